Background: an optimization exercise with open tools, aiming at small area, a short achievable clock period and few clock cycles per item. Do not read the settings as production practice. Where RTL was checked, it was by simulation tests only, not by an equivalence proof against the original. Order is by start time. A run may have started before the one above it ended, and the first run may already hold edits. Some runs may be left out. An edit can pass the tests and still lose a function that they never use. The RTL of runs 8, 22, 24 to 28, 30, 37, 38, 40 and 46 was laid out without a check of its function.

==> design/flow/design.v <==
module mdc_b(  
    input ld, clk,
    input [31:0] i_a, i_b,
    output [31:0] res,  
    output done);  
    reg [31:0] a, b;
    always @(posedge clk)
        if (ld) begin  
            a <= i_a;  
            b <= i_b;  
        end
        else  
            if (b <= a)
                a <= a - b;
            else
                b <= b - a;
    assign res = a + b;
    assign done = !(a && b);
endmodule
==> design/flow/run.sh <==
#!/bin/bash
# synth_recipe.tcl (not shown) runs the flow's synth.tcl, then flattens the netlist and writes it again
# the make line also repeats each setting of config.mk as NAME=value (left out here)
make -C /OpenROAD-flow-scripts/flow DESIGN_CONFIG=/design/flow/config.mk WORK_HOME=/design/flow/orfs CLKGATE_MAP_FILE= SYNTH_SCRIPT=/design/flow/synth_recipe.tcl finish
==> design/flow/config.mk <==
export PLATFORM = sky130hd
export DESIGN_NAME = mdc_b
export DESIGN_NICKNAME = mdc_b
export VERILOG_FILES = /design/flow/design.v
export SDC_FILE = /design/flow/constraint.sdc
export NUM_CORES = 4
export LEC_CHECK = 0
export CAP_MARGIN = 20
export CORE_MARGIN = 2
export CORE_UTILIZATION = 40
export SLEW_MARGIN = 20
==> design/flow/constraint.sdc <==
create_clock -name core_clock -period 5.5 [get_ports {clk}]
set_input_delay 1.1000 -clock core_clock [delete_from_list [all_inputs] [get_ports {clk}]]
set_output_delay 1.1000 -clock core_clock [all_outputs]
set_load 0.01 [all_outputs]
==> notes.md, run 1 <==
The biggest area contributor in the post-synthesis netlist is sky130_fd_sc_hd__edfxtp_1. The maximum frequency from static timing analysis is 191 MHz. The clock net sink count is 64. The count of warnings emitted by yosys is 1. The buffer cell driving the clock tree root is sky130_fd_sc_hd__clkbuf_16. The share of synthesized flip-flops with an asynchronous set or reset came out at 0%. After detailed routing, the total wire length is 31.4 mm. The count of state elements after synthesis is 64. After the first detailed-routing iteration, the DRC count stood at 782. The count of input and output buffers came out at 98. The mean routed wirelength per cell is 22.1 um.

The final hold violation count is 0. The full die area came out at 0.0220 mm2. Entering global routing, the biggest net connects 107 pins. The sum of net half-perimeters after detailed placement came out at 24.4 mm. The number of distinct library cells after synthesis came out at 70. The critical path in this run is classified as reg2out. The number of optimization iterations in the first detailed-route pass came out at 5. The count of hold-fix buffers inserted at cts is 0. The kind of start point of the critical path is a register. The number of nets handed over by synthesis was 1233.

The run finished with no timing, DRC or antenna violations. The portion of the clock cycle consumed by the worst path in the final layout came out at 95.4%. The die is 148 um wide.

Sorting the synthesized cells by how often they occur yields sky130_fd_sc_hd__inv_1 (108), sky130_fd_sc_hd__a21oi_1 (99), sky130_fd_sc_hd__ha_1 (94). The total track usage came out at 28.5%. The kind of path behind the tightest hold check is reg2reg. In this run the number of H-tree levels came out at 3. The net count reported at finish came out at 1309. During I/O placement, the number of pins put on the boundary was 99.

The die extent in y came out at 148 um. Ranked by total cell area, the synthesized netlist is headed by sky130_fd_sc_hd__edfxtp_1 (23%), sky130_fd_sc_hd__ha_1 (14%), sky130_fd_sc_hd__a21oi_1 (6.0%), sky130_fd_sc_hd__xnor2_1 (4.9%), sky130_fd_sc_hd__inv_1 (4.9%). The remaining antenna violation count came out at 0.

The number of cell rows is 52. The max-slew violation total from the final report came out at 0. The average size of a mapped cell came out at 7.78 um2. The actual slew at the worst max-slew pin is 1.10 ns. The remaining design rule violation count is 0. The CTS clock-pin slew for the worst setup and hold paths is 0.06 ns. Subtracting the final worst setup slack from the clock period gives 5.25 ns. The netlist area before placement is 0.00833 mm2. The most instantiated library cell after synthesis is sky130_fd_sc_hd__inv_1. For the final database, setup skew stands at 0.00500 ns. The deepest clock path buffer count is 2. The first-pass GRT wire length came out at 47.8 mm. TritonCTS created 9 clock buffers. For the worst setup path, the data arrival time is 4.15 ns. The number of instances in the synthesized netlist came out at 1070. The floorplan step defined a core boundary enclosing 0.0204 mm2.

The worst path required time came out at 4.40 ns. Compared with the post-synthesis result, the final layout area differs by 18.5%. The number of enable flip-flop cells after synthesis is 64.

Setup repair after global routing left no endpoint under its margin. The detail-routed via count per cell is 6.02. The setup TNS after final layout came out at 0 ns. The via count of the first global-routing pass came out at 8044. The tool flagged a number of max-cap violations equal to 0.

The starting density of the core is 40.9%. In this run the post-CTS setup repair buffer count came out at 0. The largest fanout on the critical path came out at 5. The endpoint kind of the worst setup timing path is an output port.

The proportion of layout cells with a drive suffix above 1 came out at 5.04%. The headroom to the max-slew limit is 26.6%. The register area share after synthesis came out at 23.1%.

TritonCTS built the clock tree. The commonest register cell after synthesis is sky130_fd_sc_hd__edfxtp_1. The portion of synthesized cell area occupied by the leading cell type came out at 23.1%. The congestion estimate from routability-driven global placement came to 0.952. After global routing the overflow that remains totals 0. Clock latency on the worst-skew pair, taken at its later pin, is 0.35 ns. The number of antenna violations at the first check in global routing came out at 0. Setup violations remaining at the end of the flow were counted as 0. The via count of the routed design is 8549. The number of antenna repair diodes is 0. Gates resized during post-CTS repair numbered 0.
[cells in the final DEF, fill, tap and decap left out, types with 15 or more instances in the layout]
cell type                         synthesis  layout
sky130_fd_sc_hd__a211oi_1                15      15
sky130_fd_sc_hd__a21o_1                  30      30
sky130_fd_sc_hd__a21oi_1                 99      99
sky130_fd_sc_hd__nand3_1                 16      15
sky130_fd_sc_hd__edfxtp_1                64      64
sky130_fd_sc_hd__nor2b_1                 15      15
sky130_fd_sc_hd__ha_1                    94      94
sky130_fd_sc_hd__nor4_1                  23      23
sky130_fd_sc_hd__inv_1                  108     108
sky130_fd_sc_hd__nand2_1                 93      93
sky130_fd_sc_hd__buf_4                    1      17
sky130_fd_sc_hd__o21bai_1                16      16
sky130_fd_sc_hd__nor3_1                  26      26
sky130_fd_sc_hd__xnor2_1                 47      47
sky130_fd_sc_hd__nor2_1                  86      86
sky130_fd_sc_hd__o21ai_0                 81      81
sky130_fd_sc_hd__clkdlybuf4s50_1          0      97
[registers in the layout (all words and copies together), names as in the netlist]
| signal | flops |
|---|---|
| a | 32 |
| b | 32 |
[routing by layer]
metal | vias up | track usage [%] | part of all wire (%)
met5 | - | 0 | 0
met4 | 0 | 10.6 | 3.7
met3 | 63 | 5.64 | 7.3
met2 | 414 | 46.8 | 46
met1 | 4047 | 37.1 | 43
li1 | 4025 | - | -
[path summary, 6_finish.rpt]
| path | start | to | slack, ns | depth (start not counted) |
|---|---|---|---|---|
| hold / removal | b[0]$_DFFE_PP_ | b[0]$_DFFE_PP_ | 0.89 | 2 |
| setup / recovery | a[1]$_DFFE_PP_ | res[28] | 0.25 | 10 |
| setup reg to reg | b[22]$_DFFE_PP_ | a[23]$_DFFE_PP_ | 1.24 | 8 |
| hold reg to reg | b[0]$_DFFE_PP_ | b[0]$_DFFE_PP_ | 0.89 | 2 |
[logic make-up after synthesis]
group	share of synthesized area [%]
AO/OA/AOI/OAI	28.0
AND/OR/NAND/NOR	18.8
buffers and inverters	7.54
adder cells (fa/ha/maj)	14.8
flip-flops	23.1
XOR/XNOR	6.21
multiplexers	1.59
[area by class of cell]
type / instances / area, um2
Sequential cell: 64 / 1920
Timing Repair Buffer: 115 / 1120
Clock buffer: 10 / 229
Tap cell: 270 / 338
Fill cell: 2035 / 10500
Multi-Input combinational cell: 845 / 5780
Clock inverter: 6 / 60.1
Inverter: 111 / 417
[stage by stage]
step                util (%)  instances  hold WS (ns)  worst slack, ns  area (um2)
global route            48.4       1421         0.935           0.0995        9870
global placement        47.0       1405         0.843            0.844        9580
CTS                     48.4       1421         0.897            0.331        9870
finish                  48.4       1421         0.893            0.253        9870
detailed placement      47.0       1405         0.882            0.702        9580
floorplan                  -       1070         0.765             1.79        8330
[critical path: stages, from the launching register on]
cell and delay, ns:
sky130_fd_sc_hd__edfxtp_1 0.49, sky130_fd_sc_hd__inv_1 0.16, sky130_fd_sc_hd__fa_1 0.48, sky130_fd_sc_hd__o21ba_1 0.19, sky130_fd_sc_hd__o21ai_0 0.34, sky130_fd_sc_hd__nand3_1 0.18
sky130_fd_sc_hd__a311oi_2 0.57, sky130_fd_sc_hd__a311o_1 0.43, sky130_fd_sc_hd__a311oi_1 0.14, sky130_fd_sc_hd__nor3b_1 0.24, sky130_fd_sc_hd__clkdlybuf4s50_1 0.57
Testbench counts, summed over its fixed seeds: cycles 560,273, items 3,200.
Power of run 1 is left out: the tool's default activity adds up to more than one toggle a clock period on the data nets, which glitch-free logic cannot reach.
==> run 2: changes to the inputs <==
==> design/flow/design.v (replaced) <==
module mdc_b(
    input ld, clk,
    input [31:0] i_a, i_b,
    output [31:0] res,
    output done);
    reg [31:0] a, b;
    reg [4:0]  k;
    wire bz = (b == 32'd0);
    wire kz = (k == 5'd0);
    wire [32:0] d_ab = {1'b0, a} - {1'b0, b};
    wire [31:0] d_ba = b - a;
    wire a_lt_b = d_ab[32];
    wire [31:0] dif = a_lt_b ? d_ba : d_ab[31:0];
    wire both_odd = a[0] & b[0];
    wire [31:0] y = both_odd ? dif : b;
    wire [31:0] x = both_odd ? (a ^ b) : b;
    reg [4:0] sh;
    integer i;
    always @* begin
        sh = 5'd0;
        for (i = 31; i >= 0; i = i - 1)
            if (x[i]) sh = i[4:0];
    end
    wire [31:0] ys = y >> sh;
    always @(posedge clk)
        if (ld) begin
            a <= i_a;
            b <= i_b;
            k <= 5'd0;
        end else if (bz) begin
            if (!kz) begin
                a <= {a[30:0], 1'b0};
                k <= k - 5'd1;
            end
        end else if (!a[0] && !b[0]) begin
            a <= {1'b0, a[31:1]};
            b <= {1'b0, b[31:1]};
            k <= k + 5'd1;
        end else if (!a[0]) begin
            a <= b;
            b <= a;
        end else begin
            if (both_odd && a_lt_b == 1'b0)
                a <= b;
            b <= ys;
        end
    assign res = a;
    assign done = bz & kz;
endmodule
==> run 2 against run 1 <==
Compared with the run above: critical endpoint is now b[6]$_DFFE_PP_; still clean on timing, DRC and antenna; critical path depth is 5 higher; critical path type is now reg2reg; register-to-register slack worse by 0.94 ns; wire length up 78%; clock-buffer cell count up 1; global-route usage increased by 9.0 points; via count grew 56%; setup slack better by 0.047 ns; non-clock buffer count grew 63; die area is 34% higher.
==> notes.md, run 2 <==
Status: finished clean (unchanged). The count of hold-fix buffers inserted at cts is 0 (unchanged). The critical path's largest stage delay came out at 0.66 ns (was 0.57 ns). The portion of the clock cycle consumed by the worst path in the final layout is 94.5% (was 95.4%). The worst path required time came out at 5.71 ns (was 4.40 ns).

The number of distinct library cells after synthesis is 104 (was 70). The actual slew at the worst max-slew pin came out at 0.914 ns (was 1.10 ns). The final setup skew came to 0.0102 ns (was 0.00500 ns). The average size of a mapped cell was 7.46 um2 (was 7.78 um2). The full die area came out at 0.0295 mm2 (was 0.0220 mm2). The starting density of the core came out at 40.6% (was 40.9%). The sum of net half-perimeters after detailed placement is 43.7 mm (was 24.4 mm).

The logic depth of the worst register-to-register path came out at 15 (was 8). The number of enable flip-flop cells after synthesis is 64 (unchanged). The number of optimization iterations in the first detailed-route pass came out at 9 (was 5).

The number of antenna repair diodes came out at 0 (unchanged). The total length of routed wires is 55.9 mm (was 31.4 mm). The total track usage is 37.4% (was 28.5%). The deepest level of the CTS H-tree came out at 3 (unchanged). Commonest cells after routing, fill and taps aside: sky130_fd_sc_hd__a21oi_1 (219), sky130_fd_sc_hd__inv_1 (113), sky130_fd_sc_hd__nand2_1 (112), sky130_fd_sc_hd__o21ai_0 (99), sky130_fd_sc_hd__nor2_1 (98) (was sky130_fd_sc_hd__inv_1 (108), sky130_fd_sc_hd__a21oi_1 (99), sky130_fd_sc_hd__clkdlybuf4s50_1 (97), sky130_fd_sc_hd__ha_1 (94), sky130_fd_sc_hd__nand2_1 (93)). The post-synthesis cell type with the largest combined area is sky130_fd_sc_hd__edfxtp_1 (unchanged). The shortest period the worst path allows came out at 5.20 ns (was 5.25 ns). The maximum number of pins on one net before global-route repair came to 69 (was 107). The headroom to the max-slew limit came out at 38.5% (was 26.6%). The peak-usage layer in the global routing report is met1 (was met2). The detail-routed via count per cell is 6.75 (was 6.02).

The count of warnings emitted by yosys was 1 (unchanged). The post-cts resize count is 0 (unchanged). The filler cell count in the final layout came out at 2831 (was 2035). The number of cell rows is 61 (was 52). The synthesis-to-finish area growth is 16.8% (was 18.5%). The kind of start point of the critical path is a register (unchanged). RSZ-0062 raised after global routing: false (unchanged). The remaining antenna violation count is 0 (unchanged). The number of instances in the synthesized netlist came out at 1511 (was 1070).

The end point of the critical path is b[6]$_DFFE_PP_ (was res[28]). The met2 usage is 52.9% (was 46.8%). The via count of the routed design came to 13294 (was 8549).

The remaining design rule violation count is 0 (unchanged). The final worst hold slack came out at 0.479 ns (was 0.893 ns). The die extent in y is 172 um (was 148 um). The commonest register cell after synthesis is sky130_fd_sc_hd__edfxtp_1 (unchanged).

The final core area utilization is 47.4% (was 48.4%). The total congestion overflow is 0 (unchanged). The max-capacitance violation count came out at 0 (unchanged).

The first-pass GRT wire length came out at 81.0 mm (was 47.8 mm). The critical path start-end classification is reg2reg (was reg2out). The end of the worst register-to-register path was b[6]$_DFFE_PP_ (was a[23]$_DFFE_PP_). The top-level I/O count came out at 99 (unchanged). The kind of path behind the tightest hold check is reg2reg (unchanged). The fraction of met3 tracks used by global routing came out at 10.6% (was 5.64%). The portion of synthesized cell area occupied by the leading cell type came to 17.1% (was 23.1%). The net count reported at finish came out at 1724 (was 1309). The most instantiated library cell after synthesis was sky130_fd_sc_hd__a21oi_1 (was sky130_fd_sc_hd__inv_1). The number of antenna violations at the first check in global routing is 1 (was 0). The clock net sink count is 69 (was 64).

The number of buffers added for setup after CTS is 0 (unchanged). The setup TNS after final layout is 0 ns (unchanged). The count of routing violations after the opening detailed-route iteration is 1965 (was 782).

The proportion of layout cells with a drive suffix above 1 came out at 10.8% (was 5.04%). The final weighted congestion in routability-driven placement was 1.02 (was 0.952). The clock latency reported for the late side of the worst-skew pair was 0.36 ns (was 0.35 ns).

The slowest stage cell on the critical path is sky130_fd_sc_hd__ha_1 (was sky130_fd_sc_hd__a311oi_2). The core area came out at 0.0278 mm2 (was 0.0204 mm2). The count of input and output buffers came out at 98 (unchanged). The number of buffers created by CTS came out at 9 (unchanged). The register area share after synthesis was 17.9% (was 23.1%). The critical path data arrival time came to 5.41 ns (was 4.15 ns).

The CTS tree was built (unchanged). Ranking of synthesized cells by instance count: sky130_fd_sc_hd__a21oi_1 (219), sky130_fd_sc_hd__inv_1 (113), sky130_fd_sc_hd__nand2_1 (113) (was sky130_fd_sc_hd__inv_1 (108), sky130_fd_sc_hd__a21oi_1 (99), sky130_fd_sc_hd__ha_1 (94)). The mean routed wirelength per cell is 28.4 um (was 22.1 um). The pre-CTS setup slack came out at 0.497 ns (was 0.702 ns). The maximum frequency from static timing analysis was 192 MHz (was 191 MHz). The final hold violation count came to 0 (unchanged). The commonest non-fill, non-tap cell in the layout was sky130_fd_sc_hd__a21oi_1 (was sky130_fd_sc_hd__inv_1). The count of state elements after synthesis came to 69 (was 64). Dominant cells by area after synthesis: sky130_fd_sc_hd__edfxtp_1 (17%), sky130_fd_sc_hd__a21oi_1 (9.7%), sky130_fd_sc_hd__ha_1 (7.7%), sky130_fd_sc_hd__o21ai_0 (4.4%), sky130_fd_sc_hd__mux2i_1 (4.0%) (was sky130_fd_sc_hd__edfxtp_1 (23%), sky130_fd_sc_hd__ha_1 (14%), sky130_fd_sc_hd__a21oi_1 (6.0%), sky130_fd_sc_hd__xnor2_1 (4.9%), sky130_fd_sc_hd__inv_1 (4.9%)).

Largest registers: a: 32 flops, b: 32 flops, k: 5 flops (was a: 32 flops, b: 32 flops). The met1 usage came to 53.5% (was 37.1%). The origin of the worst setup path is b[20]$_DFFE_PP_ (was a[1]$_DFFE_PP_). Critical Path, Cell by Cell: inv_1 > ha_1 > nand2_1 > nor3_1 > buf_4 > nand2_1 > a21oi_1 > nand3b_1 > o32a_1 > nand3_1 > a221oi_1 > mux2i_1 > o2bb2ai_1 > a22oi_1 > a21oi_1 (was inv_1 > fa_1 > o21ba_1 > o21ai_0 > nand3_1 > a311oi_2 > a311o_1 > a311oi_1 > nor3b_1 > clkdlybuf4s50_1). The worst setup margin came out at 0.300 ns (was 0.253 ns). The max-slew violation total from the final report came out at 0 (unchanged). The reg-to-reg startpoint is b[20]$_DFFE_PP_ (was b[22]$_DFFE_PP_). The largest fanout on the critical path came out at 13 (was 5). The endpoint kind of the worst setup timing path was a register (was output port). The via count of the first global-routing pass is 12360 (was 8044). The flop-to-flop setup slack came to 0.30 ns (was 1.24 ns). The share of synthesized flip-flops with an asynchronous set or reset came out at 0% (unchanged).

The CTS clock-pin slew for the worst setup and hold paths came out at 0.06 ns (about the same). The synthesized netlist net count came to 1649 (was 1233). The die boundary width came out at 172 um (was 148 um). The netlist area before placement came out at 0.0113 mm2 (was 0.00833 mm2). The number of setup violations in the final report is 0 (unchanged). The deepest clock path buffer count came out at 2 (unchanged). The buffer cell driving the clock tree root was sky130_fd_sc_hd__clkbuf_16 (unchanged).
-- run 2: cell count changes in the layout (fill, tap and decap cells not counted), sizes merged, moves of 22 or more --
cell	change
mux2i	+35
a211oi	+38
a21oi	+127
nand2	+22
o21ai	+24
buf	+63
ha	-25
xnor2	-36
-- run 2: final cells by class --
cell class                      count  area (um2)  share of cell area, %
Tap cell                          378         473                   3.59
Multi-Input combinational cell   1215        8320                   63.2
Clock inverter                      5        75.1                  0.571
Sequential cell                    69        2020                   15.4
Timing Repair Buffer              178        1600                   12.2
Inverter                          113         424                   3.22
Clock buffer                       11         243                   1.84
-- run 2: routing by layer --
metal  routed length, um  up-vias
met2               22800      923
met5                  18        -
met3                6770      133
met1               24100     6362
li1                    -     5874
met4                2300        2
-- run 2: stage by stage --
stage,std cells,area (um2)
floorplan,1511,11300
global placement,1953,12800
detailed placement,1953,12800
CTS,1969,13200
global route,1969,13200
finish,1969,13200
-- run 2: logic make-up (layout without fill, tap and decap cells) --
kind of cell,after synthesis,in the layout,synth area share (%)
and+or+nand+nor,408,408,17.9
DFF,69,69,17.9
xor gates and xnor gates,29,29,2.25
muxes,62,62,6.35
buffers and inverters,227,307,8.66
adders and majority gates,72,72,8.20
AOI/OAI and AO/OA,644,644,38.7
-- run 2: how the worst min path moves through the flow --
stage | cells after the start | slack (ns) | end | from
final | 2 | 0.48 | k[4]$_SDFFE_PP0P_ | k[4]$_SDFFE_PP0P_
after global routing | 2 | 0.52 | k[4]$_SDFFE_PP0P_ | k[4]$_SDFFE_PP0P_
after CTS | 2 | 0.49 | k[4]$_SDFFE_PP0P_ | k[4]$_SDFFE_PP0P_
after detailed placement | 2 | 0.48 | k[4]$_SDFFE_PP0P_ | k[4]$_SDFFE_PP0P_
after global placement | 2 | 0.47 | k[4]$_SDFFE_PP0P_ | k[4]$_SDFFE_PP0P_
after floorplan | 2 | 0.45 | k[4]$_SDFFE_PP0P_ | k[4]$_SDFFE_PP0P_
-- run 2: critical path: cells and delay by family, from the launching register on --
kind / cells / cell delay [ns]
AO/OA/AOI/OAI: 6 / 2.08
AND/OR/NAND/NOR: 5 / 1.12
adder cells (fa/ha/maj): 1 / 0.66
flip-flops: 1 / 0.63
buffers and inverters: 2 / 0.36
multiplexers: 1 / 0.19
Testbench counts for the RTL of run 2, summed over its fixed seeds: cycles 73,918, items 3,200.
Power of run 2 is left out for the same reason.
==> run 3: changes to the inputs <==
==> design/flow/design.v (replaced) <==
module mdc_b(
    input ld, clk,
    input [31:0] i_a, i_b,
    output [31:0] res,
    output done);
    reg [31:0] a, b;
    reg [4:0]  k;
    wire bz = (b == 32'd0);
    wire kz = (k == 5'd0);
    wire both_odd = a[0] & b[0];
    wire a_even   = ~a[0];
    wire [32:0] d   = {1'b0, a} - {1'b0, b};
    wire        neg = d[32];
    wire [32:0] y = both_odd ? d : a_even ? {1'b0, a} : {1'b0, b};
    wire [8:0]  x = both_odd ? (a[8:0] ^ b[8:0]) : a_even ? a[8:0] : b[8:0];
    wire [2:0] sh = x[1] ? 3'd0 : x[2] ? 3'd1 : x[3] ? 3'd2 : x[4] ? 3'd3 :
                    x[5] ? 3'd4 : x[6] ? 3'd5 : x[7] ? 3'd6 : 3'd7;
    wire       big = (x[8:1] == 8'd0);
    wire [32:0] y1 = {y[32], y[32:1]};
    wire [40:0] yx = {{8{y1[32]}}, y1} >> sh;
    wire [32:0] ys = yx[32:0];
    wire        fix = both_odd & neg;
    wire [31:0] nb  = fix ? {~ys[31:1], 1'b1} : ys[31:0];
    always @(posedge clk)
        if (ld) begin
            a <= i_a;
            b <= i_b;
            k <= 5'd0;
        end else if (bz) begin
            if (!kz) begin
                a <= {a[30:0], 1'b0};
                k <= k - 5'd1;
            end
        end else if (!a[0] && !b[0]) begin
            a <= {1'b0, a[31:1]};
            b <= {1'b0, b[31:1]};
            k <= k + 5'd1;
        end else if (fix && big) begin
            a <= b;
            b <= a;
        end else begin
            if (a_even || (both_odd && !neg))
                a <= b;
            b <= nb;
        end
    assign res = a;
    assign done = bz & kz;
endmodule
==> run 3 against run 2 <==
Compared with the run above: synthesized cell count shrank 18%; clock-buffer cell count shrank 1; highest routed layer is now met4; core utilization shrank 0.11 points.
==> notes.md, run 3 <==
The portion of synthesized cell area occupied by the leading cell type is 22.0% (was 17.1%). The critical path data arrival time is 4.78 ns (was 5.41 ns). The number of instances in the synthesized netlist came out at 1242 (was 1511). The synthesis-to-finish area growth is 16.9% (was 16.8%). The deepest level of the CTS H-tree came to 3 (unchanged). The largest fanout on the critical path came out at 21 (was 13). The clock net sink count was 69 (unchanged). The die boundary width is 152 um (was 172 um). The deepest clock path buffer count came out at 2 (unchanged). The max-capacitance violation count came to 0 (unchanged). The via count of the routed design came out at 9934 (was 13294). The number of antenna violations at the first check in global routing is 0 (was 1). The final setup skew came out at 0.00850 ns (was 0.0102 ns).

The worst setup margin is 0.800 ns (was 0.300 ns). The filler cell count in the final layout came out at 2272 (was 2831). The actual slew at the worst max-slew pin came out at 1.11 ns (was 0.914 ns).

The count of state elements after synthesis came out at 69 (unchanged). The synthesized netlist net count came out at 1344 (was 1649). The top-level I/O count is 99 (unchanged).

The headroom to the max-slew limit came to 26.0% (was 38.5%). The starting density of the core came out at 40.4% (was 40.6%). The critical path start-end classification is reg2reg (unchanged).

The number of enable flip-flop cells after synthesis came to 64 (unchanged). The critical path's largest stage delay is 0.88 ns (was 0.66 ns). The total congestion overflow came out at 0 (unchanged). The number of distinct library cells after synthesis came to 78 (was 104). The remaining antenna violation count is 0 (unchanged).

RSZ-0062 raised after global routing: false (unchanged). The count of hold-fix buffers inserted at cts is 0 (unchanged). The average size of a mapped cell was 7.04 um2 (was 7.46 um2). Largest registers: a: 32 flops, b: 32 flops, k: 5 flops (unchanged). The number of cell rows is 54 (was 61).

The most instantiated library cell after synthesis is sky130_fd_sc_hd__nand2_1 (was sky130_fd_sc_hd__a21oi_1). The CTS tree is built (unchanged). The count of input and output buffers came out at 98 (unchanged). The maximum frequency from static timing analysis is 213 MHz (was 192 MHz). The proportion of layout cells with a drive suffix above 1 is 5.81% (was 10.8%).

The count of routing violations after the opening detailed-route iteration was 1090 (was 1965). The worst path required time is 5.58 ns (was 5.71 ns). The shortest period the worst path allows is 4.70 ns (was 5.20 ns).

The maximum number of pins on one net before global-route repair came out at 92 (was 69). The commonest register cell after synthesis is sky130_fd_sc_hd__edfxtp_1 (unchanged). The post-cts resize count is 0 (unchanged).

The net count reported at finish is 1387 (was 1724). The CTS clock-pin slew for the worst setup and hold paths was 0.06 ns (about the same). The placed instance count came out at 1554 (was 1953). The pre-CTS setup slack came out at 0.950 ns (was 0.497 ns).

Commonest cells after routing, fill and taps aside: sky130_fd_sc_hd__nand2_1 (210), sky130_fd_sc_hd__a21oi_1 (165), sky130_fd_sc_hd__o21ai_0 (110), sky130_fd_sc_hd__nor2_1 (103), sky130_fd_sc_hd__clkdlybuf4s50_1 (97) (was sky130_fd_sc_hd__a21oi_1 (219), sky130_fd_sc_hd__inv_1 (113), sky130_fd_sc_hd__nand2_1 (112), sky130_fd_sc_hd__o21ai_0 (99), sky130_fd_sc_hd__nor2_1 (98)). The number of optimization iterations in the first detailed-route pass is 5 (was 9). The buffer cell driving the clock tree root is sky130_fd_sc_hd__clkbuf_16 (unchanged). The share of synthesized flip-flops with an asynchronous set or reset is 0% (unchanged). Dominant cells by area after synthesis: sky130_fd_sc_hd__edfxtp_1 (22%), sky130_fd_sc_hd__a21oi_1 (9.5%), sky130_fd_sc_hd__nand2_1 (9.1%), sky130_fd_sc_hd__o21ai_0 (6.3%), sky130_fd_sc_hd__ha_1 (4.9%) (was sky130_fd_sc_hd__edfxtp_1 (17%), sky130_fd_sc_hd__a21oi_1 (9.7%), sky130_fd_sc_hd__ha_1 (7.7%), sky130_fd_sc_hd__o21ai_0 (4.4%), sky130_fd_sc_hd__mux2i_1 (4.0%)).

The number of buffers added for setup after CTS came out at 0 (unchanged). The endpoint kind of the worst setup timing path is a register (unchanged). The portion of the clock cycle consumed by the worst path in the final layout is 85.5% (was 94.5%). The number of setup violations in the final report came out at 0 (unchanged). The detail-routed via count per cell came to 6.33 (was 6.75). The slowest stage cell on the critical path is sky130_fd_sc_hd__o21ai_2 (was sky130_fd_sc_hd__ha_1). The die extent in y is 152 um (was 172 um).

The total track usage came out at 28.8% (was 37.4%). The setup TNS after final layout is 0 ns (unchanged). The netlist area before placement came to 0.00874 mm2 (was 0.0113 mm2). The count of warnings emitted by yosys came out at 1 (unchanged).

The number of buffers created by CTS came out at 9 (unchanged). The footprint of the multi-input gates came out at 0.00619 mm2 (was 0.00832 mm2). The mean routed wirelength per cell came to 22.0 um (was 28.4 um). The sum of net half-perimeters after detailed placement came out at 26.3 mm (was 43.7 mm). The commonest non-fill, non-tap cell in the layout is sky130_fd_sc_hd__nand2_1 (was sky130_fd_sc_hd__a21oi_1). The core area came out at 0.0216 mm2 (was 0.0278 mm2). The max-slew violation total from the final report was 0 (unchanged). Critical Path, Cell by Cell: nor2b_4 > fa_1 > nand2b_1 > a21oi_1 > o21ai_1 > o211ai_2 > a31oi_1 > o211a_1 > o21ai_2 > nand2_1 > o211ai_1 > o21ai_0 > a221o_1 (was inv_1 > ha_1 > nand2_1 > nor3_1 > buf_4 > nand2_1 > a21oi_1 > nand3b_1 > o32a_1 > nand3_1 > a221oi_1 > mux2i_1 > o2bb2ai_1 > a22oi_1 > a21oi_1). Ranking of synthesized cells by instance count: sky130_fd_sc_hd__nand2_1 (211), sky130_fd_sc_hd__a21oi_1 (165), sky130_fd_sc_hd__o21ai_0 (110) (was sky130_fd_sc_hd__a21oi_1 (219), sky130_fd_sc_hd__inv_1 (113), sky130_fd_sc_hd__nand2_1 (113)). The clock latency reported for the late side of the worst-skew pair came out at 0.34 ns (was 0.36 ns). The remaining design rule violation count is 0 (unchanged). The final weighted congestion in routability-driven placement came to 1.01 (was 1.02). The final hold violation count is 0 (unchanged). The number of antenna repair diodes is 0 (unchanged). Status: finished clean (unchanged). The first-pass GRT wire length came out at 53.2 mm (was 81.0 mm).

The kind of start point of the critical path is a register (unchanged). The register area share after synthesis came out at 23.1% (was 17.9%). The post-synthesis cell type with the largest combined area is sky130_fd_sc_hd__edfxtp_1 (unchanged). The via count of the first global-routing pass is 9092 (was 12360). The post-layout instance count excluding filler cells is 1570 (was 1969). The combined flip-flop and latch cell area is 0.00202 mm2 (unchanged). The total length of routed wires is 34.5 mm (was 55.9 mm). The full die area was 0.0230 mm2 (was 0.0295 mm2). The kind of path behind the tightest hold check is reg2reg (unchanged).
[run 3: kinds of logic after synthesis]
group                    count (synthesis)  synth area share (%)
AND/OR/NAND/NOR                        451                  22.7
AO/OA/AOI/OAI                          486                  35.3
buffers and inverters                  138                  6.36
adder cells (fa/ha/maj)                 36                  5.33
flip-flops                              69                  23.1
multiplexers                            36                  4.64
XOR/XNOR                                26                  2.61
[run 3: path summary, 6_finish.rpt]
| path | startpoint | depth (start not counted) | slack, ns | endpoint |
|---|---|---|---|---|
| setup / recovery | b[0]$_DFFE_PP_ | 13 | 0.80 | b[23]$_DFFE_PP_ |
| hold reg to reg | k[4]$_SDFFE_PP0P_ | 2 | 0.49 | k[4]$_SDFFE_PP0P_ |
| hold / removal | k[4]$_SDFFE_PP0P_ | 2 | 0.49 | k[4]$_SDFFE_PP0P_ |
| setup reg to reg | b[0]$_DFFE_PP_ | 13 | 0.80 | b[23]$_DFFE_PP_ |
[run 3: cell type report]
class / instances / share of cell area [%]
timing repair buffer: 125 / 11.6
inverter: 45 / 1.65
clock buffer: 10 / 2.24
multi-input combinational: 1035 / 60.6
clock inverter: 6 / 0.759
sequential: 69 / 19.8
tap: 280 / 3.43
[run 3: per-stage QoR]
step / utilization (%) / hold slack [ns] / instance area [um2]
final: 47.3 / 0.485 / 10200
after CTS: 47.3 / 0.490 / 10200
after global placement: 45.8 / 0.471 / 9910
after global routing: 47.3 / 0.534 / 10200
after floorplan: - / 0.453 / 8740
after detailed placement: 45.8 / 0.481 / 9910
[run 3: critical path: cells and delay by family, from the launching register on]
family | cells | cell delay, ns
AND/OR/NAND/NOR | 3 | 0.88
adder cells (fa/ha/maj) | 1 | 0.37
AO/OA/AOI/OAI | 9 | 2.72
flip-flops | 1 | 0.48
[run 3: routing by layer]
metal | wire [um] | vias to the layer above | global-route usage (%) | share of wire, %
met3 | 3490 | 58 | 5.56 | 10
met2 | 14100 | 508 | 40.9 | 41
met4 | 887 | 0 | 8.10 | 2.6
met1 | 16000 | 4660 | 44.2 | 46
li1 | - | 4708 | - | -
met5 | 0 | - | 0 | 0
Testbench counts for the RTL of run 3, summed over its fixed seeds: cycles 73,086, items 3,200.
Power of run 3 is left out for the same reason.
==> run 4: changes to the inputs <==
--- a/design/flow/config.mk
+++ b/design/flow/config.mk
@@ -8,4 +8,5 @@
 export CAP_MARGIN = 20
 export CORE_MARGIN = 2
 export CORE_UTILIZATION = 40
+export SETUP_SLACK_MARGIN = 1
 export SLEW_MARGIN = 20
==> run 4 against run 3 <==
Compared with the run above: wire length grew 0.59%; first-iteration DRC count increased by 8.2%; synthesized cell count unchanged; critical path type is now reg2out.
==> notes.md, run 4 <==
The count of routing violations after the opening detailed-route iteration is 1179 (was 1090). The reg-to-reg startpoint is b[0]$_DFFE_PP_ (unchanged). The number of setup violations in the final report was 0 (unchanged). The deepest clock path buffer count is 2 (unchanged). The starting density of the core came out at 40.4% (unchanged). Commonest cells after routing, fill and taps aside: sky130_fd_sc_hd__nand2_1 (209), sky130_fd_sc_hd__a21oi_1 (165), sky130_fd_sc_hd__o21ai_0 (110), sky130_fd_sc_hd__nor2_1 (102), sky130_fd_sc_hd__clkdlybuf4s50_1 (97) (was sky130_fd_sc_hd__nand2_1 (210), sky130_fd_sc_hd__a21oi_1 (165), sky130_fd_sc_hd__o21ai_0 (110), sky130_fd_sc_hd__nor2_1 (103), sky130_fd_sc_hd__clkdlybuf4s50_1 (97)).

The setup TNS after final layout came out at 0 ns (unchanged). The via count of the first global-routing pass is 9092 (unchanged). Status: finished clean (unchanged).

The critical path start-end classification is reg2out (was reg2reg). The number of enable flip-flop cells after synthesis is 64 (unchanged). The average size of a mapped cell is 7.04 um2 (unchanged). The maximum number of pins on one net before global-route repair came out at 92 (unchanged). The via count of the routed design was 9948 (was 9934). The count of warnings emitted by yosys was 1 (unchanged). The buffer cell driving the clock tree root was sky130_fd_sc_hd__clkbuf_16 (unchanged). The deepest level of the CTS H-tree came to 3 (unchanged).

The portion of the clock cycle consumed by the worst path in the final layout is 79.8% (was 85.5%). The total track usage is 28.8% (unchanged). The proportion of layout cells with a drive suffix above 1 came to 6.20% (was 5.81%). The shortest period the worst path allows came out at 4.39 ns (was 4.70 ns).

The filler cell count in the final layout is 2263 (was 2272). The CTS tree is built (unchanged). The first-pass GRT wire length was 53.2 mm (unchanged). The number of antenna repair diodes is 0 (unchanged).

The endpoint kind of the worst setup timing path was an output port (was register). The flop-to-flop setup slack is 1.20 ns (was 0.80 ns). Largest registers: a: 32 flops, b: 32 flops, k: 5 flops (unchanged). The maximum frequency from static timing analysis came out at 228 MHz (was 213 MHz). The commonest non-fill, non-tap cell in the layout is sky130_fd_sc_hd__nand2_1 (unchanged).

The most instantiated library cell after synthesis was sky130_fd_sc_hd__nand2_1 (unchanged). The CTS clock-pin slew for the worst setup and hold paths came to 0.06 ns (about the same). The number of distinct library cells after synthesis was 78 (unchanged).

The sum of net half-perimeters after detailed placement was 26.3 mm (unchanged). The mean routed wirelength per cell is 22.1 um (was 22.0 um). The commonest register cell after synthesis was sky130_fd_sc_hd__edfxtp_1 (unchanged). The register area share after synthesis came to 23.1% (unchanged). The count of input and output buffers came out at 98 (unchanged). The final weighted congestion in routability-driven placement is 1.01 (unchanged). The synthesized netlist net count came to 1344 (unchanged). The remaining antenna violation count came out at 0 (unchanged).

The final hold violation count was 0 (unchanged). The top-level I/O count is 99 (unchanged). The actual slew at the worst max-slew pin is 1.03 ns (was 1.11 ns). The share of synthesized flip-flops with an asynchronous set or reset came to 0% (unchanged). The core area came out at 0.0216 mm2 (unchanged). Dominant cells by area after synthesis: sky130_fd_sc_hd__edfxtp_1 (22%), sky130_fd_sc_hd__a21oi_1 (9.5%), sky130_fd_sc_hd__nand2_1 (9.1%), sky130_fd_sc_hd__o21ai_0 (6.3%), sky130_fd_sc_hd__ha_1 (4.9%) (unchanged). The number of instances in the synthesized netlist was 1242 (unchanged). The end of the worst register-to-register path is b[23]$_DFFE_PP_ (unchanged). The number of optimization iterations in the first detailed-route pass came out at 6 (was 5).

The number of antenna violations at the first check in global routing is 0 (unchanged). The total congestion overflow was 0 (unchanged). The full die area is 0.0230 mm2 (unchanged). The portion of synthesized cell area occupied by the leading cell type is 22.0% (unchanged).

The origin of the worst setup path is b[5]$_DFFE_PP_ (was b[0]$_DFFE_PP_). The count of state elements after synthesis was 69 (unchanged). The synthesis-to-finish area growth came out at 17.5% (was 16.9%). The number of buffers created by CTS is 9 (unchanged). The end point of the critical path is done (was b[23]$_DFFE_PP_). The final setup skew is 0.00854 ns (was 0.00850 ns). The die boundary width is 152 um (unchanged).

Ranking of synthesized cells by instance count: sky130_fd_sc_hd__nand2_1 (211), sky130_fd_sc_hd__a21oi_1 (165), sky130_fd_sc_hd__o21ai_0 (110) (unchanged). The remaining design rule violation count is 0 (unchanged). The max-slew violation total from the final report is 0 (unchanged). The net count reported at finish is 1387 (unchanged). The largest fanout on the critical path is 5 (was 21). The worst path required time came to 4.40 ns (was 5.58 ns). The headroom to the max-slew limit came out at 30.7% (was 26.0%).

The kind of path behind the tightest hold check was reg2reg (unchanged). The die extent in y came out at 152 um (unchanged). The number of cell rows is 54 (unchanged). The kind of start point of the critical path was a register (unchanged). The post-synthesis cell type with the largest combined area is sky130_fd_sc_hd__edfxtp_1 (unchanged). The max-capacitance violation count is 0 (unchanged). The detail-routed via count per cell is 6.34 (was 6.33). RSZ-0062 raised after global routing: true (was false).

The clock latency reported for the late side of the worst-skew pair came out at 0.33 ns (was 0.34 ns). The critical path data arrival time is 3.29 ns (was 4.78 ns). The netlist area before placement came out at 0.00874 mm2 (unchanged). The logic depth of the worst register-to-register path came out at 13 (unchanged). The total length of routed wires came out at 34.7 mm (was 34.5 mm). The clock net sink count came out at 69 (unchanged).
[run 4: cell counts after synthesis]
No cell type changed its count.
[run 4: worst min path at each step]
stage                       from                end  depth (start not counted)
2_1_floorplan  k[4]$_SDFFE_PP0P_  k[4]$_SDFFE_PP0P_                          2
3_3_place_gp   k[4]$_SDFFE_PP0P_  k[4]$_SDFFE_PP0P_                          2
3_5_place_dp   k[4]$_SDFFE_PP0P_  k[4]$_SDFFE_PP0P_                          2
4_1_cts        k[4]$_SDFFE_PP0P_  k[4]$_SDFFE_PP0P_                          2
5_1_grt        k[4]$_SDFFE_PP0P_  k[4]$_SDFFE_PP0P_                          2
6_report       k[4]$_SDFFE_PP0P_  k[4]$_SDFFE_PP0P_                          2
[run 4: repair_timing]
action	in CTS	in global routing
hold buffers	0	0
setup endpoints to repair	3	21
setup buffers	0	0
gates resized for setup	1	7
gates cloned	0	0
[run 4: area by class of cell]
cell class	count	area, um2	share of cell area (%)
well taps	280	350	3.41
multi-input cells	1035	6240	60.8
repair buffers	125	1180	11.5
clock buffers	10	229	2.23
clock inverters	6	77.6	0.756
inverters	45	169	1.65
flip-flops and latches	69	2020	19.7
[run 4: cells by family (layout without fill, tap and decap cells)]
logic type | Yosys count | after routing | share of synthesized area, %
flip-flops | 69 | 69 | 23.1
buffers and inverters | 138 | 186 | 6.36
XOR/XNOR | 26 | 26 | 2.61
AO/OA/AOI/OAI | 486 | 486 | 35.3
multiplexers | 36 | 36 | 4.64
adder cells (fa/ha/maj) | 36 | 36 | 5.33
AND/OR/NAND/NOR | 451 | 451 | 22.7
[run 4: worst max-delay path, stage by stage, from the launching register on]
cell and delay (ns):
sky130_fd_sc_hd__edfxtp_1 0.49, sky130_fd_sc_hd__nor4_1 0.92, sky130_fd_sc_hd__nand4_1 0.34, sky130_fd_sc_hd__nor2_4 0.19, sky130_fd_sc_hd__inv_1 0.09, sky130_fd_sc_hd__nor3_1 0.32
sky130_fd_sc_hd__clkdlybuf4s50_1 0.61
[run 4: per-layer routing]
metal  share of wire, %  track usage, %
met1                 46            44.2
met2                 41            40.9
met3                 11            5.56
met4                2.5            8.10
met5                  0               0
[run 4: per-stage QoR]
stage	std cells	hold WS, ns	setup WS [ns]	util [%]	instance area [um2]
final	1570	0.485	1.11	47.5	10300
after global routing	1570	0.534	0.947	47.5	10300
after CTS	1570	0.490	1.12	47.3	10200
after detailed placement	1554	0.481	0.950	45.8	9910
after global placement	1554	0.471	0.948	45.8	9910
after floorplan	1242	0.453	1.98	-	8740
Power of run 4 is left out for the same reason.
==> run 5: changes to the inputs <==
--- a/design/flow/config.mk
+++ b/design/flow/config.mk
@@ -8,5 +8,5 @@
 export CAP_MARGIN = 20
 export CORE_MARGIN = 2
 export CORE_UTILIZATION = 40
-export SETUP_SLACK_MARGIN = 1
+export SETUP_SLACK_MARGIN = 2
 export SLEW_MARGIN = 20
==> run 5 against run 4 <==
Compared with the run above: flip-flop and latch count stayed put; setup slack better by 0.73 ns; non-clock buffer count is 123 higher; worst hold slack better by 0.0053 ns.
==> notes.md, run 5 <==
The number of distinct library cells after synthesis came out at 78 (unchanged). The actual slew at the worst max-slew pin is 0.902 ns (was 1.03 ns). The top-level I/O count came to 99 (unchanged).

The count of warnings emitted by yosys is 1 (unchanged). The starting density of the core came out at 40.4% (unchanged). The count of routing violations after the opening detailed-route iteration was 1524 (was 1179). The register area share after synthesis is 23.1% (unchanged).

The total track usage is 32.2% (was 28.8%). The critical path data arrival time came out at 3.72 ns (was 3.29 ns). The final hold violation count came out at 0 (unchanged). The most instantiated library cell after synthesis was sky130_fd_sc_hd__nand2_1 (unchanged). The kind of path behind the tightest hold check is reg2reg (unchanged). The mean routed wirelength per cell is 23.3 um (was 22.1 um). The remaining design rule violation count is 0 (unchanged). The CTS tree is built (unchanged). The total length of routed wires came out at 39.6 mm (was 34.7 mm). The die boundary width is 152 um (unchanged). The number of instances in the synthesized netlist came to 1242 (unchanged). The count of hold-fix buffers inserted at cts came out at 0 (unchanged). The net count reported at finish is 1514 (was 1387). The met1 usage came out at 47.9% (was 44.2%). The max-slew violation total from the final report is 0 (unchanged). Status: finished clean (unchanged). The proportion of layout cells with a drive suffix above 1 came out at 26.6% (was 6.20%).

The number of antenna violations at the first check in global routing is 1 (was 0). The number of optimization iterations in the first detailed-route pass is 6 (unchanged). The share of synthesized flip-flops with an asynchronous set or reset is 0% (unchanged). The logic depth of the worst register-to-register path came to 13 (unchanged). The met2 usage came out at 46.4% (was 40.9%). The commonest non-fill, non-tap cell in the layout is sky130_fd_sc_hd__nand2_1 (unchanged). The full die area is 0.0230 mm2 (unchanged).

RSZ-0062 raised after global routing: true (unchanged). The clock net sink count came out at 69 (unchanged). Dominant cells by area after synthesis: sky130_fd_sc_hd__edfxtp_1 (22%), sky130_fd_sc_hd__a21oi_1 (9.5%), sky130_fd_sc_hd__nand2_1 (9.1%), sky130_fd_sc_hd__o21ai_0 (6.3%), sky130_fd_sc_hd__ha_1 (4.9%) (unchanged). The count of state elements after synthesis came out at 69 (unchanged). The via count of the first global-routing pass is 9738 (was 9092). The detail-routed via count per cell is 6.38 (was 6.34). The number of enable flip-flop cells after synthesis is 64 (unchanged). The deepest clock path buffer count came to 2 (unchanged). The post-synthesis cell type with the largest combined area is sky130_fd_sc_hd__edfxtp_1 (unchanged).

The portion of synthesized cell area occupied by the leading cell type came out at 22.0% (unchanged). The peak-usage layer in the global routing report is met1 (unchanged). Ranking of synthesized cells by instance count: sky130_fd_sc_hd__nand2_1 (211), sky130_fd_sc_hd__a21oi_1 (165), sky130_fd_sc_hd__o21ai_0 (110) (unchanged). The maximum frequency from static timing analysis is 273 MHz (was 228 MHz). The via count of the routed design is 10823 (was 9948). The largest fanout on the critical path is 6 (was 5). The shortest period the worst path allows is 3.66 ns (was 4.39 ns). The headroom to the max-slew limit is 39.6% (was 30.7%).

Commonest cells after routing, fill and taps aside: sky130_fd_sc_hd__nand2_1 (206), sky130_fd_sc_hd__a21oi_1 (142), sky130_fd_sc_hd__buf_4 (134), sky130_fd_sc_hd__clkdlybuf4s50_1 (96), sky130_fd_sc_hd__nor2_1 (93) (was sky130_fd_sc_hd__nand2_1 (209), sky130_fd_sc_hd__a21oi_1 (165), sky130_fd_sc_hd__o21ai_0 (110), sky130_fd_sc_hd__nor2_1 (102), sky130_fd_sc_hd__clkdlybuf4s50_1 (97)). The total congestion overflow is 0 (unchanged). The average size of a mapped cell is 7.04 um2 (unchanged).

The maximum number of pins on one net before global-route repair is 85 (was 92). The commonest register cell after synthesis was sky130_fd_sc_hd__edfxtp_1 (unchanged). The max-capacitance violation count was 0 (unchanged). The deepest level of the CTS H-tree was 3 (unchanged).

The setup TNS after final layout came out at 0 ns (unchanged). The count of input and output buffers is 98 (unchanged). The core area was 0.0216 mm2 (unchanged). The number of cell rows is 54 (unchanged).

The fraction of met3 tracks used by global routing is 7.13% (was 5.56%). The portion of the clock cycle consumed by the worst path in the final layout is 66.6% (was 79.8%). Largest registers: a: 32 flops, b: 32 flops, k: 5 flops (unchanged).

The synthesized netlist net count was 1344 (unchanged). The critical path start-end classification is reg2reg (was reg2out). The final weighted congestion in routability-driven placement came to 0.991 (was 1.01). The CTS clock-pin slew for the worst setup and hold paths was 0.07 ns (was 0.06 ns). The sum of net half-perimeters after detailed placement is 26.6 mm (was 26.3 mm).

The worst path required time came out at 5.56 ns (was 4.40 ns). The netlist area before placement is 0.00874 mm2 (unchanged). The number of setup violations in the final report came out at 0 (unchanged). The endpoint kind of the worst setup timing path is a register (was output port).

The die extent in y came out at 152 um (unchanged). The final setup skew is 0.0129 ns (was 0.00854 ns). The number of buffers created by CTS is 9 (unchanged). The count of cells along the worst hold path came to 2 (unchanged). The remaining antenna violation count came out at 0 (unchanged). The buffer cell driving the clock tree root is sky130_fd_sc_hd__clkbuf_16 (unchanged). The synthesis-to-finish area growth is 44.2% (was 17.5%). The filler cell count in the final layout is 1987 (was 2263). The number of antenna repair diodes came out at 0 (unchanged). The kind of start point of the critical path was a register (unchanged). The first-pass GRT wire length is 58.6 mm (was 53.2 mm). The clock latency reported for the late side of the worst-skew pair is 0.34 ns (was 0.33 ns).
-- run 5: routing by layer --
layer	routed length, um	share of wire [%]
met1	16800	42
met2	16500	42
met3	5240	13
met4	1020	2.6
met5	23	0.058
-- run 5: layout make-up --
type                       count  area [um2]  area share [%]
multi-input combinational   1039        7470            59.3
timing repair buffer         248        2240            17.8
sequential                    69        2020            16.1
tap                          280         350            2.78
clock buffer                  10         229            1.82
inverter                      45         175            1.39
clock inverter                 6         111           0.884
-- run 5: cell families (layout without fill, tap and decap cells) --
group	after synthesis	after routing	share of synthesized area [%]
compound gates	486	488	35.3
fa+ha+maj	36	36	5.33
simple gates	451	453	22.7
buf+inv	138	309	6.36
mux	36	36	4.64
xor+xnor	26	26	2.61
flops	69	69	23.1
-- run 5: worst max-delay path, stage by stage, from the launching register on --
cell and delay, ns:
sky130_fd_sc_hd__edfxtp_1 0.47, sky130_fd_sc_hd__buf_6 0.17, sky130_fd_sc_hd__ha_4 0.26, sky130_fd_sc_hd__nand2_2 0.05
sky130_fd_sc_hd__o21a_4 0.22, sky130_fd_sc_hd__o31a_1 0.34, sky130_fd_sc_hd__o2111a_1 0.28, sky130_fd_sc_hd__a221o_1 0.29
sky130_fd_sc_hd__mux4_2 0.50, sky130_fd_sc_hd__mux2_4 0.32, sky130_fd_sc_hd__nand2_1 0.07, sky130_fd_sc_hd__o21ai_1 0.07
sky130_fd_sc_hd__mux2i_1 0.23, sky130_fd_sc_hd__o31ai_1 0.10
-- run 5: what timing repair did --
| action | 4_1_cts | 5_1_grt |
|---|---|---|
| hold endpoints to repair | 0 | 0 |
| pin swaps | 47 | 77 |
| resized for setup | 177 | 122 |
| buffers inserted | 70 | 51 |
| gates cloned | 5 | 0 |
| setup endpoints to repair | 67 | 65 |
-- run 5: worst paths after layout --
path                          start           endpoint  slack (ns)
hold reg to reg   k[4]$_SDFFE_PP0P_  k[4]$_SDFFE_PP0P_        0.49
setup reg to reg     a[1]$_DFFE_PP_     b[8]$_DFFE_PP_        1.84
hold / removal    k[4]$_SDFFE_PP0P_  k[4]$_SDFFE_PP0P_        0.49
setup / recovery     a[1]$_DFFE_PP_     b[8]$_DFFE_PP_        1.84
-- run 5: per-stage QoR --
stage | setup slack (ns) | hold WS [ns] | cells | cell area (um2) | utilization [%]
floorplan | 2.02 | 0.453 | 1242 | 8740 | -
global placement | 1.11 | 0.471 | 1555 | 9920 | 45.9
detailed placement | 1.11 | 0.486 | 1555 | 9920 | 45.9
CTS | 1.92 | 0.495 | 1646 | 11700 | 54.1
global route | 1.76 | 0.550 | 1697 | 12600 | 58.3
finish | 1.84 | 0.490 | 1697 | 12600 | 58.3
Power of run 5 is left out for the same reason.
==> run 6: changes to the inputs <==
--- a/design/flow/config.mk
+++ b/design/flow/config.mk
@@ -8,5 +8,5 @@
 export CAP_MARGIN = 20
 export CORE_MARGIN = 2
 export CORE_UTILIZATION = 40
-export SETUP_SLACK_MARGIN = 2
+export SETUP_SLACK_MARGIN = 1.6
 export SLEW_MARGIN = 20
==> run 6 against run 5 <==
Compared with the run above: non-clock buffer count is 65 lower; critical endpoint is now b[12]$_DFFE_PP_; final cell count is 3.8% lower; global-route usage is 2.0 points lower; via count is 3.6% lower; fmax is 4.5% lower; still clean on timing, DRC and antenna; die area stayed put; clock-buffer cell count stayed put; largest cell class unchanged; clock skew is 0.0034 ns lower.
==> notes.md, run 6 <==
The filler cell count in the final layout came out at 2163 (was 1987). The combined flip-flop and latch cell area was 0.00202 mm2 (unchanged). The count of hold-fix buffers inserted at cts came to 0 (unchanged).

The number of antenna violations at the first check in global routing is 0 (was 1). The netlist area before placement came out at 0.00874 mm2 (unchanged). The post-detailed-placement cell area is 0.00991 mm2 (was 0.00992 mm2). The detail-routed via count per cell is 6.39 (was 6.38). The mean routed wirelength per cell came out at 22.9 um (was 23.3 um). The via count of the first global-routing pass came to 9317 (was 9738). The commonest non-fill, non-tap cell in the layout was sky130_fd_sc_hd__nand2_1 (unchanged). The die extent in y is 152 um (unchanged). The critical path's largest stage delay is 0.51 ns (was 0.50 ns). The placed instance count came out at 1554 (was 1555). The maximum frequency from static timing analysis is 261 MHz (was 273 MHz). The worst setup margin came out at 1.67 ns (was 1.84 ns). The clock latency reported for the late side of the worst-skew pair was 0.34 ns (about the same).

The number of cell rows is 54 (unchanged). The most numerous cell type found on the critical path is sky130_fd_sc_hd__a21oi_1. The flop-to-flop setup slack is 1.67 ns (was 1.84 ns). The post-synthesis cell type with the largest combined area is sky130_fd_sc_hd__edfxtp_1 (unchanged). The number of antenna repair diodes came out at 0 (unchanged). The slowest stage cell on the critical path is sky130_fd_sc_hd__edfxtp_1 (was sky130_fd_sc_hd__mux4_2). The total length of routed wires came to 37.3 mm (was 39.6 mm).

The clock net sink count is 69 (unchanged). The path length in cells of the critical path is 14 (was 13). The headroom to the max-slew limit is 33.6% (was 39.6%). The register area share after synthesis is 23.1% (unchanged). The sum of net half-perimeters after detailed placement was 26.3 mm (was 26.6 mm). Critical Path, Cell by Cell: inv_2 > ha_2 > a21oi_1 > o21ai_0 > or2_2 > o211a_4 > or3_1 > nand3_1 > a21oi_1 > o21bai_1 > mux2i_2 > a221o_1 > a21oi_1 > a211o_1 (was buf_6 > ha_4 > nand2_2 > o21a_4 > o31a_1 > o2111a_1 > a221o_1 > mux4_2 > mux2_4 > nand2_1 > o21ai_1 > mux2i_1 > o31ai_1).

The kind of path behind the tightest hold check is reg2reg (unchanged). The total congestion overflow is 0 (unchanged). The core area came out at 0.0216 mm2 (unchanged).

The synthesized netlist net count was 1344 (unchanged). The portion of synthesized cell area occupied by the leading cell type is 22.0% (unchanged). Largest registers: a: 32 flops, b: 32 flops, k: 5 flops (unchanged).

Status: finished clean (unchanged). The final weighted congestion in routability-driven placement was 1.01 (was 0.991). The count of state elements after synthesis is 69 (unchanged). The end of the worst register-to-register path is b[12]$_DFFE_PP_ (was b[8]$_DFFE_PP_).

The number of setup violations in the final report came to 0 (unchanged). The critical path data arrival time is 3.92 ns (was 3.72 ns). The largest fanout on the critical path is 8 (was 6). The via count of the routed design came out at 10429 (was 10823). The most instantiated library cell after synthesis is sky130_fd_sc_hd__nand2_1 (unchanged). The kind of start point of the critical path is a register (unchanged). Dominant cells by area after synthesis: sky130_fd_sc_hd__edfxtp_1 (22%), sky130_fd_sc_hd__a21oi_1 (9.5%), sky130_fd_sc_hd__nand2_1 (9.1%), sky130_fd_sc_hd__o21ai_0 (6.3%), sky130_fd_sc_hd__ha_1 (4.9%) (unchanged). The max-capacitance violation count was 0 (unchanged). The CTS tree is built (unchanged). The worst hold path startpoint is k[4]$_SDFFE_PP0P_ (unchanged). The shortest period the worst path allows is 3.83 ns (was 3.66 ns). The buffer cell driving the clock tree root is sky130_fd_sc_hd__clkbuf_16 (unchanged).

The count of input and output buffers is 98 (unchanged). The portion of the clock cycle consumed by the worst path in the final layout is 69.7% (was 66.6%). The total track usage came out at 30.2% (was 32.2%).

The average size of a mapped cell is 7.04 um2 (unchanged). The starting density of the core is 40.4% (unchanged). The first-pass GRT wire length came out at 55.5 mm (was 58.6 mm). The top cell family by delay on the critical path is compound AO/OA/AOI/OAI gates (unchanged). The number of instances in the synthesized netlist came out at 1242 (unchanged). Commonest cells after routing, fill and taps aside: sky130_fd_sc_hd__nand2_1 (208), sky130_fd_sc_hd__a21oi_1 (154), sky130_fd_sc_hd__o21ai_0 (103), sky130_fd_sc_hd__nor2_1 (99), sky130_fd_sc_hd__clkdlybuf4s50_1 (96) (was sky130_fd_sc_hd__nand2_1 (206), sky130_fd_sc_hd__a21oi_1 (142), sky130_fd_sc_hd__buf_4 (134), sky130_fd_sc_hd__clkdlybuf4s50_1 (96), sky130_fd_sc_hd__nor2_1 (93)).

The commonest register cell after synthesis is sky130_fd_sc_hd__edfxtp_1 (unchanged). The worst path required time is 5.59 ns (was 5.56 ns). The share of synthesized flip-flops with an asynchronous set or reset is 0% (unchanged). The footprint of the multi-input gates is 0.00674 mm2 (was 0.00747 mm2). The pre-CTS setup slack is 0.950 ns (was 1.11 ns). The count of warnings emitted by yosys came to 1 (unchanged). The logic depth of the worst register-to-register path was 14 (was 13). The endpoint with the worst hold slack is k[4]$_SDFFE_PP0P_ (unchanged). The count of routing violations after the opening detailed-route iteration came out at 1267 (was 1524). The remaining antenna violation count came out at 0 (unchanged).

The die boundary width is 152 um (unchanged). The max-slew violation total from the final report is 0 (unchanged). The CTS clock-pin slew for the worst setup and hold paths is 0.06 ns (was 0.07 ns). The full die area came to 0.0230 mm2 (unchanged). The critical path start-end classification is reg2reg (unchanged).

The number of optimization iterations in the first detailed-route pass is 5 (was 6). The remaining design rule violation count came out at 0 (unchanged). Ranking of synthesized cells by instance count: sky130_fd_sc_hd__nand2_1 (211), sky130_fd_sc_hd__a21oi_1 (165), sky130_fd_sc_hd__o21ai_0 (110) (unchanged). The net count reported at finish came out at 1449 (was 1514). The endpoint kind of the worst setup timing path is a register (unchanged).

The count of cells along the worst hold path is 2 (unchanged). The reg-to-reg startpoint is b[11]$_DFFE_PP_ (was a[1]$_DFFE_PP_). The deepest level of the CTS H-tree is 3 (unchanged). The deepest clock path buffer count came out at 2 (unchanged). RSZ-0062 raised after global routing: true (unchanged).

The number of enable flip-flop cells after synthesis is 64 (unchanged). The synthesis-to-finish area growth is 29.1% (was 44.2%). The maximum number of pins on one net before global-route repair came out at 92 (was 85).

The setup TNS after final layout is 0 ns (unchanged). The final instance area is 0.0113 mm2 (was 0.0126 mm2). The final hold violation count came out at 0 (unchanged).

The number of buffers created by CTS came out at 9 (unchanged). The number of distinct library cells after synthesis is 78 (unchanged). The number of buffers and inverters on the critical path came out at 1 (unchanged).

The final setup skew came out at 0.00956 ns (was 0.0129 ns). The proportion of layout cells with a drive suffix above 1 came out at 16.0% (was 26.6%). The post-layout instance count excluding filler cells came out at 1632 (was 1697). The top-level I/O count came to 99 (unchanged). The actual slew at the worst max-slew pin came out at 0.993 ns (was 0.902 ns).
==> run 6: cell count changes in the layout (fill, tap and decap cells not counted), moves of 6 or more <==
cell and delta:
sky130_fd_sc_hd__o21ai_2 -8, sky130_fd_sc_hd__buf_4 -55, sky130_fd_sc_hd__o21ai_0 +18, sky130_fd_sc_hd__a21oi_1 +12, sky130_fd_sc_hd__a21oi_2 -8, sky130_fd_sc_hd__nor2_2 -6
sky130_fd_sc_hd__o21ai_1 -6, sky130_fd_sc_hd__inv_1 +7, sky130_fd_sc_hd__inv_2 -6, sky130_fd_sc_hd__buf_6 -7, sky130_fd_sc_hd__nor2_1 +6, sky130_fd_sc_hd__ha_4 -13
sky130_fd_sc_hd__ha_1 +14
==> run 6: metrics by stage <==
| stage | hold WS, ns | utilization, % |
|---|---|---|
| floorplan | 0.453 | - |
| global placement | 0.471 | 45.8 |
| detailed placement | 0.481 | 45.8 |
| CTS | 0.490 | 48.8 |
| global route | 0.535 | 52.2 |
| finish | 0.485 | 52.2 |
==> run 6: cell type report <==
cell class	count	share of cell area [%]
clock buffer	10	2.03
sequential	69	17.9
timing repair buffer	183	15.0
inverter	45	1.53
multi-input combinational	1039	59.7
tap	280	3.11
clock inverter	6	0.688
==> run 6: worst max path at each step <==
| stage | start | to | slack, ns |
|---|---|---|---|
| floorplan | a[0]$_DFFE_PP_ | b[25]$_DFFE_PP_ | 1.98 |
| global placement | b[0]$_DFFE_PP_ | b[23]$_DFFE_PP_ | 0.95 |
| detailed placement | b[0]$_DFFE_PP_ | b[23]$_DFFE_PP_ | 0.95 |
| CTS | b[9]$_DFFE_PP_ | b[15]$_DFFE_PP_ | 1.56 |
| global route | a[5]$_DFFE_PP_ | b[9]$_DFFE_PP_ | 1.49 |
| finish | b[11]$_DFFE_PP_ | b[12]$_DFFE_PP_ | 1.67 |
==> run 6: cells by family (layout without fill, tap and decap cells) <==
logic type | Yosys count | in the layout | share of synthesized area, %
muxes | 36 | 36 | 4.64
xor gates and xnor gates | 26 | 26 | 2.61
AOI/OAI and AO/OA | 486 | 489 | 35.3
adders and majority gates | 36 | 36 | 5.33
DFF | 69 | 69 | 23.1
buffers and inverters | 138 | 244 | 6.36
and+or+nand+nor | 451 | 452 | 22.7
==> run 6: timing repair <==
| item | 4_1_cts | 5_1_grt |
|---|---|---|
| pin swaps | 6 | 14 |
| endpoints found under the setup margin | 65 | 62 |
| buffers inserted | 13 | 44 |
| gates cloned | 2 | 3 |
| resized for setup | 39 | 84 |
==> run 6: per-layer routing <==
layer | track usage, % | vias up | part of all wire (%)
li1 | - | 4836 | -
met1 | 45.6 | 4896 | 44
met2 | 44.8 | 630 | 42
met3 | 5.48 | 67 | 12
met4 | 6.68 | 0 | 2.2
met5 | 0 | - | 0
==> run 6: tightest hold or removal path, stage by stage (launching register included) <==
cell                      delay, ns
sky130_fd_sc_hd__dfxtp_1       0.31
sky130_fd_sc_hd__o21ai_0       0.07
sky130_fd_sc_hd__a21oi_1       0.06
Power of run 6 is left out for the same reason.
==> run 7: changes to the inputs <==
--- a/design/flow/config.mk
+++ b/design/flow/config.mk
@@ -8,5 +8,5 @@
 export CAP_MARGIN = 20
 export CORE_MARGIN = 2
 export CORE_UTILIZATION = 40
-export SETUP_SLACK_MARGIN = 1.6
+export SETUP_SLACK_MARGIN = 1.3
 export SLEW_MARGIN = 20
==> run 7 against run 6 <==
Compared with the run above: first-iteration DRC count is 8.1% lower; area after synthesis did not move; flip-flop and latch count unchanged; clock-buffer cell count unchanged; cell area decreased by 6.7%; synthesized cell count stayed put; critical path type unchanged; critical endpoint unchanged; largest cell class unchanged; highest routed layer unchanged.
==> notes.md, run 7 <==
The count of state elements after synthesis is 69 (unchanged). The synthesis-to-finish area growth came out at 20.4% (was 29.1%). The net count reported at finish came to 1400 (was 1449).

The final weighted congestion in routability-driven placement is 1.01 (unchanged). The count of warnings emitted by yosys was 1 (unchanged). The max-capacitance violation count is 0 (unchanged).

The clock latency reported for the late side of the worst-skew pair is 0.34 ns (about the same). The number of cell rows came to 54 (unchanged). The CTS clock-pin slew for the worst setup and hold paths is 0.06 ns (about the same). The commonest register cell after synthesis is sky130_fd_sc_hd__edfxtp_1 (unchanged). The combined flip-flop and latch cell area was 0.00202 mm2 (unchanged).

Commonest cells after routing, fill and taps aside: sky130_fd_sc_hd__nand2_1 (208), sky130_fd_sc_hd__a21oi_1 (160), sky130_fd_sc_hd__o21ai_0 (108), sky130_fd_sc_hd__nor2_1 (101), sky130_fd_sc_hd__clkdlybuf4s50_1 (97) (was sky130_fd_sc_hd__nand2_1 (208), sky130_fd_sc_hd__a21oi_1 (154), sky130_fd_sc_hd__o21ai_0 (103), sky130_fd_sc_hd__nor2_1 (99), sky130_fd_sc_hd__clkdlybuf4s50_1 (96)). The count of input and output buffers came to 98 (unchanged). The slowest stage cell on the critical path is sky130_fd_sc_hd__edfxtp_1 (unchanged).

The via count of the first global-routing pass is 9126 (was 9317). The via count of the routed design was 10074 (was 10429). The shortest period the worst path allows was 4.09 ns (was 3.83 ns).

The commonest non-fill, non-tap cell in the layout was sky130_fd_sc_hd__nand2_1 (unchanged). The max-slew violation total from the final report came out at 0 (unchanged). The proportion of layout cells with a drive suffix above 1 came out at 8.75% (was 16.0%). The clock net sink count came out at 69 (unchanged).

The setup TNS after final layout is 0 ns (unchanged). The sum of net half-perimeters after detailed placement came out at 26.3 mm (unchanged). The worst path required time came out at 5.59 ns (about the same). The register area share after synthesis came out at 23.1% (unchanged).

The post-synthesis cell type with the largest combined area is sky130_fd_sc_hd__edfxtp_1 (unchanged). The die boundary width came out at 152 um (unchanged). The most instantiated library cell after synthesis was sky130_fd_sc_hd__nand2_1 (unchanged). The portion of synthesized cell area occupied by the leading cell type is 22.0% (unchanged). The core area came to 0.0216 mm2 (unchanged). The buffer cell driving the clock tree root is sky130_fd_sc_hd__clkbuf_16 (unchanged). The average size of a mapped cell was 7.04 um2 (unchanged). The number of distinct library cells after synthesis came out at 78 (unchanged). The number of setup violations in the final report came to 0 (unchanged). The number of optimization iterations in the first detailed-route pass came out at 6 (was 5).

The starting density of the core came out at 40.4% (unchanged). The CTS tree is built (unchanged). The mean routed wirelength per cell is 22.5 um (was 22.9 um).

The critical path data arrival time came out at 4.17 ns (was 3.92 ns). Dominant cells by area after synthesis: sky130_fd_sc_hd__edfxtp_1 (22%), sky130_fd_sc_hd__a21oi_1 (9.5%), sky130_fd_sc_hd__nand2_1 (9.1%), sky130_fd_sc_hd__o21ai_0 (6.3%), sky130_fd_sc_hd__ha_1 (4.9%) (unchanged). The critical path start-end classification is reg2reg (unchanged).

The total congestion overflow came out at 0 (unchanged). The count of routing violations after the opening detailed-route iteration came out at 1164 (was 1267). Status: finished clean (unchanged). The footprint of the multi-input gates came out at 0.00639 mm2 (was 0.00674 mm2). The remaining antenna violation count is 0 (unchanged).

The maximum number of pins on one net before global-route repair is 92 (unchanged). The deepest level of the CTS H-tree is 3 (unchanged). The number of enable flip-flop cells after synthesis came to 64 (unchanged). Critical Path, Cell by Cell: inv_1 > ha_1 > nand2_1 > o211ai_1 > o21ai_1 > nand2b_2 > a21o_1 > buf_4 > nor2_1 > a211oi_1 > a21o_1 > a221o_1 > a21oi_1 > a211o_1 (was inv_2 > ha_2 > a21oi_1 > o21ai_0 > or2_2 > o211a_4 > or3_1 > nand3_1 > a21oi_1 > o21bai_1 > mux2i_2 > a221o_1 > a21oi_1 > a211o_1).

The share of synthesized flip-flops with an asynchronous set or reset came out at 0% (unchanged). The endpoint kind of the worst setup timing path was a register (unchanged). The first-pass GRT wire length came out at 53.4 mm (was 55.5 mm). The largest fanout on the critical path came out at 34 (was 8). The count of hold-fix buffers inserted at cts came to 0 (unchanged). Largest registers: a: 32 flops, b: 32 flops, k: 5 flops (unchanged). The top-level I/O count came to 99 (unchanged). The number of antenna repair diodes came out at 0 (unchanged).

RSZ-0062 raised after global routing: true (unchanged). The total track usage came out at 28.9% (was 30.2%). Ranking of synthesized cells by instance count: sky130_fd_sc_hd__nand2_1 (211), sky130_fd_sc_hd__a21oi_1 (165), sky130_fd_sc_hd__o21ai_0 (110) (unchanged).

The full die area is 0.0230 mm2 (unchanged). The kind of start point of the critical path is a register (unchanged). The maximum frequency from static timing analysis is 245 MHz (was 261 MHz). The final hold violation count came out at 0 (unchanged).

The number of antenna violations at the first check in global routing is 0 (unchanged). The kind of path behind the tightest hold check is reg2reg (unchanged). The netlist area before placement came out at 0.00874 mm2 (unchanged). The critical path's largest stage delay is 0.55 ns (was 0.51 ns). The deepest clock path buffer count came to 2 (unchanged).

The die extent in y is 152 um (unchanged). The remaining design rule violation count is 0 (unchanged). The synthesized netlist net count is 1344 (unchanged). The final setup skew is 0.00972 ns (was 0.00956 ns).

The detail-routed via count per cell was 6.36 (was 6.39). The number of buffers created by CTS is 9 (unchanged). The filler cell count in the final layout was 2246 (was 2163). The portion of the clock cycle consumed by the worst path in the final layout was 74.3% (was 69.7%). The headroom to the max-slew limit is 27.7% (was 33.6%). The number of instances in the synthesized netlist was 1242 (unchanged). The actual slew at the worst max-slew pin came out at 1.07 ns (was 0.993 ns). The total length of routed wires is 35.6 mm (was 37.3 mm). The most repeated library cell on the critical path is sky130_fd_sc_hd__a21o_1 (was sky130_fd_sc_hd__a21oi_1).
==> run 7: cell count changes in the layout (fill, tap and decap cells not counted), moves of 4 or more <==
cell	before	now
sky130_fd_sc_hd__buf_4	79	34
sky130_fd_sc_hd__ha_1	23	34
sky130_fd_sc_hd__ha_2	8	0
sky130_fd_sc_hd__inv_1	36	44
sky130_fd_sc_hd__inv_2	7	0
sky130_fd_sc_hd__a21oi_1	154	160
sky130_fd_sc_hd__o21ai_0	103	108
sky130_fd_sc_hd__a21oi_4	4	0
sky130_fd_sc_hd__nor4_2	1	5
sky130_fd_sc_hd__nor4_4	4	0
==> run 7: cell type report <==
class                           instances  area share, %
Inverter                               45           1.61
Sequential cell                        69           19.2
Clock buffer                           10           2.18
Timing Repair Buffer                  135           12.2
Tap cell                              280           3.33
Clock inverter                          6          0.737
Multi-Input combinational cell       1038           60.7
==> run 7: repair_timing <==
item	in CTS	in global routing
pin swaps	0	2
cloned	0	3
setup buffers	0	10
resized for setup	10	29
setup endpoints to repair	30	63
==> run 7: path summary, 6_finish.rpt <==
kind / from / slack (ns) / cells past startpoint / to
max: b[1]$_DFFE_PP_ / 1.41 / 14 / b[12]$_DFFE_PP_
min: k[4]$_SDFFE_PP0P_ / 0.49 / 2 / k[4]$_SDFFE_PP0P_
max reg2reg: b[1]$_DFFE_PP_ / 1.41 / 14 / b[12]$_DFFE_PP_
min reg2reg: k[4]$_SDFFE_PP0P_ / 0.49 / 2 / k[4]$_SDFFE_PP0P_
==> run 7: cell families after synthesis <==
family | count (synthesis) | share of synthesized area, %
compound gates | 486 | 35.3
simple gates | 451 | 22.7
buf+inv | 138 | 6.36
flops | 69 | 23.1
mux | 36 | 4.64
fa+ha+maj | 36 | 5.33
xor+xnor | 26 | 2.61
==> run 7: layer usage <==
metal	track usage, %	vias up	wire [um]
li1	-	4729	-
met3	5.33	57	3700
met4	8.19	0	981
met1	44.4	4732	16200
met2	41.0	556	14700
met5	0	-	0
==> run 7: worst max-delay path: cells and delay by family (launching register included) <==
kind / cells / cell delay, ns
flip-flops: 1 / 0.55
buffers and inverters: 2 / 0.54
AND/OR/NAND/NOR: 3 / 0.65
adder cells (fa/ha/maj): 1 / 0.33
AO/OA/AOI/OAI: 8 / 1.74
==> run 7: metrics by stage <==
stage | cell area, um2 | worst slack (ns) | hold slack [ns] | utilization, % | cells
after CTS | 10300 | 1.27 | 0.490 | 47.5 | 1570
after global placement | 9910 | 0.948 | 0.471 | 45.8 | 1554
after floorplan | 8740 | 1.98 | 0.453 | - | 1242
after global routing | 10500 | 1.26 | 0.535 | 48.7 | 1583
final | 10500 | 1.41 | 0.485 | 48.7 | 1583
after detailed placement | 9910 | 0.950 | 0.481 | 45.8 | 1554
Power of run 7 is left out for the same reason.
==> run 8: changes to the inputs <==
==> design/flow/design.v (replaced) <==
module mdc_b(
    input ld, clk,
    input [31:0] i_a, i_b,
    output [31:0] res,
    output done);
    reg [31:0] a, b;
    reg [4:0]  k;
    wire bz = (b == 32'd0);
    wire kz = (k == 5'd0);
    wire [31:0] bg  = b & {32{a[0]}};
    wire [32:0] d   = {1'b0, a} - {1'b0, bg};
    wire        neg = d[32];
    wire [8:0]  x   = a[8:0] ^ bg[8:0];
    wire [2:0] sh = x[1] ? 3'd0 : x[2] ? 3'd1 : x[3] ? 3'd2 : x[4] ? 3'd3 :
                    x[5] ? 3'd4 : x[6] ? 3'd5 : x[7] ? 3'd6 : 3'd7;
    wire       big = (x[8:1] == 8'd0);
    wire [40:0] yx = {{9{neg}}, d[32:1]} >> sh;
    wire [31:0] ys = yx[31:0];
    wire [31:0] nb = neg ? {~ys[31:1], 1'b1} : ys;
    always @(posedge clk)
        if (ld) begin
            a <= i_a;
            b <= i_b;
            k <= 5'd0;
        end else if (bz) begin
            if (!kz) begin
                a <= {a[30:0], 1'b0};
                k <= k - 5'd1;
            end
        end else if (!a[0] && !b[0]) begin
            a <= {1'b0, a[31:1]};
            b <= {1'b0, b[31:1]};
            k <= k + 5'd1;
        end else if (!b[0] || (neg && big)) begin
            a <= b;
            b <= a;
        end else begin
            if (!neg)
                a <= b;
            b <= nb;
        end
    assign res = a;
    assign done = bz & kz;
endmodule
==> run 8 against run 7 <==
Compared with the run above: critical endpoint is now b[28]$_DFFE_PP_; die area fell by 5.8%; cell area fell by 6.6%; critical path type unchanged; wire length fell by 13%; critical path depth did not move; non-clock buffer count fell by 10; sequential share of layout area rose by 1.3 points; still clean.
==> notes.md, run 8 <==
The share of synthesized flip-flops with an asynchronous set or reset is 0% (unchanged). The die extent in y came out at 147 um (was 152 um). The average size of a mapped cell came out at 7.36 um2 (was 7.04 um2). The remaining antenna violation count came to 0 (unchanged).

The full die area came to 0.0217 mm2 (was 0.0230 mm2). The final setup skew is 0.00739 ns (was 0.00972 ns). The starting density of the core came to 40.6% (was 40.4%).

The count of routing violations after the opening detailed-route iteration is 910 (was 1164). The count of hold-fix buffers inserted at cts came out at 0 (unchanged). The clock net sink count came to 69 (unchanged). RSZ-0062 raised after global routing: false (was true). The endpoint kind of the worst setup timing path is a register (unchanged). The critical path start-end classification is reg2reg (unchanged). The core area is 0.0202 mm2 (was 0.0216 mm2).

The portion of the clock cycle consumed by the worst path in the final layout came out at 74.3% (about the same). The mean routed wirelength per cell came to 21.4 um (was 22.5 um). The final hold violation count came out at 0 (unchanged). The most instantiated library cell after synthesis was sky130_fd_sc_hd__nand2_1 (unchanged). The critical path data arrival time came out at 4.20 ns (was 4.17 ns).

The synthesis-to-finish area growth came out at 19.6% (was 20.4%). The shortest period the worst path allows came out at 4.09 ns (about the same). The combined flip-flop and latch cell area is 0.00202 mm2 (unchanged). The post-synthesis cell type with the largest combined area is sky130_fd_sc_hd__edfxtp_1 (unchanged).

The critical path's largest stage delay is 0.55 ns (about the same). The maximum number of pins on one net before global-route repair is 68 (was 92). The total congestion overflow is 0 (unchanged). The synthesized netlist net count is 1223 (was 1344).

The CTS tree was built (unchanged). The commonest non-fill, non-tap cell in the layout is sky130_fd_sc_hd__nand2_1 (unchanged). The clock latency reported for the late side of the worst-skew pair is 0.36 ns (was 0.34 ns).

The footprint of the multi-input gates came out at 0.00590 mm2 (was 0.00639 mm2). The slowest stage cell on the critical path is sky130_fd_sc_hd__mux4_2 (was sky130_fd_sc_hd__edfxtp_1). The count of input and output buffers came out at 98 (unchanged). The logic depth of the worst register-to-register path is 14 (unchanged).

The total track usage came out at 28.0% (was 28.9%). The netlist area before placement is 0.00822 mm2 (was 0.00874 mm2). The max-slew violation total from the final report came to 0 (unchanged).

The number of instances in the synthesized netlist is 1117 (was 1242). The top-level I/O count is 99 (unchanged). The kind of start point of the critical path is a register (unchanged). The die boundary width is 147 um (was 152 um). The number of distinct library cells after synthesis came out at 80 (was 78). The number of antenna violations at the first check in global routing came out at 1 (was 0). The total length of routed wires came to 31.0 mm (was 35.6 mm).

The worst path required time is 5.61 ns (was 5.59 ns). The reg-to-reg startpoint is a[0]$_DFFE_PP_ (was b[1]$_DFFE_PP_). The via count of the routed design came out at 8902 (was 10074). The headroom to the max-slew limit came out at 33.1% (was 27.7%). The number of optimization iterations in the first detailed-route pass was 6 (unchanged). The deepest clock path buffer count came out at 2 (unchanged).

The count of warnings emitted by yosys came out at 1 (unchanged). The buffer cell driving the clock tree root was sky130_fd_sc_hd__clkbuf_16 (unchanged). The deepest level of the CTS H-tree is 3 (unchanged). The first-pass GRT wire length is 47.5 mm (was 53.4 mm). The detail-routed via count per cell came out at 6.16 (was 6.36).

The number of buffers created by CTS is 9 (unchanged). The flop-to-flop setup slack came to 1.41 ns (about the same). Critical Path, Cell by Cell: buf_6 > nand2_1 > inv_1 > fa_1 > nand2b_1 > a21oi_4 > o21ai_1 > and3_4 > or3_1 > o21ai_1 > xor2_1 > mux4_2 > mux2i_1 > a211o_1 (was inv_1 > ha_1 > nand2_1 > o211ai_1 > o21ai_1 > nand2b_2 > a21o_1 > buf_4 > nor2_1 > a211oi_1 > a21o_1 > a221o_1 > a21oi_1 > a211o_1).

The count of state elements after synthesis is 69 (unchanged). Ranking of synthesized cells by instance count: sky130_fd_sc_hd__nand2_1 (212), sky130_fd_sc_hd__a21oi_1 (149), sky130_fd_sc_hd__nor2_1 (90) (was sky130_fd_sc_hd__nand2_1 (211), sky130_fd_sc_hd__a21oi_1 (165), sky130_fd_sc_hd__o21ai_0 (110)). The origin of the worst setup path is a[0]$_DFFE_PP_ (was b[1]$_DFFE_PP_). The kind of path behind the tightest hold check is reg2reg (unchanged).

The CTS clock-pin slew for the worst setup and hold paths is 0.06 ns (about the same). Status: finished clean (unchanged). The maximum frequency from static timing analysis was 245 MHz (about the same).

The number of setup violations in the final report came out at 0 (unchanged). The net count reported at finish is 1277 (was 1400). Commonest cells after routing, fill and taps aside: sky130_fd_sc_hd__nand2_1 (211), sky130_fd_sc_hd__a21oi_1 (145), sky130_fd_sc_hd__clkdlybuf4s50_1 (97), sky130_fd_sc_hd__nor2_1 (88), sky130_fd_sc_hd__o21ai_0 (79) (was sky130_fd_sc_hd__nand2_1 (208), sky130_fd_sc_hd__a21oi_1 (160), sky130_fd_sc_hd__o21ai_0 (108), sky130_fd_sc_hd__nor2_1 (101), sky130_fd_sc_hd__clkdlybuf4s50_1 (97)). The most repeated library cell on the critical path is sky130_fd_sc_hd__o21ai_1 (was sky130_fd_sc_hd__a21o_1). The largest fanout on the critical path came out at 13 (was 34). The setup TNS after final layout came out at 0 ns (unchanged). The proportion of layout cells with a drive suffix above 1 is 7.91% (was 8.75%). The via count of the first global-routing pass is 8377 (was 9126). The filler cell count in the final layout is 2040 (was 2246). The number of enable flip-flop cells after synthesis came to 64 (unchanged). The remaining design rule violation count is 0 (unchanged). The end point of the critical path is b[28]$_DFFE_PP_ (was b[12]$_DFFE_PP_). The register area share after synthesis came out at 24.6% (was 23.1%). The number of cell rows is 52 (was 54).

Dominant cells by area after synthesis: sky130_fd_sc_hd__edfxtp_1 (23%), sky130_fd_sc_hd__nand2_1 (9.7%), sky130_fd_sc_hd__a21oi_1 (9.1%), sky130_fd_sc_hd__ha_1 (5.8%), sky130_fd_sc_hd__o21ai_0 (4.9%) (was sky130_fd_sc_hd__edfxtp_1 (22%), sky130_fd_sc_hd__a21oi_1 (9.5%), sky130_fd_sc_hd__nand2_1 (9.1%), sky130_fd_sc_hd__o21ai_0 (6.3%), sky130_fd_sc_hd__ha_1 (4.9%)). The max-capacitance violation count was 0 (unchanged). Largest registers: a: 32 flops, b: 32 flops, k: 5 flops (unchanged). The number of antenna repair diodes came to 0 (unchanged). The final weighted congestion in routability-driven placement came to 0.923 (was 1.01).

The commonest register cell after synthesis is sky130_fd_sc_hd__edfxtp_1 (unchanged). The sum of net half-perimeters after detailed placement came out at 23.0 mm (was 26.3 mm). The portion of synthesized cell area occupied by the leading cell type came out at 23.4% (was 22.0%). The end of the worst register-to-register path is b[28]$_DFFE_PP_ (was b[12]$_DFFE_PP_). The actual slew at the worst max-slew pin was 1.00 ns (was 1.07 ns).
[run 8: logic make-up after synthesis]
kind of cell / share of synthesized area, %
mux: 6.41
other cells: 0.0456
compound gates: 29.7
simple gates: 22.7
xor+xnor: 5.40
buf+inv: 4.92
fa+ha+maj: 6.27
flops: 24.6
[run 8: how the worst min path moves through the flow]
stage	from	endpoint	slack [ns]	cells after the start
floorplan	k[4]$_SDFFE_PP0P_	k[4]$_SDFFE_PP0P_	0.45	2
global placement	k[4]$_SDFFE_PP0P_	k[4]$_SDFFE_PP0P_	0.47	2
detailed placement	k[4]$_SDFFE_PP0P_	k[4]$_SDFFE_PP0P_	0.49	2
CTS	k[4]$_SDFFE_PP0P_	k[4]$_SDFFE_PP0P_	0.50	2
global route	k[4]$_SDFFE_PP0P_	k[4]$_SDFFE_PP0P_	0.54	2
finish	k[4]$_SDFFE_PP0P_	k[4]$_SDFFE_PP0P_	0.50	2
[run 8: worst max-delay path, delay by kind of cell (launching register included)]
kind	cells	cell delay (ns)
adders and majority gates	1	0.43
buffers and inverters	2	0.24
xor gates and xnor gates	1	0.11
AOI/OAI and AO/OA	4	0.90
and+or+nand+nor	4	0.99
muxes	2	0.75
DFF	1	0.40
[run 8: layer usage]
layer / global-route usage (%) / wire (um) / up-vias
li1: - / - / 4251
met1: 39.8 / 13900 / 4184
met2: 42.1 / 13600 / 399
met3: 5.78 / 2540 / 68
met4: 10.0 / 969 / 0
met5: 0 / 0 / -
[run 8: what timing repair did]
item,CTS,global route
endpoints found under the setup margin,64,50
buffers inserted,4,1
pin swaps,0,1
cloned,0,0
gates resized for setup,1,16
[run 8: area by class of cell]
class / instances / area share (%)
multi-input cells: 949 / 60.0
flip-flops and latches: 69 / 20.6
repair buffers: 125 / 12.4
well taps: 270 / 3.44
clock buffers: 11 / 2.57
inverters: 17 / 0.649
clock inverters: 5 / 0.344
[run 8: per-stage QoR]
stage / instances / hold slack (ns) / cell area, um2 / util (%) / worst slack [ns]
2_1_floorplan: 1117 / 0.453 / 8230 / - / 1.35
3_3_place_gp: 1425 / 0.471 / 9420 / 46.6 / 0.800
3_5_place_dp: 1425 / 0.491 / 9420 / 46.6 / 0.809
4_1_cts: 1445 / 0.503 / 9760 / 48.2 / 1.29
5_1_grt: 1446 / 0.544 / 9830 / 48.6 / 1.30
6_report: 1446 / 0.499 / 9830 / 48.6 / 1.41
Power of run 8 is left out for the same reason.
==> run 9: changes to the inputs <==
--- a/design/flow/design.v
+++ b/design/flow/design.v
@@ -8,9 +8,29 @@
     wire bz = (b == 32'd0);
     wire kz = (k == 5'd0);
     wire [31:0] bg  = b & {32{a[0]}};
-    wire [32:0] d   = {1'b0, a} - {1'b0, bg};
+    wire [31:0] gg = a & ~bg;
+    wire [31:0] pp = ~(a ^ bg);
+    reg  [31:0] G, P;
+    integer i, j;
+    always @* begin
+        G = gg; P = pp;
+        for (i = 1; i <= 5; i = i + 1)
+            for (j = (1 << i) - 1; j < 32; j = j + (1 << i)) begin
+                G[j] = G[j] | (P[j] & G[j - (1 << (i - 1))]);
+                P[j] = P[j] & P[j - (1 << (i - 1))];
+            end
+        for (i = 5; i > 0; i = i - 1)
+            for (j = (1 << i) + (1 << (i - 1)) - 1; j < 32; j = j + (1 << i)) begin
+                G[j] = G[j] | (P[j] & G[j - (1 << (i - 1))]);
+                P[j] = P[j] & P[j - (1 << (i - 1))];
+            end
+    end
+    wire [32:0] c   = {G | P, 1'b1};
+    wire [32:0] d   = {~c[32], pp ^ c[31:0]};
+    wire        eq  = P[31];
     wire        neg = d[32];
-    wire [8:0]  x   = a[8:0] ^ bg[8:0];
+    wire both_even  = ~a[0] & ~b[0];
+    wire [8:0]  x   = (a[8:0] ^ bg[8:0]) | {7'd0, both_even, 1'b0};
     wire [2:0] sh = x[1] ? 3'd0 : x[2] ? 3'd1 : x[3] ? 3'd2 : x[4] ? 3'd3 :
                     x[5] ? 3'd4 : x[6] ? 3'd5 : x[7] ? 3'd6 : 3'd7;
     wire       big = (x[8:1] == 8'd0);
@@ -27,9 +47,9 @@
                 a <= {a[30:0], 1'b0};
                 k <= k - 5'd1;
             end
-        end else if (!a[0] && !b[0]) begin
-            a <= {1'b0, a[31:1]};
-            b <= {1'b0, b[31:1]};
+        end else if (both_even) begin
+            a <= {1'b0, b[31:1]};
+            b <= nb;
             k <= k + 5'd1;
         end else if (!b[0] || (neg && big)) begin
             a <= b;
@@ -40,5 +60,5 @@
             b <= nb;
         end
     assign res = a;
-    assign done = bz & kz;
+    assign done = kz & (bz | (eq & a[0]));
 endmodule
==> run 9 against run 8 <==
Compared with the run above: still clean; non-clock buffer count is 11 higher; global-route usage increased by 0.079 points; cell area decreased by 6.5%; register-to-register slack better by 0.12 ns; clock skew is 0.0016 ns higher; setup slack better by 0.071 ns; die area fell by 8.8%; core utilization is 2.1 points higher.
==> notes.md, run 9 <==
The number of antenna repair diodes is 0 (unchanged). The net count reported at finish is 1092 (was 1277). The die boundary width came to 141 um (was 147 um). The portion of the clock cycle consumed by the worst path in the final layout came out at 73.0% (was 74.3%). The shortest period the worst path allows came out at 4.02 ns (was 4.09 ns). The count of warnings emitted by yosys is 1 (unchanged). The setup TNS after final layout came out at 0 ns (unchanged).

The final weighted congestion in routability-driven placement came out at 0.999 (was 0.923). The maximum frequency from static timing analysis came out at 249 MHz (was 245 MHz). The final instance area was 0.00920 mm2 (was 0.00983 mm2).

Largest registers: a: 32 flops, b: 32 flops, k: 5 flops (unchanged). The CTS tree was built (unchanged). The total congestion overflow came out at 0 (unchanged). The headroom to the max-slew limit was 38.8% (was 33.1%). The count of routing violations after the opening detailed-route iteration was 842 (was 910). The die extent in y is 141 um (was 147 um).

The kind of path behind the tightest hold check is reg2reg (unchanged). The via count of the routed design is 8021 (was 8902). The top cell family by delay on the critical path was simple AND/OR/NAND/NOR gates (unchanged). The synthesized netlist net count is 1015 (was 1223). The maximum number of pins on one net before global-route repair is 78 (was 68). The number of setup violations in the final report came to 0 (unchanged).

RSZ-0062 raised after global routing: true (was false). The total track usage came out at 28.1% (was 28.0%). The share of synthesized flip-flops with an asynchronous set or reset was 0% (unchanged).

The met2 usage is 46.0% (was 42.1%). The buffer cell driving the clock tree root is sky130_fd_sc_hd__clkbuf_16 (unchanged). The max-capacitance violation count is 0 (unchanged). The number of optimization iterations in the first detailed-route pass is 7 (was 6). The top-level I/O count is 99 (unchanged).

The number of instances in the synthesized netlist is 914 (was 1117). The post-synthesis cell type with the largest combined area is sky130_fd_sc_hd__edfxtp_1 (unchanged). The max-slew violation total from the final report was 0 (unchanged). The clock latency reported for the late side of the worst-skew pair came out at 0.35 ns (was 0.36 ns). The mean routed wirelength per cell came out at 23.4 um (was 21.4 um). The sum of net half-perimeters after detailed placement is 21.0 mm (was 23.0 mm). The final setup skew came out at 0.00898 ns (was 0.00739 ns). The count of hold-fix buffers inserted at cts came out at 0 (unchanged). The largest fanout on the critical path is 11 (was 13). The met1 usage came to 36.8% (was 39.8%). Critical Path, Cell by Cell: buf_12 > nand2_1 > ha_2 > nand4_1 > or2_2 > nor3_1 > a31oi_2 > nor3_1 > dlygate4sd2_1 (was buf_6 > nand2_1 > inv_1 > fa_1 > nand2b_1 > a21oi_4 > o21ai_1 > and3_4 > or3_1 > o21ai_1 > xor2_1 > mux4_2 > mux2i_1 > a211o_1).

The netlist area before placement was 0.00747 mm2 (was 0.00822 mm2). The final hold violation count was 0 (unchanged). The number of distinct library cells after synthesis was 77 (was 80). The most repeated library cell on the critical path is sky130_fd_sc_hd__nor3_1 (was sky130_fd_sc_hd__o21ai_1). The register area share after synthesis is 27.1% (was 24.6%).

The critical path start-end classification is reg2out (was reg2reg). The average size of a mapped cell is 8.18 um2 (was 7.36 um2). The number of cell rows is 49 (was 52). The total length of routed wires is 28.7 mm (was 31.0 mm). Commonest cells after routing, fill and taps aside: sky130_fd_sc_hd__clkdlybuf4s50_1 (96), sky130_fd_sc_hd__nand2_1 (89), sky130_fd_sc_hd__a21oi_1 (71), sky130_fd_sc_hd__edfxtp_1 (64), sky130_fd_sc_hd__nor2_1 (56) (was sky130_fd_sc_hd__nand2_1 (211), sky130_fd_sc_hd__a21oi_1 (145), sky130_fd_sc_hd__clkdlybuf4s50_1 (97), sky130_fd_sc_hd__nor2_1 (88), sky130_fd_sc_hd__o21ai_0 (79)). The critical path's largest stage delay is 0.44 ns (was 0.55 ns). The number of buffers created by CTS was 9 (unchanged). The critical path data arrival time came out at 2.92 ns (was 4.20 ns).

The first-pass GRT wire length came out at 43.0 mm (was 47.5 mm). The via count of the first global-routing pass is 7344 (was 8377). The worst path required time is 4.40 ns (was 5.61 ns). Dominant cells by area after synthesis: sky130_fd_sc_hd__edfxtp_1 (26%), sky130_fd_sc_hd__ha_1 (5.7%), sky130_fd_sc_hd__a21oi_1 (4.8%), sky130_fd_sc_hd__nand2_1 (4.5%), sky130_fd_sc_hd__o21ai_0 (3.3%) (was sky130_fd_sc_hd__edfxtp_1 (23%), sky130_fd_sc_hd__nand2_1 (9.7%), sky130_fd_sc_hd__a21oi_1 (9.1%), sky130_fd_sc_hd__ha_1 (5.8%), sky130_fd_sc_hd__o21ai_0 (4.9%)). The count of input and output buffers came to 98 (unchanged).

The actual slew at the worst max-slew pin is 0.918 ns (was 1.00 ns). The number of buffers and inverters on the critical path came out at 2 (unchanged). The commonest register cell after synthesis is sky130_fd_sc_hd__edfxtp_1 (unchanged). The portion of synthesized cell area occupied by the leading cell type came out at 25.7% (was 23.4%). The most instantiated library cell after synthesis is sky130_fd_sc_hd__nand2_1 (unchanged). The full die area came to 0.0198 mm2 (was 0.0217 mm2).

The post-detailed-placement cell area is 0.00867 mm2 (was 0.00942 mm2). The starting density of the core came out at 41.2% (was 40.6%). Ranking of synthesized cells by instance count: sky130_fd_sc_hd__nand2_1 (89), sky130_fd_sc_hd__a21oi_1 (72), sky130_fd_sc_hd__edfxtp_1 (64) (was sky130_fd_sc_hd__nand2_1 (212), sky130_fd_sc_hd__a21oi_1 (149), sky130_fd_sc_hd__nor2_1 (90)). The deepest level of the CTS H-tree is 3 (unchanged).

The number of antenna violations at the first check in global routing is 0 (was 1). The detail-routed via count per cell came out at 6.55 (was 6.16). The CTS clock-pin slew for the worst setup and hold paths is 0.06 ns (about the same).

The deepest clock path buffer count is 2 (unchanged). The synthesis-to-finish area growth came out at 23.0% (was 19.6%). The core area is 0.0181 mm2 (was 0.0202 mm2). The peak-usage layer in the global routing report is met2 (unchanged). Status: finished clean (unchanged).

The endpoint kind of the worst setup timing path is an output port (was register). The remaining antenna violation count came out at 0 (unchanged). The fraction of met3 tracks used by global routing came to 5.23% (was 5.78%). The remaining design rule violation count is 0 (unchanged). The commonest non-fill, non-tap cell in the layout was sky130_fd_sc_hd__clkdlybuf4s50_1 (was sky130_fd_sc_hd__nand2_1). The proportion of layout cells with a drive suffix above 1 is 13.0% (was 7.91%).

The kind of start point of the critical path is a register (unchanged). The clock net sink count came out at 69 (unchanged). The number of enable flip-flop cells after synthesis is 64 (unchanged).

The count of state elements after synthesis is 69 (unchanged). The slowest stage cell on the critical path is sky130_fd_sc_hd__ha_2 (was sky130_fd_sc_hd__mux4_2).
[run 9: cell types whose count changed after synthesis, moves of 15 or more]
cell                       change
sky130_fd_sc_hd__a21oi_1      -77
sky130_fd_sc_hd__a22oi_1      +19
sky130_fd_sc_hd__nand2_1     -123
sky130_fd_sc_hd__clkbuf_1     -15
sky130_fd_sc_hd__nor2_1       -30
sky130_fd_sc_hd__mux2i_1      -17
sky130_fd_sc_hd__o21ai_0      -31
sky130_fd_sc_hd__a221o_1      +17
sky130_fd_sc_hd__nor3b_1      +24
[run 9: area by class of cell]
| class | instances | area, um2 |
|---|---|---|
| clock buffer | 9 | 225 |
| clock inverter | 7 | 73.8 |
| fill | 1792 | 8950 |
| inverter | 29 | 109 |
| multi-input combinational | 746 | 5190 |
| sequential | 69 | 2020 |
| tap | 229 | 287 |
| timing repair buffer | 136 | 1290 |
[run 9: final timing paths]
| path | start | to | slack, ns | cells past startpoint |
|---|---|---|---|---|
| worst max register to register | a[0]$_DFFE_PP_ | b[13]$_DFFE_PP_ | 1.53 | 14 |
| worst min-delay path | k[4]$_SDFFE_PP0P_ | k[4]$_SDFFE_PP0P_ | 0.53 | 2 |
| worst max-delay path | a[0]$_DFFE_PP_ | done | 1.48 | 9 |
| worst min register to register | k[4]$_SDFFE_PP0P_ | k[4]$_SDFFE_PP0P_ | 0.53 | 2 |
[run 9: cells by family (layout without fill, tap and decap cells)]
logic type / after synthesis / after routing / share of synthesized area, %
flops: 69 / 69 / 27.1
buf+inv: 99 / 181 / 5.42
fa+ha+maj: 35 / 35 / 5.96
simple gates: 316 / 316 / 21.5
mux: 39 / 39 / 5.49
compound gates: 336 / 336 / 32.3
xor+xnor: 20 / 20 / 2.34
[run 9: what timing repair did]
action | CTS | global route
setup endpoints to repair | 51 | 47
buffers inserted | 7 | 6
pin swaps | 3 | 4
resized for setup | 9 | 17
[run 9: stage by stage]
step | setup WS, ns | std cells | hold WS [ns] | util, %
2_1_floorplan | 1.71 | 914 | 0.471 | -
3_3_place_gp | 0.735 | 1196 | 0.495 | 47.8
3_5_place_dp | 0.589 | 1196 | 0.511 | 47.8
4_1_cts | 1.31 | 1219 | 0.533 | 50.0
5_1_grt | 1.29 | 1225 | 0.583 | 50.7
6_report | 1.48 | 1225 | 0.527 | 50.7
[run 9: worst register-to-register path, stage by stage, from the launching register on]
cell,delay [ns]
sky130_fd_sc_hd__edfxtp_1,0.39
sky130_fd_sc_hd__buf_12,0.15
sky130_fd_sc_hd__buf_4,0.21
sky130_fd_sc_hd__nand2_1,0.08
sky130_fd_sc_hd__ha_1,0.46
sky130_fd_sc_hd__o21ai_2,0.17
sky130_fd_sc_hd__a2111o_1,0.45
sky130_fd_sc_hd__a21oi_4,0.27
sky130_fd_sc_hd__o21a_1,0.21
sky130_fd_sc_hd__nor3_1,0.08
sky130_fd_sc_hd__o31ai_2,0.40
sky130_fd_sc_hd__a31oi_1,0.21
sky130_fd_sc_hd__mux2i_1,0.28
sky130_fd_sc_hd__mux2i_1,0.28
sky130_fd_sc_hd__nand2_1,0.07
[run 9: layer usage]
layer / share of wire (%) / vias to the layer above
li1: - / 3703
met3: 7.3 / 83
met5: 0 / -
met2: 46 / 405
met1: 42 / 3830
met4: 4.3 / 0
Testbench counts for the RTL of run 9, summed over its fixed seeds: cycles 72,118, items 3,200.
Power of run 9 is not shown: the default activity estimate is doubtful for this run.
==> run 10: changes to the inputs <==
==> design/flow/flow/run.sh (new file) <==
#!/bin/bash
# Standard layout, except that the port buffers are the smallest buffer
# (sky130_fd_sc_hd__buf_1) rather than the cell buffer_ports picks by itself.
# Every input and output port still gets its own buffer.
set -o pipefail
export BUFFER_PORTS_ARGS="-inputs -outputs -buffer_cell sky130_fd_sc_hd__buf_1"
bash standard.sh > standard.log 2>&1
==> design/flow/standard.sh (new file) <==
#!/bin/bash
# synth_recipe.tcl (not shown) runs the flow's synth.tcl, then flattens the netlist and writes it again
# the make line also repeats each setting of config.mk as NAME=value (left out here)
make -C /OpenROAD-flow-scripts/flow DESIGN_CONFIG=/design/flow/config.mk WORK_HOME=/design/flow/orfs CLKGATE_MAP_FILE= SYNTH_SCRIPT=/design/flow/synth_recipe.tcl "${@:-finish}"
removed: design/flow/run.sh
==> run 10 against run 9 <==
Compared with the run above: still clean; sequential share of layout area grew 1.7 points; critical path depth is the same; first-iteration DRC count is 13% higher; core utilization decreased by 3.7 points; non-clock buffer count down 5; worst hold slack worse by 0.0022 ns; clock skew rose by 0.0018 ns; via count is 0.42% lower; wire length decreased by 4.3%; largest cell class unchanged.
==> notes.md, run 10 <==
Status: finished clean (unchanged). The critical path data arrival time came out at 2.99 ns (was 2.92 ns). Commonest cells after routing, fill and taps aside: sky130_fd_sc_hd__buf_1 (97), sky130_fd_sc_hd__nand2_1 (89), sky130_fd_sc_hd__a21oi_1 (72), sky130_fd_sc_hd__edfxtp_1 (64), sky130_fd_sc_hd__nor2_1 (57) (was sky130_fd_sc_hd__clkdlybuf4s50_1 (96), sky130_fd_sc_hd__nand2_1 (89), sky130_fd_sc_hd__a21oi_1 (71), sky130_fd_sc_hd__edfxtp_1 (64), sky130_fd_sc_hd__nor2_1 (56)).

The max-slew violation total from the final report came out at 0 (unchanged). The full die area is 0.0198 mm2 (unchanged). The final setup skew is 0.0107 ns (was 0.00898 ns). The remaining design rule violation count is 0 (unchanged). The critical path start-end classification is reg2out (unchanged). The number of cell rows came out at 49 (unchanged). Critical Path, Cell by Cell: buf_4 > nand2_1 > ha_1 > nand4_1 > or2_2 > nor3_1 > a31oi_1 > nor3_1 > buf_1 (was buf_12 > nand2_1 > ha_2 > nand4_1 > or2_2 > nor3_1 > a31oi_2 > nor3_1 > dlygate4sd2_1).

The number of setup violations in the final report was 0 (unchanged). The slowest stage cell on the critical path is sky130_fd_sc_hd__edfxtp_1 (was sky130_fd_sc_hd__ha_2). The CTS clock-pin slew for the worst setup and hold paths is 0.06 ns (about the same). The count of warnings emitted by yosys came out at 1 (unchanged). The proportion of layout cells with a drive suffix above 1 is 11.3% (was 13.0%). The final weighted congestion in routability-driven placement was 0.981 (was 0.999). The average size of a mapped cell came out at 8.18 um2 (unchanged). The number of distinct library cells after synthesis is 77 (unchanged). The setup TNS after final layout is 0 ns (unchanged). The worst path required time came out at 4.40 ns (about the same). The number of buffers created by CTS came out at 9 (unchanged). The final hold violation count came out at 0 (unchanged). The kind of path behind the tightest hold check was reg2reg (unchanged). The largest fanout on the critical path is 11 (unchanged). The logic depth of the worst register-to-register path is 14 (unchanged).

The portion of the clock cycle consumed by the worst path in the final layout is 74.3% (was 73.0%). The worst setup margin is 1.41 ns (was 1.48 ns). The synthesis-to-finish area growth is 14.0% (was 23.0%). The via count of the routed design came out at 7987 (was 8021). The mean routed wirelength per cell is 22.5 um (was 23.4 um). The commonest register cell after synthesis was sky130_fd_sc_hd__edfxtp_1 (unchanged).

The flop-to-flop setup slack is 1.43 ns (was 1.53 ns). The most repeated library cell on the critical path was sky130_fd_sc_hd__nor3_1 (unchanged). The number of instances in the synthesized netlist was 914 (unchanged). The deepest clock path buffer count came out at 2 (unchanged). Dominant cells by area after synthesis: sky130_fd_sc_hd__edfxtp_1 (26%), sky130_fd_sc_hd__ha_1 (5.7%), sky130_fd_sc_hd__a21oi_1 (4.8%), sky130_fd_sc_hd__nand2_1 (4.5%), sky130_fd_sc_hd__o21ai_0 (3.3%) (unchanged). The total length of routed wires is 27.4 mm (was 28.7 mm).

The netlist area before placement is 0.00747 mm2 (unchanged). The number of antenna repair diodes came to 0 (unchanged). The max-capacitance violation count was 0 (unchanged). The complex-gate fraction of the synthesized area is 32.3% (unchanged).

The actual slew at the worst max-slew pin is 0.833 ns (was 0.918 ns). The xor and xnor fraction of the mapped netlist area came to 2.34% (unchanged). The clock latency reported for the late side of the worst-skew pair came out at 0.34 ns (was 0.35 ns).

The top-level I/O count came out at 99 (unchanged). The post-synthesis simple-gate area fraction came out at 21.5% (unchanged). The starting density of the core came out at 41.2% (unchanged).

The count of cells along the worst hold path is 2 (unchanged). The maximum number of pins on one net before global-route repair was 77 (was 78). The fraction of the mapped netlist area in adder cells is 5.96% (unchanged). The count of routing violations after the opening detailed-route iteration is 951 (was 842).

The register area share after synthesis came out at 27.1% (unchanged). The pre-CTS setup slack came out at 0.684 ns (was 0.589 ns). The via count of the first global-routing pass came out at 7094 (was 7344). The end of the worst register-to-register path was b[28]$_DFFE_PP_ (was b[13]$_DFFE_PP_). The CTS tree is built (unchanged). Largest registers: a: 32 flops, b: 32 flops, k: 5 flops (unchanged). The deepest level of the CTS H-tree came out at 3 (unchanged). The synthesized netlist net count came to 1015 (unchanged).

The remaining antenna violation count is 0 (unchanged). The count of hold-fix buffers inserted at cts came out at 0 (unchanged). The number of enable flip-flop cells after synthesis is 64 (unchanged). The number of antenna violations at the first check in global routing was 0 (unchanged). The endpoint kind of the worst setup timing path is an output port (unchanged). The buffer cell driving the clock tree root is sky130_fd_sc_hd__clkbuf_16 (unchanged).

The headroom to the max-slew limit came out at 44.5% (was 38.8%). The die boundary width is 141 um (unchanged). The origin of the worst setup path is a[0]$_DFFE_PP_ (unchanged). The portion of synthesized cell area occupied by the leading cell type came out at 25.7% (unchanged). The total track usage came out at 26.9% (was 28.1%). The die extent in y came out at 141 um (unchanged). The clock net sink count came out at 69 (unchanged). Ranking of synthesized cells by instance count: sky130_fd_sc_hd__nand2_1 (89), sky130_fd_sc_hd__a21oi_1 (72), sky130_fd_sc_hd__edfxtp_1 (64) (unchanged). The commonest non-fill, non-tap cell in the layout is sky130_fd_sc_hd__buf_1 (was sky130_fd_sc_hd__clkdlybuf4s50_1). The most instantiated library cell after synthesis is sky130_fd_sc_hd__nand2_1 (unchanged). RSZ-0062 raised after global routing: true (unchanged). The count of input and output buffers came out at 98 (unchanged). The net count reported at finish came out at 1087 (was 1092). The largest family of logic cells by synthesized area is compound AO/OA/AOI/OAI gates (unchanged). The detail-routed via count per cell came out at 6.55 (about the same). The kind of start point of the critical path is a register (unchanged). The end point of the critical path is done (unchanged). The number of optimization iterations in the first detailed-route pass is 5 (was 7). The share of synthesized flip-flops with an asynchronous set or reset came out at 0% (unchanged). The shortest period the worst path allows was 4.09 ns (was 4.02 ns).

The multiplexer area fraction after synthesis is 5.49% (unchanged). The reg-to-reg startpoint was a[0]$_DFFE_PP_ (unchanged). The critical path's largest stage delay is 0.41 ns (was 0.44 ns). The total congestion overflow is 0 (unchanged).

The maximum frequency from static timing analysis came out at 245 MHz (was 249 MHz). The core area came out at 0.0181 mm2 (unchanged). The post-synthesis cell type with the largest combined area was sky130_fd_sc_hd__edfxtp_1 (unchanged). The sum of net half-perimeters after detailed placement is 20.2 mm (was 21.0 mm).

The count of state elements after synthesis is 69 (unchanged). The first-pass GRT wire length is 41.6 mm (was 43.0 mm).
-- run 10: changes by cell type in the layout (fill, tap and decap cells not counted), sizes merged --
cell,previous run,this run
buf,39,130
clkinv,1,3
inv,31,29
dlygate4sd2,1,0
clkbuf,9,14
clkdlybuf4s50,96,0
bufinv,1,0
clkinvlp,3,0
-- run 10: logic make-up (layout without fill, tap and decap cells) --
logic type | after synthesis | count (layout)
compound gates | 336 | 336
xor+xnor | 20 | 20
fa+ha+maj | 35 | 35
buf+inv | 99 | 176
flops | 69 | 69
mux | 39 | 39
simple gates | 316 | 316
-- run 10: per-layer routing --
| metal | up-vias | track usage (%) | share of wire, % |
|---|---|---|---|
| met3 | 69 | 4.42 | 9.1 |
| met2 | 437 | 42.5 | 44 |
| met1 | 3793 | 37.4 | 42 |
| li1 | 3688 | - | - |
| met4 | 0 | 9.47 | 4.0 |
| met5 | - | 0 | 0 |
-- run 10: worst max-delay path: cells and delay by family, from the launching register on --
family                   cells  cell delay (ns)
AND/OR/NAND/NOR              5             1.21
buffers and inverters        2             0.44
flip-flops                   1             0.41
adder cells (fa/ha/maj)      1             0.38
AO/OA/AOI/OAI                1             0.20
-- run 10: layout make-up --
class                      count  area (um2)
inverter                      29         109
multi-input combinational    746        5140
timing repair buffer         131         636
fill                        1820        9620
sequential                    69        2020
tap                          229         287
clock buffer                  13         304
clock inverter                 3        22.5
-- run 10: worst min-delay path by stage --
stage	start	to	slack, ns
6_report	k[4]$_SDFFE_PP0P_	k[4]$_SDFFE_PP0P_	0.52
3_5_place_dp	k[4]$_SDFFE_PP0P_	k[4]$_SDFFE_PP0P_	0.50
5_1_grt	k[3]$_SDFFE_PP0P_	k[3]$_SDFFE_PP0P_	0.56
2_1_floorplan	k[4]$_SDFFE_PP0P_	k[4]$_SDFFE_PP0P_	0.47
4_1_cts	k[4]$_SDFFE_PP0P_	k[4]$_SDFFE_PP0P_	0.52
3_3_place_gp	k[4]$_SDFFE_PP0P_	k[4]$_SDFFE_PP0P_	0.49
-- run 10: per-stage QoR --
stage / hold WS (ns) / cell area [um2] / cells / utilization (%)
after floorplan: 0.471 / 7470 / 914 / -
after global placement: 0.486 / 8050 / 1195 / 44.3
after detailed placement: 0.500 / 8050 / 1195 / 44.3
after CTS: 0.520 / 8440 / 1215 / 46.5
after global routing: 0.558 / 8520 / 1220 / 47.0
final: 0.525 / 8520 / 1220 / 47.0
-- run 10: timing repair --
item,in CTS,in global routing
pin swaps,1,5
hold endpoints to repair,0,0
setup endpoints to repair,55,45
buffers inserted,4,5
resized for setup,3,11
Power of run 10 is not shown: the default activity estimate is doubtful for this run.
==> run 11: changes to the inputs <==
--- a/design/flow/config.mk
+++ b/design/flow/config.mk
@@ -5,6 +5,7 @@
 export SDC_FILE = /design/flow/constraint.sdc
 export NUM_CORES = 4
 export LEC_CHECK = 0
+export ABC_AREA = 1
 export CAP_MARGIN = 20
 export CORE_MARGIN = 2
 export CORE_UTILIZATION = 40
==> run 11 against run 10 <==
Compared with the run above: clock skew fell by 0.0042 ns; sequential share of layout area grew 1.5 points; still clean; via count fell by 6.6%; cell area is 5.9% lower; critical path depth increased by 1; final cell count rose by 12%; largest cell class unchanged; worst hold slack worse by 0.030 ns; flip-flop and latch count did not move; setup slack better by 0.12 ns.
==> notes.md, run 11 <==
The placed instance count came out at 1346 (was 1195). The max-capacitance violation count came out at 0 (unchanged). The largest fanout on the critical path is 19 (was 11). The number of enable flip-flop cells after synthesis came to 64 (unchanged). The synthesized netlist net count came out at 1164 (was 1015).

The shortest period the worst path allows was 3.97 ns (was 4.09 ns). The portion of synthesized cell area occupied by the leading cell type is 26.9% (was 25.7%). Ranking of synthesized cells by instance count: sky130_fd_sc_hd__nand2_1 (357), sky130_fd_sc_hd__nand3_1 (127), sky130_fd_sc_hd__inv_1 (83) (was sky130_fd_sc_hd__nand2_1 (89), sky130_fd_sc_hd__a21oi_1 (72), sky130_fd_sc_hd__edfxtp_1 (64)). The maximum frequency from static timing analysis is 252 MHz (was 245 MHz). Status: finished clean (unchanged). The die extent in y is 138 um (was 141 um). The flop-to-flop setup slack came out at 1.54 ns (was 1.43 ns). The core area came out at 0.0174 mm2 (was 0.0181 mm2). The detail-routed via count per cell is 5.46 (was 6.55). The critical path data arrival time is 2.87 ns (was 2.99 ns).

Dominant cells by area after synthesis: sky130_fd_sc_hd__edfxtp_1 (27%), sky130_fd_sc_hd__nand2_1 (19%), sky130_fd_sc_hd__nand3_1 (8.9%), sky130_fd_sc_hd__ha_1 (6.0%), sky130_fd_sc_hd__inv_1 (4.4%) (was sky130_fd_sc_hd__edfxtp_1 (26%), sky130_fd_sc_hd__ha_1 (5.7%), sky130_fd_sc_hd__a21oi_1 (4.8%), sky130_fd_sc_hd__nand2_1 (4.5%), sky130_fd_sc_hd__o21ai_0 (3.3%)). The kind of path behind the tightest hold check is reg2reg (unchanged). The via count of the first global-routing pass was 6622 (was 7094). Largest registers: a: 32 flops, b: 32 flops, k: 5 flops (unchanged). The sum of net half-perimeters after detailed placement is 17.8 mm (was 20.2 mm). RSZ-0062 raised after global routing: false (was true).

The reg-to-reg startpoint is a[0]$_DFFE_PP_ (unchanged). The commonest non-fill, non-tap cell in the layout is sky130_fd_sc_hd__nand2_1 (was sky130_fd_sc_hd__buf_1). The kind of start point of the critical path is a register (unchanged). The end point of the critical path is done (unchanged). The net count reported at finish is 1237 (was 1087). The maximum number of pins on one net before global-route repair came out at 67 (was 77). The count of state elements after synthesis came out at 69 (unchanged).

The most instantiated library cell after synthesis was sky130_fd_sc_hd__nand2_1 (unchanged). The count of routing violations after the opening detailed-route iteration came to 654 (was 951). The deepest level of the CTS H-tree is 3 (unchanged). The total congestion overflow came out at 0 (unchanged).

The count of input and output buffers came out at 98 (unchanged). The top-level I/O count is 99 (unchanged). The worst setup margin came to 1.53 ns (was 1.41 ns).

The number of antenna repair diodes is 0 (unchanged). The number of optimization iterations in the first detailed-route pass came out at 5 (unchanged). The number of instances in the synthesized netlist was 1063 (was 914). The pre-CTS setup slack is 1.15 ns (was 0.684 ns). The deepest clock path buffer count came out at 2 (unchanged). The netlist area before placement is 0.00715 mm2 (was 0.00747 mm2).

The proportion of layout cells with a drive suffix above 1 is 13.0% (was 11.3%). The via count of the routed design came out at 7461 (was 7987). The CTS tree was built (unchanged).

The number of buffers created by CTS was 9 (unchanged). The first-pass GRT wire length is 36.9 mm (was 41.6 mm). The mean routed wirelength per cell is 17.3 um (was 22.5 um).

The share of synthesized flip-flops with an asynchronous set or reset is 0% (unchanged). The die boundary width came to 138 um (was 141 um). The filler cell count in the final layout is 1820 (unchanged). The portion of the clock cycle consumed by the worst path in the final layout is 72.1% (was 74.3%).

The origin of the worst setup path is a[0]$_DFFE_PP_ (unchanged). The max-slew violation total from the final report is 0 (unchanged). The synthesis-to-finish area growth was 12.2% (was 14.0%). The setup TNS after final layout is 0 ns (unchanged). Commonest cells after routing, fill and taps aside: sky130_fd_sc_hd__nand2_1 (357), sky130_fd_sc_hd__nand3_1 (127), sky130_fd_sc_hd__buf_1 (97), sky130_fd_sc_hd__inv_1 (81), sky130_fd_sc_hd__edfxtp_1 (64) (was sky130_fd_sc_hd__buf_1 (97), sky130_fd_sc_hd__nand2_1 (89), sky130_fd_sc_hd__a21oi_1 (72), sky130_fd_sc_hd__edfxtp_1 (64), sky130_fd_sc_hd__nor2_1 (57)). The clock latency reported for the late side of the worst-skew pair is 0.35 ns (was 0.34 ns). The headroom to the max-slew limit came out at 36.9% (was 44.5%). The total track usage is 25.4% (was 26.9%). The number of setup violations in the final report is 0 (unchanged). The starting density of the core came out at 41.2% (about the same). The register area share after synthesis came out at 28.3% (was 27.1%). The final weighted congestion in routability-driven placement is 0.890 (was 0.981). The count of warnings emitted by yosys came out at 1 (unchanged). The remaining antenna violation count was 0 (unchanged).

The clock net sink count came out at 69 (unchanged). The CTS clock-pin slew for the worst setup and hold paths came out at 0.06 ns (about the same). The end of the worst register-to-register path is b[30]$_DFFE_PP_ (was b[28]$_DFFE_PP_). The actual slew at the worst max-slew pin came out at 0.945 ns (was 0.833 ns). The buffer cell driving the clock tree root was sky130_fd_sc_hd__clkbuf_16 (unchanged). The post-synthesis cell type with the largest combined area is sky130_fd_sc_hd__edfxtp_1 (unchanged). The post-layout instance count excluding filler cells was 1366 (was 1220). The remaining design rule violation count came out at 0 (unchanged).

The number of cell rows is 48 (was 49). The final hold violation count is 0 (unchanged). The critical path start-end classification is reg2out (unchanged).

The total length of routed wires is 23.6 mm (was 27.4 mm). The full die area is 0.0190 mm2 (was 0.0198 mm2). The worst path required time is 4.40 ns (about the same). The number of distinct library cells after synthesis came to 47 (was 77). The endpoint kind of the worst setup timing path is an output port (unchanged).

The average size of a mapped cell was 6.73 um2 (was 8.18 um2). The number of antenna violations at the first check in global routing is 0 (unchanged). The logic depth of the worst register-to-register path came out at 19 (was 14). The final setup skew is 0.00658 ns (was 0.0107 ns). The commonest register cell after synthesis is sky130_fd_sc_hd__edfxtp_1 (unchanged).
run 11: cell types whose count changed in the layout (fill, tap and decap cells not counted), moves of 19 or more:
cell / before / now
sky130_fd_sc_hd__a211oi_1: 19 / 0
sky130_fd_sc_hd__a22oi_1: 23 / 4
sky130_fd_sc_hd__mux2i_1: 23 / 0
sky130_fd_sc_hd__a21oi_1: 72 / 37
sky130_fd_sc_hd__nand3_2: 0 / 29
sky130_fd_sc_hd__nand3_1: 20 / 127
sky130_fd_sc_hd__nor3_1: 29 / 7
sky130_fd_sc_hd__o21ai_1: 4 / 28
sky130_fd_sc_hd__nor3b_1: 25 / 0
sky130_fd_sc_hd__nand2_2: 0 / 43
sky130_fd_sc_hd__inv_1: 29 / 81
sky130_fd_sc_hd__nand2_1: 89 / 357
sky130_fd_sc_hd__nor2_1: 57 / 32
run 11: cell type report:
type	count	area (um2)	area share [%]
Inverter	97	367	4.57
Sequential cell	69	2020	25.2
Tap cell	225	282	3.51
Clock inverter	5	85.1	1.06
Timing Repair Buffer	115	520	6.49
Clock buffer	11	243	3.03
Multi-Input combinational cell	844	4500	56.1
run 11: repair_timing:
item                                    CTS  global route
gates resized for setup                   0             3
pin swaps                                 0             0
endpoints found under the setup margin   32            32
endpoints found under the hold margin     0             0
setup buffers                             3             0
hold buffers                              0             0
run 11: cell families after synthesis:
| logic type | count (synthesis) | synth area share [%] |
|---|---|---|
| AO/OA/AOI/OAI | 149 | 12.1 |
| XOR/XNOR | 15 | 2.05 |
| adder cells (fa/ha/maj) | 35 | 6.23 |
| buffers and inverters | 150 | 8.96 |
| flip-flops | 69 | 28.3 |
| AND/OR/NAND/NOR | 645 | 42.4 |
run 11: metal layers:
layer | global-route usage (%) | share of wire [%] | vias to the layer above
li1 | - | - | 3734
met1 | 38.1 | 47 | 3421
met2 | 38.8 | 44 | 292
met3 | 3.72 | 8.0 | 14
met4 | 4.76 | 0.91 | 0
met5 | 0 | 0 | -
run 11: critical path: stages (launching register included):
cell and delay [ns]:
sky130_fd_sc_hd__edfxtp_1 0.50, sky130_fd_sc_hd__buf_6 0.24, sky130_fd_sc_hd__nand2_1 0.08, sky130_fd_sc_hd__ha_1 0.38, sky130_fd_sc_hd__nand2_2 0.09, sky130_fd_sc_hd__nor2_2 0.15, sky130_fd_sc_hd__nand4_1 0.14, sky130_fd_sc_hd__nor3_1 0.27
sky130_fd_sc_hd__nand3_1 0.22, sky130_fd_sc_hd__a21boi_0 0.24, sky130_fd_sc_hd__buf_1 0.18
run 11: stage by stage:
step                      cell area [um2]  hold WS [ns]  utilization (%)
final                                8020         0.494             46.2
after global routing                 8020         0.533             46.2
after CTS                            8000         0.495             46.1
after detailed placement             7640         0.484             44.0
after global placement               7640         0.474             44.0
after floorplan                      7160         0.445                -
run 11: worst min-delay path by stage:
| stage | from | to | slack (ns) | cells after the start |
|---|---|---|---|---|
| 6_report | k[4]$_SDFFE_PP0P_ | k[4]$_SDFFE_PP0P_ | 0.49 | 2 |
| 5_1_grt | k[0]$_SDFFE_PP0P_ | k[0]$_SDFFE_PP0P_ | 0.53 | 1 |
| 4_1_cts | k[4]$_SDFFE_PP0P_ | k[4]$_SDFFE_PP0P_ | 0.49 | 2 |
| 3_5_place_dp | k[4]$_SDFFE_PP0P_ | k[4]$_SDFFE_PP0P_ | 0.48 | 2 |
| 3_3_place_gp | k[4]$_SDFFE_PP0P_ | k[4]$_SDFFE_PP0P_ | 0.47 | 2 |
| 2_1_floorplan | k[4]$_SDFFE_PP0P_ | k[4]$_SDFFE_PP0P_ | 0.44 | 2 |
Power of run 11 is left out: the tool's default activity adds up to more than one toggle a clock period on the data nets, which glitch-free logic cannot reach.
==> run 12: changes to the inputs <==
--- a/design/flow/config.mk
+++ b/design/flow/config.mk
@@ -9,5 +9,5 @@
 export CAP_MARGIN = 20
 export CORE_MARGIN = 2
 export CORE_UTILIZATION = 40
-export SETUP_SLACK_MARGIN = 1.3
+export SETUP_SLACK_MARGIN = 1.7
 export SLEW_MARGIN = 20
==> run 12 against run 11 <==
Compared with the run above: clock-buffer cell count is the same; final cell count rose by 0.15%; largest cell class unchanged; via count is 0.19% lower; first-iteration DRC count down 9.9%; synthesized cell count stayed put; flip-flop and latch count is the same; cell area up 0.59%; worst hold slack gained 0.0029 ns; area after synthesis is the same; setup slack better by 0.19 ns.
==> notes.md, run 12 <==
Status: finished clean (unchanged). The placed instance count came out at 1346 (unchanged). The proportion of layout cells with a drive suffix above 1 is 13.5% (was 13.0%).

The most instantiated library cell after synthesis is sky130_fd_sc_hd__nand2_1 (unchanged). The final hold violation count is 0 (unchanged). The total track usage came out at 25.4% (about the same).

The count of hold-fix buffers inserted at cts was 0 (unchanged). The footprint of the multi-input gates came out at 0.00453 mm2 (was 0.00450 mm2). The reg-to-reg startpoint is a[0]$_DFFE_PP_ (unchanged). Largest registers: a: 32 flops, b: 32 flops, k: 5 flops (unchanged). The die boundary width is 138 um (unchanged). The total congestion overflow is 0 (unchanged). The max-capacitance violation count is 0 (unchanged). The kind of start point of the critical path is a register (unchanged). The total length of routed wires is 23.7 mm (was 23.6 mm). The number of instances in the synthesized netlist is 1063 (unchanged).

The portion of synthesized cell area occupied by the leading cell type is 26.9% (unchanged). The combined flip-flop and latch cell area is 0.00202 mm2 (unchanged). The commonest register cell after synthesis was sky130_fd_sc_hd__edfxtp_1 (unchanged).

The core area is 0.0174 mm2 (unchanged). The kind of path behind the tightest hold check is reg2reg (unchanged). The top-level I/O count is 99 (unchanged). The portion of the clock cycle consumed by the worst path in the final layout is 68.6% (was 72.1%). The full die area is 0.0190 mm2 (unchanged).

The CTS tree is built (unchanged). The number of buffers created by CTS is 9 (unchanged). The shortest period the worst path allows was 3.78 ns (was 3.97 ns). Dominant cells by area after synthesis: sky130_fd_sc_hd__edfxtp_1 (27%), sky130_fd_sc_hd__nand2_1 (19%), sky130_fd_sc_hd__nand3_1 (8.9%), sky130_fd_sc_hd__ha_1 (6.0%), sky130_fd_sc_hd__inv_1 (4.4%) (unchanged). Commonest cells after routing, fill and taps aside: sky130_fd_sc_hd__nand2_1 (357), sky130_fd_sc_hd__nand3_1 (127), sky130_fd_sc_hd__buf_1 (97), sky130_fd_sc_hd__inv_1 (81), sky130_fd_sc_hd__edfxtp_1 (64) (unchanged). The starting density of the core is 41.2% (unchanged). The largest fanout on the critical path is 19 (unchanged). The final core area utilization is 46.5% (was 46.2%). The remaining antenna violation count came to 0 (unchanged). The worst path required time came out at 4.40 ns (about the same). The final setup skew was 0.00682 ns (was 0.00658 ns). The die extent in y came out at 138 um (unchanged). The register area share after synthesis is 28.3% (unchanged). The filler cell count in the final layout is 1806 (was 1820). The remaining design rule violation count came out at 0 (unchanged).

The critical path data arrival time came out at 2.68 ns (was 2.87 ns). The max-slew violation total from the final report is 0 (unchanged). The average size of a mapped cell is 6.73 um2 (unchanged).

The deepest level of the CTS H-tree came out at 3 (unchanged). The setup TNS after final layout was 0 ns (unchanged). The deepest clock path buffer count is 2 (unchanged). The clock latency reported for the late side of the worst-skew pair came out at 0.34 ns (was 0.35 ns). The logic depth of the worst register-to-register path is 20 (was 19). The first-pass GRT wire length is 36.9 mm (about the same). The count of state elements after synthesis is 69 (unchanged). The maximum number of pins on one net before global-route repair came out at 67 (unchanged).

The number of cell rows came out at 48 (unchanged). The count of warnings emitted by yosys is 1 (unchanged). The endpoint kind of the worst setup timing path was an output port (unchanged). The maximum frequency from static timing analysis is 265 MHz (was 252 MHz). The count of cells along the worst hold path is 2 (unchanged). The final worst hold slack came out at 0.497 ns (was 0.494 ns).

The number of setup violations in the final report came out at 0 (unchanged). The final weighted congestion in routability-driven placement is 0.890 (unchanged). The number of enable flip-flop cells after synthesis is 64 (unchanged). The worst hold path startpoint is k[4]$_SDFFE_PP0P_ (unchanged). The post-layout instance count excluding filler cells came to 1368 (was 1366). The number of antenna repair diodes came to 0 (unchanged). The number of distinct library cells after synthesis came out at 47 (unchanged). The share of synthesized flip-flops with an asynchronous set or reset came out at 0% (unchanged).

The post-synthesis cell type with the largest combined area is sky130_fd_sc_hd__edfxtp_1 (unchanged). The detail-routed via count per cell was 5.44 (was 5.46). The number of optimization iterations in the first detailed-route pass came out at 5 (unchanged). The count of routing violations after the opening detailed-route iteration came to 589 (was 654). The commonest non-fill, non-tap cell in the layout was sky130_fd_sc_hd__nand2_1 (unchanged). The number of antenna violations at the first check in global routing came to 0 (unchanged). The actual slew at the worst max-slew pin was 0.983 ns (was 0.945 ns). The mean routed wirelength per cell came out at 17.3 um (about the same). The netlist area before placement is 0.00715 mm2 (unchanged). The synthesized netlist net count is 1164 (unchanged).

The CTS clock-pin slew for the worst setup and hold paths is 0.06 ns (about the same). The buffer cell driving the clock tree root was sky130_fd_sc_hd__clkbuf_16 (unchanged). RSZ-0062 raised after global routing: true (was false). The count of input and output buffers is 98 (unchanged). The via count of the first global-routing pass came out at 6631 (was 6622).

The via count of the routed design was 7447 (was 7461). The headroom to the max-slew limit came out at 34.4% (was 36.9%). The clock net sink count is 69 (unchanged).

Ranking of synthesized cells by instance count: sky130_fd_sc_hd__nand2_1 (357), sky130_fd_sc_hd__nand3_1 (127), sky130_fd_sc_hd__inv_1 (83) (unchanged). The origin of the worst setup path is a[0]$_DFFE_PP_ (unchanged). The synthesis-to-finish area growth came out at 12.9% (was 12.2%). The net count reported at finish was 1239 (was 1237). The critical path start-end classification is reg2out (unchanged). The sum of net half-perimeters after detailed placement is 17.8 mm (unchanged).
[run 12: cell counts after synthesis]
Identical to the previous run, type by type.
[run 12: area by class of cell]
cell class | count | area share, %
timing repair buffer | 117 | 6.68
tap | 225 | 3.49
sequential | 69 | 25.1
clock inverter | 5 | 1.05
multi-input combinational | 844 | 56.2
clock buffer | 11 | 3.01
inverter | 97 | 4.54
[run 12: metrics by stage]
step	instance area [um2]	setup slack, ns
floorplan	7160	1.84
finish	8070	1.72
global route	8070	1.61
CTS	8020	1.64
detailed placement	7640	1.15
global placement	7640	1.25
[run 12: critical path, cell delays in order (launching register included)]
cell                       delay [ns]
sky130_fd_sc_hd__edfxtp_1        0.43
sky130_fd_sc_hd__buf_6           0.23
sky130_fd_sc_hd__nand2_1         0.08
sky130_fd_sc_hd__ha_1            0.38
sky130_fd_sc_hd__nand2_2         0.09
sky130_fd_sc_hd__nor2_2          0.15
sky130_fd_sc_hd__nand4_1         0.17
sky130_fd_sc_hd__nor3_2          0.21
sky130_fd_sc_hd__nand3_1         0.19
sky130_fd_sc_hd__a21boi_1        0.21
sky130_fd_sc_hd__buf_1           0.17
[run 12: cells by family (layout without fill, tap and decap cells)]
group	Yosys count	count (layout)	share of synthesized area (%)
buffers and inverters	150	230	8.96
AND/OR/NAND/NOR	645	645	42.4
adder cells (fa/ha/maj)	35	35	6.23
flip-flops	69	69	28.3
AO/OA/AOI/OAI	149	149	12.1
XOR/XNOR	15	15	2.05
[run 12: metal layers]
metal	share of wire, %	vias up	global-route usage, %
li1	-	3722	-
met1	46	3398	38.4
met2	44	309	38.5
met3	8.9	18	3.61
met4	1.2	0	5.27
met5	0	-	0
[run 12: what timing repair did]
| action | in CTS | in global routing |
|---|---|---|
| pin swaps | 1 | 0 |
| endpoints found under the setup margin | 62 | 44 |
| gates resized for setup | 3 | 7 |
| buffers inserted | 4 | 1 |
[run 12: final timing paths]
path	end	slack, ns
hold / removal	k[4]$_SDFFE_PP0P_	0.50
setup reg to reg	b[30]$_DFFE_PP_	1.89
setup / recovery	done	1.72
hold reg to reg	k[4]$_SDFFE_PP0P_	0.50
Power of run 12 is left out for the same reason.
==> run 13: changes to the inputs <==
==> design/flow/run.sh (new file) <==
#!/bin/bash
# synth_recipe.tcl (not shown) runs the flow's synth.tcl, then flattens the netlist and writes it again
# the make line also repeats each setting of config.mk as NAME=value (left out here)
make -C /OpenROAD-flow-scripts/flow DESIGN_CONFIG=/design/flow/config.mk WORK_HOME=/design/flow/orfs CLKGATE_MAP_FILE= SYNTH_SCRIPT=/design/flow/synth_recipe.tcl finish
--- a/design/flow/config.mk
+++ b/design/flow/config.mk
@@ -9,5 +9,5 @@
 export CAP_MARGIN = 20
 export CORE_MARGIN = 2
 export CORE_UTILIZATION = 40
-export SETUP_SLACK_MARGIN = 1.7
+export SETUP_SLACK_MARGIN = 1.3
 export SLEW_MARGIN = 20
removed: design/flow/flow/run.sh
removed: design/flow/standard.sh
==> run 13 against run 12 <==
Compared with the run above: critical path depth grew 1; cell area increased by 6.7%; area after synthesis is the same; fmax fell by 6.8%; synthesized cell count unchanged; highest routed layer unchanged.
==> notes.md, run 13 <==
Status: finished clean (unchanged). The top layer used by detailed routing is met4 (unchanged). The sum of net half-perimeters after detailed placement is 18.2 mm (was 17.8 mm). The footprint of the multi-input gates came out at 0.00452 mm2 (was 0.00453 mm2). The count of input and output buffers is 98 (unchanged). The average size of a mapped cell came out at 6.73 um2 (unchanged).

The largest fanout on the critical path is 21 (was 19). The final weighted congestion in routability-driven placement is 0.881 (was 0.890). The detail-routed via count per cell came to 5.45 (was 5.44).

The count of state elements after synthesis is 69 (unchanged). The sum of met3 wire segment lengths after detailed routing came out at 1.97 mm (was 2.12 mm). The number of instances in the synthesized netlist is 1063 (unchanged). The number of antenna violations at the first check in global routing is 0 (unchanged). The actual slew at the worst max-slew pin came out at 1.03 ns (was 0.983 ns).

The routed length on met1 came to 11.6 mm (was 10.9 mm). The share of synthesized flip-flops with an asynchronous set or reset came out at 0% (unchanged). The number of antenna repair diodes is 0 (unchanged). The count of cells along the worst hold path is 2 (unchanged). The number of buffers and inverters on the critical path came out at 4 (was 2). Critical Path, Cell by Cell: buf_4 > buf_6 > nand2_1 > ha_1 > nand2_1 > inv_2 > nand3_1 > nor3_2 > nand3_1 > a21boi_0 > clkdlybuf4s50_1 (was buf_6 > nand2_1 > ha_1 > nand2_2 > nor2_2 > nand4_1 > nor3_2 > nand3_1 > a21boi_1 > buf_1).

The number of optimization iterations in the first detailed-route pass came out at 5 (unchanged). The max-slew violation total from the final report is 0 (unchanged). The clock latency reported for the late side of the worst-skew pair came out at 0.36 ns (was 0.34 ns). The via count of the routed design is 7451 (was 7447). The commonest non-fill, non-tap cell in the layout is sky130_fd_sc_hd__nand2_1 (unchanged). The core area is 0.0174 mm2 (unchanged).

The max-capacitance violation count is 0 (unchanged). The number of buffers created by CTS is 9 (unchanged). The flop-to-flop setup slack is 1.67 ns (was 1.89 ns).

The portion of the clock cycle consumed by the worst path in the final layout is 73.7% (was 68.6%). The endpoint kind of the worst setup timing path is an output port (unchanged). The post-synthesis cell type with the largest combined area is sky130_fd_sc_hd__edfxtp_1 (unchanged).

The slowest stage cell on the critical path is sky130_fd_sc_hd__clkdlybuf4s50_1 (was sky130_fd_sc_hd__edfxtp_1). The worst path required time came to 4.40 ns (about the same). The count of warnings emitted by yosys came out at 1 (unchanged).

The portion of synthesized cell area occupied by the leading cell type came out at 26.9% (unchanged). The count of routing violations after the opening detailed-route iteration is 637 (was 589). The number of setup violations in the final report came to 0 (unchanged).

The first-pass GRT wire length came out at 37.6 mm (was 36.9 mm). The synthesis-to-finish area growth is 20.5% (was 12.9%). The netlist area before placement came out at 0.00715 mm2 (unchanged). The number of distinct library cells after synthesis came out at 47 (unchanged).

The critical path start-end classification is reg2out (unchanged). The CTS clock-pin slew for the worst setup and hold paths is 0.07 ns (was 0.06 ns). The full die area is 0.0190 mm2 (unchanged).

RSZ-0062 raised after global routing: true (unchanged). The critical path data arrival time came to 2.95 ns (was 2.68 ns). The filler cell count in the final layout is 1763 (was 1806). The register area share after synthesis came out at 28.3% (unchanged). The deepest level of the CTS H-tree is 3 (unchanged).

The headroom to the max-slew limit came to 31.0% (was 34.4%). The endpoint with the worst hold slack is k[4]$_SDFFE_PP0P_ (unchanged). The commonest register cell after synthesis is sky130_fd_sc_hd__edfxtp_1 (unchanged). The kind of start point of the critical path is a register (unchanged). The final setup skew is 0.0133 ns (was 0.00682 ns). The total congestion overflow came to 0 (unchanged). The routed length on met2 was 10.1 mm (was 10.4 mm). The final hold violation count came to 0 (unchanged). The shortest period the worst path allows is 4.05 ns (was 3.78 ns). The logic depth of the worst register-to-register path came to 18 (was 20).

The buffer cell driving the clock tree root is sky130_fd_sc_hd__clkbuf_16 (unchanged). The most instantiated library cell after synthesis is sky130_fd_sc_hd__nand2_1 (unchanged). The top-level I/O count is 99 (unchanged). The reg-to-reg startpoint is a[0]$_DFFE_PP_ (unchanged). The maximum frequency from static timing analysis was 247 MHz (was 265 MHz). The kind of path behind the tightest hold check is reg2reg (unchanged).

The starting density of the core is 41.2% (unchanged). The remaining antenna violation count came to 0 (unchanged). The end of the worst register-to-register path is b[1]$_DFFE_PP_ (was b[30]$_DFFE_PP_). The number of enable flip-flop cells after synthesis was 64 (unchanged).

The die boundary width came out at 138 um (unchanged). Dominant cells by area after synthesis: sky130_fd_sc_hd__edfxtp_1 (27%), sky130_fd_sc_hd__nand2_1 (19%), sky130_fd_sc_hd__nand3_1 (8.9%), sky130_fd_sc_hd__ha_1 (6.0%), sky130_fd_sc_hd__inv_1 (4.4%) (unchanged). The net count reported at finish was 1237 (was 1239). The proportion of layout cells with a drive suffix above 1 came out at 13.1% (was 13.5%). Largest registers: a: 32 flops, b: 32 flops, k: 5 flops (unchanged).

The number of cell rows came to 48 (unchanged). The critical path's largest stage delay came to 0.57 ns (was 0.43 ns). The combined flip-flop and latch cell area came out at 0.00202 mm2 (unchanged). The setup TNS after final layout is 0 ns (unchanged).

The via count of the first global-routing pass is 6806 (was 6631). The total length of routed wires is 24.1 mm (was 23.7 mm). The CTS tree is built (unchanged). The top cell family by delay on the critical path is buffers and inverters (was simple AND/OR/NAND/NOR gates).

The total track usage came out at 26.2% (was 25.4%). The remaining design rule violation count is 0 (unchanged). The worst hold path startpoint was k[4]$_SDFFE_PP0P_ (unchanged). The synthesized netlist net count came out at 1164 (unchanged). The clock net sink count is 69 (unchanged). Ranking of synthesized cells by instance count: sky130_fd_sc_hd__nand2_1 (357), sky130_fd_sc_hd__nand3_1 (127), sky130_fd_sc_hd__inv_1 (83) (unchanged).

The maximum number of pins on one net before global-route repair came out at 48 (was 67). The mean routed wirelength per cell came out at 17.6 um (was 17.3 um). Commonest cells after routing, fill and taps aside: sky130_fd_sc_hd__nand2_1 (357), sky130_fd_sc_hd__nand3_1 (127), sky130_fd_sc_hd__clkdlybuf4s50_1 (97), sky130_fd_sc_hd__inv_1 (81), sky130_fd_sc_hd__edfxtp_1 (64) (was sky130_fd_sc_hd__nand2_1 (357), sky130_fd_sc_hd__nand3_1 (127), sky130_fd_sc_hd__buf_1 (97), sky130_fd_sc_hd__inv_1 (81), sky130_fd_sc_hd__edfxtp_1 (64)). The deepest clock path buffer count is 2 (unchanged). The die extent in y came out at 138 um (unchanged).
==> run 13: kinds of logic (layout without fill, tap and decap cells) <==
kind of cell / Yosys count / count (layout) / synth area share (%)
buffers and inverters: 150 / 228 / 8.96
DFF: 69 / 69 / 28.3
adders and majority gates: 35 / 35 / 6.23
and+or+nand+nor: 645 / 645 / 42.4
xor gates and xnor gates: 15 / 15 / 2.05
AOI/OAI and AO/OA: 149 / 149 / 12.1
==> run 13: area by class of cell <==
| class | instances | share of cell area, % |
|---|---|---|
| clock buffer | 12 | 3.24 |
| clock inverter | 4 | 0.407 |
| inverter | 97 | 4.26 |
| multi-input combinational | 844 | 52.5 |
| sequential | 69 | 23.5 |
| tap | 225 | 3.27 |
| timing repair buffer | 115 | 12.9 |
==> run 13: how the worst max path moves through the flow <==
stage	startpoint	endpoint	slack (ns)	cells past startpoint
floorplan	a[0]$_DFFE_PP_	a[0]$_DFFE_PP_	1.84	13
global placement	a[0]$_DFFE_PP_	b[16]$_DFFE_PP_	1.34	18
detailed placement	a[0]$_DFFE_PP_	b[14]$_DFFE_PP_	1.25	20
CTS	a[0]$_DFFE_PP_	done	1.33	10
global route	a[0]$_DFFE_PP_	done	1.29	11
finish	a[0]$_DFFE_PP_	done	1.45	11
==> run 13: repair_timing <==
item | 4_1_cts | 5_1_grt
setup endpoints to repair | 20 | 7
hold buffers | 0 | 0
resized for setup | 0 | 7
gates cloned | 0 | 0
setup buffers | 4 | 0
==> run 13: layer usage <==
| metal | global-route usage, % | vias up |
|---|---|---|
| li1 | - | 3723 |
| met1 | 39.6 | 3417 |
| met2 | 37.3 | 283 |
| met3 | 5.52 | 28 |
| met4 | 7.09 | 0 |
| met5 | 0 | - |
==> run 13: stage by stage <==
step                      setup WS [ns]  instance area (um2)  util (%)  hold WS [ns]  std cells
after floorplan                    1.84                 7160         -         0.445       1063
after global placement             1.34                 8240      47.5         0.474       1346
after detailed placement           1.25                 8240      47.5         0.483       1346
after CTS                          1.33                 8580      49.5         0.493       1366
after global routing               1.29                 8610      49.6         0.531       1366
final                              1.45                 8610      49.6         0.484       1366
==> run 13: worst register-to-register path: cells and delay by family (launching register included) <==
family          cells  cell delay, ns
buf+inv             5            1.13
compound gates      5            1.01
simple gates        6            0.45
fa+ha+maj           1            0.36
flops               1            0.35
xor+xnor            1            0.28
Power of run 13 is left out for the same reason.
==> run 14: changes to the inputs <==
==> design/flow/flow/run.sh (new file) <==
#!/bin/bash
# Standard layout, except that the port buffers are the smallest buffer
# (sky130_fd_sc_hd__buf_1) rather than the cell buffer_ports picks by itself.
# Every input and output port still gets its own buffer.
set -o pipefail
export BUFFER_PORTS_ARGS="-inputs -outputs -buffer_cell sky130_fd_sc_hd__buf_1"
bash standard.sh > standard.log 2>&1
==> design/flow/standard.sh (new file) <==
#!/bin/bash
# synth_recipe.tcl (not shown) runs the flow's synth.tcl, then flattens the netlist and writes it again
# the make line also repeats each setting of config.mk as NAME=value (left out here)
make -C /OpenROAD-flow-scripts/flow DESIGN_CONFIG=/design/flow/config.mk WORK_HOME=/design/flow/orfs CLKGATE_MAP_FILE= SYNTH_SCRIPT=/design/flow/synth_recipe.tcl "${@:-finish}"
--- a/design/flow/config.mk
+++ b/design/flow/config.mk
@@ -9,5 +9,6 @@
 export CAP_MARGIN = 20
 export CORE_MARGIN = 2
 export CORE_UTILIZATION = 40
+export CTS_BUF_LIST = sky130_fd_sc_hd__clkbuf_4 sky130_fd_sc_hd__clkbuf_8
 export SETUP_SLACK_MARGIN = 1.3
 export SLEW_MARGIN = 20
removed: design/flow/run.sh
==> run 14 against run 13 <==
Compared with the run above: die area unchanged; worst hold slack improved by 0.014 ns; core utilization decreased by 4.0 points; area after synthesis unchanged; clock-buffer cell count decreased by 1; final cell count about the same; register-to-register slack got worse by 0.07 ns; critical path type unchanged; first-iteration DRC count increased by 0.63%.
==> notes.md, run 14 <==
The count of routing violations after the opening detailed-route iteration is 641 (was 637). The core area is 0.0174 mm2 (unchanged). The via count of the first global-routing pass was 6622 (was 6806). The maximum frequency from static timing analysis came out at 251 MHz (was 247 MHz). The kind of path behind the tightest hold check is reg2reg (unchanged). Status: finished clean (unchanged). The net count reported at finish is 1236 (was 1237). The first-pass GRT wire length is 36.8 mm (was 37.6 mm). The worst path required time is 4.40 ns (about the same). The register area share after synthesis came out at 28.3% (unchanged). The remaining design rule violation count is 0 (unchanged). The count of state elements after synthesis is 69 (unchanged). The portion of synthesized cell area occupied by the leading cell type came out at 26.9% (unchanged).

The maximum number of pins on one net before global-route repair came out at 67 (was 48). The critical path data arrival time came out at 2.89 ns (was 2.95 ns). The actual slew at the worst max-slew pin is 0.928 ns (was 1.03 ns). The starting density of the core is 41.2% (unchanged).

The via count of the routed design is 7402 (was 7451). The worst hold path startpoint is k[4]$_SDFFE_PP0P_ (unchanged). The detail-routed via count per cell came out at 5.42 (was 5.45). The CTS clock-pin slew for the worst setup and hold paths was 0.09 ns (was 0.07 ns).

The clock latency reported for the late side of the worst-skew pair came to 0.37 ns (was 0.36 ns). The synthesis-to-finish area growth came out at 10.7% (was 20.5%). The final setup skew is 0.0114 ns (was 0.0133 ns). The largest fanout on the critical path was 19 (was 21).

The setup TNS after final layout came out at 0 ns (unchanged). The max-capacitance violation count is 0 (unchanged). The number of antenna violations at the first check in global routing was 0 (unchanged). RSZ-0062 raised after global routing: false (was true). The number of antenna repair diodes came to 0 (unchanged). The number of buffers created by CTS is 9 (unchanged). The commonest non-fill, non-tap cell in the layout is sky130_fd_sc_hd__nand2_1 (unchanged). The number of distinct library cells after synthesis is 47 (unchanged). The netlist area before placement came to 0.00715 mm2 (unchanged). The mean routed wirelength per cell came to 17.2 um (was 17.6 um).

The die extent in y was 138 um (unchanged). The total length of routed wires came out at 23.5 mm (was 24.1 mm). The critical path start-end classification is reg2out (unchanged). Ranking of synthesized cells by instance count: sky130_fd_sc_hd__nand2_1 (357), sky130_fd_sc_hd__nand3_1 (127), sky130_fd_sc_hd__inv_1 (83) (unchanged). The count of warnings emitted by yosys came out at 1 (unchanged). The total track usage is 25.3% (was 26.2%). The number of setup violations in the final report is 0 (unchanged).

The total congestion overflow is 0 (unchanged). The logic depth of the worst register-to-register path is 19 (was 18). The number of optimization iterations in the first detailed-route pass is 5 (unchanged).

The final hold violation count is 0 (unchanged). The endpoint kind of the worst setup timing path is an output port (unchanged). The flop-to-flop setup slack came to 1.60 ns (was 1.67 ns). The average size of a mapped cell is 6.73 um2 (unchanged). The max-slew violation total from the final report came to 0 (unchanged).

The clock net sink count is 69 (unchanged). The portion of the clock cycle consumed by the worst path in the final layout is 72.5% (was 73.7%). The deepest clock path buffer count came out at 2 (unchanged).

The buffer cell driving the clock tree root is sky130_fd_sc_hd__clkbuf_8 (was sky130_fd_sc_hd__clkbuf_16). Commonest cells after routing, fill and taps aside: sky130_fd_sc_hd__nand2_1 (357), sky130_fd_sc_hd__nand3_1 (127), sky130_fd_sc_hd__buf_1 (97), sky130_fd_sc_hd__inv_1 (81), sky130_fd_sc_hd__edfxtp_1 (64) (was sky130_fd_sc_hd__nand2_1 (357), sky130_fd_sc_hd__nand3_1 (127), sky130_fd_sc_hd__clkdlybuf4s50_1 (97), sky130_fd_sc_hd__inv_1 (81), sky130_fd_sc_hd__edfxtp_1 (64)). Largest registers: a: 32 flops, b: 32 flops, k: 5 flops (unchanged). The proportion of layout cells with a drive suffix above 1 came out at 13.0% (was 13.1%). The deepest level of the CTS H-tree was 3 (unchanged).

The end of the worst register-to-register path was b[30]$_DFFE_PP_ (was b[1]$_DFFE_PP_). The count of cells along the worst hold path is 2 (unchanged). The final weighted congestion in routability-driven placement is 0.890 (was 0.881). The CTS tree was built (unchanged).

The final core area utilization is 45.6% (was 49.6%). Dominant cells by area after synthesis: sky130_fd_sc_hd__edfxtp_1 (27%), sky130_fd_sc_hd__nand2_1 (19%), sky130_fd_sc_hd__nand3_1 (8.9%), sky130_fd_sc_hd__ha_1 (6.0%), sky130_fd_sc_hd__inv_1 (4.4%) (unchanged). The share of synthesized flip-flops with an asynchronous set or reset came out at 0% (unchanged). The synthesized netlist net count came out at 1164 (unchanged). The number of instances in the synthesized netlist is 1063 (unchanged). The remaining antenna violation count came out at 0 (unchanged). The count of input and output buffers is 98 (unchanged). The filler cell count in the final layout was 1836 (was 1763). The kind of start point of the critical path was a register (unchanged). The number of enable flip-flop cells after synthesis is 64 (unchanged). The commonest register cell after synthesis is sky130_fd_sc_hd__edfxtp_1 (unchanged). The headroom to the max-slew limit came out at 38.0% (was 31.0%).

The reg-to-reg startpoint is a[0]$_DFFE_PP_ (unchanged). The die boundary width came out at 138 um (unchanged). The full die area is 0.0190 mm2 (unchanged). The endpoint with the worst hold slack is k[4]$_SDFFE_PP0P_ (unchanged). The top-level I/O count came to 99 (unchanged). The post-synthesis cell type with the largest combined area is sky130_fd_sc_hd__edfxtp_1 (unchanged). The number of cell rows is 48 (unchanged).

The sum of net half-perimeters after detailed placement came out at 17.8 mm (was 18.2 mm). The most instantiated library cell after synthesis is sky130_fd_sc_hd__nand2_1 (unchanged). The shortest period the worst path allows is 3.99 ns (was 4.05 ns).
## run 14: cell counts after synthesis
Identical to the previous run, type by type.
## run 14: cell type report
cell class                 count  area [um2]  area share (%)
clock buffer                  11         145            1.83
clock inverter                 5        85.1            1.08
inverter                      97         367            4.63
multi-input combinational    844        4500            56.9
sequential                    69        2020            25.5
tap                          225         282            3.56
timing repair buffer         114         509            6.43
## run 14: logic make-up (layout without fill, tap and decap cells)
| family | Yosys count | in the layout | synth area share [%] |
|---|---|---|---|
| AND/OR/NAND/NOR | 645 | 645 | 42.4 |
| AO/OA/AOI/OAI | 149 | 149 | 12.1 |
| XOR/XNOR | 15 | 15 | 2.05 |
| buffers and inverters | 150 | 227 | 8.96 |
| adder cells (fa/ha/maj) | 35 | 35 | 6.23 |
| flip-flops | 69 | 69 | 28.3 |
## run 14: worst max-delay path by stage
| stage | to | from | cells after the start |
|---|---|---|---|
| 5_1_grt | b[30]$_DFFE_PP_ | a[0]$_DFFE_PP_ | 19 |
| 6_report | done | a[0]$_DFFE_PP_ | 10 |
| 2_1_floorplan | a[0]$_DFFE_PP_ | a[0]$_DFFE_PP_ | 13 |
| 3_3_place_gp | b[13]$_DFFE_PP_ | a[0]$_DFFE_PP_ | 18 |
| 4_1_cts | b[30]$_DFFE_PP_ | a[0]$_DFFE_PP_ | 19 |
| 3_5_place_dp | b[11]$_DFFE_PP_ | a[0]$_DFFE_PP_ | 20 |
## run 14: critical path, stage by stage, from the launching register on
cell and delay (ns):
sky130_fd_sc_hd__edfxtp_1 0.42, sky130_fd_sc_hd__buf_4 0.28, sky130_fd_sc_hd__nand2_1 0.09, sky130_fd_sc_hd__ha_1 0.38, sky130_fd_sc_hd__nand2_2 0.09, sky130_fd_sc_hd__nor2_2 0.15, sky130_fd_sc_hd__nand4_1 0.15, sky130_fd_sc_hd__nor3_1 0.28
sky130_fd_sc_hd__nand3_1 0.22, sky130_fd_sc_hd__a21boi_0 0.25, sky130_fd_sc_hd__buf_1 0.18
## run 14: stage by stage
step	setup slack [ns]	std cells	area, um2	hold WS, ns
final	1.51	1365	7910	0.497
after detailed placement	1.15	1346	7640	0.484
after global placement	1.25	1346	7640	0.474
after CTS	1.49	1364	7880	0.498
after floorplan	1.84	1063	7160	0.445
after global routing	1.34	1365	7910	0.538
## run 14: per-layer routing
layer | wire [um] | up-vias | share of wire (%) | track usage (%)
met3 | 1700 | 24 | 7.2 | 3.46
met4 | 284 | 0 | 1.2 | 5.73
met5 | 0 | - | 0 | 0
li1 | - | 3717 | - | -
met1 | 11300 | 3393 | 48 | 38.3
met2 | 10200 | 268 | 44 | 38.2
## run 14: what timing repair did
action                                 in CTS  in global routing
setup endpoints to repair                  32                 30
pin swaps                                   0                  0
hold buffers                                0                  0
buffers inserted                            2                  0
endpoints found under the hold margin       0                  0
gates resized for setup                     0                  2
Power of run 14 is left out for the same reason.
==> run 15: changes to the inputs <==
--- a/design/flow/config.mk
+++ b/design/flow/config.mk
@@ -10,5 +10,5 @@
 export CORE_MARGIN = 2
 export CORE_UTILIZATION = 40
 export CTS_BUF_LIST = sky130_fd_sc_hd__clkbuf_4 sky130_fd_sc_hd__clkbuf_8
-export SETUP_SLACK_MARGIN = 1.3
+export SETUP_SLACK_MARGIN = 2.1
 export SLEW_MARGIN = 20
==> run 15 against run 14 <==
Compared with the run above: core utilization rose by 7.9 points; wire length rose by 12%; fmax rose by 12%; final cell count rose by 4.1%; die area did not move; still clean; sequential share of layout area fell by 3.8 points; synthesized cell count did not move; cell area rose by 17%; area after synthesis did not move; clock-buffer cell count did not move; flip-flop and latch count did not move; largest cell class unchanged.
==> notes.md, run 15 <==
The buffer cell driving the clock tree root is sky130_fd_sc_hd__clkbuf_8 (unchanged). The number of instances in the synthesized netlist is 1063 (unchanged). The kind of path behind the tightest hold check is reg2reg (unchanged).

The register area share after synthesis is 28.3% (unchanged). The starting density of the core is 41.2% (unchanged). The total track usage is 26.1% (was 25.3%). The portion of synthesized cell area occupied by the leading cell type came out at 26.9% (unchanged). The total congestion overflow is 0 (unchanged). The commonest non-fill, non-tap cell in the layout is sky130_fd_sc_hd__nand2_1 (unchanged). The count of routing violations after the opening detailed-route iteration came out at 946 (was 641). The top-level I/O count came out at 99 (unchanged).

Critical Path, Cell by Cell: buf_6 > nand2_1 > ha_4 > nand2_1 > clkinv_1 > nand4_1 > nor3_4 > nand3_2 > a21boi_2 > buf_2 (was buf_4 > nand2_1 > ha_1 > nand2_2 > nor2_2 > nand4_1 > nor3_1 > nand3_1 > a21boi_0 > buf_1). The slowest stage cell on the critical path is sky130_fd_sc_hd__edfxtp_1 (unchanged). The netlist area before placement was 0.00715 mm2 (unchanged). The filler cell count in the final layout came out at 1665 (was 1836). The largest fanout on the critical path is 6 (was 19). The detail-routed via count per cell came out at 5.59 (was 5.42). The top cell family by delay on the critical path is simple AND/OR/NAND/NOR gates (unchanged). The number of buffers and inverters on the critical path came out at 3 (was 2). The count of cells along the worst hold path is 2 (unchanged). The final hold violation count came out at 0 (unchanged). The logic depth of the worst register-to-register path came to 15 (was 19).

The sum of net half-perimeters after detailed placement came to 18.1 mm (was 17.8 mm). The die boundary width is 138 um (unchanged). The end of the worst register-to-register path was b[1]$_DFFE_PP_ (was b[30]$_DFFE_PP_). The clock latency reported for the late side of the worst-skew pair is 0.36 ns (was 0.37 ns). The critical path's largest stage delay is 0.38 ns (was 0.42 ns). The remaining design rule violation count was 0 (unchanged). The final instance area came out at 0.00929 mm2 (was 0.00791 mm2). The footprint of the multi-input gates is 0.00531 mm2 (was 0.00450 mm2). The critical path data arrival time is 2.45 ns (was 2.89 ns). The average size of a mapped cell is 6.73 um2 (unchanged). The number of distinct library cells after synthesis is 47 (unchanged).

The via count of the first global-routing pass is 6796 (was 6622). The full die area came out at 0.0190 mm2 (unchanged). The mean routed wirelength per cell is 18.5 um (was 17.2 um).

The post-detailed-placement cell area is 0.00766 mm2 (was 0.00764 mm2). The combined flip-flop and latch cell area came to 0.00202 mm2 (unchanged). The CTS tree is built (unchanged).

The CTS clock-pin slew for the worst setup and hold paths is 0.07 ns (was 0.09 ns). The post-synthesis cell type with the largest combined area is sky130_fd_sc_hd__edfxtp_1 (unchanged). The die extent in y was 138 um (unchanged). The count of input and output buffers was 98 (unchanged). The deepest level of the CTS H-tree was 3 (unchanged). The number of antenna violations at the first check in global routing came out at 0 (unchanged). The endpoint with the worst hold slack is k[4]$_SDFFE_PP0P_ (unchanged).

The final worst hold slack was 0.491 ns (was 0.497 ns). The number of setup violations in the final report was 0 (unchanged). The reg-to-reg startpoint is a[0]$_DFFE_PP_ (unchanged). The portion of the clock cycle consumed by the worst path in the final layout is 64.6% (was 72.5%). The via count of the routed design came out at 7950 (was 7402). The shortest period the worst path allows is 3.55 ns (was 3.99 ns). Commonest cells after routing, fill and taps aside: sky130_fd_sc_hd__nand2_1 (330), sky130_fd_sc_hd__nand3_1 (102), sky130_fd_sc_hd__buf_1 (96), sky130_fd_sc_hd__inv_1 (77), sky130_fd_sc_hd__edfxtp_1 (64) (was sky130_fd_sc_hd__nand2_1 (357), sky130_fd_sc_hd__nand3_1 (127), sky130_fd_sc_hd__buf_1 (97), sky130_fd_sc_hd__inv_1 (81), sky130_fd_sc_hd__edfxtp_1 (64)). The setup TNS after final layout came out at 0 ns (unchanged). The net count reported at finish came out at 1292 (was 1236). The number of buffers created by CTS was 9 (unchanged). The worst hold path startpoint is k[4]$_SDFFE_PP0P_ (unchanged). The most repeated library cell on the critical path is sky130_fd_sc_hd__nand2_1. The endpoint kind of the worst setup timing path is an output port (unchanged). The maximum frequency from static timing analysis came out at 282 MHz (was 251 MHz).

The kind of start point of the critical path is a register (unchanged). The deepest clock path buffer count is 2 (unchanged). The max-capacitance violation count came out at 0 (unchanged).

The most instantiated library cell after synthesis is sky130_fd_sc_hd__nand2_1 (unchanged). The commonest register cell after synthesis is sky130_fd_sc_hd__edfxtp_1 (unchanged). The actual slew at the worst max-slew pin is 0.700 ns (was 0.928 ns). The count of hold-fix buffers inserted at cts is 0 (unchanged). Dominant cells by area after synthesis: sky130_fd_sc_hd__edfxtp_1 (27%), sky130_fd_sc_hd__nand2_1 (19%), sky130_fd_sc_hd__nand3_1 (8.9%), sky130_fd_sc_hd__ha_1 (6.0%), sky130_fd_sc_hd__inv_1 (4.4%) (unchanged). The number of cell rows came out at 48 (unchanged). The first-pass GRT wire length is 37.7 mm (was 36.8 mm).

The total length of routed wires came out at 26.3 mm (was 23.5 mm). Ranking of synthesized cells by instance count: sky130_fd_sc_hd__nand2_1 (357), sky130_fd_sc_hd__nand3_1 (127), sky130_fd_sc_hd__inv_1 (83) (unchanged). The proportion of layout cells with a drive suffix above 1 came out at 25.8% (was 13.0%). The final weighted congestion in routability-driven placement came to 0.900 (was 0.890).

RSZ-0062 raised after global routing: true (was false). The critical path start-end classification is reg2out (unchanged). The worst path required time is 4.40 ns (about the same). The number of optimization iterations in the first detailed-route pass is 7 (was 5). The clock net sink count is 69 (unchanged). The count of state elements after synthesis is 69 (unchanged).

The core area came out at 0.0174 mm2 (unchanged). Status: finished clean (unchanged). The path length in cells of the critical path is 10 (unchanged). The number of antenna repair diodes is 0 (unchanged).

The remaining antenna violation count came out at 0 (unchanged). The synthesis-to-finish area growth came out at 29.9% (was 10.7%). The maximum number of pins on one net before global-route repair was 48 (was 67). The share of synthesized flip-flops with an asynchronous set or reset is 0% (unchanged). The max-slew violation total from the final report is 0 (unchanged). The synthesized netlist net count came out at 1164 (unchanged). The final setup skew is 0.0112 ns (was 0.0114 ns). The count of warnings emitted by yosys was 1 (unchanged). The flop-to-flop setup slack came to 2.15 ns (was 1.60 ns). The number of enable flip-flop cells after synthesis came out at 64 (unchanged). Largest registers: a: 32 flops, b: 32 flops, k: 5 flops (unchanged).

The headroom to the max-slew limit is 53.3% (was 38.0%).
## run 15: routing by layer
metal / share of wire [%] / vias up / GRT usage (%)
li1: - / 3833 / -
met2: 44 / 402 / 38.5
met1: 45 / 3689 / 40.4
met4: 1.3 / 0 / 4.93
met3: 9.0 / 26 / 3.75
met5: 0 / - / 0
## run 15: what timing repair did
item / 4_1_cts / 5_1_grt
cloned: 0 / 7
gates resized for setup: 69 / 117
buffers inserted: 24 / 25
endpoints found under the setup margin: 64 / 64
pin swaps: 21 / 43
## run 15: how the worst max path moves through the flow
stage	from	end	slack, ns
3_5_place_dp	a[0]$_DFFE_PP_	done	1.30
6_report	a[0]$_DFFE_PP_	done	1.95
3_3_place_gp	a[0]$_DFFE_PP_	done	1.33
4_1_cts	a[0]$_DFFE_PP_	done	1.92
2_1_floorplan	a[0]$_DFFE_PP_	a[0]$_DFFE_PP_	2.16
5_1_grt	a[0]$_DFFE_PP_	done	1.90
## run 15: through the flow
step	setup WS, ns	util, %	instances
detailed placement	1.30	44.1	1348
floorplan	2.16	-	1063
global placement	1.33	44.1	1348
global route	1.90	53.5	1421
finish	1.95	53.5	1421
CTS	1.92	48.6	1388
## run 15: worst min-delay path, delay by kind of cell (launching register included)
family                 cells  cell delay [ns]
AOI/OAI and AO/OA          1             0.06
DFF                        1             0.30
buffers and inverters      1             0.08
## run 15: kinds of logic after synthesis
family | count (synthesis) | share of synthesized area (%)
adder cells (fa/ha/maj) | 35 | 6.23
AO/OA/AOI/OAI | 149 | 12.1
buffers and inverters | 150 | 8.96
AND/OR/NAND/NOR | 645 | 42.4
flip-flops | 69 | 28.3
XOR/XNOR | 15 | 2.05
## run 15: layout make-up
type	instances	share of cell area [%]
repair buffers	164	11.1
flip-flops and latches	69	21.8
repair inverters	6	0.633
clock buffers	11	1.50
clock inverters	5	0.552
well taps	225	3.03
multi-input cells	844	57.2
inverters	97	4.24
Power of run 15 is left out for the same reason.
==> run 16: changes to the inputs <==
--- a/design/flow/config.mk
+++ b/design/flow/config.mk
@@ -10,5 +10,5 @@
 export CORE_MARGIN = 2
 export CORE_UTILIZATION = 40
 export CTS_BUF_LIST = sky130_fd_sc_hd__clkbuf_4 sky130_fd_sc_hd__clkbuf_8
-export SETUP_SLACK_MARGIN = 2.1
+export SETUP_SLACK_MARGIN = 1.7
 export SLEW_MARGIN = 20
==> run 16 against run 15 <==
Compared with the run above: setup slack got worse by 0.23 ns; fmax decreased by 6.0%; sequential share of layout area increased by 3.5 points; critical path type unchanged; still clean on timing, DRC and antenna; first-iteration DRC count decreased by 32%.
==> notes.md, run 16 <==
Critical Path, Cell by Cell: buf_12 > nand2_1 > ha_2 > nand2_2 > nor2_2 > nand4_1 > nor3_2 > nand3_2 > a21boi_1 > clkbuf_2 (was buf_6 > nand2_1 > ha_4 > nand2_1 > clkinv_1 > nand4_1 > nor3_4 > nand3_2 > a21boi_2 > buf_2). The kind of start point of the critical path is a register (unchanged). The pre-CTS setup slack is 1.15 ns (was 1.30 ns).

The first-pass GRT wire length came out at 36.7 mm (was 37.7 mm). The full die area is 0.0190 mm2 (unchanged). Commonest cells after routing, fill and taps aside: sky130_fd_sc_hd__nand2_1 (357), sky130_fd_sc_hd__nand3_1 (126), sky130_fd_sc_hd__buf_1 (96), sky130_fd_sc_hd__inv_1 (80), sky130_fd_sc_hd__edfxtp_1 (64) (was sky130_fd_sc_hd__nand2_1 (330), sky130_fd_sc_hd__nand3_1 (102), sky130_fd_sc_hd__buf_1 (96), sky130_fd_sc_hd__inv_1 (77), sky130_fd_sc_hd__edfxtp_1 (64)). The net count reported at finish is 1240 (was 1292).

The clock latency reported for the late side of the worst-skew pair is 0.37 ns (was 0.36 ns). The headroom to the max-slew limit is 37.0% (was 53.3%). The count of warnings emitted by yosys is 1 (unchanged).

The mean routed wirelength per cell is 17.3 um (was 18.5 um). The share of synthesized flip-flops with an asynchronous set or reset is 0% (unchanged). The endpoint kind of the worst setup timing path is an output port (unchanged). The logic depth of the worst register-to-register path was 20 (was 15). The number of optimization iterations in the first detailed-route pass came out at 5 (was 7).

The number of antenna violations at the first check in global routing is 0 (unchanged). The most instantiated library cell after synthesis was sky130_fd_sc_hd__nand2_1 (unchanged). The shortest period the worst path allows came out at 3.78 ns (was 3.55 ns). The CTS clock-pin slew for the worst setup and hold paths is 0.09 ns (was 0.07 ns). The critical path's largest stage delay came out at 0.47 ns (was 0.38 ns).

The count of state elements after synthesis is 69 (unchanged). The clock net sink count is 69 (unchanged). The via count of the first global-routing pass came to 6632 (was 6796).

The final worst hold slack is 0.498 ns (was 0.491 ns). The number of antenna repair diodes was 0 (unchanged). The netlist area before placement is 0.00715 mm2 (unchanged). The deepest clock path buffer count is 2 (unchanged). The placed instance count came out at 1346 (was 1348). The total track usage is 25.4% (was 26.1%). The number of cell rows is 48 (unchanged). The max-slew violation total from the final report came out at 0 (unchanged).

The commonest non-fill, non-tap cell in the layout is sky130_fd_sc_hd__nand2_1 (unchanged). The commonest register cell after synthesis is sky130_fd_sc_hd__edfxtp_1 (unchanged). The largest fanout on the critical path is 13 (was 6). The portion of the clock cycle consumed by the worst path in the final layout came out at 68.7% (was 64.6%). The number of setup violations in the final report is 0 (unchanged). The register area share after synthesis was 28.3% (unchanged). The total length of routed wires is 23.6 mm (was 26.3 mm). The number of instances in the synthesized netlist came out at 1063 (unchanged). The count of cells along the worst hold path is 2 (unchanged).

The critical path data arrival time is 2.68 ns (was 2.45 ns). The number of enable flip-flop cells after synthesis came out at 64 (unchanged). The die extent in y is 138 um (unchanged).

The slowest stage cell on the critical path is sky130_fd_sc_hd__edfxtp_1 (unchanged). The total congestion overflow came out at 0 (unchanged). The final hold violation count came out at 0 (unchanged).

The setup TNS after final layout is 0 ns (unchanged). Dominant cells by area after synthesis: sky130_fd_sc_hd__edfxtp_1 (27%), sky130_fd_sc_hd__nand2_1 (19%), sky130_fd_sc_hd__nand3_1 (8.9%), sky130_fd_sc_hd__ha_1 (6.0%), sky130_fd_sc_hd__inv_1 (4.4%) (unchanged). The max-capacitance violation count is 0 (unchanged). Ranking of synthesized cells by instance count: sky130_fd_sc_hd__nand2_1 (357), sky130_fd_sc_hd__nand3_1 (127), sky130_fd_sc_hd__inv_1 (83) (unchanged). The remaining design rule violation count is 0 (unchanged). The final weighted congestion in routability-driven placement came out at 0.890 (was 0.900). The kind of path behind the tightest hold check is reg2reg (unchanged). The buffer cell driving the clock tree root was sky130_fd_sc_hd__clkbuf_8 (unchanged). The maximum frequency from static timing analysis is 265 MHz (was 282 MHz). The final setup skew came out at 0.0110 ns (was 0.0112 ns). The deepest level of the CTS H-tree came out at 3 (unchanged). The number of distinct library cells after synthesis came out at 47 (unchanged).

The portion of synthesized cell area occupied by the leading cell type came out at 26.9% (unchanged). The count of routing violations after the opening detailed-route iteration is 642 (was 946). RSZ-0062 raised after global routing: true (unchanged). The average size of a mapped cell came out at 6.73 um2 (unchanged). The detail-routed via count per cell came out at 5.44 (was 5.59). The sum of net half-perimeters after detailed placement came out at 17.8 mm (was 18.1 mm). The core area came out at 0.0174 mm2 (unchanged). The remaining antenna violation count came to 0 (unchanged). The count of input and output buffers is 98 (unchanged).

The filler cell count in the final layout is 1826 (was 1665). The die boundary width was 138 um (unchanged). The actual slew at the worst max-slew pin came out at 0.944 ns (was 0.700 ns). The CTS tree is built (unchanged). The worst path required time came out at 4.40 ns (about the same). The number of buffers created by CTS was 9 (unchanged).

The via count of the routed design came out at 7445 (was 7950). The top-level I/O count came out at 99 (unchanged). The synthesis-to-finish area growth is 12.1% (was 29.9%).

Status: finished clean (unchanged). The post-synthesis cell type with the largest combined area was sky130_fd_sc_hd__edfxtp_1 (unchanged). The proportion of layout cells with a drive suffix above 1 is 14.0% (was 25.8%). The post-layout instance count excluding filler cells is 1369 (was 1421). The critical path start-end classification is reg2out (unchanged). The maximum number of pins on one net before global-route repair is 67 (was 48). The synthesized netlist net count is 1164 (unchanged). Largest registers: a: 32 flops, b: 32 flops, k: 5 flops (unchanged). The worst setup margin came out at 1.72 ns (was 1.95 ns). The starting density of the core is 41.2% (unchanged).
[run 16: cell counts after synthesis]
No cell type changed its count.
[run 16: worst paths after layout]
kind | endpoint | slack, ns | startpoint
min reg2reg | k[4]$_SDFFE_PP0P_ | 0.50 | k[4]$_SDFFE_PP0P_
max | done | 1.72 | a[0]$_DFFE_PP_
max reg2reg | b[30]$_DFFE_PP_ | 1.87 | a[0]$_DFFE_PP_
min | k[4]$_SDFFE_PP0P_ | 0.50 | k[4]$_SDFFE_PP0P_
[run 16: what timing repair did]
action	CTS	global route
pin swaps	1	2
hold buffers	0	0
buffers inserted	3	3
gates resized for setup	4	12
setup endpoints to repair	62	41
endpoints found under the hold margin	0	0
[run 16: layout make-up]
type	count	area (um2)	area share, %
multi-input combinational	844	4530	56.6
sequential	69	2020	25.2
timing repair buffer	118	573	7.15
inverter	97	370	4.62
tap	225	282	3.51
clock buffer	11	145	1.81
clock inverter	5	85.1	1.06
[run 16: critical path, delay by kind of cell (launching register included)]
kind / cells / cell delay, ns
buffers and inverters: 2 / 0.33
adder cells (fa/ha/maj): 1 / 0.39
AND/OR/NAND/NOR: 6 / 0.91
flip-flops: 1 / 0.47
AO/OA/AOI/OAI: 1 / 0.18
[run 16: logic make-up (layout without fill, tap and decap cells)]
group           count (synthesis)  after routing  synth area share (%)
compound gates                149            149                  12.1
fa+ha+maj                      35             35                  6.23
buf+inv                       150            231                  8.96
xor+xnor                       15             15                  2.05
flops                          69             69                  28.3
simple gates                  645            645                  42.4
[run 16: metrics by stage]
| step | util [%] | instance area [um2] |
|---|---|---|
| finish | 46.2 | 8010 |
| global route | 46.2 | 8010 |
| CTS | 45.5 | 7910 |
| detailed placement | 44.0 | 7640 |
| global placement | 44.0 | 7640 |
| floorplan | - | 7160 |
[run 16: metal layers]
layer	GRT usage [%]	wire length, um
met5	0	0
met3	3.46	1920
met4	5.73	306
met2	38.2	10400
met1	38.3	11100
Power of run 16 is left out for the same reason.
==> run 17: changes to the inputs <==
==> design/flow/flow/run.sh (replaced) <==
#!/bin/bash
# The standard layout (standard.sh) with two changes:
#  - synthesis maps the logic with the ABC script flow/abc.script (an
#    area-oriented mapping) in place of ORFS's; everything else in the
#    synthesis, including the registers and their names, is the standard flow's own;
#  - the port buffers are sky130_fd_sc_hd__buf_1; every port still gets one.
# The output of the whole run goes to standard.log; ORFS's per-step logs are
# under orfs/logs/.
set -euo pipefail
here=$(pwd)
export BUFFER_PORTS_ARGS="-inputs -outputs -buffer_cell sky130_fd_sc_hd__buf_1"
sed 's#log_cmd abc {\*}$abc_args#set abc_args [lreplace $abc_args 1 1 '"$here"'/flow/abc.script]\n  log_cmd abc {*}$abc_args#' \
    "$FLOW_HOME/scripts/synth.tcl" > synth_custom.tcl
grep -q 'flow/abc.script' synth_custom.tcl
sed 's#source $::env(SCRIPTS_DIR)/synth.tcl#source '"$here"'/synth_custom.tcl#' synth_recipe.tcl > synth_recipe_custom.tcl
grep -q 'synth_custom.tcl' synth_recipe_custom.tcl
sed 's#SYNTH_SCRIPT=[^ ]*#SYNTH_SCRIPT='"$here"'/synth_recipe_custom.tcl#' standard.sh > standard_custom.sh
grep -q 'synth_recipe_custom.tcl' standard_custom.sh
bash standard_custom.sh > standard.log 2>&1
==> design/flow/flow/abc.script (new file) <==
&get -n
&st
&dch
&nf -R 1000
&put
topo
stime -c
buffer -c
upsize -c
dnsize -c
==> run 17 against run 16 <==
Compared with the run above: worst hold slack gained 0.015 ns; area after synthesis shrank 13%; critical path depth grew 14; clock skew shrank 0.0010 ns; largest cell class unchanged; still clean on timing, DRC and antenna; wire length shrank 11%; via count shrank 14%; non-clock buffer count grew 51; synthesized cell count shrank 28%; fmax shrank 6.2%.
==> notes.md, run 17 <==
Status: finished clean (unchanged). The headroom to the max-slew limit came out at 47.8% (was 37.0%). The final weighted congestion in routability-driven placement is 0.869 (was 0.890). The deepest clock path buffer count is 2 (unchanged). The endpoint with the worst hold slack is k[4]$_SDFFE_PP0P_ (unchanged). The deepest level of the CTS H-tree is 3 (unchanged). The maximum frequency from static timing analysis came out at 248 MHz (was 265 MHz). The synthesis-to-finish area growth came to 31.4% (was 12.1%).

The number of distinct library cells after synthesis is 54 (was 47). The number of cell rows was 45 (was 48). The first-pass GRT wire length came to 31.7 mm (was 36.7 mm).

The number of instances in the synthesized netlist came out at 768 (was 1063). The sum of met3 wire segment lengths after detailed routing was 1.18 mm (was 1.92 mm). The remaining antenna violation count is 0 (unchanged). The most instantiated library cell after synthesis was sky130_fd_sc_hd__nand2_1 (unchanged). The count of hold-fix buffers inserted at cts is 0 (unchanged). The die extent in y is 129 um (was 138 um). The filler cell count in the final layout was 1414 (was 1826). The combined flip-flop and latch cell area came out at 0.00202 mm2 (unchanged).

The net count reported at finish came out at 998 (was 1240). The total congestion overflow came to 0 (unchanged). The actual slew at the worst max-slew pin is 0.784 ns (was 0.944 ns). The portion of synthesized cell area occupied by the leading cell type came out at 30.8% (was 26.9%). The critical path data arrival time came out at 4.12 ns (was 2.68 ns). The clock latency reported for the late side of the worst-skew pair came out at 0.38 ns (was 0.37 ns).

The clock net sink count came to 69 (unchanged). The mean routed wirelength per cell is 19.2 um (was 17.3 um). The core area is 0.0152 mm2 (was 0.0174 mm2). The total length of routed wires is 20.9 mm (was 23.6 mm). Ranking of synthesized cells by instance count: sky130_fd_sc_hd__nand2_1 (121), sky130_fd_sc_hd__o21ai_0 (89), sky130_fd_sc_hd__nor2_1 (87) (was sky130_fd_sc_hd__nand2_1 (357), sky130_fd_sc_hd__nand3_1 (127), sky130_fd_sc_hd__inv_1 (83)). The via count of the routed design came out at 6387 (was 7445). The netlist area before placement is 0.00623 mm2 (was 0.00715 mm2).

Commonest cells after routing, fill and taps aside: sky130_fd_sc_hd__nand2_1 (113), sky130_fd_sc_hd__buf_1 (96), sky130_fd_sc_hd__nor2_1 (75), sky130_fd_sc_hd__o21ai_0 (71), sky130_fd_sc_hd__edfxtp_1 (64) (was sky130_fd_sc_hd__nand2_1 (357), sky130_fd_sc_hd__nand3_1 (126), sky130_fd_sc_hd__buf_1 (96), sky130_fd_sc_hd__inv_1 (80), sky130_fd_sc_hd__edfxtp_1 (64)). The detail-routed via count per cell was 5.86 (was 5.44). The footprint of the multi-input gates came out at 0.00467 mm2 (was 0.00453 mm2). The top layer used by detailed routing is met4 (unchanged). The largest fanout on the critical path came to 6 (was 13). The commonest non-fill, non-tap cell in the layout was sky130_fd_sc_hd__nand2_1 (unchanged). The sum of net half-perimeters after detailed placement came out at 13.1 mm (was 17.8 mm).

RSZ-0062 raised after global routing: true (unchanged). Largest registers: a: 32 flops, b: 32 flops, k: 5 flops (unchanged). The routed length on met2 is 9.47 mm (was 10.4 mm).

The routed length on met1 came out at 9.67 mm (was 11.1 mm). The reg-to-reg startpoint is a[0]$_DFFE_PP_ (unchanged). The most numerous cell type found on the critical path is sky130_fd_sc_hd__buf_4. The remaining design rule violation count came out at 0 (unchanged).

The total track usage came out at 24.4% (was 25.4%). The count of warnings emitted by yosys came out at 1 (unchanged). The count of input and output buffers came out at 98 (unchanged). The critical path start-end classification was reg2reg (was reg2out).

The commonest register cell after synthesis was sky130_fd_sc_hd__edfxtp_1 (unchanged). The via count of the first global-routing pass came to 6047 (was 6632). The end of the worst register-to-register path is b[20]$_DFFE_PP_ (was b[30]$_DFFE_PP_).

The max-slew violation total from the final report is 0 (unchanged). The number of antenna repair diodes is 0 (unchanged). The worst hold path startpoint was k[4]$_SDFFE_PP0P_ (unchanged). The top-level I/O count is 99 (unchanged). The number of setup violations in the final report is 0 (unchanged).

Dominant cells by area after synthesis: sky130_fd_sc_hd__edfxtp_1 (31%), sky130_fd_sc_hd__nand2_1 (7.3%), sky130_fd_sc_hd__o21ai_0 (7.2%), sky130_fd_sc_hd__ha_1 (6.8%), sky130_fd_sc_hd__nor2_1 (5.2%) (was sky130_fd_sc_hd__edfxtp_1 (27%), sky130_fd_sc_hd__nand2_1 (19%), sky130_fd_sc_hd__nand3_1 (8.9%), sky130_fd_sc_hd__ha_1 (6.0%), sky130_fd_sc_hd__inv_1 (4.4%)). The buffer cell driving the clock tree root is sky130_fd_sc_hd__clkbuf_8 (unchanged). The maximum number of pins on one net before global-route repair came out at 88 (was 67).

The proportion of layout cells with a drive suffix above 1 came out at 24.4% (was 14.0%). The flop-to-flop setup slack is 1.47 ns (was 1.87 ns). The count of state elements after synthesis came out at 69 (unchanged). The CTS clock-pin slew for the worst setup and hold paths was 0.08 ns (was 0.09 ns). The starting density of the core is 41.0% (was 41.2%). The final setup skew is 0.00994 ns (was 0.0110 ns). The synthesized netlist net count is 869 (was 1164). The die boundary width came out at 129 um (was 138 um). The full die area came to 0.0166 mm2 (was 0.0190 mm2).

Critical Path, Cell by Cell: buf_4 > buf_12 > buf_4 > nand2_1 > ha_4 > nand2_1 > o21ai_1 > a21o_1 > inv_2 > o21ai_4 > inv_1 > o21ai_2 > a21o_1 > a21oi_2 > buf_4 > buf_4 > xor2_2 > a21oi_2 > nor2_1 > a21oi_4 > mux2i_1 > xnor2_1 > nor2_1 > o31ai_2 (was buf_12 > nand2_1 > ha_2 > nand2_2 > nor2_2 > nand4_1 > nor3_2 > nand3_2 > a21boi_1 > clkbuf_2). The shortest period the worst path allows came out at 4.03 ns (was 3.78 ns). The kind of path behind the tightest hold check is reg2reg (unchanged). The average size of a mapped cell came out at 8.11 um2 (was 6.73 um2). The worst path required time came out at 5.59 ns (was 4.40 ns). The slowest stage cell on the critical path is sky130_fd_sc_hd__edfxtp_1 (unchanged). The critical path's largest stage delay came out at 0.33 ns (was 0.47 ns). The kind of start point of the critical path is a register (unchanged). The max-capacitance violation count came out at 0 (unchanged). The number of antenna violations at the first check in global routing is 0 (unchanged). The count of routing violations after the opening detailed-route iteration came out at 499 (was 642). The endpoint kind of the worst setup timing path is a register (was output port).

The setup TNS after final layout is 0 ns (unchanged). The share of synthesized flip-flops with an asynchronous set or reset is 0% (unchanged). The final hold violation count is 0 (unchanged). The post-synthesis cell type with the largest combined area is sky130_fd_sc_hd__edfxtp_1 (unchanged). The number of enable flip-flop cells after synthesis came out at 64 (unchanged). The number of optimization iterations in the first detailed-route pass came out at 7 (was 5). The CTS tree is built (unchanged).

The count of cells along the worst hold path is 1 (was 2). The portion of the clock cycle consumed by the worst path in the final layout came out at 73.3% (was 68.7%). The logic depth of the worst register-to-register path came out at 24 (was 20). The register area share after synthesis came out at 32.5% (was 28.3%). The number of buffers created by CTS is 9 (unchanged).
==> run 17: cell types whose count changed in the layout (fill, tap and decap cells not counted), moves of 28 or more <==
cell	delta
sky130_fd_sc_hd__mux2i_1	+28
sky130_fd_sc_hd__buf_4	+45
sky130_fd_sc_hd__nand2_1	-244
sky130_fd_sc_hd__nand3_1	-124
sky130_fd_sc_hd__nand3_2	-30
sky130_fd_sc_hd__nand2_2	-35
sky130_fd_sc_hd__nor2_1	+43
sky130_fd_sc_hd__a22oi_1	+32
sky130_fd_sc_hd__inv_1	-64
sky130_fd_sc_hd__o21ai_0	+32
==> run 17: cell families after synthesis <==
family,synth area share [%]
DFF,32.5
AOI/OAI and AO/OA,26.2
buffers and inverters,4.54
xor gates and xnor gates,7.45
muxes,5.92
and+or+nand+nor,16.3
adders and majority gates,7.15
==> run 17: stage by stage <==
| stage | hold WS [ns] | instance area (um2) | instances | utilization, % | setup WS, ns |
|---|---|---|---|---|---|
| global placement | 0.487 | 6850 | 1016 | 45.0 | 0.819 |
| CTS | 0.520 | 7740 | 1069 | 50.9 | 1.44 |
| global route | 0.531 | 8190 | 1090 | 53.8 | 1.26 |
| floorplan | 0.463 | 6320 | 768 | - | 1.70 |
| detailed placement | 0.499 | 6850 | 1016 | 45.0 | 0.737 |
| finish | 0.514 | 8190 | 1090 | 53.8 | 1.47 |
==> run 17: worst max-delay path by stage <==
stage | startpoint | to | slack (ns) | cells past startpoint
floorplan | a[0]$_DFFE_PP_ | b[10]$_DFFE_PP_ | 1.70 | 22
global placement | a[0]$_DFFE_PP_ | b[23]$_DFFE_PP_ | 0.82 | 20
detailed placement | a[0]$_DFFE_PP_ | b[23]$_DFFE_PP_ | 0.74 | 20
CTS | a[0]$_DFFE_PP_ | b[27]$_DFFE_PP_ | 1.44 | 22
global route | a[0]$_DFFE_PP_ | b[20]$_DFFE_PP_ | 1.26 | 24
finish | a[0]$_DFFE_PP_ | b[20]$_DFFE_PP_ | 1.47 | 24
==> run 17: layout make-up <==
| type | instances | area share, % |
|---|---|---|
| Clock buffer | 13 | 2.19 |
| Inverter | 18 | 0.825 |
| Tap cell | 188 | 2.87 |
| Sequential cell | 69 | 24.7 |
| Multi-Input combinational cell | 630 | 57.1 |
| Timing Repair Buffer | 169 | 12.1 |
| Clock inverter | 3 | 0.214 |
==> run 17: worst max-delay path, delay by kind of cell (launching register included) <==
kind,cells,cell delay (ns)
XOR/XNOR,2,0.32
flip-flops,1,0.33
AO/OA/AOI/OAI,9,1.43
buffers and inverters,7,0.83
AND/OR/NAND/NOR,4,0.39
multiplexers,1,0.12
adder cells (fa/ha/maj),1,0.31
==> run 17: routing by layer <==
metal	up-vias	track usage [%]
met5	-	0
met4	0	8.44
met3	60	5.20
met2	216	38.4
met1	3042	33.4
li1	3069	-
==> run 17: repair_timing <==
action | 4_1_cts | 5_1_grt
cloned | 3 | 2
resized for setup | 78 | 68
buffers inserted | 34 | 19
setup endpoints to repair | 65 | 65
pin swaps | 50 | 56
Power of run 17 is left out for the same reason.
==> run 18: changes to the inputs <==
==> design/flow/flow/abc.script (replaced) <==
strash
dch
amap
topo
stime -c
buffer -c
upsize -c
dnsize -c
==> run 18 against run 17 <==
Compared with the run above: die area down 2.4%; non-clock buffer count down 11; setup slack worse by 0.16 ns; critical path depth up 2; synthesized cell count down 2.2%; largest cell class unchanged; via count up 1.6%.
==> notes.md, run 18 <==
The fraction of the mapped netlist area in adder cells is 7.33% (was 7.15%). The core area is 0.0150 mm2 (was 0.0152 mm2). The average size of a mapped cell came out at 8.09 um2 (was 8.11 um2). The final weighted congestion in routability-driven placement is 0.904 (was 0.869). The CTS tree was built (unchanged). The shortest period the worst path allows came out at 4.19 ns (was 4.03 ns). The synthesized netlist net count is 852 (was 869). The max-capacitance violation count came to 0 (unchanged). The clock latency reported for the late side of the worst-skew pair was 0.38 ns (about the same).

The count of input and output buffers was 98 (unchanged). The headroom to the max-slew limit is 46.8% (was 47.8%). The complex-gate fraction of the synthesized area is 38.4% (was 26.2%). The final hold violation count is 0 (unchanged). Status: finished clean (unchanged). The die extent in y came out at 127 um (was 129 um). The number of distinct library cells after synthesis is 47 (was 54). The post-synthesis cell type with the largest combined area is sky130_fd_sc_hd__edfxtp_1 (unchanged). The netlist area before placement came to 0.00608 mm2 (was 0.00623 mm2). The deepest clock path buffer count is 2 (unchanged).

The remaining antenna violation count came to 0 (unchanged). The remaining design rule violation count is 0 (unchanged). The actual slew at the worst max-slew pin was 0.798 ns (was 0.784 ns).

The share of synthesized flip-flops with an asynchronous set or reset is 0% (unchanged). The deepest level of the CTS H-tree was 3 (unchanged). The maximum frequency from static timing analysis came out at 239 MHz (was 248 MHz). The buffer cell driving the clock tree root is sky130_fd_sc_hd__clkbuf_8 (unchanged).

The proportion of layout cells with a drive suffix above 1 is 22.9% (was 24.4%). The first-pass GRT wire length came to 32.1 mm (was 31.7 mm). The footprint of the multi-input gates is 0.00420 mm2 (was 0.00467 mm2). The count of cells along the worst hold path was 1 (unchanged). The placed instance count came out at 999 (was 1016). The detail-routed via count per cell came out at 6.14 (was 5.86).

Commonest cells after routing, fill and taps aside: sky130_fd_sc_hd__buf_1 (96), sky130_fd_sc_hd__nand2_1 (89), sky130_fd_sc_hd__edfxtp_1 (64), sky130_fd_sc_hd__nor2_1 (60), sky130_fd_sc_hd__a21oi_1 (54) (was sky130_fd_sc_hd__nand2_1 (113), sky130_fd_sc_hd__buf_1 (96), sky130_fd_sc_hd__nor2_1 (75), sky130_fd_sc_hd__o21ai_0 (71), sky130_fd_sc_hd__edfxtp_1 (64)). The number of setup violations in the final report is 0 (unchanged). The commonest non-fill, non-tap cell in the layout was sky130_fd_sc_hd__buf_1 (was sky130_fd_sc_hd__nand2_1). The multiplexer area fraction after synthesis is 0% (was 5.92%). The slowest stage cell on the critical path was sky130_fd_sc_hd__or3_4 (was sky130_fd_sc_hd__edfxtp_1).

Ranking of synthesized cells by instance count: sky130_fd_sc_hd__nand2_1 (94), sky130_fd_sc_hd__a21oi_1 (76), sky130_fd_sc_hd__nor2_1 (76) (was sky130_fd_sc_hd__nand2_1 (121), sky130_fd_sc_hd__o21ai_0 (89), sky130_fd_sc_hd__nor2_1 (87)). The total track usage is 24.7% (was 24.4%). RSZ-0062 raised after global routing: true (unchanged). The die boundary width is 127 um (was 129 um). The mean routed wirelength per cell is 20.0 um (was 19.2 um). The kind of start point of the critical path was a register (unchanged). The CTS clock-pin slew for the worst setup and hold paths came to 0.09 ns (was 0.08 ns). The worst path required time came to 5.61 ns (was 5.59 ns).

The via count of the first global-routing pass was 6258 (was 6047). The critical path data arrival time came out at 4.30 ns (was 4.12 ns). The clock net sink count is 69 (unchanged).

The most instantiated library cell after synthesis is sky130_fd_sc_hd__nand2_1 (unchanged). The post-synthesis simple-gate area fraction came out at 14.5% (was 16.3%). The maximum number of pins on one net before global-route repair is 90 (was 88). The number of enable flip-flop cells after synthesis came out at 64 (unchanged). The portion of the clock cycle consumed by the worst path in the final layout was 76.2% (was 73.3%). Dominant cells by area after synthesis: sky130_fd_sc_hd__edfxtp_1 (32%), sky130_fd_sc_hd__ha_1 (7.0%), sky130_fd_sc_hd__o22a_1 (6.8%), sky130_fd_sc_hd__a21oi_1 (6.3%), sky130_fd_sc_hd__o21ai_0 (6.0%) (was sky130_fd_sc_hd__edfxtp_1 (31%), sky130_fd_sc_hd__nand2_1 (7.3%), sky130_fd_sc_hd__o21ai_0 (7.2%), sky130_fd_sc_hd__ha_1 (6.8%), sky130_fd_sc_hd__nor2_1 (5.2%)). The endpoint kind of the worst setup timing path is a register (unchanged). The number of antenna repair diodes came to 0 (unchanged).

The largest fanout on the critical path came out at 6 (unchanged). The top-level I/O count is 99 (unchanged). The kind of path behind the tightest hold check is reg2reg (unchanged).

The post-layout instance count excluding filler cells is 1058 (was 1090). The critical path start-end classification is reg2reg (unchanged). The portion of synthesized cell area occupied by the leading cell type is 31.6% (was 30.8%). The sum of net half-perimeters after detailed placement is 13.9 mm (was 13.1 mm).

The largest family of logic cells by synthesized area is compound AO/OA/AOI/OAI gates (unchanged). Largest registers: a: 32 flops, b: 32 flops, k: 5 flops (unchanged). The commonest register cell after synthesis is sky130_fd_sc_hd__edfxtp_1 (unchanged).

The final setup skew is 0.0127 ns (was 0.00994 ns). The combined flip-flop and latch cell area came out at 0.00202 mm2 (unchanged). The flop-to-flop setup slack is 1.31 ns (was 1.47 ns). The number of buffers created by CTS is 9 (unchanged). The logic depth of the worst register-to-register path came out at 26 (was 24).

The critical path's largest stage delay is 0.39 ns (was 0.33 ns). The xor and xnor fraction of the mapped netlist area came to 0% (was 7.45%). The number of instances in the synthesized netlist is 751 (was 768). The synthesis-to-finish area growth is 30.6% (was 31.4%). The setup TNS after final layout is 0 ns (unchanged).

The total congestion overflow came to 0 (unchanged). The max-slew violation total from the final report is 0 (unchanged). The number of optimization iterations in the first detailed-route pass was 8 (was 7). The full die area came to 0.0162 mm2 (was 0.0166 mm2). The starting density of the core came out at 40.4% (was 41.0%). The total length of routed wires came out at 21.2 mm (was 20.9 mm).

The net count reported at finish is 966 (was 998). The via count of the routed design is 6491 (was 6387). The register area share after synthesis came out at 33.3% (was 32.5%). The count of routing violations after the opening detailed-route iteration was 686 (was 499). The filler cell count in the final layout is 1422 (was 1414). The number of antenna violations at the first check in global routing came out at 0 (unchanged). The count of warnings emitted by yosys was 1 (unchanged). The count of state elements after synthesis is 69 (unchanged). The number of cell rows is 45 (unchanged).
[run 18: changes by cell type in the layout (fill, tap and decap cells not counted), moves of 17 or more]
cell                       change
sky130_fd_sc_hd__a21oi_1      +23
sky130_fd_sc_hd__o21ai_0      -23
sky130_fd_sc_hd__o22ai_1      +18
sky130_fd_sc_hd__nand2_1      -24
sky130_fd_sc_hd__xnor2_1      -31
sky130_fd_sc_hd__a222oi_1     +17
sky130_fd_sc_hd__buf_4        -17
sky130_fd_sc_hd__a22oi_1      -30
sky130_fd_sc_hd__o22a_1       +46
sky130_fd_sc_hd__mux2i_1      -28
sky130_fd_sc_hd__inv_1        +18
[run 18: logic make-up (layout without fill, tap and decap cells)]
| group | after synthesis | in the layout |
|---|---|---|
| buffers and inverters | 103 | 222 |
| and+or+nand+nor | 208 | 208 |
| AOI/OAI and AO/OA | 336 | 336 |
| DFF | 69 | 69 |
| adders and majority gates | 35 | 35 |
[run 18: layout make-up]
type / count / area share [%]
clock buffers: 10 / 1.73
flip-flops and latches: 69 / 25.5
well taps: 188 / 2.96
multi-input cells: 579 / 52.9
inverters: 47 / 2.58
clock inverters: 6 / 1.69
repair buffers: 158 / 12.6
repair inverters: 1 / 0.0630
[run 18: per-stage QoR]
step | setup WS (ns) | area (um2) | hold WS, ns | utilization [%]
after global routing | 1.10 | 7940 | 0.493 | 52.8
after detailed placement | 0.831 | 6700 | 0.461 | 44.6
after global placement | 0.923 | 6700 | 0.460 | 44.6
final | 1.31 | 7940 | 0.470 | 52.8
after CTS | 1.37 | 7400 | 0.469 | 49.2
after floorplan | 1.42 | 6190 | 0.437 | -
[run 18: layer usage]
metal  share of wire (%)  up-vias  routed length, um  GRT usage, %
met3                 4.6       21                976          3.02
met5                   0        -                  0             0
li1                    -     3146                  -             -
met1                  44     3103               9430          32.8
met2                  49      221              10400          42.2
met4                 1.7        0                355          7.89
[run 18: path summary, 6_finish.rpt]
kind	startpoint	to
setup / recovery	a[0]$_DFFE_PP_	b[25]$_DFFE_PP_
hold / removal	k[4]$_SDFFE_PP0P_	k[4]$_SDFFE_PP0P_
setup reg to reg	a[0]$_DFFE_PP_	b[25]$_DFFE_PP_
hold reg to reg	k[4]$_SDFFE_PP0P_	k[4]$_SDFFE_PP0P_
[run 18: critical path: cells and delay by family (launching register included)]
kind                       cells  cell delay [ns]
and+or+nand+nor                6             0.95
AOI/OAI and AO/OA             13             1.84
DFF                            1             0.38
buffers and inverters          6             0.43
adders and majority gates      1             0.29
[run 18: timing repair]
item | CTS | global route
setup endpoints to repair | 65 | 65
resized for setup | 63 | 73
gates cloned | 1 | 5
hold buffers | 0 | 0
pin swaps | 15 | 27
setup buffers | 21 | 15
Power of run 18 is left out for the same reason.
==> run 19: changes to the inputs <==
==> design/flow/flow/abc.script (replaced) <==
strash
dch
map -D 3000
topo
stime -c
buffer -c
upsize -c
dnsize -c
--- a/design/flow/config.mk
+++ b/design/flow/config.mk
@@ -8,7 +8,7 @@
 export ABC_AREA = 1
 export CAP_MARGIN = 20
 export CORE_MARGIN = 2
-export CORE_UTILIZATION = 40
+export CORE_UTILIZATION = 50
 export CTS_BUF_LIST = sky130_fd_sc_hd__clkbuf_4 sky130_fd_sc_hd__clkbuf_8
 export SETUP_SLACK_MARGIN = 1.7
 export SLEW_MARGIN = 20
==> run 19 against run 18 <==
Compared with the run above: still clean on timing, DRC and antenna; die area fell by 16%; wire length decreased by 0.29%; fmax up 2.8%; register-to-register slack better by 0.11 ns; clock skew grew 0.0014 ns; setup slack improved by 0.11 ns; first-iteration DRC count shrank 4.2%; largest cell class unchanged.
==> notes.md, run 19 <==
Status: finished clean (unchanged). Largest registers: a: 32 flops, b: 32 flops, k: 5 flops (unchanged). The register area share after synthesis came out at 31.7% (was 33.3%). The full die area came out at 0.0137 mm2 (was 0.0162 mm2). The critical path data arrival time is 4.22 ns (was 4.30 ns).

The remaining antenna violation count was 0 (unchanged). The detail-routed via count per cell is 5.89 (was 6.14). The number of setup violations in the final report came out at 0 (unchanged).

The clock latency reported for the late side of the worst-skew pair is 0.38 ns (about the same). The pre-CTS setup slack came to 1.03 ns (was 0.831 ns). The worst setup margin came out at 1.42 ns (was 1.31 ns). The kind of start point of the critical path was a register (unchanged). The final setup skew came out at 0.0140 ns (was 0.0127 ns). The deepest clock path buffer count was 2 (unchanged). The number of enable flip-flop cells after synthesis came out at 64 (unchanged). The CTS clock-pin slew for the worst setup and hold paths is 0.08 ns (was 0.09 ns). The sum of net half-perimeters after detailed placement is 13.7 mm (was 13.9 mm). The average size of a mapped cell came out at 7.22 um2 (was 8.09 um2). The via count of the first global-routing pass came out at 6343 (was 6258).

The synthesized netlist net count came out at 985 (was 852). The first-pass GRT wire length is 31.7 mm (was 32.1 mm). The total congestion overflow is 0 (unchanged). Commonest cells after routing, fill and taps aside: sky130_fd_sc_hd__nand2_1 (198), sky130_fd_sc_hd__buf_1 (96), sky130_fd_sc_hd__o21ai_0 (85), sky130_fd_sc_hd__nor2_1 (73), sky130_fd_sc_hd__edfxtp_1 (64) (was sky130_fd_sc_hd__buf_1 (96), sky130_fd_sc_hd__nand2_1 (89), sky130_fd_sc_hd__edfxtp_1 (64), sky130_fd_sc_hd__nor2_1 (60), sky130_fd_sc_hd__a21oi_1 (54)). The die boundary width is 117 um (was 127 um).

Ranking of synthesized cells by instance count: sky130_fd_sc_hd__nand2_1 (202), sky130_fd_sc_hd__o21ai_0 (108), sky130_fd_sc_hd__nor2_1 (86) (was sky130_fd_sc_hd__nand2_1 (94), sky130_fd_sc_hd__a21oi_1 (76), sky130_fd_sc_hd__nor2_1 (76)). The portion of the clock cycle consumed by the worst path in the final layout is 74.2% (was 76.2%). The final hold violation count is 0 (unchanged).

The endpoint kind of the worst setup timing path is a register (unchanged). The final weighted congestion in routability-driven placement is 0.931 (was 0.904). The number of antenna violations at the first check in global routing came to 0 (unchanged). The origin of the worst setup path is a[0]$_DFFE_PP_ (unchanged). The largest fanout on the critical path came out at 9 (was 6). The total length of routed wires came to 21.1 mm (was 21.2 mm). The count of input and output buffers is 98 (unchanged).

The most instantiated library cell after synthesis is sky130_fd_sc_hd__nand2_1 (unchanged). The number of distinct library cells after synthesis was 47 (unchanged). The starting density of the core was 51.0% (was 40.4%). The deepest level of the CTS H-tree came out at 3 (unchanged).

The number of cell rows is 41 (was 45). The end point of the critical path is b[23]$_DFFE_PP_ (was b[25]$_DFFE_PP_). The maximum frequency from static timing analysis came out at 245 MHz (was 239 MHz). The synthesis-to-finish area growth is 21.8% (was 30.6%). The shortest period the worst path allows is 4.08 ns (was 4.19 ns). The filler cell count in the final layout was 1209 (was 1422).

The end of the worst register-to-register path is b[23]$_DFFE_PP_ (was b[25]$_DFFE_PP_). The max-capacitance violation count was 0 (unchanged). The xor and xnor fraction of the mapped netlist area came to 6.04% (was 0%). The number of antenna repair diodes came out at 0 (unchanged). The reg-to-reg startpoint is a[0]$_DFFE_PP_ (unchanged). The via count of the routed design was 6862 (was 6491). The max-slew violation total from the final report is 0 (unchanged). The number of instances in the synthesized netlist came out at 884 (was 751). The multiplexer area fraction after synthesis was 1.10% (was 0%). Dominant cells by area after synthesis: sky130_fd_sc_hd__edfxtp_1 (30%), sky130_fd_sc_hd__nand2_1 (12%), sky130_fd_sc_hd__o21ai_0 (8.5%), sky130_fd_sc_hd__ha_1 (6.7%), sky130_fd_sc_hd__a22oi_1 (5.4%) (was sky130_fd_sc_hd__edfxtp_1 (32%), sky130_fd_sc_hd__ha_1 (7.0%), sky130_fd_sc_hd__o22a_1 (6.8%), sky130_fd_sc_hd__a21oi_1 (6.3%), sky130_fd_sc_hd__o21ai_0 (6.0%)).

The post-synthesis simple-gate area fraction came out at 20.7% (was 14.5%). The die extent in y came out at 117 um (was 127 um). The actual slew at the worst max-slew pin is 1.07 ns (was 0.798 ns).

The maximum number of pins on one net before global-route repair came out at 57 (was 90). The count of hold-fix buffers inserted at cts came out at 0 (unchanged). The total track usage came out at 29.8% (was 24.7%).

The top-level I/O count is 99 (unchanged). The critical path start-end classification is reg2reg (unchanged). The netlist area before placement is 0.00638 mm2 (was 0.00608 mm2). The number of buffers created by CTS came out at 9 (unchanged). The count of state elements after synthesis is 69 (unchanged). The net count reported at finish is 1089 (was 966). The flop-to-flop setup slack came out at 1.42 ns (was 1.31 ns).

The kind of path behind the tightest hold check is reg2reg (unchanged). The clock net sink count came out at 69 (unchanged). The largest family of logic cells by synthesized area was compound AO/OA/AOI/OAI gates (unchanged). The proportion of layout cells with a drive suffix above 1 is 16.1% (was 22.9%).

The CTS tree is built (unchanged). The commonest non-fill, non-tap cell in the layout is sky130_fd_sc_hd__nand2_1 (was sky130_fd_sc_hd__buf_1). The logic depth of the worst register-to-register path is 23 (was 26). The mean routed wirelength per cell is 18.1 um (was 20.0 um). The core area came out at 0.0125 mm2 (was 0.0150 mm2). The headroom to the max-slew limit came out at 28.3% (was 46.8%). The fraction of the mapped netlist area in adder cells is 6.98% (was 7.33%). The worst path required time is 5.64 ns (was 5.61 ns).

The final core area utilization is 62.1% (was 52.8%). The number of optimization iterations in the first detailed-route pass came to 5 (was 8). RSZ-0062 raised after global routing: true (unchanged). The remaining design rule violation count is 0 (unchanged).

The portion of synthesized cell area occupied by the leading cell type came out at 30.1% (was 31.6%). The complex-gate fraction of the synthesized area is 26.7% (was 38.4%). The post-synthesis cell type with the largest combined area is sky130_fd_sc_hd__edfxtp_1 (unchanged). The setup TNS after final layout came out at 0 ns (unchanged). The share of synthesized flip-flops with an asynchronous set or reset came out at 0% (unchanged). The count of routing violations after the opening detailed-route iteration is 657 (was 686).

The buffer cell driving the clock tree root is sky130_fd_sc_hd__clkbuf_8 (unchanged). The count of warnings emitted by yosys is 1 (unchanged). The commonest register cell after synthesis is sky130_fd_sc_hd__edfxtp_1 (unchanged).
-- run 19: cell types whose count changed in the layout (fill, tap and decap cells not counted), moves of 14 or more --
cell	before	now
sky130_fd_sc_hd__a21oi_2	22	6
sky130_fd_sc_hd__o21ai_0	48	85
sky130_fd_sc_hd__o221ai_1	14	0
sky130_fd_sc_hd__o22a_1	46	0
sky130_fd_sc_hd__a222oi_1	30	0
sky130_fd_sc_hd__a22oi_1	6	46
sky130_fd_sc_hd__o22ai_1	19	0
sky130_fd_sc_hd__xor2_1	0	33
sky130_fd_sc_hd__o21ai_1	15	32
sky130_fd_sc_hd__inv_1	34	51
sky130_fd_sc_hd__nand2_1	89	198
-- run 19: layout make-up --
class | count | area [um2] | share of cell area [%]
clock buffer | 11 | 139 | 1.79
clock inverter | 5 | 27.5 | 0.354
inverter | 65 | 256 | 3.30
multi-input combinational | 701 | 4300 | 55.3
sequential | 69 | 2020 | 26.0
tap | 172 | 215 | 2.77
timing repair buffer | 140 | 792 | 10.2
timing repair inverter | 2 | 20.0 | 0.258
-- run 19: per-layer routing --
metal	part of all wire (%)	up-vias	routed length, um	track usage (%)
met5	0	-	0	0
met2	45	262	9520	46.5
li1	-	3303	-	-
met3	6.4	36	1360	3.35
met1	46	3261	9670	42.0
met4	2.8	0	584	12.6
-- run 19: kinds of logic after synthesis --
group | Yosys count
AO/OA/AOI/OAI | 286
adder cells (fa/ha/maj) | 35
multiplexers | 7
AND/OR/NAND/NOR | 329
flip-flops | 69
buffers and inverters | 114
XOR/XNOR | 44
-- run 19: per-stage QoR --
step | area, um2 | hold WS, ns | cells
detailed placement | 6920 | 0.471 | 1119
CTS | 7220 | 0.485 | 1141
floorplan | 6400 | 0.445 | 884
global placement | 6920 | 0.463 | 1119
finish | 7770 | 0.484 | 1165
global route | 7770 | 0.522 | 1165
-- run 19: worst min path at each step --
stage	start	end	cells after the start
finish	k[4]$_SDFFE_PP0P_	k[4]$_SDFFE_PP0P_	2
global route	k[4]$_SDFFE_PP0P_	k[4]$_SDFFE_PP0P_	2
CTS	k[4]$_SDFFE_PP0P_	k[4]$_SDFFE_PP0P_	2
detailed placement	k[4]$_SDFFE_PP0P_	k[4]$_SDFFE_PP0P_	2
global placement	k[4]$_SDFFE_PP0P_	k[4]$_SDFFE_PP0P_	2
floorplan	k[4]$_SDFFE_PP0P_	k[4]$_SDFFE_PP0P_	2
-- run 19: worst max-delay path, stage by stage (launching register included) --
cell and delay [ns]:
sky130_fd_sc_hd__edfxtp_1 0.42, sky130_fd_sc_hd__buf_12 0.17, sky130_fd_sc_hd__nand2_1 0.10, sky130_fd_sc_hd__ha_4 0.22
sky130_fd_sc_hd__a21oi_2 0.15, sky130_fd_sc_hd__nor3_1 0.07, sky130_fd_sc_hd__a211oi_2 0.22, sky130_fd_sc_hd__inv_1 0.06
sky130_fd_sc_hd__a31oi_1 0.21, sky130_fd_sc_hd__a21boi_2 0.26, sky130_fd_sc_hd__buf_4 0.15, sky130_fd_sc_hd__o21ai_4 0.07
sky130_fd_sc_hd__o21ai_2 0.16, sky130_fd_sc_hd__a21boi_2 0.10, sky130_fd_sc_hd__o21ai_2 0.18, sky130_fd_sc_hd__nand2_1 0.11
sky130_fd_sc_hd__xor2_2 0.17, sky130_fd_sc_hd__o21ai_2 0.19, sky130_fd_sc_hd__mux2i_1 0.14, sky130_fd_sc_hd__buf_4 0.16
sky130_fd_sc_hd__o21ai_2 0.12, sky130_fd_sc_hd__xor2_1 0.15, sky130_fd_sc_hd__nand2_1 0.07, sky130_fd_sc_hd__a22o_1 0.18
-- run 19: repair_timing --
| item | 4_1_cts | 5_1_grt |
|---|---|---|
| setup endpoints to repair | 65 | 83 |
| pin swaps | 6 | 23 |
| resized for setup | 21 | 93 |
| gates cloned | 0 | 4 |
| buffers inserted | 6 | 20 |
Power of run 19 is left out for the same reason.
==> run 20: changes to the inputs <==
==> design/flow/flow/run.sh (replaced) <==
#!/bin/bash
# Standard layout, except that the port buffers are the smallest buffer
# (sky130_fd_sc_hd__buf_1) rather than the cell buffer_ports picks by itself.
# Every input and output port still gets its own buffer.
set -o pipefail
export BUFFER_PORTS_ARGS="-inputs -outputs -buffer_cell sky130_fd_sc_hd__buf_1"
bash standard.sh > standard.log 2>&1
--- a/design/flow/config.mk
+++ b/design/flow/config.mk
@@ -10,5 +10,5 @@
 export CORE_MARGIN = 2
 export CORE_UTILIZATION = 50
 export CTS_BUF_LIST = sky130_fd_sc_hd__clkbuf_4 sky130_fd_sc_hd__clkbuf_8
-export SETUP_SLACK_MARGIN = 1.7
+export SETUP_SLACK_MARGIN = 1.5
 export SLEW_MARGIN = 20
removed: design/flow/flow/abc.script
==> run 20 against run 19 <==
Compared with the run above: die area increased by 12%; via count increased by 9.0%; register-to-register slack improved by 0.39 ns; critical path depth decreased by 13; cell area increased by 0.71%; largest cell class unchanged; area after synthesis increased by 12%.
==> notes.md, run 20 <==
The starting density of the core came to 51.3% (was 51.0%). Ranking of synthesized cells by instance count: sky130_fd_sc_hd__nand2_1 (357), sky130_fd_sc_hd__nand3_1 (127), sky130_fd_sc_hd__inv_1 (83) (was sky130_fd_sc_hd__nand2_1 (202), sky130_fd_sc_hd__o21ai_0 (108), sky130_fd_sc_hd__nor2_1 (86)). The worst path required time is 4.40 ns (was 5.64 ns). The net count reported at finish was 1237 (was 1089). The pre-CTS setup slack came out at 1.38 ns (was 1.03 ns). The max-capacitance violation count is 0 (unchanged). The worst hold path startpoint was k[4]$_SDFFE_PP0P_ (unchanged). The CTS tree is built (unchanged). The top-level I/O count came out at 99 (unchanged). The number of setup violations in the final report came out at 0 (unchanged). The portion of synthesized cell area occupied by the leading cell type is 26.9% (was 30.1%). The worst setup margin came to 1.75 ns (was 1.42 ns).

The synthesis-to-finish area growth is 9.50% (was 21.8%). The peak-usage layer in the global routing report is met1 (was met2). The number of antenna violations at the first check in global routing came out at 0 (unchanged).

Status: finished clean (unchanged). The largest fanout on the critical path is 21 (was 9). The number of distinct library cells after synthesis is 47 (unchanged).

The remaining antenna violation count came to 0 (unchanged). The count of state elements after synthesis is 69 (unchanged). The number of enable flip-flop cells after synthesis is 64 (unchanged).

The clock latency reported for the late side of the worst-skew pair came to 0.35 ns (was 0.38 ns). The placed instance count came out at 1302 (was 1119). The via count of the routed design is 7482 (was 6862).

The critical path start-end classification was reg2out (was reg2reg). The final worst hold slack came to 0.478 ns (was 0.484 ns). The filler cell count in the final layout is 1441 (was 1209). The reg-to-reg startpoint is a[0]$_DFFE_PP_ (unchanged). The actual slew at the worst max-slew pin came to 0.947 ns (was 1.07 ns). The total track usage is 31.3% (was 29.8%). The max-slew violation total from the final report was 0 (unchanged).

RSZ-0062 raised after global routing: false (was true). The full die area was 0.0153 mm2 (was 0.0137 mm2). The met2 usage came out at 43.2% (was 46.5%).

The headroom to the max-slew limit came out at 36.8% (was 28.3%). The deepest level of the CTS H-tree is 3 (unchanged). The critical path data arrival time is 2.65 ns (was 4.22 ns). The remaining design rule violation count came out at 0 (unchanged). The setup TNS after final layout came out at 0 ns (unchanged). The kind of start point of the critical path was a register (unchanged).

The flop-to-flop setup slack is 1.81 ns (was 1.42 ns). The endpoint kind of the worst setup timing path is an output port (was register). The netlist area before placement came out at 0.00715 mm2 (was 0.00638 mm2). The die extent in y is 124 um (was 117 um). The first-pass GRT wire length is 36.1 mm (was 31.7 mm).

The maximum frequency from static timing analysis came out at 267 MHz (was 245 MHz). The deepest clock path buffer count came out at 2 (unchanged). Commonest cells after routing, fill and taps aside: sky130_fd_sc_hd__nand2_1 (357), sky130_fd_sc_hd__nand3_1 (127), sky130_fd_sc_hd__buf_1 (97), sky130_fd_sc_hd__inv_1 (81), sky130_fd_sc_hd__edfxtp_1 (64) (was sky130_fd_sc_hd__nand2_1 (198), sky130_fd_sc_hd__buf_1 (96), sky130_fd_sc_hd__o21ai_0 (85), sky130_fd_sc_hd__nor2_1 (73), sky130_fd_sc_hd__edfxtp_1 (64)). The total congestion overflow came out at 0 (unchanged). The via count of the first global-routing pass is 6465 (was 6343). The post-synthesis cell type with the largest combined area is sky130_fd_sc_hd__edfxtp_1 (unchanged). The number of optimization iterations in the first detailed-route pass came out at 7 (was 5). The count of cells along the worst hold path is 2 (unchanged). The end of the worst register-to-register path is b[29]$_DFFE_PP_ (was b[23]$_DFFE_PP_). Largest registers: a: 32 flops, b: 32 flops, k: 5 flops (unchanged).

The synthesized netlist net count is 1164 (was 985). The commonest register cell after synthesis is sky130_fd_sc_hd__edfxtp_1 (unchanged). The share of synthesized flip-flops with an asynchronous set or reset came to 0% (unchanged). Dominant cells by area after synthesis: sky130_fd_sc_hd__edfxtp_1 (27%), sky130_fd_sc_hd__nand2_1 (19%), sky130_fd_sc_hd__nand3_1 (8.9%), sky130_fd_sc_hd__ha_1 (6.0%), sky130_fd_sc_hd__inv_1 (4.4%) (was sky130_fd_sc_hd__edfxtp_1 (30%), sky130_fd_sc_hd__nand2_1 (12%), sky130_fd_sc_hd__o21ai_0 (8.5%), sky130_fd_sc_hd__ha_1 (6.7%), sky130_fd_sc_hd__a22oi_1 (5.4%)).

The logic depth of the worst register-to-register path came out at 19 (was 23). The number of antenna repair diodes came out at 0 (unchanged). The fraction of met3 tracks used by global routing is 5.86% (was 3.35%). The average size of a mapped cell came out at 6.73 um2 (was 7.22 um2). The clock net sink count is 69 (unchanged). The core area was 0.0139 mm2 (was 0.0125 mm2). The portion of the clock cycle consumed by the worst path in the final layout was 68.2% (was 74.2%). The maximum number of pins on one net before global-route repair came to 69 (was 57). The final setup skew is 0.0109 ns (was 0.0140 ns). The final hold violation count was 0 (unchanged). The detail-routed via count per cell is 5.66 (was 5.89).

The sum of net half-perimeters after detailed placement is 18.0 mm (was 13.7 mm). The count of routing violations after the opening detailed-route iteration came out at 878 (was 657). The endpoint with the worst hold slack is k[4]$_SDFFE_PP0P_ (unchanged). The proportion of layout cells with a drive suffix above 1 was 13.3% (was 16.1%).

The final weighted congestion in routability-driven placement is 0.948 (was 0.931). The post-layout instance count excluding filler cells is 1321 (was 1165). The number of instances in the synthesized netlist came out at 1063 (was 884). The count of warnings emitted by yosys is 1 (unchanged).

The CTS clock-pin slew for the worst setup and hold paths is 0.07 ns (was 0.08 ns). The shortest period the worst path allows came out at 3.75 ns (was 4.08 ns). The count of input and output buffers is 98 (unchanged). The total length of routed wires is 23.5 mm (was 21.1 mm). The register area share after synthesis came to 28.3% (was 31.7%). The commonest non-fill, non-tap cell in the layout is sky130_fd_sc_hd__nand2_1 (unchanged). The buffer cell driving the clock tree root is sky130_fd_sc_hd__clkbuf_8 (unchanged). The most instantiated library cell after synthesis is sky130_fd_sc_hd__nand2_1 (unchanged). The count of hold-fix buffers inserted at cts came to 0 (unchanged).

The met1 usage is 49.6% (was 42.0%). The die boundary width is 124 um (was 117 um). The kind of path behind the tightest hold check was reg2reg (unchanged). The number of buffers created by CTS is 9 (unchanged). The mean routed wirelength per cell came out at 17.8 um (was 18.1 um). The number of cell rows came out at 43 (was 41).
run 20: worst max-delay path, cell delays in order (launching register included):
cell and delay (ns):
sky130_fd_sc_hd__edfxtp_1 0.36, sky130_fd_sc_hd__buf_4 0.27, sky130_fd_sc_hd__nand2_1 0.09, sky130_fd_sc_hd__ha_1 0.39
sky130_fd_sc_hd__nand2_2 0.09, sky130_fd_sc_hd__nor2_2 0.15, sky130_fd_sc_hd__nand4_1 0.14, sky130_fd_sc_hd__nor3_2 0.19
sky130_fd_sc_hd__nand3_1 0.22, sky130_fd_sc_hd__a21boi_1 0.23, sky130_fd_sc_hd__buf_1 0.17
run 20: per-layer routing:
| metal | vias to the layer above | routed length [um] |
|---|---|---|
| met5 | - | 0 |
| met4 | 0 | 357 |
| met3 | 31 | 2220 |
| met2 | 325 | 9510 |
| met1 | 3409 | 11400 |
| li1 | 3717 | - |
run 20: cell families (layout without fill, tap and decap cells):
family          after synthesis  in the layout  share of synthesized area [%]
fa+ha+maj                    35             35                           6.23
buf+inv                     150            228                           8.96
compound gates              149            149                           12.1
xor+xnor                     15             15                           2.05
simple gates                645            645                           42.4
flops                        69             69                           28.3
run 20: repair_timing:
item | 4_1_cts | 5_1_grt
gates cloned | 0 | 0
setup endpoints to repair | 49 | 35
gates resized for setup | 0 | 5
pin swaps | 0 | 1
setup buffers | 1 | 2
run 20: worst max-delay path by stage:
stage | from | endpoint | depth (start not counted)
after floorplan | a[0]$_DFFE_PP_ | a[0]$_DFFE_PP_ | 13
after global placement | a[0]$_DFFE_PP_ | b[29]$_DFFE_PP_ | 19
after detailed placement | a[0]$_DFFE_PP_ | a[9]$_DFFE_PP_ | 15
after CTS | a[0]$_DFFE_PP_ | done | 10
after global routing | a[0]$_DFFE_PP_ | b[29]$_DFFE_PP_ | 19
final | a[0]$_DFFE_PP_ | done | 10
run 20: through the flow:
| stage | instance area, um2 | utilization [%] |
|---|---|---|
| 2_1_floorplan | 7160 | - |
| 3_3_place_gp | 7580 | 54.4 |
| 3_5_place_dp | 7580 | 54.4 |
| 4_1_cts | 7790 | 55.9 |
| 5_1_grt | 7830 | 56.2 |
| 6_report | 7830 | 56.2 |
run 20: cell type report:
cell class                 instances  area (um2)  area share, %
tap                              180         225           2.88
sequential                        69        2020           25.8
multi-input combinational        844        4520           57.7
timing repair buffer             115         497           6.34
inverter                          97         369           4.71
clock buffer                      15         194           2.48
clock inverter                     1        5.00         0.0639
Power of run 20 is left out for the same reason.
==> run 21: changes to the inputs <==
--- a/design/flow/config.mk
+++ b/design/flow/config.mk
@@ -10,5 +10,5 @@
 export CORE_MARGIN = 2
 export CORE_UTILIZATION = 50
 export CTS_BUF_LIST = sky130_fd_sc_hd__clkbuf_4 sky130_fd_sc_hd__clkbuf_8
-export SETUP_SLACK_MARGIN = 1.5
+export SETUP_SLACK_MARGIN = 1.9
 export SLEW_MARGIN = 20
==> run 21 against run 20 <==
Compared with the run above: final cell count is 0.45% higher; register-to-register slack better by 0.23 ns; fmax rose by 0.87%; clock skew increased by 0.0020 ns; sequential share of layout area is 0.47 points lower; still clean on timing, DRC and antenna; global-route usage increased by 0.95 points; core utilization increased by 1.1 points; flip-flop and latch count did not move; first-iteration DRC count fell by 2.6%; area after synthesis is the same; die area is the same; highest routed layer unchanged; setup slack improved by 0.032 ns.
==> notes.md, run 21 <==
The actual slew at the worst max-slew pin came out at 0.958 ns (was 0.947 ns). The post-layout instance count excluding filler cells is 1327 (was 1321). The remaining design rule violation count is 0 (unchanged). Commonest cells after routing, fill and taps aside: sky130_fd_sc_hd__nand2_1 (357), sky130_fd_sc_hd__nand3_1 (126), sky130_fd_sc_hd__buf_1 (97), sky130_fd_sc_hd__inv_1 (80), sky130_fd_sc_hd__edfxtp_1 (64) (was sky130_fd_sc_hd__nand2_1 (357), sky130_fd_sc_hd__nand3_1 (127), sky130_fd_sc_hd__buf_1 (97), sky130_fd_sc_hd__inv_1 (81), sky130_fd_sc_hd__edfxtp_1 (64)). The largest fanout on the critical path is 9 (was 21). The worst setup margin came out at 1.78 ns (was 1.75 ns). The synthesis-to-finish area growth was 11.6% (was 9.50%).

The number of optimization iterations in the first detailed-route pass is 9 (was 7). The commonest register cell after synthesis is sky130_fd_sc_hd__edfxtp_1 (unchanged). The kind of start point of the critical path is a register (unchanged). The share of synthesized flip-flops with an asynchronous set or reset came out at 0% (unchanged). The final hold violation count is 0 (unchanged). The count of warnings emitted by yosys came to 1 (unchanged). The full die area came out at 0.0153 mm2 (unchanged). The portion of the clock cycle consumed by the worst path in the final layout is 67.6% (was 68.2%). Dominant cells by area after synthesis: sky130_fd_sc_hd__edfxtp_1 (27%), sky130_fd_sc_hd__nand2_1 (19%), sky130_fd_sc_hd__nand3_1 (8.9%), sky130_fd_sc_hd__ha_1 (6.0%), sky130_fd_sc_hd__inv_1 (4.4%) (unchanged). The number of setup violations in the final report was 0 (unchanged). The remaining antenna violation count is 0 (unchanged).

The count of routing violations after the opening detailed-route iteration is 855 (was 878). The commonest non-fill, non-tap cell in the layout is sky130_fd_sc_hd__nand2_1 (unchanged). The proportion of layout cells with a drive suffix above 1 was 14.6% (was 13.3%). The netlist area before placement is 0.00715 mm2 (unchanged). The number of cell rows is 43 (unchanged). The maximum number of pins on one net before global-route repair came to 69 (unchanged). The kind of path behind the tightest hold check is reg2reg (unchanged). The CTS tree is built (unchanged). The most instantiated library cell after synthesis is sky130_fd_sc_hd__nand2_1 (unchanged). The filler cell count in the final layout came out at 1442 (was 1441). The count of state elements after synthesis came out at 69 (unchanged). The worst path required time came to 4.40 ns (about the same). The portion of synthesized cell area occupied by the leading cell type is 26.9% (unchanged). The clock net sink count came out at 69 (unchanged). The die extent in y was 124 um (unchanged). Status: finished clean (unchanged). The count of input and output buffers is 98 (unchanged).

The core area was 0.0139 mm2 (unchanged). Critical Path, Cell by Cell: buf_4 > nand2_1 > ha_1 > inv_1 > nor3_2 > nand2_1 > nor3_2 > nand3_2 > a21boi_0 > buf_1 (was buf_4 > nand2_1 > ha_1 > nand2_2 > nor2_2 > nand4_1 > nor3_2 > nand3_1 > a21boi_1 > buf_1). The via count of the routed design came to 7550 (was 7482). The peak-usage layer in the global routing report is met1 (unchanged). The setup TNS after final layout came out at 0 ns (unchanged). The final worst hold slack came out at 0.483 ns (was 0.478 ns). The first-pass GRT wire length was 37.0 mm (was 36.1 mm).

The final setup skew came to 0.0128 ns (was 0.0109 ns). The deepest level of the CTS H-tree was 3 (unchanged). The detail-routed via count per cell came out at 5.69 (was 5.66). The total congestion overflow came out at 0 (unchanged).

The mean routed wirelength per cell is 18.2 um (was 17.8 um). The placed instance count came out at 1302 (unchanged). The CTS clock-pin slew for the worst setup and hold paths is 0.08 ns (was 0.07 ns).

The clock latency reported for the late side of the worst-skew pair came out at 0.36 ns (was 0.35 ns). The critical path start-end classification is reg2out (unchanged). The net count reported at finish is 1243 (was 1237). The buffer cell driving the clock tree root was sky130_fd_sc_hd__clkbuf_8 (unchanged).

The shortest period the worst path allows is 3.72 ns (was 3.75 ns). The final weighted congestion in routability-driven placement came out at 0.938 (was 0.948). RSZ-0062 raised after global routing: true (was false). The die boundary width is 124 um (unchanged). Largest registers: a: 32 flops, b: 32 flops, k: 5 flops (unchanged).

The number of distinct library cells after synthesis came to 47 (unchanged). The deepest clock path buffer count is 2 (unchanged). The average size of a mapped cell came to 6.73 um2 (unchanged). The via count of the first global-routing pass came to 6676 (was 6465). Ranking of synthesized cells by instance count: sky130_fd_sc_hd__nand2_1 (357), sky130_fd_sc_hd__nand3_1 (127), sky130_fd_sc_hd__inv_1 (83) (unchanged). The slowest stage cell on the critical path is sky130_fd_sc_hd__edfxtp_1 (was sky130_fd_sc_hd__ha_1). The maximum frequency from static timing analysis came out at 269 MHz (was 267 MHz). The critical path's largest stage delay was 0.39 ns (about the same). The number of instances in the synthesized netlist is 1063 (unchanged). The number of enable flip-flop cells after synthesis is 64 (unchanged). The top-level I/O count is 99 (unchanged). The sum of net half-perimeters after detailed placement came out at 18.1 mm (was 18.0 mm).

The post-synthesis cell type with the largest combined area was sky130_fd_sc_hd__edfxtp_1 (unchanged). The fraction of met3 tracks used by global routing is 5.17% (was 5.86%). The met1 usage is 51.4% (was 49.6%).

The critical path data arrival time came out at 2.62 ns (was 2.65 ns). The count of hold-fix buffers inserted at cts came to 0 (unchanged). The synthesized netlist net count came out at 1164 (unchanged). The max-slew violation total from the final report was 0 (unchanged). The number of antenna repair diodes came out at 0 (unchanged). The pre-CTS setup slack is 1.18 ns (was 1.38 ns).

The endpoint kind of the worst setup timing path was an output port (unchanged). The met2 usage came out at 45.5% (was 43.2%). The register area share after synthesis is 28.3% (unchanged).

The headroom to the max-slew limit is 36.1% (was 36.8%). The number of antenna violations at the first check in global routing is 0 (unchanged). The starting density of the core came out at 51.3% (unchanged). The number of buffers created by CTS came to 9 (unchanged).

The max-capacitance violation count is 0 (unchanged). The total length of routed wires is 24.2 mm (was 23.5 mm). The total track usage came out at 32.2% (was 31.3%).
## run 21: cell counts after synthesis
Identical to the previous run, type by type.
## run 21: kinds of logic after synthesis
logic type / count (synthesis) / synth area share, %
xor+xnor: 15 / 2.05
buf+inv: 150 / 8.96
fa+ha+maj: 35 / 6.23
flops: 69 / 28.3
compound gates: 149 / 12.1
simple gates: 645 / 42.4
## run 21: layout make-up
class                      instances  area, um2  area share [%]
tap                              180        225            2.82
clock inverter                     7       90.1            1.13
timing repair buffer             120        551            6.90
multi-input combinational        844       4580            57.4
sequential                        69       2020            25.4
inverter                          97        375            4.71
timing repair inverter             1       7.51          0.0941
clock buffer                       9        124            1.55
## run 21: stage by stage
| stage | util (%) | cell area, um2 |
|---|---|---|
| after floorplan | - | 7170 |
| after global placement | 54.5 | 7600 |
| after detailed placement | 54.5 | 7600 |
| after CTS | 56.4 | 7860 |
| after global routing | 57.2 | 7980 |
| final | 57.2 | 7980 |
## run 21: path summary, 6_finish.rpt
kind                          start           endpoint  slack [ns]  cells after the start
setup reg to reg     a[0]$_DFFE_PP_    b[20]$_DFFE_PP_        2.04                     28
hold reg to reg   k[4]$_SDFFE_PP0P_  k[4]$_SDFFE_PP0P_        0.48                      2
setup / recovery     a[0]$_DFFE_PP_               done        1.78                     10
hold / removal    k[4]$_SDFFE_PP0P_  k[4]$_SDFFE_PP0P_        0.48                      2
## run 21: worst max-delay path: cells and delay by family, from the launching register on
kind | cells | cell delay (ns)
AO/OA/AOI/OAI | 1 | 0.23
AND/OR/NAND/NOR | 5 | 0.87
adder cells (fa/ha/maj) | 1 | 0.32
flip-flops | 1 | 0.39
buffers and inverters | 3 | 0.46
## run 21: repair_timing
action / in CTS / in global routing
resized for setup: 6 / 14
pin swaps: 0 / 1
setup endpoints to repair: 64 / 64
gates cloned: 0 / 1
buffers inserted: 3 / 4
## run 21: per-layer routing
metal / vias to the layer above / wire (um)
li1: 3718 / -
met1: 3458 / 11800
met2: 352 / 10100
met3: 22 / 2020
met4: 0 / 291
met5: - / 0
Power of run 21 is left out for the same reason.
==> run 22: changes to the inputs <==
--- a/design/flow/design.v
+++ b/design/flow/design.v
@@ -10,20 +10,19 @@
     wire [31:0] bg  = b & {32{a[0]}};
     wire [31:0] gg = a & ~bg;
     wire [31:0] pp = ~(a ^ bg);
-    reg  [31:0] G, P;
+    reg  [31:0] G, P, Gn, Pn;
     integer i, j;
     always @* begin
         G = gg; P = pp;
-        for (i = 1; i <= 5; i = i + 1)
-            for (j = (1 << i) - 1; j < 32; j = j + (1 << i)) begin
-                G[j] = G[j] | (P[j] & G[j - (1 << (i - 1))]);
-                P[j] = P[j] & P[j - (1 << (i - 1))];
-            end
-        for (i = 5; i > 0; i = i - 1)
-            for (j = (1 << i) + (1 << (i - 1)) - 1; j < 32; j = j + (1 << i)) begin
-                G[j] = G[j] | (P[j] & G[j - (1 << (i - 1))]);
-                P[j] = P[j] & P[j - (1 << (i - 1))];
-            end
+        for (i = 0; i < 5; i = i + 1) begin
+            Gn = G; Pn = P;
+            for (j = 0; j < 32; j = j + 1)
+                if (j[i]) begin
+                    Gn[j] = G[j] | (P[j] & G[((j >> i) << i) - 1]);
+                    Pn[j] = P[j] & P[((j >> i) << i) - 1];
+                end
+            G = Gn; P = Pn;
+        end
     end
     wire [32:0] c   = {G | P, 1'b1};
     wire [32:0] d   = {~c[32], pp ^ c[31:0]};
--- a/design/flow/config.mk
+++ b/design/flow/config.mk
@@ -10,5 +10,5 @@
 export CORE_MARGIN = 2
 export CORE_UTILIZATION = 50
 export CTS_BUF_LIST = sky130_fd_sc_hd__clkbuf_4 sky130_fd_sc_hd__clkbuf_8
-export SETUP_SLACK_MARGIN = 1.9
+export SETUP_SLACK_MARGIN = 1.7
 export SLEW_MARGIN = 20
==> run 22 against run 21 <==
Compared with the run above: flip-flop and latch count did not move; core utilization increased by 1.6 points; sequential share of layout area decreased by 0.87 points.
==> notes.md, run 22 <==
Status: finished clean (unchanged). The number of antenna violations at the first check in global routing is 0 (unchanged). Ranking of synthesized cells by instance count: sky130_fd_sc_hd__nand2_1 (379), sky130_fd_sc_hd__nand3_1 (219), sky130_fd_sc_hd__inv_1 (88) (was sky130_fd_sc_hd__nand2_1 (357), sky130_fd_sc_hd__nand3_1 (127), sky130_fd_sc_hd__inv_1 (83)). The logic depth of the worst register-to-register path is 16 (was 28).

The setup TNS after final layout came out at 0 ns (unchanged). Critical Path, Cell by Cell: buf_12 > bufbuf_16 > nand2_1 > ha_1 > nand2_1 > nor2_4 > and3_4 > nand3b_4 > nor2_1 > o21a_1 > buf_2 (was buf_4 > nand2_1 > ha_1 > inv_1 > nor3_2 > nand2_1 > nor3_2 > nand3_2 > a21boi_0 > buf_1). The footprint of the multi-input gates is 0.00478 mm2 (was 0.00458 mm2). The synthesis-to-finish area growth came out at 14.0% (was 11.6%). The count of cells along the worst hold path came out at 2 (unchanged).

The portion of the clock cycle consumed by the worst path in the final layout is 66.8% (was 67.6%). RSZ-0062 raised after global routing: false (was true). The number of optimization iterations in the first detailed-route pass came out at 6 (was 9). The critical path start-end classification is reg2out (unchanged). The via count of the routed design is 8167 (was 7550). The clock latency reported for the late side of the worst-skew pair is 0.37 ns (was 0.36 ns). The largest family of logic cells by synthesized area is simple AND/OR/NAND/NOR gates (unchanged). The number of enable flip-flop cells after synthesis came out at 64 (unchanged). The buffer cell driving the clock tree root is sky130_fd_sc_hd__clkbuf_8 (unchanged).

The mean routed wirelength per cell came out at 18.0 um (was 18.2 um). The max-slew violation total from the final report was 0 (unchanged). The die extent in y is 124 um (about the same).

The filler cell count in the final layout came out at 1457 (was 1442). The largest fanout on the critical path is 17 (was 9). The final weighted congestion in routability-driven placement came out at 0.933 (was 0.938).

The number of instances in the synthesized netlist came out at 1133 (was 1063). The count of warnings emitted by yosys came out at 1 (unchanged). The synthesized netlist net count is 1234 (was 1164). The clock net sink count was 69 (unchanged).

The share of synthesized flip-flops with an asynchronous set or reset was 0% (unchanged). The remaining design rule violation count is 0 (unchanged). The full die area is 0.0155 mm2 (was 0.0153 mm2). The first-pass GRT wire length is 39.4 mm (was 37.0 mm). The most numerous cell type found on the critical path is sky130_fd_sc_hd__nand2_1. The number of buffers created by CTS is 9 (unchanged).

The core area is 0.0140 mm2 (was 0.0139 mm2). The detail-routed via count per cell came out at 5.84 (was 5.69). The worst path required time is 4.40 ns (about the same).

The commonest non-fill, non-tap cell in the layout is sky130_fd_sc_hd__nand2_1 (unchanged). The final instance area is 0.00826 mm2 (was 0.00798 mm2). The flop-to-flop setup slack came out at 2.00 ns (was 2.04 ns). The deepest clock path buffer count is 2 (unchanged). The number of antenna repair diodes came out at 0 (unchanged). The count of routing violations after the opening detailed-route iteration came out at 782 (was 855).

The proportion of layout cells with a drive suffix above 1 is 9.27% (was 14.6%). The total track usage is 31.8% (was 32.2%). The deepest level of the CTS H-tree came out at 3 (unchanged). The actual slew at the worst max-slew pin came to 0.915 ns (was 0.958 ns). The average size of a mapped cell came out at 6.39 um2 (was 6.73 um2). The sum of net half-perimeters after detailed placement is 18.4 mm (was 18.1 mm). The most instantiated library cell after synthesis is sky130_fd_sc_hd__nand2_1 (unchanged). The total length of routed wires is 25.2 mm (was 24.2 mm).

The post-detailed-placement cell area is 0.00771 mm2 (was 0.00760 mm2). The worst setup margin came out at 1.82 ns (was 1.78 ns). The critical path data arrival time is 2.58 ns (was 2.62 ns).

The count of input and output buffers came to 98 (unchanged). The remaining antenna violation count is 0 (unchanged). The via count of the first global-routing pass came out at 7230 (was 6676).

The pre-CTS setup slack is 1.72 ns (was 1.18 ns). The post-synthesis cell type with the largest combined area was sky130_fd_sc_hd__edfxtp_1 (unchanged). The kind of path behind the tightest hold check was reg2reg (unchanged).

Dominant cells by area after synthesis: sky130_fd_sc_hd__edfxtp_1 (27%), sky130_fd_sc_hd__nand2_1 (20%), sky130_fd_sc_hd__nand3_1 (15%), sky130_fd_sc_hd__ha_1 (5.9%), sky130_fd_sc_hd__inv_1 (4.6%) (was sky130_fd_sc_hd__edfxtp_1 (27%), sky130_fd_sc_hd__nand2_1 (19%), sky130_fd_sc_hd__nand3_1 (8.9%), sky130_fd_sc_hd__ha_1 (6.0%), sky130_fd_sc_hd__inv_1 (4.4%)). The number of setup violations in the final report came out at 0 (unchanged). The maximum frequency from static timing analysis was 272 MHz (was 269 MHz). The CTS tree is built (unchanged).

The final hold violation count is 0 (unchanged). The top cell family by delay on the critical path is simple AND/OR/NAND/NOR gates (unchanged). The final setup skew is 0.0173 ns (was 0.0128 ns). The register area share after synthesis is 27.9% (was 28.3%). The net count reported at finish came to 1315 (was 1243). The count of hold-fix buffers inserted at cts came out at 0 (unchanged). The number of cell rows came out at 43 (unchanged). The count of state elements after synthesis came out at 69 (unchanged).

The critical path's largest stage delay was 0.38 ns (was 0.39 ns). The xor and xnor fraction of the mapped netlist area was 0.967% (was 2.05%). The post-synthesis simple-gate area fraction is 46.3% (was 42.4%). The portion of synthesized cell area occupied by the leading cell type was 26.5% (was 26.9%). The headroom to the max-slew limit is 38.9% (was 36.1%). The max-capacitance violation count is 0 (unchanged). The fraction of the mapped netlist area in adder cells is 6.15% (was 6.23%). The number of distinct library cells after synthesis is 49 (was 47). The number of buffers and inverters on the critical path came out at 3 (unchanged). Commonest cells after routing, fill and taps aside: sky130_fd_sc_hd__nand2_1 (375), sky130_fd_sc_hd__nand3_1 (219), sky130_fd_sc_hd__buf_1 (96), sky130_fd_sc_hd__inv_1 (87), sky130_fd_sc_hd__edfxtp_1 (64) (was sky130_fd_sc_hd__nand2_1 (357), sky130_fd_sc_hd__nand3_1 (126), sky130_fd_sc_hd__buf_1 (97), sky130_fd_sc_hd__inv_1 (80), sky130_fd_sc_hd__edfxtp_1 (64)).

The CTS clock-pin slew for the worst setup and hold paths is 0.09 ns (was 0.08 ns). The endpoint kind of the worst setup timing path is an output port (unchanged). The total congestion overflow is 0 (unchanged). The netlist area before placement came to 0.00724 mm2 (was 0.00715 mm2). The kind of start point of the critical path was a register (unchanged).

The path length in cells of the critical path came out at 11 (was 10). The complex-gate fraction of the synthesized area was 10.1% (was 12.1%). The die boundary width came out at 124 um (about the same). The slowest stage cell on the critical path is sky130_fd_sc_hd__edfxtp_1 (unchanged). The combined flip-flop and latch cell area is 0.00202 mm2 (unchanged). The top-level I/O count is 99 (unchanged). The maximum number of pins on one net before global-route repair came to 61 (was 69).

The shortest period the worst path allows came out at 3.68 ns (was 3.72 ns). The commonest register cell after synthesis is sky130_fd_sc_hd__edfxtp_1 (unchanged). The starting density of the core came out at 51.6% (was 51.3%). Largest registers: a: 32 flops, b: 32 flops, k: 5 flops (unchanged).

The multiplexer area fraction after synthesis is 0% (unchanged).
[run 22: logic make-up after synthesis]
family | after synthesis
simple gates | 736
buf+inv | 153
compound gates | 132
flops | 69
fa+ha+maj | 35
xor+xnor | 8
[run 22: metrics by stage]
stage | hold slack, ns | std cells | utilization [%]
global placement | 0.474 | 1371 | 54.9
CTS | 0.491 | 1393 | 57.6
floorplan | 0.445 | 1133 | -
detailed placement | 0.479 | 1371 | 54.9
global route | 0.528 | 1399 | 58.8
finish | 0.487 | 1399 | 58.8
[run 22: final cells by class]
class                      instances  share of cell area [%]
inverter                         100                    4.59
timing repair buffer             122                    7.67
tap                              180                    2.73
clock buffer                       9                    1.50
clock inverter                     7                    1.18
sequential                        69                    24.5
multi-input combinational        912                    57.9
[run 22: what timing repair did]
item	4_1_cts	5_1_grt
endpoints found under the setup margin	1	57
gates cloned	2	1
pin swaps	1	6
gates resized for setup	9	25
setup buffers	4	5
[run 22: final timing paths]
check / start / end
setup / recovery: a[0]$_DFFE_PP_ / done
setup reg to reg: a[0]$_DFFE_PP_ / a[6]$_DFFE_PP_
hold / removal: k[4]$_SDFFE_PP0P_ / k[4]$_SDFFE_PP0P_
hold reg to reg: k[4]$_SDFFE_PP0P_ / k[4]$_SDFFE_PP0P_
[run 22: tightest hold or removal path: cells and delay by family (launching register included)]
family                 cells  cell delay (ns)
DFF                        1             0.30
buffers and inverters      1             0.08
AOI/OAI and AO/OA          1             0.06
[run 22: routing by layer]
metal  vias to the layer above  share of wire [%]  track usage (%)
met5                         -                  0                0
met4                         0                1.1             6.08
met3                        22                9.4             4.55
met2                       356                 42             46.7
met1                      3770                 48             49.5
li1                       4019                  -                -
Power of run 22 is left out for the same reason.
==> run 23: changes to the inputs <==
--- a/design/flow/design.v
+++ b/design/flow/design.v
@@ -10,19 +10,20 @@
     wire [31:0] bg  = b & {32{a[0]}};
     wire [31:0] gg = a & ~bg;
     wire [31:0] pp = ~(a ^ bg);
-    reg  [31:0] G, P, Gn, Pn;
+    reg  [31:0] G, P;
     integer i, j;
     always @* begin
         G = gg; P = pp;
-        for (i = 0; i < 5; i = i + 1) begin
-            Gn = G; Pn = P;
-            for (j = 0; j < 32; j = j + 1)
-                if (j[i]) begin
-                    Gn[j] = G[j] | (P[j] & G[((j >> i) << i) - 1]);
-                    Pn[j] = P[j] & P[((j >> i) << i) - 1];
-                end
-            G = Gn; P = Pn;
-        end
+        for (i = 1; i <= 5; i = i + 1)
+            for (j = (1 << i) - 1; j < 32; j = j + (1 << i)) begin
+                G[j] = G[j] | (P[j] & G[j - (1 << (i - 1))]);
+                P[j] = P[j] & P[j - (1 << (i - 1))];
+            end
+        for (i = 5; i > 0; i = i - 1)
+            for (j = (1 << i) + (1 << (i - 1)) - 1; j < 32; j = j + (1 << i)) begin
+                G[j] = G[j] | (P[j] & G[j - (1 << (i - 1))]);
+                P[j] = P[j] & P[j - (1 << (i - 1))];
+            end
     end
     wire [32:0] c   = {G | P, 1'b1};
     wire [32:0] d   = {~c[32], pp ^ c[31:0]};
==> design/flow/flow/run.sh (replaced) <==
#!/bin/bash
# The standard layout (standard.sh) with two changes:
#  - the port buffers are sky130_fd_sc_hd__buf_1 (every port still gets one);
#  - clock tree synthesis uses clkbuf_4/clkbuf_8 and inserts no dummy loads.
# The output of the whole run goes to standard.log; ORFS's per-step logs are
# under orfs/logs/.
set -euo pipefail
export BUFFER_PORTS_ARGS="-inputs -outputs -buffer_cell sky130_fd_sc_hd__buf_1"
export CTS_ARGS="-sink_clustering_enable -repair_clock_nets -dont_use_dummy_load -buf_list {sky130_fd_sc_hd__clkbuf_4 sky130_fd_sc_hd__clkbuf_8}"
bash standard.sh > standard.log 2>&1
--- a/design/flow/config.mk
+++ b/design/flow/config.mk
@@ -9,6 +9,5 @@
 export CAP_MARGIN = 20
 export CORE_MARGIN = 2
 export CORE_UTILIZATION = 50
-export CTS_BUF_LIST = sky130_fd_sc_hd__clkbuf_4 sky130_fd_sc_hd__clkbuf_8
 export SETUP_SLACK_MARGIN = 1.7
 export SLEW_MARGIN = 20
==> run 23 against run 22 <==
Compared with the run above: via count down 8.6%; wire length is 6.9% lower; global-route usage is 0.42 points lower; synthesized cell count fell by 6.2%; clock skew hardly changed; first-iteration DRC count grew 10%; still clean; critical path type unchanged.
==> notes.md, run 23 <==
The proportion of layout cells with a drive suffix above 1 was 13.0% (was 9.27%). The logic depth of the worst register-to-register path is 15 (was 16). The headroom to the max-slew limit is 39.3% (was 38.9%). The remaining design rule violation count is 0 (unchanged).

The net count reported at finish was 1240 (was 1315). The top cell family by delay on the critical path was simple AND/OR/NAND/NOR gates (unchanged). The detail-routed via count per cell came out at 5.67 (was 5.84). Dominant cells by area after synthesis: sky130_fd_sc_hd__edfxtp_1 (27%), sky130_fd_sc_hd__nand2_1 (19%), sky130_fd_sc_hd__nand3_1 (8.9%), sky130_fd_sc_hd__ha_1 (6.0%), sky130_fd_sc_hd__inv_1 (4.4%) (was sky130_fd_sc_hd__edfxtp_1 (27%), sky130_fd_sc_hd__nand2_1 (20%), sky130_fd_sc_hd__nand3_1 (15%), sky130_fd_sc_hd__ha_1 (5.9%), sky130_fd_sc_hd__inv_1 (4.6%)).

The number of instances in the synthesized netlist is 1063 (was 1133). The number of distinct library cells after synthesis came out at 47 (was 49). The synthesis-to-finish area growth is 8.80% (was 14.0%). The clock net sink count is 69 (unchanged).

The share of synthesized flip-flops with an asynchronous set or reset is 0% (unchanged). The portion of the clock cycle consumed by the worst path in the final layout came out at 68.1% (was 66.8%). The kind of start point of the critical path is a register (unchanged).

The end point of the critical path was done (unchanged). The top-level I/O count came to 99 (unchanged). The buffer cell driving the clock tree root is sky130_fd_sc_hd__clkbuf_8 (unchanged). The path length in cells of the critical path is 10 (was 11). The final worst hold slack came out at 0.476 ns (was 0.487 ns). The max-slew violation total from the final report came out at 0 (unchanged). The count of routing violations after the opening detailed-route iteration came out at 862 (was 782). The synthesized netlist net count came to 1164 (was 1234). Largest registers: a: 32 flops, b: 32 flops, k: 5 flops (unchanged).

RSZ-0062 raised after global routing: true (was false). The slowest stage cell on the critical path is sky130_fd_sc_hd__ha_1 (was sky130_fd_sc_hd__edfxtp_1). The critical path's largest stage delay came out at 0.39 ns (was 0.38 ns). The CTS clock-pin slew for the worst setup and hold paths came out at 0.08 ns (was 0.09 ns). The end of the worst register-to-register path is a[10]$_DFFE_PP_ (was a[6]$_DFFE_PP_). The setup TNS after final layout came out at 0 ns (unchanged).

The count of cells along the worst hold path came to 2 (unchanged). The number of buffers created by CTS came out at 9 (unchanged). The total congestion overflow came out at 0 (unchanged). The core area is 0.0139 mm2 (was 0.0140 mm2). The max-capacitance violation count was 0 (unchanged).

The largest fanout on the critical path is 21 (was 17). The number of antenna repair diodes came out at 0 (unchanged). The starting density of the core is 51.3% (was 51.6%). The number of setup violations in the final report came out at 0 (unchanged).

The actual slew at the worst max-slew pin is 0.909 ns (was 0.915 ns). Ranking of synthesized cells by instance count: sky130_fd_sc_hd__nand2_1 (357), sky130_fd_sc_hd__nand3_1 (127), sky130_fd_sc_hd__inv_1 (83) (was sky130_fd_sc_hd__nand2_1 (379), sky130_fd_sc_hd__nand3_1 (219), sky130_fd_sc_hd__inv_1 (88)). The most instantiated library cell after synthesis was sky130_fd_sc_hd__nand2_1 (unchanged). The deepest clock path buffer count is 2 (unchanged). The clock latency reported for the late side of the worst-skew pair came to 0.36 ns (was 0.37 ns).

Status: finished clean (unchanged). The total track usage was 31.4% (was 31.8%). The total length of routed wires was 23.5 mm (was 25.2 mm). The number of antenna violations at the first check in global routing was 0 (unchanged).

The number of enable flip-flop cells after synthesis is 64 (unchanged). The worst path required time is 4.40 ns (about the same). The flop-to-flop setup slack was 1.91 ns (was 2.00 ns). The full die area is 0.0153 mm2 (was 0.0155 mm2). The critical path data arrival time is 2.64 ns (was 2.58 ns). The commonest register cell after synthesis is sky130_fd_sc_hd__edfxtp_1 (unchanged). The register area share after synthesis came out at 28.3% (was 27.9%). The count of input and output buffers is 98 (unchanged).

The final weighted congestion in routability-driven placement is 0.948 (was 0.933). The first-pass GRT wire length is 36.1 mm (was 39.4 mm). The remaining antenna violation count is 0 (unchanged). Commonest cells after routing, fill and taps aside: sky130_fd_sc_hd__nand2_1 (357), sky130_fd_sc_hd__nand3_1 (127), sky130_fd_sc_hd__buf_1 (97), sky130_fd_sc_hd__inv_1 (81), sky130_fd_sc_hd__edfxtp_1 (64) (was sky130_fd_sc_hd__nand2_1 (375), sky130_fd_sc_hd__nand3_1 (219), sky130_fd_sc_hd__buf_1 (96), sky130_fd_sc_hd__inv_1 (87), sky130_fd_sc_hd__edfxtp_1 (64)). The die boundary width came to 124 um (about the same). The deepest level of the CTS H-tree was 3 (unchanged). The number of buffers and inverters on the critical path is 2 (was 3). The reg-to-reg startpoint was a[0]$_DFFE_PP_ (unchanged). The commonest non-fill, non-tap cell in the layout is sky130_fd_sc_hd__nand2_1 (unchanged). The number of cell rows came to 43 (unchanged).

The sum of net half-perimeters after detailed placement is 18.0 mm (was 18.4 mm). Critical Path, Cell by Cell: buf_4 > nand2_1 > ha_1 > nand2_2 > nor2_2 > nand4_1 > nor3_2 > nand3_1 > a21boi_1 > buf_1 (was buf_12 > bufbuf_16 > nand2_1 > ha_1 > nand2_1 > nor2_4 > and3_4 > nand3b_4 > nor2_1 > o21a_1 > buf_2). The final hold violation count came out at 0 (unchanged). The maximum number of pins on one net before global-route repair was 69 (was 61). The post-synthesis cell type with the largest combined area is sky130_fd_sc_hd__edfxtp_1 (unchanged). The critical path start-end classification is reg2out (unchanged). The final setup skew came to 0.0175 ns (was 0.0173 ns). The endpoint kind of the worst setup timing path is an output port (unchanged). The CTS tree is built (unchanged). The count of state elements after synthesis came out at 69 (unchanged). The portion of synthesized cell area occupied by the leading cell type came out at 26.9% (was 26.5%). The shortest period the worst path allows is 3.74 ns (was 3.68 ns). The netlist area before placement is 0.00715 mm2 (was 0.00724 mm2). The kind of path behind the tightest hold check was reg2reg (unchanged). The origin of the worst setup path is a[0]$_DFFE_PP_ (unchanged). The die extent in y is 124 um (about the same). The via count of the first global-routing pass is 6496 (was 7230).

The maximum frequency from static timing analysis is 267 MHz (was 272 MHz). The mean routed wirelength per cell is 17.8 um (was 18.0 um). The via count of the routed design is 7462 (was 8167).

The count of warnings emitted by yosys came out at 1 (unchanged). The number of optimization iterations in the first detailed-route pass came out at 5 (was 6). The average size of a mapped cell is 6.73 um2 (was 6.39 um2). The count of hold-fix buffers inserted at cts is 0 (unchanged).
-- run 23: logic make-up (layout without fill, tap and decap cells) --
family	count (synthesis)	after routing	share of synthesized area, %
buf+inv	150	224	8.96
compound gates	149	149	12.1
flops	69	69	28.3
xor+xnor	15	15	2.05
simple gates	645	645	42.4
fa+ha+maj	35	35	6.23
-- run 23: routing by layer --
metal / part of all wire, % / track usage [%]
met3: 9.0 / 5.59
met5: 0 / 0
met1: 49 / 49.9
met2: 41 / 43.4
met4: 1.4 / 7.17
-- run 23: worst min path at each step --
stage	from	end	slack (ns)
detailed placement	k[4]$_SDFFE_PP0P_	k[4]$_SDFFE_PP0P_	0.47
global route	k[4]$_SDFFE_PP0P_	k[4]$_SDFFE_PP0P_	0.52
floorplan	k[4]$_SDFFE_PP0P_	k[4]$_SDFFE_PP0P_	0.44
global placement	k[4]$_SDFFE_PP0P_	k[4]$_SDFFE_PP0P_	0.47
finish	k[4]$_SDFFE_PP0P_	k[4]$_SDFFE_PP0P_	0.48
CTS	k[4]$_SDFFE_PP0P_	k[4]$_SDFFE_PP0P_	0.48
-- run 23: layout make-up --
| class | count | area [um2] |
|---|---|---|
| Fill cell | 1448 | 6160 |
| Multi-Input combinational cell | 844 | 4520 |
| Sequential cell | 69 | 2020 |
| Timing Repair Buffer | 118 | 519 |
| Inverter | 97 | 372 |
| Tap cell | 180 | 225 |
| Clock buffer | 9 | 124 |
-- run 23: tightest hold or removal path: cells and delay by family, from the launching register on --
kind	cells	cell delay, ns
DFF	1	0.30
AOI/OAI and AO/OA	1	0.06
buffers and inverters	1	0.07
-- run 23: timing repair --
item	in CTS	in global routing
setup buffers	1	5
endpoints found under the setup margin	64	63
resized for setup	2	5
pin swaps	0	1
-- run 23: per-stage QoR --
step                util [%]  setup WS (ns)  instances  cell area [um2]
floorplan                  -           1.84       1063             7160
global placement        54.4           1.49       1302             7580
detailed placement      54.4           1.38       1302             7580
CTS                     55.4           1.73       1312             7730
global route            55.8           1.54       1317             7780
finish                  55.8           1.76       1317             7780
Testbench counts for the RTL of run 23, summed over its fixed seeds: cycles 72,118, items 3,200.
Power of run 23 is left out for the same reason.
==> run 24: changes to the inputs <==
--- a/design/flow/design.v
+++ b/design/flow/design.v
@@ -5,9 +5,10 @@
     output done);
     reg [31:0] a, b;
     reg [4:0]  k;
+    reg        bo;    
     wire bz = (b == 32'd0);
     wire kz = (k == 5'd0);
-    wire [31:0] bg  = b & {32{a[0]}};
+    wire [31:0] bg  = b & {32{bo}};
     wire [31:0] gg = a & ~bg;
     wire [31:0] pp = ~(a ^ bg);
     reg  [31:0] G, P;
@@ -37,28 +38,38 @@
     wire [40:0] yx = {{9{neg}}, d[32:1]} >> sh;
     wire [31:0] ys = yx[31:0];
     wire [31:0] nb = neg ? {~ys[31:1], 1'b1} : ys;
-    always @(posedge clk)
+    reg [31:0] an, bn;
+    reg [4:0]  kn;
+    always @* begin
+        an = a; bn = b; kn = k;
         if (ld) begin
-            a <= i_a;
-            b <= i_b;
-            k <= 5'd0;
+            an = i_a;
+            bn = i_b;
+            kn = 5'd0;
         end else if (bz) begin
             if (!kz) begin
-                a <= {a[30:0], 1'b0};
-                k <= k - 5'd1;
+                an = {a[30:0], 1'b0};
+                kn = k - 5'd1;
             end
         end else if (both_even) begin
-            a <= {1'b0, b[31:1]};
-            b <= nb;
-            k <= k + 5'd1;
+            an = {1'b0, b[31:1]};
+            bn = nb;
+            kn = k + 5'd1;
         end else if (!b[0] || (neg && big)) begin
-            a <= b;
-            b <= a;
+            an = b;
+            bn = a;
         end else begin
             if (!neg)
-                a <= b;
-            b <= nb;
+                an = b;
+            bn = nb;
         end
+    end
+    always @(posedge clk) begin
+        a  <= an;
+        b  <= bn;
+        k  <= kn;
+        bo <= an[0] & bn[0];
+    end
     assign res = a;
     assign done = kz & (bz | (eq & a[0]));
 endmodule
==> design/flow/flow/run.sh (replaced) <==
#!/bin/bash
# Standard layout, except that the port buffers are the smallest buffer
# (sky130_fd_sc_hd__buf_1) rather than the cell buffer_ports picks by itself.
# Every input and output port still gets its own buffer.
set -o pipefail
export BUFFER_PORTS_ARGS="-inputs -outputs -buffer_cell sky130_fd_sc_hd__buf_1"
bash standard.sh > standard.log 2>&1
--- a/design/flow/config.mk
+++ b/design/flow/config.mk
@@ -9,5 +9,6 @@
 export CAP_MARGIN = 20
 export CORE_MARGIN = 2
 export CORE_UTILIZATION = 50
+export CTS_BUF_LIST = sky130_fd_sc_hd__clkbuf_4 sky130_fd_sc_hd__clkbuf_8
 export SETUP_SLACK_MARGIN = 1.7
 export SLEW_MARGIN = 20
==> run 24 against run 23 <==
Compared with the run above: core utilization up 2.0 points; setup slack better by 0.048 ns; critical endpoint unchanged; global-route usage up 1.4 points; clock skew down 0.0067 ns; worst hold slack better by 0.022 ns; synthesized cell count up 3.9%; highest routed layer unchanged; register-to-register slack better by 0.09 ns; wire length up 4.3%; cell area up 3.6%; flip-flop and latch count up 1; non-clock buffer count up 3.
==> notes.md, run 24 <==
The first-pass GRT wire length was 37.9 mm (was 36.1 mm). The count of warnings emitted by yosys came out at 1 (unchanged). Critical Path, Cell by Cell: buf_12 > nand2_4 > ha_4 > nand2_2 > nor2_2 > nand2_1 > nor2_2 > nand2_1 > inv_1 > nand3_1 > a21oi_2 > buf_1 (was buf_4 > nand2_1 > ha_1 > nand2_2 > nor2_2 > nand4_1 > nor3_2 > nand3_1 > a21boi_1 > buf_1). The number of enable flip-flop cells after synthesis came out at 62 (was 64).

The largest fanout on the critical path is 11 (was 21). The number of buffers created by CTS is 9 (unchanged). The top layer used by detailed routing was met4 (unchanged). The critical path's largest stage delay was 0.38 ns (was 0.39 ns). The netlist area before placement is 0.00714 mm2 (was 0.00715 mm2). The remaining antenna violation count is 0 (unchanged).

The average size of a mapped cell came out at 6.47 um2 (was 6.73 um2). The number of antenna violations at the first check in global routing came to 0 (unchanged). The filler cell count in the final layout came out at 1459 (was 1448). The starting density of the core is 51.2% (was 51.3%). The proportion of layout cells with a drive suffix above 1 came out at 8.45% (was 13.0%).

The share of synthesized flip-flops with an asynchronous set or reset is 0% (unchanged). The synthesis-to-finish area growth is 12.9% (was 8.80%). The post-synthesis cell type with the largest combined area is sky130_fd_sc_hd__edfxtp_1 (unchanged).

The final weighted congestion in routability-driven placement is 0.902 (was 0.948). The max-capacitance violation count came to 0 (unchanged). The setup TNS after final layout is 0 ns (unchanged). The shortest period the worst path allows is 3.69 ns (was 3.74 ns). The kind of path behind the tightest hold check is reg2reg (unchanged). The buffer cell driving the clock tree root is sky130_fd_sc_hd__clkbuf_8 (unchanged).

The endpoint kind of the worst setup timing path was an output port (unchanged). Dominant cells by area after synthesis: sky130_fd_sc_hd__edfxtp_1 (26%), sky130_fd_sc_hd__nand2_1 (21%), sky130_fd_sc_hd__nand3_1 (12%), sky130_fd_sc_hd__ha_1 (6.3%), sky130_fd_sc_hd__inv_1 (4.8%) (was sky130_fd_sc_hd__edfxtp_1 (27%), sky130_fd_sc_hd__nand2_1 (19%), sky130_fd_sc_hd__nand3_1 (8.9%), sky130_fd_sc_hd__ha_1 (6.0%), sky130_fd_sc_hd__inv_1 (4.4%)). The reg-to-reg startpoint is bo$_DFF_P_ (was a[0]$_DFFE_PP_). The total length of routed wires came out at 24.5 mm (was 23.5 mm). The portion of synthesized cell area occupied by the leading cell type is 26.1% (was 26.9%). The portion of the clock cycle consumed by the worst path in the final layout is 67.2% (was 68.1%). Commonest cells after routing, fill and taps aside: sky130_fd_sc_hd__nand2_1 (384), sky130_fd_sc_hd__nand3_1 (170), sky130_fd_sc_hd__buf_1 (97), sky130_fd_sc_hd__inv_1 (89), sky130_fd_sc_hd__edfxtp_1 (62) (was sky130_fd_sc_hd__nand2_1 (357), sky130_fd_sc_hd__nand3_1 (127), sky130_fd_sc_hd__buf_1 (97), sky130_fd_sc_hd__inv_1 (81), sky130_fd_sc_hd__edfxtp_1 (64)).

The commonest register cell after synthesis was sky130_fd_sc_hd__edfxtp_1 (unchanged). The slowest stage cell on the critical path is sky130_fd_sc_hd__dfxtp_4 (was sky130_fd_sc_hd__ha_1). The final hold violation count came out at 0 (unchanged). The top-level I/O count is 99 (unchanged). RSZ-0062 raised after global routing: true (unchanged). The deepest clock path buffer count is 2 (unchanged). The register area share after synthesis came out at 28.3% (about the same). The most instantiated library cell after synthesis is sky130_fd_sc_hd__nand2_1 (unchanged). The number of buffers and inverters on the critical path is 3 (was 2). The count of input and output buffers came out at 98 (unchanged). The post-layout instance count excluding filler cells came out at 1364 (was 1317).

The critical path data arrival time is 2.59 ns (was 2.64 ns). The kind of start point of the critical path was a register (unchanged). Status: finished clean (unchanged). The number of setup violations in the final report came out at 0 (unchanged). Ranking of synthesized cells by instance count: sky130_fd_sc_hd__nand2_1 (390), sky130_fd_sc_hd__nand3_1 (170), sky130_fd_sc_hd__inv_1 (92) (was sky130_fd_sc_hd__nand2_1 (357), sky130_fd_sc_hd__nand3_1 (127), sky130_fd_sc_hd__inv_1 (83)). The worst path required time is 4.40 ns (about the same). The top cell family by delay on the critical path is simple AND/OR/NAND/NOR gates (unchanged). The count of state elements after synthesis came out at 70 (was 69). The total track usage is 32.8% (was 31.4%).

The sum of net half-perimeters after detailed placement is 18.0 mm (about the same). The maximum number of pins on one net before global-route repair is 52 (was 69). The full die area is 0.0153 mm2 (about the same). The mean routed wirelength per cell is 17.9 um (was 17.8 um).

The number of optimization iterations in the first detailed-route pass was 6 (was 5). The die extent in y is 123 um (was 124 um). The synthesized netlist net count came out at 1207 (was 1164).

The critical path start-end classification is reg2out (unchanged). The CTS tree is built (unchanged). The CTS clock-pin slew for the worst setup and hold paths came out at 0.09 ns (was 0.08 ns). Largest registers: a: 32 flops, b: 32 flops, k: 5 flops (unchanged). The headroom to the max-slew limit came out at 28.5% (was 39.3%). The number of distinct library cells after synthesis was 47 (unchanged). The actual slew at the worst max-slew pin came out at 1.07 ns (was 0.909 ns). The worst setup margin is 1.81 ns (was 1.76 ns). The via count of the routed design is 7908 (was 7462). The via count of the first global-routing pass is 6941 (was 6496).

The final setup skew came out at 0.0108 ns (was 0.0175 ns). The routed length on met1 is 11.6 mm (was 11.4 mm). The net count reported at finish is 1282 (was 1240). The final worst hold slack is 0.498 ns (was 0.476 ns). The maximum frequency from static timing analysis came out at 271 MHz (was 267 MHz). The total congestion overflow came out at 0 (unchanged).

The clock net sink count is 70 (was 69). The detail-routed via count per cell came out at 5.80 (was 5.67). The number of instances in the synthesized netlist is 1104 (was 1063). The die boundary width came out at 123 um (was 124 um). The worst hold path startpoint is k[4]$_SDFFE_PP0P_ (unchanged). The footprint of the multi-input gates is 0.00466 mm2 (was 0.00452 mm2). The sum of met3 wire segment lengths after detailed routing came to 2.61 mm (was 2.11 mm). The core area came out at 0.0139 mm2 (unchanged).

The deepest level of the CTS H-tree is 3 (unchanged). The pre-CTS setup slack came out at 1.43 ns (was 1.38 ns). The clock latency reported for the late side of the worst-skew pair is 0.38 ns (was 0.36 ns). The combined flip-flop and latch cell area is 0.00203 mm2 (was 0.00202 mm2). The origin of the worst setup path is bo$_DFF_P_ (was a[0]$_DFFE_PP_).

The remaining design rule violation count came out at 0 (unchanged). The placed instance count came out at 1342 (was 1302). The number of cell rows came to 43 (unchanged).

The max-slew violation total from the final report is 0 (unchanged). The number of antenna repair diodes is 0 (unchanged). The commonest non-fill, non-tap cell in the layout is sky130_fd_sc_hd__nand2_1 (unchanged). The count of routing violations after the opening detailed-route iteration came to 814 (was 862). The routed length on met2 came out at 10.0 mm (was 9.56 mm).
==> run 24: path summary, 6_finish.rpt <==
path	endpoint	slack [ns]	cells past startpoint
max reg2reg	b[5]$_DFFE_PP_	2.00	18
min reg2reg	k[4]$_SDFFE_PP0P_	0.50	2
min	k[4]$_SDFFE_PP0P_	0.50	2
max	done	1.81	12
==> run 24: what timing repair did <==
item                                    4_1_cts  5_1_grt
setup buffers                                 1        5
resized for setup                             3        7
pin swaps                                     0        1
hold buffers                                  0        0
endpoints found under the setup margin       47       49
hold endpoints to repair                      0        0
==> run 24: cell type report <==
class | instances | share of cell area, %
Multi-Input combinational cell | 881 | 57.8
Clock buffer | 9 | 1.54
Timing Repair Buffer | 121 | 6.92
Tap cell | 180 | 2.79
Clock inverter | 7 | 1.21
Inverter | 96 | 4.60
Sequential cell | 70 | 25.2
==> run 24: worst min-delay path, stage by stage (launching register included) <==
cell and delay, ns:
sky130_fd_sc_hd__dfxtp_1 0.31, sky130_fd_sc_hd__inv_1 0.09, sky130_fd_sc_hd__a21oi_1 0.07
==> run 24: cell families after synthesis <==
kind of cell / after synthesis / synth area share (%)
AND/OR/NAND/NOR: 661 / 39.7
AO/OA/AOI/OAI: 164 / 14.3
buffers and inverters: 153 / 8.75
flip-flops: 70 / 28.3
adder cells (fa/ha/maj): 37 / 6.59
XOR/XNOR: 18 / 2.21
multiplexers: 1 / 0.140
==> run 24: metal layers <==
metal	vias up	GRT usage [%]
met3	22	8.81
met1	3609	50.7
met2	385	44.9
met5	-	0
li1	3892	-
met4	0	7.24
==> run 24: stage by stage <==
step                      instance area, um2  util [%]
after detailed placement                7740      55.6
final                                   8060      57.8
after floorplan                         7300         -
after global routing                    8060      57.8
after global placement                  7740      55.6
after CTS                               7990      57.3
Power of run 24 is left out for the same reason.
==> run 25: changes to the inputs <==
==> design/flow/flow/run.sh (replaced) <==
#!/bin/bash
# The standard layout (standard.sh) with two changes:
#  - the port buffers are sky130_fd_sc_hd__buf_1 (every port still gets one);
#  - clock tree synthesis uses clkbuf_4/clkbuf_8 and inserts no dummy loads.
# The output of the whole run goes to standard.log; ORFS's per-step logs are
# under orfs/logs/.
set -euo pipefail
export BUFFER_PORTS_ARGS="-inputs -outputs -buffer_cell sky130_fd_sc_hd__buf_1"
export CTS_ARGS="-sink_clustering_enable -repair_clock_nets -dont_use_dummy_load -buf_list {sky130_fd_sc_hd__clkbuf_4 sky130_fd_sc_hd__clkbuf_8}"
bash standard.sh > standard.log 2>&1
--- a/design/flow/config.mk
+++ b/design/flow/config.mk
@@ -9,6 +9,5 @@
 export CAP_MARGIN = 20
 export CORE_MARGIN = 2
 export CORE_UTILIZATION = 50
-export CTS_BUF_LIST = sky130_fd_sc_hd__clkbuf_4 sky130_fd_sc_hd__clkbuf_8
 export SETUP_SLACK_MARGIN = 1.7
 export SLEW_MARGIN = 20
==> run 25 against run 24 <==
Compared with the run above: critical path type unchanged; first-iteration DRC count decreased by 14%; clock skew increased by 0.017 ns; global-route usage about the same; critical path depth decreased by 2; sequential share of layout area increased by 0.28 points; non-clock buffer count increased by 1; highest routed layer unchanged; core utilization decreased by 0.65 points.
==> notes.md, run 25 <==
The remaining design rule violation count is 0 (unchanged). The worst path required time came to 4.40 ns (about the same). The die extent in y came out at 123 um (unchanged). The largest family of logic cells by synthesized area is simple AND/OR/NAND/NOR gates (unchanged). The xor and xnor fraction of the mapped netlist area came out at 2.21% (unchanged). The count of input and output buffers is 98 (unchanged).

The total track usage was 32.7% (was 32.8%). Largest registers: a: 32 flops, b: 32 flops, k: 5 flops (unchanged). The maximum number of pins on one net before global-route repair came out at 52 (unchanged). The proportion of layout cells with a drive suffix above 1 came to 8.06% (was 8.45%). The portion of synthesized cell area occupied by the leading cell type is 26.1% (unchanged). The commonest non-fill, non-tap cell in the layout is sky130_fd_sc_hd__nand2_1 (unchanged). The top-level I/O count is 99 (unchanged). The netlist area before placement came out at 0.00714 mm2 (unchanged).

The number of cell rows came to 43 (unchanged). The die boundary width came out at 123 um (unchanged). The setup TNS after final layout is 0 ns (unchanged).

The kind of start point of the critical path is a register (unchanged). The actual slew at the worst max-slew pin is 1.07 ns (about the same). The first-pass GRT wire length is 37.7 mm (was 37.9 mm). The post-synthesis simple-gate area fraction is 39.7% (unchanged).

The total congestion overflow was 0 (unchanged). The count of hold-fix buffers inserted at cts came out at 0 (unchanged). The complex-gate fraction of the synthesized area came out at 14.3% (unchanged).

The register area share after synthesis came to 28.3% (unchanged). The via count of the first global-routing pass is 6902 (was 6941). The number of optimization iterations in the first detailed-route pass came out at 5 (was 6). The total length of routed wires is 24.3 mm (was 24.5 mm).

The starting density of the core came out at 51.2% (unchanged). The shortest period the worst path allows is 3.70 ns (was 3.69 ns). The count of state elements after synthesis was 70 (unchanged).

Status: finished clean (unchanged). Ranking of synthesized cells by instance count: sky130_fd_sc_hd__nand2_1 (390), sky130_fd_sc_hd__nand3_1 (170), sky130_fd_sc_hd__inv_1 (92) (unchanged). The commonest register cell after synthesis is sky130_fd_sc_hd__edfxtp_1 (unchanged). The portion of the clock cycle consumed by the worst path in the final layout came out at 67.2% (about the same).

The count of routing violations after the opening detailed-route iteration is 702 (was 814). The headroom to the max-slew limit was 28.3% (was 28.5%). The critical path's largest stage delay came out at 0.53 ns (was 0.38 ns). The share of synthesized flip-flops with an asynchronous set or reset is 0% (unchanged).

The full die area was 0.0153 mm2 (unchanged). The final setup skew came out at 0.0276 ns (was 0.0108 ns). RSZ-0062 raised after global routing: true (unchanged). The remaining antenna violation count came out at 0 (unchanged). The endpoint kind of the worst setup timing path is an output port (unchanged). The number of antenna violations at the first check in global routing came to 0 (unchanged). The sum of net half-perimeters after detailed placement is 18.0 mm (unchanged).

The synthesized netlist net count is 1207 (unchanged). The count of warnings emitted by yosys came out at 1 (unchanged). The number of distinct library cells after synthesis was 47 (unchanged). The count of cells along the worst hold path is 2 (unchanged). The via count of the routed design came to 7827 (was 7908). The mean routed wirelength per cell came out at 17.9 um (about the same). The number of antenna repair diodes came out at 0 (unchanged).

The logic depth of the worst register-to-register path came out at 18 (unchanged). The CTS clock-pin slew for the worst setup and hold paths is 0.08 ns (was 0.09 ns). The core area is 0.0139 mm2 (unchanged).

The critical path data arrival time is 2.60 ns (was 2.59 ns). The slowest stage cell on the critical path is sky130_fd_sc_hd__edfxtp_1 (was sky130_fd_sc_hd__dfxtp_4). The kind of path behind the tightest hold check was reg2reg (unchanged). The clock net sink count is 70 (unchanged). Dominant cells by area after synthesis: sky130_fd_sc_hd__edfxtp_1 (26%), sky130_fd_sc_hd__nand2_1 (21%), sky130_fd_sc_hd__nand3_1 (12%), sky130_fd_sc_hd__ha_1 (6.3%), sky130_fd_sc_hd__inv_1 (4.8%) (unchanged). The deepest level of the CTS H-tree is 3 (unchanged). The number of instances in the synthesized netlist is 1104 (unchanged). The critical path start-end classification is reg2out (unchanged). The deepest clock path buffer count is 2 (unchanged). The net count reported at finish came out at 1283 (was 1282). The maximum frequency from static timing analysis is 270 MHz (was 271 MHz). The number of setup violations in the final report is 0 (unchanged). The multiplexer area fraction after synthesis is 0.140% (unchanged). The max-slew violation total from the final report came to 0 (unchanged).

The largest fanout on the critical path came out at 5 (was 11). The number of buffers created by CTS is 9 (unchanged). The detail-routed via count per cell came to 5.76 (was 5.80). Critical Path, Cell by Cell: ha_4 > nand2_2 > nor2_2 > nand2_1 > nor2_2 > nand2_1 > inv_1 > nand3_1 > a21oi_2 > buf_1 (was buf_12 > nand2_4 > ha_4 > nand2_2 > nor2_2 > nand2_1 > nor2_2 > nand2_1 > inv_1 > nand3_1 > a21oi_2 > buf_1). The clock latency reported for the late side of the worst-skew pair is 0.38 ns (about the same). The most instantiated library cell after synthesis was sky130_fd_sc_hd__nand2_1 (unchanged). The buffer cell driving the clock tree root was sky130_fd_sc_hd__clkbuf_8 (unchanged). Commonest cells after routing, fill and taps aside: sky130_fd_sc_hd__nand2_1 (384), sky130_fd_sc_hd__nand3_1 (170), sky130_fd_sc_hd__buf_1 (97), sky130_fd_sc_hd__inv_1 (89), sky130_fd_sc_hd__edfxtp_1 (62) (unchanged).

The combined flip-flop and latch cell area came out at 0.00203 mm2 (unchanged). The footprint of the multi-input gates came out at 0.00466 mm2 (unchanged). The fraction of the mapped netlist area in adder cells came to 6.59% (unchanged).

The number of enable flip-flop cells after synthesis came out at 62 (unchanged). The CTS tree is built (unchanged). The max-capacitance violation count came out at 0 (unchanged).

The filler cell count in the final layout came out at 1470 (was 1459). The final hold violation count is 0 (unchanged). The average size of a mapped cell is 6.47 um2 (unchanged). The post-synthesis cell type with the largest combined area is sky130_fd_sc_hd__edfxtp_1 (unchanged).

The final weighted congestion in routability-driven placement is 0.902 (unchanged). The synthesis-to-finish area growth was 11.6% (was 12.9%).
[run 25: cell count changes in the layout (fill, tap and decap cells not counted)]
cell	delta
sky130_fd_sc_hd__inv_6	-1
sky130_fd_sc_hd__buf_4	+1
sky130_fd_sc_hd__bufinv_16	-2
sky130_fd_sc_hd__clkinvlp_4	-1
sky130_fd_sc_hd__clkinv_1	-1
sky130_fd_sc_hd__clkinv_4	-2
[run 25: routing by layer]
layer / part of all wire, % / GRT usage, % / vias up
met5: 0 / 0 / -
met4: 1.1 / 8.31 / 0
met3: 10 / 7.98 / 20
met2: 41 / 44.9 / 353
met1: 48 / 50.6 / 3569
li1: - / - / 3885
[run 25: worst paths after layout]
| kind | from | to | slack, ns |
|---|---|---|---|
| setup / recovery | a[6]$_DFFE_PP_ | done | 1.80 |
| hold reg to reg | k[4]$_SDFFE_PP0P_ | k[4]$_SDFFE_PP0P_ | 0.49 |
| hold / removal | k[4]$_SDFFE_PP0P_ | k[4]$_SDFFE_PP0P_ | 0.49 |
| setup reg to reg | bo$_DFF_P_ | b[5]$_DFFE_PP_ | 2.02 |
[run 25: critical path: cells and delay by family, from the launching register on]
kind                       cells  cell delay [ns]
adders and majority gates      1             0.36
DFF                            1             0.53
and+or+nand+nor                6             0.75
AOI/OAI and AO/OA              1             0.25
buffers and inverters          2             0.34
[run 25: area by class of cell]
| cell class | count | area share [%] |
|---|---|---|
| Clock buffer | 9 | 1.55 |
| Inverter | 96 | 4.65 |
| Multi-Input combinational cell | 881 | 58.4 |
| Sequential cell | 70 | 25.4 |
| Tap cell | 180 | 2.83 |
| Timing Repair Buffer | 122 | 7.10 |
[run 25: cell families (layout without fill, tap and decap cells)]
group / count (synthesis) / count (layout)
AO/OA/AOI/OAI: 164 / 164
buffers and inverters: 153 / 227
adder cells (fa/ha/maj): 37 / 37
XOR/XNOR: 18 / 18
AND/OR/NAND/NOR: 661 / 661
flip-flops: 70 / 70
multiplexers: 1 / 1
[run 25: metrics by stage]
stage | instances | hold slack (ns) | worst slack [ns] | utilization [%] | area, um2
detailed placement | 1342 | 0.492 | 1.43 | 55.6 | 7740
global placement | 1342 | 0.483 | 1.51 | 55.6 | 7740
floorplan | 1104 | 0.445 | 1.68 | - | 7300
CTS | 1352 | 0.502 | 1.64 | 56.6 | 7890
finish | 1358 | 0.495 | 1.80 | 57.2 | 7970
global route | 1358 | 0.545 | 1.64 | 57.2 | 7970
[run 25: timing repair]
item,in CTS,in global routing
setup endpoints to repair,47,49
hold endpoints to repair,0,0
setup buffers,1,6
gates resized for setup,3,7
Power of run 25 is left out for the same reason.
==> run 26: changes to the inputs <==
--- a/design/flow/design.v
+++ b/design/flow/design.v
@@ -4,11 +4,13 @@
     output [31:0] res,
     output done);
     reg [31:0] a, b;
+    reg        bs;    
     reg [4:0]  k;
     reg        bo;    
+    wire [31:0] ba = {b[31:1] ^ {31{bs}}, b[0]};
     wire bz = (b == 32'd0);
     wire kz = (k == 5'd0);
-    wire [31:0] bg  = b & {32{bo}};
+    wire [31:0] bg  = ba & {32{bo}};
     wire [31:0] gg = a & ~bg;
     wire [31:0] pp = ~(a ^ bg);
     reg  [31:0] G, P;
@@ -37,14 +39,15 @@
     wire       big = (x[8:1] == 8'd0);
     wire [40:0] yx = {{9{neg}}, d[32:1]} >> sh;
     wire [31:0] ys = yx[31:0];
-    wire [31:0] nb = neg ? {~ys[31:1], 1'b1} : ys;
     reg [31:0] an, bn;
+    reg        bsn;
     reg [4:0]  kn;
     always @* begin
-        an = a; bn = b; kn = k;
+        an = a; bn = b; bsn = bs; kn = k;
         if (ld) begin
             an = i_a;
             bn = i_b;
+            bsn = 1'b0;
             kn = 5'd0;
         end else if (bz) begin
             if (!kz) begin
@@ -52,21 +55,25 @@
                 kn = k - 5'd1;
             end
         end else if (both_even) begin
-            an = {1'b0, b[31:1]};
-            bn = nb;
+            an = {1'b0, ba[31:1]};
+            bn = ys;
+            bsn = 1'b0;
             kn = k + 5'd1;
         end else if (!b[0] || (neg && big)) begin
-            an = b;
+            an = ba;
             bn = a;
+            bsn = 1'b0;
         end else begin
             if (!neg)
-                an = b;
-            bn = nb;
+                an = ba;
+            bn = ys;
+            bsn = neg;
         end
     end
     always @(posedge clk) begin
         a  <= an;
         b  <= bn;
+        bs <= bsn;
         k  <= kn;
         bo <= an[0] & bn[0];
     end
==> design/flow/flow/run.sh (replaced) <==
#!/bin/bash
# Standard layout, except that the port buffers are the smallest buffer
# (sky130_fd_sc_hd__buf_1) rather than the cell buffer_ports picks by itself.
# Every input and output port still gets its own buffer.
set -o pipefail
export BUFFER_PORTS_ARGS="-inputs -outputs -buffer_cell sky130_fd_sc_hd__buf_1"
bash standard.sh > standard.log 2>&1
--- a/design/flow/config.mk
+++ b/design/flow/config.mk
@@ -9,5 +9,6 @@
 export CAP_MARGIN = 20
 export CORE_MARGIN = 2
 export CORE_UTILIZATION = 50
+export CTS_BUF_LIST = sky130_fd_sc_hd__clkbuf_4 sky130_fd_sc_hd__clkbuf_8
 export SETUP_SLACK_MARGIN = 1.7
 export SLEW_MARGIN = 20
==> run 26 against run 25 <==
Compared with the run above: still clean on timing, DRC and antenna; synthesized cell count shrank 4.3%; sequential share of layout area fell by 1.4 points; clock skew shrank 0.010 ns; critical path depth stayed put; flip-flop and latch count increased by 1; worst hold slack improved by 0.0076 ns; highest routed layer unchanged.
==> notes.md, run 26 <==
Dominant cells by area after synthesis: sky130_fd_sc_hd__edfxtp_1 (27%), sky130_fd_sc_hd__nand2_1 (22%), sky130_fd_sc_hd__nand3_1 (6.9%), sky130_fd_sc_hd__ha_1 (6.4%), sky130_fd_sc_hd__xor2_1 (4.4%) (was sky130_fd_sc_hd__edfxtp_1 (26%), sky130_fd_sc_hd__nand2_1 (21%), sky130_fd_sc_hd__nand3_1 (12%), sky130_fd_sc_hd__ha_1 (6.3%), sky130_fd_sc_hd__inv_1 (4.8%)). The net count reported at finish came out at 1254 (was 1283). The deepest clock path buffer count came to 2 (unchanged). The flop-to-flop setup slack is 1.83 ns (was 2.02 ns). The commonest register cell after synthesis is sky130_fd_sc_hd__edfxtp_1 (unchanged). The total congestion overflow came out at 0 (unchanged).

The number of optimization iterations in the first detailed-route pass is 5 (unchanged). The portion of synthesized cell area occupied by the leading cell type came out at 26.6% (was 26.1%). The number of antenna repair diodes is 0 (unchanged). The post-synthesis cell type with the largest combined area is sky130_fd_sc_hd__edfxtp_1 (unchanged).

The logic depth of the worst register-to-register path is 20 (was 18). The total track usage is 34.1% (was 32.7%). The number of distinct library cells after synthesis is 46 (was 47). The most instantiated library cell after synthesis is sky130_fd_sc_hd__nand2_1 (unchanged). The endpoint with the worst hold slack is k[4]$_SDFFE_PP0P_ (unchanged). The post-synthesis simple-gate area fraction came out at 37.5% (was 39.7%). The multiplexer area fraction after synthesis came to 0% (was 0.140%). The critical path data arrival time came out at 2.83 ns (was 2.60 ns).

The number of buffers created by CTS came out at 9 (unchanged). Largest registers: a: 32 flops, b: 32 flops, k: 5 flops (unchanged). The CTS clock-pin slew for the worst setup and hold paths is 0.10 ns (was 0.08 ns). The starting density of the core is 50.9% (was 51.2%). The count of warnings emitted by yosys is 1 (unchanged). The first-pass GRT wire length came out at 38.3 mm (was 37.7 mm). The clock latency reported for the late side of the worst-skew pair is 0.39 ns (was 0.38 ns). The kind of start point of the critical path is a register (unchanged). The number of enable flip-flop cells after synthesis is 62 (unchanged). The max-capacitance violation count is 0 (unchanged). Commonest cells after routing, fill and taps aside: sky130_fd_sc_hd__nand2_1 (398), sky130_fd_sc_hd__buf_1 (96), sky130_fd_sc_hd__nand3_1 (93), sky130_fd_sc_hd__nor2_1 (65) (was sky130_fd_sc_hd__nand2_1 (384), sky130_fd_sc_hd__nand3_1 (170), sky130_fd_sc_hd__buf_1 (97), sky130_fd_sc_hd__inv_1 (89), sky130_fd_sc_hd__edfxtp_1 (62)). The largest fanout on the critical path is 6 (was 5). The count of state elements after synthesis is 71 (was 70). The top-level I/O count came out at 99 (unchanged). The synthesis-to-finish area growth is 21.8% (was 11.6%). The count of routing violations after the opening detailed-route iteration came out at 811 (was 702). The remaining design rule violation count came out at 0 (unchanged).

The via count of the routed design is 7678 (was 7827). The detail-routed via count per cell is 5.75 (was 5.76). The remaining antenna violation count is 0 (unchanged). The maximum number of pins on one net before global-route repair came to 51 (was 52). The final setup skew is 0.0173 ns (was 0.0276 ns). The die extent in y is 122 um (was 123 um).

The final hold violation count came out at 0 (unchanged). The portion of the clock cycle consumed by the worst path in the final layout came out at 71.4% (was 67.2%). The synthesized netlist net count is 1160 (was 1207).

The full die area is 0.0150 mm2 (was 0.0153 mm2). Status: finished clean (unchanged). The commonest non-fill, non-tap cell in the layout is sky130_fd_sc_hd__nand2_1 (unchanged). The number of cell rows came to 43 (unchanged). The number of setup violations in the final report came out at 0 (unchanged). The worst hold path startpoint is k[4]$_SDFFE_PP0P_ (unchanged). The maximum frequency from static timing analysis is 255 MHz (was 270 MHz).

The fraction of the mapped netlist area in adder cells was 6.72% (was 6.59%). The total length of routed wires is 25.4 mm (was 24.3 mm). The netlist area before placement was 0.00701 mm2 (was 0.00714 mm2). The max-slew violation total from the final report came out at 0 (unchanged). The clock net sink count is 71 (was 70). Ranking of synthesized cells by instance count: sky130_fd_sc_hd__nand2_1 (407), sky130_fd_sc_hd__nand3_1 (96), sky130_fd_sc_hd__nor2_1 (70) (was sky130_fd_sc_hd__nand2_1 (390), sky130_fd_sc_hd__nand3_1 (170), sky130_fd_sc_hd__inv_1 (92)). The largest family of logic cells by synthesized area is simple AND/OR/NAND/NOR gates (unchanged).

The reg-to-reg startpoint was bs$_SDFFE_PP0N_ (was bo$_DFF_P_). The buffer cell driving the clock tree root is sky130_fd_sc_hd__clkbuf_8 (unchanged). The register area share after synthesis is 29.1% (was 28.3%).

The critical path start-end classification is reg2out (unchanged). RSZ-0062 raised after global routing: true (unchanged). The die boundary width was 122 um (was 123 um). The headroom to the max-slew limit came out at 35.8% (was 28.3%). The count of cells along the worst hold path came out at 2 (unchanged). The xor and xnor fraction of the mapped netlist area came out at 5.63% (was 2.21%). The number of antenna violations at the first check in global routing came out at 0 (unchanged).

The share of synthesized flip-flops with an asynchronous set or reset came out at 0% (unchanged). The count of input and output buffers is 98 (unchanged). The endpoint kind of the worst setup timing path is an output port (unchanged). The proportion of layout cells with a drive suffix above 1 came out at 14.0% (was 8.06%). The number of instances in the synthesized netlist is 1057 (was 1104). The worst path required time was 4.40 ns (about the same). The deepest level of the CTS H-tree came to 3 (unchanged). The actual slew at the worst max-slew pin came to 0.961 ns (was 1.07 ns). The core area is 0.0138 mm2 (was 0.0139 mm2).

The via count of the first global-routing pass came to 6873 (was 6902). The shortest period the worst path allows came out at 3.93 ns (was 3.70 ns). The complex-gate fraction of the synthesized area came out at 13.6% (was 14.3%). The setup TNS after final layout was 0 ns (unchanged).

The end of the worst register-to-register path was b[5]$_DFFE_PP_ (unchanged). The final weighted congestion in routability-driven placement was 0.961 (was 0.902). The kind of path behind the tightest hold check is reg2reg (unchanged). The average size of a mapped cell is 6.63 um2 (was 6.47 um2). The sum of net half-perimeters after detailed placement came to 18.2 mm (was 18.0 mm). The CTS tree is built (unchanged).

The mean routed wirelength per cell came out at 19.0 um (was 17.9 um).
run 26: how the worst max path moves through the flow:
stage	to	slack, ns	from	cells past startpoint
after floorplan	a[10]$_DFFE_PP_	1.73	bs$_SDFFE_PP0N_	17
after global placement	done	1.19	bo$_DFF_P_	10
after detailed placement	done	1.20	bo$_DFF_P_	10
after CTS	done	1.62	bs$_SDFFE_PP0N_	12
after global routing	done	1.50	bs$_SDFFE_PP0N_	9
final	done	1.57	bs$_SDFFE_PP0N_	10
run 26: cell type report:
class                      instances  area [um2]
sequential                        71        2050
inverter                          74         290
tap                              180         225
multi-input combinational        862        4980
fill                            1353        5240
clock inverter                     7         101
timing repair buffer             133         768
clock buffer                       9         124
run 26: kinds of logic (layout without fill, tap and decap cells):
| family | Yosys count | after routing |
|---|---|---|
| DFF | 71 | 71 |
| xor gates and xnor gates | 45 | 45 |
| buffers and inverters | 125 | 223 |
| and+or+nand+nor | 624 | 625 |
| AOI/OAI and AO/OA | 155 | 155 |
| adders and majority gates | 37 | 37 |
run 26: what timing repair did:
item / in CTS / in global routing
resized for setup: 67 / 33
pin swaps: 14 / 7
gates cloned: 4 / 1
setup endpoints to repair: 95 / 63
hold buffers: 0 / 0
buffers inserted: 11 / 7
hold endpoints to repair: 0 / 0
run 26: routing by layer:
metal	wire length (um)	global-route usage (%)	vias to the layer above
met5	0	0	-
met4	462	10.3	0
met3	2660	5.90	31
met2	10400	47.0	398
met1	11800	53.7	3553
li1	-	-	3696
run 26: through the flow:
stage          cell area, um2  utilization [%]  std cells  hold WS [ns]  worst slack (ns)
2_1_floorplan            7010                -       1057         0.445              1.73
3_3_place_gp             7480             54.3       1297         0.476              1.19
3_5_place_dp             7480             54.3       1297         0.485              1.20
4_1_cts                  8260             60.0       1328         0.502              1.62
5_1_grt                  8530             62.0       1336         0.557              1.50
6_report                 8530             62.0       1336         0.502              1.57
run 26: worst max-delay path, stage by stage (launching register included):
cell and delay (ns):
sky130_fd_sc_hd__dfxtp_4 0.46, sky130_fd_sc_hd__buf_12 0.14, sky130_fd_sc_hd__buf_16 0.14, sky130_fd_sc_hd__xor2_1 0.27, sky130_fd_sc_hd__nand2_1 0.09, sky130_fd_sc_hd__ha_1 0.37
sky130_fd_sc_hd__nand3_4 0.12, sky130_fd_sc_hd__nor3_4 0.23, sky130_fd_sc_hd__nand4_1 0.23, sky130_fd_sc_hd__a21oi_2 0.23, sky130_fd_sc_hd__buf_2 0.15
Power of run 26 is left out for the same reason.
==> run 27: changes to the inputs <==
--- a/design/flow/design.v
+++ b/design/flow/design.v
@@ -4,13 +4,11 @@
     output [31:0] res,
     output done);
     reg [31:0] a, b;
-    reg        bs;    
     reg [4:0]  k;
     reg        bo;    
-    wire [31:0] ba = {b[31:1] ^ {31{bs}}, b[0]};
     wire bz = (b == 32'd0);
     wire kz = (k == 5'd0);
-    wire [31:0] bg  = ba & {32{bo}};
+    wire [31:0] bg  = b;
     wire [31:0] gg = a & ~bg;
     wire [31:0] pp = ~(a ^ bg);
     reg  [31:0] G, P;
@@ -33,21 +31,22 @@
     wire        eq  = P[31];
     wire        neg = d[32];
     wire both_even  = ~a[0] & ~b[0];
-    wire [8:0]  x   = (a[8:0] ^ bg[8:0]) | {7'd0, both_even, 1'b0};
+    wire [32:0] y   = bo ? d : {1'b0, a};
+    wire [8:0]  x   = (bo ? (a[8:0] ^ b[8:0]) : a[8:0]) | {7'd0, both_even, 1'b0};
     wire [2:0] sh = x[1] ? 3'd0 : x[2] ? 3'd1 : x[3] ? 3'd2 : x[4] ? 3'd3 :
                     x[5] ? 3'd4 : x[6] ? 3'd5 : x[7] ? 3'd6 : 3'd7;
     wire       big = (x[8:1] == 8'd0);
-    wire [40:0] yx = {{9{neg}}, d[32:1]} >> sh;
+    wire        sneg = bo & neg;
+    wire [40:0] yx = {{9{sneg}}, y[32:1]} >> sh;
     wire [31:0] ys = yx[31:0];
+    wire [31:0] nb = sneg ? {~ys[31:1], 1'b1} : ys;
     reg [31:0] an, bn;
-    reg        bsn;
     reg [4:0]  kn;
     always @* begin
-        an = a; bn = b; bsn = bs; kn = k;
+        an = a; bn = b; kn = k;
         if (ld) begin
             an = i_a;
             bn = i_b;
-            bsn = 1'b0;
             kn = 5'd0;
         end else if (bz) begin
             if (!kz) begin
@@ -55,25 +54,21 @@
                 kn = k - 5'd1;
             end
         end else if (both_even) begin
-            an = {1'b0, ba[31:1]};
-            bn = ys;
-            bsn = 1'b0;
+            an = {1'b0, b[31:1]};
+            bn = nb;
             kn = k + 5'd1;
-        end else if (!b[0] || (neg && big)) begin
-            an = ba;
+        end else if (!b[0] || (sneg && big)) begin
+            an = b;
             bn = a;
-            bsn = 1'b0;
         end else begin
-            if (!neg)
-                an = ba;
-            bn = ys;
-            bsn = neg;
+            if (!sneg)
+                an = b;
+            bn = nb;
         end
     end
     always @(posedge clk) begin
         a  <= an;
         b  <= bn;
-        bs <= bsn;
         k  <= kn;
         bo <= an[0] & bn[0];
     end
--- a/design/flow/config.mk
+++ b/design/flow/config.mk
@@ -10,5 +10,5 @@
 export CORE_MARGIN = 2
 export CORE_UTILIZATION = 50
 export CTS_BUF_LIST = sky130_fd_sc_hd__clkbuf_4 sky130_fd_sc_hd__clkbuf_8
-export SETUP_SLACK_MARGIN = 1.7
+export SETUP_SLACK_MARGIN = 2.0
 export SLEW_MARGIN = 20
==> run 27 against run 26 <==
Compared with the run above: still clean; setup slack better by 0.52 ns; cell area is 3.4% higher; wire length is 1.3% higher; final cell count is 8.2% higher; clock skew hardly changed; clock-buffer cell count is 2 higher; worst hold slack better by 0.023 ns; sequential share of layout area is 1.0 points lower; register-to-register slack better by 0.34 ns; area after synthesis is 7.1% higher; die area is 6.9% higher; critical path type unchanged.
==> notes.md, run 27 <==
The portion of synthesized cell area occupied by the leading cell type came out at 24.8% (was 26.6%). The slowest stage cell on the critical path is sky130_fd_sc_hd__edfxtp_1 (was sky130_fd_sc_hd__dfxtp_4). The share of synthesized flip-flops with an asynchronous set or reset came out at 0% (unchanged).

The number of antenna violations at the first check in global routing was 0 (unchanged). The final weighted congestion in routability-driven placement is 0.929 (was 0.961). The full die area is 0.0160 mm2 (was 0.0150 mm2). The via count of the first global-routing pass came to 7401 (was 6873).

The top layer used by detailed routing was met4 (unchanged). The flop-to-flop setup slack was 2.17 ns (was 1.83 ns). The largest fanout on the critical path is 4 (was 6). The number of setup violations in the final report is 0 (unchanged). Dominant cells by area after synthesis: sky130_fd_sc_hd__edfxtp_1 (25%), sky130_fd_sc_hd__nand2_1 (20%), sky130_fd_sc_hd__nand3_1 (8.7%), sky130_fd_sc_hd__ha_1 (6.2%), sky130_fd_sc_hd__inv_1 (5.3%) (was sky130_fd_sc_hd__edfxtp_1 (27%), sky130_fd_sc_hd__nand2_1 (22%), sky130_fd_sc_hd__nand3_1 (6.9%), sky130_fd_sc_hd__ha_1 (6.4%), sky130_fd_sc_hd__xor2_1 (4.4%)). The shortest period the worst path allows is 3.41 ns (was 3.93 ns). The first-pass GRT wire length is 39.6 mm (was 38.3 mm).

The count of hold-fix buffers inserted at cts is 0 (unchanged). Critical Path, Cell by Cell: inv_2 > ha_4 > nand2_1 > nor3_4 > inv_2 > nor2_4 > inv_2 > nor3_2 > inv_2 > nor2_2 > nand2_1 > a21oi_1 > buf_2 (was buf_12 > buf_16 > xor2_1 > nand2_1 > ha_1 > nand3_4 > nor3_4 > nand4_1 > a21oi_2 > buf_2). The final hold violation count came out at 0 (unchanged).

The remaining design rule violation count is 0 (unchanged). The number of distinct library cells after synthesis came out at 58 (was 46). The commonest register cell after synthesis is sky130_fd_sc_hd__edfxtp_1 (unchanged). The number of antenna repair diodes is 0 (unchanged). The origin of the worst setup path is b[19]$_DFFE_PP_ (was bs$_SDFFE_PP0N_). The number of buffers created by CTS is 9 (unchanged). The maximum frequency from static timing analysis came out at 293 MHz (was 255 MHz).

The portion of the clock cycle consumed by the worst path in the final layout came out at 62.0% (was 71.4%). The reg-to-reg startpoint was a[15]$_DFFE_PP_ (was bs$_SDFFE_PP0N_). The most repeated library cell on the critical path is sky130_fd_sc_hd__inv_2. The max-slew violation total from the final report came to 0 (unchanged). The starting density of the core came out at 51.4% (was 50.9%). The worst path required time is 4.40 ns (about the same). The deepest level of the CTS H-tree was 3 (unchanged).

The die extent in y is 126 um (was 122 um). The via count of the routed design came to 8303 (was 7678). Commonest cells after routing, fill and taps aside: sky130_fd_sc_hd__nand2_1 (390), sky130_fd_sc_hd__nand3_1 (126), sky130_fd_sc_hd__inv_1 (101), sky130_fd_sc_hd__buf_1 (96), sky130_fd_sc_hd__edfxtp_1 (62) (was sky130_fd_sc_hd__nand2_1 (398), sky130_fd_sc_hd__buf_1 (96), sky130_fd_sc_hd__nand3_1 (93), sky130_fd_sc_hd__nor2_1 (65)).

The number of instances in the synthesized netlist is 1142 (was 1057). The post-synthesis cell type with the largest combined area was sky130_fd_sc_hd__edfxtp_1 (unchanged). The headroom to the max-slew limit came out at 31.9% (was 35.8%).

The critical path start-end classification is reg2out (unchanged). Status: finished clean (unchanged). The clock net sink count came out at 70 (was 71). The post-layout instance count excluding filler cells is 1445 (was 1336). The setup TNS after final layout came out at 0 ns (unchanged). The maximum number of pins on one net before global-route repair came out at 42 (was 51).

The kind of start point of the critical path was a register (unchanged). The number of cell rows is 44 (was 43). The total length of routed wires came out at 25.7 mm (was 25.4 mm). The count of input and output buffers came out at 98 (unchanged). The CTS clock-pin slew for the worst setup and hold paths was 0.09 ns (was 0.10 ns). The filler cell count in the final layout came out at 1486 (was 1353). The top-level I/O count is 99 (unchanged). The endpoint kind of the worst setup timing path is an output port (unchanged). RSZ-0062 raised after global routing: true (unchanged). The netlist area before placement is 0.00750 mm2 (was 0.00701 mm2). The total track usage came to 31.5% (was 34.1%). The number of optimization iterations in the first detailed-route pass came out at 6 (was 5). The routed length on met2 came to 12.1 mm (was 10.4 mm). The end of the worst register-to-register path is b[23]$_DFFE_PP_ (was b[5]$_DFFE_PP_). The synthesis-to-finish area growth is 17.6% (was 21.8%). The count of routing violations after the opening detailed-route iteration came out at 715 (was 811).

The count of warnings emitted by yosys is 1 (unchanged). The routed length on met1 is 11.5 mm (was 11.8 mm). The actual slew at the worst max-slew pin is 1.02 ns (was 0.961 ns). The commonest non-fill, non-tap cell in the layout is sky130_fd_sc_hd__nand2_1 (unchanged). The pre-CTS setup slack came to 1.24 ns (was 1.20 ns).

The placed instance count came out at 1380 (was 1297). The critical path's largest stage delay is 0.38 ns (was 0.46 ns). The final setup skew was 0.0173 ns (about the same). Ranking of synthesized cells by instance count: sky130_fd_sc_hd__nand2_1 (393), sky130_fd_sc_hd__nand3_1 (131), sky130_fd_sc_hd__inv_1 (105) (was sky130_fd_sc_hd__nand2_1 (407), sky130_fd_sc_hd__nand3_1 (96), sky130_fd_sc_hd__nor2_1 (70)). The proportion of layout cells with a drive suffix above 1 is 13.7% (was 14.0%).

The register area share after synthesis is 27.0% (was 29.1%). The die boundary width is 126 um (was 122 um). The final core area utilization is 60.5% (was 62.0%). The sum of net half-perimeters after detailed placement is 17.6 mm (was 18.2 mm). The core area came to 0.0146 mm2 (was 0.0138 mm2). The clock latency reported for the late side of the worst-skew pair came out at 0.39 ns (about the same).

Largest registers: a: 32 flops, b: 32 flops, k: 5 flops (unchanged). The net count reported at finish is 1360 (was 1254). The average size of a mapped cell is 6.57 um2 (was 6.63 um2). The number of enable flip-flop cells after synthesis came to 62 (unchanged). The worst setup margin was 2.09 ns (was 1.57 ns). The CTS tree is built (unchanged).

The end point of the critical path is done (unchanged). The logic depth of the worst register-to-register path came out at 23 (was 20). The remaining antenna violation count came to 0 (unchanged). The max-capacitance violation count is 0 (unchanged). The buffer cell driving the clock tree root is sky130_fd_sc_hd__clkbuf_8 (unchanged). The detail-routed via count per cell is 5.75 (about the same). The sum of met3 wire segment lengths after detailed routing came out at 1.76 mm (was 2.66 mm).

The count of state elements after synthesis was 70 (was 71). The deepest clock path buffer count came out at 2 (unchanged). The most instantiated library cell after synthesis was sky130_fd_sc_hd__nand2_1 (unchanged).

The critical path data arrival time is 2.31 ns (was 2.83 ns). The synthesized netlist net count came out at 1246 (was 1160). The mean routed wirelength per cell is 17.8 um (was 19.0 um). The kind of path behind the tightest hold check is reg2reg (unchanged). The total congestion overflow came out at 0 (unchanged).
==> run 27: cell count changes in the layout (fill, tap and decap cells not counted), sizes merged, moves of 9 or more <==
cell / delta
a21oi: -13
a221oi: -15
a41oi: -9
buf: +24
inv: +42
nand2: -18
nand3: +43
nor2: -15
o211ai: +18
o21ai: +24
o221ai: +14
o31ai: +23
xor2: -30
==> run 27: worst min-delay path by stage <==
stage,startpoint,cells after the start,slack (ns),endpoint
6_report,k[3]$_SDFFE_PP0P_,2,0.53,k[3]$_SDFFE_PP0P_
5_1_grt,k[3]$_SDFFE_PP0P_,2,0.56,k[3]$_SDFFE_PP0P_
4_1_cts,k[3]$_SDFFE_PP0P_,2,0.53,k[3]$_SDFFE_PP0P_
3_5_place_dp,k[3]$_SDFFE_PP0P_,2,0.52,k[3]$_SDFFE_PP0P_
3_3_place_gp,k[3]$_SDFFE_PP0P_,2,0.51,k[3]$_SDFFE_PP0P_
2_1_floorplan,k[3]$_SDFFE_PP0P_,2,0.49,k[3]$_SDFFE_PP0P_
==> run 27: kinds of logic after synthesis <==
logic type	after synthesis	share of synthesized area, %
and+or+nand+nor	640	37.6
buffers and inverters	175	9.94
adders and majority gates	38	6.44
AOI/OAI and AO/OA	207	17.6
DFF	70	27.0
muxes	3	0.400
xor gates and xnor gates	9	1.05
==> run 27: worst max-delay path: cells and delay by family, from the launching register on <==
family,cells,cell delay [ns]
AO/OA/AOI/OAI,1,0.13
adder cells (fa/ha/maj),1,0.29
buffers and inverters,5,0.43
flip-flops,1,0.38
AND/OR/NAND/NOR,6,0.69
==> run 27: through the flow <==
stage,area (um2),hold WS [ns]
2_1_floorplan,7500,0.485
3_3_place_gp,7900,0.508
3_5_place_dp,7900,0.516
4_1_cts,8440,0.529
5_1_grt,8820,0.557
6_report,8820,0.525
==> run 27: cell type report <==
type                            instances  area (um2)  area share, %
Clock buffer                           11         145           1.64
Clock inverter                          5        82.6          0.936
Inverter                              120         478           5.42
Multi-Input combinational cell        899        5020           56.9
Sequential cell                        70        2030           23.0
Tap cell                              184         230           2.61
Timing Repair Buffer                  156         838           9.50
==> run 27: routing by layer <==
layer,global-route usage [%],up-vias
li1,-,4118
met1,44.3,3839
met2,52.1,314
met3,2.99,32
met4,8.40,0
met5,0,-
==> run 27: repair_timing <==
action | 4_1_cts | 5_1_grt
pin swaps | 7 | 6
setup buffers | 24 | 23
gates cloned | 2 | 0
setup endpoints to repair | 83 | 95
gates resized for setup | 20 | 41
Power of run 27 is not shown: the default activity estimate is doubtful for this run.
==> run 28: changes to the inputs <==
--- a/design/flow/config.mk
+++ b/design/flow/config.mk
@@ -10,5 +10,5 @@
 export CORE_MARGIN = 2
 export CORE_UTILIZATION = 50
 export CTS_BUF_LIST = sky130_fd_sc_hd__clkbuf_4 sky130_fd_sc_hd__clkbuf_8
-export SETUP_SLACK_MARGIN = 2.0
+export SETUP_SLACK_MARGIN = 1.7
 export SLEW_MARGIN = 20
==> run 28 against run 27 <==
Compared with the run above: still clean; via count shrank 3.5%; wire length shrank 3.3%; clock skew shrank 0.0036 ns; worst hold slack is essentially flat; critical path depth shrank 5; final cell count shrank 2.8%.
==> notes.md, run 28 <==
The filler cell count in the final layout came to 1537 (was 1486). The proportion of layout cells with a drive suffix above 1 came out at 8.03% (was 13.7%). The full die area is 0.0160 mm2 (unchanged). The synthesis-to-finish area growth is 9.62% (was 17.6%). The clock net sink count was 70 (unchanged). The multiplexer area fraction after synthesis is 0.400% (unchanged). The number of buffers created by CTS came to 9 (unchanged). The number of antenna violations at the first check in global routing came out at 0 (unchanged).

The deepest clock path buffer count came out at 2 (unchanged). The max-capacitance violation count is 0 (unchanged). The worst path required time is 4.40 ns (about the same).

The critical path start-end classification is reg2out (unchanged). The deepest level of the CTS H-tree was 3 (unchanged). The remaining antenna violation count was 0 (unchanged). The buffer cell driving the clock tree root was sky130_fd_sc_hd__clkbuf_8 (unchanged).

The count of state elements after synthesis came out at 70 (unchanged). The post-detailed-placement cell area came to 0.00790 mm2 (unchanged). Dominant cells by area after synthesis: sky130_fd_sc_hd__edfxtp_1 (25%), sky130_fd_sc_hd__nand2_1 (20%), sky130_fd_sc_hd__nand3_1 (8.7%), sky130_fd_sc_hd__ha_1 (6.2%), sky130_fd_sc_hd__inv_1 (5.3%) (unchanged). The commonest non-fill, non-tap cell in the layout was sky130_fd_sc_hd__nand2_1 (unchanged). The average size of a mapped cell is 6.57 um2 (unchanged). The end of the worst register-to-register path is a[3]$_DFFE_PP_ (was b[23]$_DFFE_PP_). The remaining design rule violation count was 0 (unchanged).

The largest family of logic cells by synthesized area is simple AND/OR/NAND/NOR gates (unchanged). The share of synthesized flip-flops with an asynchronous set or reset came to 0% (unchanged). Largest registers: a: 32 flops, b: 32 flops, k: 5 flops (unchanged). The post-synthesis cell type with the largest combined area was sky130_fd_sc_hd__edfxtp_1 (unchanged). The final setup skew is 0.0137 ns (was 0.0173 ns). The number of antenna repair diodes is 0 (unchanged).

The critical path data arrival time is 2.58 ns (was 2.31 ns). The headroom to the max-slew limit came out at 33.0% (was 31.9%). The total track usage came out at 30.6% (was 31.5%). The post-synthesis simple-gate area fraction is 37.6% (unchanged). The flop-to-flop setup slack came out at 1.88 ns (was 2.17 ns). The detail-routed via count per cell came out at 5.71 (was 5.75).

The origin of the worst setup path is b[19]$_DFFE_PP_ (unchanged). The count of warnings emitted by yosys is 1 (unchanged). The net count reported at finish is 1319 (was 1360). The total length of routed wires is 24.9 mm (was 25.7 mm). The actual slew at the worst max-slew pin came out at 1.01 ns (was 1.02 ns). The synthesized netlist net count is 1246 (unchanged). The count of input and output buffers was 98 (unchanged). The number of distinct library cells after synthesis is 58 (unchanged). The largest fanout on the critical path is 7 (was 4). Ranking of synthesized cells by instance count: sky130_fd_sc_hd__nand2_1 (393), sky130_fd_sc_hd__nand3_1 (131), sky130_fd_sc_hd__inv_1 (105) (unchanged). The mean routed wirelength per cell is 17.7 um (was 17.8 um). The logic depth of the worst register-to-register path is 14 (was 23). The clock latency reported for the late side of the worst-skew pair came out at 0.38 ns (was 0.39 ns). The xor and xnor fraction of the mapped netlist area came out at 1.05% (unchanged).

The end point of the critical path is done (unchanged). The worst hold path startpoint was k[3]$_SDFFE_PP0P_ (unchanged). The most instantiated library cell after synthesis is sky130_fd_sc_hd__nand2_1 (unchanged).

The kind of path behind the tightest hold check is reg2reg (unchanged). The critical path's largest stage delay was 0.40 ns (was 0.38 ns). The portion of the clock cycle consumed by the worst path in the final layout came out at 66.9% (was 62.0%). The die extent in y came out at 126 um (unchanged). The total congestion overflow is 0 (unchanged). The path length in cells of the critical path came out at 8 (was 13). The max-slew violation total from the final report came out at 0 (unchanged). The via count of the routed design is 8011 (was 8303). The number of setup violations in the final report came out at 0 (unchanged). The maximum number of pins on one net before global-route repair came out at 42 (unchanged).

Critical Path, Cell by Cell: inv_1 > nand4_1 > nor3_1 > nand3_1 > nor2_2 > inv_1 > a21oi_1 > buf_1 (was inv_2 > ha_4 > nand2_1 > nor3_4 > inv_2 > nor2_4 > inv_2 > nor3_2 > inv_2 > nor2_2 > nand2_1 > a21oi_1 > buf_2). Commonest cells after routing, fill and taps aside: sky130_fd_sc_hd__nand2_1 (393), sky130_fd_sc_hd__nand3_1 (130), sky130_fd_sc_hd__inv_1 (105), sky130_fd_sc_hd__buf_1 (97), sky130_fd_sc_hd__edfxtp_1 (62) (was sky130_fd_sc_hd__nand2_1 (390), sky130_fd_sc_hd__nand3_1 (126), sky130_fd_sc_hd__inv_1 (101), sky130_fd_sc_hd__buf_1 (96), sky130_fd_sc_hd__edfxtp_1 (62)). The slowest stage cell on the critical path is sky130_fd_sc_hd__edfxtp_1 (unchanged). The number of optimization iterations in the first detailed-route pass came out at 6 (unchanged). The number of enable flip-flop cells after synthesis was 62 (unchanged). The register area share after synthesis came out at 27.0% (unchanged).

The endpoint kind of the worst setup timing path is an output port (unchanged). The met2 usage came to 50.2% (was 52.1%). The final worst hold slack was 0.525 ns (about the same).

The kind of start point of the critical path was a register (unchanged). The final instance area came to 0.00822 mm2 (was 0.00882 mm2). The portion of synthesized cell area occupied by the leading cell type was 24.8% (unchanged). The count of routing violations after the opening detailed-route iteration came out at 788 (was 715). The met1 usage came out at 43.2% (was 44.3%). The via count of the first global-routing pass came to 7258 (was 7401). The peak-usage layer in the global routing report was met2 (unchanged). The maximum frequency from static timing analysis came to 272 MHz (was 293 MHz). The top cell family by delay on the critical path is simple AND/OR/NAND/NOR gates (unchanged). The sum of net half-perimeters after detailed placement came to 17.6 mm (unchanged). RSZ-0062 raised after global routing: false (was true).

The shortest period the worst path allows came out at 3.68 ns (was 3.41 ns). The top-level I/O count came out at 99 (unchanged). The number of buffers and inverters on the critical path is 3 (was 5).

Status: finished clean (unchanged). The setup TNS after final layout is 0 ns (unchanged). The complex-gate fraction of the synthesized area came to 17.6% (unchanged). The most repeated library cell on the critical path is sky130_fd_sc_hd__inv_1 (was sky130_fd_sc_hd__inv_2). The core area was 0.0146 mm2 (unchanged). The count of hold-fix buffers inserted at cts came out at 0 (unchanged).

The commonest register cell after synthesis is sky130_fd_sc_hd__edfxtp_1 (unchanged). The final weighted congestion in routability-driven placement came out at 0.929 (unchanged). The die boundary width is 126 um (unchanged).

The CTS clock-pin slew for the worst setup and hold paths is 0.09 ns (about the same). The CTS tree is built (unchanged). The number of cell rows came out at 44 (unchanged). The fraction of met3 tracks used by global routing is 2.70% (was 2.99%). The fraction of the mapped netlist area in adder cells came out at 6.44% (unchanged).

The reg-to-reg startpoint is a[0]$_DFF_P_ (was a[15]$_DFFE_PP_). The number of instances in the synthesized netlist is 1142 (unchanged). The final hold violation count is 0 (unchanged). The first-pass GRT wire length is 38.6 mm (was 39.6 mm). The netlist area before placement is 0.00750 mm2 (unchanged). The starting density of the core came out at 51.4% (unchanged).
run 28: worst min-delay path, cell delays in order, from the launching register on:
cell                      delay [ns]
sky130_fd_sc_hd__dfxtp_1        0.34
sky130_fd_sc_hd__nor2_1         0.10
sky130_fd_sc_hd__nor2_1         0.05
run 28: worst min path at each step:
stage	cells past startpoint	end	slack [ns]
5_1_grt	2	k[3]$_SDFFE_PP0P_	0.56
3_3_place_gp	2	k[3]$_SDFFE_PP0P_	0.51
4_1_cts	2	k[3]$_SDFFE_PP0P_	0.53
3_5_place_dp	2	k[3]$_SDFFE_PP0P_	0.52
6_report	2	k[3]$_SDFFE_PP0P_	0.53
2_1_floorplan	2	k[3]$_SDFFE_PP0P_	0.49
run 28: layer usage:
metal  routed length (um)  part of all wire, %
met1                11300                   45
met2                11600                   46
met3                 1650                  6.7
met4                  340                  1.4
met5                    0                    0
run 28: cell type report:
class / instances / area [um2] / area share, %
flip-flops and latches: 70 / 2030 / 24.6
well taps: 184 / 230 / 2.80
repair buffers: 115 / 497 / 6.04
clock buffers: 11 / 145 / 1.76
inverters: 120 / 465 / 5.66
multi-input cells: 899 / 4780 / 58.1
clock inverters: 5 / 82.6 / 1.00
run 28: stage by stage:
stage	std cells	setup WS, ns	util, %
finish	1404	1.82	56.4
global route	1404	1.70	56.4
CTS	1396	1.67	55.8
detailed placement	1380	1.24	54.2
global placement	1380	1.25	54.2
floorplan	1142	2.46	-
run 28: timing repair:
action                     in CTS  in global routing
gates cloned                    0                  2
setup endpoints to repair      33                 37
setup buffers                   0                  6
pin swaps                       0                  3
gates resized for setup         3                  7
run 28: cells by family (layout without fill, tap and decap cells):
kind of cell | after synthesis | in the layout
mux | 3 | 3
simple gates | 640 | 642
flops | 70 | 70
xor+xnor | 9 | 9
fa+ha+maj | 38 | 38
compound gates | 207 | 207
buf+inv | 175 | 251
Power of run 28 is not shown: the default activity estimate is doubtful for this run.
==> run 29: changes to the inputs <==
==> design/flow/design.v (replaced) <==
module mdc_b(
    input ld, clk,
    input [31:0] i_a, i_b,
    output [31:0] res,
    output done);
    reg [31:0] a, b;
    reg [4:0]  k;
    wire bz = (b == 32'd0);
    wire kz = (k == 5'd0);
    wire [31:0] bg  = b & {32{a[0]}};
    wire [31:0] gg = a & ~bg;
    wire [31:0] pp = ~(a ^ bg);
    reg  [31:0] G, P;
    integer i, j;
    always @* begin
        G = gg; P = pp;
        for (i = 1; i <= 5; i = i + 1)
            for (j = (1 << i) - 1; j < 32; j = j + (1 << i)) begin
                G[j] = G[j] | (P[j] & G[j - (1 << (i - 1))]);
                P[j] = P[j] & P[j - (1 << (i - 1))];
            end
        for (i = 5; i > 0; i = i - 1)
            for (j = (1 << i) + (1 << (i - 1)) - 1; j < 32; j = j + (1 << i)) begin
                G[j] = G[j] | (P[j] & G[j - (1 << (i - 1))]);
                P[j] = P[j] & P[j - (1 << (i - 1))];
            end
    end
    wire [32:0] c   = {G | P, 1'b1};
    wire [32:0] d   = {~c[32], pp ^ c[31:0]};
    wire        eq  = P[31];
    wire        neg = d[32];
    wire both_even  = ~a[0] & ~b[0];
    wire [8:0]  x   = (a[8:0] ^ bg[8:0]) | {7'd0, both_even, 1'b0};
    wire [2:0] sh = x[1] ? 3'd0 : x[2] ? 3'd1 : x[3] ? 3'd2 : x[4] ? 3'd3 :
                    x[5] ? 3'd4 : x[6] ? 3'd5 : x[7] ? 3'd6 : 3'd7;
    wire       big = (x[8:1] == 8'd0);
    wire [40:0] yx = {{9{neg}}, d[32:1]} >> sh;
    wire [31:0] ys = yx[31:0];
    wire [31:0] nb = neg ? {~ys[31:1], 1'b1} : ys;
    always @(posedge clk)
        if (ld) begin
            a <= i_a;
            b <= i_b;
            k <= 5'd0;
        end else if (bz) begin
            if (!kz) begin
                a <= {a[30:0], 1'b0};
                k <= k - 5'd1;
            end
        end else if (both_even) begin
            a <= {1'b0, b[31:1]};
            b <= nb;
            k <= k + 5'd1;
        end else if (!b[0] || (neg && big)) begin
            a <= b;
            b <= a;
        end else begin
            if (!neg)
                a <= b;
            b <= nb;
        end
    assign res = a;
    assign done = kz & (bz | (eq & a[0]));
endmodule
==> run 29 against run 28 <==
Compared with the run above: still clean; setup slack worse by 0.024 ns; core utilization is essentially flat; die area fell by 4.6%; wire length shrank 5.7%; area after synthesis down 4.7%; critical path depth increased by 2; synthesized cell count shrank 6.9%; final cell count down 5.7%; non-clock buffer count grew 3; clock skew about the same; clock-buffer cell count is 4 higher; flip-flop and latch count down 1; critical path type unchanged; highest routed layer unchanged.
==> notes.md, run 29 <==
Status: finished clean (unchanged). The kind of start point of the critical path is a register (unchanged). The net count reported at finish came out at 1240 (was 1319). The clock latency reported for the late side of the worst-skew pair was 0.36 ns (was 0.38 ns). The buffer cell driving the clock tree root is sky130_fd_sc_hd__clkbuf_8 (unchanged). Ranking of synthesized cells by instance count: sky130_fd_sc_hd__nand2_1 (357), sky130_fd_sc_hd__nand3_1 (127), sky130_fd_sc_hd__inv_1 (83) (was sky130_fd_sc_hd__nand2_1 (393), sky130_fd_sc_hd__nand3_1 (131), sky130_fd_sc_hd__inv_1 (105)). The portion of synthesized cell area occupied by the leading cell type is 26.9% (was 24.8%). The number of enable flip-flop cells after synthesis came out at 64 (was 62). The final setup skew is 0.0134 ns (was 0.0137 ns). The portion of the clock cycle consumed by the worst path in the final layout came out at 67.4% (was 66.9%). The number of cell rows came out at 43 (was 44). The die boundary width came to 124 um (was 126 um). The critical path data arrival time came out at 2.60 ns (was 2.58 ns). The top-level I/O count came out at 99 (unchanged).

Largest registers: a: 32 flops, b: 32 flops, k: 5 flops (unchanged). The shortest period the worst path allows came out at 3.70 ns (was 3.68 ns). RSZ-0062 raised after global routing: true (was false).

The via count of the routed design came to 7486 (was 8011). The clock net sink count is 69 (was 70). The full die area was 0.0153 mm2 (was 0.0160 mm2).

The average size of a mapped cell is 6.73 um2 (was 6.57 um2). The number of setup violations in the final report is 0 (unchanged). The synthesized netlist net count is 1164 (was 1246). The commonest register cell after synthesis is sky130_fd_sc_hd__edfxtp_1 (unchanged). The number of distinct library cells after synthesis came to 47 (was 58).

The core area came out at 0.0139 mm2 (was 0.0146 mm2). The worst path required time was 4.40 ns (about the same). The maximum number of pins on one net before global-route repair is 69 (was 42).

The headroom to the max-slew limit came out at 37.5% (was 33.0%). The mean routed wirelength per cell is 17.7 um (about the same). The synthesis-to-finish area growth was 9.85% (was 9.62%). The share of synthesized flip-flops with an asynchronous set or reset is 0% (unchanged). The number of instances in the synthesized netlist was 1063 (was 1142). The endpoint kind of the worst setup timing path is an output port (unchanged). The deepest level of the CTS H-tree is 3 (unchanged).

The final worst hold slack came out at 0.478 ns (was 0.525 ns). The largest fanout on the critical path is 21 (was 7). The remaining antenna violation count came out at 0 (unchanged).

The count of warnings emitted by yosys came to 1 (unchanged). The maximum frequency from static timing analysis is 270 MHz (was 272 MHz). The critical path start-end classification is reg2out (unchanged). The final weighted congestion in routability-driven placement came out at 0.948 (was 0.929). The deepest clock path buffer count came to 2 (unchanged). The total length of routed wires is 23.4 mm (was 24.9 mm). The register area share after synthesis was 28.3% (was 27.0%). The CTS tree is built (unchanged). The post-synthesis cell type with the largest combined area is sky130_fd_sc_hd__edfxtp_1 (unchanged).

The setup TNS after final layout came out at 0 ns (unchanged). The via count of the first global-routing pass came out at 6486 (was 7258). The proportion of layout cells with a drive suffix above 1 came out at 13.5% (was 8.03%). The number of antenna violations at the first check in global routing was 0 (unchanged). The first-pass GRT wire length came out at 36.1 mm (was 38.6 mm).

The detail-routed via count per cell is 5.65 (was 5.71). The max-capacitance violation count came out at 0 (unchanged). The count of input and output buffers is 98 (unchanged). The count of routing violations after the opening detailed-route iteration is 840 (was 788).

The starting density of the core is 51.3% (was 51.4%). The kind of path behind the tightest hold check is reg2reg (unchanged). The most instantiated library cell after synthesis is sky130_fd_sc_hd__nand2_1 (unchanged). The max-slew violation total from the final report is 0 (unchanged). The CTS clock-pin slew for the worst setup and hold paths is 0.07 ns (was 0.09 ns).

The number of optimization iterations in the first detailed-route pass is 5 (was 6). The netlist area before placement is 0.00715 mm2 (was 0.00750 mm2). The pre-CTS setup slack came out at 1.38 ns (was 1.24 ns). The commonest non-fill, non-tap cell in the layout is sky130_fd_sc_hd__nand2_1 (unchanged). The worst setup margin is 1.80 ns (was 1.82 ns). The count of state elements after synthesis is 69 (was 70). The remaining design rule violation count came to 0 (unchanged).

The die extent in y is 124 um (was 126 um). The final hold violation count was 0 (unchanged). Commonest cells after routing, fill and taps aside: sky130_fd_sc_hd__nand2_1 (357), sky130_fd_sc_hd__nand3_1 (127), sky130_fd_sc_hd__buf_1 (97), sky130_fd_sc_hd__inv_1 (81), sky130_fd_sc_hd__edfxtp_1 (64) (was sky130_fd_sc_hd__nand2_1 (393), sky130_fd_sc_hd__nand3_1 (130), sky130_fd_sc_hd__inv_1 (105), sky130_fd_sc_hd__buf_1 (97), sky130_fd_sc_hd__edfxtp_1 (62)). The actual slew at the worst max-slew pin is 0.936 ns (was 1.01 ns). Dominant cells by area after synthesis: sky130_fd_sc_hd__edfxtp_1 (27%), sky130_fd_sc_hd__nand2_1 (19%), sky130_fd_sc_hd__nand3_1 (8.9%), sky130_fd_sc_hd__ha_1 (6.0%), sky130_fd_sc_hd__inv_1 (4.4%) (was sky130_fd_sc_hd__edfxtp_1 (25%), sky130_fd_sc_hd__nand2_1 (20%), sky130_fd_sc_hd__nand3_1 (8.7%), sky130_fd_sc_hd__ha_1 (6.2%), sky130_fd_sc_hd__inv_1 (5.3%)).

The total track usage is 31.3% (was 30.6%). The total congestion overflow is 0 (unchanged). The number of antenna repair diodes is 0 (unchanged). The sum of net half-perimeters after detailed placement is 18.0 mm (was 17.6 mm). The number of buffers created by CTS is 9 (unchanged).
-- run 29: cell type report --
type                            count  area (um2)
Tap cell                          180         225
Multi-Input combinational cell    844        4520
Timing Repair Buffer              118         519
Clock inverter                      1        5.00
Sequential cell                    69        2020
Inverter                           97         372
Clock buffer                       15         194
Fill cell                        1442        6080
-- run 29: timing repair --
| action | 4_1_cts | 5_1_grt |
|---|---|---|
| hold buffers | 0 | 0 |
| pin swaps | 0 | 1 |
| gates cloned | 0 | 0 |
| setup endpoints to repair | 64 | 64 |
| buffers inserted | 1 | 5 |
| resized for setup | 2 | 5 |
-- run 29: worst max-delay path, stage by stage, from the launching register on --
cell                       delay [ns]
sky130_fd_sc_hd__edfxtp_1        0.35
sky130_fd_sc_hd__buf_4           0.27
sky130_fd_sc_hd__nand2_1         0.09
sky130_fd_sc_hd__ha_1            0.39
sky130_fd_sc_hd__nand2_2         0.09
sky130_fd_sc_hd__nor2_2          0.15
sky130_fd_sc_hd__nand4_1         0.14
sky130_fd_sc_hd__nor3_2          0.19
sky130_fd_sc_hd__nand3_1         0.20
sky130_fd_sc_hd__a21boi_1        0.22
sky130_fd_sc_hd__buf_1           0.17
-- run 29: stage by stage --
| stage | utilization [%] | instance area, um2 | cells |
|---|---|---|---|
| 2_1_floorplan | - | 7160 | 1063 |
| 3_3_place_gp | 54.4 | 7580 | 1302 |
| 3_5_place_dp | 54.4 | 7580 | 1302 |
| 4_1_cts | 56.0 | 7800 | 1319 |
| 5_1_grt | 56.4 | 7850 | 1324 |
| 6_report | 56.4 | 7850 | 1324 |
-- run 29: path summary, 6_finish.rpt --
path                                         from                 to  slack (ns)  cells after the start
worst max-delay path               a[0]$_DFFE_PP_               done        1.80                     10
worst min-delay path            k[4]$_SDFFE_PP0P_  k[4]$_SDFFE_PP0P_        0.48                      2
worst max register to register     a[0]$_DFFE_PP_    a[10]$_DFFE_PP_        1.89                     15
worst min register to register  k[4]$_SDFFE_PP0P_  k[4]$_SDFFE_PP0P_        0.48                      2
-- run 29: metal layers --
layer | global-route usage, % | share of wire (%)
met1 | 49.6 | 48
met2 | 43.4 | 41
met3 | 5.86 | 9.8
met4 | 7.24 | 1.3
met5 | 0 | 0
-- run 29: kinds of logic after synthesis --
logic type / share of synthesized area [%]
compound gates: 12.1
buf+inv: 8.96
flops: 28.3
fa+ha+maj: 6.23
xor+xnor: 2.05
simple gates: 42.4
Testbench counts for the RTL of run 29, summed over its fixed seeds: cycles 72,118, items 3,200.
Power of run 29 is not shown: default switching activity piles up to over one toggle a cycle in this logic, so the estimate is an artifact.
==> run 30: changes to the inputs <==
==> design/flow/design.v (replaced) <==
module mdc_b(
    input ld, clk,
    input [31:0] i_a, i_b,
    output [31:0] res,
    output done);
    reg [31:0] a, b;
    reg [4:0]  k;
    reg        bo;    
    wire bz = (b == 32'd0);
    wire kz = (k == 5'd0);
    wire [31:0] bg  = b;
    wire [31:0] gg = a & ~bg;
    wire [31:0] pp = ~(a ^ bg);
    reg  [31:0] G, P;
    integer i, j;
    always @* begin
        G = gg; P = pp;
        for (i = 1; i <= 5; i = i + 1)
            for (j = (1 << i) - 1; j < 32; j = j + (1 << i)) begin
                G[j] = G[j] | (P[j] & G[j - (1 << (i - 1))]);
                P[j] = P[j] & P[j - (1 << (i - 1))];
            end
        for (i = 5; i > 0; i = i - 1)
            for (j = (1 << i) + (1 << (i - 1)) - 1; j < 32; j = j + (1 << i)) begin
                G[j] = G[j] | (P[j] & G[j - (1 << (i - 1))]);
                P[j] = P[j] & P[j - (1 << (i - 1))];
            end
    end
    wire [32:0] c   = {G | P, 1'b1};
    wire [32:0] d   = {~c[32], pp ^ c[31:0]};
    wire        eq  = P[31];
    wire        neg = d[32];
    wire both_even  = ~a[0] & ~b[0];
    wire [32:0] y   = bo ? d : {1'b0, a};
    wire [8:0]  x   = (bo ? (a[8:0] ^ b[8:0]) : a[8:0]) | {7'd0, both_even, 1'b0};
    wire [2:0] sh = x[1] ? 3'd0 : x[2] ? 3'd1 : x[3] ? 3'd2 : x[4] ? 3'd3 :
                    x[5] ? 3'd4 : x[6] ? 3'd5 : x[7] ? 3'd6 : 3'd7;
    wire       big = (x[8:1] == 8'd0);
    wire        sneg = bo & neg;
    wire [40:0] yx = {{9{sneg}}, y[32:1]} >> sh;
    wire [31:0] ys = yx[31:0];
    wire [31:0] nb = sneg ? {~ys[31:1], 1'b1} : ys;
    reg [31:0] an, bn;
    reg [4:0]  kn;
    always @* begin
        an = a; bn = b; kn = k;
        if (ld) begin
            an = i_a;
            bn = i_b;
            kn = 5'd0;
        end else if (bz) begin
            bn = 32'd0;   
            if (!kz) begin
                an = {a[30:0], 1'b0};
                kn = k - 5'd1;
            end
        end else if (both_even) begin
            an = {1'b0, b[31:1]};
            bn = nb;
            kn = k + 5'd1;
        end else if (!b[0] || (sneg && big)) begin
            an = b;
            bn = a;
        end else begin
            if (!sneg)
                an = b;
            bn = nb;
        end
    end
    always @(posedge clk) begin
        a  <= an;
        b  <= bn;
        k  <= kn;
        bo <= an[0] & bn[0];
    end
    assign res = a;
    assign done = kz & (bz | (eq & a[0]));
endmodule
==> run 30 against run 29 <==
Compared with the run above: sequential share of layout area fell by 3.7 points; first-iteration DRC count fell by 15%; worst hold slack improved by 0.046 ns; fmax rose by 1.7%; critical path type unchanged; flip-flop and latch count rose by 1.
==> notes.md, run 30 <==
Critical Path, Cell by Cell: ha_1 > nand4_1 > nor3_2 > nand4_1 > a21boi_0 > buf_1 (was buf_4 > nand2_1 > ha_1 > nand2_2 > nor2_2 > nand4_1 > nor3_2 > nand3_1 > a21boi_1 > buf_1). The portion of synthesized cell area occupied by the leading cell type came out at 21.2% (was 26.9%). The sum of net half-perimeters after detailed placement was 16.6 mm (was 18.0 mm).

The placed instance count came out at 1373 (was 1302). The die boundary width is 123 um (was 124 um). The post-layout instance count excluding filler cells came to 1396 (was 1324).

The remaining design rule violation count came out at 0 (unchanged). The total congestion overflow was 0 (unchanged). The top cell family by delay on the critical path was simple AND/OR/NAND/NOR gates (unchanged). The post-detailed-placement cell area came out at 0.00747 mm2 (was 0.00758 mm2). The critical path start-end classification is reg2out (unchanged). The most instantiated library cell after synthesis is sky130_fd_sc_hd__nand2_1 (unchanged). The die extent in y is 123 um (was 124 um). RSZ-0062 raised after global routing: false (was true). The starting density of the core was 51.0% (was 51.3%). The maximum frequency from static timing analysis is 275 MHz (was 270 MHz). The final worst hold slack is 0.524 ns (was 0.478 ns). The mean routed wirelength per cell was 16.7 um (was 17.7 um).

Ranking of synthesized cells by instance count: sky130_fd_sc_hd__nand2_1 (399), sky130_fd_sc_hd__nand3_1 (150), sky130_fd_sc_hd__inv_1 (105) (was sky130_fd_sc_hd__nand2_1 (357), sky130_fd_sc_hd__nand3_1 (127), sky130_fd_sc_hd__inv_1 (83)). The end of the worst register-to-register path was a[15]$_DFFE_PP_ (was a[10]$_DFFE_PP_). The logic depth of the worst register-to-register path came to 12 (was 15). The max-capacitance violation count came out at 0 (unchanged).

The proportion of layout cells with a drive suffix above 1 is 5.84% (was 13.5%). The max-slew violation total from the final report came to 0 (unchanged). Commonest cells after routing, fill and taps aside: sky130_fd_sc_hd__nand2_1 (399), sky130_fd_sc_hd__nand3_1 (150), sky130_fd_sc_hd__inv_1 (102), sky130_fd_sc_hd__buf_1 (97), sky130_fd_sc_hd__o21ai_0 (75) (was sky130_fd_sc_hd__nand2_1 (357), sky130_fd_sc_hd__nand3_1 (127), sky130_fd_sc_hd__buf_1 (97), sky130_fd_sc_hd__inv_1 (81), sky130_fd_sc_hd__edfxtp_1 (64)). The number of buffers created by CTS came out at 9 (unchanged). The final instance area came out at 0.00780 mm2 (was 0.00785 mm2). The buffer cell driving the clock tree root was sky130_fd_sc_hd__clkbuf_8 (unchanged). The number of cell rows is 43 (unchanged). The count of routing violations after the opening detailed-route iteration is 718 (was 840). The synthesis-to-finish area growth came to 10.5% (was 9.85%). The endpoint with the worst hold slack is k[3]$_SDFFE_PP0P_ (was k[4]$_SDFFE_PP0P_).

The flop-to-flop setup slack came to 2.00 ns (was 1.89 ns). Status: finished clean (unchanged). The most repeated library cell on the critical path is sky130_fd_sc_hd__nand4_1. The headroom to the max-slew limit came out at 39.2% (was 37.5%). The full die area came out at 0.0151 mm2 (was 0.0153 mm2).

The worst path required time came out at 4.40 ns (about the same). The total track usage is 31.2% (was 31.3%). The shortest period the worst path allows is 3.64 ns (was 3.70 ns). The critical path data arrival time was 2.54 ns (was 2.60 ns). The number of distinct library cells after synthesis is 51 (was 47). The number of enable flip-flop cells after synthesis came out at 31 (was 64).

The final weighted congestion in routability-driven placement came out at 0.943 (was 0.948). The endpoint kind of the worst setup timing path is an output port (unchanged). Largest registers: a: 32 flops, b: 32 flops, k: 5 flops (unchanged). The core area is 0.0138 mm2 (was 0.0139 mm2). The maximum number of pins on one net before global-route repair was 66 (was 69). The average size of a mapped cell is 6.18 um2 (was 6.73 um2). The share of synthesized flip-flops with an asynchronous set or reset is 0% (unchanged). The reg-to-reg startpoint is a[25]$_DFFE_PP_ (was a[0]$_DFFE_PP_). The number of optimization iterations in the first detailed-route pass came to 7 (was 5).

The count of state elements after synthesis was 70 (was 69). The commonest non-fill, non-tap cell in the layout is sky130_fd_sc_hd__nand2_1 (unchanged). The slowest stage cell on the critical path is sky130_fd_sc_hd__edfxtp_1 (was sky130_fd_sc_hd__ha_1).

The synthesized netlist net count came out at 1245 (was 1164). The final hold violation count came to 0 (unchanged). The largest fanout on the critical path is 5 (was 21). Dominant cells by area after synthesis: sky130_fd_sc_hd__nand2_1 (21%), sky130_fd_sc_hd__edfxtp_1 (13%), sky130_fd_sc_hd__dfxtp_1 (11%), sky130_fd_sc_hd__nand3_1 (11%), sky130_fd_sc_hd__ha_1 (6.6%) (was sky130_fd_sc_hd__edfxtp_1 (27%), sky130_fd_sc_hd__nand2_1 (19%), sky130_fd_sc_hd__nand3_1 (8.9%), sky130_fd_sc_hd__ha_1 (6.0%), sky130_fd_sc_hd__inv_1 (4.4%)). The post-synthesis cell type with the largest combined area is sky130_fd_sc_hd__nand2_1 (was sky130_fd_sc_hd__edfxtp_1).

The top-level I/O count is 99 (unchanged). The remaining antenna violation count came to 0 (unchanged). The worst hold path startpoint is k[3]$_SDFFE_PP0P_ (was k[4]$_SDFFE_PP0P_). The clock latency reported for the late side of the worst-skew pair is 0.38 ns (was 0.36 ns). The total length of routed wires came to 23.3 mm (was 23.4 mm). The count of hold-fix buffers inserted at cts came out at 0 (unchanged).

The count of warnings emitted by yosys is 1 (unchanged). The count of cells along the worst hold path is 2 (unchanged). The net count reported at finish is 1315 (was 1240). The commonest register cell after synthesis is sky130_fd_sc_hd__dfxtp_1 (was sky130_fd_sc_hd__edfxtp_1). The kind of path behind the tightest hold check is reg2reg (unchanged). The first-pass GRT wire length is 36.6 mm (was 36.1 mm).

The setup TNS after final layout is 0 ns (unchanged). The number of antenna repair diodes came out at 0 (unchanged). The CTS clock-pin slew for the worst setup and hold paths came out at 0.08 ns (was 0.07 ns). The number of antenna violations at the first check in global routing came out at 0 (unchanged). The final setup skew came out at 0.0102 ns (was 0.0134 ns). The deepest clock path buffer count is 2 (unchanged). The clock net sink count came out at 70 (was 69). The actual slew at the worst max-slew pin came to 0.912 ns (was 0.936 ns). The kind of start point of the critical path is a register (unchanged).

The netlist area before placement came out at 0.00705 mm2 (was 0.00715 mm2). The critical path's largest stage delay was 0.49 ns (was 0.39 ns). The number of instances in the synthesized netlist came out at 1141 (was 1063). The number of setup violations in the final report came out at 0 (unchanged). The portion of the clock cycle consumed by the worst path in the final layout is 66.2% (was 67.4%).

The CTS tree is built (unchanged). The via count of the routed design is 7970 (was 7486). The detail-routed via count per cell is 5.71 (was 5.65). The register area share after synthesis is 24.3% (was 28.3%). The number of buffers and inverters on the critical path is 1 (was 2). The deepest level of the CTS H-tree is 3 (unchanged).

The via count of the first global-routing pass is 7109 (was 6486). The count of input and output buffers is 98 (unchanged).
==> run 30: changes by cell type after synthesis, sizes merged, moves of 7 or more <==
cell / delta
o21ai: +10
a31oi: -11
o211ai: +20
inv: +14
nor2: +7
clkbuf: +9
dfxtp: +34
o31ai: +28
edfxtp: -33
nand4: -12
o221ai: +11
==> run 30: what timing repair did <==
item,CTS,global route
buffers inserted,2,3
pin swaps,1,2
gates cloned,1,1
endpoints found under the setup margin,10,63
resized for setup,2,10
==> run 30: how the worst max path moves through the flow <==
stage                    startpoint               to  slack [ns]  depth (start not counted)
floorplan                        ld  a[10]$_DFFE_PP_        2.44                          6
global placement     a[8]$_DFFE_PP_       bo$_DFF_P_        1.47                         15
detailed placement   a[8]$_DFFE_PP_       bo$_DFF_P_        1.45                         15
CTS                      bo$_DFF_P_       bo$_DFF_P_        1.69                         15
global route         a[8]$_DFFE_PP_             done        1.73                          6
finish              a[11]$_DFFE_PP_             done        1.86                          6
==> run 30: cell families (layout without fill, tap and decap cells) <==
logic type	Yosys count	in the layout	synth area share (%)
buffers and inverters	168	241	9.77
AO/OA/AOI/OAI	211	211	18.6
flip-flops	70	70	24.3
adder cells (fa/ha/maj)	38	38	6.85
multiplexers	5	5	0.709
XOR/XNOR	8	8	0.993
AND/OR/NAND/NOR	641	643	38.8
==> run 30: worst reg2reg max path: cells and delay by family, from the launching register on <==
kind | cells | cell delay [ns]
AOI/OAI and AO/OA | 4 | 0.87
and+or+nand+nor | 4 | 0.68
DFF | 1 | 0.49
adders and majority gates | 1 | 0.37
buffers and inverters | 3 | 0.83
==> run 30: per-stage QoR <==
stage                     worst slack (ns)  utilization [%]
after global placement                1.47             54.0
final                                 1.86             56.4
after CTS                             1.69             55.9
after floorplan                       2.44                -
after detailed placement              1.45             54.0
after global routing                  1.73             56.4
==> run 30: routing by layer <==
| metal | global-route usage (%) | share of wire (%) | routed length [um] |
|---|---|---|---|
| met4 | 9.05 | 1.7 | 400 |
| met2 | 50.0 | 44 | 10300 |
| met5 | 0 | 0 | 0 |
| met3 | 4.00 | 7.7 | 1800 |
| met1 | 43.7 | 46 | 10800 |
==> run 30: layout make-up <==
| cell class | instances | area (um2) |
|---|---|---|
| inverters | 111 | 428 |
| clock inverters | 7 | 113 |
| fillers | 1481 | 6030 |
| flip-flops and latches | 70 | 1720 |
| clock buffers | 9 | 124 |
| multi-input cells | 905 | 4700 |
| repair buffers | 114 | 489 |
| well taps | 180 | 225 |
Power of run 30 is not shown: the default activity estimate is doubtful for this run.
==> run 31: changes to the inputs <==
--- a/design/flow/design.v
+++ b/design/flow/design.v
@@ -8,7 +8,7 @@
     reg        bo;    
     wire bz = (b == 32'd0);
     wire kz = (k == 5'd0);
-    wire [31:0] bg  = b;
+    wire [31:0] bg  = b & {32{bo}};
     wire [31:0] gg = a & ~bg;
     wire [31:0] pp = ~(a ^ bg);
     reg  [31:0] G, P;
@@ -31,15 +31,13 @@
     wire        eq  = P[31];
     wire        neg = d[32];
     wire both_even  = ~a[0] & ~b[0];
-    wire [32:0] y   = bo ? d : {1'b0, a};
-    wire [8:0]  x   = (bo ? (a[8:0] ^ b[8:0]) : a[8:0]) | {7'd0, both_even, 1'b0};
+    wire [8:0]  x   = (a[8:0] ^ bg[8:0]) | {7'd0, both_even, 1'b0};
     wire [2:0] sh = x[1] ? 3'd0 : x[2] ? 3'd1 : x[3] ? 3'd2 : x[4] ? 3'd3 :
                     x[5] ? 3'd4 : x[6] ? 3'd5 : x[7] ? 3'd6 : 3'd7;
     wire       big = (x[8:1] == 8'd0);
-    wire        sneg = bo & neg;
-    wire [40:0] yx = {{9{sneg}}, y[32:1]} >> sh;
+    wire [40:0] yx = {{9{neg}}, d[32:1]} >> sh;
     wire [31:0] ys = yx[31:0];
-    wire [31:0] nb = sneg ? {~ys[31:1], 1'b1} : ys;
+    wire [31:0] nb = neg ? {~ys[31:1], 1'b1} : ys;
     reg [31:0] an, bn;
     reg [4:0]  kn;
     always @* begin
@@ -58,11 +56,11 @@
             an = {1'b0, b[31:1]};
             bn = nb;
             kn = k + 5'd1;
-        end else if (!b[0] || (sneg && big)) begin
+        end else if (!b[0] || (neg && big)) begin
             an = b;
             bn = a;
         end else begin
-            if (!sneg)
+            if (!neg)
                 an = b;
             bn = nb;
         end
==> run 31 against run 30 <==
Compared with the run above: still clean; critical path depth increased by 6; register-to-register slack worse by 0.04 ns; global-route usage up 0.22 points; first-iteration DRC count rose by 7.7%; area after synthesis shrank 2.0%; core utilization up 0.11 points; final cell count shrank 3.1%; cell area is 3.3% lower; highest routed layer unchanged.
==> notes.md, run 31 <==
Status: finished clean (unchanged). The number of antenna repair diodes came out at 0 (unchanged). The count of cells along the worst hold path is 2 (unchanged). The total track usage came out at 31.4% (was 31.2%). The final setup skew is 0.0120 ns (was 0.0102 ns). The logic depth of the worst register-to-register path is 16 (was 12).

The number of optimization iterations in the first detailed-route pass is 6 (was 7). The buffer cell driving the clock tree root was sky130_fd_sc_hd__clkbuf_8 (unchanged). The most repeated library cell on the critical path was sky130_fd_sc_hd__nand2_1 (was sky130_fd_sc_hd__nand4_1).

The via count of the first global-routing pass came out at 6686 (was 7109). The most instantiated library cell after synthesis is sky130_fd_sc_hd__nand2_1 (unchanged). The worst path required time came out at 4.40 ns (about the same).

The number of instances in the synthesized netlist came to 1106 (was 1141). Dominant cells by area after synthesis: sky130_fd_sc_hd__nand2_1 (21%), sky130_fd_sc_hd__edfxtp_1 (13%), sky130_fd_sc_hd__nand3_1 (12%), sky130_fd_sc_hd__dfxtp_1 (11%), sky130_fd_sc_hd__ha_1 (6.5%) (was sky130_fd_sc_hd__nand2_1 (21%), sky130_fd_sc_hd__edfxtp_1 (13%), sky130_fd_sc_hd__dfxtp_1 (11%), sky130_fd_sc_hd__nand3_1 (11%), sky130_fd_sc_hd__ha_1 (6.6%)). The kind of start point of the critical path is a register (unchanged). The path length in cells of the critical path is 12 (was 6).

The number of buffers and inverters on the critical path came out at 4 (was 1). The remaining antenna violation count came to 0 (unchanged). The total congestion overflow is 0 (unchanged). Largest registers: a: 32 flops, b: 32 flops, k: 5 flops (unchanged).

The sum of net half-perimeters after detailed placement was 17.5 mm (was 16.6 mm). The mean routed wirelength per cell is 17.0 um (was 16.7 um). The number of setup violations in the final report came out at 0 (unchanged). The commonest register cell after synthesis is sky130_fd_sc_hd__dfxtp_1 (unchanged).

The top cell family by delay on the critical path was simple AND/OR/NAND/NOR gates (unchanged). Critical Path, Cell by Cell: buf_4 > nand2_1 > ha_1 > nand2_1 > inv_1 > nand2_2 > nor2_1 > nand2_1 > inv_1 > nand4_1 > nand2_1 > buf_1 (was ha_1 > nand4_1 > nor3_2 > nand4_1 > a21boi_0 > buf_1). The kind of path behind the tightest hold check is reg2reg (unchanged). The final core area utilization was 56.5% (was 56.4%).

The count of warnings emitted by yosys is 1 (unchanged). The commonest non-fill, non-tap cell in the layout is sky130_fd_sc_hd__nand2_1 (unchanged). The maximum number of pins on one net before global-route repair was 55 (was 66). The total length of routed wires came out at 23.0 mm (was 23.3 mm). The CTS tree is built (unchanged). The number of cell rows came out at 42 (was 43). The number of distinct library cells after synthesis came out at 48 (was 51).

The share of synthesized flip-flops with an asynchronous set or reset came out at 0% (unchanged). The clock latency reported for the late side of the worst-skew pair is 0.36 ns (was 0.38 ns). The die boundary width is 122 um (was 123 um). The deepest clock path buffer count came to 2 (unchanged).

The portion of the clock cycle consumed by the worst path in the final layout came out at 65.4% (was 66.2%). The maximum frequency from static timing analysis is 278 MHz (was 275 MHz). The number of antenna violations at the first check in global routing is 0 (unchanged). The number of buffers created by CTS is 9 (unchanged). The critical path's largest stage delay is 0.43 ns (was 0.49 ns). The deepest level of the CTS H-tree is 3 (unchanged). The final hold violation count is 0 (unchanged). The count of routing violations after the opening detailed-route iteration came out at 773 (was 718).

The clock net sink count was 70 (unchanged). The top-level I/O count is 99 (unchanged). The count of input and output buffers came out at 98 (unchanged).

The synthesis-to-finish area growth is 9.13% (was 10.5%). The starting density of the core came to 51.8% (was 51.0%). The critical path start-end classification is reg2out (unchanged). The count of state elements after synthesis came out at 70 (unchanged).

The CTS clock-pin slew for the worst setup and hold paths came to 0.07 ns (was 0.08 ns). The die extent in y is 122 um (was 123 um). The synthesized netlist net count came out at 1209 (was 1245). RSZ-0062 raised after global routing: false (unchanged). The shortest period the worst path allows is 3.60 ns (was 3.64 ns). Commonest cells after routing, fill and taps aside: sky130_fd_sc_hd__nand2_1 (394), sky130_fd_sc_hd__nand3_1 (163), sky130_fd_sc_hd__buf_1 (97), sky130_fd_sc_hd__inv_1 (78), sky130_fd_sc_hd__nor2_1 (49) (was sky130_fd_sc_hd__nand2_1 (399), sky130_fd_sc_hd__nand3_1 (150), sky130_fd_sc_hd__inv_1 (102), sky130_fd_sc_hd__buf_1 (97), sky130_fd_sc_hd__o21ai_0 (75)).

The actual slew at the worst max-slew pin is 0.997 ns (was 0.912 ns). The core area was 0.0133 mm2 (was 0.0138 mm2). The largest fanout on the critical path came out at 18 (was 5). The slowest stage cell on the critical path is sky130_fd_sc_hd__dfxtp_4 (was sky130_fd_sc_hd__edfxtp_1). The count of hold-fix buffers inserted at cts is 0 (unchanged). The final weighted congestion in routability-driven placement came out at 0.941 (was 0.943). Ranking of synthesized cells by instance count: sky130_fd_sc_hd__nand2_1 (394), sky130_fd_sc_hd__nand3_1 (163), sky130_fd_sc_hd__inv_1 (79) (was sky130_fd_sc_hd__nand2_1 (399), sky130_fd_sc_hd__nand3_1 (150), sky130_fd_sc_hd__inv_1 (105)).

The full die area was 0.0148 mm2 (was 0.0151 mm2). The proportion of layout cells with a drive suffix above 1 is 8.24% (was 5.84%). The via count of the routed design is 7597 (was 7970).

The first-pass GRT wire length was 36.0 mm (was 36.6 mm). The critical path data arrival time was 2.50 ns (was 2.54 ns). The headroom to the max-slew limit is 33.4% (was 39.2%). The portion of synthesized cell area occupied by the leading cell type was 21.4% (was 21.2%). The max-capacitance violation count came to 0 (unchanged). The final worst hold slack came out at 0.515 ns (was 0.524 ns). The detail-routed via count per cell is 5.61 (was 5.71). The max-slew violation total from the final report is 0 (unchanged). The register area share after synthesis is 24.8% (was 24.3%). The number of enable flip-flop cells after synthesis is 31 (unchanged). The endpoint kind of the worst setup timing path is an output port (unchanged).

The post-synthesis cell type with the largest combined area is sky130_fd_sc_hd__nand2_1 (unchanged). The remaining design rule violation count is 0 (unchanged). The average size of a mapped cell is 6.25 um2 (was 6.18 um2). The setup TNS after final layout is 0 ns (unchanged). The net count reported at finish was 1276 (was 1315). The netlist area before placement came out at 0.00691 mm2 (was 0.00705 mm2).
==> run 31: cell types whose count changed after synthesis, sizes merged, moves of 11 or more <==
cell    before  now
nand3      151  169
inv        110   90
nand2      401  417
o211ai      24    8
o21ai       83   68
o31ai       29    1
o221ai      14    0
nor2        47   58
a41oi        0   27
==> run 31: worst reg2reg max path: stages (launching register included) <==
cell and delay [ns]:
sky130_fd_sc_hd__dfxtp_4 0.43, sky130_fd_sc_hd__buf_4 0.24, sky130_fd_sc_hd__nand2_1 0.08, sky130_fd_sc_hd__ha_1 0.37
sky130_fd_sc_hd__a21oi_1 0.16, sky130_fd_sc_hd__o31ai_1 0.10, sky130_fd_sc_hd__a21oi_1 0.28, sky130_fd_sc_hd__o21ai_1 0.12
sky130_fd_sc_hd__a21oi_2 0.27, sky130_fd_sc_hd__o21ai_4 0.16, sky130_fd_sc_hd__inv_6 0.27, sky130_fd_sc_hd__o21ai_2 0.12
sky130_fd_sc_hd__nor2_4 0.22, sky130_fd_sc_hd__inv_6 0.18, sky130_fd_sc_hd__o211ai_1 0.17, sky130_fd_sc_hd__o211ai_1 0.15
sky130_fd_sc_hd__a21oi_1 0.16
==> run 31: worst paths after layout <==
check / from / end / slack (ns)
setup / recovery: bo$_DFF_P_ / done / 1.90
hold reg to reg: k[3]$_SDFFE_PP0P_ / k[3]$_SDFFE_PP0P_ / 0.51
setup reg to reg: bo$_DFF_P_ / bo$_DFF_P_ / 1.96
hold / removal: k[3]$_SDFFE_PP0P_ / k[3]$_SDFFE_PP0P_ / 0.51
==> run 31: kinds of logic after synthesis <==
family | share of synthesized area (%)
xor+xnor | 2.63
simple gates | 42.3
fa+ha+maj | 6.81
compound gates | 14.4
buf+inv | 9.13
flops | 24.8
==> run 31: area by class of cell <==
type                       instances  area, um2
multi-input combinational        886       4590
fill                            1418       5810
clock inverter                     2       10.0
inverter                          94        363
timing repair buffer             112        478
tap                              176        220
sequential                        70       1720
clock buffer                      13        160
==> run 31: timing repair <==
action                                  4_1_cts  5_1_grt
cloned                                        1        0
endpoints found under the setup margin       65       56
resized for setup                             3        3
pin swaps                                     1        0
setup buffers                                 2        0
==> run 31: per-layer routing <==
metal / vias to the layer above / global-route usage, % / wire, um
met5: - / 0 / 0
met4: 0 / 6.39 / 235
li1: 3843 / - / -
met2: 329 / 42.5 / 8930
met1: 3405 / 52.2 / 11800
met3: 20 / 3.89 / 1980
==> run 31: stage by stage <==
stage	std cells	area [um2]	setup slack [ns]
after floorplan	1106	6910	2.06
after global placement	1335	7330	1.19
after CTS	1353	7530	1.83
after detailed placement	1335	7330	1.04
after global routing	1353	7540	1.70
final	1353	7540	1.90
Testbench counts for the RTL of run 31, summed over its fixed seeds: cycles 72,118, items 3,200.
Power of run 31 is not shown: default switching activity piles up to over one toggle a cycle in this logic, so the estimate is an artifact.
==> run 32: changes to the inputs <==
--- a/design/flow/config.mk
+++ b/design/flow/config.mk
@@ -10,5 +10,5 @@
 export CORE_MARGIN = 2
 export CORE_UTILIZATION = 50
 export CTS_BUF_LIST = sky130_fd_sc_hd__clkbuf_4 sky130_fd_sc_hd__clkbuf_8
-export SETUP_SLACK_MARGIN = 1.7
+export SETUP_SLACK_MARGIN = 1.9
 export SLEW_MARGIN = 20
==> run 32 against run 31 <==
Compared with the run above: synthesized cell count unchanged; non-clock buffer count rose by 5; clock skew decreased by 0.00080 ns; still clean on timing, DRC and antenna; register-to-register slack gained 0.15 ns; critical path type unchanged; fmax grew 3.7%.
==> notes.md, run 32 <==
The top-level I/O count was 99 (unchanged). Dominant cells by area after synthesis: sky130_fd_sc_hd__nand2_1 (21%), sky130_fd_sc_hd__edfxtp_1 (13%), sky130_fd_sc_hd__nand3_1 (12%), sky130_fd_sc_hd__dfxtp_1 (11%), sky130_fd_sc_hd__ha_1 (6.5%) (unchanged). The maximum number of pins on one net before global-route repair was 55 (unchanged). The CTS tree is built (unchanged). The critical path's largest stage delay came out at 0.40 ns (was 0.43 ns).

Largest registers: a: 32 flops, b: 32 flops, k: 5 flops (unchanged). The via count of the first global-routing pass is 6692 (was 6686). The remaining antenna violation count is 0 (unchanged). The max-capacitance violation count came out at 0 (unchanged). Status: finished clean (unchanged). The count of routing violations after the opening detailed-route iteration came to 785 (was 773). The combined flip-flop and latch cell area is 0.00172 mm2 (unchanged). The max-slew violation total from the final report came out at 0 (unchanged). The register area share after synthesis came out at 24.8% (unchanged). The clock latency reported for the late side of the worst-skew pair is 0.36 ns (about the same). The average size of a mapped cell is 6.25 um2 (unchanged).

The total track usage was 31.4% (about the same). The setup TNS after final layout is 0 ns (unchanged). The CTS clock-pin slew for the worst setup and hold paths is 0.07 ns (about the same). The most repeated library cell on the critical path was sky130_fd_sc_hd__nand2_1 (unchanged). The number of enable flip-flop cells after synthesis is 31 (unchanged). The deepest clock path buffer count was 2 (unchanged). The count of warnings emitted by yosys is 1 (unchanged). The number of distinct library cells after synthesis came out at 48 (unchanged). The critical path data arrival time is 2.37 ns (was 2.50 ns). The number of cell rows is 42 (unchanged). The die boundary width is 122 um (unchanged).

The proportion of layout cells with a drive suffix above 1 is 9.39% (was 8.24%). The kind of start point of the critical path is a register (unchanged). The slowest stage cell on the critical path is sky130_fd_sc_hd__dfxtp_4 (unchanged). The full die area was 0.0148 mm2 (unchanged). The first-pass GRT wire length came out at 36.0 mm (about the same). The sum of net half-perimeters after detailed placement came out at 17.5 mm (unchanged).

The portion of synthesized cell area occupied by the leading cell type came out at 21.4% (unchanged). The headroom to the max-slew limit is 32.5% (was 33.4%). The count of input and output buffers came out at 98 (unchanged). The remaining design rule violation count came to 0 (unchanged). The commonest register cell after synthesis was sky130_fd_sc_hd__dfxtp_1 (unchanged). The portion of the clock cycle consumed by the worst path in the final layout came out at 63.1% (was 65.4%). The number of antenna repair diodes came out at 0 (unchanged). The detail-routed via count per cell came to 5.65 (was 5.61). The final weighted congestion in routability-driven placement came out at 0.941 (unchanged). The mean routed wirelength per cell is 17.1 um (was 17.0 um).

The share of synthesized flip-flops with an asynchronous set or reset is 0% (unchanged). The netlist area before placement came to 0.00691 mm2 (unchanged). The starting density of the core is 51.8% (unchanged). The net count reported at finish came out at 1281 (was 1276). The core area was 0.0133 mm2 (unchanged). The commonest non-fill, non-tap cell in the layout is sky130_fd_sc_hd__nand2_1 (unchanged). The footprint of the multi-input gates is 0.00465 mm2 (was 0.00459 mm2). The number of instances in the synthesized netlist is 1106 (unchanged). The final hold violation count was 0 (unchanged).

The via count of the routed design is 7676 (was 7597). The actual slew at the worst max-slew pin came out at 1.01 ns (was 0.997 ns). The critical path start-end classification is reg2out (unchanged). The total length of routed wires is 23.2 mm (was 23.0 mm). The synthesized netlist net count came out at 1209 (unchanged). The largest fanout on the critical path came out at 6 (was 18). The shortest period the worst path allows came out at 3.47 ns (was 3.60 ns).

The number of antenna violations at the first check in global routing is 0 (unchanged). The worst path required time is 4.40 ns (about the same). RSZ-0062 raised after global routing: false (unchanged). The die extent in y is 122 um (unchanged). The kind of path behind the tightest hold check is reg2reg (unchanged). The deepest level of the CTS H-tree was 3 (unchanged). The final setup skew is 0.0112 ns (was 0.0120 ns).

The most instantiated library cell after synthesis is sky130_fd_sc_hd__nand2_1 (unchanged). The endpoint kind of the worst setup timing path was an output port (unchanged). The number of optimization iterations in the first detailed-route pass came out at 5 (was 6). The synthesis-to-finish area growth came out at 10.9% (was 9.13%). Critical Path, Cell by Cell: buf_4 > buf_4 > nand2_1 > ha_4 > nand2_1 > inv_2 > nand2_2 > nor2_2 > nand2_1 > inv_1 > nand4_1 > nand2_1 > clkbuf_2 (was buf_4 > nand2_1 > ha_1 > nand2_1 > inv_1 > nand2_2 > nor2_1 > nand2_1 > inv_1 > nand4_1 > nand2_1 > buf_1). Ranking of synthesized cells by instance count: sky130_fd_sc_hd__nand2_1 (394), sky130_fd_sc_hd__nand3_1 (163), sky130_fd_sc_hd__inv_1 (79) (unchanged). The number of setup violations in the final report came out at 0 (unchanged).

The buffer cell driving the clock tree root is sky130_fd_sc_hd__clkbuf_8 (unchanged). Commonest cells after routing, fill and taps aside: sky130_fd_sc_hd__nand2_1 (394), sky130_fd_sc_hd__nand3_1 (163), sky130_fd_sc_hd__buf_1 (96), sky130_fd_sc_hd__inv_1 (78), sky130_fd_sc_hd__nor2_1 (47) (was sky130_fd_sc_hd__nand2_1 (394), sky130_fd_sc_hd__nand3_1 (163), sky130_fd_sc_hd__buf_1 (97), sky130_fd_sc_hd__inv_1 (78), sky130_fd_sc_hd__nor2_1 (49)). The count of state elements after synthesis came to 70 (unchanged). The total congestion overflow came to 0 (unchanged). The number of buffers created by CTS is 9 (unchanged). The post-synthesis cell type with the largest combined area is sky130_fd_sc_hd__nand2_1 (unchanged). The filler cell count in the final layout came out at 1409 (was 1418). The maximum frequency from static timing analysis is 288 MHz (was 278 MHz). The clock net sink count came out at 70 (unchanged).
## run 32: cell counts after synthesis
Identical to the previous run, type by type.
## run 32: worst paths after layout
kind | cells past startpoint | slack, ns | start | end
worst max-delay path | 13 | 2.03 | bo$_DFF_P_ | done
worst min register to register | 2 | 0.51 | k[3]$_SDFFE_PP0P_ | k[3]$_SDFFE_PP0P_
worst max register to register | 16 | 2.11 | bo$_DFF_P_ | bo$_DFF_P_
worst min-delay path | 2 | 0.51 | k[3]$_SDFFE_PP0P_ | k[3]$_SDFFE_PP0P_
## run 32: per-stage QoR
| step | std cells | util [%] | hold slack (ns) | setup WS [ns] | instance area (um2) |
|---|---|---|---|---|---|
| 3_3_place_gp | 1335 | 54.9 | 0.493 | 1.19 | 7330 |
| 6_report | 1358 | 57.4 | 0.515 | 2.03 | 7660 |
| 2_1_floorplan | 1106 | - | 0.469 | 2.06 | 6910 |
| 4_1_cts | 1353 | 56.4 | 0.516 | 1.95 | 7530 |
| 3_5_place_dp | 1335 | 54.9 | 0.507 | 1.04 | 7330 |
| 5_1_grt | 1358 | 57.4 | 0.558 | 1.91 | 7660 |
## run 32: critical path: cells and delay by family, from the launching register on
family	cells	cell delay (ns)
adders and majority gates	1	0.32
buffers and inverters	5	0.60
DFF	1	0.40
and+or+nand+nor	7	0.70
## run 32: metal layers
metal  vias to the layer above  part of all wire, %  global-route usage (%)
met5                         -                    0                       0
met4                         0                  1.1                    6.39
met3                        24                  9.1                    3.89
met2                       349                   40                    42.5
met1                      3452                   50                    52.2
li1                       3851                    -                       -
## run 32: layout make-up
type,count,area share [%]
clock inverter,2,0.131
tap,176,2.87
clock buffer,13,2.09
timing repair buffer,117,7.00
inverter,94,4.80
sequential,70,22.4
multi-input combinational,886,60.7
## run 32: cells by family (layout without fill, tap and decap cells)
family / Yosys count / in the layout / synth area share [%]
and+or+nand+nor: 671 / 671 / 42.3
AOI/OAI and AO/OA: 158 / 159 / 14.4
buffers and inverters: 151 / 226 / 9.13
DFF: 70 / 70 / 24.8
adders and majority gates: 37 / 37 / 6.81
xor gates and xnor gates: 19 / 19 / 2.63
## run 32: repair_timing
| action | 4_1_cts | 5_1_grt |
|---|---|---|
| hold buffers | 0 | 0 |
| pin swaps | 1 | 2 |
| setup endpoints to repair | 75 | 60 |
| buffers inserted | 2 | 5 |
| gates cloned | 1 | 0 |
| resized for setup | 5 | 18 |
Power of run 32 is left out for the same reason.
==> run 33: changes to the inputs <==
--- a/design/flow/config.mk
+++ b/design/flow/config.mk
@@ -10,5 +10,5 @@
 export CORE_MARGIN = 2
 export CORE_UTILIZATION = 50
 export CTS_BUF_LIST = sky130_fd_sc_hd__clkbuf_4 sky130_fd_sc_hd__clkbuf_8
-export SETUP_SLACK_MARGIN = 1.9
+export SETUP_SLACK_MARGIN = 2.1
 export SLEW_MARGIN = 20
==> run 33 against run 32 <==
Compared with the run above: global-route usage grew 0.95 points; critical path type unchanged; cell area increased by 4.8%; clock skew grew 0.011 ns.
==> notes.md, run 33 <==
The actual slew at the worst max-slew pin came out at 0.911 ns (was 1.01 ns). The CTS tree is built (unchanged). The max-capacitance violation count is 0 (unchanged).

The filler cell count in the final layout is 1371 (was 1409). The detail-routed via count per cell is 5.63 (was 5.65). The remaining antenna violation count is 0 (unchanged). The first-pass GRT wire length came out at 36.8 mm (was 36.0 mm). Critical Path, Cell by Cell: buf_12 > nand2_1 > ha_2 > nand4_1 > inv_1 > and2_4 > nand2_2 > inv_2 > nand4_1 > nand2_1 > buf_2 (was buf_4 > buf_4 > nand2_1 > ha_4 > nand2_1 > inv_2 > nand2_2 > nor2_2 > nand2_1 > inv_1 > nand4_1 > nand2_1 > clkbuf_2). The mean routed wirelength per cell came to 17.4 um (was 17.1 um). The core area is 0.0133 mm2 (unchanged).

The count of routing violations after the opening detailed-route iteration is 838 (was 785). The count of input and output buffers came out at 98 (unchanged). The count of state elements after synthesis came to 70 (unchanged). The commonest register cell after synthesis is sky130_fd_sc_hd__dfxtp_1 (unchanged). The remaining design rule violation count is 0 (unchanged).

Dominant cells by area after synthesis: sky130_fd_sc_hd__nand2_1 (21%), sky130_fd_sc_hd__edfxtp_1 (13%), sky130_fd_sc_hd__nand3_1 (12%), sky130_fd_sc_hd__dfxtp_1 (11%), sky130_fd_sc_hd__ha_1 (6.5%) (unchanged). The maximum frequency from static timing analysis came out at 301 MHz (was 288 MHz). The die extent in y is 122 um (unchanged). The via count of the first global-routing pass is 6761 (was 6692). The final worst hold slack is 0.531 ns (was 0.515 ns). The CTS clock-pin slew for the worst setup and hold paths is 0.09 ns (was 0.07 ns). The worst path required time is 4.40 ns (about the same). The average size of a mapped cell came out at 6.25 um2 (unchanged). The combined flip-flop and latch cell area is 0.00172 mm2 (about the same). The max-slew violation total from the final report was 0 (unchanged). Largest registers: a: 32 flops, b: 32 flops, k: 5 flops (unchanged).

The number of setup violations in the final report came to 0 (unchanged). The count of warnings emitted by yosys came out at 1 (unchanged). The final setup skew came to 0.0225 ns (was 0.0112 ns). The clock latency reported for the late side of the worst-skew pair came out at 0.38 ns (was 0.36 ns). The number of optimization iterations in the first detailed-route pass is 5 (unchanged). Commonest cells after routing, fill and taps aside: sky130_fd_sc_hd__nand2_1 (385), sky130_fd_sc_hd__nand3_1 (163), sky130_fd_sc_hd__buf_1 (96), sky130_fd_sc_hd__inv_1 (77), sky130_fd_sc_hd__nor2_1 (45) (was sky130_fd_sc_hd__nand2_1 (394), sky130_fd_sc_hd__nand3_1 (163), sky130_fd_sc_hd__buf_1 (96), sky130_fd_sc_hd__inv_1 (78), sky130_fd_sc_hd__nor2_1 (47)). Status: finished clean (unchanged). The number of cell rows came out at 42 (unchanged).

The number of instances in the synthesized netlist is 1106 (unchanged). The post-synthesis cell type with the largest combined area is sky130_fd_sc_hd__nand2_1 (unchanged). The number of buffers created by CTS was 9 (unchanged). The die boundary width is 122 um (unchanged). The maximum number of pins on one net before global-route repair came out at 65 (was 55). The total congestion overflow is 0 (unchanged). The synthesized netlist net count is 1209 (unchanged). The number of distinct library cells after synthesis came out at 48 (unchanged). The final weighted congestion in routability-driven placement is 0.953 (was 0.941). The kind of start point of the critical path is a register (unchanged).

RSZ-0062 raised after global routing: true (was false). The full die area is 0.0148 mm2 (unchanged). The shortest period the worst path allows is 3.32 ns (was 3.47 ns).

The headroom to the max-slew limit is 39.2% (was 32.5%). The count of hold-fix buffers inserted at cts came to 0 (unchanged). The kind of path behind the tightest hold check is reg2reg (unchanged).

The share of synthesized flip-flops with an asynchronous set or reset is 0% (unchanged). The deepest clock path buffer count came out at 2 (unchanged). The number of antenna violations at the first check in global routing is 0 (unchanged). Ranking of synthesized cells by instance count: sky130_fd_sc_hd__nand2_1 (394), sky130_fd_sc_hd__nand3_1 (163), sky130_fd_sc_hd__inv_1 (79) (unchanged). The register area share after synthesis came out at 24.8% (unchanged). The buffer cell driving the clock tree root is sky130_fd_sc_hd__clkbuf_8 (unchanged).

The portion of the clock cycle consumed by the worst path in the final layout came out at 60.4% (was 63.1%). The net count reported at finish is 1288 (was 1281). The final hold violation count came out at 0 (unchanged).

The setup TNS after final layout came to 0 ns (unchanged). The number of antenna repair diodes came out at 0 (unchanged). The clock net sink count came out at 70 (unchanged).

The via count of the routed design came out at 7697 (was 7676). The critical path's largest stage delay came out at 0.39 ns (was 0.40 ns). The slowest stage cell on the critical path was sky130_fd_sc_hd__dfxtp_4 (unchanged). The top-level I/O count came out at 99 (unchanged).

The commonest non-fill, non-tap cell in the layout was sky130_fd_sc_hd__nand2_1 (unchanged). The portion of synthesized cell area occupied by the leading cell type was 21.4% (unchanged). The number of enable flip-flop cells after synthesis came out at 31 (unchanged). The total length of routed wires is 23.8 mm (was 23.2 mm). The sum of net half-perimeters after detailed placement was 17.7 mm (was 17.5 mm).

The deepest level of the CTS H-tree was 3 (unchanged). The endpoint kind of the worst setup timing path is an output port (unchanged). The footprint of the multi-input gates is 0.00492 mm2 (was 0.00465 mm2). The starting density of the core is 51.8% (unchanged). The total track usage is 32.4% (was 31.4%). The critical path start-end classification is reg2out (unchanged).

The synthesis-to-finish area growth came to 16.2% (was 10.9%). The proportion of layout cells with a drive suffix above 1 came out at 13.0% (was 9.39%). The critical path data arrival time came out at 2.22 ns (was 2.37 ns). The largest fanout on the critical path is 10 (was 6). The netlist area before placement is 0.00691 mm2 (unchanged). The most instantiated library cell after synthesis is sky130_fd_sc_hd__nand2_1 (unchanged).
-- run 33: cell counts after synthesis --
No cell type changed its count.
-- run 33: final timing paths --
path / from / end / slack, ns / cells past startpoint
worst min-delay path: k[3]$_SDFFE_PP0P_ / k[3]$_SDFFE_PP0P_ / 0.53 / 2
worst min register to register: k[3]$_SDFFE_PP0P_ / k[3]$_SDFFE_PP0P_ / 0.53 / 2
worst max register to register: bo$_DFF_P_ / b[30]$_DFF_P_ / 2.28 / 22
worst max-delay path: bo$_DFF_P_ / done / 2.18 / 11
-- run 33: worst max-delay path: cells and delay by family, from the launching register on --
family        cells  cell delay [ns]
flops             1             0.39
buf+inv           4             0.47
simple gates      6             0.61
fa+ha+maj         1             0.38
-- run 33: kinds of logic (layout without fill, tap and decap cells) --
kind of cell / Yosys count / count (layout) / share of synthesized area (%)
adder cells (fa/ha/maj): 37 / 37 / 6.81
AO/OA/AOI/OAI: 158 / 158 / 14.4
buffers and inverters: 151 / 235 / 9.13
AND/OR/NAND/NOR: 671 / 671 / 42.3
flip-flops: 70 / 70 / 24.8
XOR/XNOR: 19 / 19 / 2.63
-- run 33: layout make-up --
class | instances | share of cell area [%]
multi-input combinational | 885 | 61.3
sequential | 70 | 21.4
timing repair buffer | 125 | 7.45
inverter | 94 | 4.60
tap | 176 | 2.74
clock buffer | 10 | 1.64
clock inverter | 6 | 0.842
-- run 33: repair_timing --
action                                  in CTS  in global routing
setup buffers                                4                 10
endpoints found under the setup margin      97                 60
pin swaps                                    0                 14
gates resized for setup                     15                 45
-- run 33: routing by layer --
layer / share of wire, % / wire length [um] / global-route usage [%]
met1: 50 / 11800 / 52.6
met2: 40 / 9500 / 43.6
met3: 9.7 / 2300 / 6.88
met4: 0.82 / 195 / 5.32
met5: 0 / 0 / 0
-- run 33: stage by stage --
stage	util (%)	instances	instance area, um2	setup WS (ns)
after floorplan	-	1106	6910	2.33
after global placement	55.0	1336	7340	1.58
after detailed placement	55.0	1336	7340	1.48
after CTS	57.4	1356	7660	2.11
after global routing	60.2	1366	8030	2.07
final	60.2	1366	8030	2.18
Power of run 33 is left out for the same reason.
==> run 34: changes to the inputs <==
==> design/flow/flow/run.sh (replaced) <==
#!/bin/bash
# The standard layout (standard.sh) with two changes:
#  - the port buffers are sky130_fd_sc_hd__buf_1 (every port still gets one);
#  - clock tree synthesis uses clkbuf_4/clkbuf_8 and inserts no dummy loads.
# The output of the whole run goes to standard.log; ORFS's per-step logs are
# under orfs/logs/.
set -euo pipefail
export BUFFER_PORTS_ARGS="-inputs -outputs -buffer_cell sky130_fd_sc_hd__buf_1"
export CTS_ARGS="-sink_clustering_enable -repair_clock_nets -dont_use_dummy_load -buf_list {sky130_fd_sc_hd__clkbuf_4 sky130_fd_sc_hd__clkbuf_8}"
bash standard.sh > standard.log 2>&1
--- a/design/flow/config.mk
+++ b/design/flow/config.mk
@@ -9,6 +9,5 @@
 export CAP_MARGIN = 20
 export CORE_MARGIN = 2
 export CORE_UTILIZATION = 50
-export CTS_BUF_LIST = sky130_fd_sc_hd__clkbuf_4 sky130_fd_sc_hd__clkbuf_8
-export SETUP_SLACK_MARGIN = 2.1
+export SETUP_SLACK_MARGIN = 1.7
 export SLEW_MARGIN = 20
==> run 34 against run 33 <==
Compared with the run above: still clean; first-iteration DRC count fell by 11%; fmax fell by 6.3%; clock skew shrank 0.0075 ns; cell area down 6.6%; worst hold slack got worse by 0.019 ns; wire length down 3.4%; clock-buffer cell count decreased by 1; critical path depth up 1; via count down 1.8%; flip-flop and latch count stayed put; sequential share of layout area increased by 1.5 points; critical endpoint unchanged.
==> notes.md, run 34 <==
The clock net sink count came out at 70 (unchanged). The total length of routed wires came out at 23.0 mm (was 23.8 mm). The number of cell rows is 42 (unchanged). Status: finished clean (unchanged). The number of buffers created by CTS came out at 9 (unchanged).

The largest fanout on the critical path came out at 18 (was 10). The portion of synthesized cell area occupied by the leading cell type came out at 21.4% (unchanged). The max-slew violation total from the final report came out at 0 (unchanged). The number of distinct library cells after synthesis came out at 48 (unchanged). The sum of net half-perimeters after detailed placement came out at 17.5 mm (was 17.7 mm).

The CTS tree is built (unchanged). The first-pass GRT wire length was 35.9 mm (was 36.8 mm). The die extent in y came out at 122 um (unchanged). The average size of a mapped cell is 6.25 um2 (unchanged).

The shortest period the worst path allows was 3.55 ns (was 3.32 ns). The final hold violation count is 0 (unchanged). The headroom to the max-slew limit came to 33.0% (was 39.2%). The maximum frequency from static timing analysis is 282 MHz (was 301 MHz). The remaining antenna violation count came out at 0 (unchanged). The count of state elements after synthesis is 70 (unchanged). The kind of start point of the critical path is a register (unchanged). The total track usage came out at 31.4% (was 32.4%). The net count reported at finish is 1276 (was 1288). The deepest level of the CTS H-tree is 3 (unchanged). The maximum number of pins on one net before global-route repair came out at 55 (was 65). The remaining design rule violation count came out at 0 (unchanged). The via count of the routed design is 7562 (was 7697). The top-level I/O count is 99 (unchanged). The count of input and output buffers came out at 98 (unchanged). The final core area utilization came to 56.2% (was 60.2%).

The actual slew at the worst max-slew pin came out at 1.00 ns (was 0.911 ns). The count of routing violations after the opening detailed-route iteration is 746 (was 838). The kind of path behind the tightest hold check is reg2reg (unchanged). The number of setup violations in the final report came to 0 (unchanged). The count of warnings emitted by yosys is 1 (unchanged). The via count of the first global-routing pass is 6671 (was 6761). The number of enable flip-flop cells after synthesis is 31 (unchanged). The starting density of the core was 51.8% (unchanged).

The commonest non-fill, non-tap cell in the layout is sky130_fd_sc_hd__nand2_1 (unchanged). Commonest cells after routing, fill and taps aside: sky130_fd_sc_hd__nand2_1 (394), sky130_fd_sc_hd__nand3_1 (163), sky130_fd_sc_hd__buf_1 (97), sky130_fd_sc_hd__inv_1 (78), sky130_fd_sc_hd__nor2_1 (49) (was sky130_fd_sc_hd__nand2_1 (385), sky130_fd_sc_hd__nand3_1 (163), sky130_fd_sc_hd__buf_1 (96), sky130_fd_sc_hd__inv_1 (77), sky130_fd_sc_hd__nor2_1 (45)). The proportion of layout cells with a drive suffix above 1 is 7.77% (was 13.0%). The critical path start-end classification is reg2out (unchanged). Ranking of synthesized cells by instance count: sky130_fd_sc_hd__nand2_1 (394), sky130_fd_sc_hd__nand3_1 (163), sky130_fd_sc_hd__inv_1 (79) (unchanged). The synthesized netlist net count is 1209 (unchanged). The share of synthesized flip-flops with an asynchronous set or reset came out at 0% (unchanged). The final weighted congestion in routability-driven placement came out at 0.941 (was 0.953).

The filler cell count in the final layout came out at 1408 (was 1371). The count of hold-fix buffers inserted at cts is 0 (unchanged). The portion of the clock cycle consumed by the worst path in the final layout is 64.5% (was 60.4%). The most instantiated library cell after synthesis was sky130_fd_sc_hd__nand2_1 (unchanged). The commonest register cell after synthesis is sky130_fd_sc_hd__dfxtp_1 (unchanged).

The number of antenna repair diodes came out at 0 (unchanged). The final setup skew is 0.0150 ns (was 0.0225 ns). The critical path data arrival time came out at 2.45 ns (was 2.22 ns). The number of antenna violations at the first check in global routing is 0 (unchanged). Dominant cells by area after synthesis: sky130_fd_sc_hd__nand2_1 (21%), sky130_fd_sc_hd__edfxtp_1 (13%), sky130_fd_sc_hd__nand3_1 (12%), sky130_fd_sc_hd__dfxtp_1 (11%), sky130_fd_sc_hd__ha_1 (6.5%) (unchanged). The number of instances in the synthesized netlist came out at 1106 (unchanged). The die boundary width is 122 um (unchanged). The core area came out at 0.0133 mm2 (unchanged).

Largest registers: a: 32 flops, b: 32 flops, k: 5 flops (unchanged). The setup TNS after final layout is 0 ns (unchanged). The flop-to-flop setup slack came out at 1.99 ns (was 2.28 ns).

The number of optimization iterations in the first detailed-route pass came out at 5 (unchanged). The footprint of the multi-input gates is 0.00459 mm2 (was 0.00492 mm2). The max-capacitance violation count is 0 (unchanged). The full die area was 0.0148 mm2 (unchanged).

The worst path required time is 4.40 ns (about the same). The netlist area before placement is 0.00691 mm2 (unchanged). The combined flip-flop and latch cell area is 0.00172 mm2 (about the same). The synthesis-to-finish area growth was 8.51% (was 16.2%). The CTS clock-pin slew for the worst setup and hold paths is 0.06 ns (was 0.09 ns).

The total congestion overflow came out at 0 (unchanged). The detail-routed via count per cell came out at 5.61 (was 5.63). The post-synthesis cell type with the largest combined area is sky130_fd_sc_hd__nand2_1 (unchanged).

The deepest clock path buffer count came out at 2 (unchanged). RSZ-0062 raised after global routing: false (was true). The register area share after synthesis came to 24.8% (unchanged). The endpoint kind of the worst setup timing path is an output port (unchanged). The mean routed wirelength per cell came out at 17.0 um (was 17.4 um). The buffer cell driving the clock tree root is sky130_fd_sc_hd__clkbuf_8 (unchanged). The clock latency reported for the late side of the worst-skew pair is 0.36 ns (was 0.38 ns).
## run 34: cell counts after synthesis
No cell type changed its count.
## run 34: layout make-up
type,instances,share of cell area (%)
Multi-Input combinational cell,886,61.3
Sequential cell,70,22.9
Timing Repair Buffer,112,6.42
Inverter,94,4.84
Tap cell,176,2.94
Clock buffer,9,1.65
## run 34: critical path, cell delays in order, from the launching register on
cell,delay [ns]
sky130_fd_sc_hd__dfxtp_4,0.44
sky130_fd_sc_hd__buf_6,0.20
sky130_fd_sc_hd__nand2_1,0.07
sky130_fd_sc_hd__ha_1,0.37
sky130_fd_sc_hd__nand2_1,0.09
sky130_fd_sc_hd__inv_1,0.07
sky130_fd_sc_hd__nand2_2,0.06
sky130_fd_sc_hd__nor2_1,0.19
sky130_fd_sc_hd__nand2_1,0.10
sky130_fd_sc_hd__inv_1,0.12
sky130_fd_sc_hd__nand4_1,0.10
sky130_fd_sc_hd__nand2_1,0.14
sky130_fd_sc_hd__buf_1,0.16
## run 34: timing repair
action / CTS / global route
buffers inserted: 2 / 0
pin swaps: 1 / 0
gates cloned: 1 / 0
resized for setup: 3 / 4
endpoints found under the setup margin: 65 / 52
endpoints found under the hold margin: 0 / 0
## run 34: final timing paths
kind | to | cells after the start | from
worst min-delay path | k[3]$_SDFFE_PP0P_ | 2 | k[3]$_SDFFE_PP0P_
worst min register to register | k[3]$_SDFFE_PP0P_ | 2 | k[3]$_SDFFE_PP0P_
worst max-delay path | done | 12 | bo$_DFF_P_
worst max register to register | bo$_DFF_P_ | 16 | bo$_DFF_P_
## run 34: kinds of logic (layout without fill, tap and decap cells)
family	Yosys count	after routing	share of synthesized area, %
flops	70	70	24.8
xor+xnor	19	19	2.63
buf+inv	151	215	9.13
simple gates	671	671	42.3
fa+ha+maj	37	37	6.81
compound gates	158	159	14.4
## run 34: metal layers
layer	vias up	routed length, um	track usage, %
met1	3405	11900	52.2
met3	24	1890	4.21
met2	300	8980	42.2
li1	3833	-	-
met4	0	230	6.25
met5	-	0	0
## run 34: through the flow
stage | area [um2] | cells | hold slack, ns | setup slack, ns
final | 7500 | 1347 | 0.513 | 1.95
after global routing | 7500 | 1347 | 0.557 | 1.76
after CTS | 7480 | 1347 | 0.515 | 1.83
after detailed placement | 7330 | 1335 | 0.507 | 1.04
after global placement | 7330 | 1335 | 0.493 | 1.19
after floorplan | 6910 | 1106 | 0.469 | 2.06
Power of run 34 is left out for the same reason.
==> run 35: changes to the inputs <==
--- a/design/flow/config.mk
+++ b/design/flow/config.mk
@@ -8,6 +8,6 @@
 export ABC_AREA = 1
 export CAP_MARGIN = 20
 export CORE_MARGIN = 2
-export CORE_UTILIZATION = 50
-export SETUP_SLACK_MARGIN = 1.7
+export CORE_UTILIZATION = 55
+export SETUP_SLACK_MARGIN = 1.9
 export SLEW_MARGIN = 20
==> run 35 against run 34 <==
Compared with the run above: critical endpoint unchanged; setup slack better by 0.075 ns; area after synthesis stayed put; non-clock buffer count is 1 higher; core utilization is 5.7 points higher; die area is 8.8% lower; highest routed layer unchanged; register-to-register slack better by 0.14 ns; critical path depth is 1 lower.
==> notes.md, run 35 <==
The buffer cell driving the clock tree root is sky130_fd_sc_hd__clkbuf_8 (unchanged). The actual slew at the worst max-slew pin came out at 0.984 ns (was 1.00 ns). The CTS clock-pin slew for the worst setup and hold paths is 0.06 ns (about the same).

The register area share after synthesis was 24.8% (unchanged). The total length of routed wires came to 21.9 mm (was 23.0 mm). The number of enable flip-flop cells after synthesis came to 31 (unchanged). Status: finished clean (unchanged).

The post-synthesis cell type with the largest combined area is sky130_fd_sc_hd__nand2_1 (unchanged). The die extent in y came out at 116 um (was 122 um). The portion of synthesized cell area occupied by the leading cell type came out at 21.4% (unchanged).

RSZ-0062 raised after global routing: false (unchanged). The critical path start-end classification is reg2out (unchanged). The number of cell rows came to 40 (was 42). The commonest non-fill, non-tap cell in the layout was sky130_fd_sc_hd__nand2_1 (unchanged). The deepest clock path buffer count is 2 (unchanged). The kind of path behind the tightest hold check is reg2reg (unchanged). The top-level I/O count is 99 (unchanged). The synthesized netlist net count came out at 1209 (unchanged).

The deepest level of the CTS H-tree came out at 3 (unchanged). The count of input and output buffers came out at 98 (unchanged). The proportion of layout cells with a drive suffix above 1 is 8.03% (was 7.77%).

The remaining design rule violation count is 0 (unchanged). The combined flip-flop and latch cell area is 0.00172 mm2 (unchanged). The core area was 0.0122 mm2 (was 0.0133 mm2). The final weighted congestion in routability-driven placement was 0.936 (was 0.941). The average size of a mapped cell came out at 6.25 um2 (unchanged). Largest registers: a: 32 flops, b: 32 flops, k: 5 flops (unchanged). The count of state elements after synthesis came out at 70 (unchanged). The number of setup violations in the final report is 0 (unchanged).

The setup TNS after final layout came to 0 ns (unchanged). The number of antenna repair diodes is 0 (unchanged). The critical path data arrival time came to 2.37 ns (was 2.45 ns).

The netlist area before placement came out at 0.00691 mm2 (unchanged). The net count reported at finish came out at 1276 (unchanged). The synthesis-to-finish area growth is 8.93% (was 8.51%). The most instantiated library cell after synthesis is sky130_fd_sc_hd__nand2_1 (unchanged). The endpoint kind of the worst setup timing path is an output port (unchanged).

The shortest period the worst path allows is 3.47 ns (was 3.55 ns). The number of distinct library cells after synthesis came to 48 (unchanged). The number of optimization iterations in the first detailed-route pass came out at 6 (was 5). The clock net sink count was 70 (unchanged). Dominant cells by area after synthesis: sky130_fd_sc_hd__nand2_1 (21%), sky130_fd_sc_hd__edfxtp_1 (13%), sky130_fd_sc_hd__nand3_1 (12%), sky130_fd_sc_hd__dfxtp_1 (11%), sky130_fd_sc_hd__ha_1 (6.5%) (unchanged).

The first-pass GRT wire length is 34.7 mm (was 35.9 mm). The total congestion overflow is 0 (unchanged). The portion of the clock cycle consumed by the worst path in the final layout was 63.1% (was 64.5%). The count of warnings emitted by yosys came to 1 (unchanged). The maximum number of pins on one net before global-route repair is 55 (unchanged).

The footprint of the multi-input gates is 0.00461 mm2 (was 0.00459 mm2). The final instance area is 0.00753 mm2 (was 0.00750 mm2). The CTS tree is built (unchanged). The max-slew violation total from the final report came out at 0 (unchanged). The worst path required time is 4.40 ns (about the same).

The final worst hold slack was 0.514 ns (was 0.513 ns). The count of routing violations after the opening detailed-route iteration came to 876 (was 746). The number of antenna violations at the first check in global routing is 0 (unchanged). The die boundary width came out at 116 um (was 122 um).

The final setup skew is 0.0169 ns (was 0.0150 ns). Commonest cells after routing, fill and taps aside: sky130_fd_sc_hd__nand2_1 (394), sky130_fd_sc_hd__nand3_1 (163), sky130_fd_sc_hd__buf_1 (97), sky130_fd_sc_hd__inv_1 (78), sky130_fd_sc_hd__nor2_1 (48) (was sky130_fd_sc_hd__nand2_1 (394), sky130_fd_sc_hd__nand3_1 (163), sky130_fd_sc_hd__buf_1 (97), sky130_fd_sc_hd__inv_1 (78), sky130_fd_sc_hd__nor2_1 (49)). The remaining antenna violation count is 0 (unchanged). The full die area is 0.0135 mm2 (was 0.0148 mm2). The commonest register cell after synthesis is sky130_fd_sc_hd__dfxtp_1 (unchanged). The detail-routed via count per cell is 5.70 (was 5.61). The headroom to the max-slew limit was 34.3% (was 33.0%).

The share of synthesized flip-flops with an asynchronous set or reset came out at 0% (unchanged). The total track usage came out at 33.2% (was 31.4%). The kind of start point of the critical path was a register (unchanged). The mean routed wirelength per cell is 16.3 um (was 17.0 um).

The number of instances in the synthesized netlist came out at 1106 (unchanged). The max-capacitance violation count is 0 (unchanged). The starting density of the core is 56.8% (was 51.8%). The number of buffers created by CTS came out at 9 (unchanged). The via count of the routed design is 7628 (was 7562). The maximum frequency from static timing analysis was 288 MHz (was 282 MHz). The final core area utilization is 61.9% (was 56.2%). The filler cell count in the final layout came out at 1242 (was 1408). The largest fanout on the critical path came out at 11 (was 18). The clock latency reported for the late side of the worst-skew pair is 0.35 ns (was 0.36 ns). The final hold violation count is 0 (unchanged). Ranking of synthesized cells by instance count: sky130_fd_sc_hd__nand2_1 (394), sky130_fd_sc_hd__nand3_1 (163), sky130_fd_sc_hd__inv_1 (79) (unchanged). The via count of the first global-routing pass came out at 6650 (was 6671). The sum of net half-perimeters after detailed placement came out at 16.8 mm (was 17.5 mm). The post-detailed-placement cell area is 0.00732 mm2 (was 0.00733 mm2).
run 35: cell counts after synthesis:
Identical to the previous run, type by type.
run 35: kinds of logic (layout without fill, tap and decap cells):
group                    count (synthesis)  count (layout)  share of synthesized area, %
AND/OR/NAND/NOR                        671             671                          42.3
AO/OA/AOI/OAI                          158             158                          14.4
buffers and inverters                  151             216                          9.13
flip-flops                              70              70                          24.8
adder cells (fa/ha/maj)                 37              37                          6.81
XOR/XNOR                                19              19                          2.63
run 35: worst max-delay path, stage by stage, from the launching register on:
cell and delay, ns:
sky130_fd_sc_hd__dfxtp_4 0.41, sky130_fd_sc_hd__buf_4 0.19, sky130_fd_sc_hd__nand2_1 0.08, sky130_fd_sc_hd__ha_1 0.37
sky130_fd_sc_hd__nand4_1 0.11, sky130_fd_sc_hd__inv_1 0.11, sky130_fd_sc_hd__and2_4 0.17, sky130_fd_sc_hd__nand2_1 0.07
sky130_fd_sc_hd__inv_1 0.13, sky130_fd_sc_hd__nand4_1 0.10, sky130_fd_sc_hd__nand2_1 0.12, sky130_fd_sc_hd__buf_1 0.16
run 35: final cells by class:
| class | instances | share of cell area [%] |
|---|---|---|
| Tap cell | 168 | 2.79 |
| Timing Repair Buffer | 113 | 6.65 |
| Clock buffer | 9 | 1.65 |
| Multi-Input combinational cell | 885 | 61.3 |
| Sequential cell | 70 | 22.8 |
| Inverter | 94 | 4.85 |
run 35: worst paths after layout:
path                                   startpoint           endpoint  slack (ns)  cells past startpoint
worst max register to register         bo$_DFF_P_     a[4]$_DFFE_PP_        2.13                     15
worst min register to register  k[4]$_SDFFE_PP0P_  k[4]$_SDFFE_PP0P_        0.51                      2
worst min-delay path            k[4]$_SDFFE_PP0P_  k[4]$_SDFFE_PP0P_        0.51                      2
worst max-delay path                   bo$_DFF_P_               done        2.03                     11
run 35: routing by layer:
layer,routed length [um],vias up,GRT usage (%),share of wire [%]
li1,-,3833,-,-
met1,10400,3391,54.5,48
met2,8740,376,44.8,40
met3,2420,28,5.50,11
met4,282,0,7.30,1.3
met5,0,-,0,0
run 35: metrics by stage:
step                cells  setup slack, ns
global route         1339             1.89
CTS                  1336             1.96
finish               1339             2.03
detailed placement   1327             1.45
global placement     1327             1.61
floorplan            1106             2.06
run 35: what timing repair did:
item                       CTS  global route
hold buffers                 0             0
gates resized for setup      6            11
setup endpoints to repair   65            61
pin swaps                    0             1
buffers inserted             0             3
Power of run 35 is left out for the same reason.
==> run 36: changes to the inputs <==
--- a/design/flow/config.mk
+++ b/design/flow/config.mk
@@ -8,6 +8,7 @@
 export ABC_AREA = 1
 export CAP_MARGIN = 20
 export CORE_MARGIN = 2
-export CORE_UTILIZATION = 55
+export CORE_UTILIZATION = 50
+export PLACE_DENSITY = 0.7
 export SETUP_SLACK_MARGIN = 1.9
 export SLEW_MARGIN = 20
==> run 36 against run 35 <==
Compared with the run above: clock-buffer cell count unchanged; critical endpoint unchanged; wire length increased by 1.8%; area after synthesis is the same.
==> notes.md, run 36 <==
The mean routed wirelength per cell is 16.4 um (was 16.3 um). The deepest clock path buffer count is 2 (unchanged). The total track usage is 29.9% (was 33.2%).

The top-level I/O count came out at 99 (unchanged). The shortest period the worst path allows is 3.46 ns (was 3.47 ns). Dominant cells by area after synthesis: sky130_fd_sc_hd__nand2_1 (21%), sky130_fd_sc_hd__edfxtp_1 (13%), sky130_fd_sc_hd__nand3_1 (12%), sky130_fd_sc_hd__dfxtp_1 (11%), sky130_fd_sc_hd__ha_1 (6.5%) (unchanged). The headroom to the max-slew limit was 34.1% (was 34.3%). The full die area came out at 0.0148 mm2 (was 0.0135 mm2). The commonest register cell after synthesis is sky130_fd_sc_hd__dfxtp_1 (unchanged). The met1 usage was 48.2% (was 54.5%). The core area is 0.0133 mm2 (was 0.0122 mm2). The final hold violation count came to 0 (unchanged).

The synthesis-to-finish area growth came out at 11.3% (was 8.93%). The starting density of the core came out at 51.8% (was 56.8%). The count of hold-fix buffers inserted at cts is 0 (unchanged). The number of distinct library cells after synthesis came out at 48 (unchanged).

The number of cell rows came to 42 (was 40). The endpoint kind of the worst setup timing path is an output port (unchanged). The number of buffers created by CTS came out at 9 (unchanged). The fraction of met3 tracks used by global routing is 5.06% (was 5.50%). The commonest non-fill, non-tap cell in the layout is sky130_fd_sc_hd__nand2_1 (unchanged). The critical path data arrival time came out at 2.36 ns (was 2.37 ns). The total length of routed wires is 22.3 mm (was 21.9 mm).

The met2 usage came out at 40.7% (was 44.8%). The final setup skew is 0.0234 ns (was 0.0169 ns). The setup TNS after final layout came to 0 ns (unchanged). The largest fanout on the critical path is 15 (was 11).

The average size of a mapped cell is 6.25 um2 (unchanged). Status: finished clean (unchanged). The count of cells along the worst hold path came to 2 (unchanged). The kind of path behind the tightest hold check is reg2reg (unchanged).

The count of routing violations after the opening detailed-route iteration was 825 (was 876). The net count reported at finish is 1284 (was 1276). The proportion of layout cells with a drive suffix above 1 is 9.58% (was 8.03%). The via count of the routed design was 7719 (was 7628).

The count of state elements after synthesis came to 70 (unchanged). The max-slew violation total from the final report came to 0 (unchanged). The final instance area was 0.00769 mm2 (was 0.00753 mm2). The worst path required time is 4.40 ns (about the same). RSZ-0062 raised after global routing: true (was false).

The pre-CTS setup slack came out at 1.33 ns (was 1.45 ns). The remaining antenna violation count is 0 (unchanged). The portion of synthesized cell area occupied by the leading cell type came to 21.4% (unchanged). The detail-routed via count per cell came out at 5.70 (about the same). The portion of the clock cycle consumed by the worst path in the final layout came out at 63.0% (was 63.1%). Largest registers: a: 32 flops, b: 32 flops, k: 5 flops (unchanged).

The share of synthesized flip-flops with an asynchronous set or reset came to 0% (unchanged). The netlist area before placement is 0.00691 mm2 (unchanged). The kind of start point of the critical path is a register (unchanged). The synthesized netlist net count is 1209 (unchanged). The logic depth of the worst register-to-register path came out at 18 (was 15).

The number of enable flip-flop cells after synthesis came out at 31 (unchanged). The buffer cell driving the clock tree root is sky130_fd_sc_hd__clkbuf_8 (unchanged). The total congestion overflow is 0 (unchanged). The number of instances in the synthesized netlist was 1106 (unchanged).

Ranking of synthesized cells by instance count: sky130_fd_sc_hd__nand2_1 (394), sky130_fd_sc_hd__nand3_1 (163), sky130_fd_sc_hd__inv_1 (79) (unchanged). The clock net sink count came out at 70 (unchanged). The die extent in y is 122 um (was 116 um).

The post-detailed-placement cell area is 0.00733 mm2 (was 0.00732 mm2). The sum of net half-perimeters after detailed placement is 16.6 mm (was 16.8 mm). The number of setup violations in the final report came to 0 (unchanged). The maximum number of pins on one net before global-route repair is 66 (was 55). The peak-usage layer in the global routing report was met1 (unchanged). The die boundary width is 122 um (was 116 um). The number of antenna violations at the first check in global routing was 0 (unchanged).

The actual slew at the worst max-slew pin is 0.987 ns (was 0.984 ns). The first-pass GRT wire length came to 35.0 mm (was 34.7 mm). The max-capacitance violation count came out at 0 (unchanged).

The most instantiated library cell after synthesis is sky130_fd_sc_hd__nand2_1 (unchanged). The deepest level of the CTS H-tree is 3 (unchanged). The post-synthesis cell type with the largest combined area was sky130_fd_sc_hd__nand2_1 (unchanged).

The maximum frequency from static timing analysis is 289 MHz (was 288 MHz). The via count of the first global-routing pass is 6614 (was 6650). The CTS clock-pin slew for the worst setup and hold paths is 0.06 ns (about the same).

The number of antenna repair diodes is 0 (unchanged). The number of optimization iterations in the first detailed-route pass is 7 (was 6). The count of warnings emitted by yosys came out at 1 (unchanged).

The register area share after synthesis came out at 24.8% (unchanged). The critical path start-end classification is reg2out (unchanged). The final weighted congestion in routability-driven placement is 0.978 (was 0.936). The worst setup margin came out at 2.04 ns (was 2.03 ns).

Commonest cells after routing, fill and taps aside: sky130_fd_sc_hd__nand2_1 (394), sky130_fd_sc_hd__nand3_1 (163), sky130_fd_sc_hd__buf_1 (97), sky130_fd_sc_hd__inv_1 (78), sky130_fd_sc_hd__nor2_1 (45) (was sky130_fd_sc_hd__nand2_1 (394), sky130_fd_sc_hd__nand3_1 (163), sky130_fd_sc_hd__buf_1 (97), sky130_fd_sc_hd__inv_1 (78), sky130_fd_sc_hd__nor2_1 (48)). The count of input and output buffers is 98 (unchanged). The clock latency reported for the late side of the worst-skew pair was 0.36 ns (was 0.35 ns).

The CTS tree is built (unchanged). The remaining design rule violation count came out at 0 (unchanged).
## run 36: area by class of cell
type	instances	area, um2
clock buffers	9	124
fillers	1399	5660
inverters	94	365
multi-input cells	885	4700
flip-flops and latches	70	1720
well taps	176	220
repair buffers	120	553
repair inverters	1	8.76
## run 36: cell families (layout without fill, tap and decap cells)
| kind of cell | Yosys count | in the layout | share of synthesized area [%] |
|---|---|---|---|
| and+or+nand+nor | 671 | 671 | 42.3 |
| AOI/OAI and AO/OA | 158 | 158 | 14.4 |
| buffers and inverters | 151 | 224 | 9.13 |
| DFF | 70 | 70 | 24.8 |
| adders and majority gates | 37 | 37 | 6.81 |
| xor gates and xnor gates | 19 | 19 | 2.63 |
## run 36: metal layers
metal,vias to the layer above,share of wire (%)
li1,3860,-
met1,3467,48
met3,34,9.7
met2,358,40
met4,0,2.1
met5,-,0
## run 36: what timing repair did
action / in CTS / in global routing
gates resized for setup: 4 / 22
buffers inserted: 0 / 10
gates cloned: 0 / 1
pin swaps: 0 / 2
setup endpoints to repair: 66 / 64
## run 36: stage by stage
step                      hold slack (ns)  utilization, %  instances
final                               0.508            57.6       1355
after global routing                0.554            57.6       1355
after CTS                           0.510            55.9       1344
after detailed placement            0.500            54.9       1335
after global placement              0.486            54.9       1335
after floorplan                     0.469               -       1106
## run 36: path summary, 6_finish.rpt
| check | start | to | slack, ns |
|---|---|---|---|
| worst max-delay path | bo$_DFF_P_ | done | 2.04 |
| worst min register to register | k[4]$_SDFFE_PP0P_ | k[4]$_SDFFE_PP0P_ | 0.51 |
| worst min-delay path | k[4]$_SDFFE_PP0P_ | k[4]$_SDFFE_PP0P_ | 0.51 |
| worst max register to register | bo$_DFF_P_ | b[22]$_DFF_P_ | 2.11 |
## run 36: worst max-delay path, stage by stage (launching register included)
cell	delay (ns)
sky130_fd_sc_hd__dfxtp_4	0.42
sky130_fd_sc_hd__buf_8	0.19
sky130_fd_sc_hd__nand2_1	0.07
sky130_fd_sc_hd__ha_1	0.35
sky130_fd_sc_hd__nand2_1	0.08
sky130_fd_sc_hd__inv_2	0.08
sky130_fd_sc_hd__nand2_2	0.07
sky130_fd_sc_hd__nor2_2	0.15
sky130_fd_sc_hd__nand2_1	0.11
sky130_fd_sc_hd__inv_1	0.11
sky130_fd_sc_hd__nand4_1	0.08
sky130_fd_sc_hd__nand2_1	0.12
sky130_fd_sc_hd__buf_1	0.16
Power of run 36 is left out for the same reason.
==> run 37: changes to the inputs <==
--- a/design/flow/design.v
+++ b/design/flow/design.v
@@ -65,11 +65,13 @@
             bn = nb;
         end
     end
+    wire bon = ld ? (i_a[0] & i_b[0]) : bz ? 1'b0 : both_even ? (a[1] & b[1]) :
+               !b[0] ? 1'b0 : (neg && big) ? 1'b1 : !big;
     always @(posedge clk) begin
         a  <= an;
         b  <= bn;
         k  <= kn;
-        bo <= an[0] & bn[0];
+        bo <= bon;
     end
     assign res = a;
     assign done = kz & (bz | (eq & a[0]));
==> design/flow/flow/run.sh (replaced) <==
#!/bin/bash
# Standard layout, except that the port buffers are the smallest buffer
# (sky130_fd_sc_hd__buf_1) rather than the cell buffer_ports picks by itself.
# Every input and output port still gets its own buffer.
set -o pipefail
export BUFFER_PORTS_ARGS="-inputs -outputs -buffer_cell sky130_fd_sc_hd__buf_1"
bash standard.sh > standard.log 2>&1
--- a/design/flow/config.mk
+++ b/design/flow/config.mk
@@ -9,6 +9,6 @@
 export CAP_MARGIN = 20
 export CORE_MARGIN = 2
 export CORE_UTILIZATION = 50
-export PLACE_DENSITY = 0.7
+export CTS_BUF_LIST = sky130_fd_sc_hd__clkbuf_4 sky130_fd_sc_hd__clkbuf_8
 export SETUP_SLACK_MARGIN = 1.9
 export SLEW_MARGIN = 20
==> run 37 against run 36 <==
Compared with the run above: flip-flop and latch count stayed put; synthesized cell count hardly changed; final cell count is 0.44% higher; critical endpoint unchanged; highest routed layer is now met5.
==> notes.md, run 37 <==
The number of antenna violations at the first check in global routing is 1 (was 0). The CTS tree is built (unchanged). The critical path start-end classification was reg2out (unchanged).

The total length of routed wires came out at 22.7 mm (was 22.3 mm). The number of distinct library cells after synthesis was 43 (was 48). The mean routed wirelength per cell came to 16.7 um (was 16.4 um). The final hold violation count is 0 (unchanged). The net count reported at finish is 1283 (was 1284). The via count of the routed design is 7644 (was 7719).

The kind of start point of the critical path was a register (unchanged). The count of input and output buffers is 98 (unchanged). The deepest clock path buffer count came to 2 (unchanged).

The average size of a mapped cell came to 6.03 um2 (was 6.25 um2). The number of enable flip-flop cells after synthesis came to 32 (was 31). The portion of synthesized cell area occupied by the leading cell type is 23.6% (was 21.4%).

The count of routing violations after the opening detailed-route iteration is 932 (was 825). The number of instances in the synthesized netlist is 1105 (was 1106). The maximum number of pins on one net before global-route repair is 66 (unchanged). Largest registers: a: 32 flops, b: 32 flops, k: 5 flops (unchanged). The clock net sink count was 70 (unchanged). The remaining design rule violation count came out at 0 (unchanged). The final setup skew is 0.0111 ns (was 0.0234 ns).

The via count of the first global-routing pass came out at 6623 (was 6614). The max-slew violation total from the final report came out at 0 (unchanged). RSZ-0062 raised after global routing: true (unchanged). The maximum frequency from static timing analysis came to 286 MHz (was 289 MHz). The final weighted congestion in routability-driven placement came out at 0.922 (was 0.978). The proportion of layout cells with a drive suffix above 1 is 9.28% (was 9.58%). The headroom to the max-slew limit came to 55.7% (was 34.1%). The critical path data arrival time came out at 2.40 ns (was 2.36 ns). The number of antenna repair diodes is 0 (unchanged). The full die area came to 0.0143 mm2 (was 0.0148 mm2). The most instantiated library cell after synthesis is sky130_fd_sc_hd__nand2_1 (unchanged). The shortest period the worst path allows came out at 3.50 ns (was 3.46 ns).

The commonest non-fill, non-tap cell in the layout is sky130_fd_sc_hd__nand2_1 (unchanged). The endpoint kind of the worst setup timing path is an output port (unchanged). The top-level I/O count came out at 99 (unchanged). The total track usage came out at 31.6% (was 29.9%).

Commonest cells after routing, fill and taps aside: sky130_fd_sc_hd__nand2_1 (413), sky130_fd_sc_hd__nand3_1 (120), sky130_fd_sc_hd__buf_1 (96), sky130_fd_sc_hd__inv_1 (74), sky130_fd_sc_hd__a21oi_1 (68) (was sky130_fd_sc_hd__nand2_1 (394), sky130_fd_sc_hd__nand3_1 (163), sky130_fd_sc_hd__buf_1 (97), sky130_fd_sc_hd__inv_1 (78), sky130_fd_sc_hd__nor2_1 (45)). The kind of path behind the tightest hold check is reg2reg (unchanged). The max-capacitance violation count is 0 (unchanged). The die boundary width is 119 um (was 122 um). The largest fanout on the critical path came to 16 (was 15). The share of synthesized flip-flops with an asynchronous set or reset came out at 0% (unchanged).

Status: finished clean (unchanged). The count of state elements after synthesis came out at 70 (unchanged). The clock latency reported for the late side of the worst-skew pair is 0.35 ns (was 0.36 ns). The die extent in y came out at 119 um (was 122 um). The number of buffers created by CTS was 9 (unchanged). The starting density of the core came out at 50.7% (was 51.8%). The synthesized netlist net count is 1208 (was 1209). The sum of net half-perimeters after detailed placement came to 16.9 mm (was 16.6 mm). The count of hold-fix buffers inserted at cts was 0 (unchanged). The worst path required time came out at 4.40 ns (about the same).

The actual slew at the worst max-slew pin came out at 0.663 ns (was 0.987 ns). Ranking of synthesized cells by instance count: sky130_fd_sc_hd__nand2_1 (419), sky130_fd_sc_hd__nand3_1 (121), sky130_fd_sc_hd__inv_1 (78) (was sky130_fd_sc_hd__nand2_1 (394), sky130_fd_sc_hd__nand3_1 (163), sky130_fd_sc_hd__inv_1 (79)). The detail-routed via count per cell is 5.62 (was 5.70). The number of optimization iterations in the first detailed-route pass was 5 (was 7). The synthesis-to-finish area growth came out at 15.4% (was 11.3%). The setup TNS after final layout is 0 ns (unchanged). The final worst hold slack is 0.525 ns (was 0.508 ns). The count of warnings emitted by yosys is 1 (unchanged). The core area is 0.0131 mm2 (was 0.0133 mm2). The portion of the clock cycle consumed by the worst path in the final layout came out at 63.6% (was 63.0%). The netlist area before placement came to 0.00666 mm2 (was 0.00691 mm2). The deepest level of the CTS H-tree is 3 (unchanged).

The buffer cell driving the clock tree root is sky130_fd_sc_hd__clkbuf_8 (unchanged). The remaining antenna violation count was 0 (unchanged). The total congestion overflow is 0 (unchanged). The post-synthesis cell type with the largest combined area is sky130_fd_sc_hd__nand2_1 (unchanged). The commonest register cell after synthesis is sky130_fd_sc_hd__dfxtp_1 (unchanged). Dominant cells by area after synthesis: sky130_fd_sc_hd__nand2_1 (24%), sky130_fd_sc_hd__edfxtp_1 (14%), sky130_fd_sc_hd__dfxtp_1 (11%), sky130_fd_sc_hd__nand3_1 (9.1%), sky130_fd_sc_hd__ha_1 (6.8%) (was sky130_fd_sc_hd__nand2_1 (21%), sky130_fd_sc_hd__edfxtp_1 (13%), sky130_fd_sc_hd__nand3_1 (12%), sky130_fd_sc_hd__dfxtp_1 (11%), sky130_fd_sc_hd__ha_1 (6.5%)).

The number of cell rows was 42 (unchanged). The register area share after synthesis is 25.8% (was 24.8%). The CTS clock-pin slew for the worst setup and hold paths came out at 0.07 ns (was 0.06 ns). The filler cell count in the final layout is 1371 (was 1399).

The first-pass GRT wire length is 35.5 mm (was 35.0 mm). The number of setup violations in the final report is 0 (unchanged).
==> run 37: changes by cell type in the layout (fill, tap and decap cells not counted), sizes merged, moves of 5 or more <==
cell	change
nand3	-44
a21oi	+35
a41oi	-27
a31oi	+26
nand2	+14
inv	-6
o211ai	-6
clkbuf	+5
nor2	+5
==> run 37: critical path, cell delays in order, from the launching register on <==
cell                        delay, ns
sky130_fd_sc_hd__dfxtp_4         0.38
sky130_fd_sc_hd__bufbuf_16       0.30
sky130_fd_sc_hd__nand2_1         0.06
sky130_fd_sc_hd__ha_1            0.35
sky130_fd_sc_hd__nand2_1         0.11
sky130_fd_sc_hd__nor3_2          0.14
sky130_fd_sc_hd__nand2_1         0.13
sky130_fd_sc_hd__nor2_4          0.18
sky130_fd_sc_hd__nand3_4         0.11
sky130_fd_sc_hd__a21oi_2         0.14
sky130_fd_sc_hd__buf_2           0.14
==> run 37: cells by family (layout without fill, tap and decap cells) <==
logic type / after synthesis / after routing / share of synthesized area (%)
xor+xnor: 20 / 20 / 2.63
simple gates: 650 / 650 / 41.0
fa+ha+maj: 37 / 37 / 7.06
buf+inv: 141 / 221 / 8.23
compound gates: 187 / 187 / 15.3
flops: 70 / 70 / 25.8
==> run 37: cell type report <==
type	count	area, um2	area share (%)
clock buffer	14	174	2.26
clock inverter	2	7.51	0.0976
inverter	86	348	4.52
multi-input combinational	894	4640	60.4
sequential	70	1730	22.4
tap	176	220	2.86
timing repair buffer	118	566	7.36
timing repair inverter	1	7.51	0.0976
==> run 37: worst paths after layout <==
kind / to / slack [ns] / from / depth (start not counted)
hold / removal: k[0]$_SDFFE_PP0P_ / 0.52 / k[0]$_SDFFE_PP0P_ / 1
setup reg to reg: a[10]$_DFFE_PP_ / 2.11 / bo$_DFF_P_ / 17
hold reg to reg: k[0]$_SDFFE_PP0P_ / 0.52 / k[0]$_SDFFE_PP0P_ / 1
setup / recovery: done / 2.00 / bo$_DFF_P_ / 10
==> run 37: through the flow <==
step	std cells	setup slack (ns)	area [um2]	utilization, %
after detailed placement	1336	1.56	7150	54.4
after global placement	1336	1.68	7150	54.4
final	1361	2.00	7690	58.5
after global routing	1361	1.87	7690	58.5
after CTS	1353	1.91	7460	56.8
after floorplan	1105	2.03	6680	-
==> run 37: per-layer routing <==
metal | global-route usage (%) | share of wire (%) | vias up
met4 | 6.10 | 1.1 | 2
met3 | 3.74 | 11 | 25
li1 | - | - | 3812
met2 | 42.1 | 39 | 365
met1 | 53.3 | 49 | 3440
met5 | 0 | 0.057 | -
==> run 37: repair_timing <==
item | CTS | global route
gates cloned | 1 | 1
endpoints found under the setup margin | 60 | 65
gates resized for setup | 19 | 36
buffers inserted | 0 | 7
pin swaps | 1 | 6
Power of run 37 is left out for the same reason.
==> run 38: changes to the inputs <==
==> design/flow/flow/run.sh (replaced) <==
#!/bin/bash
# The standard layout (standard.sh) with two changes:
#  - the port buffers are sky130_fd_sc_hd__buf_1 (every port still gets one);
#  - clock tree synthesis uses clkbuf_4/clkbuf_8 and inserts no dummy loads.
# The output of the whole run goes to standard.log; ORFS's per-step logs are
# under orfs/logs/.
set -euo pipefail
export BUFFER_PORTS_ARGS="-inputs -outputs -buffer_cell sky130_fd_sc_hd__buf_1"
export CTS_ARGS="-sink_clustering_enable -repair_clock_nets -dont_use_dummy_load -buf_list {sky130_fd_sc_hd__clkbuf_4 sky130_fd_sc_hd__clkbuf_8}"
bash standard.sh > standard.log 2>&1
--- a/design/flow/config.mk
+++ b/design/flow/config.mk
@@ -9,6 +9,5 @@
 export CAP_MARGIN = 20
 export CORE_MARGIN = 2
 export CORE_UTILIZATION = 50
-export CTS_BUF_LIST = sky130_fd_sc_hd__clkbuf_4 sky130_fd_sc_hd__clkbuf_8
 export SETUP_SLACK_MARGIN = 1.9
 export SLEW_MARGIN = 20
==> run 38 against run 37 <==
Compared with the run above: register-to-register slack got worse by 0.04 ns; wire length grew 0.14%; worst hold slack got worse by 0.0011 ns; highest routed layer unchanged.
==> notes.md, run 38 <==
The share of synthesized flip-flops with an asynchronous set or reset was 0% (unchanged). The slowest stage cell on the critical path is sky130_fd_sc_hd__dfxtp_4 (unchanged). Status: finished clean (unchanged).

The number of antenna violations at the first check in global routing is 1 (unchanged). The total track usage is 31.6% (about the same). The count of warnings emitted by yosys is 1 (unchanged).

The register area share after synthesis was 25.8% (unchanged). The fraction of the mapped netlist area in adder cells is 7.06% (unchanged). The xor and xnor fraction of the mapped netlist area is 2.63% (unchanged). The reg-to-reg startpoint was bo$_DFF_P_ (unchanged). The largest fanout on the critical path came out at 16 (unchanged). The max-slew violation total from the final report is 0 (unchanged). Largest registers: a: 32 flops, b: 32 flops, k: 5 flops (unchanged). The shortest period the worst path allows is 3.51 ns (was 3.50 ns). The end of the worst register-to-register path is a[10]$_DFFE_PP_ (unchanged). The core area is 0.0131 mm2 (unchanged).

The sum of net half-perimeters after detailed placement is 16.9 mm (unchanged). The largest family of logic cells by synthesized area is simple AND/OR/NAND/NOR gates (unchanged). The headroom to the max-slew limit came out at 56.1% (was 55.7%). The end point of the critical path is done (unchanged). The remaining antenna violation count is 0 (unchanged). The worst setup margin came out at 1.99 ns (was 2.00 ns). The max-capacitance violation count is 0 (unchanged).

The final weighted congestion in routability-driven placement came to 0.922 (unchanged). The final core area utilization is 57.9% (was 58.5%). The top cell family by delay on the critical path was simple AND/OR/NAND/NOR gates (unchanged). The setup TNS after final layout is 0 ns (unchanged). The complex-gate fraction of the synthesized area is 15.3% (unchanged). The count of routing violations after the opening detailed-route iteration is 890 (was 932). The portion of synthesized cell area occupied by the leading cell type came out at 23.6% (unchanged).

The remaining design rule violation count is 0 (unchanged). The portion of the clock cycle consumed by the worst path in the final layout is 63.9% (was 63.6%). The number of antenna repair diodes came out at 0 (unchanged). The buffer cell driving the clock tree root is sky130_fd_sc_hd__clkbuf_8 (unchanged). The endpoint kind of the worst setup timing path was an output port (unchanged). The proportion of layout cells with a drive suffix above 1 came out at 8.75% (was 9.28%). The pre-CTS setup slack is 1.56 ns (unchanged). The via count of the routed design came to 7578 (was 7644). The origin of the worst setup path is bo$_DFF_P_ (unchanged).

The flop-to-flop setup slack came out at 2.07 ns (was 2.11 ns). The critical path's largest stage delay is 0.38 ns (about the same). The deepest level of the CTS H-tree is 3 (unchanged). The most instantiated library cell after synthesis is sky130_fd_sc_hd__nand2_1 (unchanged). The number of instances in the synthesized netlist came out at 1105 (unchanged). Critical Path, Cell by Cell: bufbuf_16 > nand2_1 > ha_1 > nand2_1 > nor3_2 > nand2_1 > nor2_4 > nand3_4 > a21oi_2 > buf_2 (unchanged). The post-synthesis simple-gate area fraction is 41.0% (unchanged). The deepest clock path buffer count came out at 2 (unchanged). The critical path data arrival time was 2.41 ns (was 2.40 ns). The total length of routed wires is 22.7 mm (about the same). The number of buffers created by CTS is 9 (unchanged). The number of setup violations in the final report is 0 (unchanged). The commonest non-fill, non-tap cell in the layout is sky130_fd_sc_hd__nand2_1 (unchanged). The count of input and output buffers came out at 98 (unchanged). The mean routed wirelength per cell came to 16.8 um (was 16.7 um). The total congestion overflow is 0 (unchanged). RSZ-0062 raised after global routing: true (unchanged).

The final worst hold slack came out at 0.524 ns (was 0.525 ns). The path length in cells of the critical path is 10 (unchanged). The clock latency reported for the late side of the worst-skew pair is 0.35 ns (about the same). The number of enable flip-flop cells after synthesis came to 32 (unchanged). The top-level I/O count is 99 (unchanged). The kind of start point of the critical path was a register (unchanged).

The filler cell count in the final layout is 1384 (was 1371). The number of distinct library cells after synthesis is 43 (unchanged). Ranking of synthesized cells by instance count: sky130_fd_sc_hd__nand2_1 (419), sky130_fd_sc_hd__nand3_1 (121), sky130_fd_sc_hd__inv_1 (78) (unchanged).

The starting density of the core is 50.7% (unchanged). Commonest cells after routing, fill and taps aside: sky130_fd_sc_hd__nand2_1 (415), sky130_fd_sc_hd__nand3_1 (119), sky130_fd_sc_hd__buf_1 (96), sky130_fd_sc_hd__inv_1 (74), sky130_fd_sc_hd__a21oi_1 (67) (was sky130_fd_sc_hd__nand2_1 (413), sky130_fd_sc_hd__nand3_1 (120), sky130_fd_sc_hd__buf_1 (96), sky130_fd_sc_hd__inv_1 (74), sky130_fd_sc_hd__a21oi_1 (68)). Dominant cells by area after synthesis: sky130_fd_sc_hd__nand2_1 (24%), sky130_fd_sc_hd__edfxtp_1 (14%), sky130_fd_sc_hd__dfxtp_1 (11%), sky130_fd_sc_hd__nand3_1 (9.1%), sky130_fd_sc_hd__ha_1 (6.8%) (unchanged). The count of state elements after synthesis is 70 (unchanged). The commonest register cell after synthesis is sky130_fd_sc_hd__dfxtp_1 (unchanged). The full die area was 0.0143 mm2 (unchanged). The final setup skew is 0.0134 ns (was 0.0111 ns). The first-pass GRT wire length is 35.5 mm (about the same). The via count of the first global-routing pass was 6647 (was 6623).

The most repeated library cell on the critical path was sky130_fd_sc_hd__nand2_1 (unchanged). The synthesis-to-finish area growth came out at 14.2% (was 15.4%). The die boundary width is 119 um (unchanged).

The net count reported at finish came out at 1282 (was 1283). The maximum frequency from static timing analysis came out at 285 MHz (was 286 MHz). The final hold violation count was 0 (unchanged). The multiplexer area fraction after synthesis is 0% (unchanged). The die extent in y came to 119 um (unchanged). The maximum number of pins on one net before global-route repair is 66 (unchanged). The critical path start-end classification is reg2out (unchanged). The netlist area before placement is 0.00666 mm2 (unchanged). The logic depth of the worst register-to-register path is 18 (was 17).

The number of buffers and inverters on the critical path came to 2 (unchanged). The detail-routed via count per cell was 5.60 (was 5.62). The number of optimization iterations in the first detailed-route pass came to 6 (was 5). The synthesized netlist net count came to 1208 (unchanged). The CTS tree is built (unchanged).

The worst path required time came out at 4.40 ns (about the same). The post-synthesis cell type with the largest combined area is sky130_fd_sc_hd__nand2_1 (unchanged). The CTS clock-pin slew for the worst setup and hold paths came out at 0.07 ns (about the same). The kind of path behind the tightest hold check is reg2reg (unchanged).

The actual slew at the worst max-slew pin came out at 0.657 ns (was 0.663 ns). The average size of a mapped cell came out at 6.03 um2 (unchanged). The number of cell rows is 42 (unchanged). The clock net sink count is 70 (unchanged).
-- run 38: logic make-up after synthesis --
family / count (synthesis)
adders and majority gates: 37
buffers and inverters: 141
and+or+nand+nor: 650
DFF: 70
AOI/OAI and AO/OA: 187
xor gates and xnor gates: 20
-- run 38: final cells by class --
type | count | area (um2) | share of cell area [%]
timing repair inverter | 1 | 7.51 | 0.0987
timing repair buffer | 117 | 554 | 7.28
multi-input combinational | 894 | 4630 | 60.9
inverter | 86 | 348 | 4.57
tap | 176 | 220 | 2.89
clock buffer | 9 | 124 | 1.63
sequential | 70 | 1730 | 22.7
-- run 38: repair_timing --
item | CTS | global route
resized for setup | 19 | 33
hold buffers | 0 | 0
pin swaps | 1 | 6
gates cloned | 1 | 1
buffers inserted | 0 | 6
endpoints found under the setup margin | 60 | 65
-- run 38: routing by layer --
layer	GRT usage, %	share of wire [%]
met4	6.69	0.88
met5	0	0.053
met3	4.02	9.8
met1	53.1	50
met2	41.8	40
-- run 38: worst min path at each step --
| stage | startpoint | to | slack, ns | cells past startpoint |
|---|---|---|---|---|
| after floorplan | k[0]$_SDFFE_PP0P_ | k[0]$_SDFFE_PP0P_ | 0.47 | 1 |
| after global placement | k[4]$_SDFFE_PP0P_ | k[4]$_SDFFE_PP0P_ | 0.51 | 2 |
| after detailed placement | k[0]$_SDFFE_PP0P_ | k[0]$_SDFFE_PP0P_ | 0.52 | 1 |
| after CTS | k[4]$_SDFFE_PP0P_ | k[4]$_SDFFE_PP0P_ | 0.54 | 2 |
| after global routing | k[0]$_SDFFE_PP0P_ | k[0]$_SDFFE_PP0P_ | 0.56 | 1 |
| final | k[0]$_SDFFE_PP0P_ | k[0]$_SDFFE_PP0P_ | 0.52 | 1 |
-- run 38: per-stage QoR --
stage          std cells  cell area (um2)
2_1_floorplan       1105             6680
3_3_place_gp        1336             7150
3_5_place_dp        1336             7150
4_1_cts             1346             7410
5_1_grt             1353             7610
6_report            1353             7610
-- run 38: worst reg2reg max path: stages (launching register included) --
cell and delay, ns:
sky130_fd_sc_hd__dfxtp_4 0.37, sky130_fd_sc_hd__bufbuf_16 0.29, sky130_fd_sc_hd__nand2_1 0.11, sky130_fd_sc_hd__inv_1 0.05
sky130_fd_sc_hd__ha_1 0.27, sky130_fd_sc_hd__nand2_1 0.07, sky130_fd_sc_hd__inv_1 0.07, sky130_fd_sc_hd__nand2_2 0.08
sky130_fd_sc_hd__nand3_2 0.12, sky130_fd_sc_hd__nand2_2 0.08, sky130_fd_sc_hd__nand2_2 0.07, sky130_fd_sc_hd__nand2_2 0.05
sky130_fd_sc_hd__nand2_2 0.10, sky130_fd_sc_hd__inv_2 0.05, sky130_fd_sc_hd__o21ai_2 0.31, sky130_fd_sc_hd__clkinvlp_4 0.14
sky130_fd_sc_hd__buf_4 0.19, sky130_fd_sc_hd__a32oi_4 0.23, sky130_fd_sc_hd__buf_4 0.42
Power of run 38 is left out for the same reason.
==> run 39: changes to the inputs <==
--- a/design/flow/design.v
+++ b/design/flow/design.v
@@ -65,13 +65,11 @@
             bn = nb;
         end
     end
-    wire bon = ld ? (i_a[0] & i_b[0]) : bz ? 1'b0 : both_even ? (a[1] & b[1]) :
-               !b[0] ? 1'b0 : (neg && big) ? 1'b1 : !big;
     always @(posedge clk) begin
         a  <= an;
         b  <= bn;
         k  <= kn;
-        bo <= bon;
+        bo <= an[0] & bn[0];
     end
     assign res = a;
     assign done = kz & (bz | (eq & a[0]));
==> run 39 against run 38 <==
Compared with the run above: still clean; setup slack better by 0.050 ns; global-route usage shrank 0.23 points; final cell count is 0.15% lower; sequential share of layout area about the same; core utilization decreased by 1.3 points; worst hold slack worse by 0.011 ns; cell area is 0.69% lower; clock-buffer cell count unchanged; area after synthesis is 3.7% higher; fmax is 1.4% higher; critical path type unchanged; largest cell class unchanged; highest routed layer is now met4.
==> notes.md, run 39 <==
The first-pass GRT wire length is 35.9 mm (was 35.5 mm). The maximum frequency from static timing analysis was 289 MHz (was 285 MHz). The via count of the routed design came out at 7572 (was 7578). The kind of path behind the tightest hold check is reg2reg (unchanged). The actual slew at the worst max-slew pin came to 0.986 ns (was 0.657 ns). The max-slew violation total from the final report is 0 (unchanged).

RSZ-0062 raised after global routing: true (unchanged). The die boundary width came out at 122 um (was 119 um). The synthesis-to-finish area growth came out at 9.36% (was 14.2%). The via count of the first global-routing pass is 6677 (was 6647).

The number of antenna violations at the first check in global routing is 0 (was 1). The portion of the clock cycle consumed by the worst path in the final layout is 63.0% (was 63.9%). The filler cell count in the final layout is 1407 (was 1384). The remaining design rule violation count was 0 (unchanged). The max-capacitance violation count is 0 (unchanged). The detail-routed via count per cell came out at 5.60 (about the same). The final hold violation count is 0 (unchanged). The share of synthesized flip-flops with an asynchronous set or reset came out at 0% (unchanged). The portion of synthesized cell area occupied by the leading cell type came out at 21.4% (was 23.6%).

The count of state elements after synthesis is 70 (unchanged). The count of input and output buffers came to 98 (unchanged). The sum of net half-perimeters after detailed placement was 17.5 mm (was 16.9 mm). The commonest register cell after synthesis is sky130_fd_sc_hd__dfxtp_1 (unchanged). The placed instance count came out at 1335 (was 1336).

Commonest cells after routing, fill and taps aside: sky130_fd_sc_hd__nand2_1 (394), sky130_fd_sc_hd__nand3_1 (163), sky130_fd_sc_hd__buf_1 (97), sky130_fd_sc_hd__inv_1 (78), sky130_fd_sc_hd__nor2_1 (47) (was sky130_fd_sc_hd__nand2_1 (415), sky130_fd_sc_hd__nand3_1 (119), sky130_fd_sc_hd__buf_1 (96), sky130_fd_sc_hd__inv_1 (74), sky130_fd_sc_hd__a21oi_1 (67)). The post-layout instance count excluding filler cells came out at 1351 (was 1353). The number of antenna repair diodes is 0 (unchanged). The CTS tree is built (unchanged). The maximum number of pins on one net before global-route repair is 55 (was 66). The core area was 0.0133 mm2 (was 0.0131 mm2).

The clock net sink count came out at 70 (unchanged). The commonest non-fill, non-tap cell in the layout was sky130_fd_sc_hd__nand2_1 (unchanged). The register area share after synthesis came out at 24.8% (was 25.8%).

The shortest period the worst path allows is 3.46 ns (was 3.51 ns). Status: finished clean (unchanged). The final setup skew came to 0.0139 ns (was 0.0134 ns).

The setup TNS after final layout is 0 ns (unchanged). The total congestion overflow is 0 (unchanged). The proportion of layout cells with a drive suffix above 1 is 8.43% (was 8.75%). The number of buffers created by CTS came out at 9 (unchanged).

The number of setup violations in the final report came out at 0 (unchanged). The number of distinct library cells after synthesis is 48 (was 43). The critical path start-end classification is reg2out (unchanged).

The starting density of the core came out at 51.8% (was 50.7%). The headroom to the max-slew limit came to 34.2% (was 56.1%). The mean routed wirelength per cell is 17.0 um (was 16.8 um). The count of hold-fix buffers inserted at cts is 0 (unchanged). The flop-to-flop setup slack is 2.10 ns (was 2.07 ns).

Largest registers: a: 32 flops, b: 32 flops, k: 5 flops (unchanged). The netlist area before placement is 0.00691 mm2 (was 0.00666 mm2). The number of optimization iterations in the first detailed-route pass came out at 5 (was 6). The deepest level of the CTS H-tree came to 3 (unchanged). The worst path required time was 4.40 ns (about the same).

The number of cell rows was 42 (unchanged). The number of instances in the synthesized netlist came out at 1106 (was 1105). The CTS clock-pin slew for the worst setup and hold paths came to 0.06 ns (was 0.07 ns). The die extent in y came out at 122 um (was 119 um).

Dominant cells by area after synthesis: sky130_fd_sc_hd__nand2_1 (21%), sky130_fd_sc_hd__edfxtp_1 (13%), sky130_fd_sc_hd__nand3_1 (12%), sky130_fd_sc_hd__dfxtp_1 (11%), sky130_fd_sc_hd__ha_1 (6.5%) (was sky130_fd_sc_hd__nand2_1 (24%), sky130_fd_sc_hd__edfxtp_1 (14%), sky130_fd_sc_hd__dfxtp_1 (11%), sky130_fd_sc_hd__nand3_1 (9.1%), sky130_fd_sc_hd__ha_1 (6.8%)). The most instantiated library cell after synthesis is sky130_fd_sc_hd__nand2_1 (unchanged). The largest fanout on the critical path is 10 (was 16). The critical path data arrival time is 2.36 ns (was 2.41 ns).

The endpoint kind of the worst setup timing path is an output port (unchanged). The net count reported at finish came out at 1280 (was 1282). The clock latency reported for the late side of the worst-skew pair came out at 0.36 ns (was 0.35 ns).

The kind of start point of the critical path was a register (unchanged). The remaining antenna violation count is 0 (unchanged). The total length of routed wires came out at 23.0 mm (was 22.7 mm). The final weighted congestion in routability-driven placement is 0.941 (was 0.922).

The top-level I/O count is 99 (unchanged). The buffer cell driving the clock tree root is sky130_fd_sc_hd__clkbuf_8 (unchanged). The deepest clock path buffer count came to 2 (unchanged). The count of routing violations after the opening detailed-route iteration is 802 (was 890). The post-synthesis cell type with the largest combined area is sky130_fd_sc_hd__nand2_1 (unchanged). The number of enable flip-flop cells after synthesis is 31 (was 32). The full die area came out at 0.0148 mm2 (was 0.0143 mm2). The average size of a mapped cell came out at 6.25 um2 (was 6.03 um2).

The count of warnings emitted by yosys is 1 (unchanged). The total track usage came out at 31.4% (was 31.6%). Ranking of synthesized cells by instance count: sky130_fd_sc_hd__nand2_1 (394), sky130_fd_sc_hd__nand3_1 (163), sky130_fd_sc_hd__inv_1 (79) (was sky130_fd_sc_hd__nand2_1 (419), sky130_fd_sc_hd__nand3_1 (121), sky130_fd_sc_hd__inv_1 (78)). The synthesized netlist net count is 1209 (was 1208).
run 39: cell types whose count changed after synthesis, moves of 7 or more:
cell                       change
sky130_fd_sc_hd__a31oi_1      -26
sky130_fd_sc_hd__a21oi_1      -38
sky130_fd_sc_hd__a41oi_1      +27
sky130_fd_sc_hd__nand2_2       +8
sky130_fd_sc_hd__buf_1         -7
sky130_fd_sc_hd__nor2_1        -7
sky130_fd_sc_hd__nand2_1      -25
sky130_fd_sc_hd__nand3_1      +42
sky130_fd_sc_hd__buf_2         +9
sky130_fd_sc_hd__clkbuf_1      -8
run 39: metal layers:
layer	vias to the layer above	track usage, %	wire length, um	share of wire [%]
met5	-	0	0	0
met4	0	6.25	231	1.0
met3	23	4.21	1780	7.8
met2	286	42.2	9000	39
met1	3418	52.2	12000	52
li1	3845	-	-	-
run 39: cells by family after synthesis:
| family | synth area share, % |
|---|---|
| flip-flops | 24.8 |
| AO/OA/AOI/OAI | 14.4 |
| AND/OR/NAND/NOR | 42.3 |
| adder cells (fa/ha/maj) | 6.81 |
| buffers and inverters | 9.13 |
| XOR/XNOR | 2.63 |
run 39: layout make-up:
type	count	area, um2	share of cell area (%)
multi-input combinational	886	4600	60.9
clock buffer	9	124	1.64
tap	176	220	2.91
inverter	94	365	4.83
timing repair buffer	116	528	6.99
sequential	70	1720	22.7
run 39: final timing paths:
kind	startpoint	end	depth (start not counted)
hold reg to reg	k[3]$_SDFFE_PP0P_	k[3]$_SDFFE_PP0P_	2
setup / recovery	bo$_DFF_P_	done	11
hold / removal	k[3]$_SDFFE_PP0P_	k[3]$_SDFFE_PP0P_	2
setup reg to reg	bo$_DFF_P_	bo$_DFF_P_	16
run 39: worst max-delay path, cell delays in order (launching register included):
cell,delay [ns]
sky130_fd_sc_hd__dfxtp_4,0.42
sky130_fd_sc_hd__buf_12,0.12
sky130_fd_sc_hd__nand2_1,0.06
sky130_fd_sc_hd__ha_1,0.34
sky130_fd_sc_hd__inv_2,0.05
sky130_fd_sc_hd__nor3_1,0.20
sky130_fd_sc_hd__and2_2,0.23
sky130_fd_sc_hd__nand2_1,0.08
sky130_fd_sc_hd__inv_1,0.12
sky130_fd_sc_hd__nand4_1,0.10
sky130_fd_sc_hd__nand2_1,0.13
sky130_fd_sc_hd__buf_1,0.16
run 39: metrics by stage:
stage          hold WS (ns)  instance area, um2  setup WS [ns]  utilization, %
2_1_floorplan         0.469                6910           2.06               -
3_3_place_gp          0.493                7330           1.19            54.9
3_5_place_dp          0.507                7330           1.04            54.9
4_1_cts               0.515                7490           1.95            56.1
5_1_grt               0.557                7560           1.88            56.6
6_report              0.513                7560           2.04            56.6
run 39: repair_timing:
action	in CTS	in global routing
cloned	1	0
setup endpoints to repair	78	58
setup buffers	2	4
resized for setup	5	8
pin swaps	1	1
Testbench counts for the RTL of run 39, summed over its fixed seeds: cycles 72,118, items 3,200.
Power of run 39 is left out for the same reason.
==> run 40: changes to the inputs <==
--- a/design/flow/design.v
+++ b/design/flow/design.v
@@ -65,11 +65,13 @@
             bn = nb;
         end
     end
+    wire bon = ld ? (i_a[0] & i_b[0]) : bz ? 1'b0 : both_even ? (a[1] & b[1]) :
+               !b[0] ? 1'b0 : (neg && big) ? 1'b1 : !big;
     always @(posedge clk) begin
         a  <= an;
         b  <= bn;
         k  <= kn;
-        bo <= an[0] & bn[0];
+        bo <= bon;
     end
     assign res = a;
     assign done = kz & (bz | (eq & a[0]));
--- a/design/flow/config.mk
+++ b/design/flow/config.mk
@@ -8,6 +8,6 @@
 export ABC_AREA = 1
 export CAP_MARGIN = 20
 export CORE_MARGIN = 2
-export CORE_UTILIZATION = 50
-export SETUP_SLACK_MARGIN = 1.9
+export CORE_UTILIZATION = 55
+export SETUP_SLACK_MARGIN = 2.1
 export SLEW_MARGIN = 20
==> run 40 against run 39 <==
Compared with the run above: still clean on timing, DRC and antenna; final cell count grew 0.37%; synthesized cell count is essentially flat; setup slack gained 0.084 ns; first-iteration DRC count grew 3.1%; core utilization grew 13 points; register-to-register slack gained 0.04 ns; largest cell class unchanged; clock skew grew 0.0032 ns; area after synthesis shrank 3.6%.
==> notes.md, run 40 <==
The flop-to-flop setup slack came out at 2.14 ns (was 2.10 ns). Largest registers: a: 32 flops, b: 32 flops, k: 5 flops (unchanged). The CTS tree is built (unchanged). The full die area is 0.0130 mm2 (was 0.0148 mm2).

The register area share after synthesis is 25.8% (was 24.8%). The number of cell rows came to 40 (was 42). The net count reported at finish came out at 1314 (was 1280). The count of routing violations after the opening detailed-route iteration came to 827 (was 802).

The average size of a mapped cell was 6.03 um2 (was 6.25 um2). Ranking of synthesized cells by instance count: sky130_fd_sc_hd__nand2_1 (419), sky130_fd_sc_hd__nand3_1 (121), sky130_fd_sc_hd__inv_1 (78) (was sky130_fd_sc_hd__nand2_1 (394), sky130_fd_sc_hd__nand3_1 (163), sky130_fd_sc_hd__inv_1 (79)). The largest fanout on the critical path was 8 (was 10). The mean routed wirelength per cell came to 17.4 um (was 17.0 um).

The count of input and output buffers was 98 (unchanged). The commonest non-fill, non-tap cell in the layout is sky130_fd_sc_hd__nand2_1 (unchanged). The count of state elements after synthesis came out at 70 (unchanged).

The top-level I/O count was 99 (unchanged). The total track usage came to 33.4% (was 31.4%). The commonest register cell after synthesis is sky130_fd_sc_hd__dfxtp_1 (unchanged).

The clock latency reported for the late side of the worst-skew pair came to 0.35 ns (was 0.36 ns). The first-pass GRT wire length is 34.2 mm (was 35.9 mm). The sum of net half-perimeters after detailed placement came out at 16.2 mm (was 17.5 mm). The maximum frequency from static timing analysis is 296 MHz (was 289 MHz).

The maximum number of pins on one net before global-route repair came out at 51 (was 55). The kind of path behind the tightest hold check was reg2reg (unchanged). The deepest level of the CTS H-tree is 3 (unchanged).

The proportion of layout cells with a drive suffix above 1 came out at 16.5% (was 8.43%). The via count of the routed design came out at 7968 (was 7572). The worst setup margin came out at 2.12 ns (was 2.04 ns). The deepest clock path buffer count is 2 (unchanged). The endpoint with the worst hold slack is k[0]$_SDFFE_PP0P_ (was k[3]$_SDFFE_PP0P_). The footprint of the multi-input gates came out at 0.00507 mm2 (was 0.00460 mm2). The count of warnings emitted by yosys is 1 (unchanged). The remaining antenna violation count came out at 0 (unchanged). The setup TNS after final layout came out at 0 ns (unchanged). The number of buffers created by CTS is 9 (unchanged). The number of instances in the synthesized netlist came out at 1105 (was 1106). The filler cell count in the final layout was 1055 (was 1407). The max-capacitance violation count is 0 (unchanged). The most instantiated library cell after synthesis is sky130_fd_sc_hd__nand2_1 (unchanged).

The detail-routed via count per cell is 5.88 (was 5.60). The max-slew violation total from the final report is 0 (unchanged). The count of cells along the worst hold path came out at 1 (was 2). The end of the worst register-to-register path is b[7]$_DFF_P_ (was bo$_DFF_P_). The clock net sink count came out at 70 (unchanged). The final setup skew came out at 0.0171 ns (was 0.0139 ns). The reg-to-reg startpoint is bo$_DFF_P_ (unchanged). The post-synthesis cell type with the largest combined area is sky130_fd_sc_hd__nand2_1 (unchanged). The headroom to the max-slew limit is 53.6% (was 34.2%). The number of setup violations in the final report is 0 (unchanged). The actual slew at the worst max-slew pin came to 0.696 ns (was 0.986 ns). The number of distinct library cells after synthesis is 43 (was 48).

The combined flip-flop and latch cell area is 0.00173 mm2 (was 0.00172 mm2). The number of antenna violations at the first check in global routing is 0 (unchanged). The total length of routed wires is 23.6 mm (was 23.0 mm). The number of enable flip-flop cells after synthesis came to 32 (was 31). The shortest period the worst path allows is 3.38 ns (was 3.46 ns). The buffer cell driving the clock tree root is sky130_fd_sc_hd__clkbuf_8 (unchanged). The synthesis-to-finish area growth is 24.7% (was 9.36%). The portion of synthesized cell area occupied by the leading cell type is 23.6% (was 21.4%). The pre-CTS setup slack was 1.57 ns (was 1.04 ns). The via count of the first global-routing pass is 6545 (was 6677). The portion of the clock cycle consumed by the worst path in the final layout came out at 61.5% (was 63.0%).

The total congestion overflow came out at 0 (unchanged). RSZ-0062 raised after global routing: true (unchanged). The final hold violation count is 0 (unchanged).

The number of optimization iterations in the first detailed-route pass came out at 6 (was 5). The worst path required time was 4.40 ns (about the same). The number of antenna repair diodes is 0 (unchanged). The core area is 0.0119 mm2 (was 0.0133 mm2). The CTS clock-pin slew for the worst setup and hold paths came to 0.08 ns (was 0.06 ns). The synthesized netlist net count came to 1208 (was 1209).

The kind of start point of the critical path is a register (unchanged). The die extent in y came to 114 um (was 122 um). The remaining design rule violation count is 0 (unchanged). The critical path start-end classification is reg2out (unchanged). The worst hold path startpoint is k[0]$_SDFFE_PP0P_ (was k[3]$_SDFFE_PP0P_). The starting density of the core is 55.9% (was 51.8%). The die boundary width came to 114 um (was 122 um).

Status: finished clean (unchanged). The count of hold-fix buffers inserted at cts is 0 (unchanged). The netlist area before placement was 0.00666 mm2 (was 0.00691 mm2). Commonest cells after routing, fill and taps aside: sky130_fd_sc_hd__nand2_1 (384), sky130_fd_sc_hd__nand3_1 (119), sky130_fd_sc_hd__buf_1 (96), sky130_fd_sc_hd__inv_1 (69), sky130_fd_sc_hd__a21oi_1 (61) (was sky130_fd_sc_hd__nand2_1 (394), sky130_fd_sc_hd__nand3_1 (163), sky130_fd_sc_hd__buf_1 (97), sky130_fd_sc_hd__inv_1 (78), sky130_fd_sc_hd__nor2_1 (47)). Dominant cells by area after synthesis: sky130_fd_sc_hd__nand2_1 (24%), sky130_fd_sc_hd__edfxtp_1 (14%), sky130_fd_sc_hd__dfxtp_1 (11%), sky130_fd_sc_hd__nand3_1 (9.1%), sky130_fd_sc_hd__ha_1 (6.8%) (was sky130_fd_sc_hd__nand2_1 (21%), sky130_fd_sc_hd__edfxtp_1 (13%), sky130_fd_sc_hd__nand3_1 (12%), sky130_fd_sc_hd__dfxtp_1 (11%), sky130_fd_sc_hd__ha_1 (6.5%)). The share of synthesized flip-flops with an asynchronous set or reset was 0% (unchanged). The critical path data arrival time came out at 2.28 ns (was 2.36 ns). The final weighted congestion in routability-driven placement is 0.912 (was 0.941).

The logic depth of the worst register-to-register path came to 19 (was 16). The endpoint kind of the worst setup timing path was an output port (unchanged).
## run 40: cell types whose count changed after synthesis, moves of 9 or more
cell | before | now
sky130_fd_sc_hd__a31oi_1 | 3 | 29
sky130_fd_sc_hd__nand3_1 | 163 | 121
sky130_fd_sc_hd__nand2_1 | 394 | 419
sky130_fd_sc_hd__a21oi_1 | 35 | 73
sky130_fd_sc_hd__buf_2 | 21 | 12
sky130_fd_sc_hd__a41oi_1 | 27 | 0
## run 40: worst max path at each step
stage	startpoint	to
after floorplan	bo$_DFF_P_	a[0]$_DFFE_PP_
after global placement	bo$_DFF_P_	b[0]$_DFF_P_
after detailed placement	bo$_DFF_P_	b[0]$_DFF_P_
after CTS	bo$_DFF_P_	done
after global routing	bo$_DFF_P_	b[6]$_DFF_P_
final	bo$_DFF_P_	done
## run 40: worst max-delay path, cell delays in order, from the launching register on
cell                      delay, ns
sky130_fd_sc_hd__dfxtp_4       0.43
sky130_fd_sc_hd__buf_12        0.18
sky130_fd_sc_hd__nand2_4       0.06
sky130_fd_sc_hd__ha_4          0.31
sky130_fd_sc_hd__nand2_4       0.06
sky130_fd_sc_hd__nor3_4        0.21
sky130_fd_sc_hd__and2_4        0.18
sky130_fd_sc_hd__nand2_2       0.05
sky130_fd_sc_hd__inv_2         0.08
sky130_fd_sc_hd__nand3_4       0.10
sky130_fd_sc_hd__a21oi_2       0.13
sky130_fd_sc_hd__buf_2         0.14
## run 40: area by class of cell
class                           instances  share of cell area (%)
Clock buffer                            9                    1.49
Multi-Input combinational cell        895                    61.0
Inverter                               86                    4.38
Timing Repair inverter                  1                  0.0904
Timing Repair Buffer                  148                    10.1
Sequential cell                        70                    20.8
Tap cell                              147                    2.21
## run 40: kinds of logic after synthesis
kind of cell / share of synthesized area (%)
AOI/OAI and AO/OA: 15.3
DFF: 25.8
adders and majority gates: 7.06
xor gates and xnor gates: 2.63
buffers and inverters: 8.23
and+or+nand+nor: 41.0
## run 40: per-stage QoR
| step | std cells | area (um2) | util [%] | hold WS (ns) |
|---|---|---|---|---|
| floorplan | 1105 | 6680 | - | 0.473 |
| global placement | 1308 | 7120 | 59.8 | 0.505 |
| detailed placement | 1308 | 7120 | 59.8 | 0.514 |
| CTS | 1322 | 7530 | 63.3 | 0.530 |
| global route | 1356 | 8310 | 69.7 | 0.598 |
| finish | 1356 | 8310 | 69.7 | 0.523 |
## run 40: repair_timing
item                                   CTS  global route
setup endpoints to repair               53            64
setup buffers                            4            30
endpoints found under the hold margin    0             0
gates resized for setup                 36           107
gates cloned                             1             4
pin swaps                                7            37
## run 40: layer usage
metal	wire length (um)	up-vias	global-route usage [%]
li1	-	3873	-
met1	10900	3642	55.2
met2	9730	415	45.3
met3	2570	38	4.50
met4	413	0	7.24
met5	0	-	0
Power of run 40 is left out for the same reason.
==> run 41: changes to the inputs <==
--- a/design/flow/design.v
+++ b/design/flow/design.v
@@ -65,13 +65,11 @@
             bn = nb;
         end
     end
-    wire bon = ld ? (i_a[0] & i_b[0]) : bz ? 1'b0 : both_even ? (a[1] & b[1]) :
-               !b[0] ? 1'b0 : (neg && big) ? 1'b1 : !big;
     always @(posedge clk) begin
         a  <= an;
         b  <= bn;
         k  <= kn;
-        bo <= bon;
+        bo <= an[0] & bn[0];
     end
     assign res = a;
     assign done = kz & (bz | (eq & a[0]));
--- a/design/flow/config.mk
+++ b/design/flow/config.mk
@@ -9,5 +9,5 @@
 export CAP_MARGIN = 20
 export CORE_MARGIN = 2
 export CORE_UTILIZATION = 55
-export SETUP_SLACK_MARGIN = 2.1
+export SETUP_SLACK_MARGIN = 2.0
 export SLEW_MARGIN = 20
==> run 41 against run 40 <==
Compared with the run above: still clean; first-iteration DRC count is 3.5% higher; fmax is 2.0% lower; worst hold slack worse by 0.016 ns; sequential share of layout area is 1.8 points higher; highest routed layer unchanged.
==> notes.md, run 41 <==
The total congestion overflow is 0 (unchanged). Status: finished clean (unchanged). The CTS tree is built (unchanged). The critical path start-end classification is reg2out (unchanged). The endpoint kind of the worst setup timing path is an output port (unchanged). The remaining design rule violation count came to 0 (unchanged).

The count of routing violations after the opening detailed-route iteration came out at 856 (was 827). The placed instance count is 1327 (was 1308). The average size of a mapped cell is 6.25 um2 (was 6.03 um2). The kind of start point of the critical path was a register (unchanged). The portion of the clock cycle consumed by the worst path in the final layout came out at 62.7% (was 61.5%). The sum of net half-perimeters after detailed placement came out at 16.8 mm (was 16.2 mm). The max-slew violation total from the final report is 0 (unchanged).

The total track usage is 33.2% (was 33.4%). The buffer cell driving the clock tree root was sky130_fd_sc_hd__clkbuf_8 (unchanged). The post-layout instance count excluding filler cells was 1342 (was 1356). The net count reported at finish is 1279 (was 1314).

The top-level I/O count came out at 99 (unchanged). The actual slew at the worst max-slew pin came out at 0.962 ns (was 0.696 ns). The final core area utilization came out at 62.5% (was 69.7%). The slowest stage cell on the critical path is sky130_fd_sc_hd__nor4_1 (was sky130_fd_sc_hd__dfxtp_4).

The CTS clock-pin slew for the worst setup and hold paths came out at 0.06 ns (was 0.08 ns). The final weighted congestion in routability-driven placement came out at 0.936 (was 0.912). Commonest cells after routing, fill and taps aside: sky130_fd_sc_hd__nand2_1 (394), sky130_fd_sc_hd__nand3_1 (163), sky130_fd_sc_hd__buf_1 (96), sky130_fd_sc_hd__inv_1 (76), sky130_fd_sc_hd__nor2_1 (47) (was sky130_fd_sc_hd__nand2_1 (384), sky130_fd_sc_hd__nand3_1 (119), sky130_fd_sc_hd__buf_1 (96), sky130_fd_sc_hd__inv_1 (69), sky130_fd_sc_hd__a21oi_1 (61)). The synthesis-to-finish area growth came out at 9.92% (was 24.7%). The number of setup violations in the final report is 0 (unchanged). The worst path required time came out at 4.40 ns (about the same). The number of buffers and inverters on the critical path came to 1 (was 3). The number of enable flip-flop cells after synthesis was 31 (was 32).

The most instantiated library cell after synthesis is sky130_fd_sc_hd__nand2_1 (unchanged). The setup TNS after final layout came out at 0 ns (unchanged). The number of antenna violations at the first check in global routing came out at 0 (unchanged).

The count of warnings emitted by yosys is 1 (unchanged). The maximum number of pins on one net before global-route repair is 55 (was 51). The deepest clock path buffer count came to 2 (unchanged). The number of cell rows is 40 (unchanged). The proportion of layout cells with a drive suffix above 1 came out at 8.94% (was 16.5%). The via count of the first global-routing pass is 6648 (was 6545).

The commonest non-fill, non-tap cell in the layout was sky130_fd_sc_hd__nand2_1 (unchanged). The largest fanout on the critical path is 9 (was 8). The netlist area before placement came out at 0.00691 mm2 (was 0.00666 mm2). The number of antenna repair diodes is 0 (unchanged). The total length of routed wires came out at 22.0 mm (was 23.6 mm). The synthesized netlist net count came to 1209 (was 1208). The combined flip-flop and latch cell area is 0.00172 mm2 (was 0.00173 mm2). The count of input and output buffers came to 98 (unchanged). The register area share after synthesis is 24.8% (was 25.8%). Critical Path, Cell by Cell: nor4_1 > nand4_1 > nor2_4 > nand2_1 > nand2_1 > clkbuf_2 (was buf_12 > nand2_4 > ha_4 > nand2_4 > nor3_4 > and2_4 > nand2_2 > inv_2 > nand3_4 > a21oi_2 > buf_2). The commonest register cell after synthesis is sky130_fd_sc_hd__dfxtp_1 (unchanged). The number of buffers created by CTS is 9 (unchanged). The first-pass GRT wire length was 34.7 mm (was 34.2 mm).

Dominant cells by area after synthesis: sky130_fd_sc_hd__nand2_1 (21%), sky130_fd_sc_hd__edfxtp_1 (13%), sky130_fd_sc_hd__nand3_1 (12%), sky130_fd_sc_hd__dfxtp_1 (11%), sky130_fd_sc_hd__ha_1 (6.5%) (was sky130_fd_sc_hd__nand2_1 (24%), sky130_fd_sc_hd__edfxtp_1 (14%), sky130_fd_sc_hd__dfxtp_1 (11%), sky130_fd_sc_hd__nand3_1 (9.1%), sky130_fd_sc_hd__ha_1 (6.8%)). The portion of synthesized cell area occupied by the leading cell type came out at 21.4% (was 23.6%). RSZ-0062 raised after global routing: true (unchanged). The post-synthesis cell type with the largest combined area is sky130_fd_sc_hd__nand2_1 (unchanged).

The share of synthesized flip-flops with an asynchronous set or reset came to 0% (unchanged). The count of state elements after synthesis was 70 (unchanged). The top cell family by delay on the critical path is simple AND/OR/NAND/NOR gates (unchanged). The die boundary width came out at 116 um (was 114 um). The maximum frequency from static timing analysis came out at 290 MHz (was 296 MHz). The number of distinct library cells after synthesis is 48 (was 43). The clock latency reported for the late side of the worst-skew pair is 0.35 ns (about the same).

The number of optimization iterations in the first detailed-route pass is 6 (unchanged). The starting density of the core was 56.8% (was 55.9%). The pre-CTS setup slack is 1.45 ns (was 1.57 ns).

The headroom to the max-slew limit is 35.8% (was 53.6%). The clock net sink count was 70 (unchanged). The via count of the routed design is 7647 (was 7968). The mean routed wirelength per cell is 16.4 um (was 17.4 um). The kind of path behind the tightest hold check was reg2reg (unchanged). The detail-routed via count per cell is 5.70 (was 5.88). The filler cell count in the final layout is 1240 (was 1055). The final hold violation count is 0 (unchanged). The full die area came out at 0.0135 mm2 (was 0.0130 mm2). The max-capacitance violation count came out at 0 (unchanged). The most repeated library cell on the critical path is sky130_fd_sc_hd__nand2_1 (was sky130_fd_sc_hd__nand2_4). The number of instances in the synthesized netlist came out at 1106 (was 1105).

The remaining antenna violation count is 0 (unchanged). The core area is 0.0122 mm2 (was 0.0119 mm2). The worst setup margin is 2.05 ns (was 2.12 ns). The critical path's largest stage delay came out at 0.56 ns (was 0.43 ns). The footprint of the multi-input gates came to 0.00465 mm2 (was 0.00507 mm2). The critical path data arrival time is 2.35 ns (was 2.28 ns). Largest registers: a: 32 flops, b: 32 flops, k: 5 flops (unchanged). The final setup skew came out at 0.0179 ns (was 0.0171 ns). The deepest level of the CTS H-tree came out at 3 (unchanged). The shortest period the worst path allows is 3.45 ns (was 3.38 ns). The die extent in y came out at 116 um (was 114 um). Ranking of synthesized cells by instance count: sky130_fd_sc_hd__nand2_1 (394), sky130_fd_sc_hd__nand3_1 (163), sky130_fd_sc_hd__inv_1 (79) (was sky130_fd_sc_hd__nand2_1 (419), sky130_fd_sc_hd__nand3_1 (121), sky130_fd_sc_hd__inv_1 (78)).
## run 41: changes by cell type after synthesis, moves of 9 or more
cell	change
sky130_fd_sc_hd__a41oi_1	+27
sky130_fd_sc_hd__buf_2	+9
sky130_fd_sc_hd__nand2_1	-25
sky130_fd_sc_hd__a21oi_1	-38
sky130_fd_sc_hd__a31oi_1	-26
sky130_fd_sc_hd__nand3_1	+42
## run 41: final cells by class
class,instances,area share [%]
tap,168,2.77
multi-input combinational,885,61.2
timing repair buffer,116,7.02
sequential,70,22.6
clock buffer,9,1.63
inverter,94,4.84
## run 41: path summary, 6_finish.rpt
check | cells past startpoint | from | endpoint | slack, ns
worst max-delay path | 6 | b[8]$_DFF_P_ | done | 2.05
worst min-delay path | 2 | k[4]$_SDFFE_PP0P_ | k[4]$_SDFFE_PP0P_ | 0.51
worst min register to register | 2 | k[4]$_SDFFE_PP0P_ | k[4]$_SDFFE_PP0P_ | 0.51
worst max register to register | 18 | bo$_DFF_P_ | bo$_DFF_P_ | 2.26
## run 41: metal layers
layer  vias up  share of wire, %  GRT usage [%]
li1       3835                 -              -
met1      3376                48           54.5
met2       408                40           44.8
met3        28                11           5.50
met4         0               1.3           7.30
met5         -                 0              0
## run 41: kinds of logic after synthesis
kind of cell	share of synthesized area [%]
simple gates	42.3
compound gates	14.4
buf+inv	9.13
flops	24.8
fa+ha+maj	6.81
xor+xnor	2.63
## run 41: per-stage QoR
step           hold slack, ns  instance area (um2)
6_report                0.507                 7600
5_1_grt                 0.541                 7600
4_1_cts                 0.510                 7460
3_5_place_dp            0.498                 7320
3_3_place_gp            0.499                 7320
2_1_floorplan           0.469                 6910
## run 41: worst register-to-register path: cells and delay by family (launching register included)
kind                       cells  cell delay, ns
AOI/OAI and AO/OA              9            1.38
adders and majority gates      1            0.30
buffers and inverters          4            0.66
DFF                            1            0.41
and+or+nand+nor                4            0.42
## run 41: timing repair
action	CTS	global route
endpoints found under the hold margin	0	0
buffers inserted	0	6
hold buffers	0	0
setup endpoints to repair	65	64
pin swaps	0	2
resized for setup	7	23
Testbench counts for the RTL of run 41, summed over its fixed seeds: cycles 72,118, items 3,200.
Power of run 41 is left out for the same reason.
==> run 42: changes to the inputs <==
--- a/design/flow/config.mk
+++ b/design/flow/config.mk
@@ -9,5 +9,5 @@
 export CAP_MARGIN = 20
 export CORE_MARGIN = 2
 export CORE_UTILIZATION = 55
-export SETUP_SLACK_MARGIN = 2.0
+export SETUP_SLACK_MARGIN = 2.2
 export SLEW_MARGIN = 20
==> run 42 against run 41 <==
Compared with the run above: still clean on timing, DRC and antenna; flip-flop and latch count unchanged; core utilization up 8.1 points; non-clock buffer count up 32; sequential share of layout area down 2.5 points.
==> notes.md, run 42 <==
Status: finished clean (unchanged). The headroom to the max-slew limit came to 41.7% (was 35.8%). Largest registers: a: 32 flops, b: 32 flops, k: 5 flops (unchanged). The post-synthesis cell type with the largest combined area is sky130_fd_sc_hd__nand2_1 (unchanged). The number of antenna repair diodes came to 0 (unchanged). The CTS clock-pin slew for the worst setup and hold paths is 0.07 ns (was 0.06 ns). Ranking of synthesized cells by instance count: sky130_fd_sc_hd__nand2_1 (394), sky130_fd_sc_hd__nand3_1 (163), sky130_fd_sc_hd__inv_1 (79) (unchanged). The top layer used by detailed routing is met5 (was met4). The deepest level of the CTS H-tree was 3 (unchanged). The synthesized netlist net count is 1209 (unchanged). The endpoint kind of the worst setup timing path is an output port (unchanged). The count of hold-fix buffers inserted at cts is 0 (unchanged). The first-pass GRT wire length was 36.3 mm (was 34.7 mm). The full die area is 0.0135 mm2 (unchanged). The kind of start point of the critical path is a register (unchanged). The starting density of the core is 56.8% (unchanged).

The commonest non-fill, non-tap cell in the layout is sky130_fd_sc_hd__nand2_1 (unchanged). The net count reported at finish is 1313 (was 1279). The final instance area came out at 0.00858 mm2 (was 0.00760 mm2).

The total length of routed wires was 24.9 mm (was 22.0 mm). The top-level I/O count came to 99 (unchanged). The number of distinct library cells after synthesis is 48 (unchanged). The critical path data arrival time is 2.32 ns (was 2.35 ns). The count of warnings emitted by yosys is 1 (unchanged). Commonest cells after routing, fill and taps aside: sky130_fd_sc_hd__nand2_1 (359), sky130_fd_sc_hd__nand3_1 (153), sky130_fd_sc_hd__buf_1 (96), sky130_fd_sc_hd__inv_1 (72), sky130_fd_sc_hd__nand2_2 (46) (was sky130_fd_sc_hd__nand2_1 (394), sky130_fd_sc_hd__nand3_1 (163), sky130_fd_sc_hd__buf_1 (96), sky130_fd_sc_hd__inv_1 (76), sky130_fd_sc_hd__nor2_1 (47)). The count of input and output buffers came out at 98 (unchanged). The synthesis-to-finish area growth is 24.1% (was 9.92%). The commonest register cell after synthesis is sky130_fd_sc_hd__dfxtp_1 (unchanged). The sum of met3 wire segment lengths after detailed routing is 2.93 mm (was 2.47 mm). The via count of the routed design came out at 8140 (was 7647). The final hold violation count is 0 (unchanged). The buffer cell driving the clock tree root is sky130_fd_sc_hd__clkbuf_8 (unchanged). The maximum frequency from static timing analysis came out at 293 MHz (was 290 MHz).

The shortest period the worst path allows is 3.42 ns (was 3.45 ns). The number of cell rows came out at 40 (unchanged). The post-detailed-placement cell area came out at 0.00732 mm2 (about the same). The proportion of layout cells with a drive suffix above 1 is 19.5% (was 8.94%). The final weighted congestion in routability-driven placement came to 0.993 (was 0.936).

The number of optimization iterations in the first detailed-route pass is 6 (unchanged). Critical Path, Cell by Cell: buf_6 > clkbuf_16 > nand2_1 > ha_4 > nand2_1 > nor2_2 > nand2_2 > nor2_4 > nand4_1 > nand2_1 > buf_2 (was nor4_1 > nand4_1 > nor2_4 > nand2_1 > nand2_1 > clkbuf_2). The register area share after synthesis came to 24.8% (unchanged). The top cell family by delay on the critical path is simple AND/OR/NAND/NOR gates (unchanged).

The mean routed wirelength per cell is 18.1 um (was 16.4 um). The die boundary width was 116 um (unchanged). The setup TNS after final layout is 0 ns (unchanged). The actual slew at the worst max-slew pin was 0.875 ns (was 0.962 ns). The portion of the clock cycle consumed by the worst path in the final layout is 62.1% (was 62.7%).

The kind of path behind the tightest hold check is reg2reg (unchanged). The most repeated library cell on the critical path is sky130_fd_sc_hd__nand2_1 (unchanged). The remaining antenna violation count is 0 (unchanged). The number of setup violations in the final report is 0 (unchanged). The largest fanout on the critical path is 7 (was 9).

The CTS tree is built (unchanged). The most instantiated library cell after synthesis was sky130_fd_sc_hd__nand2_1 (unchanged). The deepest clock path buffer count was 2 (unchanged). The total congestion overflow came out at 0 (unchanged). The portion of synthesized cell area occupied by the leading cell type came out at 21.4% (unchanged). The maximum number of pins on one net before global-route repair came out at 65 (was 55). The number of antenna violations at the first check in global routing is 1 (was 0). The remaining design rule violation count is 0 (unchanged). The critical path start-end classification is reg2out (unchanged). The via count of the first global-routing pass is 6850 (was 6648). The sum of net half-perimeters after detailed placement is 17.2 mm (was 16.8 mm).

The routed length on met2 is 10.1 mm (was 8.76 mm). The share of synthesized flip-flops with an asynchronous set or reset came to 0% (unchanged). The count of routing violations after the opening detailed-route iteration is 911 (was 856). The clock latency reported for the late side of the worst-skew pair came out at 0.37 ns (was 0.35 ns).

The average size of a mapped cell came to 6.25 um2 (unchanged). The netlist area before placement came out at 0.00691 mm2 (unchanged). The number of buffers created by CTS was 9 (unchanged). The critical path's largest stage delay came to 0.40 ns (was 0.56 ns). The max-slew violation total from the final report is 0 (unchanged). The die extent in y came out at 116 um (unchanged). The number of instances in the synthesized netlist is 1106 (unchanged). The clock net sink count is 70 (unchanged). The final setup skew is 0.0113 ns (was 0.0179 ns). The slowest stage cell on the critical path was sky130_fd_sc_hd__dfxtp_4 (was sky130_fd_sc_hd__nor4_1). The core area is 0.0122 mm2 (unchanged).

RSZ-0062 raised after global routing: true (unchanged). The number of buffers and inverters on the critical path is 3 (was 1). The max-capacitance violation count came to 0 (unchanged). The worst path required time came to 4.40 ns (about the same). Dominant cells by area after synthesis: sky130_fd_sc_hd__nand2_1 (21%), sky130_fd_sc_hd__edfxtp_1 (13%), sky130_fd_sc_hd__nand3_1 (12%), sky130_fd_sc_hd__dfxtp_1 (11%), sky130_fd_sc_hd__ha_1 (6.5%) (unchanged). The total track usage came out at 35.3% (was 33.2%). The routed length on met1 is 11.1 mm (was 10.5 mm). The detail-routed via count per cell came to 5.92 (was 5.70). The number of enable flip-flop cells after synthesis came out at 31 (unchanged). The count of state elements after synthesis came out at 70 (unchanged).
==> run 42: cell counts after synthesis <==
No cell type changed its count.
==> run 42: routing by layer <==
layer	up-vias	track usage (%)
met5	-	0
met4	2	10.4
met3	55	7.32
met2	478	47.3
met1	3701	56.0
li1	3904	-
==> run 42: path summary, 6_finish.rpt <==
kind | startpoint | to | slack (ns) | cells after the start
setup / recovery | bo$_DFF_P_ | done | 2.08 | 11
hold / removal | k[3]$_SDFFE_PP0P_ | k[3]$_SDFFE_PP0P_ | 0.52 | 2
setup reg to reg | bo$_DFF_P_ | b[19]$_DFF_P_ | 2.23 | 20
hold reg to reg | k[3]$_SDFFE_PP0P_ | k[3]$_SDFFE_PP0P_ | 0.52 | 2
==> run 42: kinds of logic after synthesis <==
logic type	count (synthesis)	share of synthesized area, %
flip-flops	70	24.8
XOR/XNOR	19	2.63
AO/OA/AOI/OAI	158	14.4
adder cells (fa/ha/maj)	37	6.81
AND/OR/NAND/NOR	671	42.3
buffers and inverters	151	9.13
==> run 42: worst register-to-register path: stages, from the launching register on <==
cell	delay (ns)
sky130_fd_sc_hd__dfxtp_4	0.40
sky130_fd_sc_hd__buf_6	0.14
sky130_fd_sc_hd__clkbuf_16	0.17
sky130_fd_sc_hd__nand2_1	0.10
sky130_fd_sc_hd__ha_4	0.31
sky130_fd_sc_hd__nand2_1	0.06
sky130_fd_sc_hd__nor2_2	0.16
sky130_fd_sc_hd__nand2_2	0.12
sky130_fd_sc_hd__nor2_4	0.14
sky130_fd_sc_hd__buf_4	0.11
sky130_fd_sc_hd__buf_4	0.09
sky130_fd_sc_hd__inv_1	0.05
sky130_fd_sc_hd__o21ai_4	0.25
sky130_fd_sc_hd__inv_6	0.11
sky130_fd_sc_hd__o21ai_2	0.18
sky130_fd_sc_hd__nor2_4	0.09
sky130_fd_sc_hd__buf_4	0.19
sky130_fd_sc_hd__inv_8	0.15
sky130_fd_sc_hd__nand2_1	0.08
sky130_fd_sc_hd__nor2_1	0.18
sky130_fd_sc_hd__o21ai_1	0.08
==> run 42: through the flow <==
stage	util (%)	std cells	setup slack, ns	hold slack [ns]
2_1_floorplan	-	1106	2.33	0.469
3_5_place_dp	60.2	1327	1.91	0.503
3_3_place_gp	60.2	1327	1.94	0.501
6_report	70.5	1376	2.08	0.521
4_1_cts	63.9	1348	2.11	0.512
5_1_grt	70.5	1376	2.03	0.558
==> run 42: repair_timing <==
item / in CTS / in global routing
endpoints found under the setup margin: 63 / 93
buffers inserted: 10 / 25
gates cloned: 2 / 3
pin swaps: 8 / 44
resized for setup: 40 / 114
==> run 42: final cells by class <==
cell class	count	area, um2
flip-flops and latches	70	1720
multi-input cells	885	5270
well taps	168	210
fillers	1089	3580
clock buffers	9	124
repair buffers	148	847
inverters	94	384
repair inverters	2	18.8
Power of run 42 is left out for the same reason.
==> run 43: changes to the inputs <==
--- a/design/flow/config.mk
+++ b/design/flow/config.mk
@@ -8,6 +8,6 @@
 export ABC_AREA = 1
 export CAP_MARGIN = 20
 export CORE_MARGIN = 2
-export CORE_UTILIZATION = 55
-export SETUP_SLACK_MARGIN = 2.2
+export CORE_UTILIZATION = 60
+export SETUP_SLACK_MARGIN = 2.0
 export SLEW_MARGIN = 20
==> run 43 against run 42 <==
Compared with the run above: flip-flop and latch count unchanged; highest routed layer is now met4; setup slack better by 0.014 ns; wire length fell by 12%; still clean; sequential share of layout area grew 2.4 points; core utilization is 3.1 points lower; synthesized cell count unchanged; area after synthesis is the same; critical path depth unchanged; final cell count fell by 4.3%; die area decreased by 8.0%; fmax is 0.40% higher.
==> notes.md, run 43 <==
Status: finished clean (unchanged). The maximum number of pins on one net before global-route repair is 55 (was 65). The slowest stage cell on the critical path is sky130_fd_sc_hd__dfxtp_4 (unchanged). The count of hold-fix buffers inserted at cts is 0 (unchanged).

The count of state elements after synthesis came to 70 (unchanged). The number of antenna violations at the first check in global routing was 0 (was 1). The number of setup violations in the final report was 0 (unchanged). The logic depth of the worst register-to-register path came out at 19 (was 20). The net count reported at finish is 1279 (was 1313). Critical Path, Cell by Cell: buf_6 > nand2_1 > ha_1 > inv_2 > nor3_2 > and2_4 > nand2_1 > inv_2 > nand4_1 > nand2_1 > clkbuf_2 (was buf_6 > clkbuf_16 > nand2_1 > ha_4 > nand2_1 > nor2_2 > nand2_2 > nor2_4 > nand4_1 > nand2_1 > buf_2). The setup TNS after final layout came out at 0 ns (unchanged). The worst path required time came to 4.40 ns (about the same). The number of enable flip-flop cells after synthesis came out at 31 (unchanged). The via count of the routed design is 7763 (was 8140).

The critical path data arrival time is 2.30 ns (was 2.32 ns). The shortest period the worst path allows came out at 3.40 ns (was 3.42 ns). The maximum frequency from static timing analysis came out at 294 MHz (was 293 MHz). The number of buffers created by CTS came out at 9 (unchanged).

The max-capacitance violation count came out at 0 (unchanged). The starting density of the core is 61.0% (was 56.8%). The number of instances in the synthesized netlist is 1106 (unchanged).

Largest registers: a: 32 flops, b: 32 flops, k: 5 flops (unchanged). The number of buffers and inverters on the critical path came out at 4 (was 3). The count of cells along the worst hold path came out at 2 (unchanged). The die extent in y came out at 111 um (was 116 um). The met1 usage was 56.7% (was 56.0%). The complex-gate fraction of the synthesized area was 14.4% (unchanged). The count of warnings emitted by yosys came to 1 (unchanged). The share of synthesized flip-flops with an asynchronous set or reset is 0% (unchanged). The deepest level of the CTS H-tree came out at 3 (unchanged). The CTS tree is built (unchanged). The first-pass GRT wire length came to 35.3 mm (was 36.3 mm). The met2 usage is 48.9% (was 47.3%). Ranking of synthesized cells by instance count: sky130_fd_sc_hd__nand2_1 (394), sky130_fd_sc_hd__nand3_1 (163), sky130_fd_sc_hd__inv_1 (79) (unchanged).

The number of distinct library cells after synthesis is 48 (unchanged). The average size of a mapped cell is 6.25 um2 (unchanged). The xor and xnor fraction of the mapped netlist area is 2.63% (unchanged). The most repeated library cell on the critical path is sky130_fd_sc_hd__nand2_1 (unchanged). The post-synthesis simple-gate area fraction is 42.3% (unchanged). The buffer cell driving the clock tree root is sky130_fd_sc_hd__clkbuf_8 (unchanged). The max-slew violation total from the final report is 0 (unchanged). The critical path's largest stage delay is 0.35 ns (was 0.40 ns). The portion of the clock cycle consumed by the worst path in the final layout is 61.9% (was 62.1%). The critical path start-end classification is reg2out (unchanged). The portion of synthesized cell area occupied by the leading cell type was 21.4% (unchanged). The number of optimization iterations in the first detailed-route pass is 6 (unchanged). The largest family of logic cells by synthesized area is simple AND/OR/NAND/NOR gates (unchanged).

The proportion of layout cells with a drive suffix above 1 came out at 9.71% (was 19.5%). The total length of routed wires came out at 21.9 mm (was 24.9 mm). The path length in cells of the critical path came out at 11 (unchanged). The final setup skew is 0.0165 ns (was 0.0113 ns). The peak-usage layer in the global routing report was met1 (unchanged). The multiplexer area fraction after synthesis came out at 0% (unchanged). The fraction of the mapped netlist area in adder cells was 6.81% (unchanged). The mean routed wirelength per cell came out at 16.6 um (was 18.1 um). The count of routing violations after the opening detailed-route iteration came out at 984 (was 911).

The clock latency reported for the late side of the worst-skew pair was 0.35 ns (was 0.37 ns). The deepest clock path buffer count came out at 2 (unchanged). The largest fanout on the critical path came out at 15 (was 7). The synthesized netlist net count came to 1209 (unchanged).

The synthesis-to-finish area growth is 10.4% (was 24.1%). The total track usage is 35.1% (was 35.3%). The full die area is 0.0124 mm2 (was 0.0135 mm2). The clock net sink count is 70 (unchanged).

The actual slew at the worst max-slew pin came out at 1.01 ns (was 0.875 ns). The number of cell rows came out at 39 (was 40). The count of input and output buffers was 98 (unchanged). The final hold violation count came out at 0 (unchanged). The netlist area before placement was 0.00691 mm2 (unchanged). The final weighted congestion in routability-driven placement is 0.950 (was 0.993). Dominant cells by area after synthesis: sky130_fd_sc_hd__nand2_1 (21%), sky130_fd_sc_hd__edfxtp_1 (13%), sky130_fd_sc_hd__nand3_1 (12%), sky130_fd_sc_hd__dfxtp_1 (11%), sky130_fd_sc_hd__ha_1 (6.5%) (unchanged). The headroom to the max-slew limit is 32.9% (was 41.7%). The die boundary width is 111 um (was 116 um). Commonest cells after routing, fill and taps aside: sky130_fd_sc_hd__nand2_1 (394), sky130_fd_sc_hd__nand3_1 (163), sky130_fd_sc_hd__buf_1 (96), sky130_fd_sc_hd__inv_1 (77), sky130_fd_sc_hd__nor2_1 (45) (was sky130_fd_sc_hd__nand2_1 (359), sky130_fd_sc_hd__nand3_1 (153), sky130_fd_sc_hd__buf_1 (96), sky130_fd_sc_hd__inv_1 (72), sky130_fd_sc_hd__nand2_2 (46)). The total congestion overflow came out at 0 (unchanged).

The remaining design rule violation count is 0 (unchanged). The fraction of met3 tracks used by global routing is 5.63% (was 7.32%). The remaining antenna violation count came out at 0 (unchanged). The kind of start point of the critical path is a register (unchanged). The core area came out at 0.0113 mm2 (was 0.0122 mm2). The flop-to-flop setup slack is 2.22 ns (was 2.23 ns).

The register area share after synthesis is 24.8% (unchanged). The top-level I/O count was 99 (unchanged). The detail-routed via count per cell came out at 5.89 (was 5.92). The via count of the first global-routing pass came out at 6848 (was 6850). The sum of net half-perimeters after detailed placement is 16.5 mm (was 17.2 mm). The commonest non-fill, non-tap cell in the layout is sky130_fd_sc_hd__nand2_1 (unchanged). The most instantiated library cell after synthesis is sky130_fd_sc_hd__nand2_1 (unchanged). The post-synthesis cell type with the largest combined area was sky130_fd_sc_hd__nand2_1 (unchanged). The top cell family by delay on the critical path is simple AND/OR/NAND/NOR gates (unchanged). The kind of path behind the tightest hold check is reg2reg (unchanged).

The endpoint kind of the worst setup timing path is an output port (unchanged). The number of antenna repair diodes came to 0 (unchanged). The CTS clock-pin slew for the worst setup and hold paths came out at 0.07 ns (about the same). The commonest register cell after synthesis is sky130_fd_sc_hd__dfxtp_1 (unchanged).

RSZ-0062 raised after global routing: false (was true).
## run 43: cell types whose count changed in the layout (fill, tap and decap cells not counted), sizes merged
cell,delta
inv,+1
clkinvlp,-2
buf,-32
clkinv,-1
## run 43: logic make-up (layout without fill, tap and decap cells)
kind of cell	after synthesis	count (layout)
flip-flops	70	70
buffers and inverters	151	219
adder cells (fa/ha/maj)	37	37
XOR/XNOR	19	19
AO/OA/AOI/OAI	158	158
AND/OR/NAND/NOR	671	671
## run 43: area by class of cell
cell class,count,area [um2]
multi-input cells,885,4740
clock buffers,9,124
repair buffers,116,513
flip-flops and latches,70,1720
inverters,94,358
well taps,143,179
fillers,1080,3690
## run 43: routing by layer
metal,wire [um],vias up
li1,-,3839
met1,10200,3494
met3,2360,29
met5,0,-
met4,305,0
met2,9020,401
## run 43: what timing repair did
action / CTS / global route
setup endpoints to repair: 62 / 57
pin swaps: 0 / 2
cloned: 0 / 0
setup buffers: 3 / 1
gates resized for setup: 4 / 26
## run 43: worst paths after layout
check | from | to
max | bo$_DFF_P_ | done
min reg2reg | k[4]$_SDFFE_PP0P_ | k[4]$_SDFFE_PP0P_
max reg2reg | bo$_DFF_P_ | a[14]$_DFFE_PP_
min | k[4]$_SDFFE_PP0P_ | k[4]$_SDFFE_PP0P_
## run 43: stage by stage
step	instance area [um2]	hold WS, ns	setup WS (ns)	utilization [%]	std cells
after floorplan	6910	0.469	2.06	-	1106
after global placement	7300	0.496	1.75	64.5	1304
after detailed placement	7300	0.497	1.71	64.5	1304
after CTS	7460	0.507	2.01	65.9	1316
after global routing	7630	0.537	1.97	67.4	1317
final	7630	0.506	2.10	67.4	1317
## run 43: worst min-delay path: cells and delay by family (launching register included)
family	cells	cell delay (ns)
buf+inv	1	0.08
compound gates	1	0.07
flops	1	0.32
Power of run 43 is left out for the same reason.
==> run 44: changes to the inputs <==
--- a/design/flow/config.mk
+++ b/design/flow/config.mk
@@ -6,8 +6,8 @@
 export NUM_CORES = 4
 export LEC_CHECK = 0
 export ABC_AREA = 1
-export CAP_MARGIN = 20
+export CAP_MARGIN = 0
 export CORE_MARGIN = 2
-export CORE_UTILIZATION = 60
+export CORE_UTILIZATION = 55
 export SETUP_SLACK_MARGIN = 2.0
-export SLEW_MARGIN = 20
+export SLEW_MARGIN = 0
==> run 44 against run 43 <==
Compared with the run above: global-route usage down 1.9 points; highest routed layer unchanged; clock skew is 0.0040 ns higher; still clean; critical endpoint unchanged; area after synthesis did not move; non-clock buffer count unchanged.
==> notes.md, run 44 <==
The total track usage is 33.2% (was 35.1%). The max-capacitance violation count came out at 0 (unchanged). The proportion of layout cells with a drive suffix above 1 is 8.94% (was 9.71%).

The count of input and output buffers is 98 (unchanged). The max-slew violation total from the final report came out at 0 (unchanged). The buffer cell driving the clock tree root is sky130_fd_sc_hd__clkbuf_8 (unchanged). The portion of synthesized cell area occupied by the leading cell type came out at 21.4% (unchanged). The actual slew at the worst max-slew pin is 1.18 ns (was 1.01 ns). The setup TNS after final layout is 0 ns (unchanged).

The net count reported at finish is 1279 (unchanged). The number of instances in the synthesized netlist came out at 1106 (unchanged). The die boundary width is 116 um (was 111 um). The count of routing violations after the opening detailed-route iteration is 928 (was 984). The deepest clock path buffer count came out at 2 (unchanged). The number of cell rows came out at 40 (was 39). The xor and xnor fraction of the mapped netlist area came out at 2.63% (unchanged). The final hold violation count was 0 (unchanged).

The remaining antenna violation count is 0 (unchanged). The post-synthesis simple-gate area fraction came out at 42.3% (unchanged). The core area came out at 0.0122 mm2 (was 0.0113 mm2).

Dominant cells by area after synthesis: sky130_fd_sc_hd__nand2_1 (21%), sky130_fd_sc_hd__edfxtp_1 (13%), sky130_fd_sc_hd__nand3_1 (12%), sky130_fd_sc_hd__dfxtp_1 (11%), sky130_fd_sc_hd__ha_1 (6.5%) (unchanged). The number of enable flip-flop cells after synthesis came out at 31 (unchanged). The flop-to-flop setup slack came to 2.23 ns (was 2.22 ns). The complex-gate fraction of the synthesized area came out at 14.4% (unchanged). The count of warnings emitted by yosys came out at 1 (unchanged). RSZ-0062 raised after global routing: true (was false). The logic depth of the worst register-to-register path came to 18 (was 19). The maximum number of pins on one net before global-route repair came out at 55 (unchanged). The detail-routed via count per cell is 5.69 (was 5.89). Status: finished clean (unchanged). The netlist area before placement is 0.00691 mm2 (unchanged). The fraction of the mapped netlist area in adder cells came to 6.81% (unchanged). The critical path data arrival time came out at 2.30 ns (about the same). The full die area came out at 0.0135 mm2 (was 0.0124 mm2). The worst path required time is 4.40 ns (about the same). The synthesis-to-finish area growth came out at 9.85% (was 10.4%). The mean routed wirelength per cell is 16.4 um (was 16.6 um). The via count of the first global-routing pass is 6648 (was 6848).

Ranking of synthesized cells by instance count: sky130_fd_sc_hd__nand2_1 (394), sky130_fd_sc_hd__nand3_1 (163), sky130_fd_sc_hd__inv_1 (79) (unchanged). The register area share after synthesis is 24.8% (unchanged). Commonest cells after routing, fill and taps aside: sky130_fd_sc_hd__nand2_1 (394), sky130_fd_sc_hd__nand3_1 (163), sky130_fd_sc_hd__buf_1 (96), sky130_fd_sc_hd__inv_1 (76), sky130_fd_sc_hd__nor2_1 (47) (was sky130_fd_sc_hd__nand2_1 (394), sky130_fd_sc_hd__nand3_1 (163), sky130_fd_sc_hd__buf_1 (96), sky130_fd_sc_hd__inv_1 (77), sky130_fd_sc_hd__nor2_1 (45)). The number of optimization iterations in the first detailed-route pass was 6 (unchanged). The count of cells along the worst hold path is 2 (unchanged).

The count of state elements after synthesis is 70 (unchanged). The via count of the routed design is 7639 (was 7763). The final weighted congestion in routability-driven placement is 0.936 (was 0.950).

The total length of routed wires came out at 22.0 mm (was 21.9 mm). The number of buffers created by CTS is 9 (unchanged). Largest registers: a: 32 flops, b: 32 flops, k: 5 flops (unchanged). The most instantiated library cell after synthesis is sky130_fd_sc_hd__nand2_1 (unchanged). The end of the worst register-to-register path was bo$_DFF_P_ (was a[14]$_DFFE_PP_). The top-level I/O count is 99 (unchanged). The largest family of logic cells by synthesized area was simple AND/OR/NAND/NOR gates (unchanged). The number of antenna violations at the first check in global routing came out at 0 (unchanged). The number of antenna repair diodes came to 0 (unchanged). The maximum frequency from static timing analysis was 294 MHz (about the same). The post-synthesis cell type with the largest combined area is sky130_fd_sc_hd__nand2_1 (unchanged). The endpoint kind of the worst setup timing path is an output port (unchanged). The CTS tree is built (unchanged). The average size of a mapped cell was 6.25 um2 (unchanged).

The remaining design rule violation count is 0 (unchanged). The kind of start point of the critical path is a register (unchanged). The sum of net half-perimeters after detailed placement is 16.8 mm (was 16.5 mm).

The kind of path behind the tightest hold check is reg2reg (unchanged). The worst hold path startpoint is k[4]$_SDFFE_PP0P_ (unchanged). The shortest period the worst path allows is 3.40 ns (about the same). The clock latency reported for the late side of the worst-skew pair came to 0.35 ns (about the same). The share of synthesized flip-flops with an asynchronous set or reset was 0% (unchanged).

The CTS clock-pin slew for the worst setup and hold paths is 0.06 ns (was 0.07 ns). The critical path start-end classification is reg2out (unchanged). The total congestion overflow came out at 0 (unchanged). The reg-to-reg startpoint is bo$_DFF_P_ (unchanged). The starting density of the core came out at 56.8% (was 61.0%). The first-pass GRT wire length is 34.7 mm (was 35.3 mm). The final setup skew is 0.0204 ns (was 0.0165 ns). The endpoint with the worst hold slack is k[4]$_SDFFE_PP0P_ (unchanged). The number of distinct library cells after synthesis came to 48 (unchanged). The synthesized netlist net count is 1209 (unchanged).

The portion of the clock cycle consumed by the worst path in the final layout is 61.8% (was 61.9%). The clock net sink count is 70 (unchanged). The commonest non-fill, non-tap cell in the layout was sky130_fd_sc_hd__nand2_1 (unchanged). The commonest register cell after synthesis is sky130_fd_sc_hd__dfxtp_1 (unchanged). The largest fanout on the critical path came out at 9 (was 15).

The count of hold-fix buffers inserted at cts came out at 0 (unchanged). The headroom to the max-slew limit is 21.1% (was 32.9%). The deepest level of the CTS H-tree is 3 (unchanged). The die extent in y came to 116 um (was 111 um). The multiplexer area fraction after synthesis is 0% (unchanged). The number of setup violations in the final report is 0 (unchanged).
run 44: cell counts after synthesis:
No cell type changed its count.
run 44: worst max path at each step:
| stage | from | endpoint | slack [ns] | cells past startpoint |
|---|---|---|---|---|
| after detailed placement | bo$_DFF_P_ | bo$_DFF_P_ | 1.45 | 16 |
| after global routing | bo$_DFF_P_ | bo$_DFF_P_ | 1.95 | 18 |
| after global placement | bo$_DFF_P_ | bo$_DFF_P_ | 1.61 | 18 |
| final | b[8]$_DFF_P_ | done | 2.10 | 6 |
| after CTS | bo$_DFF_P_ | done | 2.01 | 10 |
| after floorplan | bo$_DFF_P_ | a[10]$_DFFE_PP_ | 2.06 | 18 |
run 44: cell type report:
class                           count  area, um2
Timing Repair Buffer              116        533
Clock buffer                        9        124
Sequential cell                    70       1720
Multi-Input combinational cell    885       4640
Fill cell                        1241       4570
Tap cell                          168        210
Inverter                           94        368
run 44: logic make-up after synthesis:
group,after synthesis
AOI/OAI and AO/OA,158
xor gates and xnor gates,19
adders and majority gates,37
buffers and inverters,151
DFF,70
and+or+nand+nor,671
run 44: per-layer routing:
metal | vias up | track usage [%] | part of all wire [%]
li1 | 3836 | - | -
met4 | 0 | 7.30 | 1.2
met3 | 26 | 5.50 | 11
met5 | - | 0 | 0
met2 | 393 | 44.8 | 40
met1 | 3384 | 54.5 | 48
run 44: repair_timing:
action	in CTS	in global routing
setup endpoints to repair	65	64
pin swaps	0	2
setup buffers	0	6
gates resized for setup	7	23
run 44: through the flow:
step / worst slack, ns / instances / util (%) / hold WS, ns / area [um2]
5_1_grt: 1.95 / 1342 / 62.4 / 0.541 / 7590
3_3_place_gp: 1.61 / 1327 / 60.2 / 0.499 / 7320
4_1_cts: 2.01 / 1336 / 61.3 / 0.510 / 7460
3_5_place_dp: 1.45 / 1327 / 60.2 / 0.498 / 7320
2_1_floorplan: 2.06 / 1106 / - / 0.469 / 6910
6_report: 2.10 / 1342 / 62.4 / 0.510 / 7590
run 44: critical path, stage by stage, from the launching register on:
cell                       delay (ns)
sky130_fd_sc_hd__dfxtp_1         0.36
sky130_fd_sc_hd__nor4_1          0.56
sky130_fd_sc_hd__nand4_1         0.23
sky130_fd_sc_hd__nor2_4          0.28
sky130_fd_sc_hd__nand2_1         0.22
sky130_fd_sc_hd__nand2_1         0.15
sky130_fd_sc_hd__clkbuf_2        0.14
Power of run 44 is left out for the same reason.
==> run 45: changes to the inputs <==
--- a/design/flow/config.mk
+++ b/design/flow/config.mk
@@ -6,8 +6,9 @@
 export NUM_CORES = 4
 export LEC_CHECK = 0
 export ABC_AREA = 1
-export CAP_MARGIN = 0
+export CAP_MARGIN = 20
 export CORE_MARGIN = 2
 export CORE_UTILIZATION = 55
+export GPL_ROUTABILITY_DRIVEN = 0
 export SETUP_SLACK_MARGIN = 2.0
-export SLEW_MARGIN = 0
+export SLEW_MARGIN = 20
==> run 45 against run 44 <==
Compared with the run above: core utilization increased by 0.96 points; final cell count up 0.15%; clock-buffer cell count did not move; synthesized cell count unchanged; die area did not move; fmax down 0.13%; largest cell class unchanged; non-clock buffer count grew 1; setup slack lost 0.0045 ns; register-to-register slack better by 0.03 ns; first-iteration DRC count grew 15%; global-route usage down 0.84 points; still clean; area after synthesis stayed put.
==> notes.md, run 45 <==
Status: finished clean (unchanged). The final hold violation count came to 0 (unchanged). The clock latency reported for the late side of the worst-skew pair was 0.35 ns (about the same). The die extent in y is 116 um (unchanged). The average size of a mapped cell is 6.25 um2 (unchanged). The met1 usage is 54.4% (was 54.5%). The count of hold-fix buffers inserted at cts came out at 0 (unchanged). The CTS clock-pin slew for the worst setup and hold paths is 0.07 ns (was 0.06 ns). The slowest stage cell on the critical path is sky130_fd_sc_hd__dfxtp_4 (was sky130_fd_sc_hd__nor4_1). The mean routed wirelength per cell came to 16.6 um (was 16.4 um). The actual slew at the worst max-slew pin came out at 0.988 ns (was 1.18 ns). The count of cells along the worst hold path came out at 2 (unchanged). The via count of the first global-routing pass was 6421 (was 6648). The endpoint kind of the worst setup timing path is an output port (unchanged). The commonest non-fill, non-tap cell in the layout is sky130_fd_sc_hd__nand2_1 (unchanged). Largest registers: a: 32 flops, b: 32 flops, k: 5 flops (unchanged). The starting density of the core was 56.8% (unchanged).

The number of antenna repair diodes is 0 (unchanged). The full die area came to 0.0135 mm2 (unchanged). The first-pass GRT wire length came out at 34.0 mm (was 34.7 mm). The proportion of layout cells with a drive suffix above 1 is 9.95% (was 8.94%). The top-level I/O count came to 99 (unchanged). The logic depth of the worst register-to-register path came out at 15 (was 18).

The max-slew violation total from the final report came to 0 (unchanged). The max-capacitance violation count is 0 (unchanged). Ranking of synthesized cells by instance count: sky130_fd_sc_hd__nand2_1 (394), sky130_fd_sc_hd__nand3_1 (163), sky130_fd_sc_hd__inv_1 (79) (unchanged). The critical path data arrival time came out at 2.31 ns (was 2.30 ns). The via count of the routed design is 7711 (was 7639). The share of synthesized flip-flops with an asynchronous set or reset is 0% (unchanged). The fraction of met3 tracks used by global routing was 4.62% (was 5.50%). The critical path start-end classification is reg2out (unchanged).

The count of warnings emitted by yosys came to 1 (unchanged). The total congestion overflow is 0 (unchanged). The portion of synthesized cell area occupied by the leading cell type was 21.4% (unchanged). The origin of the worst setup path is bo$_DFF_P_ (was b[8]$_DFF_P_). The reg-to-reg startpoint is bo$_DFF_P_ (unchanged). The remaining antenna violation count came to 0 (unchanged). The core area was 0.0122 mm2 (unchanged). The number of buffers created by CTS was 9 (unchanged). The met2 usage came out at 42.7% (was 44.8%).

The buffer cell driving the clock tree root was sky130_fd_sc_hd__clkbuf_8 (unchanged). RSZ-0062 raised after global routing: false (was true). The die boundary width came to 116 um (unchanged). The synthesis-to-finish area growth is 11.5% (was 9.85%). The netlist area before placement was 0.00691 mm2 (unchanged). The count of routing violations after the opening detailed-route iteration is 1065 (was 928). The maximum number of pins on one net before global-route repair came out at 65 (was 55). The setup TNS after final layout came out at 0 ns (unchanged). The final worst hold slack is 0.506 ns (was 0.510 ns).

The number of cell rows is 40 (unchanged). The number of buffers and inverters on the critical path came out at 4 (was 1). The count of input and output buffers came out at 98 (unchanged).

The kind of path behind the tightest hold check is reg2reg (unchanged). The worst path required time is 4.40 ns (about the same). The post-synthesis cell type with the largest combined area is sky130_fd_sc_hd__nand2_1 (unchanged). The endpoint with the worst hold slack was k[4]$_SDFFE_PP0P_ (unchanged). Commonest cells after routing, fill and taps aside: sky130_fd_sc_hd__nand2_1 (393), sky130_fd_sc_hd__nand3_1 (163), sky130_fd_sc_hd__buf_1 (96), sky130_fd_sc_hd__inv_1 (76), sky130_fd_sc_hd__nor2_1 (48) (was sky130_fd_sc_hd__nand2_1 (394), sky130_fd_sc_hd__nand3_1 (163), sky130_fd_sc_hd__buf_1 (96), sky130_fd_sc_hd__inv_1 (76), sky130_fd_sc_hd__nor2_1 (47)). The count of state elements after synthesis is 70 (unchanged).

The number of distinct library cells after synthesis came out at 48 (unchanged). The total track usage came out at 32.4% (was 33.2%). The portion of the clock cycle consumed by the worst path in the final layout came out at 61.9% (was 61.8%). The peak-usage layer in the global routing report is met1 (unchanged). The deepest clock path buffer count is 2 (unchanged).

The detail-routed via count per cell came to 5.74 (was 5.69). The net count reported at finish came out at 1281 (was 1279). The headroom to the max-slew limit is 33.5% (was 21.1%). The largest fanout on the critical path was 9 (unchanged). The end of the worst register-to-register path is bo$_DFF_P_ (unchanged). The number of setup violations in the final report is 0 (unchanged).

The remaining design rule violation count is 0 (unchanged). The final setup skew came to 0.0151 ns (was 0.0204 ns). The register area share after synthesis is 24.8% (unchanged). The deepest level of the CTS H-tree is 3 (unchanged). The sum of net half-perimeters after detailed placement came out at 16.9 mm (was 16.8 mm).

The shortest period the worst path allows came out at 3.41 ns (was 3.40 ns). The most repeated library cell on the critical path was sky130_fd_sc_hd__nand2_1 (unchanged). Dominant cells by area after synthesis: sky130_fd_sc_hd__nand2_1 (21%), sky130_fd_sc_hd__edfxtp_1 (13%), sky130_fd_sc_hd__nand3_1 (12%), sky130_fd_sc_hd__dfxtp_1 (11%), sky130_fd_sc_hd__ha_1 (6.5%) (unchanged).

The most instantiated library cell after synthesis was sky130_fd_sc_hd__nand2_1 (unchanged). The maximum frequency from static timing analysis came to 294 MHz (about the same). The synthesized netlist net count was 1209 (unchanged). The flop-to-flop setup slack came out at 2.26 ns (was 2.23 ns). Critical Path, Cell by Cell: buf_4 > nand2_1 > ha_4 > nand4_1 > inv_1 > and2_2 > nand2_1 > inv_2 > nand4_1 > nand2_1 > clkbuf_2 (was nor4_1 > nand4_1 > nor2_4 > nand2_1 > nand2_1 > clkbuf_2). The top cell family by delay on the critical path was simple AND/OR/NAND/NOR gates (unchanged). The worst hold path startpoint is k[4]$_SDFFE_PP0P_ (unchanged). The critical path's largest stage delay came out at 0.41 ns (was 0.56 ns). The number of instances in the synthesized netlist was 1106 (unchanged). The filler cell count in the final layout came out at 1231 (was 1241). The kind of start point of the critical path was a register (unchanged). The CTS tree is built (unchanged). The number of optimization iterations in the first detailed-route pass is 5 (was 6). The clock net sink count is 70 (unchanged). The commonest register cell after synthesis is sky130_fd_sc_hd__dfxtp_1 (unchanged).

The number of antenna violations at the first check in global routing was 0 (unchanged). The number of enable flip-flop cells after synthesis came out at 31 (unchanged). The total length of routed wires is 22.3 mm (was 22.0 mm). The final core area utilization came to 63.4% (was 62.4%).
-- run 45: cell families (layout without fill, tap and decap cells) --
group	Yosys count	in the layout	synth area share, %
AND/OR/NAND/NOR	671	671	42.3
buffers and inverters	151	221	9.13
adder cells (fa/ha/maj)	37	37	6.81
XOR/XNOR	19	19	2.63
AO/OA/AOI/OAI	158	158	14.4
flip-flops	70	70	24.8
-- run 45: worst max-delay path by stage --
| stage | to | slack [ns] | cells after the start |
|---|---|---|---|
| global placement | a[9]$_DFFE_PP_ | 1.74 | 15 |
| CTS | done | 2.00 | 10 |
| detailed placement | bo$_DFF_P_ | 1.62 | 17 |
| global route | bo$_DFF_P_ | 1.99 | 17 |
| floorplan | a[10]$_DFFE_PP_ | 2.06 | 18 |
| finish | done | 2.09 | 11 |
-- run 45: what timing repair did --
action,CTS,global route
setup endpoints to repair,56,56
pin swaps,1,2
hold endpoints to repair,0,0
buffers inserted,0,6
cloned,0,1
gates resized for setup,7,31
-- run 45: routing by layer --
layer	share of wire (%)	routed length, um
met5	0	0
met4	1.2	274
met3	10	2310
met2	40	8860
met1	49	10800
-- run 45: worst min-delay path, delay by kind of cell (launching register included) --
| kind | cells | cell delay (ns) |
|---|---|---|
| compound gates | 1 | 0.06 |
| buf+inv | 1 | 0.08 |
| flops | 1 | 0.32 |
-- run 45: area by class of cell --
type                            count  area (um2)  area share (%)
Timing Repair Buffer              117         528            6.85
Tap cell                          168         210            2.73
Timing Repair inverter              1        8.76           0.114
Inverter                           94         368            4.77
Sequential cell                    70        1720            22.3
Multi-Input combinational cell    885        4750            61.6
Clock buffer                        9         124            1.61
-- run 45: stage by stage --
| step | worst slack, ns | cell area (um2) | std cells |
|---|---|---|---|
| after CTS | 2.00 | 7480 | 1337 |
| after detailed placement | 1.62 | 7320 | 1328 |
| after global placement | 1.74 | 7320 | 1328 |
| final | 2.09 | 7710 | 1344 |
| after global routing | 1.99 | 7710 | 1344 |
| after floorplan | 2.06 | 6910 | 1106 |
Power of run 45 is left out for the same reason.
==> run 46: changes to the inputs <==
--- a/design/flow/design.v
+++ b/design/flow/design.v
@@ -65,11 +65,13 @@
             bn = nb;
         end
     end
+    wire bon = ld ? (i_a[0] & i_b[0]) : bz ? 1'b0 : both_even ? (a[1] & b[1]) :
+               !b[0] ? 1'b0 : (neg && big) ? 1'b1 : !big;
     always @(posedge clk) begin
         a  <= an;
         b  <= bn;
         k  <= kn;
-        bo <= an[0] & bn[0];
+        bo <= bon;
     end
     assign res = a;
     assign done = kz & (bz | (eq & a[0]));
--- a/design/flow/config.mk
+++ b/design/flow/config.mk
@@ -9,6 +9,5 @@
 export CAP_MARGIN = 20
 export CORE_MARGIN = 2
 export CORE_UTILIZATION = 55
-export GPL_ROUTABILITY_DRIVEN = 0
 export SETUP_SLACK_MARGIN = 2.0
 export SLEW_MARGIN = 20
==> run 46 against run 45 <==
Compared with the run above: still clean; worst hold slack improved by 0.027 ns; clock-buffer cell count unchanged; setup slack worse by 0.14 ns; sequential share of layout area rose by 0.42 points; non-clock buffer count rose by 5; via count fell by 0.30%; cell area fell by 1.1%; critical endpoint unchanged.
==> notes.md, run 46 <==
Status: finished clean (unchanged). The number of enable flip-flop cells after synthesis is 32 (was 31). The met1 usage is 56.0% (was 54.4%).

The remaining design rule violation count was 0 (unchanged). The remaining antenna violation count is 0 (unchanged). The detail-routed via count per cell is 5.78 (was 5.74). The shortest period the worst path allows is 3.54 ns (was 3.41 ns). The worst path required time is 4.40 ns (about the same). The count of cells along the worst hold path is 1 (was 2). The sum of net half-perimeters after detailed placement is 16.6 mm (was 16.9 mm).

The share of synthesized flip-flops with an asynchronous set or reset came out at 0% (unchanged). The average size of a mapped cell came out at 6.03 um2 (was 6.25 um2). The deepest level of the CTS H-tree is 3 (unchanged). The top-level I/O count was 99 (unchanged). The net count reported at finish came out at 1288 (was 1281). The register area share after synthesis is 25.8% (was 24.8%). The core area is 0.0119 mm2 (was 0.0122 mm2).

Ranking of synthesized cells by instance count: sky130_fd_sc_hd__nand2_1 (419), sky130_fd_sc_hd__nand3_1 (121), sky130_fd_sc_hd__inv_1 (78) (was sky130_fd_sc_hd__nand2_1 (394), sky130_fd_sc_hd__nand3_1 (163), sky130_fd_sc_hd__inv_1 (79)). The maximum frequency from static timing analysis is 282 MHz (was 294 MHz). The netlist area before placement was 0.00666 mm2 (was 0.00691 mm2). The synthesis-to-finish area growth is 14.4% (was 11.5%). The full die area is 0.0130 mm2 (was 0.0135 mm2). The max-capacitance violation count is 0 (unchanged). The met2 usage came out at 45.1% (was 42.7%). The kind of path behind the tightest hold check is reg2reg (unchanged). The via count of the routed design was 7688 (was 7711). The clock net sink count came out at 70 (unchanged). The number of antenna violations at the first check in global routing is 0 (unchanged). The end of the worst register-to-register path is a[23]$_DFFE_PP_ (was bo$_DFF_P_). The portion of the clock cycle consumed by the worst path in the final layout came out at 64.4% (was 61.9%). The total congestion overflow is 0 (unchanged). Critical Path, Cell by Cell: buf_4 > nand2_1 > ha_1 > inv_1 > nor3_2 > nand2_2 > nor2_4 > nand3_4 > a21oi_2 > clkbuf_2 (was buf_4 > nand2_1 > ha_4 > nand4_1 > inv_1 > and2_2 > nand2_1 > inv_2 > nand4_1 > nand2_1 > clkbuf_2). The count of hold-fix buffers inserted at cts came to 0 (unchanged). The fraction of met3 tracks used by global routing is 5.51% (was 4.62%). The combined flip-flop and latch cell area is 0.00173 mm2 (was 0.00172 mm2). The count of routing violations after the opening detailed-route iteration is 935 (was 1065). The total length of routed wires came out at 22.5 mm (was 22.3 mm).

The mean routed wirelength per cell was 16.9 um (was 16.6 um). The final setup skew is 0.0164 ns (was 0.0151 ns). The starting density of the core came out at 55.9% (was 56.8%). The die extent in y was 114 um (was 116 um). The clock latency reported for the late side of the worst-skew pair is 0.36 ns (was 0.35 ns).

The number of setup violations in the final report came out at 0 (unchanged). The filler cell count in the final layout is 1221 (was 1231). The critical path data arrival time came out at 2.44 ns (was 2.31 ns). The final hold violation count is 0 (unchanged). The largest fanout on the critical path came out at 9 (unchanged). The endpoint with the worst hold slack is k[0]$_SDFFE_PP0P_ (was k[4]$_SDFFE_PP0P_). The CTS tree is built (unchanged). The commonest non-fill, non-tap cell in the layout is sky130_fd_sc_hd__nand2_1 (unchanged). The number of distinct library cells after synthesis came out at 43 (was 48). The logic depth of the worst register-to-register path was 13 (was 15). The maximum number of pins on one net before global-route repair is 51 (was 65). The count of warnings emitted by yosys is 1 (unchanged).

The CTS clock-pin slew for the worst setup and hold paths came out at 0.07 ns (about the same). The first-pass GRT wire length came out at 34.9 mm (was 34.0 mm). The most instantiated library cell after synthesis is sky130_fd_sc_hd__nand2_1 (unchanged). Largest registers: a: 32 flops, b: 32 flops, k: 5 flops (unchanged). The headroom to the max-slew limit came out at 57.0% (was 33.5%). The final worst hold slack was 0.532 ns (was 0.506 ns). The slowest stage cell on the critical path was sky130_fd_sc_hd__dfxtp_4 (unchanged).

The reg-to-reg startpoint is bo$_DFF_P_ (unchanged). The worst hold path startpoint is k[0]$_SDFFE_PP0P_ (was k[4]$_SDFFE_PP0P_). Dominant cells by area after synthesis: sky130_fd_sc_hd__nand2_1 (24%), sky130_fd_sc_hd__edfxtp_1 (14%), sky130_fd_sc_hd__dfxtp_1 (11%), sky130_fd_sc_hd__nand3_1 (9.1%), sky130_fd_sc_hd__ha_1 (6.8%) (was sky130_fd_sc_hd__nand2_1 (21%), sky130_fd_sc_hd__edfxtp_1 (13%), sky130_fd_sc_hd__nand3_1 (12%), sky130_fd_sc_hd__dfxtp_1 (11%), sky130_fd_sc_hd__ha_1 (6.5%)). The via count of the first global-routing pass came out at 6627 (was 6421). The count of state elements after synthesis is 70 (unchanged).

The total track usage is 34.1% (was 32.4%). RSZ-0062 raised after global routing: true (was false). Commonest cells after routing, fill and taps aside: sky130_fd_sc_hd__nand2_1 (417), sky130_fd_sc_hd__nand3_1 (120), sky130_fd_sc_hd__buf_1 (96), sky130_fd_sc_hd__inv_1 (75), sky130_fd_sc_hd__a21oi_1 (67) (was sky130_fd_sc_hd__nand2_1 (393), sky130_fd_sc_hd__nand3_1 (163), sky130_fd_sc_hd__buf_1 (96), sky130_fd_sc_hd__inv_1 (76), sky130_fd_sc_hd__nor2_1 (48)). The deepest clock path buffer count was 2 (unchanged). The flop-to-flop setup slack came out at 2.19 ns (was 2.26 ns). The number of antenna repair diodes came out at 0 (unchanged). The critical path's largest stage delay is 0.41 ns (about the same). The commonest register cell after synthesis was sky130_fd_sc_hd__dfxtp_1 (unchanged).

The number of cell rows was 40 (unchanged). The endpoint kind of the worst setup timing path is an output port (unchanged). The number of instances in the synthesized netlist is 1105 (was 1106). The post-synthesis cell type with the largest combined area is sky130_fd_sc_hd__nand2_1 (unchanged).

The final weighted congestion in routability-driven placement came out at 0.947. The actual slew at the worst max-slew pin was 0.644 ns (was 0.988 ns). The count of input and output buffers came out at 98 (unchanged). The buffer cell driving the clock tree root is sky130_fd_sc_hd__clkbuf_8 (unchanged). The proportion of layout cells with a drive suffix above 1 came out at 9.55% (was 9.95%). The synthesized netlist net count came to 1208 (was 1209). The peak-usage layer in the global routing report is met1 (unchanged).

The number of buffers created by CTS is 9 (unchanged). The footprint of the multi-input gates is 0.00465 mm2 (was 0.00475 mm2). The number of optimization iterations in the first detailed-route pass is 5 (unchanged).

The die boundary width came out at 114 um (was 116 um). The critical path start-end classification was reg2out (unchanged). The setup TNS after final layout is 0 ns (unchanged).

The max-slew violation total from the final report came out at 0 (unchanged). The kind of start point of the critical path is a register (unchanged). The portion of synthesized cell area occupied by the leading cell type came out at 23.6% (was 21.4%).
## run 46: cell count changes after synthesis, moves of 7 or more
cell                       delta
sky130_fd_sc_hd__nor2_1       +7
sky130_fd_sc_hd__a41oi_1     -27
sky130_fd_sc_hd__nand2_2      -8
sky130_fd_sc_hd__buf_1        +7
sky130_fd_sc_hd__nand3_1     -42
sky130_fd_sc_hd__a21oi_1     +38
sky130_fd_sc_hd__a31oi_1     +26
sky130_fd_sc_hd__clkbuf_1     +8
sky130_fd_sc_hd__nand2_1     +25
sky130_fd_sc_hd__buf_2        -9
## run 46: metal layers
metal  part of all wire, %  vias to the layer above
li1                      -                     3813
met1                    49                     3421
met2                    40                      429
met3                    10                       25
met4                   1.3                        0
met5                     0                        -
## run 46: cell type report
class | instances | share of cell area, %
clock buffers | 9 | 1.63
inverters | 86 | 4.63
multi-input cells | 894 | 61.0
flip-flops and latches | 70 | 22.7
well taps | 147 | 2.41
repair buffers | 122 | 7.47
repair inverters | 2 | 0.164
## run 46: worst max path at each step
stage	startpoint	endpoint	slack (ns)
2_1_floorplan	bo$_DFF_P_	a[0]$_DFFE_PP_	2.03
3_3_place_gp	bo$_DFF_P_	b[0]$_DFF_P_	1.32
3_5_place_dp	bo$_DFF_P_	a[7]$_DFFE_PP_	1.41
4_1_cts	bo$_DFF_P_	done	1.80
5_1_grt	bo$_DFF_P_	done	1.85
6_report	bo$_DFF_P_	done	1.96
## run 46: timing repair
item	in CTS	in global routing
gates cloned	1	1
setup endpoints to repair	65	64
resized for setup	9	52
pin swaps	0	1
setup buffers	2	10
## run 46: logic make-up after synthesis
kind of cell             synth area share, %
adder cells (fa/ha/maj)                 7.06
buffers and inverters                   8.23
AND/OR/NAND/NOR                         41.0
XOR/XNOR                                2.63
AO/OA/AOI/OAI                           15.3
flip-flops                              25.8
## run 46: stage by stage
stage          setup WS [ns]  cells  utilization [%]  instance area [um2]
6_report                1.96   1330             64.0                 7620
4_1_cts                 1.80   1319             61.2                 7290
5_1_grt                 1.85   1330             64.0                 7620
3_5_place_dp            1.41   1307             59.7                 7110
3_3_place_gp            1.32   1307             59.7                 7110
2_1_floorplan           2.03   1105                -                 6680
## run 46: worst max-delay path, delay by kind of cell, from the launching register on
family	cells	cell delay [ns]
flip-flops	1	0.41
AO/OA/AOI/OAI	1	0.15
buffers and inverters	3	0.39
AND/OR/NAND/NOR	5	0.74
adder cells (fa/ha/maj)	1	0.37
Power of run 46 is left out for the same reason.

afterwards: timing with drivers on the ports:
How much do the figures lean on ideal ports? The routed layouts below were timed once more, with nothing changed but the port constraints. Step 1, drivers: a clkbuf_16 drives clk and a buf_2 each remaining input, both assumed. Step 2 also shifts input and output timing later by t, the mid clock arrival at the registers, as if the neighbouring blocks saw the same clock. Slacks: ideal / step 1 / step 2; pairs: ideal / step 1.
run | t (ns) | slack for setup (ns) | pins driven straight from the clock port
run 1 | 0.399 | 0.253 / 0.206 / 0.605 | 1
run 2 | 0.401 | 0.300 / 0.300 / 0.300 | 1
run 3 | 0.371 | 0.800 / 0.800 / 0.800 | 1
run 4 | 0.369 | 1.111 / 1.070 / 1.200 | 1
run 5 | 0.376 | 1.838 / 1.838 / 1.838 | 1
run 6 | 0.376 | 1.667 / 1.667 / 1.667 | 1
run 7 | 0.373 | 1.413 / 1.413 / 1.413 | 1
run 8 | 0.398 | 1.413 / 1.413 / 1.413 | 1
run 9 | 0.388 | 1.484 / 1.441 / 1.530 | 1
run 10 | 0.376 | 1.413 / 1.375 / 1.428 | 1
run 11 | 0.384 | 1.535 / 1.494 / 1.537 | 1
run 12 | 0.382 | 1.724 / 1.681 / 1.886 | 1
run 13 | 0.394 | 1.449 / 1.405 / 1.674 | 1
run 14 | 0.405 | 1.511 / 1.472 / 1.601 | 1
run 15 | 0.391 | 1.949 / 1.913 / 2.152 | 1
run 16 | 0.401 | 1.721 / 1.684 / 1.870 | 1
run 17 | 0.408 | 1.470 / 1.470 / 1.470 | 1
run 18 | 0.410 | 1.308 / 1.308 / 1.308 | 1
run 19 | 0.412 | 1.421 / 1.421 / 1.421 | 1
run 20 | 0.382 | 1.752 / 1.718 / 1.811 | 1
run 21 | 0.391 | 1.784 / 1.750 / 2.035 | 1
run 22 | 0.404 | 1.824 / 1.786 / 1.920 | 1
run 23 | 0.384 | 1.757 / 1.723 / 1.907 | 1
run 24 | 0.410 | 1.805 / 1.766 / 1.997 | 1
run 25 | 0.407 | 1.801 / 1.762 / 2.017 | 1
run 26 | 0.416 | 1.571 / 1.532 / 1.829 | 1
run 27 | 0.418 | 2.092 / 2.052 / 1.909 | 1
run 28 | 0.416 | 1.819 / 1.779 / 1.885 | 1
run 29 | 0.383 | 1.795 / 1.761 / 1.890 | 1
run 30 | 0.411 | 1.858 / 1.818 / 1.995 | 1
run 31 | 0.385 | 1.901 / 1.867 / 1.957 | 1
run 32 | 0.386 | 2.028 / 1.994 / 2.114 | 1
run 33 | 0.397 | 2.177 / 2.144 / 2.279 | 1
run 34 | 0.382 | 1.954 / 1.920 / 1.992 | 1
run 35 | 0.376 | 2.029 / 1.999 / 2.133 | 1
run 36 | 0.382 | 2.036 / 2.002 / 2.109 | 1
run 37 | 0.373 | 2.001 / 1.971 / 2.115 | 1
run 38 | 0.375 | 1.986 / 1.957 / 2.071 | 1
run 39 | 0.381 | 2.036 / 2.003 / 2.104 | 1
run 40 | 0.374 | 2.120 / 2.086 / 2.135 | 1
run 41 | 0.372 | 2.050 / 2.019 / 2.256 | 1
run 42 | 0.403 | 2.084 / 2.047 / 2.234 | 1
run 43 | 0.369 | 2.098 / 2.067 / 2.216 | 1
run 44 | 0.374 | 2.099 / 2.069 / 2.225 | 1
run 45 | 0.370 | 2.095 / 2.064 / 2.259 | 1
run 46 | 0.386 | 1.958 / 1.926 / 2.186 | 1
After both steps setup and hold are still met in every run listed. The setup slack of run 27, which loses most, moves by -0.040 ns with the drivers and by -0.183 ns with both steps.
